This is an optimization exercise on Yosys and OpenROAD, whose aim is small area and a short achievable clock period, not a production implementation.
Where RTL was checked, it was by simulation tests only, not by an equivalence proof against the original.
Order is by start time. A run may have started before the one above it ended, and the first run may already hold edits.
Some runs may be left out. An edit can pass the tests and still lose a function that they never use.
The RTL of runs 2 to 7, 9, 10, 14 to 16, 19, 20, 22 to 25, 27, 37 and 42 was laid out without a check of its function.

===== design/flow/run.sh =====
#!/bin/bash
# synth_recipe.tcl (not shown) runs the flow's synth.tcl, then flattens the netlist and writes it again
# the make line also repeats each setting of config.mk as NAME=value (left out here)
make -C /OpenROAD-flow-scripts/flow DESIGN_CONFIG=/design/flow/config.mk WORK_HOME=/design/flow/orfs CLKGATE_MAP_FILE= SYNTH_SCRIPT=/design/flow/synth_recipe.tcl finish

===== design/flow/config.mk =====
export PLATFORM = sky130hd
export DESIGN_NAME = SIMD
export DESIGN_NICKNAME = SIMD
export VERILOG_FILES = /design/flow/design.v
export SDC_FILE = /design/flow/constraint.sdc
export NUM_CORES = 4
export LEC_CHECK = 0
export CAP_MARGIN = 20
export CORE_MARGIN = 2
export CORE_UTILIZATION = 40
export SLEW_MARGIN = 20

===== design/flow/constraint.sdc =====
create_clock -name core_clock -period 10.6 [get_ports {clk}]
set_input_delay 2.1200 -clock core_clock [delete_from_list [all_inputs] [get_ports {clk}]]
set_output_delay 2.1200 -clock core_clock [all_outputs]
set_load 0.01 [all_outputs]

===== design/flow/design.v =====
`timescale 1ns/1ps
module SIMD(clk,rst,opcode,funct3,funct7,rd_data1,rd_data2,rd_data3,w_add,immed,instrc_add,wr_add,wr_data );
input clk;   
input rst;   
input [6:0] opcode;  
input [2:0] funct3;  
input [6:0] funct7;  
input [15:0] rd_data1;   
input [15:0] rd_data2;   
input [15:0] rd_data3;   
input [4:0] w_add;   
input [11:0] immed;  
output [6:0]instrc_add;
output [4:0] wr_add;     
output [15:0] wr_data;   
wire [1:0]mode;
reg [12:0]op;
wire [3:0]scr_r;
wire scr;
wire [2:0]op_r;
wire [1:0]mac_hl;
wire [15:0]sig_ex;
wire [6:0]n_instrc_add;
wire [1:0]alu_mode;
wire [12:0]alu_op;
wire alu_scr;
wire signed[15:0]source1;
wire [15:0]data2;
wire signed[15:0]source3;
wire [15:0]exsig_data;
wire signed[15:0]source2;
wire signed[7:0]source1_8_1;
wire signed[7:0]source1_8_2;
wire signed[7:0]source2_8_1;
wire signed[7:0]source2_8_2;
wire signed[7:0]source3_8_1;
wire signed[7:0]source3_8_2;
wire signed[3:0]source1_4_1;
wire signed[3:0]source1_4_2;
wire signed[3:0]source1_4_3;
wire signed[3:0]source1_4_4;
wire signed[3:0]source2_4_1;
wire signed[3:0]source2_4_2;
wire signed[3:0]source2_4_3;
wire signed[3:0]source2_4_4;
wire signed[3:0]source3_4_1;
wire signed[3:0]source3_4_2;
wire signed[3:0]source3_4_3;
wire signed[3:0]source3_4_4;
reg [15:0]result_reg;
reg [31:0]mul_reg;
reg[91:0] pip_reg;
reg [6:0] instrc_add;  
assign scr_r=opcode[3:0];
assign op_r=opcode[6:4];
assign mac_hl=funct7[1:0];
always @(posedge clk)
    begin
        if(!rst)
            instrc_add<=0;
        else
            instrc_add<=n_instrc_add;
    end
assign mode=(funct3==3'b001)? 2'b01:
            (funct3==3'b010)? 2'b10:
            (funct3==3'b100)? 2'b11:2'b00;
assign scr=(scr_r==4'b0011)? 1:0;
always @ (opcode or funct7 or mac_hl)
    begin
        case (opcode)
            7'b0111011:begin
                            case(funct7)
                                7'b0000000: op=13'b0000_0000_0000_1;  
                                7'b0100000: op=13'b0000_0000_0001_0;  
                                7'b1000001: op=13'b0000_0000_0010_0;  
                                7'b1000010: op=13'b0000_0000_0100_0;  
                                7'b0001000: op=13'b0000_0000_1000_0;  
                                7'b0010000: op=13'b0000_0001_0000_0;  
                                7'b0011000: op=13'b0000_0010_0000_0;  
                                7'b0110000: op=13'b0000_0100_0000_0;  
                                default:op=13'b0000_0000_0000_0;  
                            endcase
                        end
             7'b1001011:begin
                            case(mac_hl)
                                2'b01:op=13'b0000_1000_0000_0;  
                                2'b10:op=13'b0001_0000_0000_0;  
                                default:op=13'b0000_0000_0000_0;  
                            endcase
                        end
             7'b0100011:op=13'b0010_0000_0000_0;  
             7'b1100011:op=13'b0100_0000_0000_0;  
             7'b1010011:op=13'b1000_0000_0000_0;  
             default:op=13'b0000_0000_0000_0;  
        endcase                                   
    end
assign sig_ex={{4{immed[10]}},immed};
assign n_instrc_add=instrc_add+3'b100;
always @(posedge clk)
    begin
        if(!rst)
            pip_reg <=0;
        else
            begin
                pip_reg[1:0]<=mode;  
                pip_reg[14:2]<=op;  
                pip_reg[15]<=scr;  
                pip_reg[31:16]<= rd_data1;  
                pip_reg[47:32]<= rd_data2;  
                pip_reg[63:48]<= rd_data3;  
                pip_reg[68:64]<= w_add;  
                pip_reg[91:76]<= sig_ex; 
            end 
    end
assign alu_mode=pip_reg[1:0];
assign alu_op=pip_reg[14:2];
assign alu_scr=pip_reg[15];
assign source1=pip_reg[31:16];
assign data2=pip_reg[47:32];
assign source3=pip_reg[63:48];
assign wr_add=pip_reg[68:64];
assign exsig_data=pip_reg[91:76];
assign source2=(alu_scr==1'b0)? data2:exsig_data;
assign source1_8_1=source1[7:0];
assign source1_8_2=source1[15:8];
assign source2_8_1=source2[7:0];
assign source2_8_2=source2[15:8];
assign source3_8_1=source3[7:0];
assign source3_8_2=source3[15:8];
assign source1_4_1=source1[3:0];
assign source1_4_2=source1[7:4];
assign source1_4_3=source1[11:8];
assign source1_4_4=source1[15:12];
assign source2_4_1=source2[3:0];
assign source2_4_2=source2[7:4];
assign source2_4_3=source2[11:8];
assign source2_4_4=source2[15:12];
assign source3_4_1=source3[3:0];
assign source3_4_2=source3[7:4];
assign source3_4_3=source3[11:8];
assign source3_4_4=source3[15:12];
always @(alu_op or alu_mode or source1 or source2 or source3 or source1_8_1 or source1_8_2 or 
         source2_8_1 or source2_8_2 or source3_8_1 or source3_8_2 or source1_4_1 or source1_4_2 or
         source1_4_3 or source1_4_4 or source2_4_1 or source2_4_2 or source2_4_3 or source2_4_4 or
         source3_4_1 or source3_4_2 or source3_4_3 or source3_4_3 or source3_4_4)
    begin
        mul_reg=0;
        result_reg=0;
        case(alu_op)
           13'b0000_0000_0000_1:begin
                                    case(alu_mode)
                                        2'b01:result_reg=source1+source2;  
                                        2'b10:result_reg={source1_8_2+source2_8_2,source1_8_1+source2_8_1};  
                                        2'b11:result_reg={source1_4_4+source2_4_4,source1_4_3+source2_4_3,source1_4_2+source2_4_2,source1_4_1+source2_4_1};  
                                        default:result_reg=0;
                                    endcase
                                end
           13'b0000_0000_0001_0:begin
                                    case(alu_mode)
                                        2'b01:result_reg=source1-source2;  
                                        2'b10:result_reg={source1_8_2-source2_8_2,source1_8_1-source2_8_1};  
                                        2'b11:result_reg={source1_4_4-source2_4_4,source1_4_3-source2_4_3,source1_4_2-source2_4_2,source1_4_1-source2_4_1};  
                                        default:result_reg=0;                       
                                    endcase
                                end
           13'b0000_0000_0010_0:begin
                                    case(alu_mode)
                                        2'b01:begin
                                                mul_reg=source1*source2;  
                                                result_reg=mul_reg[15:0];  
                                              end
                                        2'b10:begin
                                                mul_reg[15:0]=source1_8_1*source2_8_1;  
                                                mul_reg[31:16]=source1_8_2*source2_8_2;
                                                result_reg={mul_reg[23:16],mul_reg[7:0]}; 
                                              end
                                        2'b11:begin
                                                mul_reg[7:0]=source1_4_1*source2_4_1;  
                                                mul_reg[15:8]=source1_4_2*source2_4_2;
                                                mul_reg[23:16]=source1_4_3*source2_4_3;
                                                mul_reg[31:24]=source1_4_4*source2_4_4;
                                                result_reg={mul_reg[27:24],mul_reg[19:16],mul_reg[11:8],mul_reg[3:0]}; 
                                              end
                                        default:begin
                                                    result_reg=0;
                                                    mul_reg=0;
                                                end
                                    endcase
                                end
           13'b0000_0000_0100_0:begin
                                    case(alu_mode)
                                        2'b01:begin 
                                                mul_reg=source1*source2;  
                                                result_reg=mul_reg[31:16];  
                                              end
                                        2'b10:begin
                                                mul_reg[15:0]=source1_8_1*source2_8_1;  
                                                mul_reg[31:16]=source1_8_2*source2_8_2;
                                                result_reg={mul_reg[31:24],mul_reg[15:8]}; 
                                              end
                                        2'b11:begin
                                                mul_reg[7:0]=source1_4_1*source2_4_1;  
                                                mul_reg[15:8]=source1_4_2*source2_4_2;
                                                mul_reg[23:16]=source1_4_3*source2_4_3;
                                                mul_reg[31:24]=source1_4_4*source2_4_4;
                                                result_reg={mul_reg[31:28],mul_reg[23:20],mul_reg[15:12],mul_reg[7:4]}; 
                                              end
                                        default:begin
                                                    result_reg=0;
                                                    mul_reg=0;
                                                end
                                    endcase
                                end
           13'b0000_0000_1000_0:result_reg=source1&source2;  
           13'b0000_0001_0000_0:result_reg=source1|source2;  
           13'b0000_0010_0000_0:result_reg=source1^source2;  
           13'b0000_0100_0000_0:result_reg=~source1;  
           13'b0000_1000_0000_0:begin
                                    case(alu_mode)
                                        2'b01:begin
                                                mul_reg=source1*source2+{{16{1'b0}},source3};  
                                                result_reg=mul_reg[15:0];  
                                              end
                                        2'b10:begin
                                                mul_reg[15:0]=source1_8_1*source2_8_1+{{8{1'b0}},source3_8_1};  
                                                mul_reg[31:16]=source1_8_2*source2_8_2+{{8{1'b0}},source3_8_2};
                                                result_reg={mul_reg[23:16],mul_reg[7:0]}; 
                                              end
                                        2'b11:begin
                                                mul_reg[7:0]=source1_4_1*source2_4_1+{{4{1'b0}},source3_4_1};  
                                                mul_reg[15:8]=source1_4_2*source2_4_2+{{4{1'b0}},source3_4_2};
                                                mul_reg[23:16]=source1_4_3*source2_4_3+{{4{1'b0}},source3_4_3};
                                                mul_reg[31:24]=source1_4_4*source2_4_4+{{4{1'b0}},source3_4_4};
                                                result_reg={mul_reg[27:24],mul_reg[19:16],mul_reg[11:8],mul_reg[3:0]}; 
                                              end
                                        default:begin
                                                    result_reg=0;
                                                    mul_reg=0;
                                                end
                                    endcase
                                end
           13'b0001_0000_0000_0:begin
                                    case(alu_mode)
                                        2'b01:begin
                                                mul_reg=source1*source2+{{16{1'b0}},source3};  
                                                result_reg=mul_reg[31:16];  
                                              end
                                        2'b10:begin
                                                mul_reg[15:0]=source1_8_1*source2_8_1+{{8{1'b0}},source3_8_1};  
                                                mul_reg[31:16]=source1_8_2*source2_8_2+{{8{1'b0}},source3_8_2};
                                                result_reg={mul_reg[31:24],mul_reg[15:8]}; 
                                              end
                                        2'b11:begin
                                                mul_reg[7:0]=source1_4_1*source2_4_1+{{4{1'b0}},source3_4_1};  
                                                mul_reg[15:8]=source1_4_2*source2_4_2+{{4{1'b0}},source3_4_2};
                                                mul_reg[23:16]=source1_4_3*source2_4_3+{{4{1'b0}},source3_4_3};
                                                mul_reg[31:24]=source1_4_4*source2_4_4+{{4{1'b0}},source3_4_4};
                                                result_reg={mul_reg[31:28],mul_reg[23:20],mul_reg[15:12],mul_reg[7:4]}; 
                                              end
                                        default:begin
                                                    result_reg=0;
                                                    mul_reg=0;
                                                end                                    
                                    endcase
                                end
           13'b0010_0000_0000_0:result_reg=(source1<<source2);  
           13'b0100_0000_0000_0:result_reg=(source1>>source2);  
           13'b1000_0000_0000_0:result_reg=(source1<<<source2);  
           default:result_reg=0;
        endcase
    end
assign wr_data=result_reg;
endmodule

==> results of run 1 <==
-- logic make-up after synthesis --
family,count (synthesis),share of synthesized area
AOI/OAI and AO/OA,629,0.126
xor gates and xnor gates,168,0.0445
adders and majority gates,994,0.510
buffers and inverters,1077,0.123
DFF,86,0.0520
muxes,49,0.0165
other,1,0.000113
and+or+nand+nor,897,0.127
-- layer usage --
metal | vias up | track usage | share of wire | wire (microns)
met1 | 14209 | 0.413 | 0.41 | 53400
met4 | 4 | 0.157 | 0.060 | 7870
li1 | 12704 | - | - | -
met2 | 1331 | 0.494 | 0.45 | 58500
met3 | 333 | 0.0530 | 0.087 | 11400
met5 | - | 0 | 0.00022 | 29
-- what timing repair did --
| action | 4_1_cts | 5_1_grt |
|---|---|---|
| resized for setup | 19 | 38 |
| pin swaps | 1 | 7 |
| endpoints found under the setup margin | 8 | 10 |
| buffers inserted | 0 | 1 |
-- cells in the mapped netlist, drive strengths merged (7+ instances only) --
cell type  number
inv           931
fa            593
ha            401
nand2         288
nor2          267
a21oi         170
xnor2         115
clkbuf        113
o21ai         112
dfxtp          86
and2           81
nor3           54
xor2           53
nand3          52
mux2i          42
a21o           41
a211oi         35
o211ai         27
o22ai          23
buf            22
nor2b          21
o21a           21
nand4          19
a31oi          18
o21bai         18
nand2b         17
o221ai         17
a22oi          16
or3            16
a221oi         15
nor4           15
a2111oi        13
and3           11
clkinv         11
a211o          10
nor4b          10
nor3b           9
o2111ai         9
o31ai           9
o32ai           8
or2             8
a221o           7
a311oi          7
a32oi           7
-- stage by stage --
step / hold WS [ns] / setup WS (ns)
after global routing: 0.529 / -0.230
after floorplan: 0.476 / 0.589
after detailed placement: 0.473 / 0.175
after global placement: 0.468 / 0.133
after CTS: 0.491 / 0.0559
final: 0.486 / 0.167
-- worst max-delay path: cells and delay by family, from the launching register on --
kind                       cells  cell delay (ns)
adders and majority gates      7             3.00
buffers and inverters         12             2.14
AOI/OAI and AO/OA              7             1.46
and+or+nand+nor                4             0.70
DFF                            1             0.38
muxes                          1             0.25
-- worst paths after layout --
kind | from | end | slack [ns] | cells past startpoint
max | pip_reg[15] | wr_data[14] | 0.17 | 31
min | instrc_add[2] | instrc_add[2] | 0.49 | 1
max reg2reg | instrc_add[2] | instrc_add[6] | 9.53 | 4
min reg2reg | instrc_add[2] | instrc_add[2] | 0.49 | 1
-- area by class of cell --
| type | count | share of cell area |
|---|---|---|
| Multi-Input combinational cell | 2739 | 0.746 |
| Inverter | 942 | 0.0960 |
| Timing Repair Buffer | 276 | 0.0667 |
| Sequential cell | 86 | 0.0468 |
| Tap cell | 1070 | 0.0363 |
| Clock buffer | 9 | 0.00611 |
| Clock inverter | 7 | 0.00227 |
| Antenna cell | 1 | 0.0000679 |
==> metrics.md, run 1 <==
| Metric | Value |
|---|---|
| Skew-Pair Late Insertion Delay | between 0.3 and 0.4 ns |
| # port buffers | approximately 110 |
| Worst Clk Skew | between 0.004 and 0.005 ns |
| Synth Warn # | 1 |
| Total vias in the final route | about 29000 |
| Fmax | 95.9 MHz |
| Critical path class | flop to output port |
| Maximum fanout along the worst path | 12 |
| Top cell type by total area after synthesis | fa_1 |
| WP data arrival | 8.31 ns |
| Final Hold Viols | 0 |
| Die Wd | approximately 290 microns |
| Asr flop ratio synth | 0 |
| Die area | 85000 sq um |
| Synthesized cell area | 33100 sq um |
| Placed insts | ~5000 |
| Startpoint type of the worst setup path | flop |
| Overall routing resource usage | 0.312 |
| WP data required | 8.48 ns |
| Core Footprint | a little over 80000 sq um |
| Dpl cell area | 36400 sq um |
| Share of the synthesized area in the top cell type | 0.359 |
| Outcome | timing/DRC/antenna clean |
| Initial DRC count | between 2000 and 3000 |
| Vias per cell | 5.57 |
| Final period utilization | 0.984 |
| Primary FF master, synth | dfxtp_1 |
| Layout cell share with drive strength beyond 1 | 0.0673 |
| Clk sinks | 86 |
| DRC violations left | 0 |
| FP Rows | between 100 and 150 |
| Final std cells w/o fill | around 5100 |
| Number of fill cells | roughly 8200 |
| Post-synthesis cell count | around 4000 |
| Root buf cell | clkbuf_16 |
| Commonest non-fill, non-tap cell in the layout | inv_1 |
| Largest cells by area after synthesis | fa_1 (36%), ha_1 (15%), inv_1 (10%) |
| Max_slew headroom | 0.221 |
| Post-synthesis sequential area ratio | 0.0520 |
| CTS max path bufs | 2 |
| Tightest Hold Check Type | flop to flop |
| H-Tree Depth | 3 |
| Vias in the first global route | around 30000 |
| Setup_tns | 0 ns |
| MaxCap Viol Count | 0 |
| Pre-antenna DRT Iters | 8 |
| CTS tree | built |
| Most frequent cell on the critical path | buf_4 |
| Final Util | 0.450 |
| Critical path endpoint category | output port |
| Leading cell types in the layout, fill and taps excluded | inv_1 (923), fa_1 (589), ha_1 (398) |
| Avg Inst Size Synth | 8.48 sq um |
| Netlist cell types | 81 |
| Worst slew pin tran | around 1.1 ns |
| Area Overhead vs Synth | 11.5% |
| Detail Route Antenna Nets | 0 |
| Largest net degree at the start of global routing | between 70 and 80 |
| Post-route minimum period | roughly 10 ns |
| Initial core utilization | 0.404 |
| NumNets Final | roughly 5100 |
| Crit-path slowest cell | clkdlybuf4s50_1 |
| Synthesized flop and latch total | 86 |
| Routability cong. | roughly 1.0 |
| First-pass GRT wire length | approximately 200 mm |
| Detailed Route WL | 131 mm |
| Die Y | 292 microns |
| Post-synth EDFFs | 0 |
| Hold buffer count at CTS | 0 |
| Total congestion overflow | 0 |
| CTS Buf Count | 9 |
| DP HPWL | around 110 mm |
| RSZ-0062 raised after global routing | true |
| Drt wl/cell | about 26 microns |
| Setup-failing EPs final | 0 |
| Slew Viols, Final | 0 |
| Area of all sequential standard cells | between 1500 and 2000 sq um |
| Multi-input gate area | between 20000 and 30000 sq um |
| Max reg flops | between 80 and 90 |
| Initial antenna violation count | 4 |
| Crit-path max cell delay | around 0.55 ns |
| Io pins | ~110 |
| Clock-pin slew on the worst setup and hold paths | about 0.070 ns |
| Fin area | approximately 37000 sq um |
Power of run 1 is not shown: the default activity estimate is doubtful for this run.
--- run 2: outline of the changes from run 1 ---
design/flow/design.v: 273 -> 895 lines; modules unchanged: 0
  SIMD: edited, 272 -> 895 lines, shown in part
  code outside the modules changed too, not shown
==> module SIMD, changes in run 2, first 68 of 1166 lines <==
@@ -1,272 +1,895 @@
-module SIMD(clk,rst,opcode,funct3,funct7,rd_data1,rd_data2,rd_data3,w_add,immed,instrc_add,wr_add,wr_data );
-input clk;   
-input rst;   
-input [6:0] opcode;  
-input [2:0] funct3;  
-input [6:0] funct7;  
-input [15:0] rd_data1;   
-input [15:0] rd_data2;   
-input [15:0] rd_data3;   
-input [4:0] w_add;   
-input [11:0] immed;  
-output [6:0]instrc_add;
-output [4:0] wr_add;     
-output [15:0] wr_data;   
-wire [1:0]mode;
-reg [12:0]op;
-wire [3:0]scr_r;
-wire scr;
-wire [2:0]op_r;
-wire [1:0]mac_hl;
-wire [15:0]sig_ex;
-wire [6:0]n_instrc_add;
-wire [1:0]alu_mode;
-wire [12:0]alu_op;
-wire alu_scr;
-wire signed[15:0]source1;
-wire [15:0]data2;
-wire signed[15:0]source3;
-wire [15:0]exsig_data;
-wire signed[15:0]source2;
-wire signed[7:0]source1_8_1;
-wire signed[7:0]source1_8_2;
-wire signed[7:0]source2_8_1;
-wire signed[7:0]source2_8_2;
-wire signed[7:0]source3_8_1;
-wire signed[7:0]source3_8_2;
-wire signed[3:0]source1_4_1;
-wire signed[3:0]source1_4_2;
-wire signed[3:0]source1_4_3;
-wire signed[3:0]source1_4_4;
-wire signed[3:0]source2_4_1;
-wire signed[3:0]source2_4_2;
-wire signed[3:0]source2_4_3;
-wire signed[3:0]source2_4_4;
-wire signed[3:0]source3_4_1;
-wire signed[3:0]source3_4_2;
-wire signed[3:0]source3_4_3;
-wire signed[3:0]source3_4_4;
-reg [15:0]result_reg;
-reg [31:0]mul_reg;
-reg[91:0] pip_reg;
-reg [6:0] instrc_add;  
-assign scr_r=opcode[3:0];
-assign op_r=opcode[6:4];
-assign mac_hl=funct7[1:0];
-always @(posedge clk)
-    begin
-        if(!rst)
-            instrc_add<=0;
-        else
-            instrc_add<=n_instrc_add;
+module SIMD(clk,rst,opcode,funct3,funct7,rd_data1,rd_data2,rd_data3,w_add,immed,instrc_add,wr_add,wr_data);
+input clk;
+input rst;
+input [6:0] opcode;
+input [2:0] funct3;
+input [6:0] funct7;
==> run 2 against run 1 <==
Compared with the run above: worst setup slack gained 1.9 ns; non-clock buffer count shrank 142; cell area shrank 55%; core utilization grew 0.18 points; register-to-register slack is essentially flat; global-route usage shrank 2.0 points; synthesized cell count shrank 55%; final cell count shrank 55%; critical path type is now input pin to flop; critical endpoint is now rx[15].
==> metrics.md, run 2 <==
| Metric | Value |
|---|---|
| Synthesized cell area | ~15000 sq um |
| Largest cells by area after synthesis | fa_1 (32%), dfxtp_1 (11%), ha_1 (7.2%) |
| Detailed Route WL | 54.4 mm |
| Avg Inst Size Synth | 8.28 sq um |
| Hold_ws | 0.481 ns |
| Core Footprint | between 30000 and 40000 sq um |
| Final Hold Viols | 0 |
| Routability cong. | 1.02 |
| Netlist cell types | 81 |
| Slew Viols, Final | 0 |
| Commonest non-fill, non-tap cell in the layout | fa_1 |
| Area Overhead vs Synth | 11.9% |
| Total congestion overflow | 0 |
| Largest net degree at the start of global routing | 70 |
| Clk sinks | around 80 |
| Total vias in the final route | between 10000 and 15000 |
| Post-synthesis cell count | around 1800 |
| Pre-antenna DRT Iters | 6 |
| Layout cell share with drive strength beyond 1 | 0.0444 |
| DRC violations left | 0 |
| Die area | 38200 sq um |
| Root buf cell | clkbuf_16 |
| Critical path endpoint category | flop |
| # port buffers | between 100 and 150 |
| Initial antenna violation count | 1 |
| Die Y | slightly below 200 microns |
| Post-route minimum period | ~8.5 ns |
| Ant diodes | 0 |
| RSZ-0062 raised after global routing | false |
| H-Tree Depth | 3 |
| Die Wd | 196 microns |
| CTS resizes | 0 |
| Fmax | 117 MHz |
| Worst Clk Skew | 0.000477 ns |
| Initial DRC count | ~1400 |
| Max_slew headroom | 0.239 |
| CTS max path bufs | 2 |
| Primary FF master, synth | dfxtp_1 |
| Clock-pin slew on the worst setup and hold paths | ~0.090 ns |
| Post-synthesis sequential area ratio | 0.112 |
| Overall routing resource usage | 0.292 |
| Maximum fanout along the worst path | 14 |
| Outcome | timing/DRC/antenna clean |
| Dpl cell area | approximately 16000 sq um |
| CTS Buf Count | 9 |
| Initial core utilization | 0.404 |
| CTS tree | built |
| Most common cell in the synthesized netlist | fa_1 |
| Setup_tns | 0 ns |
| WP data required | ~11 ns |
| Asr flop ratio synth | 0 |
| Final worst slack | between 2 and 2.5 ns |
| MaxCap Viol Count | 0 |
| Detail Route Antenna Nets | 0 |
| Drt wl/cell | between 20 and 25 microns |
| FP Rows | 70 |
| Fin area | 16400 sq um |
| Critical path class | input pin to flop |
| Number of fill cells | 3597 |
| Post-synth EDFFs | 0 |
| Commonest cells in the synthesized netlist | fa_1 (231), inv_1 (220), nand2_1 (220) |
| Skew-Pair Late Insertion Delay | about 0.36 ns |
| Pre-CTS setup slack | between 1.5 and 2 ns |
| Synth Warn # | 1 |
| Postcts setup bufs | 0 |
| First-pass GRT wire length | about 83 mm |
| Leading cell types in the layout, fill and taps excluded | fa_1 (231), nand2_1 (220), inv_1 (219) |
| Vias per cell | 5.78 |
| WP data arrival | 8.78 ns |
| Tightest Hold Check Type | flop to flop |
| Vias in the first global route | 13520 |
| Synthesized flop and latch total | 82 |
| Hold buffer count at CTS | 0 |
| DP HPWL | 43.3 mm |
| NumNets Final | ~2200 |
| Startpoint type of the worst setup path | input pin |
| Worst slew pin tran | between 1 and 1.5 ns |
| Final period utilization | 0.804 |
| Top cell type by total area after synthesis | fa_1 |
| Io pins | ~110 |
| Share of the synthesized area in the top cell type | 0.315 |
| Setup-failing EPs final | 0 |
## run 2: changes by cell type after synthesis, sizes merged, moves of 48 or more
cell,change
inv,-709
a21oi,-83
clkbuf,-49
xnor2,-51
ha,-316
nand2,-66
fa,-362
nor2,-93
and2,-48
## run 2: worst max-delay path, stage by stage
cell and delay (ns):
clkdlybuf4s50_1 0.47, nand4bb_1 0.25, nand4bb_1 0.53, a2111oi_4 1.07, buf_4 0.34, a21o_1 0.49, and2_1 0.29, nand2_1 0.10
fa_1 0.44, fa_1 0.43, fa_1 0.54, inv_1 0.05, fa_1 0.47, inv_1 0.05, fa_1 0.54, inv_1 0.05
ha_1 0.23, a311oi_1 0.19, o21ai_0 0.11
## run 2: path summary, 6_finish.rpt
kind / depth (start not counted) / start / slack (ns) / end
hold / removal: 1 / pc[0] / 0.48 / pc[0]
setup reg to reg: 4 / pc[0] / 9.54 / pc[4]
hold reg to reg: 1 / pc[0] / 0.48 / pc[0]
setup / recovery: 19 / opcode[6] / 2.08 / rx[15]
## run 2: logic make-up (layout without fill, tap and decap cells)
family / Yosys count / after routing / share of synthesized area
compound gates: 319 / 319 / 0.144
xor+xnor: 88 / 88 / 0.0525
fa+ha+maj: 316 / 316 / 0.388
buf+inv: 323 / 374 / 0.0871
flops: 82 / 82 / 0.112
mux: 36 / 36 / 0.0281
other cells: 1 / 2 / 0.000256
simple gates: 607 / 607 / 0.189
## run 2: area by class of cell
class,count,area (sq um),area share
Inverter,224,841,0.0512
Multi-Input combinational cell,1368,11800,0.717
Clock buffer,9,225,0.0137
Sequential cell,82,1640,0.100
Timing Repair Buffer,134,1280,0.0779
Clock inverter,7,70.1,0.00427
Tap cell,468,586,0.0357
## run 2: stage by stage
stage,cells,util
floorplan,1773,-
global placement,2276,0.444
detailed placement,2276,0.444
CTS,2292,0.452
global route,2292,0.452
finish,2292,0.452
## run 2: metal layers
metal  GRT usage  wire length, microns
met5           0                     0
met4       0.120                  2440
met3      0.0724                  5350
met2       0.468                 24500
met1       0.379                 22100
Power of run 2 is not shown: the default activity estimate is doubtful for this run.
==> run 3: changes to the inputs <==
--- a/design/flow/design.v
+++ b/design/flow/design.v
@@ -872,24 +872,17 @@
 assign instrc_add = {pc, 2'b00};
 assign wr_add = wr_add_r;
-wire [31:0] nx = tx | {16'h0000, lres};
-reg [31:0] rx, ry;
-reg r_k8, r_k16;
-reg [5:0] rsel;
-always @(posedge clk) begin
-    rx <= nx;
-    ry <= ty;
-    r_k8 <= p8;
-    r_k16 <= p16;
-    if (!rst) rsel <= 6'd0;
-    else rsel <= {m4 & hi, m4 & ~hi & ~lg, m8 & hi, m8 & ~hi & ~lg, m16 & hi, lg | (m16 & ~hi)};
-end
-wire [34:0] gx = {rx[31:24], r_k8, rx[23:16], r_k16, rx[15:8], r_k8, rx[7:0]};
-wire [34:0] gy = {ry[31:24], 1'b0, ry[23:16], 1'b0, ry[15:8], 1'b0, ry[7:0]};
+wire [34:0] gx = {tx[31:24], p8, tx[23:16], p16, tx[15:8], p8, tx[7:0]};
+wire [34:0] gy = {ty[31:24], 1'b0, ty[23:16], 1'b0, ty[15:8], 1'b0, ty[7:0]};
 wire [34:0] gs = gx + gy;
 wire [31:0] P = {gs[34:27], gs[25:18], gs[16:9], gs[7:0]};
-wire [15:0] res = ({16{rsel[0]}} & P[15:0]) | ({16{rsel[1]}} & P[31:16]) |
-                  ({16{rsel[2]}} & {P[23:16], P[7:0]}) | ({16{rsel[3]}} & {P[31:24], P[15:8]}) |
-                  ({16{rsel[4]}} & {P[27:24], P[19:16], P[11:8], P[3:0]}) |
-                  ({16{rsel[5]}} & {P[31:28], P[23:20], P[15:12], P[7:4]});
-assign wr_data = res;
+wire [15:0] res = ({16{m16 & ~hi}} & P[15:0]) | ({16{m16 & hi}} & P[31:16]) |
+                  ({16{m8 & ~hi}} & {P[23:16], P[7:0]}) | ({16{m8 & hi}} & {P[31:24], P[15:8]}) |
+                  ({16{m4 & ~hi}} & {P[27:24], P[19:16], P[11:8], P[3:0]}) |
+                  ({16{m4 & hi}} & {P[31:28], P[23:20], P[15:12], P[7:4]});
+reg [15:0] wr_data_r;
+always @(posedge clk) begin
+    if (!rst) wr_data_r <= 16'h0000;
+    else wr_data_r <= res | lres;
+end
+assign wr_data = wr_data_r;
 endmodule
==> run 3 against run 2 <==
Compared with the run above: core utilization up 1.3 points; sequential share of layout area down 6.7 points; register-to-register slack better by 0.07 ns; global-route usage up 1.7 points; area after synthesis down 6.4%; final cell count down 3.4%; worst setup slack worse by 1.6 ns.
==> metrics.md, run 3 <==
| Metric | Value |
|---|---|
| FP Rows | 67 |
| Drt wl/cell | ~25 microns |
| GRT Max-Usage Layer | met2 |
| DP HPWL | between 40 and 50 mm |
| Max_slew headroom | 0.258 |
| H-Tree Depth | 1 |
| Total vias in the final route | about 13000 |
| WP data arrival | slightly above 10 ns |
| Leading cell types in the layout, fill and taps excluded | inv_1 (236), fa_1 (230), nand2_1 (206) |
| HP Start | pc[0] |
| Setup-failing EPs final | 0 |
| Die Y | 189 microns |
| Asr flop ratio synth | 0 |
| Slew Viols, Final | 0 |
| Overall routing resource usage | 0.309 |
| Synthesized flop and latch total | 26 |
| Io pins | between 100 and 150 |
| CTS max path bufs | 2 |
| Vias per cell | 5.91 |
| Clock-pin slew on the worst setup and hold paths | approximately 0.070 ns |
| Ant diodes | 0 |
| Post-synth EDFFs | 0 |
| Critical path endpoint category | flop |
| Max reg flops | 16 |
| WP data required | approximately 11 ns |
| Hold depth | 1 |
| Largest net degree at the start of global routing | 41 |
| Hold buffer count at CTS | 0 |
| Met1 usage | 0.429 |
| Clk sinks | 26 |
| Initial antenna violation count | 0 |
| Netlist cell types | 84 |
| RSZ-0062 raised after global routing | false |
| Fin area | 15700 sq um |
| Worst R2R End | pc[4] |
| Final std cells w/o fill | 2214 |
| Startpoint type of the worst setup path | input pin |
| Final Hold Viols | 0 |
| Most common cell in the synthesized netlist | inv_1 |
| Flop2flop setup slack | 9.61 ns |
| Postcts setup bufs | 0 |
| Area of all sequential standard cells | ~520 sq um |
| Post-synthesis cell count | between 1500 and 2000 |
| Detailed Route WL | about 55 mm |
| Final period utilization | 0.956 |
| Number of fill cells | roughly 3400 |
| DRC violations left | 0 |
| Reg2Reg Launch Point | pc[0] |
| Worst Hold Path EP | pc[0] |
| Multi-input gate area | between 10000 and 15000 sq um |
| Largest cells by area after synthesis | fa_1 (34%), ha_1 (7.8%), inv_1 (6.4%) |
| Core Footprint | approximately 34000 sq um |
| Synthesized cell area | 13700 sq um |
| Crit-path max cell delay | 0.66 ns |
| CTS resizes | 0 |
| Outcome | timing/DRC/antenna clean |
| # port buffers | ~110 |
| Top cell type by total area after synthesis | fa_1 |
| Die area | 35800 sq um |
| First-pass GRT wire length | about 83 mm |
| Initial DRC count | about 1400 |
| Avg Inst Size Synth | about 8.2 sq um |
| Area Overhead vs Synth | 14.0% |
| Skew-Pair Late Insertion Delay | 0.26 ns |
| Commonest cells in the synthesized netlist | inv_1 (236), fa_1 (230), nand2_1 (207) |
| Crit-path slowest cell | fa_1 |
| Maximum fanout along the worst path | 20 |
| Initial core utilization | 0.408 |
| Detail Route Antenna Nets | 0 |
| Worst slew pin tran | roughly 1.1 ns |
| Setup_tns | 0 ns |
| CTS tree | built |
| Met2 Use GR | 0.481 |
| MaxCap Viol Count | 0 |
| GRT met3 Usage | 0.0562 |
| Synth Warn # | 1 |
| Share of the synthesized area in the top cell type | 0.335 |
| Root buf cell | clkbuf_16 |
| R2R depth | 4 |
| Pre-antenna DRT Iters | 5 |
| Dpl cell area | approximately 16000 sq um |
| Post-synthesis sequential area ratio | 0.0379 |
| Placed insts | 2210 |
| Primary FF master, synth | dfxtp_1 |
| Total congestion overflow | 0 |
| Post-route minimum period | ~10 ns |
| Tightest Hold Check Type | flop to flop |
| Fmax | 98.7 MHz |
| Layout cell share with drive strength beyond 1 | 0.0742 |
| Routability cong. | 0.984 |
| NumNets Final | between 2000 and 2500 |
| CTS Buf Count | 3 |
| Commonest non-fill, non-tap cell in the layout | inv_1 |
| Die Wd | between 150 and 200 microns |
| Worst Clk Skew | a little over 0.0006 ns |
| Critical path class | input pin to flop |
| Most frequent cell on the critical path | fa_1 |
| Vias in the first global route | between 10000 and 15000 |
==> run 3: cell count changes after synthesis, sizes merged, moves of 16 or more <==
cell / previous run / this run
nor2: 174 / 100
dfxtp: 82 / 26
a21oi: 87 / 54
and2: 33 / 63
o21ai: 67 / 42
mux2i: 30 / 49
mux2: 2 / 19
a21o: 32 / 16
buf: 35 / 19
==> run 3: logic make-up (layout without fill, tap and decap cells) <==
kind of cell | count (synthesis) | in the layout | share of synthesized area
adder cells (fa/ha/maj) | 316 | 316 | 0.414
flip-flops | 26 | 26 | 0.0379
buffers and inverters | 332 | 420 | 0.0932
AO/OA/AOI/OAI | 272 | 272 | 0.142
other | 1 | 2 | 0.000273
multiplexers | 70 | 70 | 0.0546
XOR/XNOR | 88 | 88 | 0.0561
AND/OR/NAND/NOR | 572 | 572 | 0.203
==> run 3: critical path, delay by kind of cell <==
| kind | cells | cell delay, ns |
|---|---|---|
| AOI/OAI and AO/OA | 6 | 1.42 |
| xor gates and xnor gates | 1 | 0.37 |
| adders and majority gates | 7 | 3.52 |
| buffers and inverters | 6 | 1.21 |
| and+or+nand+nor | 7 | 1.64 |
==> run 3: worst max path at each step <==
stage | depth (start not counted) | startpoint | slack [ns] | endpoint
final | 27 | funct3[0] | 0.47 | wr_data_r[4]
after global routing | 28 | funct3[2] | 0.1 | wr_data_r[13]
after CTS | 27 | funct3[2] | 0.45 | wr_data_r[4]
after detailed placement | 27 | funct3[2] | 0.19 | wr_data_r[4]
after global placement | 25 | opcode[1] | 0.35 | wr_data_r[14]
after floorplan | 28 | funct3[2] | 1.43 | wr_data_r[14]
==> run 3: through the flow <==
stage | hold WS, ns | utilization | worst slack [ns]
after floorplan | 0.469 | - | 1.43
after global placement | 0.449 | 0.461 | 0.351
after detailed placement | 0.452 | 0.461 | 0.193
after CTS | 0.471 | 0.464 | 0.453
after global routing | 0.496 | 0.464 | 0.0981
final | 0.461 | 0.464 | 0.470
==> run 3: layer usage <==
layer | vias up | wire length [microns]
met4 | 0 | 2510
li1 | 5697 | -
met1 | 6521 | 23000
met2 | 741 | 24300
met3 | 133 | 5320
met5 | - | 0
==> run 3: cell type report <==
| cell class | count | area share |
|---|---|---|
| clock inverters | 1 | 0.00192 |
| multi-input cells | 1320 | 0.764 |
| flip-flops and latches | 26 | 0.0333 |
| repair buffers | 178 | 0.103 |
| clock buffers | 3 | 0.00480 |
| well taps | 448 | 0.0358 |
| inverters | 238 | 0.0571 |
Power of run 3 is not shown: the default activity estimate is doubtful for this run.
--- run 4: outline of the changes from run 3 ---
design/flow/design.v: 888 -> 661 lines; modules unchanged: 0
  SIMD: edited, 888 -> 653 lines, shown in part
  SIMD_fa: new, 4 lines
  SIMD_ha: new, 4 lines
==> module SIMD, changes in run 4, first 36 of 877 lines <==
@@ -34,8 +34,11 @@
 wire hi = op_mulh | op_maddh;
 wire lg = op_and | op_or | op_xor | op_not | shl | shr;
-wire sgn = op_mulh;
-wire s4 = sgn & m4;
-wire s8 = sgn & m8;
-wire s16 = sgn & m16;
+wire ar = opcode[3];                  
+wire bsel = opcode[6] | funct7[6];    
+wire blog = funct7[4] | funct7[3];    
+wire sgn = ar & ~opcode[6] & funct7[6] & funct7[1];    
+wire s4 = sgn & funct3[2];
+wire s8 = sgn & funct3[1];
+wire s16 = sgn & funct3[0];
 wire i_16 = s16;
 wire i_4 = s4;
@@ -45,14 +48,20 @@
 wire i_8_16 = s8 | s16;
 wire [15:0] a = rd_data2;
-wire [15:0] lane1 = m16 ? 16'h0001 : m8 ? 16'h0101 : 16'h1111;
-wire [15:0] b = bmul ? rd_data1 : op_add ? lane1 : {16{op_sub}};
-wire [15:0] b8 = b & {16{m8 | m16}};
-wire [15:0] b16 = b & {16{m16}};
-wire [15:0] csrc = (op_madd | op_maddh) ? rd_data3 : (op_add | op_sub) ? rd_data1 : 16'h0000;
-wire [31:0] cc = m16 ? {16'h0000, csrc} :
-                 m8  ? {8'h00, csrc[15:8], 8'h00, csrc[7:0]} :
-                 m4  ? {4'h0, csrc[15:12], 4'h0, csrc[11:8], 4'h0, csrc[7:4], 4'h0, csrc[3:0]} : 32'h0;
-wire p8 = ~m4;         
-wire p16 = m16;        
+wire [15:0] lane1 = {3'b000, funct3[2], 3'b000, ~funct3[0], 3'b000, funct3[2], 4'b0001};
+wire [15:0] b = ~ar ? 16'h0000 : bsel ? rd_data1 : blog ? 16'h0000 : funct7[5] ? 16'hffff : lane1;
+wire [15:0] b8 = b & {16{~funct3[2]}};
+wire [15:0] b16 = b & {16{funct3[0]}};
+wire cen = ar & (opcode[6] | ~(funct7[6] | blog));
+wire [15:0] csrc = {16{cen}} & (opcode[6] ? rd_data3 : rd_data1);
+wire [31:0] cc = {4'h0,
==> module SIMD_fa as of run 4 <==
module SIMD_fa(input a, input b, input c, output s, output co);
assign s = a ^ b ^ c;
assign co = (a & b) | (c & (a ^ b));
endmodule
==> module SIMD_ha as of run 4 <==
module SIMD_ha(input a, input b, output s, output co);
assign s = a ^ b;
assign co = a & b;
endmodule
--- a/design/flow/config.mk
+++ b/design/flow/config.mk
@@ -10,2 +10,4 @@
 export CORE_UTILIZATION = 40
 export SLEW_MARGIN = 20
+export SYNTH_HIERARCHICAL = 1
+export SYNTH_MINIMUM_KEEP_SIZE = 0
==> run 4 against run 3 <==
Compared with the run above: clock skew up 0.0020 ns; sequential share of layout area up 7.0 points; critical path depth down 13; worst setup slack better by 1.6 ns; area after synthesis up 3.3%; global-route usage down 1.2 points.
==> metrics.md, run 4 <==
| Metric | Value |
|---|---|
| Outcome | timing/DRC/antenna clean |
| Worst Clk Skew | about 0.0026 ns |
| Hold buffer count at CTS | 0 |
| Commonest non-fill, non-tap cell in the layout | fa_1 |
| Synthesized flop and latch total | about 80 |
| Avg Inst Size Synth | just over 9 sq um |
| RSZ-0062 raised after global routing | false |
| Post-synthesis sequential area ratio | 0.116 |
| # port buffers | about 110 |
| Synth Warn # | 7 |
| Hold depth | 1 |
| Post-route minimum period | around 8.5 ns |
| Clk sinks | approximately 80 |
| Io pins | between 100 and 150 |
| Final Util | 0.460 |
| Pre-antenna DRT Iters | 6 |
| Startpoint type of the worst setup path | input pin |
| Leading cell types in the layout, fill and taps excluded | fa_1 (235), nor2_1 (167), nand2_1 (141) |
| Most common cell in the synthesized netlist | fa_1 |
| Area Overhead vs Synth | 12.5% |
| Die Wd | approximately 190 microns |
| Worst slew pin tran | approximately 1.2 ns |
| Critical path endpoint category | flop |
| Die Y | just under 200 microns |
| Final Hold Viols | 0 |
| Max_slew headroom | 0.222 |
| Final period utilization | 0.802 |
| Vias per cell | ~6.0 |
| Critical-path cell list | clkdlybuf4s50_1 -> buf_4 -> or2_1 -> o21a_1 -> o21a_1 -> a21boi_1 -> and3_1 -> fa_1 -> fa_1 -> fa_1 -> fa_1 -> fa_1 -> fa_1 -> and2_1 |
| MaxCap Viol Count | 0 |
| Initial DRC count | 1408 |
| Initial core utilization | 0.409 |
| Overall routing resource usage | 0.297 |
| Postcts setup bufs | 0 |
| Post-synth EDFFs | 0 |
| Die area | about 37000 sq um |
| CTS max path bufs | 2 |
| Detailed Route WL | approximately 53 mm |
| NumNets Final | between 2000 and 2500 |
| Netlist cell types | 79 |
| Fmax | 118 MHz |
| Maximum fanout along the worst path | 26 |
| CTS tree | built |
| Skew-Pair Late Insertion Delay | 0.35 ns |
| Asr flop ratio synth | 0 |
| H-Tree Depth | 3 |
| Commonest cells in the synthesized netlist | fa_1 (235), nor2_1 (168), nand2_1 (141) |
| Slew Viols, Final | 0 |
| Setup-failing EPs final | 0 |
| FP Rows | 68 |
| Total congestion overflow | 0 |
| Primary FF master, synth | dfxtp_1 |
| Share of the synthesized area in the top cell type | 0.332 |
| Root buf cell | clkbuf_16 |
| Post-synthesis cell count | approximately 1600 |
| Crit-path max cell delay | between 0.9 and 1 ns |
| Synthesized cell area | between 10000 and 15000 sq um |
| WP data arrival | between 8 and 9 ns |
| Layout cell share with drive strength beyond 1 | 0.0413 |
| Largest net degree at the start of global routing | roughly 160 |
| Clock-pin slew on the worst setup and hold paths | ~0.06 ns |
| Critical path class | input pin to flop |
| Largest cells by area after synthesis | fa_1 (33%), dfxtp_1 (12%), ha_1 (7.2%) |
| Core Footprint | 34700 sq um |
| Drt wl/cell | around 26 microns |
| Detail Route Antenna Nets | 0 |
| R2R depth | 4 |
| Setup_tns | 0 ns |
| First-pass GRT wire length | 81.0 mm |
| DRC violations left | 0 |
| Top cell type by total area after synthesis | fa_1 |
| Vias in the first global route | between 10000 and 15000 |
| Total vias in the final route | between 10000 and 15000 |
| CTS resizes | 0 |
| Initial antenna violation count | 1 |
| WP data required | about 11 ns |
| Most frequent cell on the critical path | fa_1 |
| Crit-path slowest cell | a21boi_1 |
| Routability cong. | around 1.0 |
| Tightest Hold Check Type | flop to flop |
| DP HPWL | between 40 and 50 mm |
| CTS Buf Count | 9 |
==> run 4: changes by cell type after synthesis, sizes merged, moves of 15 or more <==
cell and change:
dfxtp +56, nor2b +16, mux2 -16, xnor2 +15
nand3 -46, nor2 +69, nand2 -66, o21ai +31
xor2 -15, and3 +94, inv -194
==> run 4: final cells by class <==
type | count | area (sq um)
antenna | 2 | 5.00
clock buffer | 11 | 243
clock inverter | 5 | 38.8
fill | 3408 | 18800
inverter | 44 | 165
multi-input combinational | 1349 | 12000
sequential | 82 | 1640
tap | 455 | 569
timing repair buffer | 133 | 1270
==> run 4: cell families (layout without fill, tap and decap cells) <==
kind of cell	count (synthesis)	count (layout)	synth area share
xor gates and xnor gates	88	88	0.0543
AOI/OAI and AO/OA	274	274	0.130
muxes	60	60	0.0452
buffers and inverters	140	193	0.0391
adders and majority gates	317	317	0.404
DFF	82	82	0.116
and+or+nand+nor	604	604	0.211
other	1	8	0.000264
==> run 4: worst paths after layout <==
kind              from  endpoint  slack (ns)
min reg2reg      pc[0]     pc[0]        0.48
min              pc[0]     pc[0]        0.48
max          opcode[6]    rx[16]        2.10
max reg2reg      pc[0]     pc[4]        9.55
==> run 4: through the flow <==
stage                     area (sq um)  hold slack, ns  setup slack [ns]  cells
after floorplan                  14200           0.476              4.03   1571
after global placement           15700           0.456              1.98   2063
after detailed placement         15700           0.467              1.78   2063
after CTS                        15900           0.489              2.13   2079
after global routing             16000           0.519              1.84   2080
final                            16000           0.483              2.10   2081
==> run 4: critical path, delay by kind of cell <==
family | cells | cell delay, ns
compound gates | 3 | 2.00
fa+ha+maj | 6 | 2.70
buf+inv | 2 | 0.84
simple gates | 3 | 1.07
==> run 4: per-module statistics from Yosys, one instance, submodules excluded <==
module | cells | times used | area, sq um
SIMD_fa | 1 | 234 | 20.0
SIMD_ha | 1 | 18 | 12.5
SIMD | 1314 | 1 | 9280
==> run 4: routing by layer <==
layer	track usage	wire length, microns
met4	0.0969	1710
met2	0.444	22800
met1	0.420	23200
met5	0	0
met3	0.0764	5800
Power of run 4 is not shown: the default activity estimate is doubtful for this run.
==> run 5: changes to the inputs <==
--- a/design/flow/design.v
+++ b/design/flow/design.v
@@ -629,26 +629,19 @@
 assign instrc_add = {pc, 2'b00};
 assign wr_add = wr_add_r;
-wire [31:0] nx = tx | {16'h0000, lres};
-reg [31:0] rx, ry;
-reg r_k8, r_k16;
-reg [5:0] rsel;
 wire lov = op_add | op_sub | op_mul | op_madd;
-always @(posedge clk) begin
-    rx <= nx;
-    ry <= ty;
-    r_k8 <= p8;
-    r_k16 <= p16;
-    if (!rst) rsel <= 6'd0;
-    else rsel <= {m4 & hi, m4 & lov, m8 & hi, m8 & lov, m16 & hi, lg | (m16 & lov)};
-end
-wire [34:0] gx = {rx[31:24], r_k8, rx[23:16], r_k16, rx[15:8], r_k8, rx[7:0]};
-wire [34:0] gy = {ry[31:24], 1'b0, ry[23:16], 1'b0, ry[15:8], 1'b0, ry[7:0]};
+wire [34:0] gx = {tx[31:24], p8, tx[23:16], p16, tx[15:8], p8, tx[7:0]};
+wire [34:0] gy = {ty[31:24], 1'b0, ty[23:16], 1'b0, ty[15:8], 1'b0, ty[7:0]};
 wire [34:0] gs = gx + gy;
 wire [31:0] P = {gs[34:27], gs[25:18], gs[16:9], gs[7:0]};
-wire [15:0] res = ({16{rsel[0]}} & P[15:0]) | ({16{rsel[1]}} & P[31:16]) |
-                  ({16{rsel[2]}} & {P[23:16], P[7:0]}) | ({16{rsel[3]}} & {P[31:24], P[15:8]}) |
-                  ({16{rsel[4]}} & {P[27:24], P[19:16], P[11:8], P[3:0]}) |
-                  ({16{rsel[5]}} & {P[31:28], P[23:20], P[15:12], P[7:4]});
-assign wr_data = res;
+wire [15:0] res = ({16{m16 & lov}} & P[15:0]) | ({16{m16 & hi}} & P[31:16]) |
+                  ({16{m8 & lov}} & {P[23:16], P[7:0]}) | ({16{m8 & hi}} & {P[31:24], P[15:8]}) |
+                  ({16{m4 & lov}} & {P[27:24], P[19:16], P[11:8], P[3:0]}) |
+                  ({16{m4 & hi}} & {P[31:28], P[23:20], P[15:12], P[7:4]});
+reg [15:0] wr_data_r;
+always @(posedge clk) begin
+    if (!rst) wr_data_r <= 16'h0000;
+    else wr_data_r <= res | lres;
+end
+assign wr_data = wr_data_r;
 endmodule
 module SIMD_fa(input a, input b, input c, output s, output co);
==> run 5 against run 4 <==
Compared with the run above: still clean on timing, DRC and antenna; flip-flop and latch count down 56; cell area down 7.7%; non-clock buffer count up 18; fmax down 12%; clock-buffer cell count down 8; die area down 7.8%; critical path type unchanged.
==> metrics.md, run 5 <==
| Metric | Value |
|---|---|
| RSZ-0062 raised after global routing | false |
| Critical path endpoint category | flop |
| Routability cong. | 1.01 |
| Initial DRC count | 1469 |
| Vias per cell | 6.15 |
| Critical path class | input pin to flop |
| Area of all sequential standard cells | approximately 520 sq um |
| Synth Warn # | 7 |
| Layout cell share with drive strength beyond 1 | 0.0512 |
| Post-synthesis sequential area ratio | 0.0398 |
| Drt wl/cell | 26.3 microns |
| Final Hold Viols | 0 |
| WP data required | ~11 ns |
| Largest cells by area after synthesis | fa_1 (36%), ha_1 (7.9%), and3_1 (5.8%) |
| Core Footprint | 32400 sq um |
| Overall routing resource usage | 0.311 |
| Worst Clk Skew | ~0.00047 ns |
| Die Wd | about 180 microns |
| Crit-path max cell delay | about 0.68 ns |
| Initial antenna violation count | 1 |
| CTS Buf Count | 3 |
| FP Rows | 66 |
| Number of fill cells | around 3300 |
| Max_slew headroom | 0.257 |
| Post-synth EDFFs | 0 |
| Setup crit start | opcode[6] |
| Avg Inst Size Synth | between 8 and 9 sq um |
| Share of the synthesized area in the top cell type | 0.360 |
| Maximum fanout along the worst path | 23 |
| Area Overhead vs Synth | 12.7% |
| WP buf/inv | 4 |
| Skew-Pair Late Insertion Delay | around 0.26 ns |
| Die Y | roughly 180 microns |
| Detail Route Antenna Nets | 0 |
| Total vias in the final route | roughly 12000 |
| Vias in the first global route | between 10000 and 15000 |
| Top delay family on crit path | adder cells |
| Multi-input gate area | approximately 12000 sq um |
| Detailed Route WL | around 52 mm |
| Ant diodes | 0 |
| DP HPWL | between 40 and 50 mm |
| Postcts setup bufs | 0 |
| Crit-path slowest cell | clkdlybuf4s50_1 |
| Total congestion overflow | 0 |
| CTS resizes | 0 |
| Setup_tns | 0 ns |
| Setup-failing EPs final | 0 |
| Pre-antenna DRT Iters | 6 |
| CTS tree | built |
| Netlist cell types | 73 |
| CTS max path bufs | 2 |
| Clk sinks | 26 |
| Startpoint type of the worst setup path | input pin |
| H-Tree Depth | 1 |
| Hold buffer count at CTS | 0 |
| Most frequent cell on the critical path | fa_1 |
| Clock-pin slew on the worst setup and hold paths | about 0.060 ns |
| Primary FF master, synth | dfxtp_1 |
| First-pass GRT wire length | about 79 mm |
| Commonest cells in the synthesized netlist | fa_1 (235), nor2_1 (157), nand2_1 (125) |
| Synthesized cell area | about 13000 sq um |
| Asr flop ratio synth | 0 |
| DRC violations left | 0 |
| Synthesized flop and latch total | 26 |
| Fmax | a little over 100 MHz |
| Root buf cell | clkbuf_16 |
| NumNets Final | approximately 2000 |
| Slew Viols, Final | 0 |
| Io pins | ~110 |
| Top cell type by total area after synthesis | fa_1 |
| Tightest Hold Check Type | flop to flop |
| Flop2flop setup slack | around 9.6 ns |
| Post-route minimum period | around 9.7 ns |
| Commonest non-fill, non-tap cell in the layout | fa_1 |
| HP Start | pc[0] |
| Final period utilization | 0.914 |
| Leading cell types in the layout, fill and taps excluded | fa_1 (235), nor2_1 (157), nand2_1 (125) |
| Post-synthesis cell count | 1481 |
| Largest net degree at the start of global routing | around 110 |
| Worst slew pin tran | around 1.1 ns |
| Outcome | timing/DRC/antenna clean |
| # port buffers | 109 |
| Max reg flops | 16 |
| WP data arrival | about 9.8 ns |
| Initial core utilization | 0.404 |
| MaxCap Viol Count | 0 |
| Most common cell in the synthesized netlist | fa_1 |
| Reg2Reg Launch Point | pc[0] |
| Die area | around 34000 sq um |
[run 5: cell count changes after synthesis, sizes merged, moves of 11 or more]
cell	change
nand2b	+22
o21ai	-18
nor2	-11
nand2	-16
a31oi	+11
a21oi	-11
dfxtp	-56
[run 5: area by class of cell]
class | count | area share
clock inverters | 1 | 0.00204
flip-flops and latches | 26 | 0.0353
inverters | 54 | 0.0138
multi-input cells | 1309 | 0.812
clock buffers | 3 | 0.00510
well taps | 442 | 0.0376
repair buffers | 151 | 0.0947
[run 5: per-module statistics from Yosys (local to each module, per instance)]
module,times used,cells inside,flops+latches
SIMD,1,1229,26
SIMD_ha,18,1,0
SIMD_fa,234,1,0
[run 5: path summary, 6_finish.rpt]
check                 end  cells past startpoint
max          wr_data_r[5]                     25
min                 pc[0]                      1
max reg2reg         pc[4]                      4
min reg2reg         pc[0]                      1
[run 5: kinds of logic after synthesis]
logic type | count (synthesis) | synth area share
adder cells (fa/ha/maj) | 317 | 0.439
AO/OA/AOI/OAI | 246 | 0.129
multiplexers | 64 | 0.0571
AND/OR/NAND/NOR | 589 | 0.230
XOR/XNOR | 87 | 0.0583
other | 1 | 0.000287
flip-flops | 26 | 0.0398
buffers and inverters | 151 | 0.0473
[run 5: worst reg2reg max path: stages, from the launching register on]
cell and delay (ns):
dfxtp_1 0.38, ha_1 0.20, nand3_1 0.09, xor2_1 0.14, nor2_1 0.05
[run 5: routing by layer]
| layer | vias to the layer above | GRT usage | wire [microns] |
|---|---|---|---|
| met3 | 96 | 0.0356 | 4850 |
| met2 | 691 | 0.504 | 24100 |
| met4 | 0 | 0.0851 | 1640 |
| li1 | 5207 | - | - |
| met1 | 6211 | 0.440 | 21600 |
| met5 | - | 0 | 0 |
[run 5: stage by stage]
stage / cell area, sq um / hold WS [ns] / worst slack [ns] / utilization / std cells
3_5_place_dp: 14600 / 0.453 / 0.747 / 0.452 / 1982
3_3_place_gp: 14600 / 0.446 / 0.749 / 0.452 / 1982
2_1_floorplan: 13100 / 0.469 / 2.01 / - / 1486
5_1_grt: 14700 / 0.535 / 0.552 / 0.455 / 1986
6_report: 14700 / 0.467 / 0.914 / 0.455 / 1986
4_1_cts: 14700 / 0.472 / 1.01 / 0.455 / 1986
Power of run 5 is not shown: the default activity estimate is doubtful for this run.
==> run 6: changes to the inputs <==
--- a/design/flow/design.v
+++ b/design/flow/design.v
@@ -629,19 +629,26 @@
 assign instrc_add = {pc, 2'b00};
 assign wr_add = wr_add_r;
+wire [31:0] nx = tx | {16'h0000, lres};
+reg [31:0] rx, ry;
+reg r_k8, r_k16;
+reg [5:0] rsel;
 wire lov = op_add | op_sub | op_mul | op_madd;
-wire [34:0] gx = {tx[31:24], p8, tx[23:16], p16, tx[15:8], p8, tx[7:0]};
-wire [34:0] gy = {ty[31:24], 1'b0, ty[23:16], 1'b0, ty[15:8], 1'b0, ty[7:0]};
-wire [34:0] gs = gx + gy;
-wire [31:0] P = {gs[34:27], gs[25:18], gs[16:9], gs[7:0]};
-wire [15:0] res = ({16{m16 & lov}} & P[15:0]) | ({16{m16 & hi}} & P[31:16]) |
-                  ({16{m8 & lov}} & {P[23:16], P[7:0]}) | ({16{m8 & hi}} & {P[31:24], P[15:8]}) |
-                  ({16{m4 & lov}} & {P[27:24], P[19:16], P[11:8], P[3:0]}) |
-                  ({16{m4 & hi}} & {P[31:28], P[23:20], P[15:12], P[7:4]});
-reg [15:0] wr_data_r;
 always @(posedge clk) begin
-    if (!rst) wr_data_r <= 16'h0000;
-    else wr_data_r <= res | lres;
+    rx <= nx;
+    ry <= ty;
+    r_k8 <= p8;
+    r_k16 <= p16;
+    if (!rst) rsel <= 6'd0;
+    else rsel <= {m4 & hi, m4 & lov, m8 & hi, m8 & lov, m16 & hi, lg | (m16 & lov)};
 end
-assign wr_data = wr_data_r;
+wire [34:0] gx = {rx[31:24], r_k8, rx[23:16], r_k16, rx[15:8], r_k8, rx[7:0]};
+wire [34:0] gy = {ry[31:24], 1'b0, ry[23:16], 1'b0, ry[15:8], 1'b0, ry[7:0]};
+wire [34:0] gs = gx + gy;
+wire [31:0] P = {gs[34:27], gs[25:18], gs[16:9], gs[7:0]};
+wire [15:0] res = ({16{rsel[0]}} & P[15:0]) | ({16{rsel[1]}} & P[31:16]) |
+                  ({16{rsel[2]}} & {P[23:16], P[7:0]}) | ({16{rsel[3]}} & {P[31:24], P[15:8]}) |
+                  ({16{rsel[4]}} & {P[27:24], P[19:16], P[11:8], P[3:0]}) |
+                  ({16{rsel[5]}} & {P[31:28], P[23:20], P[15:12], P[7:4]});
+assign wr_data = res;
 endmodule
 module SIMD_fa(input a, input b, input c, output s, output co);
--- a/design/flow/config.mk
+++ b/design/flow/config.mk
@@ -9,4 +9,5 @@
 export CORE_MARGIN = 2
 export CORE_UTILIZATION = 40
+export SETUP_SLACK_MARGIN = 5
 export SLEW_MARGIN = 20
 export SYNTH_HIERARCHICAL = 1
==> run 6 against run 5 <==
Compared with the run above: still clean on timing, DRC and antenna; global-route usage down 0.49 points; synthesized cell count up 5.7%; worst hold slack gained 0.020 ns; critical path type unchanged; critical endpoint is now ry[17]; largest cell class unchanged.
==> metrics.md, run 6 <==
| Metric | Value |
|---|---|
| Fmax | 159 MHz |
| Flop2flop setup slack | 9.51 ns |
| Setup-failing EPs final | 0 |
| Placed insts | between 2000 and 2500 |
| Outcome | timing/DRC/antenna clean |
| HP Start | pc[0] |
| Vias per cell | 6.10 |
| Startpoint type of the worst setup path | input pin |
| Post-Synth Adder-Cell Area | 0.404 |
| Final Hold Viols | 0 |
| Clock-pin slew on the worst setup and hold paths | 0.07 ns |
| Post-synthesis sequential area ratio | 0.116 |
| Die Y | between 150 and 200 microns |
| Mux cell area share after synthesis | 0.0452 |
| Simple-gate share of the synthesized area | 0.211 |
| Root buf cell | clkbuf_16 |
| Slew Viols, Final | 0 |
| Netlist cell types | 79 |
| Worst Clk Skew | ~0.00065 ns |
| Final period utilization | 0.594 |
| Post-synth EDFFs | 0 |
| Total vias in the final route | between 10000 and 15000 |
| Drt wl/cell | ~26 microns |
| Max_slew headroom | 0.314 |
| Asr flop ratio synth | 0 |
| Routability cong. | 1.01 |
| Synth Warn # | 7 |
| Initial antenna violation count | 2 |
| Core Footprint | 34700 sq um |
| Largest net degree at the start of global routing | about 150 |
| DRC violations left | 0 |
| First-pass GRT wire length | approximately 83 mm |
| Synthesized flop and latch total | 82 |
| Setup_tns | 0 ns |
| Detail Route Antenna Nets | 0 |
| Commonest cells in the synthesized netlist | fa_1 (235), nor2_1 (168), nand2_1 (141) |
| WP data required | 10.81 ns |
| Die area | between 30000 and 40000 sq um |
| Area Overhead vs Synth | 27.6% |
| CTS tree | built |
| Largest cells by area after synthesis | fa_1 (33%), dfxtp_1 (12%), ha_1 (7.2%) |
| CTS Buf Count | 9 |
| Tightest Hold Check Type | flop to flop |
| Initial DRC count | around 1400 |
| FP Rows | just under 70 |
| Total congestion overflow | 0 |
| Post-route minimum period | 6.30 ns |
| Maximum fanout along the worst path | 4 |
| CTS max path bufs | 2 |
| DP HPWL | 40.9 mm |
| Primary FF master, synth | dfxtp_1 |
| Critical path class | input pin to flop |
| Most common cell in the synthesized netlist | fa_1 |
| Pre-antenna DRT Iters | 7 |
| Top cell type by total area after synthesis | fa_1 |
| Setup crit start | opcode[6] |
| Synthesized cell area | around 14000 sq um |
| Critical path endpoint category | flop |
| Die Wd | a little under 200 microns |
| NumNets Final | between 2000 and 2500 |
| H-Tree Depth | 3 |
| Xor/xnor share of the synthesized area | 0.0543 |
| Avg Inst Size Synth | just over 9 sq um |
| Clk sinks | 82 |
| Synth Area in Compound Gates | 0.130 |
| Share of the synthesized area in the top cell type | 0.332 |
| Commonest non-fill, non-tap cell in the layout | nor2_1 |
| Final std cells w/o fill | 2172 |
| Reg2Reg Launch Point | pc[0] |
| MaxCap Viol Count | 0 |
| Hold buffer count at CTS | 0 |
| Largest family of logic cells by synthesized area | adder cells |
| Layout cell share with drive strength beyond 1 | 0.231 |
| Overall routing resource usage | 0.306 |
| WP data arrival | between 6 and 7 ns |
| # port buffers | about 110 |
| Detailed Route WL | ~57 mm |
| Worst slew pin tran | ~1.0 ns |
| Initial core utilization | 0.409 |
| Skew-Pair Late Insertion Delay | 0.34 ns |
| Leading cell types in the layout, fill and taps excluded | nor2_1 (164), nand2_1 (132), fa_1 (122) |
| Post-synthesis cell count | between 1500 and 2000 |
| Vias in the first global route | about 13000 |
| Io pins | approximately 110 |
| RSZ-0062 raised after global routing | true |
[run 6: worst max-delay path, cell delays in order]
cell	delay, ns
buf_8	0.10
buf_12	0.12
or2_4	0.27
buf_6	0.14
buf_12	0.12
o31ai_4	0.35
a21oi_4	0.07
buf_6	0.15
buf_6	0.12
and3_4	0.17
fa_2	0.42
fa_1	0.59
fa_2	0.44
fa_2	0.35
fa_2	0.54
fa_2	0.43
[run 6: worst paths after layout]
| kind | to | cells after the start |
|---|---|---|
| setup / recovery | ry[17] | 16 |
| hold / removal | pc[0] | 1 |
| setup reg to reg | pc[4] | 4 |
| hold reg to reg | pc[0] | 1 |
[run 6: cell families (layout without fill, tap and decap cells)]
group           after synthesis  after routing
buf+inv                     140            281
compound gates              274            276
simple gates                604            604
xor+xnor                     88             88
flops                        82             82
mux                          60             60
fa+ha+maj                   317            317
other cells                   1              9
[run 6: per-module statistics from Yosys, one instance, submodules excluded]
module / area, sq um / flops+latches / copies in the design
SIMD: 9280 / 82 / 1
SIMD_fa: 20.0 / 0 / 234
SIMD_ha: 12.5 / 0 / 18
[run 6: metrics by stage]
step | util | hold WS [ns] | instance area, sq um | setup WS (ns)
floorplan | - | 0.476 | 14600 | 4.32
global placement | 0.461 | 0.468 | 16000 | 2.38
detailed placement | 0.461 | 0.475 | 16000 | 2.28
CTS | 0.508 | 0.495 | 17600 | 4.37
global route | 0.521 | 0.552 | 18100 | 4.27
finish | 0.521 | 0.488 | 18100 | 4.30
[run 6: per-layer routing]
layer	track usage	wire, microns	up-vias
met1	0.422	23500	6597
met3	0.0702	6100	153
met2	0.473	24800	822
met4	0.103	2130	0
li1	-	-	5679
met5	0	0	-
[run 6: cell type report]
type	instances	area [sq um]
antenna	3	7.51
clock buffer	9	225
clock inverter	7	106
fill	3179	16600
inverter	44	173
multi-input combinational	1351	13100
sequential	82	1640
tap	455	569
timing repair buffer	221	2250
[run 6: timing repair]
item / in CTS / in global routing
gates resized for setup: 203 / 89
hold endpoints to repair: 0 / 0
buffers inserted: 68 / 15
cloned: 7 / 1
setup endpoints to repair: 69 / 52
pin swaps: 51 / 77
Power of run 6 is not shown: the default activity estimate is doubtful for this run.
==> run 7: changes to the inputs <==
--- a/design/flow/config.mk
+++ b/design/flow/config.mk
@@ -9,5 +9,5 @@
 export CORE_MARGIN = 2
 export CORE_UTILIZATION = 40
-export SETUP_SLACK_MARGIN = 5
+export SETUP_SLACK_MARGIN = 3
 export SLEW_MARGIN = 20
 export SYNTH_HIERARCHICAL = 1
==> run 7 against run 6 <==
Compared with the run above: first-iteration DRC count down 5.8%; critical endpoint is now ry[16]; still clean; core utilization decreased by 5.9 points; cell area fell by 11%.
==> metrics.md, run 7 <==
| Metric | Value |
|---|---|
| Top delay family on crit path | adder cells |
| Die Y | ~190 microns |
| First-pass GRT wire length | just over 80 mm |
| Share of the synthesized area in the top cell type | 0.332 |
| NumNets Final | between 2000 and 2500 |
| Worst slew pin tran | 1.10 ns |
| Avg Inst Size Synth | a little over 9 sq um |
| WP buf/inv | 3 |
| Post-synth EDFFs | 0 |
| Initial core utilization | 0.409 |
| Critical-path cell list | clkdlybuf4s50_1 -> buf_4 -> and4b_1 -> buf_4 -> nand2_1 -> nand2_1 -> xnor2_1 -> fa_1 -> fa_1 -> fa_1 -> fa_1 -> fa_1 -> and2_1 -> fa_1 |
| Crit-path slowest cell | nand2_1 |
| Most common cell in the synthesized netlist | fa_1 |
| Initial antenna violation count | 1 |
| Hold depth | 1 |
| Pre-antenna DRT Iters | 8 |
| Final period utilization | 0.691 |
| Max_slew headroom | 0.260 |
| Initial DRC count | about 1300 |
| Synthesized cell area | between 10000 and 15000 sq um |
| Fmax | between 100 and 150 MHz |
| Io pins | 112 |
| # port buffers | approximately 110 |
| Most frequent cell on the critical path | fa_1 |
| Largest net degree at the start of global routing | around 160 |
| Total vias in the final route | about 13000 |
| Setup crit start | opcode[6] |
| DRC violations left | 0 |
| Critical path class | input pin to flop |
| Crit-path max cell delay | approximately 0.5 ns |
| Synth Warn # | 7 |
| WP data arrival | 7.55 ns |
| Total congestion overflow | 0 |
| Drt wl/cell | 25.7 microns |
| CTS tree | built |
| CTS Buf Count | 9 |
| DP HPWL | between 40 and 50 mm |
| Setup_tns | 0 ns |
| Final Hold Viols | 0 |
| Slew Viols, Final | 0 |
| R2R depth | 4 |
| Tightest Hold Check Type | flop to flop |
| Worst Clk Skew | ~0.0033 ns |
| Commonest cells in the synthesized netlist | fa_1 (235), nor2_1 (168), nand2_1 (141) |
| WP data required | 10.83 ns |
| Clock-pin slew on the worst setup and hold paths | 0.07 ns |
| Die Wd | ~190 microns |
| Maximum fanout along the worst path | 26 |
| Commonest non-fill, non-tap cell in the layout | fa_1 |
| H-Tree Depth | 3 |
| Startpoint type of the worst setup path | input pin |
| Reg2Reg Launch Point | pc[0] |
| Post-synthesis sequential area ratio | 0.116 |
| Core Footprint | between 30000 and 40000 sq um |
| HP Start | pc[0] |
| Area Overhead vs Synth | 13.1% |
| Overall routing resource usage | 0.298 |
| Detail Route Antenna Nets | 0 |
| Setup-failing EPs final | 0 |
| CTS max path bufs | 2 |
| Vias in the first global route | 12982 |
| FP Rows | between 60 and 70 |
| Die area | 37000 sq um |
| Number of fill cells | 3397 |
| Top cell type by total area after synthesis | fa_1 |
| Hold buffer count at CTS | 0 |
| Leading cell types in the layout, fill and taps excluded | fa_1 (235), nor2_1 (167), nand2_1 (141) |
| Synthesized flop and latch total | 82 |
| Clk sinks | 82 |
| Skew-Pair Late Insertion Delay | 0.35 ns |
| MaxCap Viol Count | 0 |
| Post-synthesis cell count | between 1500 and 2000 |
| RSZ-0062 raised after global routing | false |
| Detailed Route WL | around 54 mm |
| Crit path depth | 14 |
| Vias per cell | 6.04 |
| Routability cong. | between 1 and 1.5 |
| Netlist cell types | 79 |
| Post-route minimum period | roughly 7.3 ns |
| Layout cell share with drive strength beyond 1 | 0.0491 |
| Root buf cell | clkbuf_16 |
| Primary FF master, synth | dfxtp_1 |
| Largest cells by area after synthesis | fa_1 (33%), dfxtp_1 (12%), ha_1 (7.2%) |
| Critical path endpoint category | flop |
| Outcome | timing/DRC/antenna clean |
| Asr flop ratio synth | 0 |
-- run 7: cell count changes in the layout (fill, tap and decap cells not counted), sizes merged --
cell           delta
buf              -84
bufbuf            -2
bufinv            -2
clkdlybuf4s15     -4
clkdlybuf4s50    +38
clkinv            -1
clkinvlp          +2
diode             -1
dlygate4sd2      -21
dlymetal6s2s      -9
inv               -1
o21a              -2
-- run 7: metal layers --
metal	up-vias	part of all wire	GRT usage	wire length [microns]
li1	5495	-	-	-
met4	0	0.032	0.0960	1700
met5	-	0	0	0
met2	713	0.43	0.444	22900
met1	6286	0.43	0.423	23300
met3	102	0.11	0.0735	5790
-- run 7: timing repair --
| item | in CTS | in global routing |
|---|---|---|
| buffers inserted | 0 | 4 |
| resized for setup | 14 | 1 |
| cloned | 0 | 0 |
| endpoints found under the setup margin | 31 | 22 |
| pin swaps | 0 | 1 |
-- run 7: metrics by stage --
step	hold slack, ns	utilization	setup WS, ns	cells	area, sq um
2_1_floorplan	0.476	-	4.03	1571	14200
3_3_place_gp	0.456	0.451	1.98	2063	15700
3_5_place_dp	0.467	0.451	1.78	2063	15700
4_1_cts	0.489	0.461	3.06	2079	16000
5_1_grt	0.519	0.462	3.06	2084	16000
6_report	0.483	0.462	3.28	2085	16000
-- run 7: worst register-to-register path: cells and delay by family (launching register included) --
family	cells	cell delay (ns)
xor+xnor	1	0.12
fa+ha+maj	1	0.21
flops	1	0.39
simple gates	2	0.23
-- run 7: worst paths after layout --
| kind | slack [ns] | to |
|---|---|---|
| setup reg to reg | 9.55 | pc[4] |
| hold / removal | 0.48 | pc[0] |
| hold reg to reg | 0.48 | pc[0] |
| setup / recovery | 3.28 | ry[16] |
-- run 7: modules after synthesis, one instance, submodules excluded --
| module | cell area, sq um | times used |
|---|---|---|
| SIMD | 9280 | 1 |
| SIMD_ha | 12.5 | 18 |
| SIMD_fa | 20.0 | 234 |
-- run 7: cell families (layout without fill, tap and decap cells) --
logic type                 after synthesis  in the layout  share of synthesized area
and+or+nand+nor                        604            604                      0.211
adders and majority gates              317            317                      0.404
other                                    1              8                   0.000264
AOI/OAI and AO/OA                      274            274                      0.130
DFF                                     82             82                      0.116
xor gates and xnor gates                88             88                     0.0543
muxes                                   60             60                     0.0452
buffers and inverters                  140            197                     0.0391
-- run 7: area by class of cell --
class / count / area (sq um) / share of cell area
Multi-Input combinational cell: 1349 / 12100 / 0.753
Sequential cell: 82 / 1640 / 0.102
Timing Repair Buffer: 137 / 1300 / 0.0812
Tap cell: 455 / 569 / 0.0355
Clock buffer: 11 / 243 / 0.0151
Inverter: 44 / 165 / 0.0103
Clock inverter: 5 / 38.8 / 0.00242
Antenna cell: 2 / 5.00 / 0.000312
Power of run 7 is not shown: the default activity estimate is doubtful for this run.
## Run 8: large edit since run 7, in outline
design/flow/design.v: 661 -> 672 lines; modules unchanged: 2
  SIMD: edited, 653 -> 664 lines, shown in part
==> module SIMD, changes in run 8, first 41 of 672 lines <==
@@ -20,21 +20,28 @@
 wire m8  = (funct3 == 3'b010);
 wire m4  = (funct3 == 3'b100);
-wire mv  = m16 | m8 | m4;
-wire op_add  = alu & (funct7 == 7'b0000000) & mv;
-wire op_sub  = alu & (funct7 == 7'b0100000) & mv;
-wire op_mul  = alu & (funct7 == 7'b1000001) & mv;
-wire op_mulh = alu & (funct7 == 7'b1000010) & mv;
-wire op_madd  = mac & (funct7[1:0] == 2'b01) & mv;
-wire op_maddh = mac & (funct7[1:0] == 2'b10) & mv;
+wire op_add  = alu & (funct7 == 7'b0000000);
+wire op_sub  = alu & (funct7 == 7'b0100000);
+wire op_mul  = alu & (funct7 == 7'b1000001);
+wire op_mulh = alu & (funct7 == 7'b1000010);
+wire op_madd  = mac & (funct7[1:0] == 2'b01);
+wire op_maddh = mac & (funct7[1:0] == 2'b10);
 wire op_and = alu & (funct7 == 7'b0001000);
 wire op_or  = alu & (funct7 == 7'b0010000);
 wire op_xor = alu & (funct7 == 7'b0011000);
 wire op_not = alu & (funct7 == 7'b0110000);
-wire bmul = op_mul | op_mulh | op_madd | op_maddh;
-wire hi = op_mulh | op_maddh;
-wire lg = op_and | op_or | op_xor | op_not | shl | shr;
-wire ar = opcode[3];                  
-wire bsel = opcode[6] | funct7[6];    
-wire blog = funct7[4] | funct7[3];    
+wire lov = op_add | op_sub | op_mul | op_madd;    
+wire hiv = op_mulh | op_maddh;                    
+wire [15:0] imm = {{4{immed[10]}}, immed};
+wire [3:0] k = imm[3:0];
+wire shz = |imm[15:4];                            
+wire k0 = (k == 4'd0);
+wire lg = op_and | op_or | op_xor | op_not;
+wire sel_lo16 = lg | (m16 & lov) | shl | (shr & k0);
+wire sel_hi16 = (m16 & hiv) | (shr & ~k0);
+wire ar = opcode[3];                   
+wire bmul = opcode[6] | funct7[6];     
+wire blog = funct7[4] | funct7[3];     
+wire addsub = ar & ~bmul & ~blog;
+wire sub = addsub & funct7[5];
 wire sgn = ar & ~opcode[6] & funct7[6] & funct7[1];    
--- a/design/flow/config.mk
+++ b/design/flow/config.mk
@@ -9,5 +9,5 @@
 export CORE_MARGIN = 2
 export CORE_UTILIZATION = 40
-export SETUP_SLACK_MARGIN = 3
+export SETUP_SLACK_MARGIN = 5
 export SLEW_MARGIN = 20
 export SYNTH_HIERARCHICAL = 1
==> run 8 against run 7 <==
Compared with the run above: highest routed layer unchanged; critical endpoint is now ry[20]; via count is 4.4% lower; still clean on timing, DRC and antenna; flip-flop and latch count stayed put; core utilization is 8.1 points higher.
==> metrics.md, run 8 <==
| Metric | Value |
|---|---|
| Outcome | timing/DRC/antenna clean |
| Critical-path cell list | buf_12 -> and4bb_2 -> o311ai_4 -> xor2_2 -> buf_4 -> nor2_4 -> a222oi_1 -> buf_4 -> buf_6 -> nor3_1 -> fa_1 -> fa_2 -> fa_1 -> fa_2 -> fa_1 -> fa_2 -> fa_1 |
| Top delay family on crit path | adder cells |
| Startpoint type of the worst setup path | input pin |
| Synthesized flop and latch total | 82 |
| Critical path class | input pin to flop |
| Max_slew headroom | 0.262 |
| Total congestion overflow | 0 |
| Asr flop ratio synth | 0 |
| Share of the synthesized area in the top cell type | 0.363 |
| Avg Inst Size Synth | 9.38 sq um |
| Setup crit start | opcode[3] |
| HP Start | pc[0] |
| Post-route minimum period | between 6 and 7 ns |
| Initial antenna violation count | 1 |
| Final Util | 0.543 |
| DRC violations left | 0 |
| Worst Clk Skew | 0.000230 ns |
| Initial DRC count | roughly 1200 |
| Maximum fanout along the worst path | 4 |
| Number of fill cells | approximately 2900 |
| Netlist cell types | between 70 and 80 |
| Total vias in the final route | between 10000 and 15000 |
| Pre-antenna DRT Iters | 8 |
| Reg2Reg Launch Point | pc[0] |
| Crit-path slowest cell | fa_1 |
| Die Wd | approximately 190 microns |
| Overall routing resource usage | 0.312 |
| WP data arrival | between 6 and 7 ns |
| Setup_tns | 0 ns |
| Skew-Pair Late Insertion Delay | 0.34 ns |
| Commonest cells in the synthesized netlist | fa_1 (239), nor2_1 (184), nand2_1 (121) |
| Placed insts | ~1900 |
| Fmax | 148 MHz |
| Primary FF master, synth | dfxtp_1 |
| Hold_ws | 0.484 ns |
| Drt wl/cell | 26.2 microns |
| Clk sinks | a little over 80 |
| Most frequent cell on the critical path | fa_1 |
| FP Rows | 66 |
| MaxCap Viol Count | 0 |
| Synth Warn # | 7 |
| Routability cong. | 0.976 |
| Commonest non-fill, non-tap cell in the layout | nor2_1 |
| Final period utilization | 0.636 |
| Detailed Route WL | 53.7 mm |
| RSZ-0062 raised after global routing | true |
| Tightest Hold Check Type | flop to flop |
| Final Hold Viols | 0 |
| Leading cell types in the layout, fill and taps excluded | nor2_1 (148), fa_1 (124), fa_2 (115) |
| Post-synthesis sequential area ratio | 0.124 |
| CTS Buf Count | 9 |
| Die Y | between 150 and 200 microns |
| WP buf/inv | 4 |
| First-pass GRT wire length | slightly below 80 mm |
| Setup-failing EPs final | 0 |
| Detail Route Antenna Nets | 0 |
| Vias per cell | 5.87 |
| Final std cells w/o fill | around 2100 |
| Hold buffer count at CTS | 0 |
| Slew Viols, Final | 0 |
| Worst slew pin tran | 1.10 ns |
| Most common cell in the synthesized netlist | fa_1 |
| Root buf cell | clkbuf_16 |
| Critical path endpoint category | flop |
| WP data required | between 10 and 15 ns |
| Io pins | 112 |
| Synthesized cell area | approximately 13000 sq um |
| Post-synthesis cell count | 1407 |
| Area Overhead vs Synth | 34.0% |
| Clock-pin slew on the worst setup and hold paths | roughly 0.070 ns |
| Largest net degree at the start of global routing | 33 |
| # port buffers | around 110 |
| Top cell type by total area after synthesis | fa_1 |
| Largest cells by area after synthesis | fa_1 (36%), dfxtp_1 (12%), ha_1 (8.2%) |
| Initial core utilization | 0.406 |
| DP HPWL | 39.2 mm |
| CTS max path bufs | 2 |
| Die area | around 34000 sq um |
| CTS tree | built |
| Layout cell share with drive strength beyond 1 | 0.309 |
| Crit-path max cell delay | about 0.52 ns |
| Core Footprint | about 33000 sq um |
| Vias in the first global route | 12109 |
| NumNets Final | between 2000 and 2500 |
| H-Tree Depth | 3 |
| Post-synth EDFFs | 0 |
## run 8: worst reg2reg max path, cell delays in order (launching register included)
cell and delay, ns:
dfxtp_1 0.39, ha_1 0.21, nand3_1 0.09, xnor2_1 0.13, and2_1 0.14
## run 8: final cells by class
type	instances	area, sq um	area share
multi-input combinational	1206	12400	0.704
inverter	49	200	0.0113
tap	442	553	0.0313
clock buffer	9	225	0.0127
antenna	1	2.50	0.000142
clock inverter	7	66.3	0.00375
timing repair buffer	257	2550	0.144
sequential	82	1640	0.0928
## run 8: Yosys stat by module, one instance, submodules excluded
module,cell area [sq um],cells
SIMD_fa,20.0,1
SIMD,8170,1148
SIMD_ha,12.5,1
## run 8: metal layers
metal	share of wire	track usage
met5	0	0
met1	0.40	0.418
met3	0.12	0.0965
met4	0.043	0.110
met2	0.44	0.479
## run 8: final timing paths
| kind | slack, ns | depth (start not counted) | to |
|---|---|---|---|
| hold / removal | 0.48 | 1 | pc[0] |
| hold reg to reg | 0.48 | 1 | pc[0] |
| setup reg to reg | 9.55 | 4 | pc[4] |
| setup / recovery | 3.86 | 17 | ry[20] |
## run 8: what timing repair did
action	CTS	global route
pin swaps	95	75
gates cloned	3	2
gates resized for setup	260	118
setup endpoints to repair	67	58
buffers inserted	91	36
## run 8: cell families (layout without fill, tap and decap cells)
family / after synthesis / in the layout / synth area share
other: 1 / 7 / 0.000284
AO/OA/AOI/OAI: 210 / 210 / 0.120
adder cells (fa/ha/maj): 326 / 326 / 0.445
multiplexers: 13 / 13 / 0.00995
AND/OR/NAND/NOR: 556 / 557 / 0.199
flip-flops: 82 / 82 / 0.124
XOR/XNOR: 94 / 94 / 0.0624
buffers and inverters: 125 / 322 / 0.0385
## run 8: metrics by stage
stage	instance area, sq um	worst slack [ns]
after global placement	14900	2.55
after detailed placement	14900	2.43
final	17700	3.86
after CTS	16800	3.90
after floorplan	13500	3.68
after global routing	17700	3.80
Power of run 8 is not shown: the default activity estimate is doubtful for this run.
==> run 9: too many edits to list; what changed since run 8 <==
design/flow/design.v: 672 -> 672 lines; modules unchanged: 2
  SIMD: edited, 664 -> 664 lines, not shown
--- a/design/flow/config.mk
+++ b/design/flow/config.mk
@@ -9,5 +9,5 @@
 export CORE_MARGIN = 2
 export CORE_UTILIZATION = 40
-export SETUP_SLACK_MARGIN = 5
+export SETUP_SLACK_MARGIN = 4
 export SLEW_MARGIN = 20
 export SYNTH_HIERARCHICAL = 1
==> run 9 against run 8 <==
Compared with the run above: sequential share of layout area up 0.38 points; via count down 0.41%; cell area down 3.9%; clock-buffer cell count unchanged; area after synthesis down 0.62%; clock skew up 0.0036 ns; critical path depth up 1; synthesized cell count up 2.1%; register-to-register slack about the same; critical path type unchanged; worst setup slack worse by 0.084 ns.
==> metrics.md, run 9 <==
| Metric | Value |
|---|---|
| Root buf cell | clkbuf_16 |
| Share of the synthesized area in the top cell type | 0.365 |
| Layout cell share with drive strength beyond 1 | 0.241 |
| Area Overhead vs Synth | 29.6% |
| Multi-input gate area | 12100 sq um |
| Final period utilization | 0.643 |
| Io pins | 112 |
| Critical path class | input pin to flop |
| Asr flop ratio synth | 0 |
| Fmax | ~150 MHz |
| Max_slew headroom | 0.348 |
| Hold_ws | just under 0.5 ns |
| Synthesized cell area | 13100 sq um |
| DP HPWL | 38.6 mm |
| Die Y | about 190 microns |
| Hold buffer count at CTS | 0 |
| NumNets Final | between 2000 and 2500 |
| MaxCap Viol Count | 0 |
| Post-route minimum period | just under 7 ns |
| RSZ-0062 raised after global routing | true |
| Initial DRC count | about 1100 |
| Primary FF master, synth | dfxtp_1 |
| Mux cell area share after synthesis | 0.00773 |
| First-pass GRT wire length | between 70 and 80 mm |
| Critical path endpoint category | flop |
| Post-synthesis sequential area ratio | 0.125 |
| Number of fill cells | 2915 |
| FP Rows | 66 |
| # port buffers | 109 |
| Initial core utilization | 0.404 |
| Area of all sequential standard cells | 1640 sq um |
| CTS tree | built |
| Commonest non-fill, non-tap cell in the layout | nor2_1 |
| WP data required | 10.83 ns |
| Initial antenna violation count | 0 |
| Avg Inst Size Synth | 9.13 sq um |
| Outcome | timing/DRC/antenna clean |
| Worst Clk Skew | 0.00387 ns |
| Startpoint type of the worst setup path | input pin |
| Slew Viols, Final | 0 |
| Detailed Route WL | about 52 mm |
| CTS Buf Count | 9 |
| Maximum fanout along the worst path | 16 |
| Total vias in the final route | ~12000 |
| Post-synthesis cell count | 1436 |
| Most common cell in the synthesized netlist | nor2_1 |
| Post-Synth Adder-Cell Area | 0.449 |
| Vias per cell | between 5 and 6 |
| Commonest cells in the synthesized netlist | nor2_1 (261), fa_1 (239), nand2_1 (91) |
| CTS max path bufs | 2 |
| Core Footprint | 32500 sq um |
| Setup-failing EPs final | 0 |
| Drt wl/cell | around 25 microns |
| Detail Route Antenna Nets | 0 |
| Skew-Pair Late Insertion Delay | approximately 0.34 ns |
| Clk sinks | slightly above 80 |
| Die Wd | between 150 and 200 microns |
| Tightest Hold Check Type | flop to flop |
| Ant diodes | 0 |
| Xor/xnor share of the synthesized area | 0.0548 |
| Setup_tns | 0 ns |
| DRC violations left | 0 |
| H-Tree Depth | 3 |
| Post-synth EDFFs | 0 |
| Die area | between 30000 and 40000 sq um |
| Synth Area in Compound Gates | 0.141 |
| Pre-antenna DRT Iters | 5 |
| Total congestion overflow | 0 |
| Routability cong. | roughly 0.98 |
| Clock-pin slew on the worst setup and hold paths | ~0.07 ns |
| Overall routing resource usage | 0.307 |
| Leading cell types in the layout, fill and taps excluded | nor2_1 (224), fa_1 (139), fa_2 (100) |
| Vias in the first global route | around 12000 |
| Largest net degree at the start of global routing | 39 |
| Netlist cell types | 70 |
| Synth Warn # | 7 |
| Final Hold Viols | 0 |
| Worst slew pin tran | about 0.98 ns |
| WP data arrival | between 7 and 8 ns |
| Simple-gate share of the synthesized area | 0.185 |
| Largest family of logic cells by synthesized area | adder cells |
| Largest cells by area after synthesis | fa_1 (36%), dfxtp_1 (13%), ha_1 (8.4%) |
| Synthesized flop and latch total | 82 |
| Top cell type by total area after synthesis | fa_1 |
-- run 9: area by class of cell --
cell class / instances / area share
multi-input cells: 1237 / 0.711
repair buffers: 215 / 0.128
flip-flops and latches: 82 / 0.0966
well taps: 442 / 0.0325
clock buffers: 9 / 0.0133
inverters: 50 / 0.0119
clock inverters: 7 / 0.00751
-- run 9: per-module statistics from Yosys, one instance, submodules excluded --
module	flops+latches	cell area [sq um]	cells inside
SIMD	82	8090	1177
SIMD_fa	0	20.0	1
SIMD_ha	0	12.5	1
-- run 9: worst max-delay path: stages --
cell and delay [ns]:
buf_12 0.10, nand4bb_4 0.25, or2_4 0.31, a21o_1 0.20, a21oi_2 0.18, nor2_4 0.07, buf_4 0.13, a22oi_2 0.20
buf_12 0.21, nor2_1 0.09, fa_1 0.46, fa_1 0.40, and2_1 0.18, fa_2 0.35, fa_2 0.54, fa_2 0.44
fa_1 0.52, ha_2 0.26
-- run 9: layer usage --
metal / wire (microns) / vias to the layer above / GRT usage / share of wire
li1: - / 5188 / - / -
met1: 20800 / 5975 / 0.403 / 0.40
met2: 23100 / 692 / 0.485 / 0.45
met3: 5200 / 142 / 0.0733 / 0.10
met4: 2550 / 0 / 0.131 / 0.049
met5: 0 / - / 0 / 0
-- run 9: kinds of logic (layout without fill, tap and decap cells) --
logic type                 after synthesis  after routing
and+or+nand+nor                        527            527
adders and majority gates              327            327
AOI/OAI and AO/OA                      281            285
buffers and inverters                  126            281
xor gates and xnor gates                82             82
DFF                                     82             82
muxes                                   10             10
other                                    1              6
-- run 9: what timing repair did --
item	in CTS	in global routing
gates cloned	7	0
gates resized for setup	220	95
buffers inserted	68	15
pin swaps	86	57
endpoints found under the setup margin	48	34
-- run 9: per-stage QoR --
| step | cells | utilization | worst slack (ns) | instance area, sq um |
|---|---|---|---|---|
| floorplan | 1441 | - | 3.51 | 13400 |
| global placement | 1935 | 0.458 | 2.46 | 14900 |
| detailed placement | 1936 | 0.458 | 2.34 | 14900 |
| CTS | 2027 | 0.510 | 3.91 | 16600 |
| global route | 2042 | 0.524 | 3.72 | 17000 |
| finish | 2042 | 0.524 | 3.78 | 17000 |
-- run 9: final timing paths --
path / start / cells after the start / slack, ns / end
worst max-delay path: opcode[3] / 18 / 3.78 / ry[17]
worst max register to register: pc[0] / 4 / 9.54 / pc[4]
worst min register to register: pc[0] / 1 / 0.48 / pc[0]
worst min-delay path: pc[0] / 1 / 0.48 / pc[0]
Power of run 9 is not shown: the default activity estimate is doubtful for this run.
==> run 10: changes to the inputs <==
--- a/design/flow/config.mk
+++ b/design/flow/config.mk
@@ -9,5 +9,5 @@
 export CORE_MARGIN = 2
 export CORE_UTILIZATION = 40
-export SETUP_SLACK_MARGIN = 4
+export SETUP_SLACK_MARGIN = 5
 export SLEW_MARGIN = 20
 export SYNTH_HIERARCHICAL = 1
==> run 10 against run 9 <==
Compared with the run above: synthesized cell count is the same; critical path depth decreased by 8; area after synthesis stayed put; sequential share of layout area decreased by 0.25 points; first-iteration DRC count grew 12%; clock-buffer cell count did not move; clock skew decreased by 0.0025 ns; cell area rose by 2.6%; routed wire length is 0.92% higher; via count grew 0.81%; still clean on timing, DRC and antenna; register-to-register slack about the same; global-route usage rose by 0.12 points.
==> metrics.md, run 10 <==
| Metric | Value |
|---|---|
| Clock-pin slew on the worst setup and hold paths | around 0.07 ns |
| Startpoint type of the worst setup path | input pin |
| Detailed Route WL | about 52 mm |
| Die Y | about 190 microns |
| Io pins | 112 |
| Synthesized flop and latch total | 82 |
| Primary FF master, synth | dfxtp_1 |
| Layout cell share with drive strength beyond 1 | 0.282 |
| Reg2Reg Launch Point | pc[0] |
| First-pass GRT wire length | 77.1 mm |
| Final period utilization | 0.649 |
| Synth Warn # | 7 |
| Post-synthesis cell count | 1436 |
| Die area | 34300 sq um |
| Worst Clk Skew | roughly 0.0014 ns |
| Initial core utilization | 0.404 |
| Initial DRC count | approximately 1300 |
| Setup_tns | 0 ns |
| Vias in the first global route | between 10000 and 15000 |
| DRC violations left | 0 |
| Flop2flop setup slack | about 9.5 ns |
| Worst slew pin tran | ~1.1 ns |
| RSZ-0062 raised after global routing | true |
| WP data required | about 11 ns |
| Synthesized cell area | roughly 13000 sq um |
| Die Wd | ~190 microns |
| Max_slew headroom | 0.240 |
| CTS max path bufs | 2 |
| DP HPWL | about 38 mm |
| FP Rows | 66 |
| Maximum fanout along the worst path | 9 |
| Core Footprint | 32500 sq um |
| Asr flop ratio synth | 0 |
| Setup-failing EPs final | 0 |
| Total congestion overflow | 0 |
| Hold buffer count at CTS | 0 |
| R2R depth | 4 |
| Share of the synthesized area in the top cell type | 0.365 |
| Commonest non-fill, non-tap cell in the layout | nor2_1 |
| Drt wl/cell | approximately 25 microns |
| Final Hold Viols | 0 |
| Hold depth | 1 |
| Number of fill cells | between 2000 and 3000 |
| Worst R2R End | pc[4] |
| Largest net degree at the start of global routing | 34 |
| CTS tree | built |
| Root buf cell | clkbuf_16 |
| Detail Route Antenna Nets | 0 |
| CTS Buf Count | 9 |
| Skew-Pair Late Insertion Delay | about 0.35 ns |
| Commonest cells in the synthesized netlist | nor2_1 (261), fa_1 (239), nand2_1 (91) |
| Post-route minimum period | slightly below 7 ns |
| H-Tree Depth | 3 |
| Slew Viols, Final | 0 |
| Leading cell types in the layout, fill and taps excluded | nor2_1 (215), fa_2 (123), fa_1 (116) |
| Overall routing resource usage | 0.308 |
| Area of all sequential standard cells | ~1600 sq um |
| Worst Hold Path EP | pc[0] |
| Fmax | 145 MHz |
| Critical path class | input pin to flop |
| # port buffers | 109 |
| Critical path endpoint category | flop |
| Total vias in the final route | roughly 12000 |
| WP data arrival | approximately 7.2 ns |
| Post-synth EDFFs | 0 |
| Netlist cell types | 70 |
| Tightest Hold Check Type | flop to flop |
| Multi-input gate area | roughly 12000 sq um |
| Area Overhead vs Synth | 33.0% |
| Vias per cell | 5.85 |
| Post-synthesis sequential area ratio | 0.125 |
| NumNets Final | 2029 |
| Pre-antenna DRT Iters | 5 |
| Initial antenna violation count | 5 |
| Clk sinks | 82 |
| Routability cong. | roughly 0.99 |
| Most common cell in the synthesized netlist | nor2_1 |
| HP Start | pc[0] |
| Outcome | timing/DRC/antenna clean |
| Avg Inst Size Synth | slightly above 9 sq um |
| Top cell type by total area after synthesis | fa_1 |
| MaxCap Viol Count | 0 |
| Largest cells by area after synthesis | fa_1 (36%), dfxtp_1 (13%), ha_1 (8.4%) |
-- run 10: cell counts after synthesis --
Identical to the previous run, type by type.
-- run 10: metrics by stage --
| stage | setup slack [ns] | util | hold WS [ns] | cells | instance area [sq um] |
|---|---|---|---|---|---|
| 2_1_floorplan | 3.51 | - | 0.476 | 1441 | 13500 |
| 3_3_place_gp | 2.53 | 0.459 | 0.460 | 1936 | 14900 |
| 3_5_place_dp | 2.39 | 0.459 | 0.469 | 1936 | 14900 |
| 4_1_cts | 3.89 | 0.523 | 0.487 | 2040 | 17000 |
| 5_1_grt | 3.66 | 0.537 | 0.512 | 2066 | 17400 |
| 6_report | 3.72 | 0.537 | 0.488 | 2067 | 17400 |
-- run 10: cells by family (layout without fill, tap and decap cells) --
family	Yosys count	after routing	synth area share
buffers and inverters	126	307	0.0375
and+or+nand+nor	527	527	0.185
DFF	82	82	0.125
AOI/OAI and AO/OA	281	282	0.141
muxes	10	10	0.00773
xor gates and xnor gates	82	82	0.0548
other	1	8	0.000286
adders and majority gates	327	327	0.449
-- run 10: worst max-delay path, stage by stage --
cell	delay [ns]
clkdlybuf4s50_1	0.83
clkinv_1	0.71
nor3_1	0.49
fa_2	0.29
fa_1	0.45
fa_1	0.53
fa_2	0.37
fa_1	0.46
fa_2	0.36
fa_2	0.54
-- run 10: final cells by class --
type,count,area share
Sequential cell,82,0.0941
Clock inverter,7,0.00610
Tap cell,442,0.0317
Antenna cell,2,0.000287
Inverter,50,0.0114
Clock buffer,9,0.0129
Timing Repair Buffer,241,0.139
Multi-Input combinational cell,1234,0.704
-- run 10: Yosys stat by module, one instance, submodules excluded --
module   area [sq um]  times used
SIMD_ha          12.5          21
SIMD_fa          20.0         238
SIMD             8090           1
-- run 10: repair_timing --
action / CTS / global route
gates resized for setup: 318 / 73
endpoints found under the setup margin: 74 / 62
gates cloned: 6 / 1
pin swaps: 90 / 73
buffers inserted: 82 / 24
-- run 10: worst max-delay path by stage --
stage | from | endpoint | slack, ns | depth (start not counted)
2_1_floorplan | opcode[3] | ry[18] | 3.51 | 18
5_1_grt | opcode[2] | ry[18] | 3.66 | 18
3_3_place_gp | opcode[3] | ry[18] | 2.53 | 16
3_5_place_dp | opcode[3] | rx[15] | 2.39 | 18
4_1_cts | opcode[3] | ry[20] | 3.89 | 16
6_report | rd_data1[4] | ry[20] | 3.72 | 10
-- run 10: routing by layer --
layer / vias to the layer above / wire length, microns / share of wire / track usage
li1: 5228 / - / - / -
met1: 6073 / 21900 / 0.42 / 0.419
met2: 674 / 23400 / 0.45 / 0.487
met3: 119 / 4660 / 0.089 / 0.0578
met4: 0 / 2180 / 0.042 / 0.120
met5: - / 0 / 0 / 0
Power of run 10 is not shown: the default activity estimate is doubtful for this run.
==> run 11: changes to the inputs <==
==> design/flow/design.v: back to that of run 8 <==
--- a/design/flow/config.mk
+++ b/design/flow/config.mk
@@ -9,5 +9,5 @@
 export CORE_MARGIN = 2
 export CORE_UTILIZATION = 40
-export SETUP_SLACK_MARGIN = 5
+export SETUP_SLACK_MARGIN = 4
 export SLEW_MARGIN = 20
 export SYNTH_HIERARCHICAL = 1
==> run 11 against run 10 <==
Compared with the run above: synthesized cell count shrank 2.0%; cell area decreased by 4.2%; non-clock buffer count decreased by 19; clock-buffer cell count is the same; global-route usage decreased by 1.1 points; fmax increased by 1.1%; sequential share of layout area grew 0.41 points; clock skew rose by 0.0034 ns; critical path type unchanged; critical endpoint is now ry[18]; highest routed layer is now met5.
==> metrics.md, run 11 <==
| Metric | Value |
|---|---|
| RSZ-0062 raised after global routing | true |
| Vias in the first global route | around 12000 |
| Post-route minimum period | about 6.8 ns |
| Setup_tns | 0 ns |
| Slew Viols, Final | 0 |
| Io pins | 112 |
| FP Rows | 66 |
| WP data required | between 10 and 15 ns |
| Max_slew headroom | 0.225 |
| Area Overhead vs Synth | 26.6% |
| Initial DRC count | 1328 |
| Final Hold Viols | 0 |
| Critical-path cell list | buf_12 -> and4bb_4 -> o311ai_4 -> xor2_2 -> buf_4 -> nor3_2 -> buf_4 -> buf_4 -> a22oi_2 -> buf_6 -> nor3_1 -> fa_2 -> fa_2 -> fa_2 -> fa_2 -> fa_2 -> fa_2 -> ha_4 |
| Overall routing resource usage | 0.298 |
| Largest net degree at the start of global routing | 54 |
| Most frequent cell on the critical path | fa_2 |
| Largest cells by area after synthesis | fa_1 (36%), dfxtp_1 (12%), ha_1 (8.2%) |
| Number of fill cells | a little over 3000 |
| Worst slew pin tran | 1.16 ns |
| Synthesized flop and latch total | 82 |
| Post-synth EDFFs | 0 |
| Pre-antenna DRT Iters | 7 |
| Primary FF master, synth | dfxtp_1 |
| First-pass GRT wire length | around 75 mm |
| Multi-input gate area | approximately 12000 sq um |
| Drt wl/cell | 25.2 microns |
| CTS max path bufs | 2 |
| Commonest cells in the synthesized netlist | fa_1 (239), nor2_1 (184), nand2_1 (121) |
| Routability cong. | 0.991 |
| DRC violations left | 0 |
| Asr flop ratio synth | 0 |
| CTS Buf Count | 9 |
| MaxCap Viol Count | 0 |
| Leading cell types in the layout, fill and taps excluded | nor2_1 (171), fa_1 (166), nand2_1 (109) |
| Detailed Route WL | 50.9 mm |
| H-Tree Depth | 3 |
| Critical path endpoint category | flop |
| Total congestion overflow | 0 |
| Total vias in the final route | about 12000 |
| Ant diodes | 0 |
| Share of the synthesized area in the top cell type | 0.363 |
| Maximum fanout along the worst path | 7 |
| Outcome | timing/DRC/antenna clean |
| Setup crit start | opcode[3] |
| Synth Warn # | 7 |
| Vias per cell | 5.86 |
| Skew-Pair Late Insertion Delay | around 0.35 ns |
| Clock-pin slew on the worst setup and hold paths | approximately 0.070 ns |
| Critical path class | input pin to flop |
| Final period utilization | 0.642 |
| Die Wd | 186 microns |
| Startpoint type of the worst setup path | input pin |
| Hold buffer count at CTS | 0 |
| Synthesized cell area | 13200 sq um |
| Post-synthesis sequential area ratio | 0.124 |
| Die Y | about 190 microns |
| CTS tree | built |
| Core Footprint | roughly 33000 sq um |
| Setup-failing EPs final | 0 |
| Avg Inst Size Synth | 9.38 sq um |
| Tightest Hold Check Type | flop to flop |
| Most common cell in the synthesized netlist | fa_1 |
| WP data arrival | roughly 7 ns |
| Top cell type by total area after synthesis | fa_1 |
| # port buffers | about 110 |
| Initial antenna violation count | 1 |
| Reg2Reg Launch Point | pc[0] |
| Root buf cell | clkbuf_16 |
| Fmax | between 100 and 150 MHz |
| Post-synthesis cell count | 1407 |
| Worst Clk Skew | approximately 0.0048 ns |
| Crit-path slowest cell | fa_2 |
| Detail Route Antenna Nets | 0 |
| Crit-path max cell delay | between 0.5 and 0.6 ns |
| Layout cell share with drive strength beyond 1 | 0.215 |
| HP Start | pc[0] |
| Initial core utilization | 0.406 |
| DP HPWL | about 38 mm |
| Netlist cell types | 76 |
| Commonest non-fill, non-tap cell in the layout | nor2_1 |
| Clk sinks | approximately 80 |
| Die area | roughly 34000 sq um |
| Area of all sequential standard cells | ~1600 sq um |
| NumNets Final | ~2000 |
==> run 11: final cells by class <==
| type | count | area share |
|---|---|---|
| Clock inverter | 7 | 0.00629 |
| Clock buffer | 9 | 0.0135 |
| Timing Repair Buffer | 222 | 0.128 |
| Sequential cell | 82 | 0.0982 |
| Multi-Input combinational cell | 1206 | 0.709 |
| Inverter | 49 | 0.0121 |
| Tap cell | 442 | 0.0331 |
==> run 11: per-module statistics from Yosys (local to each module, per instance) <==
module | times used | flip-flops and latches | cell area [sq um] | cells inside
SIMD_fa | 238 | 0 | 20.0 | 1
SIMD | 1 | 82 | 8170 | 1148
SIMD_ha | 21 | 0 | 12.5 | 1
==> run 11: cell families (layout without fill, tap and decap cells) <==
kind of cell             Yosys count  after routing  share of synthesized area
AND/OR/NAND/NOR                  556            557                      0.199
multiplexers                      13             13                    0.00995
buffers and inverters            125            287                     0.0385
XOR/XNOR                          94             94                     0.0624
AO/OA/AOI/OAI                    210            210                      0.120
adder cells (fa/ha/maj)          326            326                      0.445
flip-flops                        82             82                      0.124
other                              1              6                   0.000284
==> run 11: metal layers <==
metal | share of wire | track usage | wire, microns | vias to the layer above
li1 | - | - | - | 5073
met1 | 0.41 | 0.395 | 20800 | 5838
met2 | 0.42 | 0.445 | 21500 | 723
met3 | 0.11 | 0.0802 | 5370 | 191
met4 | 0.063 | 0.157 | 3210 | 2
met5 | 0.00027 | 0 | 14 | -
==> run 11: final timing paths <==
| check | slack, ns | cells after the start | endpoint |
|---|---|---|---|
| min | 0.49 | 1 | pc[0] |
| min reg2reg | 0.49 | 1 | pc[0] |
| max reg2reg | 9.53 | 4 | pc[4] |
| max | 3.79 | 18 | ry[18] |
==> run 11: timing repair <==
item                       in CTS  in global routing
pin swaps                      36                 56
buffers inserted               64                 30
setup endpoints to repair      49                 30
resized for setup             142                 90
gates cloned                    4                  0
==> run 11: through the flow <==
stage	worst slack, ns	cell area (sq um)	hold WS (ns)	std cells	utilization
floorplan	3.68	13400	0.476	1412	-
global placement	2.55	14800	0.454	1903	0.455
detailed placement	2.44	14800	0.470	1903	0.455
CTS	3.87	16100	0.491	1987	0.495
global route	3.73	16700	0.515	2017	0.514
finish	3.79	16700	0.489	2017	0.514
==> run 11: worst max-delay path: cells and delay by family <==
| kind | cells | cell delay, ns |
|---|---|---|
| AOI/OAI and AO/OA | 2 | 0.17 |
| xor gates and xnor gates | 1 | 0.21 |
| adders and majority gates | 7 | 3.04 |
| buffers and inverters | 5 | 0.73 |
| and+or+nand+nor | 3 | 0.76 |
Power of run 11 is not shown: the default activity estimate is doubtful for this run.
==> run 12: changes to the inputs <==
--- a/design/flow/config.mk
+++ b/design/flow/config.mk
@@ -8,5 +8,5 @@
 export CAP_MARGIN = 20
 export CORE_MARGIN = 2
-export CORE_UTILIZATION = 40
+export CORE_UTILIZATION = 60
 export SETUP_SLACK_MARGIN = 4
 export SLEW_MARGIN = 20
==> run 12 against run 11 <==
Compared with the run above: routed wire length down 6.5%; global-route usage up 11 points; flip-flop and latch count is the same; worst hold slack got worse by 0.00078 ns; first-iteration DRC count grew 14%; via count is 0.43% higher; critical path depth is 3 lower; core utilization grew 23 points; final cell count fell by 10%; fmax up 0.74%; clock skew decreased by 0.0044 ns; largest cell class unchanged.
==> metrics.md, run 12 <==
| Metric | Value |
|---|---|
| Outcome | timing/DRC/antenna clean |
| Overall routing resource usage | 0.408 |
| Detailed Route WL | ~48 mm |
| Routability cong. | 1.02 |
| Initial core utilization | 0.609 |
| Share of the synthesized area in the top cell type | 0.363 |
| DP HPWL | about 35 mm |
| Setup-failing EPs final | 0 |
| Worst slew pin tran | slightly above 0.9 ns |
| Setup_tns | 0 ns |
| Clk sinks | ~80 |
| Critical path endpoint category | flop |
| Post-synthesis cell count | around 1400 |
| Die Wd | roughly 150 microns |
| CTS tree | built |
| H-Tree Depth | 3 |
| Crit path depth | 15 |
| Detail Route Antenna Nets | 0 |
| Reg2Reg Launch Point | pc[0] |
| Top cell type by total area after synthesis | fa_1 |
| FP Rows | 54 |
| Hold buffer count at CTS | 0 |
| Critical path class | input pin to flop |
| Top delay family on crit path | adder cells |
| Multi-input gate area | 11700 sq um |
| Final std cells w/o fill | approximately 1800 |
| Largest family of logic cells by synthesized area | adder cells |
| Placed insts | roughly 1700 |
| Pre-antenna DRT Iters | 5 |
| Synth Warn # | 7 |
| HP Start | pc[0] |
| Hold_ws | ~0.5 ns |
| R2R depth | 4 |
| Largest net degree at the start of global routing | 54 |
| Die area | 23200 sq um |
| Clock-pin slew on the worst setup and hold paths | around 0.07 ns |
| Primary FF master, synth | dfxtp_1 |
| Die Y | 152 microns |
| Largest cells by area after synthesis | fa_1 (36%), dfxtp_1 (12%), ha_1 (8.2%) |
| Post-Synth Adder-Cell Area | 0.445 |
| Asr flop ratio synth | 0 |
| Worst Clk Skew | around 0.00036 ns |
| Final Hold Viols | 0 |
| # port buffers | 109 |
| Slew Viols, Final | 0 |
| Most common cell in the synthesized netlist | fa_1 |
| Io pins | 112 |
| First-pass GRT wire length | just over 70 mm |
| Core Footprint | ~22000 sq um |
| Fmax | approximately 150 MHz |
| Post-synth EDFFs | 0 |
| Max_slew headroom | 0.389 |
| Commonest non-fill, non-tap cell in the layout | fa_1 |
| RSZ-0062 raised after global routing | true |
| WP data arrival | roughly 7 ns |
| Critical-path cell list | buf_12 -> and4bb_2 -> o311ai_4 -> xor2_2 -> and4_4 -> a222oi_1 -> buf_4 -> nor3_4 -> fa_1 -> fa_2 -> fa_1 -> fa_2 -> fa_1 -> fa_2 -> fa_2 |
| Final period utilization | 0.637 |
| Netlist cell types | 76 |
| Simple-gate share of the synthesized area | 0.199 |
| Avg Inst Size Synth | about 9.4 sq um |
| Startpoint type of the worst setup path | input pin |
| Vias per cell | 6.56 |
| WP data required | about 11 ns |
| Area Overhead vs Synth | 21.5% |
| Drt wl/cell | 26.3 microns |
| CTS Buf Count | 9 |
| Mux cell area share after synthesis | 0.00995 |
| WP buf/inv | 2 |
| Most frequent cell on the critical path | fa_2 |
| Post-route minimum period | 6.76 ns |
| Total congestion overflow | 0 |
| Initial antenna violation count | 2 |
| Initial DRC count | between 1500 and 2000 |
| Synth Area in Compound Gates | 0.120 |
| Setup crit start | opcode[3] |
| Number of fill cells | around 1600 |
| Leading cell types in the layout, fill and taps excluded | fa_1 (177), nor2_1 (159), nand2_1 (114) |
| Dpl cell area | 14600 sq um |
| NumNets Final | just under 2000 |
| Crit-path slowest cell | fa_2 |
| Fin area | 16000 sq um |
| Post-synthesis sequential area ratio | 0.124 |
| MaxCap Viol Count | 0 |
| Xor/xnor share of the synthesized area | 0.0624 |
| Synthesized flop and latch total | 82 |
| Maximum fanout along the worst path | 6 |
| Skew-Pair Late Insertion Delay | 0.34 ns |
| Root buf cell | clkbuf_16 |
| Commonest cells in the synthesized netlist | fa_1 (239), nor2_1 (184), nand2_1 (121) |
| Crit-path max cell delay | between 0.5 and 0.6 ns |
| DRC violations left | 0 |
| Vias in the first global route | 12091 |
| CTS max path bufs | 2 |
| Hold depth | 1 |
| Area of all sequential standard cells | 1640 sq um |
| Total vias in the final route | 11878 |
| Layout cell share with drive strength beyond 1 | 0.178 |
| Synthesized cell area | 13200 sq um |
| Tightest Hold Check Type | flop to flop |
==> run 12: final cells by class <==
type                            instances  share of cell area
Antenna cell                            2            0.000312
Clock buffer                            9              0.0140
Clock inverter                          7             0.00577
Inverter                               49              0.0122
Multi-Input combinational cell       1206               0.732
Sequential cell                        82               0.102
Tap cell                              280              0.0219
Timing Repair Buffer                  176               0.111
==> run 12: modules after synthesis (local to each module, per instance) <==
module   times used  cell area (sq um)  flip-flops and latches  cells inside
SIMD              1               8170                      82          1148
SIMD_fa         238               20.0                       0             1
SIMD_ha          21               12.5                       0             1
==> run 12: logic make-up after synthesis <==
kind of cell	after synthesis
flops	82
simple gates	556
compound gates	210
other cells	1
buf+inv	125
mux	13
fa+ha+maj	326
xor+xnor	94
==> run 12: metrics by stage <==
| stage | worst slack, ns | util |
|---|---|---|
| floorplan | 3.68 | - |
| global placement | 2.47 | 0.673 |
| detailed placement | 2.44 | 0.673 |
| CTS | 3.97 | 0.722 |
| global route | 3.77 | 0.739 |
| finish | 3.84 | 0.739 |
==> run 12: path summary, 6_finish.rpt <==
kind / to / slack [ns]
setup / recovery: ry[20] / 3.84
hold / removal: pc[0] / 0.49
setup reg to reg: pc[4] / 9.54
hold reg to reg: pc[0] / 0.49
==> run 12: what timing repair did <==
action	CTS	global route
gates resized for setup	111	79
cloned	2	0
pin swaps	31	33
setup buffers	42	9
setup endpoints to repair	49	27
==> run 12: per-layer routing <==
layer	GRT usage	vias to the layer above	share of wire
li1	-	4982	-
met1	0.533	5796	0.37
met5	0	-	0
met2	0.634	915	0.45
met4	0.190	0	0.051
met3	0.117	185	0.13
Power of run 12 is not shown: the default activity estimate is doubtful for this run.
==> run 13: changes to the inputs <==
--- a/design/flow/config.mk
+++ b/design/flow/config.mk
@@ -6,9 +6,9 @@
 export NUM_CORES = 4
 export LEC_CHECK = 0
-export CAP_MARGIN = 20
+export CAP_MARGIN = 0
 export CORE_MARGIN = 2
-export CORE_UTILIZATION = 60
+export CORE_UTILIZATION = 40
 export SETUP_SLACK_MARGIN = 4
-export SLEW_MARGIN = 20
+export SLEW_MARGIN = 0
 export SYNTH_HIERARCHICAL = 1
 export SYNTH_MINIMUM_KEEP_SIZE = 0
==> run 13 against run 12 <==
Compared with the run above: global-route usage down 11 points; clock skew up 0.0044 ns; flip-flop and latch count unchanged; area after synthesis unchanged; critical endpoint is now ry[18]; worst setup slack worse by 0.050 ns; non-clock buffer count up 46; die area up 49%; final cell count up 11%.
==> metrics.md, run 13 <==
| Metric | Value |
|---|---|
| Max_slew headroom | 0.225 |
| HP Start | pc[0] |
| WP data arrival | 7.04 ns |
| Primary FF master, synth | dfxtp_1 |
| First-pass GRT wire length | about 75 mm |
| Clk sinks | between 80 and 90 |
| Die area | ~34000 sq um |
| Final Hold Viols | 0 |
| Startpoint type of the worst setup path | input pin |
| Post-synthesis sequential area ratio | 0.124 |
| Die Wd | 186 microns |
| Worst Clk Skew | roughly 0.0048 ns |
| Initial DRC count | roughly 1300 |
| Total vias in the final route | 11827 |
| CTS tree | built |
| Final period utilization | 0.642 |
| Skew-Pair Late Insertion Delay | ~0.35 ns |
| Netlist cell types | 76 |
| Ant diodes | 0 |
| DRC violations left | 0 |
| CTS max path bufs | 2 |
| Most frequent cell on the critical path | fa_2 |
| Hold depth | 1 |
| Area Overhead vs Synth | 26.6% |
| CTS Buf Count | 9 |
| Vias per cell | between 5 and 6 |
| Setup-failing EPs final | 0 |
| Fin area | ~17000 sq um |
| Core Footprint | 32500 sq um |
| Post-route minimum period | around 6.8 ns |
| WP data required | 10.84 ns |
| Synthesized cell area | around 13000 sq um |
| H-Tree Depth | 3 |
| Fmax | between 100 and 150 MHz |
| Crit-path slowest cell | fa_2 |
| R2R depth | 4 |
| Die Y | 186 microns |
| Largest cells by area after synthesis | fa_1 (36%), dfxtp_1 (12%), ha_1 (8.2%) |
| Reg2Reg Launch Point | pc[0] |
| Critical path endpoint category | flop |
| Worst Hold Path EP | pc[0] |
| Tightest Hold Check Type | flop to flop |
| Outcome | timing/DRC/antenna clean |
| Slew Viols, Final | 0 |
| Synth Warn # | 7 |
| Asr flop ratio synth | 0 |
| Pre-antenna DRT Iters | 7 |
| Detail Route Antenna Nets | 0 |
| Crit-path max cell delay | 0.57 ns |
| Detailed Route WL | 50.9 mm |
| Leading cell types in the layout, fill and taps excluded | nor2_1 (171), fa_1 (166), nand2_1 (109) |
| Top cell type by total area after synthesis | fa_1 |
| Overall routing resource usage | 0.298 |
| Post-synthesis cell count | ~1400 |
| Hold buffer count at CTS | 0 |
| Clock-pin slew on the worst setup and hold paths | around 0.070 ns |
| Synthesized flop and latch total | 82 |
| Critical path class | input pin to flop |
| Routability cong. | between 0.9 and 1 |
| Critical-path cell list | buf_12 -> and4bb_4 -> o311ai_4 -> xor2_2 -> buf_4 -> nor3_2 -> buf_4 -> buf_4 -> a22oi_2 -> buf_6 -> nor3_1 -> fa_2 -> fa_2 -> fa_2 -> fa_2 -> fa_2 -> fa_2 -> ha_4 |
| RSZ-0062 raised after global routing | true |
| Most common cell in the synthesized netlist | fa_1 |
| Commonest non-fill, non-tap cell in the layout | nor2_1 |
| MaxCap Viol Count | 0 |
| Dpl cell area | 14800 sq um |
| Drt wl/cell | 25.2 microns |
| FP Rows | 66 |
| Commonest cells in the synthesized netlist | fa_1 (239), nor2_1 (184), nand2_1 (121) |
| NumNets Final | 1980 |
| Flop2flop setup slack | 9.53 ns |
| Layout cell share with drive strength beyond 1 | 0.215 |
| Vias in the first global route | approximately 12000 |
| Avg Inst Size Synth | approximately 9.4 sq um |
| Maximum fanout along the worst path | 7 |
| Worst R2R End | pc[4] |
| # port buffers | between 100 and 150 |
| Number of fill cells | 3023 |
| Post-synth EDFFs | 0 |
| Initial antenna violation count | 1 |
| Total congestion overflow | 0 |
| Initial core utilization | 0.406 |
| Worst slew pin tran | between 1 and 1.5 ns |
| DP HPWL | roughly 38 mm |
| Largest net degree at the start of global routing | 54 |
| Hold_ws | 0.489 ns |
| Share of the synthesized area in the top cell type | 0.363 |
| Root buf cell | clkbuf_16 |
| Setup_tns | 0 ns |
| Io pins | 112 |
[run 13: cell types whose count changed in the layout (fill, tap and decap cells not counted), moves of 6 or more]
cell / delta
buf_4: +35
buf_6: +14
fa_1: -11
fa_2: +11
nand2_2: +6
nor2_1: +12
nor2_2: -6
nor2_4: -6
nor3_1: -8
nor3_4: +8
[run 13: how the worst max path moves through the flow]
stage	start	end	slack, ns	cells past startpoint
6_report	opcode[3]	ry[18]	3.79	18
5_1_grt	opcode[3]	ry[18]	3.73	19
4_1_cts	opcode[2]	ry[20]	3.87	18
3_5_place_dp	opcode[3]	ry[18]	2.44	15
3_3_place_gp	opcode[3]	ry[18]	2.55	16
2_1_floorplan	opcode[3]	ry[17]	3.68	16
[run 13: area by class of cell]
class / count / area [sq um] / share of cell area
clock inverter: 7 / 105 / 0.00629
tap: 442 / 553 / 0.0331
clock buffer: 9 / 225 / 0.0135
multi-input combinational: 1206 / 11800 / 0.709
timing repair buffer: 222 / 2140 / 0.128
sequential: 82 / 1640 / 0.0982
inverter: 49 / 203 / 0.0121
[run 13: per-stage QoR]
stage | setup WS, ns | util | instances
6_report | 3.79 | 0.514 | 2017
3_5_place_dp | 2.44 | 0.455 | 1903
3_3_place_gp | 2.55 | 0.455 | 1903
2_1_floorplan | 3.68 | - | 1412
5_1_grt | 3.73 | 0.514 | 2017
4_1_cts | 3.87 | 0.495 | 1987
[run 13: what timing repair did]
item	CTS	global route
endpoints found under the setup margin	49	30
pin swaps	36	56
buffers inserted	64	30
gates cloned	4	0
resized for setup	142	90
[run 13: routing by layer]
layer,up-vias,part of all wire,GRT usage
met5,-,0.00027,0
met4,2,0.063,0.157
met3,191,0.11,0.0802
met2,723,0.42,0.445
met1,5838,0.41,0.395
li1,5073,-,-
[run 13: cells by family (layout without fill, tap and decap cells)]
family / count (synthesis) / in the layout / share of synthesized area
AND/OR/NAND/NOR: 556 / 557 / 0.199
adder cells (fa/ha/maj): 326 / 326 / 0.445
AO/OA/AOI/OAI: 210 / 210 / 0.120
buffers and inverters: 125 / 287 / 0.0385
XOR/XNOR: 94 / 94 / 0.0624
flip-flops: 82 / 82 / 0.124
multiplexers: 13 / 13 / 0.00995
other: 1 / 6 / 0.000284
[run 13: worst max-delay path: cells and delay by family]
family,cells,cell delay (ns)
adders and majority gates,7,3.04
xor gates and xnor gates,1,0.21
buffers and inverters,5,0.73
and+or+nand+nor,3,0.76
AOI/OAI and AO/OA,2,0.17
[run 13: modules after synthesis (local to each module, per instance)]
| module | flip-flops and latches | cells | cell area [sq um] |
|---|---|---|---|
| SIMD_ha | 0 | 1 | 12.5 |
| SIMD | 82 | 1148 | 8170 |
| SIMD_fa | 0 | 1 | 20.0 |
Power of run 13 is not shown: the default activity estimate is doubtful for this run.
## Run 14: large edit since run 13, in outline
design/flow/design.v: 672 -> 864 lines; modules unchanged: 2
  SIMD: edited, 664 -> 856 lines, not shown
--- a/design/flow/config.mk
+++ b/design/flow/config.mk
@@ -6,9 +6,9 @@
 export NUM_CORES = 4
 export LEC_CHECK = 0
-export CAP_MARGIN = 0
+export CAP_MARGIN = 20
 export CORE_MARGIN = 2
-export CORE_UTILIZATION = 40
+export CORE_UTILIZATION = 60
 export SETUP_SLACK_MARGIN = 4
-export SLEW_MARGIN = 0
+export SLEW_MARGIN = 20
 export SYNTH_HIERARCHICAL = 1
 export SYNTH_MINIMUM_KEEP_SIZE = 0
==> run 14 against run 13 <==
Compared with the run above: worst hold slack barely moved; area after synthesis fell by 3.4%; first-iteration DRC count fell by 16%; via count fell by 5.7%; flip-flop and latch count fell by 2; core utilization rose by 24 points; worst setup slack got worse by 0.11 ns.
==> metrics.md, run 14 <==
| Metric | Value |
|---|---|
| Setup-failing EPs final | 0 |
| HP Start | pc[0] |
| Fmax | between 100 and 150 MHz |
| Synth Warn # | 7 |
| Post-synthesis sequential area ratio | 0.126 |
| Setup crit start | immed[4] |
| Largest cells by area after synthesis | fa_1 (40%), dfxtp_1 (13%), ha_1 (8.5%) |
| Pre-antenna DRT Iters | 7 |
| Die area | approximately 22000 sq um |
| Hold buffer count at CTS | 0 |
| Core Footprint | ~21000 sq um |
| Number of fill cells | ~1500 |
| WP data required | roughly 11 ns |
| Area Overhead vs Synth | 24.7% |
| Vias in the first global route | between 10000 and 15000 |
| Reg2Reg Launch Point | pc[0] |
| Routability cong. | between 1 and 1.5 |
| Die Wd | between 100 and 150 microns |
| Worst slew pin tran | 0.978 ns |
| Io pins | around 110 |
| Final period utilization | 0.653 |
| Synthesized cell area | roughly 13000 sq um |
| MaxCap Viol Count | 0 |
| Clk sinks | 80 |
| Initial core utilization | 0.608 |
| Skew-Pair Late Insertion Delay | ~0.35 ns |
| CTS max path bufs | 2 |
| Maximum fanout along the worst path | 6 |
| First-pass GRT wire length | between 60 and 70 mm |
| Ant diodes | 0 |
| DP HPWL | approximately 32 mm |
| H-Tree Depth | 3 |
| Post-synthesis cell count | 1300 |
| Primary FF master, synth | dfxtp_1 |
| Largest net degree at the start of global routing | 38 |
| Vias per cell | roughly 6.4 |
| DRC violations left | 0 |
| Commonest non-fill, non-tap cell in the layout | nor2_1 |
| Critical path endpoint category | flop |
| Critical path class | input pin to flop |
| Initial antenna violation count | 0 |
| Outcome | timing/DRC/antenna clean |
| Worst Clk Skew | between 0.0015 and 0.002 ns |
| Post-route minimum period | about 6.9 ns |
| NumNets Final | 1893 |
| Total vias in the final route | between 10000 and 15000 |
| Tightest Hold Check Type | flop to flop |
| Commonest cells in the synthesized netlist | nor2_1 (268), fa_1 (252), ha_1 (87) |
| Top cell type by total area after synthesis | fa_1 |
| Share of the synthesized area in the top cell type | 0.396 |
| Asr flop ratio synth | 0 |
| Root buf cell | clkbuf_16 |
| Total congestion overflow | 0 |
| Netlist cell types | between 70 and 80 |
| Detail Route Antenna Nets | 0 |
| Max_slew headroom | 0.345 |
| WP data arrival | roughly 7.2 ns |
| CTS Buf Count | 9 |
| CTS tree | built |
| FP Rows | between 50 and 60 |
| Initial DRC count | about 1100 |
| Detailed Route WL | ~44 mm |
| Final Hold Viols | 0 |
| Die Y | between 100 and 150 microns |
| Most common cell in the synthesized netlist | nor2_1 |
| Layout cell share with drive strength beyond 1 | 0.214 |
| Avg Inst Size Synth | roughly 9.8 sq um |
| Synthesized flop and latch total | 80 |
| RSZ-0062 raised after global routing | true |
| Drt wl/cell | roughly 25 microns |
| Leading cell types in the layout, fill and taps excluded | nor2_1 (228), fa_1 (174), clkdlybuf4s50_1 (89) |
| Setup_tns | 0 ns |
| Startpoint type of the worst setup path | input pin |
| Clock-pin slew on the worst setup and hold paths | roughly 0.070 ns |
| Slew Viols, Final | 0 |
| Post-synth EDFFs | 0 |
| Overall routing resource usage | 0.402 |
| # port buffers | 109 |
[run 14: cell count changes in the layout (fill, tap and decap cells not counted), moves of 14 or more]
cell      previous run  this run
mux2i_1             12        42
nand2_1            109        69
inv_1               42        71
xnor2_1             55        40
buf_4               79        65
nor3_1              44         7
nor2b_1             42        20
a211o_1              1        15
nor2_1             171       228
nor2_4               3        21
nor3_2              16         1
a211oi_1            34         2
[run 14: final cells by class]
class                           instances  area (sq um)  share of cell area
Multi-Input combinational cell       1095         11300               0.711
Tap cell                              275           344              0.0216
Inverter                               75           294              0.0185
Sequential cell                        80          1600               0.101
Timing Repair Buffer                  209          2060               0.129
Clock buffer                            9           225              0.0142
Clock inverter                          7          70.1             0.00441
[run 14: cells by family (layout without fill, tap and decap cells)]
family	Yosys count	in the layout	synth area share
AO/OA/AOI/OAI	168	168	0.101
XOR/XNOR	74	74	0.0509
adder cells (fa/ha/maj)	339	339	0.481
buffers and inverters	130	300	0.0414
flip-flops	80	80	0.126
multiplexers	43	43	0.0338
other	1	6	0.000294
AND/OR/NAND/NOR	465	465	0.166
[run 14: worst paths after layout]
path	to	slack [ns]	cells past startpoint
worst max-delay path	ry[19]	3.68	18
worst min-delay path	pc[0]	0.49	1
worst max register to register	pc[4]	9.54	4
worst min register to register	pc[0]	0.49	1
[run 14: timing repair]
item                       4_1_cts  5_1_grt
gates resized for setup        156       79
gates cloned                     2        2
setup endpoints to repair       55       38
pin swaps                       71       44
buffers inserted                68       17
[run 14: per-module statistics from Yosys (local to each module, per instance)]
module / copies in the design / flip-flops and latches / cells / area (sq um)
SIMD: 1 / 80 / 1041 / 7720
SIMD_ha: 21 / 0 / 1 / 12.5
SIMD_fa: 238 / 0 / 1 / 20.0
[run 14: through the flow]
step	hold WS [ns]	cell area [sq um]	utilization	cells	setup slack, ns
2_1_floorplan	0.476	13100	-	1305	3.67
3_3_place_gp	0.460	14300	0.682	1645	2.45
3_5_place_dp	0.476	14300	0.682	1645	2.34
4_1_cts	0.494	15500	0.740	1731	3.77
5_1_grt	0.514	15900	0.759	1750	3.54
6_report	0.488	15900	0.759	1750	3.68
[run 14: critical path, cell delays in order]
cell and delay (ns):
clkdlybuf4s15_1 0.16, or3_4 0.37, nor4_4 0.32, a21bo_4 0.29
nor2_4 0.14, buf_6 0.13, buf_12 0.10, a22oi_2 0.06
buf_4 0.17, buf_12 0.14, nor2_2 0.13, fa_1 0.46
fa_1 0.52, fa_1 0.44, fa_2 0.35, fa_1 0.51
fa_2 0.45, ha_1 0.28
[run 14: routing by layer]
layer / vias up / GRT usage / wire length, microns
met5: - / 0 / 0
met4: 0 / 0.158 / 2290
met3: 184 / 0.148 / 5940
met2: 823 / 0.631 / 19600
met1: 5510 / 0.509 / 16500
li1: 4633 / - / -
Power of run 14 is not shown: the default activity estimate is doubtful for this run.
==> run 15: changes to the inputs <==
--- a/design/flow/config.mk
+++ b/design/flow/config.mk
@@ -8,5 +8,5 @@
 export CAP_MARGIN = 20
 export CORE_MARGIN = 2
-export CORE_UTILIZATION = 60
+export CORE_UTILIZATION = 75
 export SETUP_SLACK_MARGIN = 4
 export SLEW_MARGIN = 20
==> run 15 against run 14 <==
Compared with the run above: the run now fails in global routing; synthesized cell count is the same; area after synthesis is the same.
==> metrics.md, run 15 <==
| Metric | Value |
|---|---|
| Outcome | aborted with a tool error |
| Last stage | global routing |
| Error message | [ERROR GRT-0116] Global routing finished with congestion. Check the congestion regions in the DRC Viewer. |
| Die Wd | about 130 microns |
| Vias in the first global route | 15780 |
| Overall routing resource usage | 0.744 |
| Mux cell area share after synthesis | 0.0338 |
| Xor/xnor share of the synthesized area | 0.0509 |
| Synth Area in Compound Gates | 0.101 |
| Synth Warn # | 7 |
| Synthesized flop and latch total | 80 |
| DP HPWL | between 30 and 40 mm |
| Post-Synth Adder-Cell Area | 0.481 |
| Simple-gate share of the synthesized area | 0.166 |
| CTS max path bufs | 2 |
| Netlist cell types | between 70 and 80 |
| Asr flop ratio synth | 0 |
| Post-synth EDFFs | 0 |
| Avg Inst Size Synth | between 9 and 10 sq um |
| FP Rows | 47 |
| Synthesized cell area | roughly 13000 sq um |
| H-Tree Depth | 3 |
| Share of the synthesized area in the top cell type | 0.396 |
| Hold buffer count at CTS | 0 |
| First-pass GRT wire length | slightly below 100 mm |
| Primary FF master, synth | dfxtp_1 |
| Post-synthesis sequential area ratio | 0.126 |
| Top cell type by total area after synthesis | fa_1 |
| Post-synthesis cell count | 1300 |
| Commonest cells in the synthesized netlist | nor2_1 (268), fa_1 (252), ha_1 (87) |
| Largest net degree at the start of global routing | 38 |
| Io pins | roughly 110 |
| Initial core utilization | 0.768 |
| Routability cong. | 1.04 |
| # port buffers | 109 |
| Root buf cell | clkbuf_16 |
| Clk sinks | 80 |
| Most common cell in the synthesized netlist | nor2_1 |
| Largest cells by area after synthesis | fa_1 (40%), dfxtp_1 (13%), ha_1 (8.5%) |
| Die Y | 134 microns |
| CTS Buf Count | 9 |
| Total congestion overflow | between 40 and 50 |
| Largest family of logic cells by synthesized area | adder cells |
run 15: what timing repair did:
| action | CTS |
|---|---|
| endpoints found under the setup margin | 62 |
| pin swaps | 61 |
| resized for setup | 200 |
| setup buffers | 87 |
| cloned | 2 |
run 15: worst max-delay path by stage:
| stage | cells after the start | endpoint | slack, ns |
|---|---|---|---|
| 2_1_floorplan | 15 | ry[20] | 3.67 |
| 3_3_place_gp | 15 | ry[17] | 2.45 |
| 3_5_place_dp | 15 | rx[24] | 2.27 |
| 4_1_cts | 16 | ry[20] | 3.76 |
run 15: per-module statistics from Yosys, one instance, submodules excluded:
module | area, sq um | flops+latches | times used | cells
SIMD_fa | 20.0 | 0 | 238 | 1
SIMD_ha | 12.5 | 0 | 21 | 1
SIMD | 7720 | 80 | 1 | 1041
run 15: kinds of logic after synthesis:
kind of cell,count (synthesis)
AOI/OAI and AO/OA,168
xor gates and xnor gates,74
adders and majority gates,339
buffers and inverters,130
DFF,80
muxes,43
other,1
and+or+nand+nor,465
run 15: per-layer routing:
| metal | GRT overflow | GRT usage |
|---|---|---|
| met4 | 21 | 0.723 |
| met2 | 28 | 0.936 |
| met1 | 0 | 0.737 |
| met3 | 0 | 0.576 |
| met5 | 0 | 0.261 |
run 15: metrics by stage:
stage          hold slack, ns  utilization  worst slack [ns]  cells  area, sq um
2_1_floorplan           0.476            -              3.67   1305        13100
3_3_place_gp            0.452        0.856              2.45   1587        14200
3_5_place_dp            0.513        0.856              2.27   1587        14200
4_1_cts                 0.532        0.948              3.76   1692        15700
==> run 16: too many edits to list; what changed since run 15 <==
design/flow/design.v: 864 -> 864 lines; modules unchanged: 2
  SIMD: edited, 856 -> 856 lines, not shown
--- a/design/flow/config.mk
+++ b/design/flow/config.mk
@@ -8,5 +8,5 @@
 export CAP_MARGIN = 20
 export CORE_MARGIN = 2
-export CORE_UTILIZATION = 75
+export CORE_UTILIZATION = 60
 export SETUP_SLACK_MARGIN = 4
 export SLEW_MARGIN = 20
==> run 16 against run 15 <==
Compared with the run above: synthesized cell count is 4.6% higher; area after synthesis grew 1.8%; now clean on timing, DRC and antenna.
==> metrics.md, run 16 <==
| Metric | Value |
|---|---|
| Largest cells by area after synthesis | fa_1 (39%), dfxtp_1 (12%), ha_1 (8.3%) |
| CTS max path bufs | 2 |
| Io pins | about 110 |
| NumNets Final | ~1900 |
| Clk sinks | 80 |
| Final period utilization | 0.635 |
| HP Start | pc[0] |
| Crit-path slowest cell | fa_1 |
| Top cell type by total area after synthesis | fa_1 |
| Synthesized flop and latch total | 80 |
| # port buffers | about 110 |
| Number of fill cells | ~1500 |
| Worst Clk Skew | 0.000415 ns |
| Largest net degree at the start of global routing | 54 |
| Skew-Pair Late Insertion Delay | 0.33 ns |
| Hold depth | 1 |
| Post-route minimum period | a little under 7 ns |
| Worst slew pin tran | about 1.1 ns |
| Die Y | 151 microns |
| Detail Route Antenna Nets | 0 |
| Fmax | 149 MHz |
| H-Tree Depth | 3 |
| Total vias in the final route | 11456 |
| CTS Buf Count | 9 |
| Flop2flop setup slack | 9.55 ns |
| Die Wd | 151 microns |
| Max_slew headroom | 0.240 |
| Initial DRC count | roughly 1400 |
| Most frequent cell on the critical path | fa_1 |
| Critical-path cell list | clkdlybuf4s50_1 -> buf_12 -> nor2_2 -> and3_4 -> a221oi_2 -> buf_6 -> nor3_1 -> fa_1 -> fa_1 -> fa_1 -> fa_1 -> fa_1 -> fa_2 |
| Leading cell types in the layout, fill and taps excluded | fa_1 (191), nor2_1 (178), clkdlybuf4s50_1 (91) |
| Maximum fanout along the worst path | 16 |
| Pre-antenna DRT Iters | 5 |
| MaxCap Viol Count | 0 |
| Final Hold Viols | 0 |
| Clock-pin slew on the worst setup and hold paths | about 0.060 ns |
| Reg2Reg Launch Point | pc[0] |
| Share of the synthesized area in the top cell type | 0.389 |
| Xor/xnor share of the synthesized area | 0.0486 |
| Setup-failing EPs final | 0 |
| Largest family of logic cells by synthesized area | adder cells |
| Overall routing resource usage | 0.406 |
| Vias per cell | about 6.5 |
| Detailed Route WL | between 40 and 50 mm |
| Top delay family on crit path | adder cells |
| Area Overhead vs Synth | 24.0% |
| Root buf cell | clkbuf_16 |
| Primary FF master, synth | dfxtp_1 |
| FP Rows | 53 |
| Pre-CTS setup slack | 2.29 ns |
| DP HPWL | approximately 33 mm |
| Drt wl/cell | roughly 25 microns |
| Setup_tns | 0 ns |
| CTS tree | built |
| Final worst slack | between 3 and 4 ns |
| Asr flop ratio synth | 0 |
| Total congestion overflow | 0 |
| WP data arrival | ~7 ns |
| Synth Area in Compound Gates | 0.111 |
| Netlist cell types | 74 |
| Core Footprint | ~21000 sq um |
| First-pass GRT wire length | between 60 and 70 mm |
| Simple-gate share of the synthesized area | 0.173 |
| Mux cell area share after synthesis | 0.0208 |
| Commonest non-fill, non-tap cell in the layout | fa_1 |
| Critical path class | input pin to flop |
| Tightest Hold Check Type | flop to flop |
| Routability cong. | 1.01 |
| Critical path endpoint category | flop |
| Crit-path max cell delay | ~0.6 ns |
| Startpoint type of the worst setup path | input pin |
| Worst R2R End | pc[4] |
| Initial antenna violation count | 1 |
| R2R depth | 4 |
| Most common cell in the synthesized netlist | fa_1 |
| Commonest cells in the synthesized netlist | fa_1 (252), nor2_1 (202), ha_1 (86) |
| Synth Warn # | 7 |
| Vias in the first global route | 11766 |
| Layout cell share with drive strength beyond 1 | 0.198 |
| Post-Synth Adder-Cell Area | 0.472 |
| Post-synth EDFFs | 0 |
| Initial core utilization | 0.615 |
| Avg Inst Size Synth | ~9.5 sq um |
| Worst Hold Path EP | pc[0] |
| WP buf/inv | 3 |
| RSZ-0062 raised after global routing | true |
| Post-synthesis sequential area ratio | 0.123 |
| Outcome | timing/DRC/antenna clean |
| Post-synthesis cell count | about 1400 |
| Slew Viols, Final | 0 |
| DRC violations left | 0 |
| Synthesized cell area | roughly 13000 sq um |
| WP data required | about 11 ns |
| Die area | ~23000 sq um |
-- run 16: cell families (layout without fill, tap and decap cells) --
family                   count (synthesis)  count (layout)
AO/OA/AOI/OAI                          205             205
XOR/XNOR                                72              72
adder cells (fa/ha/maj)                338             338
buffers and inverters                  162             291
flip-flops                              80              80
multiplexers                            27              27
other                                    1               7
AND/OR/NAND/NOR                        475             476
-- run 16: area by class of cell --
cell class                 count  area, sq um  share of cell area
multi-input combinational   1124        11600               0.722
timing repair buffer         188         1860               0.116
clock buffer                  10          239              0.0149
sequential                    80         1600              0.0996
tap                          275          344              0.0214
clock inverter                 6         92.6             0.00576
inverter                      87          333              0.0207
antenna                        1         2.50            0.000156
-- run 16: modules after synthesis (local to each module, per instance) --
module	copies in the design	cells inside	area, sq um
SIMD_fa	238	1	20.0
SIMD_ha	21	1	12.5
SIMD	1	1101	7940
-- run 16: layer usage --
metal	GRT usage	wire, microns	up-vias
met2	0.616	19400	925
met5	0	0	-
li1	-	-	4789
met1	0.519	16800	5544
met3	0.156	6390	198
met4	0.185	2460	0
-- run 16: worst max-delay path by stage --
| stage | startpoint | endpoint | cells past startpoint |
|---|---|---|---|
| floorplan | opcode[3] | ry[17] | 16 |
| global placement | opcode[3] | ry[17] | 15 |
| detailed placement | opcode[3] | ry[17] | 15 |
| CTS | opcode[2] | ry[20] | 15 |
| global route | opcode[3] | ry[17] | 18 |
| finish | funct7[4] | ry[20] | 13 |
-- run 16: through the flow --
| step | utilization | std cells | area, sq um | hold WS, ns |
|---|---|---|---|---|
| after floorplan | - | 1365 | 13100 | 0.476 |
| after global placement | 0.678 | 1687 | 14300 | 0.453 |
| after detailed placement | 0.678 | 1687 | 14300 | 0.457 |
| after CTS | 0.738 | 1758 | 15600 | 0.473 |
| after global routing | 0.762 | 1770 | 16100 | 0.514 |
| final | 0.762 | 1771 | 16100 | 0.471 |
-- run 16: what timing repair did --
action,in CTS,in global routing
gates resized for setup,155,115
cloned,2,1
buffers inserted,53,11
hold buffers,0,0
pin swaps,32,48
setup endpoints to repair,49,31
Power of run 16 is not shown: the default activity estimate is doubtful for this run.
==> run 17: changes to the inputs <==
==> design/flow/design.v: back to that of run 8 <==
--- a/design/flow/config.mk
+++ b/design/flow/config.mk
@@ -8,5 +8,5 @@
 export CAP_MARGIN = 20
 export CORE_MARGIN = 2
-export CORE_UTILIZATION = 60
+export CORE_UTILIZATION = 65
 export SETUP_SLACK_MARGIN = 4
 export SLEW_MARGIN = 20
==> run 17 against run 16 <==
Compared with the run above: still clean; worst hold slack better by 0.014 ns; area after synthesis up 1.8%; sequential share of layout area rose by 0.22 points; fmax fell by 1.2%; core utilization grew 3.9 points; critical path depth shrank 2; die area fell by 5.9%; cell area grew 0.27%; clock-buffer cell count shrank 1; first-iteration DRC count rose by 11%; clock skew barely moved.
==> metrics.md, run 17 <==
| Metric | Value |
|---|---|
| Detail Route Antenna Nets | 0 |
| First-pass GRT wire length | between 70 and 80 mm |
| Tightest Hold Check Type | flop to flop |
| Max_slew headroom | 0.245 |
| Detailed Route WL | about 48 mm |
| Worst slew pin tran | about 1.1 ns |
| MaxCap Viol Count | 0 |
| Avg Inst Size Synth | roughly 9.4 sq um |
| Synth Warn # | 7 |
| FP Rows | 52 |
| Root buf cell | clkbuf_16 |
| Clk sinks | 82 |
| Die area | roughly 21000 sq um |
| Final Hold Viols | 0 |
| Synthesized cell area | 13200 sq um |
| Largest cells by area after synthesis | fa_1 (36%), dfxtp_1 (12%), ha_1 (8.2%) |
| Hold buffer count at CTS | 0 |
| Asr flop ratio synth | 0 |
| Pre-antenna DRT Iters | 6 |
| Ant diodes | 0 |
| Post-route minimum period | 6.81 ns |
| CTS Buf Count | 9 |
| Maximum fanout along the worst path | 11 |
| Vias per cell | 6.73 |
| Setup-failing EPs final | 0 |
| Most common cell in the synthesized netlist | fa_1 |
| Startpoint type of the worst setup path | input pin |
| Area Overhead vs Synth | 22.1% |
| Commonest non-fill, non-tap cell in the layout | fa_1 |
| Setup_tns | 0 ns |
| Post-synthesis sequential area ratio | 0.124 |
| Netlist cell types | 76 |
| Final std cells w/o fill | 1814 |
| Total vias in the final route | about 12000 |
| # port buffers | 109 |
| Initial DRC count | ~1500 |
| CTS tree | built |
| Vias in the first global route | 12317 |
| H-Tree Depth | 3 |
| Critical path class | input pin to flop |
| NumNets Final | slightly below 2000 |
| Critical path endpoint category | flop |
| Outcome | timing/DRC/antenna clean |
| Fin area | around 16000 sq um |
| Skew-Pair Late Insertion Delay | about 0.35 ns |
| Drt wl/cell | around 27 microns |
| RSZ-0062 raised after global routing | true |
| Placed insts | roughly 1700 |
| Primary FF master, synth | dfxtp_1 |
| Worst Clk Skew | approximately 0.0005 ns |
| Initial core utilization | 0.656 |
| Synthesized flop and latch total | between 80 and 90 |
| Core Footprint | between 20000 and 25000 sq um |
| DRC violations left | 0 |
| Clock-pin slew on the worst setup and hold paths | roughly 0.070 ns |
| Layout cell share with drive strength beyond 1 | 0.185 |
| Post-synth EDFFs | 0 |
| Post-synthesis cell count | approximately 1400 |
| Commonest cells in the synthesized netlist | fa_1 (239), nor2_1 (184), nand2_1 (121) |
| Final period utilization | 0.642 |
| Initial antenna violation count | 0 |
| Die Y | 146 microns |
| WP data arrival | between 7 and 8 ns |
| Largest net degree at the start of global routing | between 50 and 60 |
| Overall routing resource usage | 0.446 |
| Die Wd | 146 microns |
| Top cell type by total area after synthesis | fa_1 |
| Share of the synthesized area in the top cell type | 0.363 |
| DP HPWL | approximately 34 mm |
| Leading cell types in the layout, fill and taps excluded | fa_1 (180), nor2_1 (165), nand2_1 (111) |
| Io pins | 112 |
| Fmax | 147 MHz |
| Slew Viols, Final | 0 |
| Total congestion overflow | 0 |
| Dpl cell area | 14600 sq um |
| CTS max path bufs | 2 |
| Routability cong. | 1.02 |
| WP data required | ~11 ns |
## run 17: changes by cell type after synthesis, sizes merged, moves of 14 or more
cell    change
nor2       -17
inv        -36
mux2i      -15
o21ai      -25
clkbuf     +14
nand2      +53
a211oi     +30
xnor2      +20
a21oi      -19
nor2b      +15
and2       +25
## run 17: per-module statistics from Yosys (local to each module, per instance)
module,cells inside,flip-flops and latches
SIMD_fa,1,0
SIMD,1148,82
SIMD_ha,1,0
## run 17: per-layer routing
layer / track usage / part of all wire
met3: 0.134 / 0.14
met4: 0.270 / 0.075
met1: 0.562 / 0.35
met5: 0 / 0
met2: 0.680 / 0.44
## run 17: final timing paths
kind / start / end / slack, ns / cells after the start
hold reg to reg: pc[0] / pc[0] / 0.48 / 1
setup / recovery: rd_data1[2] / rx[15] / 3.79 / 11
setup reg to reg: pc[0] / pc[4] / 9.56 / 4
hold / removal: pc[0] / pc[0] / 0.48 / 1
## run 17: area by class of cell
| class | instances | area (sq um) |
|---|---|---|
| clock buffer | 9 | 225 |
| clock inverter | 7 | 70.1 |
| fill | 1295 | 3990 |
| inverter | 49 | 203 |
| multi-input combinational | 1206 | 11700 |
| sequential | 82 | 1640 |
| tap | 270 | 338 |
| timing repair buffer | 191 | 1920 |
## run 17: metrics by stage
stage          utilization  hold WS [ns]  worst slack, ns
2_1_floorplan            -         0.476             3.68
3_3_place_gp         0.726         0.451             2.61
3_5_place_dp         0.726         0.477             2.47
4_1_cts              0.782         0.497             3.95
5_1_grt              0.802         0.524             3.62
6_report             0.802         0.485             3.79
## run 17: cells by family (layout without fill, tap and decap cells)
| kind of cell | Yosys count | after routing | share of synthesized area |
|---|---|---|---|
| and+or+nand+nor | 556 | 557 | 0.199 |
| buffers and inverters | 125 | 256 | 0.0385 |
| xor gates and xnor gates | 94 | 94 | 0.0624 |
| AOI/OAI and AO/OA | 210 | 210 | 0.120 |
| DFF | 82 | 82 | 0.124 |
| muxes | 13 | 13 | 0.00995 |
| adders and majority gates | 326 | 326 | 0.445 |
| other | 1 | 6 | 0.000284 |
## run 17: critical path: stages
cell	delay (ns)
clkdlybuf4s50_1	0.88
inv_1	0.51
nor3_1	0.73
fa_1	0.60
fa_2	0.43
fa_2	0.38
fa_2	0.56
fa_2	0.43
ha_2	0.18
a211oi_2	0.13
nand2_1	0.07
## run 17: what timing repair did
action                                  CTS  global route
hold endpoints to repair                  0             0
resized for setup                       118            71
pin swaps                                28            37
gates cloned                              2             1
endpoints found under the setup margin   49            25
buffers inserted                         51            14
Power of run 17 is not shown: the default activity estimate is doubtful for this run.
==> run 18: changes to the inputs <==
--- a/design/flow/config.mk
+++ b/design/flow/config.mk
@@ -6,7 +6,8 @@
 export NUM_CORES = 4
 export LEC_CHECK = 0
+export ABC_AREA = 1
 export CAP_MARGIN = 20
 export CORE_MARGIN = 2
-export CORE_UTILIZATION = 65
+export CORE_UTILIZATION = 60
 export SETUP_SLACK_MARGIN = 4
 export SLEW_MARGIN = 20
==> run 18 against run 17 <==
Compared with the run above: still clean on timing, DRC and antenna; flip-flop and latch count did not move; first-iteration DRC count grew 28%; routed wire length up 11%; core utilization is 6.5 points lower; clock skew is essentially flat; global-route usage is 1.2 points lower; critical path type unchanged.
==> metrics.md, run 18 <==
| Metric | Value |
|---|---|
| Outcome | timing/DRC/antenna clean |
| CTS tree | built |
| Final period utilization | 0.624 |
| Detail Route Antenna Nets | 0 |
| Fmax | around 150 MHz |
| Post-synth EDFFs | 0 |
| Crit-path max cell delay | between 0.5 and 0.6 ns |
| Initial core utilization | 0.609 |
| Layout cell share with drive strength beyond 1 | 0.135 |
| Xor/xnor share of the synthesized area | 0.0210 |
| Routability cong. | 1.02 |
| Slew Viols, Final | 0 |
| Asr flop ratio synth | 0 |
| Vias in the first global route | 14103 |
| Core Footprint | 23300 sq um |
| Worst slew pin tran | about 0.95 ns |
| First-pass GRT wire length | just under 80 mm |
| Primary FF master, synth | dfxtp_1 |
| Avg Inst Size Synth | about 7.4 sq um |
| Top delay family on crit path | adder cells |
| Leading cell types in the layout, fill and taps excluded | nand2_1 (459), nor2_1 (273), inv_1 (207) |
| NumNets Final | between 2000 and 2500 |
| # port buffers | around 110 |
| R2R depth | 4 |
| Initial DRC count | 1939 |
| WP data arrival | 6.84 ns |
| Share of the synthesized area in the top cell type | 0.337 |
| Initial antenna violation count | 0 |
| Simple-gate share of the synthesized area | 0.318 |
| Critical path class | input pin to flop |
| Vias per cell | about 6.2 |
| Mux cell area share after synthesis | 0 |
| Total congestion overflow | 0 |
| MaxCap Viol Count | 0 |
| Setup-failing EPs final | 0 |
| Clock-pin slew on the worst setup and hold paths | about 0.070 ns |
| Top cell type by total area after synthesis | fa_1 |
| DRC violations left | 0 |
| Largest net degree at the start of global routing | 46 |
| Crit-path slowest cell | fa_2 |
| Startpoint type of the worst setup path | input pin |
| Post-synthesis cell count | 1915 |
| DP HPWL | about 40 mm |
| Area Overhead vs Synth | 21.1% |
| Netlist cell types | 47 |
| Largest cells by area after synthesis | fa_1 (34%), nand2_1 (13%), dfxtp_1 (12%) |
| Max_slew headroom | 0.363 |
| Synthesized flop and latch total | 82 |
| Root buf cell | clkbuf_16 |
| Clk sinks | 82 |
| Post-synthesis sequential area ratio | 0.116 |
| Number of fill cells | about 1800 |
| Most common cell in the synthesized netlist | nand2_1 |
| Post-Synth Adder-Cell Area | 0.414 |
| Commonest cells in the synthesized netlist | nand2_1 (497), nor2_1 (321), fa_1 (239) |
| Hold_ws | between 0.4 and 0.5 ns |
| CTS max path bufs | 2 |
| H-Tree Depth | 3 |
| Ant diodes | 0 |
| Synth Warn # | 7 |
| WP buf/inv | 3 |
| Total vias in the final route | ~15000 |
| Commonest non-fill, non-tap cell in the layout | nand2_1 |
| Die Wd | ~160 microns |
| Most frequent cell on the critical path | fa_2 |
| Skew-Pair Late Insertion Delay | between 0.3 and 0.4 ns |
| Detailed Route WL | roughly 54 mm |
| Pre-CTS setup slack | ~2.2 ns |
| Pre-antenna DRT Iters | 8 |
| CTS Buf Count | 9 |
| Post-route minimum period | 6.61 ns |
| RSZ-0062 raised after global routing | true |
| Largest family of logic cells by synthesized area | adder cells |
| Tightest Hold Check Type | flop to flop |
| Final worst slack | around 4.0 ns |
| Critical path endpoint category | flop |
| Crit path depth | 15 |
| Worst Clk Skew | ~0.00026 ns |
| Die area | approximately 25000 sq um |
| Overall routing resource usage | 0.433 |
| Final Hold Viols | 0 |
| Hold buffer count at CTS | 0 |
| Maximum fanout along the worst path | 17 |
| Drt wl/cell | around 23 microns |
| Synthesized cell area | about 14000 sq um |
| Setup_tns | 0 ns |
| Critical-path cell list | clkdlybuf4s50_1 -> nor2_1 -> nand3_2 -> inv_8 -> a32oi_2 -> nor2_1 -> fa_1 -> fa_1 -> nand2_1 -> inv_1 -> fa_2 -> fa_2 -> fa_2 -> fa_2 -> ha_1 |
| Hold depth | 1 |
| WP data required | 10.83 ns |
| FP Rows | 56 |
| Die Y | 158 microns |
| Io pins | between 100 and 150 |
| Synth Area in Compound Gates | 0.0492 |
[run 18: cell families (layout without fill, tap and decap cells)]
logic type,Yosys count,in the layout
AND/OR/NAND/NOR,1065,1065
adder cells (fa/ha/maj),326,326
buffers and inverters,295,421
AO/OA/AOI/OAI,112,113
flip-flops,82,82
XOR/XNOR,34,34
other,1,6
[run 18: layout make-up]
class / instances / area (sq um) / area share
Sequential cell: 82 / 1640 / 0.0954
Inverter: 230 / 917 / 0.0533
Tap cell: 319 / 399 / 0.0232
Timing Repair inverter: 1 / 5.00 / 0.000291
Timing Repair Buffer: 174 / 1650 / 0.0960
Clock buffer: 9 / 225 / 0.0131
Multi-Input combinational cell: 1544 / 12300 / 0.715
Clock inverter: 7 / 58.8 / 0.00342
[run 18: timing repair]
item	in CTS	in global routing
setup buffers	42	15
gates cloned	2	0
gates resized for setup	197	92
pin swaps	60	48
setup endpoints to repair	43	27
[run 18: path summary, 6_finish.rpt]
| kind | from | endpoint | slack [ns] |
|---|---|---|---|
| worst max-delay path | funct7[4] | ry[18] | 3.99 |
| worst min-delay path | pc[0] | pc[0] | 0.49 |
| worst max register to register | pc[0] | pc[4] | 9.58 |
| worst min register to register | pc[0] | pc[0] | 0.49 |
[run 18: layer usage]
layer	track usage	up-vias	part of all wire
li1	-	6256	-
met4	0.280	0	0.090
met5	0	-	0
met3	0.117	372	0.13
met1	0.519	6833	0.34
met2	0.691	1270	0.44
[run 18: through the flow]
| stage | cells | utilization | instance area [sq um] |
|---|---|---|---|
| 2_1_floorplan | 1920 | - | 14200 |
| 3_3_place_gp | 2290 | 0.662 | 15500 |
| 3_5_place_dp | 2290 | 0.663 | 15500 |
| 4_1_cts | 2350 | 0.718 | 16700 |
| 5_1_grt | 2366 | 0.737 | 17200 |
| 6_report | 2366 | 0.737 | 17200 |
[run 18: per-module statistics from Yosys, one instance, submodules excluded]
module	cells inside	area [sq um]	flip-flops and latches	times used
SIMD_fa	1	20.0	0	238
SIMD	1656	9180	82	1
SIMD_ha	1	12.5	0	21
[run 18: worst reg2reg max path: cells and delay by family, from the launching register on]
kind,cells,cell delay [ns]
XOR/XNOR,1,0.13
adder cells (fa/ha/maj),1,0.23
flip-flops,1,0.40
AND/OR/NAND/NOR,2,0.15
Power of run 18 is not shown: the default activity estimate is doubtful for this run.
==> run 19: changes to the inputs <==
--- a/design/flow/design.v
+++ b/design/flow/design.v
@@ -58,6 +58,8 @@
 wire u16 = sub & ~funct3[0];
 wire [15:0] a = rd_data1;
-wire [4:0] sha = shr ? 5'd16 - {1'b0, k} : {1'b0, k};
-wire [15:0] bsh = (16'h0001 << sha[3:0]) & {16{~shz & ~ar}};
+wire [15:0] kd = 16'h0001 << k;
+wire shsel_l = ~ar & ~shz & ~(opcode[6] & opcode[5]);
+wire shsel_r = ~ar & ~shz & opcode[6] & opcode[5];
+wire [15:0] bsh = ({16{shsel_l}} & kd) | ({16{shsel_r}} & {kd[1], kd[2], kd[3], kd[4], kd[5], kd[6], kd[7], kd[8], kd[9], kd[10], kd[11], kd[12], kd[13], kd[14], kd[15], kd[0]});
 wire [15:0] lane1 = {3'b000, funct3[2], 3'b000, ~funct3[0], 3'b000, funct3[2], 4'b0001};
 wire [15:0] b = ({16{ar & bmul}} & rd_data2) | ({16{addsub}} & lane1) | bsh;
@@ -643,14 +645,13 @@
 wire [31:0] nx = tx | {16'h0000, lres};
 reg [31:0] rx, ry;
-reg r_k8, r_k16;
 reg [5:0] rsel;
 always @(posedge clk) begin
     rx <= nx;
     ry <= ty;
-    r_k8 <= p8;
-    r_k16 <= p16;
     if (!rst) rsel <= 6'd0;
     else rsel <= {m4 & hiv, m4 & lov, m8 & hiv, m8 & lov, sel_hi16, sel_lo16};
 end
+wire r_k8 = ~(rsel[4] | rsel[5]);    
+wire r_k16 = rsel[0] | rsel[1];      
 wire [34:0] gx = {rx[31:24], r_k8, rx[23:16], r_k16, rx[15:8], r_k8, rx[7:0]};
 wire [34:0] gy = {ry[31:24], 1'b0, ry[23:16], 1'b0, ry[15:8], 1'b0, ry[7:0]};
--- a/design/flow/config.mk
+++ b/design/flow/config.mk
@@ -6,5 +6,4 @@
 export NUM_CORES = 4
 export LEC_CHECK = 0
-export ABC_AREA = 1
 export CAP_MARGIN = 20
 export CORE_MARGIN = 2
==> run 19 against run 18 <==
Compared with the run above: still clean on timing, DRC and antenna; worst hold slack worse by 0.012 ns; die area down 5.4%; routed wire length down 8.0%; critical endpoint is now ry[20]; largest cell class unchanged.
==> metrics.md, run 19 <==
| Metric | Value |
|---|---|
| Hold buffer count at CTS | 0 |
| # port buffers | 109 |
| Post-route minimum period | between 6 and 7 ns |
| Initial core utilization | 0.613 |
| Pre-antenna DRT Iters | 8 |
| Worst slew pin tran | approximately 1.1 ns |
| Synthesized cell area | 13400 sq um |
| Asr flop ratio synth | 0 |
| Max_slew headroom | 0.271 |
| Area Overhead vs Synth | 19.8% |
| Hold_ws | ~0.48 ns |
| Die Y | about 150 microns |
| Outcome | timing/DRC/antenna clean |
| Maximum fanout along the worst path | 8 |
| NumNets Final | about 1900 |
| First-pass GRT wire length | 73.0 mm |
| FP Rows | 54 |
| Routability cong. | ~1 |
| Vias in the first global route | 12456 |
| Critical-path cell list | dlygate4sd2_1 -> or3_4 -> nor3_4 -> buf_6 -> nand4_1 -> a21oi_4 -> nor2_4 -> buf_6 -> nor3_4 -> fa_1 -> fa_2 -> fa_2 -> fa_2 -> fa_1 -> fa_2 -> fa_1 |
| Skew-Pair Late Insertion Delay | 0.35 ns |
| Die area | ~24000 sq um |
| Final worst slack | about 3.7 ns |
| Primary FF master, synth | dfxtp_1 |
| Vias per cell | 6.83 |
| Io pins | 112 |
| CTS max path bufs | 2 |
| Setup_tns | 0 ns |
| Slew Viols, Final | 0 |
| Synth Warn # | 7 |
| Total congestion overflow | 0 |
| Detail Route Antenna Nets | 0 |
| Pre-CTS setup slack | around 2.6 ns |
| Share of the synthesized area in the top cell type | 0.357 |
| Total vias in the final route | approximately 12000 |
| Number of fill cells | about 1600 |
| Detailed Route WL | between 40 and 50 mm |
| H-Tree Depth | 3 |
| Overall routing resource usage | 0.414 |
| Tightest Hold Check Type | flop to flop |
| Crit-path max cell delay | about 0.48 ns |
| Initial antenna violation count | 2 |
| DRC violations left | 0 |
| Leading cell types in the layout, fill and taps excluded | fa_1 (203), and3_1 (109), nor2_1 (99) |
| CTS tree | built |
| Largest net degree at the start of global routing | 51 |
| Avg Inst Size Synth | between 9 and 10 sq um |
| Clock-pin slew on the worst setup and hold paths | ~0.070 ns |
| Post-synthesis cell count | approximately 1400 |
| Critical path class | input pin to flop |
| Die Wd | between 150 and 200 microns |
| WP data arrival | slightly above 7 ns |
| Reg2Reg Launch Point | pc[0] |
| DP HPWL | ~37 mm |
| Setup crit start | immed[5] |
| Worst Clk Skew | just under 0.001 ns |
| Netlist cell types | 70 |
| MaxCap Viol Count | 0 |
| Ant diodes | 0 |
| Startpoint type of the worst setup path | input pin |
| Core Footprint | 21900 sq um |
| Most frequent cell on the critical path | fa_2 |
| CTS Buf Count | 9 |
| Final period utilization | 0.647 |
| Largest cells by area after synthesis | fa_1 (36%), dfxtp_1 (12%), ha_1 (7.9%) |
| Commonest non-fill, non-tap cell in the layout | fa_1 |
| Drt wl/cell | between 20 and 30 microns |
| Final Hold Viols | 0 |
| Initial DRC count | 1779 |
| RSZ-0062 raised after global routing | true |
| Layout cell share with drive strength beyond 1 | 0.149 |
| Critical path endpoint category | flop |
| Clk sinks | 80 |
| Synthesized flop and latch total | 80 |
| Post-synth EDFFs | 0 |
| Root buf cell | clkbuf_16 |
| Commonest cells in the synthesized netlist | fa_1 (239), and3_1 (117), nand2_1 (107) |
| Most common cell in the synthesized netlist | fa_1 |
| WP data required | ~11 ns |
| Setup-failing EPs final | 0 |
| WP buf/inv | 3 |
| Top cell type by total area after synthesis | fa_1 |
| Crit-path slowest cell | fa_1 |
| HP Start | pc[0] |
| Fmax | ~150 MHz |
| Post-synthesis sequential area ratio | 0.119 |
| Top delay family on crit path | adder cells |
==> run 19: changes by cell type in the layout (fill, tap and decap cells not counted), sizes merged, moves of 64 or more <==
cell	before	now
and2	3	80
and3	1	117
inv	227	51
nor2	327	106
nand3	132	43
nand2	504	107
xnor2	1	65
==> run 19: repair_timing <==
| action | CTS | global route |
|---|---|---|
| buffers inserted | 36 | 16 |
| cloned | 0 | 1 |
| pin swaps | 36 | 12 |
| endpoints found under the setup margin | 42 | 27 |
| resized for setup | 123 | 56 |
==> run 19: cell type report <==
type                       count  area (sq um)  share of cell area
multi-input combinational   1210         12000               0.746
inverter                      53           211              0.0132
clock buffer                  11           233              0.0145
timing repair buffer         177          1650               0.102
sequential                    80          1600              0.0996
tap                          280           350              0.0218
clock inverter                 5          33.8             0.00210
==> run 19: path summary, 6_finish.rpt <==
| path | endpoint | slack (ns) | depth (start not counted) |
|---|---|---|---|
| worst max-delay path | ry[20] | 3.74 | 16 |
| worst max register to register | pc[4] | 9.53 | 4 |
| worst min-delay path | pc[0] | 0.48 | 1 |
| worst min register to register | pc[0] | 0.48 | 1 |
==> run 19: per-module statistics from Yosys, one instance, submodules excluded <==
module / area [sq um] / cells inside
SIMD_ha: 12.5 / 1
SIMD_fa: 20.0 / 1
SIMD: 8390 / 1166
==> run 19: logic make-up (layout without fill, tap and decap cells) <==
| family | after synthesis | after routing | synth area share |
|---|---|---|---|
| flops | 80 | 80 | 0.119 |
| other cells | 1 | 6 | 0.000279 |
| fa+ha+maj | 324 | 324 | 0.436 |
| mux | 8 | 8 | 0.00597 |
| compound gates | 203 | 203 | 0.111 |
| simple gates | 567 | 568 | 0.221 |
| buf+inv | 141 | 246 | 0.0409 |
| xor+xnor | 101 | 101 | 0.0659 |
==> run 19: through the flow <==
step                       util  cell area, sq um  cells
after floorplan               -             13600   1430
after global placement    0.676             14800   1747
after detailed placement  0.676             14800   1747
after CTS                 0.718             15700   1799
after global routing      0.734             16100   1816
final                     0.734             16100   1816
==> run 19: metal layers <==
metal,track usage,part of all wire,routed length (microns),vias to the layer above
met2,0.633,0.44,21800,1049
met4,0.273,0.082,4070,4
met3,0.112,0.13,6310,289
met1,0.518,0.35,17300,5976
met5,0,0.00057,28,-
li1,-,-,-,5090
==> run 19: worst register-to-register path: stages (launching register included) <==
cell     delay [ns]
dfxtp_1        0.38
ha_1           0.20
nand3_1        0.11
xnor2_1        0.13
and2_1         0.15
Power of run 19 is not shown: the default activity estimate is doubtful for this run.
==> run 20: changes to the inputs <==
--- a/design/flow/design.v
+++ b/design/flow/design.v
@@ -37,6 +37,6 @@
 wire k0 = (k == 4'd0);
 wire lg = op_and | op_or | op_xor | op_not;
-wire sel_lo16 = lg | (m16 & lov) | shl | (shr & k0);
-wire sel_hi16 = (m16 & hiv) | (shr & ~k0);
+wire sel_lo16 = lg | (m16 & lov) | (shl & ~shz) | (shr & k0 & ~shz);
+wire sel_hi16 = (m16 & hiv) | (shr & ~k0 & ~shz);
 wire ar = opcode[3];                   
 wire bmul = opcode[6] | funct7[6];     
@@ -59,6 +59,6 @@
 wire [15:0] a = rd_data1;
 wire [15:0] kd = 16'h0001 << k;
-wire shsel_l = ~ar & ~shz & ~(opcode[6] & opcode[5]);
-wire shsel_r = ~ar & ~shz & opcode[6] & opcode[5];
+wire shsel_l = ~ar & ~(opcode[6] & opcode[5]);
+wire shsel_r = ~ar & opcode[6] & opcode[5];
 wire [15:0] bsh = ({16{shsel_l}} & kd) | ({16{shsel_r}} & {kd[1], kd[2], kd[3], kd[4], kd[5], kd[6], kd[7], kd[8], kd[9], kd[10], kd[11], kd[12], kd[13], kd[14], kd[15], kd[0]});
 wire [15:0] lane1 = {3'b000, funct3[2], 3'b000, ~funct3[0], 3'b000, funct3[2], 4'b0001};
@@ -656,5 +656,198 @@
 wire [34:0] gx = {rx[31:24], r_k8, rx[23:16], r_k16, rx[15:8], r_k8, rx[7:0]};
 wire [34:0] gy = {ry[31:24], 1'b0, ry[23:16], 1'b0, ry[15:8], 1'b0, ry[7:0]};
-wire [34:0] gs = gx + gy;
+wire [34:0] gs_g, gs_p;
+assign gs_g[0] = gx[0] & gy[0];
+assign gs_p[0] = gx[0] ^ gy[0];
+assign gs_g[1] = gx[1] & gy[1];
+assign gs_p[1] = gx[1] ^ gy[1];
+assign gs_g[2] = gx[2] & gy[2];
+assign gs_p[2] = gx[2] ^ gy[2];
+assign gs_g[3] = gx[3] & gy[3];
+assign gs_p[3] = gx[3] ^ gy[3];
+assign gs_g[4] = gx[4] & gy[4];
+assign gs_p[4] = gx[4] ^ gy[4];
+assign gs_g[5] = gx[5] & gy[5];
+assign gs_p[5] = gx[5] ^ gy[5];
+assign gs_g[6] = gx[6] & gy[6];
+assign gs_p[6] = gx[6] ^ gy[6];
+assign gs_g[7] = gx[7] & gy[7];
+assign gs_p[7] = gx[7] ^ gy[7];
+assign gs_g[8] = gx[8] & gy[8];
+assign gs_p[8] = gx[8] ^ gy[8];
+assign gs_g[9] = gx[9] & gy[9];
+assign gs_p[9] = gx[9] ^ gy[9];
+assign gs_g[10] = gx[10] & gy[10];
+assign gs_p[10] = gx[10] ^ gy[10];
+assign gs_g[11] = gx[11] & gy[11];
+assign gs_p[11] = gx[11] ^ gy[11];
+assign gs_g[12] = gx[12] & gy[12];
+assign gs_p[12] = gx[12] ^ gy[12];
+assign gs_g[13] = gx[13] & gy[13];
+assign gs_p[13] = gx[13] ^ gy[13];
+assign gs_g[14] = gx[14] & gy[14];
+assign gs_p[14] = gx[14] ^ gy[14];
+assign gs_g[15] = gx[15] & gy[15];
+assign gs_p[15] = gx[15] ^ gy[15];
+assign gs_g[16] = gx[16] & gy[16];
+assign gs_p[16] = gx[16] ^ gy[16];
+assign gs_g[17] = gx[17] & gy[17];
+assign gs_p[17] = gx[17] ^ gy[17];
+assign gs_g[18] = gx[18] & gy[18];
+assign gs_p[18] = gx[18] ^ gy[18];
+assign gs_g[19] = gx[19] & gy[19];
+assign gs_p[19] = gx[19] ^ gy[19];
+assign gs_g[20] = gx[20] & gy[20];
+assign gs_p[20] = gx[20] ^ gy[20];
+assign gs_g[21] = gx[21] & gy[21];
+assign gs_p[21] = gx[21] ^ gy[21];
+assign gs_g[22] = gx[22] & gy[22];
+assign gs_p[22] = gx[22] ^ gy[22];
+assign gs_g[23] = gx[23] & gy[23];
+assign gs_p[23] = gx[23] ^ gy[23];
+assign gs_g[24] = gx[24] & gy[24];
+assign gs_p[24] = gx[24] ^ gy[24];
+assign gs_g[25] = gx[25] & gy[25];
+assign gs_p[25] = gx[25] ^ gy[25];
+assign gs_g[26] = gx[26] & gy[26];
+assign gs_p[26] = gx[26] ^ gy[26];
+assign gs_g[27] = gx[27] & gy[27];
+assign gs_p[27] = gx[27] ^ gy[27];
+assign gs_g[28] = gx[28] & gy[28];
+assign gs_p[28] = gx[28] ^ gy[28];
+assign gs_g[29] = gx[29] & gy[29];
+assign gs_p[29] = gx[29] ^ gy[29];
+assign gs_g[30] = gx[30] & gy[30];
+assign gs_p[30] = gx[30] ^ gy[30];
+assign gs_g[31] = gx[31] & gy[31];
+assign gs_p[31] = gx[31] ^ gy[31];
+assign gs_g[32] = gx[32] & gy[32];
+assign gs_p[32] = gx[32] ^ gy[32];
+assign gs_g[33] = gx[33] & gy[33];
+assign gs_p[33] = gx[33] ^ gy[33];
+assign gs_g[34] = gx[34] & gy[34];
+assign gs_p[34] = gx[34] ^ gy[34];
+wire gs_G1 = gs_g[1] | (gs_p[1] & gs_g[0]);
+wire gs_P1 = gs_p[1] & gs_p[0];
+wire gs_G2 = gs_g[3] | (gs_p[3] & gs_g[2]);
+wire gs_P2 = gs_p[3] & gs_p[2];
+wire gs_G3 = gs_g[5] | (gs_p[5] & gs_g[4]);
+wire gs_P3 = gs_p[5] & gs_p[4];
+wire gs_G4 = gs_g[7] | (gs_p[7] & gs_g[6]);
+wire gs_P4 = gs_p[7] & gs_p[6];
+wire gs_G5 = gs_g[9] | (gs_p[9] & gs_g[8]);
+wire gs_P5 = gs_p[9] & gs_p[8];
+wire gs_G6 = gs_g[11] | (gs_p[11] & gs_g[10]);
+wire gs_P6 = gs_p[11] & gs_p[10];
+wire gs_G7 = gs_g[13] | (gs_p[13] & gs_g[12]);
+wire gs_P7 = gs_p[13] & gs_p[12];
+wire gs_G8 = gs_g[15] | (gs_p[15] & gs_g[14]);
+wire gs_P8 = gs_p[15] & gs_p[14];
+wire gs_G9 = gs_g[17] | (gs_p[17] & gs_g[16]);
+wire gs_P9 = gs_p[17] & gs_p[16];
+wire gs_G10 = gs_g[19] | (gs_p[19] & gs_g[18]);
+wire gs_P10 = gs_p[19] & gs_p[18];
+wire gs_G11 = gs_g[21] | (gs_p[21] & gs_g[20]);
+wire gs_P11 = gs_p[21] & gs_p[20];
+wire gs_G12 = gs_g[23] | (gs_p[23] & gs_g[22]);
+wire gs_P12 = gs_p[23] & gs_p[22];
+wire gs_G13 = gs_g[25] | (gs_p[25] & gs_g[24]);
+wire gs_P13 = gs_p[25] & gs_p[24];
+wire gs_G14 = gs_g[27] | (gs_p[27] & gs_g[26]);
+wire gs_P14 = gs_p[27] & gs_p[26];
+wire gs_G15 = gs_g[29] | (gs_p[29] & gs_g[28]);
+wire gs_P15 = gs_p[29] & gs_p[28];
+wire gs_G16 = gs_g[31] | (gs_p[31] & gs_g[30]);
+wire gs_P16 = gs_p[31] & gs_p[30];
+wire gs_G17 = gs_g[33] | (gs_p[33] & gs_g[32]);
+wire gs_P17 = gs_p[33] & gs_p[32];
+wire gs_G18 = gs_G2 | (gs_P2 & gs_G1);
+wire gs_P18 = gs_P2 & gs_P1;
+wire gs_G19 = gs_G4 | (gs_P4 & gs_G3);
+wire gs_P19 = gs_P4 & gs_P3;
+wire gs_G20 = gs_G6 | (gs_P6 & gs_G5);
+wire gs_P20 = gs_P6 & gs_P5;
+wire gs_G21 = gs_G8 | (gs_P8 & gs_G7);
+wire gs_P21 = gs_P8 & gs_P7;
+wire gs_G22 = gs_G10 | (gs_P10 & gs_G9);
+wire gs_P22 = gs_P10 & gs_P9;
+wire gs_G23 = gs_G12 | (gs_P12 & gs_G11);
+wire gs_P23 = gs_P12 & gs_P11;
+wire gs_G24 = gs_G14 | (gs_P14 & gs_G13);
+wire gs_P24 = gs_P14 & gs_P13;
+wire gs_G25 = gs_G16 | (gs_P16 & gs_G15);
+wire gs_P25 = gs_P16 & gs_P15;
+wire gs_G26 = gs_G19 | (gs_P19 & gs_G18);
+wire gs_P26 = gs_P19 & gs_P18;
+wire gs_G27 = gs_G21 | (gs_P21 & gs_G20);
+wire gs_P27 = gs_P21 & gs_P20;
+wire gs_G28 = gs_G23 | (gs_P23 & gs_G22);
+wire gs_P28 = gs_P23 & gs_P22;
+wire gs_G29 = gs_G25 | (gs_P25 & gs_G24);
+wire gs_P29 = gs_P25 & gs_P24;
+wire gs_G30 = gs_G27 | (gs_P27 & gs_G26);
+wire gs_P30 = gs_P27 & gs_P26;
+wire gs_G31 = gs_G29 | (gs_P29 & gs_G28);
+wire gs_P31 = gs_P29 & gs_P28;
+wire gs_G32 = gs_G31 | (gs_P31 & gs_G30);
+wire gs_P32 = gs_P31 & gs_P30;
+wire gs_G33 = gs_G28 | (gs_P28 & gs_G30);
+wire gs_P33 = gs_P28 & gs_P30;
+wire gs_G34 = gs_G20 | (gs_P20 & gs_G26);
+wire gs_P34 = gs_P20 & gs_P26;
+wire gs_G35 = gs_G22 | (gs_P22 & gs_G30);
+wire gs_P35 = gs_P22 & gs_P30;
+wire gs_G36 = gs_G24 | (gs_P24 & gs_G33);
+wire gs_P36 = gs_P24 & gs_P33;
+wire gs_G37 = gs_G3 | (gs_P3 & gs_G18);
+wire gs_P37 = gs_P3 & gs_P18;
+wire gs_G38 = gs_G5 | (gs_P5 & gs_G26);
+wire gs_P38 = gs_P5 & gs_P26;
+wire gs_G39 = gs_G7 | (gs_P7 & gs_G34);
+wire gs_P39 = gs_P7 & gs_P34;
+wire gs_G40 = gs_G9 | (gs_P9 & gs_G30);
+wire gs_P40 = gs_P9 & gs_P30;
+wire gs_G41 = gs_G11 | (gs_P11 & gs_G35);
+wire gs_P41 = gs_P11 & gs_P35;
+wire gs_G42 = gs_G13 | (gs_P13 & gs_G33);
+wire gs_P42 = gs_P13 & gs_P33;
+wire gs_G43 = gs_G15 | (gs_P15 & gs_G36);
+wire gs_P43 = gs_P15 & gs_P36;
+wire gs_G44 = gs_G17 | (gs_P17 & gs_G32);
+wire gs_P44 = gs_P17 & gs_P32;
+wire gs_G45 = gs_g[2] | (gs_p[2] & gs_G1);
+wire gs_P45 = gs_p[2] & gs_P1;
+wire gs_G46 = gs_g[4] | (gs_p[4] & gs_G18);
+wire gs_P46 = gs_p[4] & gs_P18;
+wire gs_G47 = gs_g[6] | (gs_p[6] & gs_G37);
+wire gs_P47 = gs_p[6] & gs_P37;
+wire gs_G48 = gs_g[8] | (gs_p[8] & gs_G26);
+wire gs_P48 = gs_p[8] & gs_P26;
+wire gs_G49 = gs_g[10] | (gs_p[10] & gs_G38);
+wire gs_P49 = gs_p[10] & gs_P38;
+wire gs_G50 = gs_g[12] | (gs_p[12] & gs_G34);
+wire gs_P50 = gs_p[12] & gs_P34;
+wire gs_G51 = gs_g[14] | (gs_p[14] & gs_G39);
+wire gs_P51 = gs_p[14] & gs_P39;
+wire gs_G52 = gs_g[16] | (gs_p[16] & gs_G30);
+wire gs_P52 = gs_p[16] & gs_P30;
+wire gs_G53 = gs_g[18] | (gs_p[18] & gs_G40);
+wire gs_P53 = gs_p[18] & gs_P40;
+wire gs_G54 = gs_g[20] | (gs_p[20] & gs_G35);
+wire gs_P54 = gs_p[20] & gs_P35;
+wire gs_G55 = gs_g[22] | (gs_p[22] & gs_G41);
+wire gs_P55 = gs_p[22] & gs_P41;
+wire gs_G56 = gs_g[24] | (gs_p[24] & gs_G33);
+wire gs_P56 = gs_p[24] & gs_P33;
+wire gs_G57 = gs_g[26] | (gs_p[26] & gs_G42);
+wire gs_P57 = gs_p[26] & gs_P42;
+wire gs_G58 = gs_g[28] | (gs_p[28] & gs_G36);
+wire gs_P58 = gs_p[28] & gs_P36;
+wire gs_G59 = gs_g[30] | (gs_p[30] & gs_G43);
+wire gs_P59 = gs_p[30] & gs_P43;
+wire gs_G60 = gs_g[32] | (gs_p[32] & gs_G32);
+wire gs_P60 = gs_p[32] & gs_P32;
+wire gs_G61 = gs_g[34] | (gs_p[34] & gs_G44);
+wire gs_P61 = gs_p[34] & gs_P44;
+wire [34:0] gs = {gs_p[34] ^ gs_G44, gs_p[33] ^ gs_G60, gs_p[32] ^ gs_G32, gs_p[31] ^ gs_G59, gs_p[30] ^ gs_G43, gs_p[29] ^ gs_G58, gs_p[28] ^ gs_G36, gs_p[27] ^ gs_G57, gs_p[26] ^ gs_G42, gs_p[25] ^ gs_G56, gs_p[24] ^ gs_G33, gs_p[23] ^ gs_G55, gs_p[22] ^ gs_G41, gs_p[21] ^ gs_G54, gs_p[20] ^ gs_G35, gs_p[19] ^ gs_G53, gs_p[18] ^ gs_G40, gs_p[17] ^ gs_G52, gs_p[16] ^ gs_G30, gs_p[15] ^ gs_G51, gs_p[14] ^ gs_G39, gs_p[13] ^ gs_G50, gs_p[12] ^ gs_G34, gs_p[11] ^ gs_G49, gs_p[10] ^ gs_G38, gs_p[9] ^ gs_G48, gs_p[8] ^ gs_G26, gs_p[7] ^ gs_G47, gs_p[6] ^ gs_G37, gs_p[5] ^ gs_G46, gs_p[4] ^ gs_G18, gs_p[3] ^ gs_G45, gs_p[2] ^ gs_G1, gs_p[1] ^ gs_g[0], gs_p[0]};
 wire [31:0] P = {gs[34:27], gs[25:18], gs[16:9], gs[7:0]};
 wire [15:0] res = ({16{rsel[0]}} & P[15:0]) | ({16{rsel[1]}} & P[31:16]) |
==> run 20 against run 19 <==
Compared with the run above: fmax grew 4.8%; clock-buffer cell count shrank 2; flip-flop and latch count is the same; die area shrank 2.8%; core utilization shrank 2.2 points; register-to-register slack gained 0.02 ns; area after synthesis shrank 2.9%; final cell count shrank 5.9%; critical path depth shrank 2; non-clock buffer count shrank 19; cell area shrank 6.3%; synthesized cell count shrank 5.5%; critical endpoint is now rx[14].
==> metrics.md, run 20 <==
| Metric | Value |
|---|---|
| Outcome | timing/DRC/antenna clean |
| Post-synthesis sequential area ratio | 0.123 |
| Io pins | 112 |
| WP buf/inv | 3 |
| Pre-CTS setup slack | roughly 2.5 ns |
| H-Tree Depth | 3 |
| Area of all sequential standard cells | 1600 sq um |
| Detail Route Antenna Nets | 0 |
| Critical path class | input pin to flop |
| Die Wd | roughly 150 microns |
| Most common cell in the synthesized netlist | fa_1 |
| Startpoint type of the worst setup path | input pin |
| WP data arrival | 6.75 ns |
| Multi-input gate area | 11000 sq um |
| Post-synthesis cell count | between 1000 and 1500 |
| MaxCap Viol Count | 0 |
| Final worst slack | between 4 and 5 ns |
| Top delay family on crit path | adder cells |
| Metal2 WL | between 20 and 25 mm |
| Initial DRC count | ~1500 |
| Netlist cell types | 66 |
| Share of the synthesized area in the top cell type | 0.387 |
| CTS Buf Count | 9 |
| Area Overhead vs Synth | 15.6% |
| Worst Clk Skew | about 0.0053 ns |
| CTS tree | built |
| Core Footprint | roughly 21000 sq um |
| Root buf cell | clkbuf_16 |
| Max layer used | met5 |
| RSZ-0062 raised after global routing | true |
| Final Util | 0.712 |
| Critical path endpoint category | flop |
| Max_slew headroom | 0.293 |
| WP data required | 10.80 ns |
| Fmax | around 150 MHz |
| Largest cells by area after synthesis | fa_1 (39%), dfxtp_1 (12%), ha_1 (8.1%) |
| Overall routing resource usage | 0.429 |
| Die area | approximately 23000 sq um |
| Critical-path cell list | clkdlybuf4s50_1 -> a22oi_1 -> o21ai_2 -> buf_6 -> buf_4 -> and3_1 -> fa_1 -> fa_1 -> fa_1 -> fa_1 -> fa_1 -> ha_1 -> a221oi_1 -> o21ai_1 |
| Skew-Pair Late Insertion Delay | 0.34 ns |
| Vias in the first global route | 11486 |
| Drt wl/cell | about 28 microns |
| Final Hold Viols | 0 |
| Synthesized cell area | approximately 13000 sq um |
| Top cell type by total area after synthesis | fa_1 |
| Primary FF master, synth | dfxtp_1 |
| Setup_tns | 0 ns |
| Avg Inst Size Synth | roughly 9.7 sq um |
| Worst slew pin tran | 1.05 ns |
| DP HPWL | between 30 and 40 mm |
| CTS max path bufs | 2 |
| NumNets Final | 1847 |
| Synth Warn # | 7 |
| DRT met1 WL | between 15 and 20 mm |
| Total vias in the final route | ~11000 |
| Final period utilization | 0.618 |
| Largest net degree at the start of global routing | ~60 |
| Number of fill cells | roughly 1600 |
| Clock-pin slew on the worst setup and hold paths | ~0.06 ns |
| Leading cell types in the layout, fill and taps excluded | fa_1 (250), and3_1 (104), clkdlybuf4s50_1 (87) |
| Die Y | roughly 150 microns |
| Crit-path slowest cell | clkdlybuf4s50_1 |
| FP Rows | 53 |
| First-pass GRT wire length | 70.6 mm |
| Vias per cell | around 6.6 |
| Pre-antenna DRT Iters | 6 |
| Most frequent cell on the critical path | fa_1 |
| Routability cong. | ~1.0 |
| Initial core utilization | 0.616 |
| Slew Viols, Final | 0 |
| Setup-failing EPs final | 0 |
| Tightest Hold Check Type | flop to flop |
| Asr flop ratio synth | 0 |
| Layout cell share with drive strength beyond 1 | 0.0978 |
| Initial antenna violation count | 1 |
| Detailed Route WL | 47.6 mm |
| Maximum fanout along the worst path | 9 |
| DRC violations left | 0 |
| Commonest non-fill, non-tap cell in the layout | fa_1 |
| Synthesized flop and latch total | 80 |
| Clk sinks | 80 |
| Post-route minimum period | around 6.5 ns |
| Crit-path max cell delay | 0.66 ns |
| Total congestion overflow | 0 |
| WL met3 | around 6.9 mm |
| Post-synth EDFFs | 0 |
| # port buffers | 109 |
| Commonest cells in the synthesized netlist | fa_1 (252), and3_1 (104), nand2_1 (93) |
## run 20: cell types whose count changed in the layout (fill, tap and decap cells not counted), sizes merged, moves of 6 or more
| cell | previous run | this run |
|---|---|---|
| a22o | 16 | 3 |
| and2 | 80 | 67 |
| and3 | 117 | 104 |
| buf | 72 | 52 |
| fa | 239 | 252 |
| inv | 51 | 75 |
| mux2i | 8 | 0 |
| nand2 | 107 | 93 |
| nand3 | 43 | 33 |
| nor2 | 106 | 71 |
| nor2b | 29 | 36 |
| o21ai | 34 | 56 |
| xnor2 | 65 | 71 |
| xor2 | 36 | 21 |
## run 20: path summary, 6_finish.rpt
| kind | from | end | slack, ns | depth (start not counted) |
|---|---|---|---|---|
| worst max-delay path | rd_data2[8] | rx[14] | 4.05 | 14 |
| worst min-delay path | pc[0] | pc[0] | 0.48 | 1 |
| worst max register to register | pc[0] | pc[4] | 9.55 | 4 |
| worst min register to register | pc[0] | pc[0] | 0.48 | 1 |
## run 20: layout make-up
type,count,share of cell area
repair buffers,158,0.0969
diodes,2,0.000332
clock buffers,9,0.0150
well taps,275,0.0228
clock inverters,7,0.00714
flip-flops and latches,80,0.106
multi-input cells,1104,0.732
inverters,74,0.0192
## run 20: metrics by stage
step | cell area, sq um | hold slack (ns) | std cells
2_1_floorplan | 13100 | 0.476 | 1351
3_3_place_gp | 14300 | 0.451 | 1665
3_5_place_dp | 14300 | 0.464 | 1665
4_1_cts | 14900 | 0.481 | 1697
5_1_grt | 15100 | 0.499 | 1707
6_report | 15100 | 0.479 | 1709
## run 20: per-module statistics from Yosys (local to each module, per instance)
module,flip-flops and latches,cell area [sq um]
SIMD_fa,0,20.0
SIMD_ha,0,12.5
SIMD,80,8010
## run 20: cells by family after synthesis
group,after synthesis,share of synthesized area
adder cells (fa/ha/maj),336,0.468
other,1,0.000288
AND/OR/NAND/NOR,483,0.198
AO/OA/AOI/OAI,186,0.0977
XOR/XNOR,92,0.0618
buffers and inverters,168,0.0514
flip-flops,80,0.123
## run 20: per-layer routing
layer	GRT usage	up-vias
met1	0.560	5515
met5	0	-
met2	0.642	881
met3	0.149	198
met4	0.204	2
li1	-	4656
## run 20: repair_timing
action / in CTS / in global routing
setup buffers: 15 / 10
gates cloned: 1 / 0
setup endpoints to repair: 43 / 29
pin swaps: 4 / 5
gates resized for setup: 64 / 43
hold buffers: 0 / 0
Power of run 20 is not shown: the default activity estimate is doubtful for this run.
==> run 21: changes to the inputs <==
--- a/design/flow/design.v
+++ b/design/flow/design.v
@@ -37,6 +37,6 @@
 wire k0 = (k == 4'd0);
 wire lg = op_and | op_or | op_xor | op_not;
-wire sel_lo16 = lg | (m16 & lov) | (shl & ~shz) | (shr & k0 & ~shz);
-wire sel_hi16 = (m16 & hiv) | (shr & ~k0 & ~shz);
+wire sel_lo16 = lg | (m16 & lov) | shl | (shr & k0);
+wire sel_hi16 = (m16 & hiv) | (shr & ~k0);
 wire ar = opcode[3];                   
 wire bmul = opcode[6] | funct7[6];     
@@ -59,6 +59,6 @@
 wire [15:0] a = rd_data1;
 wire [15:0] kd = 16'h0001 << k;
-wire shsel_l = ~ar & ~(opcode[6] & opcode[5]);
-wire shsel_r = ~ar & opcode[6] & opcode[5];
+wire shsel_l = ~ar & ~shz & ~(opcode[6] & opcode[5]);
+wire shsel_r = ~ar & ~shz & opcode[6] & opcode[5];
 wire [15:0] bsh = ({16{shsel_l}} & kd) | ({16{shsel_r}} & {kd[1], kd[2], kd[3], kd[4], kd[5], kd[6], kd[7], kd[8], kd[9], kd[10], kd[11], kd[12], kd[13], kd[14], kd[15], kd[0]});
 wire [15:0] lane1 = {3'b000, funct3[2], 3'b000, ~funct3[0], 3'b000, funct3[2], 4'b0001};
==> run 21 against run 20 <==
Compared with the run above: non-clock buffer count is 17 higher; critical path depth is 3 higher; clock skew is 0.0014 ns lower; flip-flop and latch count stayed put; register-to-register slack hardly changed; routed wire length is 3.6% lower; clock-buffer cell count is 2 higher; cell area is 2.6% higher.
==> metrics.md, run 21 <==
| Metric | Value |
|---|---|
| Outcome | timing/DRC/antenna clean |
| Worst R2R End | pc[4] |
| WP data required | roughly 11 ns |
| Overall routing resource usage | 0.413 |
| Most common cell in the synthesized netlist | fa_1 |
| Leading cell types in the layout, fill and taps excluded | fa_1 (221), nor2_1 (148), clkdlybuf4s50_1 (87) |
| Skew-Pair Late Insertion Delay | between 0.3 and 0.4 ns |
| Initial antenna violation count | 1 |
| FP Rows | between 50 and 60 |
| Root buf cell | clkbuf_16 |
| CTS max path bufs | 2 |
| Initial core utilization | 0.613 |
| Final period utilization | 0.622 |
| Critical path endpoint category | flop |
| Vias in the first global route | 11551 |
| Avg Inst Size Synth | ~10 sq um |
| Largest net degree at the start of global routing | 54 |
| Primary FF master, synth | dfxtp_1 |
| Startpoint type of the worst setup path | input pin |
| Tightest Hold Check Type | flop to flop |
| NumNets Final | approximately 1900 |
| Post-route minimum period | 6.59 ns |
| Slew Viols, Final | 0 |
| Setup-failing EPs final | 0 |
| Worst slew pin tran | about 0.97 ns |
| Final std cells w/o fill | around 1700 |
| Routability cong. | between 0.9 and 1 |
| Area Overhead vs Synth | 20.1% |
| CTS Buf Count | 9 |
| Die Y | 150 microns |
| Critical Path Sink | rx[15] |
| Die area | 22600 sq um |
| Setup_tns | 0 ns |
| Detail Route Antenna Nets | 0 |
| Pre-antenna DRT Iters | 5 |
| Placed insts | 1667 |
| Largest cells by area after synthesis | fa_1 (39%), dfxtp_1 (12%), ha_1 (8.2%) |
| MaxCap Viol Count | 0 |
| Post-synthesis sequential area ratio | 0.124 |
| Fmax | between 150 and 200 MHz |
| Share of the synthesized area in the top cell type | 0.392 |
| Post-synth EDFFs | 0 |
| DP HPWL | approximately 34 mm |
| Total congestion overflow | 0 |
| R2R depth | 4 |
| # port buffers | 109 |
| DRC violations left | 0 |
| Top cell type by total area after synthesis | fa_1 |
| Clock-pin slew on the worst setup and hold paths | 0.06 ns |
| Commonest cells in the synthesized netlist | fa_1 (252), nor2_1 (154), ha_1 (84) |
| H-Tree Depth | 3 |
| RSZ-0062 raised after global routing | true |
| Initial DRC count | about 1100 |
| Max_slew headroom | 0.353 |
| First-pass GRT wire length | ~68 mm |
| Critical path class | input pin to flop |
| Synthesized flop and latch total | 80 |
| Maximum fanout along the worst path | 6 |
| Io pins | approximately 110 |
| Ant diodes | 0 |
| Commonest non-fill, non-tap cell in the layout | fa_1 |
| Final Hold Viols | 0 |
| WP data arrival | around 6.8 ns |
| Detailed Route WL | approximately 46 mm |
| Hold buffer count at CTS | 0 |
| Netlist cell types | between 70 and 80 |
| CTS tree | built |
| Flop2flop setup slack | about 9.6 ns |
| Synthesized cell area | about 13000 sq um |
| Synth Warn # | 7 |
| Vias per cell | between 6 and 7 |
| Clk sinks | 80 |
| Setup crit start | immed[8] |
| Die Wd | 150 microns |
| Drt wl/cell | between 20 and 30 microns |
| Total vias in the final route | 11374 |
| Core Footprint | approximately 21000 sq um |
| Layout cell share with drive strength beyond 1 | 0.153 |
| Worst Clk Skew | approximately 0.0038 ns |
| Post-synthesis cell count | around 1300 |
| Reg2Reg Launch Point | pc[0] |
| Asr flop ratio synth | 0 |
==> run 21: cell count changes after synthesis, moves of 12 or more <==
cell      previous run  this run
nor3_1              43        63
nand3_1             33        15
clkbuf_1            76        47
xnor2_1             71        53
nor2_1              69       154
nand2_1             93        71
xor2_1              21        39
a22o_1               3        15
and3_1             104        47
o22ai_1              2        14
==> run 21: what timing repair did <==
action,4_1_cts,5_1_grt
gates cloned,1,0
setup buffers,27,19
endpoints found under the setup margin,41,24
pin swaps,30,50
gates resized for setup,108,84
==> run 21: layout make-up <==
type                            count  area (sq um)
Fill cell                        1580          5560
Inverter                           76           322
Clock inverter                      4          30.0
Clock buffer                       11           243
Timing Repair Buffer              175          1670
Multi-Input combinational cell   1108         11300
Sequential cell                    80          1600
Tap cell                          275           344
==> run 21: worst min-delay path by stage <==
stage	start	to	slack, ns	cells after the start
after global placement	pc[0]	pc[0]	0.45	1
after detailed placement	pc[0]	pc[0]	0.47	1
final	pc[0]	pc[0]	0.49	1
after floorplan	pc[0]	pc[0]	0.48	1
after global routing	pc[0]	pc[0]	0.52	1
after CTS	pc[0]	pc[0]	0.49	1
==> run 21: worst max-delay path, cell delays in order <==
cell	delay, ns
dlygate4sd2_1	0.26
nor4_4	0.13
buf_4	0.18
nand3_4	0.12
nor4b_4	0.35
buf_4	0.17
a222oi_1	0.07
buf_4	0.22
nor3_4	0.16
fa_2	0.52
fa_2	0.41
fa_1	0.50
fa_2	0.60
fa_2	0.47
ha_1	0.21
a221oi_2	0.18
o21ai_1	0.12
==> run 21: per-module statistics from Yosys (local to each module, per instance) <==
module / cells / copies in the design / cell area, sq um / flops+latches
SIMD_fa: 1 / 238 / 20.0 / 0
SIMD_ha: 1 / 21 / 12.5 / 0
SIMD: 1066 / 1 / 7850 / 80
==> run 21: logic make-up after synthesis <==
family                   share of synthesized area
XOR/XNOR                                    0.0626
adder cells (fa/ha/maj)                      0.473
AND/OR/NAND/NOR                              0.188
flip-flops                                   0.124
AO/OA/AOI/OAI                                0.103
buffers and inverters                       0.0444
other                                     0.000291
multiplexers                               0.00389
==> run 21: metal layers <==
metal | vias up | part of all wire | track usage | routed length [microns]
met5 | - | 0.00057 | 0 | 26
met2 | 911 | 0.44 | 0.629 | 20200
li1 | 4691 | - | - | -
met4 | 2 | 0.063 | 0.220 | 2870
met3 | 232 | 0.13 | 0.102 | 5830
met1 | 5538 | 0.37 | 0.548 | 16900
==> run 21: per-stage QoR <==
stage / cell area (sq um) / hold WS [ns] / setup slack, ns / utilization
floorplan: 13000 / 0.476 / 3.99 / -
global placement: 14200 / 0.455 / 2.88 / 0.677
detailed placement: 14200 / 0.473 / 2.79 / 0.677
CTS: 15100 / 0.492 / 3.99 / 0.717
global route: 15500 / 0.522 / 3.95 / 0.736
finish: 15500 / 0.494 / 4.01 / 0.736
Power of run 21 is not shown: the default activity estimate is doubtful for this run.
==> run 22: changes to the inputs <==
--- a/design/flow/design.v
+++ b/design/flow/design.v
@@ -37,6 +37,6 @@
 wire k0 = (k == 4'd0);
 wire lg = op_and | op_or | op_xor | op_not;
-wire sel_lo16 = lg | (m16 & lov) | shl | (shr & k0);
-wire sel_hi16 = (m16 & hiv) | (shr & ~k0);
+wire sel_lo16 = lg | (m16 & lov) | (shl & ~shz) | (shr & k0 & ~shz);
+wire sel_hi16 = (m16 & hiv) | (shr & ~k0 & ~shz);
 wire ar = opcode[3];                   
 wire bmul = opcode[6] | funct7[6];     
@@ -59,6 +59,6 @@
 wire [15:0] a = rd_data1;
 wire [15:0] kd = 16'h0001 << k;
-wire shsel_l = ~ar & ~shz & ~(opcode[6] & opcode[5]);
-wire shsel_r = ~ar & ~shz & opcode[6] & opcode[5];
+wire shsel_l = ~ar & ~(opcode[6] & opcode[5]);
+wire shsel_r = ~ar & opcode[6] & opcode[5];
 wire [15:0] bsh = ({16{shsel_l}} & kd) | ({16{shsel_r}} & {kd[1], kd[2], kd[3], kd[4], kd[5], kd[6], kd[7], kd[8], kd[9], kd[10], kd[11], kd[12], kd[13], kd[14], kd[15], kd[0]});
 wire [15:0] lane1 = {3'b000, funct3[2], 3'b000, ~funct3[0], 3'b000, funct3[2], 4'b0001};
==> design/flow/flow/run.sh (new file) <==
#!/bin/bash
# The standard layout, with one change: the port buffers that placement
# inserts start as buf_1 instead of the default delay buffer (the resizer
# still sizes them as timing needs). Synthesis is the standard one, unchanged.
set -e
bash standard.sh synth > synth.log 2>&1
export BUFFER_PORTS_ARGS="-buffer_cell sky130_fd_sc_hd__buf_1"
bash standard.sh > layout.log 2>&1
==> design/flow/standard.sh (new file) <==
#!/bin/bash
# synth_recipe.tcl (not shown) runs the flow's synth.tcl, then flattens the netlist and writes it again
# the make line also repeats each setting of config.mk as NAME=value (left out here)
make -C /OpenROAD-flow-scripts/flow DESIGN_CONFIG=/design/flow/config.mk WORK_HOME=/design/flow/orfs CLKGATE_MAP_FILE= SYNTH_SCRIPT=/design/flow/synth_recipe.tcl "${@:-finish}"
removed: design/flow/run.sh
==> run 22 against run 21 <==
Compared with the run above: still clean on timing, DRC and antenna; clock-buffer cell count is 2 lower; die area increased by 1.2%; clock skew rose by 0.0035 ns; area after synthesis rose by 1.2%; final cell count fell by 1.6%; cell area down 7.2%; worst setup slack gained 0.044 ns; worst hold slack got worse by 0.0098 ns; critical endpoint is now rx[24].
==> metrics.md, run 22 <==
| Metric | Value |
|---|---|
| First-pass GRT wire length | a little under 70 mm |
| Post-synthesis sequential area ratio | 0.123 |
| Critical path endpoint category | flop |
| Hold depth | 1 |
| Post-route minimum period | between 6 and 7 ns |
| FP Rows | 53 |
| Hold_ws | between 0.4 and 0.5 ns |
| Die Y | about 150 microns |
| Synth Warn # | 7 |
| Overall routing resource usage | 0.420 |
| Setup-failing EPs final | 0 |
| Initial DRC count | ~1300 |
| Commonest non-fill, non-tap cell in the layout | fa_1 |
| Post-synth EDFFs | 0 |
| Initial core utilization | 0.616 |
| Outcome | timing/DRC/antenna clean |
| RSZ-0062 raised after global routing | true |
| Setup crit start | funct3[0] |
| Setup_tns | 0 ns |
| Primary FF master, synth | dfxtp_1 |
| Most common cell in the synthesized netlist | fa_1 |
| DRC violations left | 0 |
| Critical path class | input pin to flop |
| Tightest Hold Check Type | flop to flop |
| WP data arrival | around 6.8 ns |
| Maximum fanout along the worst path | between 60 and 70 |
| MaxCap Viol Count | 0 |
| Skew-Pair Late Insertion Delay | about 0.34 ns |
| Layout cell share with drive strength beyond 1 | 0.0953 |
| Synthesized flop and latch total | 80 |
| NumNets Final | 1842 |
| Hold buffer count at CTS | 0 |
| Asr flop ratio synth | 0 |
| Detailed Route WL | approximately 46 mm |
| Leading cell types in the layout, fill and taps excluded | fa_1 (246), and3_1 (103), buf_1 (101) |
| Final Hold Viols | 0 |
| Clk sinks | 80 |
| Startpoint type of the worst setup path | input pin |
| R2R depth | 4 |
| Ant diodes | 0 |
| Worst slew pin tran | between 1 and 1.5 ns |
| Max_slew headroom | 0.268 |
| CTS max path bufs | 2 |
| Area Overhead vs Synth | 10.1% |
| Top cell type by total area after synthesis | fa_1 |
| Largest cells by area after synthesis | fa_1 (39%), dfxtp_1 (12%), ha_1 (8.1%) |
| DP HPWL | ~35 mm |
| Commonest cells in the synthesized netlist | fa_1 (252), and3_1 (104), nand2_1 (93) |
| Worst R2R End | pc[4] |
| Synthesized cell area | roughly 13000 sq um |
| Io pins | about 110 |
| Avg Inst Size Synth | a little under 10 sq um |
| Vias in the first global route | approximately 11000 |
| Fmax | 153 MHz |
| Routability cong. | between 0.9 and 1 |
| Root buf cell | clkbuf_16 |
| H-Tree Depth | 3 |
| Core Footprint | approximately 21000 sq um |
| Worst Hold Path EP | pc[0] |
| Clock-pin slew on the worst setup and hold paths | around 0.07 ns |
| Total congestion overflow | 0 |
| Number of fill cells | 1696 |
| Flop2flop setup slack | 9.55 ns |
| Die Wd | roughly 150 microns |
| Slew Viols, Final | 0 |
| CTS Buf Count | 9 |
| Reg2Reg Launch Point | pc[0] |
| Netlist cell types | 66 |
| Die area | about 23000 sq um |
| Detail Route Antenna Nets | 0 |
| HP Start | pc[0] |
| Pre-antenna DRT Iters | 6 |
| Vias per cell | approximately 6.5 |
| Final period utilization | 0.617 |
| Drt wl/cell | roughly 27 microns |
| Total vias in the final route | roughly 11000 |
| Share of the synthesized area in the top cell type | 0.387 |
| Initial antenna violation count | 0 |
| CTS tree | built |
| WP data required | roughly 11 ns |
| # port buffers | 109 |
| Largest net degree at the start of global routing | 63 |
| Final Util | 0.679 |
| Post-synthesis cell count | 1346 |
| Worst Clk Skew | between 0.007 and 0.008 ns |
run 22: cell families (layout without fill, tap and decap cells):
family | count (synthesis) | in the layout | synth area share
other cells | 1 | 6 | 0.000288
simple gates | 483 | 483 | 0.198
fa+ha+maj | 336 | 336 | 0.468
xor+xnor | 92 | 92 | 0.0618
buf+inv | 168 | 244 | 0.0514
flops | 80 | 80 | 0.123
compound gates | 186 | 186 | 0.0977
run 22: routing by layer:
layer | part of all wire | vias to the layer above | wire length [microns] | global-route usage
li1 | - | 4639 | - | -
met1 | 0.38 | 5412 | 17600 | 0.567
met2 | 0.42 | 805 | 19300 | 0.607
met3 | 0.14 | 161 | 6420 | 0.136
met4 | 0.057 | 0 | 2600 | 0.214
met5 | 0 | - | 0 | 0
run 22: layout make-up:
type                    instances  area (sq um)  area share
clock buffers                   9           225      0.0157
clock inverters                 7          80.1     0.00558
inverters                      74           285      0.0199
multi-input cells            1103         11000       0.768
flip-flops and latches         80          1600       0.112
well taps                     275           344      0.0240
repair buffers                154           798      0.0556
run 22: critical path, stage by stage:
cell,delay [ns]
buf_1,0.08
buf_6,0.27
clkinvlp_4,0.24
nand2_8,0.21
buf_8,0.30
and2_2,0.36
nand2_1,0.10
xnor2_1,0.30
fa_1,0.48
fa_1,0.47
fa_1,0.41
fa_1,0.46
fa_1,0.41
fa_1,0.38
nor2b_1,0.14
run 22: worst max-delay path by stage:
| stage | slack, ns | endpoint |
|---|---|---|
| after global routing | 3.99 | ry[18] |
| after detailed placement | 3.08 | ry[20] |
| final | 4.05 | rx[24] |
| after global placement | 3.15 | ry[20] |
| after floorplan | 4.01 | ry[20] |
| after CTS | 4.02 | ry[20] |
run 22: timing repair:
action,CTS,global route
pin swaps,2,2
resized for setup,33,32
setup buffers,12,8
endpoints found under the setup margin,30,19
run 22: stage by stage:
step | cell area [sq um] | cells | setup WS (ns)
5_1_grt | 14400 | 1702 | 3.99
3_5_place_dp | 13700 | 1665 | 3.08
4_1_cts | 14200 | 1693 | 4.02
2_1_floorplan | 13100 | 1351 | 4.01
6_report | 14400 | 1702 | 4.05
3_3_place_gp | 13700 | 1665 | 3.15
run 22: Yosys stat by module, one instance, submodules excluded:
module   cells  flops+latches
SIMD_fa      1              0
SIMD_ha      1              0
SIMD      1087             80
Power of run 22 is not shown: the default activity estimate is doubtful for this run.
==> run 23: changes to the inputs <==
--- a/design/flow/config.mk
+++ b/design/flow/config.mk
@@ -9,5 +9,5 @@
 export CORE_MARGIN = 2
 export CORE_UTILIZATION = 60
-export SETUP_SLACK_MARGIN = 4
+export SETUP_SLACK_MARGIN = 5
 export SLEW_MARGIN = 20
 export SYNTH_HIERARCHICAL = 1
==> run 23 against run 22 <==
Compared with the run above: still clean; routed wire length increased by 6.6%; non-clock buffer count increased by 80; via count increased by 7.2%; sequential share of layout area decreased by 1.5 points; first-iteration DRC count increased by 20%; cell area increased by 15%; die area unchanged; clock skew decreased by 0.0064 ns.
==> metrics.md, run 23 <==
| Metric | Value |
|---|---|
| H-Tree Depth | 3 |
| DRC violations left | 0 |
| Die Y | 151 microns |
| Critical path endpoint category | flop |
| Leading cell types in the layout, fill and taps excluded | fa_1 (141), fa_2 (111), and3_1 (87) |
| Pre-antenna DRT Iters | 6 |
| Core Footprint | around 21000 sq um |
| Multi-input gate area | 12200 sq um |
| Final period utilization | 0.585 |
| Detailed Route WL | between 40 and 50 mm |
| Commonest non-fill, non-tap cell in the layout | fa_1 |
| Maximum fanout along the worst path | 5 |
| Tightest Hold Check Type | flop to flop |
| Setup_tns | 0 ns |
| Asr flop ratio synth | 0 |
| Outcome | timing/DRC/antenna clean |
| Mux cell area share after synthesis | 0 |
| CTS tree | built |
| Critical path class | input pin to flop |
| Clk sinks | 80 |
| Io pins | ~110 |
| Max_slew headroom | 0.357 |
| NumNets Final | roughly 1900 |
| Die area | 22900 sq um |
| Drt wl/cell | roughly 27 microns |
| Largest family of logic cells by synthesized area | adder cells |
| Die Wd | between 150 and 200 microns |
| Share of the synthesized area in the top cell type | 0.387 |
| Largest net degree at the start of global routing | between 50 and 60 |
| CTS max path bufs | 2 |
| Root buf cell | clkbuf_16 |
| Area Overhead vs Synth | 26.8% |
| Total congestion overflow | 0 |
| Post-route minimum period | roughly 6.2 ns |
| Fmax | around 160 MHz |
| Most common cell in the synthesized netlist | fa_1 |
| Synth Area in Compound Gates | 0.0977 |
| Number of fill cells | between 1000 and 1500 |
| WP data arrival | around 6.4 ns |
| FP Rows | 53 |
| First-pass GRT wire length | about 72 mm |
| Commonest cells in the synthesized netlist | fa_1 (252), and3_1 (104), nand2_1 (93) |
| Vias per cell | about 6.6 |
| Largest cells by area after synthesis | fa_1 (39%), dfxtp_1 (12%), ha_1 (8.1%) |
| Worst Clk Skew | 0.000941 ns |
| Overall routing resource usage | 0.436 |
| Area of all sequential standard cells | between 1500 and 2000 sq um |
| Initial DRC count | about 1500 |
| Worst slew pin tran | around 0.96 ns |
| Startpoint type of the worst setup path | input pin |
| Synth Warn # | 7 |
| Netlist cell types | 66 |
| Slew Viols, Final | 0 |
| Primary FF master, synth | dfxtp_1 |
| Top cell type by total area after synthesis | fa_1 |
| Layout cell share with drive strength beyond 1 | 0.304 |
| Post-synth EDFFs | 0 |
| Setup-failing EPs final | 0 |
| Post-synthesis cell count | about 1300 |
| Vias in the first global route | ~12000 |
| Simple-gate share of the synthesized area | 0.198 |
| Detail Route Antenna Nets | 0 |
| Avg Inst Size Synth | a little under 10 sq um |
| RSZ-0062 raised after global routing | true |
| CTS Buf Count | 9 |
| Post-synthesis sequential area ratio | 0.123 |
| Total vias in the final route | around 12000 |
| Placed insts | 1667 |
| Post-Synth Adder-Cell Area | 0.468 |
| Final std cells w/o fill | around 1800 |
| Clock-pin slew on the worst setup and hold paths | 0.07 ns |
| MaxCap Viol Count | 0 |
| # port buffers | ~110 |
| Initial antenna violation count | 1 |
| Synthesized flop and latch total | 80 |
| Synthesized cell area | ~13000 sq um |
| Xor/xnor share of the synthesized area | 0.0618 |
| Final Hold Viols | 0 |
| Initial core utilization | 0.616 |
| WP data required | roughly 11 ns |
| Skew-Pair Late Insertion Delay | roughly 0.34 ns |
| Routability cong. | 1.00 |
| DP HPWL | about 34 mm |
-- run 23: cell count changes in the layout (fill, tap and decap cells not counted), sizes merged --
cell      before  now
inv           73   76
clkinv         4    0
clkbuf        13   18
o21ai         56   57
bufbuf         0    3
buf          150  222
diode          0    1
nand2         93   94
clkinvlp       3    5
-- run 23: final cells by class --
class | instances | share of cell area
Clock inverter | 7 | 0.00515
Tap cell | 275 | 0.0208
Sequential cell | 80 | 0.0971
Antenna cell | 1 | 0.000151
Clock buffer | 9 | 0.0136
Multi-Input combinational cell | 1105 | 0.737
Inverter | 74 | 0.0179
Timing Repair inverter | 1 | 0.000379
Timing Repair Buffer | 234 | 0.108
-- run 23: per-stage QoR --
step | util | setup slack (ns) | hold WS (ns) | area, sq um
floorplan | - | 4.21 | 0.476 | 13700
finish | 0.781 | 4.40 | 0.473 | 16500
global route | 0.781 | 4.34 | 0.494 | 16500
global placement | 0.666 | 2.85 | 0.449 | 14100
detailed placement | 0.666 | 2.71 | 0.464 | 14100
CTS | 0.759 | 4.43 | 0.480 | 16100
-- run 23: final timing paths --
path                            slack (ns)  startpoint      to  depth (start not counted)
worst max-delay path                  4.40   opcode[3]  ry[20]                         16
worst min-delay path                  0.47       pc[0]   pc[0]                          1
worst max register to register        9.55       pc[0]   pc[4]                          4
worst min register to register        0.47       pc[0]   pc[0]                          1
-- run 23: modules after synthesis (local to each module, per instance) --
module / cell area, sq um / flip-flops and latches / cells inside / times used
SIMD_ha: 12.5 / 0 / 1 / 21
SIMD_fa: 20.0 / 0 / 1 / 238
SIMD: 8010 / 80 / 1087 / 1
-- run 23: kinds of logic after synthesis --
kind of cell,count (synthesis)
AO/OA/AOI/OAI,186
XOR/XNOR,92
adder cells (fa/ha/maj),336
buffers and inverters,168
flip-flops,80
other,1
AND/OR/NAND/NOR,483
-- run 23: what timing repair did --
| action | 4_1_cts | 5_1_grt |
|---|---|---|
| setup buffers | 80 | 13 |
| hold buffers | 0 | 0 |
| pin swaps | 66 | 65 |
| endpoints found under the setup margin | 66 | 58 |
| gates cloned | 7 | 1 |
| resized for setup | 224 | 89 |
-- run 23: critical path, cell delays in order --
cell and delay [ns]:
buf_12 0.09, nor2b_4 0.15, nor4b_4 0.24, buf_4 0.17, buf_8 0.12, a221oi_4 0.08, buf_6 0.16, buf_16 0.13
nor3_4 0.19, fa_1 0.47, fa_2 0.38, fa_1 0.46, fa_2 0.37, fa_1 0.49, fa_2 0.36, fa_1 0.43
-- run 23: per-layer routing --
| metal | track usage | vias to the layer above | wire length (microns) | share of wire |
|---|---|---|---|---|
| met5 | 0 | - | 0 | 0 |
| met4 | 0.285 | 0 | 3690 | 0.075 |
| met3 | 0.163 | 268 | 6920 | 0.14 |
| met2 | 0.646 | 949 | 21100 | 0.43 |
| met1 | 0.534 | 5767 | 17300 | 0.35 |
| li1 | - | 4823 | - | - |
Power of run 23 is not shown: the default activity estimate is doubtful for this run.
==> run 24: changes to the inputs <==
--- a/design/flow/flow/run.sh
+++ b/design/flow/flow/run.sh
@@ -6,3 +6,4 @@
 bash standard.sh synth > synth.log 2>&1
 export BUFFER_PORTS_ARGS="-buffer_cell sky130_fd_sc_hd__buf_1"
+export RECOVER_POWER=100
 bash standard.sh > layout.log 2>&1
--- a/design/flow/config.mk
+++ b/design/flow/config.mk
@@ -9,5 +9,5 @@
 export CORE_MARGIN = 2
 export CORE_UTILIZATION = 60
-export SETUP_SLACK_MARGIN = 5
+export SETUP_SLACK_MARGIN = 4
 export SLEW_MARGIN = 20
 export SYNTH_HIERARCHICAL = 1
==> run 24 against run 23 <==
Compared with the run above: the layout now fails its checks (max-capacitance violations, max-slew violations); non-clock buffer count shrank 80; via count fell by 6.4%; die area unchanged; cell area down 13%; worst hold slack better by 0.011 ns; global-route usage decreased by 1.6 points; first-iteration DRC count down 18%; synthesized cell count is the same; critical path type unchanged; critical endpoint is now rx[15].
==> metrics.md, run 24 <==
| Metric | Value |
|---|---|
| Vias per cell | 6.48 |
| Post-synthesis cell count | between 1000 and 1500 |
| Hold depth | 1 |
| Startpoint type of the worst setup path | input pin |
| Number of fill cells | 1706 |
| Most common cell in the synthesized netlist | fa_1 |
| H-Tree Depth | 3 |
| Blocking Checks | max-capacitance violations, max-slew violations |
| Overall routing resource usage | 0.420 |
| Commonest cells in the synthesized netlist | fa_1 (252), and3_1 (104), nand2_1 (93) |
| Outcome | failed layout checks |
| Flop2flop setup slack | roughly 9.5 ns |
| Crit-path max cell delay | between 1.5 and 2 ns |
| Die Y | 151 microns |
| Initial DRC count | between 1000 and 1500 |
| Max_slew headroom | -0.861 |
| Tightest Hold Check Type | flop to flop |
| Max layer used | met4 |
| FP Rows | 53 |
| Primary FF master, synth | dfxtp_1 |
| Skew-Pair Late Insertion Delay | 0.34 ns |
| Setup-failing EPs final | 0 |
| Post-route minimum period | between 8 and 9 ns |
| Hold buffer count at CTS | 0 |
| Core Footprint | 21200 sq um |
| Clk sinks | 80 |
| DP HPWL | 34.7 mm |
| Synthesized flop and latch total | 80 |
| Critical-path cell list | clkbuf_2 -> clkbuf_1 -> xnor2_1 -> o21ai_0 -> and2_0 -> fa_1 -> fa_2 -> fa_1 -> fa_1 -> fa_1 -> ha_1 -> a221oi_1 -> o21ai_0 |
| Share of the synthesized area in the top cell type | 0.387 |
| WP buf/inv | 2 |
| R2R depth | 4 |
| Most frequent cell on the critical path | fa_1 |
| Final Hold Viols | 0 |
| MaxCap Viol Count | 2 |
| Metal2 WL | around 19 mm |
| Die area | 22900 sq um |
| Worst Clk Skew | between 0.006 and 0.007 ns |
| Final Util | 0.677 |
| Slew Viols, Final | 55 |
| Final worst slack | 2.43 ns |
| Worst R2R End | pc[4] |
| Reg2Reg Launch Point | pc[0] |
| # port buffers | between 100 and 150 |
| Setup_tns | 0 ns |
| Vias in the first global route | between 10000 and 15000 |
| Crit-path slowest cell | clkbuf_1 |
| Largest net degree at the start of global routing | 63 |
| Total vias in the final route | about 11000 |
| HP Start | pc[0] |
| Detailed Route WL | between 40 and 50 mm |
| CTS max path bufs | 2 |
| Final period utilization | 0.770 |
| Critical path class | input pin to flop |
| Maximum fanout along the worst path | 54 |
| RSZ-0062 raised after global routing | true |
| CTS Buf Count | 9 |
| Synthesized cell area | about 13000 sq um |
| WL met3 | 6.37 mm |
| Area Overhead vs Synth | 9.83% |
| Synth Warn # | 7 |
| Worst Hold Path EP | pc[0] |
| DRC violations left | 0 |
| Root buf cell | clkbuf_16 |
| WP data required | roughly 11 ns |
| First-pass GRT wire length | 68.6 mm |
| Routability cong. | 0.977 |
| Top cell type by total area after synthesis | fa_1 |
| DRT met1 WL | approximately 18 mm |
| Hold_ws | ~0.48 ns |
| Netlist cell types | 66 |
| Fmax | ~120 MHz |
| Layout cell share with drive strength beyond 1 | 0.0890 |
| NumNets Final | 1842 |
| Initial core utilization | 0.616 |
| Avg Inst Size Synth | 9.68 sq um |
| Worst slew pin tran | 2.79 ns |
| Critical path endpoint category | flop |
| Leading cell types in the layout, fill and taps excluded | fa_1 (249), and3_1 (103), buf_1 (100) |
| Io pins | between 100 and 150 |
| Asr flop ratio synth | 0 |
| Total congestion overflow | 0 |
| Top delay family on crit path | adder cells |
| Drt wl/cell | between 20 and 30 microns |
| Die Wd | around 150 microns |
| Post-synth EDFFs | 0 |
| Pre-antenna DRT Iters | 6 |
| CTS tree | built |
| Clock-pin slew on the worst setup and hold paths | 0.07 ns |
| Post-synthesis sequential area ratio | 0.123 |
| Initial antenna violation count | 0 |
| Commonest non-fill, non-tap cell in the layout | fa_1 |
| Largest cells by area after synthesis | fa_1 (39%), dfxtp_1 (12%), ha_1 (8.1%) |
| Detail Route Antenna Nets | 0 |
| Pre-CTS setup slack | just over 3 ns |
| WP data arrival | 8.35 ns |
run 24: cell counts after synthesis:
Identical to the previous run, type by type.
run 24: worst max path at each step:
stage	slack [ns]	startpoint	to	cells after the start
floorplan	4.01	opcode[5]	ry[20]	16
global placement	3.15	opcode[3]	ry[20]	12
detailed placement	3.08	opcode[3]	ry[20]	12
CTS	4.02	immed[0]	ry[20]	14
global route	2.22	funct7[5]	rx[15]	13
finish	2.43	funct7[5]	rx[15]	13
run 24: through the flow:
stage | cells | instance area, sq um
after CTS | 1693 | 14200
after global routing | 1702 | 14300
after floorplan | 1351 | 13100
after detailed placement | 1665 | 13700
after global placement | 1665 | 13700
final | 1704 | 14300
run 24: layout make-up:
cell class / instances / area, sq um / share of cell area
sequential: 80 / 1600 / 0.112
clock buffer: 9 / 225 / 0.0157
timing repair buffer: 154 / 795 / 0.0555
tap: 275 / 344 / 0.0240
inverter: 74 / 283 / 0.0198
clock inverter: 7 / 80.1 / 0.00559
multi-input combinational: 1103 / 11000 / 0.767
antenna: 2 / 5.00 / 0.000350
run 24: repair_timing:
item	in CTS	in global routing
resized for setup	33	32
setup endpoints to repair	30	19
cloned	0	0
pin swaps	2	2
setup buffers	12	8
run 24: worst reg2reg max path, delay by kind of cell (launching register included):
| kind | cells | cell delay, ns |
|---|---|---|
| DFF | 1 | 0.38 |
| and+or+nand+nor | 2 | 0.23 |
| xor gates and xnor gates | 1 | 0.13 |
| adders and majority gates | 1 | 0.21 |
run 24: modules after synthesis, one instance, submodules excluded:
module	copies in the design	area [sq um]
SIMD_fa	238	20.0
SIMD	1	8010
SIMD_ha	21	12.5
run 24: routing by layer:
layer | global-route usage | up-vias
met4 | 0.214 | 0
met1 | 0.567 | 5406
met3 | 0.136 | 166
met5 | 0 | -
li1 | - | 4639
met2 | 0.607 | 837
run 24: logic make-up (layout without fill, tap and decap cells):
group / after synthesis / count (layout) / synth area share
AND/OR/NAND/NOR: 483 / 483 / 0.198
adder cells (fa/ha/maj): 336 / 336 / 0.468
AO/OA/AOI/OAI: 186 / 186 / 0.0977
buffers and inverters: 168 / 244 / 0.0514
XOR/XNOR: 92 / 92 / 0.0618
flip-flops: 80 / 80 / 0.123
other: 1 / 8 / 0.000288
Power of run 24 is not shown: the default activity estimate is doubtful for this run.
==> run 25: changes to the inputs <==
==> design/flow/flow/run.sh (replaced) <==
#!/bin/bash
# The standard layout with two changes after synthesis (which is the
# standard one, unchanged): the port buffers that placement inserts start as
# buf_1 instead of the default delay buffer, and the resizer may swap a cell
# for one of another footprint.
set -e
bash standard.sh synth > synth.log 2>&1
export BUFFER_PORTS_ARGS="-buffer_cell sky130_fd_sc_hd__buf_1"
bash standard.sh MATCH_CELL_FOOTPRINT=0 finish > layout.log 2>&1
==> run 25 against run 24 <==
Compared with the run above: now clean on timing, DRC and antenna; clock-buffer cell count did not move; clock skew decreased by 0.0016 ns; register-to-register slack about the same; sequential share of layout area is essentially flat; fmax increased by 25%; final cell count is essentially flat; worst setup slack better by 1.6 ns; critical path type unchanged; critical endpoint is now ry[20].
==> metrics.md, run 25 <==
| Metric | Value |
|---|---|
| CTS max path bufs | 2 |
| Critical path endpoint category | flop |
| MaxCap Viol Count | 0 |
| Core Footprint | around 21000 sq um |
| Synthesized cell area | 13000 sq um |
| WP data required | 10.84 ns |
| Initial antenna violation count | 1 |
| Post-route minimum period | roughly 6.5 ns |
| Worst R2R End | pc[4] |
| CTS tree | built |
| Die area | between 20000 and 25000 sq um |
| # port buffers | around 110 |
| Largest net degree at the start of global routing | 86 |
| Initial DRC count | ~1400 |
| Setup_tns | 0 ns |
| Fin area | between 10000 and 15000 sq um |
| Dpl cell area | 13700 sq um |
| Flop2flop setup slack | 9.54 ns |
| Total congestion overflow | 0 |
| Final Util | 0.678 |
| Worst Hold Path EP | pc[0] |
| Post-synthesis sequential area ratio | 0.123 |
| Crit-path slowest cell | fa_1 |
| Synth Warn # | 7 |
| Final period utilization | 0.617 |
| Number of fill cells | between 1500 and 2000 |
| Leading cell types in the layout, fill and taps excluded | fa_1 (249), and3_1 (104), buf_1 (101) |
| Final std cells w/o fill | between 1500 and 2000 |
| Crit-path max cell delay | 0.48 ns |
| Share of the synthesized area in the top cell type | 0.387 |
| NumNets Final | roughly 1800 |
| DRC violations left | 0 |
| Primary FF master, synth | dfxtp_1 |
| DP HPWL | around 34 mm |
| Hold depth | 1 |
| Routability cong. | around 1 |
| Hold buffer count at CTS | 0 |
| Final Hold Viols | 0 |
| HP Start | pc[0] |
| Fmax | roughly 150 MHz |
| WP data arrival | 6.79 ns |
| Pre-antenna DRT Iters | 6 |
| Top cell type by total area after synthesis | fa_1 |
| Worst slew pin tran | approximately 1.2 ns |
| Worst Clk Skew | roughly 0.0053 ns |
| Commonest non-fill, non-tap cell in the layout | fa_1 |
| Placed insts | 1666 |
| Clk sinks | 80 |
| First-pass GRT wire length | between 60 and 70 mm |
| Synthesized flop and latch total | 80 |
| Commonest cells in the synthesized netlist | fa_1 (252), and3_1 (104), nand2_1 (93) |
| Skew-Pair Late Insertion Delay | around 0.36 ns |
| Maximum fanout along the worst path | 12 |
| RSZ-0062 raised after global routing | true |
| CTS Buf Count | 9 |
| Die Wd | roughly 150 microns |
| Outcome | timing/DRC/antenna clean |
| Reg2Reg Launch Point | pc[0] |
| Setup-failing EPs final | 0 |
| Root buf cell | clkbuf_16 |
| Layout cell share with drive strength beyond 1 | 0.0911 |
| FP Rows | between 50 and 60 |
| Most common cell in the synthesized netlist | fa_1 |
| Overall routing resource usage | 0.414 |
| Tightest Hold Check Type | flop to flop |
| Vias in the first global route | roughly 11000 |
| Largest cells by area after synthesis | fa_1 (39%), dfxtp_1 (12%), ha_1 (8.1%) |
| Detail Route Antenna Nets | 0 |
| Critical path class | input pin to flop |
| Initial core utilization | 0.616 |
| Drt wl/cell | around 27 microns |
| Slew Viols, Final | 0 |
| Asr flop ratio synth | 0 |
| Area of all sequential standard cells | 1600 sq um |
| R2R depth | 4 |
| Clock-pin slew on the worst setup and hold paths | around 0.090 ns |
| Total vias in the final route | roughly 11000 |
| Area Overhead vs Synth | 10.1% |
| H-Tree Depth | 3 |
| Vias per cell | about 6.5 |
| Most frequent cell on the critical path | fa_1 |
| Max_slew headroom | 0.205 |
| Post-synth EDFFs | 0 |
| Critical-path cell list | buf_4 -> nor2b_4 -> nor4b_4 -> clkinvlp_4 -> o21ai_2 -> buf_6 -> buf_4 -> and2_1 -> fa_1 -> fa_1 -> fa_1 -> fa_1 -> fa_1 -> fa_1 -> fa_1 |
| Post-synthesis cell count | ~1300 |
| Detailed Route WL | roughly 46 mm |
| Netlist cell types | 66 |
| Multi-input gate area | between 10000 and 15000 sq um |
| Io pins | 112 |
| Avg Inst Size Synth | between 9 and 10 sq um |
| Die Y | about 150 microns |
| Startpoint type of the worst setup path | input pin |
## run 25: worst max-delay path by stage
stage,end,cells after the start,slack (ns),startpoint
after floorplan,ry[20],15,4.00,opcode[5]
after global placement,ry[20],15,2.58,opcode[3]
after detailed placement,ry[20],15,2.38,opcode[3]
after CTS,ry[20],15,3.95,opcode[3]
after global routing,ry[20],15,3.90,opcode[3]
final,ry[20],15,4.05,opcode[3]
## run 25: layout make-up
cell class	count	area share
well taps	275	0.0240
clock inverters	7	0.00462
diodes	3	0.000523
clock buffers	9	0.0157
flip-flops and latches	80	0.112
inverters	74	0.0196
repair buffers	153	0.0563
multi-input cells	1104	0.768
## run 25: metrics by stage
step	hold WS [ns]	setup WS [ns]
after CTS	0.481	3.95
after global placement	0.451	2.58
after detailed placement	0.462	2.38
after global routing	0.522	3.90
after floorplan	0.476	4.00
final	0.485	4.05
## run 25: modules after synthesis, one instance, submodules excluded
module,flops+latches,cells
SIMD,80,1087
SIMD_fa,0,1
SIMD_ha,0,1
## run 25: kinds of logic after synthesis
logic type / share of synthesized area
compound gates: 0.0977
xor+xnor: 0.0618
fa+ha+maj: 0.468
buf+inv: 0.0514
flops: 0.123
other cells: 0.000288
simple gates: 0.198
## run 25: per-layer routing
metal  routed length, microns  global-route usage  part of all wire
met5                        0                   0                 0
met4                     2720               0.210             0.059
met3                     6630               0.165              0.14
met2                    19400               0.599              0.42
met1                    17000               0.539              0.37
## run 25: worst max-delay path: cells and delay by family
kind	cells	cell delay, ns
AO/OA/AOI/OAI	1	0.20
adder cells (fa/ha/maj)	7	3.07
AND/OR/NAND/NOR	3	0.63
buffers and inverters	4	0.78
## run 25: repair_timing
action                                  in CTS  in global routing
endpoints found under the setup margin      43                 17
gates resized for setup                     21                 44
setup buffers                                7                 12
pin swaps                                    1                  5
cloned                                       0                  1
Power of run 25 is not shown: the default activity estimate is doubtful for this run.
==> run 26: changes to the inputs <==
--- a/design/flow/design.v
+++ b/design/flow/design.v
@@ -37,6 +37,6 @@
 wire k0 = (k == 4'd0);
 wire lg = op_and | op_or | op_xor | op_not;
-wire sel_lo16 = lg | (m16 & lov) | (shl & ~shz) | (shr & k0 & ~shz);
-wire sel_hi16 = (m16 & hiv) | (shr & ~k0 & ~shz);
+wire sel_lo16 = lg | (m16 & lov) | shl | (shr & k0);
+wire sel_hi16 = (m16 & hiv) | (shr & ~k0);
 wire ar = opcode[3];                   
 wire bmul = opcode[6] | funct7[6];     
@@ -59,6 +59,6 @@
 wire [15:0] a = rd_data1;
 wire [15:0] kd = 16'h0001 << k;
-wire shsel_l = ~ar & ~(opcode[6] & opcode[5]);
-wire shsel_r = ~ar & opcode[6] & opcode[5];
+wire shsel_l = ~ar & ~shz & ~(opcode[6] & opcode[5]);
+wire shsel_r = ~ar & ~shz & opcode[6] & opcode[5];
 wire [15:0] bsh = ({16{shsel_l}} & kd) | ({16{shsel_r}} & {kd[1], kd[2], kd[3], kd[4], kd[5], kd[6], kd[7], kd[8], kd[9], kd[10], kd[11], kd[12], kd[13], kd[14], kd[15], kd[0]});
 wire [15:0] lane1 = {3'b000, funct3[2], 3'b000, ~funct3[0], 3'b000, funct3[2], 4'b0001};
==> design/flow/flow/run.sh (replaced) <==
#!/bin/bash
set -e
export BUFFER_PORTS_ARGS="-buffer_cell sky130_fd_sc_hd__buf_1"
bash standard.sh > standard.log 2>&1
==> run 26 against run 25 <==
Compared with the run above: clock-buffer cell count is the same; core utilization grew 0.22 points; non-clock buffer count shrank 1; critical path depth is the same; critical path type unchanged; routed wire length shrank 1.4%; die area shrank 1.2%; register-to-register slack gained 0.02 ns.
==> metrics.md, run 26 <==
| Metric | Value |
|---|---|
| Hold buffer count at CTS | 0 |
| Die Wd | about 150 microns |
| Clk sinks | 80 |
| Worst slew pin tran | just under 0.9 ns |
| WP data arrival | about 6.8 ns |
| Initial core utilization | 0.613 |
| Vias per cell | 6.44 |
| Post-route minimum period | 6.55 ns |
| Largest net degree at the start of global routing | 56 |
| Avg Inst Size Synth | 9.72 sq um |
| Setup-failing EPs final | 0 |
| First-pass GRT wire length | 66.2 mm |
| Synth Warn # | 7 |
| Critical path endpoint category | flop |
| Fmax | about 150 MHz |
| Final period utilization | 0.618 |
| Drt wl/cell | ~26 microns |
| Final Hold Viols | 0 |
| Routability cong. | 0.948 |
| Io pins | 112 |
| CTS tree | built |
| Startpoint type of the worst setup path | input pin |
| Synthesized cell area | around 13000 sq um |
| H-Tree Depth | 3 |
| Leading cell types in the layout, fill and taps excluded | fa_1 (250), nor2_1 (153), buf_1 (104) |
| Core Footprint | ~21000 sq um |
| Critical path class | input pin to flop |
| MaxCap Viol Count | 0 |
| Largest cells by area after synthesis | fa_1 (39%), dfxtp_1 (12%), ha_1 (8.2%) |
| Commonest non-fill, non-tap cell in the layout | fa_1 |
| Detail Route Antenna Nets | 0 |
| Asr flop ratio synth | 0 |
| CTS max path bufs | 2 |
| Setup_tns | 0 ns |
| # port buffers | approximately 110 |
| Die area | 22600 sq um |
| Number of fill cells | ~1800 |
| Maximum fanout along the worst path | 11 |
| Total vias in the final route | 11004 |
| Tightest Hold Check Type | flop to flop |
| NumNets Final | about 1800 |
| DRC violations left | 0 |
| Netlist cell types | just under 80 |
| FP Rows | 53 |
| Die Y | approximately 150 microns |
| Top cell type by total area after synthesis | fa_1 |
| Post-synthesis sequential area ratio | 0.124 |
| Worst Clk Skew | 0.000553 ns |
| Most common cell in the synthesized netlist | fa_1 |
| DP HPWL | 34.2 mm |
| Vias in the first global route | between 10000 and 15000 |
| Max_slew headroom | 0.405 |
| Clock-pin slew on the worst setup and hold paths | 0.08 ns |
| Pre-antenna DRT Iters | 6 |
| Primary FF master, synth | dfxtp_1 |
| Area Overhead vs Synth | 11.1% |
| Share of the synthesized area in the top cell type | 0.392 |
| Synthesized flop and latch total | 80 |
| Detailed Route WL | 45.1 mm |
| RSZ-0062 raised after global routing | true |
| Post-synth EDFFs | 0 |
| Overall routing resource usage | 0.410 |
| Initial DRC count | ~1200 |
| CTS Buf Count | 9 |
| Initial antenna violation count | 1 |
| Post-synthesis cell count | 1325 |
| Total congestion overflow | 0 |
| Layout cell share with drive strength beyond 1 | 0.0936 |
| Outcome | timing/DRC/antenna clean |
| Slew Viols, Final | 0 |
| WP data required | ~11 ns |
| Commonest cells in the synthesized netlist | fa_1 (252), nor2_1 (154), ha_1 (84) |
| Skew-Pair Late Insertion Delay | about 0.36 ns |
| Root buf cell | clkbuf_16 |
## run 26: cell types whose count changed in the layout (fill, tap and decap cells not counted), moves of 9 or more
cell and delta:
o22ai_1 +12, o21ai_1 -12, and3_1 -59, nand3_1 -19, nor3_1 +9, nor2_1 +85
xnor2_1 -18, and2_1 -10, nor3_2 +10, a22o_1 +9, clkinv_1 +11, xor2_1 +18
nand2_1 -20
## run 26: routing by layer
metal,track usage,vias up,wire [microns]
met5,0,-,0
li1,-,4640,-
met3,0.112,154,5450
met1,0.544,5409,17100
met4,0.206,0,2150
met2,0.623,801,20500
## run 26: modules after synthesis (local to each module, per instance)
module,times used,area (sq um),flops+latches,cells inside
SIMD,1,7850,80,1066
SIMD_fa,238,20.0,0,1
SIMD_ha,21,12.5,0,1
## run 26: what timing repair did
action                                  in CTS  in global routing
setup buffers                               17                  2
endpoints found under the hold margin        0                  0
pin swaps                                    4                  4
resized for setup                           19                 34
endpoints found under the setup margin      30                 21
## run 26: cell families (layout without fill, tap and decap cells)
kind of cell	Yosys count	count (layout)	share of synthesized area
multiplexers	5	5	0.00389
buffers and inverters	142	244	0.0444
XOR/XNOR	92	92	0.0626
adder cells (fa/ha/maj)	336	336	0.473
other	1	7	0.000291
flip-flops	80	80	0.124
AND/OR/NAND/NOR	479	479	0.188
AO/OA/AOI/OAI	190	190	0.103
## run 26: path summary, 6_finish.rpt
path | from | endpoint | slack (ns) | cells past startpoint
setup / recovery | immed[8] | ry[20] | 4.05 | 15
hold reg to reg | pc[0] | pc[0] | 0.48 | 1
setup reg to reg | pc[0] | pc[4] | 9.56 | 4
hold / removal | pc[0] | pc[0] | 0.48 | 1
## run 26: final cells by class
| cell class | instances | area [sq um] | area share |
|---|---|---|---|
| Antenna cell | 1 | 2.50 | 0.000175 |
| Timing Repair Buffer | 152 | 777 | 0.0543 |
| Sequential cell | 80 | 1600 | 0.112 |
| Inverter | 76 | 292 | 0.0204 |
| Clock buffer | 9 | 225 | 0.0157 |
| Multi-Input combinational cell | 1108 | 11000 | 0.767 |
| Clock inverter | 7 | 85.1 | 0.00595 |
| Tap cell | 275 | 344 | 0.0241 |
## run 26: critical path: stages
cell      delay, ns
buf_1          0.10
nor4_4         0.35
nand3_2        0.21
buf_4          0.18
nor2_1         0.13
a222oi_1       0.12
buf_4          0.24
nor2_1         0.19
fa_1           0.48
fa_1           0.47
fa_1           0.49
fa_1           0.41
fa_1           0.47
fa_1           0.39
fa_1           0.43
## run 26: through the flow
| step | hold slack, ns | instance area, sq um | instances | setup WS, ns | utilization |
|---|---|---|---|---|---|
| after global placement | 0.452 | 13600 | 1672 | 3.19 | 0.647 |
| final | 0.483 | 14300 | 1708 | 4.05 | 0.680 |
| after detailed placement | 0.467 | 13600 | 1672 | 3.12 | 0.647 |
| after CTS | 0.482 | 14100 | 1705 | 4.00 | 0.672 |
| after floorplan | 0.476 | 13000 | 1330 | 3.99 | - |
| after global routing | 0.511 | 14300 | 1707 | 3.91 | 0.680 |
Power of run 26 is not shown: the default activity estimate is doubtful for this run.
==> run 27: changes to the inputs <==
--- a/design/flow/design.v
+++ b/design/flow/design.v
@@ -37,6 +37,6 @@
 wire k0 = (k == 4'd0);
 wire lg = op_and | op_or | op_xor | op_not;
-wire sel_lo16 = lg | (m16 & lov) | shl | (shr & k0);
-wire sel_hi16 = (m16 & hiv) | (shr & ~k0);
+wire sel_lo16 = lg | (m16 & lov) | (shl & ~shz) | (shr & k0 & ~shz);
+wire sel_hi16 = (m16 & hiv) | (shr & ~k0 & ~shz);
 wire ar = opcode[3];                   
 wire bmul = opcode[6] | funct7[6];     
@@ -59,6 +59,6 @@
 wire [15:0] a = rd_data1;
 wire [15:0] kd = 16'h0001 << k;
-wire shsel_l = ~ar & ~shz & ~(opcode[6] & opcode[5]);
-wire shsel_r = ~ar & ~shz & opcode[6] & opcode[5];
+wire shsel_l = ~ar & ~(opcode[6] & opcode[5]);
+wire shsel_r = ~ar & opcode[6] & opcode[5];
 wire [15:0] bsh = ({16{shsel_l}} & kd) | ({16{shsel_r}} & {kd[1], kd[2], kd[3], kd[4], kd[5], kd[6], kd[7], kd[8], kd[9], kd[10], kd[11], kd[12], kd[13], kd[14], kd[15], kd[0]});
 wire [15:0] lane1 = {3'b000, funct3[2], 3'b000, ~funct3[0], 3'b000, funct3[2], 4'b0001};
==> design/flow/flow/run.sh (replaced) <==
#!/bin/bash
# The standard layout with two changes after synthesis (which is the
# standard one, unchanged): the port buffers that placement inserts start as
# buf_1 instead of the default delay buffer, and the resizer may swap a cell
# for one of another footprint.
set -e
bash standard.sh synth > synth.log 2>&1
export BUFFER_PORTS_ARGS="-buffer_cell sky130_fd_sc_hd__buf_1"
bash standard.sh MATCH_CELL_FOOTPRINT=0 finish > layout.log 2>&1
--- a/design/flow/config.mk
+++ b/design/flow/config.mk
@@ -9,4 +9,5 @@
 export CORE_MARGIN = 2
 export CORE_UTILIZATION = 60
+export PLACE_DENSITY = 0.75
 export SETUP_SLACK_MARGIN = 4
 export SLEW_MARGIN = 20
==> run 27 against run 26 <==
Compared with the run above: still clean on timing, DRC and antenna; fmax hardly changed; register-to-register slack worse by 0.03 ns; global-route usage is 1.2 points lower; clock skew is 0.0032 ns higher; via count is 1.3% higher; core utilization is 0.13 points higher; critical path depth is 5 lower; synthesized cell count is 1.6% higher; clock-buffer cell count stayed put; die area is 1.2% higher; worst hold slack hardly changed; flip-flop and latch count stayed put.
==> metrics.md, run 27 <==
| Metric | Value |
|---|---|
| Top delay family on crit path | adder cells |
| First-pass GRT wire length | around 66 mm |
| WP data arrival | slightly below 7 ns |
| Vias in the first global route | about 11000 |
| Slew Viols, Final | 0 |
| Clock-pin slew on the worst setup and hold paths | ~0.06 ns |
| Synthesized cell area | about 13000 sq um |
| Setup-failing EPs final | 0 |
| Total congestion overflow | 0 |
| Startpoint type of the worst setup path | input pin |
| Synth Warn # | 7 |
| Top cell type by total area after synthesis | fa_1 |
| Root buf cell | clkbuf_16 |
| Worst slew pin tran | 1.12 ns |
| Total vias in the final route | around 11000 |
| Initial antenna violation count | 3 |
| Largest net degree at the start of global routing | 59 |
| Post-synthesis cell count | roughly 1300 |
| Netlist cell types | 66 |
| Post-route minimum period | between 6 and 7 ns |
| WP buf/inv | 2 |
| Initial DRC count | ~1200 |
| Outcome | timing/DRC/antenna clean |
| Post-synth EDFFs | 0 |
| Skew-Pair Late Insertion Delay | between 0.3 and 0.4 ns |
| Met2 Use GR | 0.582 |
| CTS max path bufs | 2 |
| Post-synthesis sequential area ratio | 0.123 |
| Asr flop ratio synth | 0 |
| Share of the synthesized area in the top cell type | 0.387 |
| FP Rows | 53 |
| # port buffers | between 100 and 150 |
| H-Tree Depth | 3 |
| Hold_ws | just under 0.5 ns |
| Avg Inst Size Synth | approximately 9.7 sq um |
| Final period utilization | 0.619 |
| Met1 usage | 0.524 |
| CTS Buf Count | 9 |
| Clk sinks | 80 |
| Largest cells by area after synthesis | fa_1 (39%), dfxtp_1 (12%), ha_1 (8.1%) |
| Most common cell in the synthesized netlist | fa_1 |
| Final Hold Viols | 0 |
| DP HPWL | 32.9 mm |
| Pre-antenna DRT Iters | 5 |
| Synthesized flop and latch total | 80 |
| Die Wd | approximately 150 microns |
| WP data required | roughly 11 ns |
| Detailed Route WL | 43.6 mm |
| Most frequent cell on the critical path | fa_1 |
| Core Footprint | 21200 sq um |
| Final worst slack | between 4 and 5 ns |
| Die area | 22900 sq um |
| GRT Max-Usage Layer | met2 |
| Worst Clk Skew | ~0.0037 ns |
| Tightest Hold Check Type | flop to flop |
| Die Y | between 150 and 200 microns |
| Critical path endpoint category | flop |
| Pre-CTS setup slack | ~2.7 ns |
| GRT met3 Usage | 0.154 |
| Detail Route Antenna Nets | 0 |
| Critical-path cell list | buf_1 -> inv_1 -> nor3_1 -> fa_1 -> fa_1 -> fa_1 -> fa_1 -> fa_1 -> fa_1 -> fa_1 |
| DRC violations left | 0 |
| Primary FF master, synth | dfxtp_1 |
| Max_slew headroom | 0.247 |
| Crit-path slowest cell | buf_1 |
| Layout cell share with drive strength beyond 1 | 0.0924 |
| Routability cong. | 0.998 |
| CTS tree | built |
| NumNets Final | between 1500 and 2000 |
| Initial core utilization | 0.616 |
| Io pins | 112 |
| Maximum fanout along the worst path | 14 |
| RSZ-0062 raised after global routing | true |
| Critical path class | input pin to flop |
| Leading cell types in the layout, fill and taps excluded | fa_1 (248), and3_1 (104), buf_1 (100) |
| Commonest non-fill, non-tap cell in the layout | fa_1 |
| Setup_tns | 0 ns |
| Drt wl/cell | approximately 26 microns |
| Fmax | roughly 150 MHz |
| MaxCap Viol Count | 0 |
| Vias per cell | about 6.5 |
| Overall routing resource usage | 0.399 |
| Area Overhead vs Synth | 10.6% |
| Crit-path max cell delay | about 0.77 ns |
| Commonest cells in the synthesized netlist | fa_1 (252), and3_1 (104), nand2_1 (93) |
-- run 27: final cells by class --
| cell class | count | area [sq um] |
|---|---|---|
| Clock inverter | 7 | 106 |
| Inverter | 74 | 285 |
| Sequential cell | 80 | 1600 |
| Clock buffer | 9 | 225 |
| Multi-Input combinational cell | 1103 | 11000 |
| Timing Repair Buffer | 156 | 847 |
| Fill cell | 1671 | 6740 |
| Antenna cell | 2 | 5.00 |
| Tap cell | 275 | 344 |
-- run 27: cells by family (layout without fill, tap and decap cells) --
kind of cell | Yosys count | after routing | synth area share
buffers and inverters | 168 | 246 | 0.0514
AO/OA/AOI/OAI | 186 | 186 | 0.0977
other | 1 | 8 | 0.000288
XOR/XNOR | 92 | 92 | 0.0618
adder cells (fa/ha/maj) | 336 | 336 | 0.468
flip-flops | 80 | 80 | 0.123
AND/OR/NAND/NOR | 483 | 483 | 0.198
-- run 27: repair_timing --
| item | CTS | global route |
|---|---|---|
| setup endpoints to repair | 35 | 24 |
| setup buffers | 20 | 5 |
| gates resized for setup | 29 | 35 |
| pin swaps | 4 | 3 |
| hold buffers | 0 | 0 |
-- run 27: layer usage --
layer	share of wire	wire length [microns]
met3	0.15	6420
met5	0.00053	23
met2	0.42	18500
met4	0.055	2420
met1	0.37	16300
-- run 27: modules after synthesis, one instance, submodules excluded --
module / cells inside / flip-flops and latches / area [sq um] / copies in the design
SIMD_fa: 1 / 0 / 20.0 / 238
SIMD: 1087 / 80 / 8010 / 1
SIMD_ha: 1 / 0 / 12.5 / 21
-- run 27: final timing paths --
check / start / endpoint / slack, ns / depth (start not counted)
worst max-delay path: rd_data1[2] / ry[20] / 4.04 / 10
worst min-delay path: pc[0] / pc[0] / 0.48 / 1
worst max register to register: pc[0] / pc[4] / 9.53 / 4
worst min register to register: pc[0] / pc[0] / 0.48 / 1
-- run 27: stage by stage --
stage               utilization  cell area, sq um  std cells
finish                    0.682             14400       1706
global route              0.681             14400       1704
CTS                       0.673             14200       1699
detailed placement        0.644             13600       1663
global placement          0.644             13600       1663
floorplan                     -             13100       1351
Power of run 27 is not shown: the default activity estimate is doubtful for this run.
## Run 28: large edit since run 27, in outline
design/flow/design.v: 866 -> 852 lines; modules unchanged: 2
  SIMD: edited, 858 -> 844 lines, shown in part
==> module SIMD as of run 28, first 48 of 844 lines <==
module SIMD(clk,rst,opcode,funct3,funct7,rd_data1,rd_data2,rd_data3,w_add,immed,instrc_add,wr_add,wr_data);
input clk;
input rst;
input [6:0] opcode;
input [2:0] funct3;
input [6:0] funct7;
input [15:0] rd_data1;
input [15:0] rd_data2;
input [15:0] rd_data3;
input [4:0] w_add;
input [11:0] immed;
output [6:0] instrc_add;
output [4:0] wr_add;
output [15:0] wr_data;
wire alu = (opcode == 7'b0111011);
wire mac = (opcode == 7'b1001011);
wire shl = (opcode == 7'b0100011) | (opcode == 7'b1010011);
wire shr = (opcode == 7'b1100011);
wire m16 = (funct3 == 3'b001);
wire m8  = (funct3 == 3'b010);
wire m4  = (funct3 == 3'b100);
wire op_add  = alu & (funct7 == 7'b0000000);
wire op_sub  = alu & (funct7 == 7'b0100000);
wire op_mul  = alu & (funct7 == 7'b1000001);
wire op_mulh = alu & (funct7 == 7'b1000010);
wire op_madd  = mac & (funct7[1:0] == 2'b01);
wire op_maddh = mac & (funct7[1:0] == 2'b10);
wire op_and = alu & (funct7 == 7'b0001000);
wire op_or  = alu & (funct7 == 7'b0010000);
wire op_xor = alu & (funct7 == 7'b0011000);
wire op_not = alu & (funct7 == 7'b0110000);
wire lov = op_add | op_sub | op_mul | op_madd;    
wire hiv = op_mulh | op_maddh;                    
wire [15:0] imm = {{4{immed[10]}}, immed};
wire [3:0] k = imm[3:0];
wire shz = |imm[15:4];                            
wire k0 = (k == 4'd0);
wire lg = op_and | op_or | op_xor | op_not;
wire sel_lo16 = lg | (m16 & lov) | (shl & ~shz) | (shr & k0 & ~shz);
wire sel_hi16 = (m16 & hiv) | (shr & ~k0 & ~shz);
wire ar = opcode[3];                   
wire bmul = opcode[6] | funct7[6];     
wire blog = funct7[4] | funct7[3];     
wire addsub = ar & ~bmul & ~blog;
wire sub = addsub & funct7[5];
wire sgn = ar & ~opcode[6] & funct7[6] & funct7[1];    
wire s4 = sgn & funct3[2];
wire s8 = sgn & funct3[1];
--- a/design/flow/config.mk
+++ b/design/flow/config.mk
@@ -9,6 +9,5 @@
 export CORE_MARGIN = 2
 export CORE_UTILIZATION = 60
-export PLACE_DENSITY = 0.75
-export SETUP_SLACK_MARGIN = 4
+export SETUP_SLACK_MARGIN = 3.5
 export SLEW_MARGIN = 20
 export SYNTH_HIERARCHICAL = 1
==> run 28 against run 27 <==
Compared with the run above: still clean; die area fell by 0.26%; clock skew decreased by 0.0036 ns; critical path depth grew 3; worst setup slack got worse by 0.35 ns; critical path type unchanged; critical endpoint is now ry[16].
==> metrics.md, run 28 <==
| Metric | Value |
|---|---|
| Outcome | timing/DRC/antenna clean |
| Layout cell share with drive strength beyond 1 | 0.0384 |
| WP data required | about 11 ns |
| MaxCap Viol Count | 0 |
| Clock-pin slew on the worst setup and hold paths | ~0.06 ns |
| GRT met3 Usage | 0.149 |
| Leading cell types in the layout, fill and taps excluded | fa_1 (240), buf_1 (107), nor3_1 (88), and3_1 (88), ha_1 (83) |
| DP HPWL | between 30 and 40 mm |
| RSZ-0062 raised after global routing | false |
| Worst slew pin tran | 1.00 ns |
| Vias per cell | 6.48 |
| Initial antenna violation count | 0 |
| Drt wl/cell | between 20 and 30 microns |
| Flop2flop setup slack | approximately 9.6 ns |
| Critical-path cell list | buf_1 -> nand3b_1 -> nor2_1 -> a221o_1 -> and3_1 -> fa_1 -> fa_1 -> fa_1 -> fa_1 -> fa_1 -> fa_1 -> and2_1 -> fa_1 |
| CTS Buf Count | 9 |
| Most frequent cell on the critical path | fa_1 |
| Total congestion overflow | 0 |
| Maximum fanout along the worst path | 16 |
| Hold buffer count at CTS | 0 |
| Clk sinks | 80 |
| Routability cong. | 0.986 |
| HP Start | pc[0] |
| Post-synth EDFFs | 0 |
| Overall routing resource usage | 0.397 |
| Detailed Route WL | 43.4 mm |
| Most common cell in the synthesized netlist | fa_1 |
| Reg2Reg Launch Point | pc[0] |
| Largest cells by area after synthesis | fa_1 (37%), dfxtp_1 (12%), ha_1 (8.0%) |
| Startpoint type of the worst setup path | input pin |
| Slew Viols, Final | 0 |
| Final period utilization | 0.652 |
| Postcts setup bufs | 0 |
| FP Rows | between 50 and 60 |
| Post-synthesis cell count | ~1300 |
| Critical path endpoint category | flop |
| Total vias in the final route | between 10000 and 15000 |
| Vias in the first global route | 11068 |
| Met1 usage | 0.523 |
| Io pins | approximately 110 |
| WP buf/inv | 1 |
| Asr flop ratio synth | 0 |
| Core Footprint | about 21000 sq um |
| Top delay family on crit path | adder cells |
| Avg Inst Size Synth | around 9.7 sq um |
| Commonest cells in the synthesized netlist | fa_1 (240), and3_1 (88), nor3_1 (88) |
| Detail Route Antenna Nets | 0 |
| Root buf cell | clkbuf_16 |
| Share of the synthesized area in the top cell type | 0.370 |
| NumNets Final | about 1800 |
| Post-synthesis sequential area ratio | 0.123 |
| GRT Max-Usage Layer | met2 |
| Initial DRC count | roughly 1100 |
| # port buffers | about 110 |
| Worst Clk Skew | about 0.00013 ns |
| Critical path class | input pin to flop |
| Skew-Pair Late Insertion Delay | approximately 0.32 ns |
| Number of fill cells | between 1500 and 2000 |
| CTS tree | built |
| First-pass GRT wire length | between 60 and 70 mm |
| Commonest non-fill, non-tap cell in the layout | fa_1 |
| Top cell type by total area after synthesis | fa_1 |
| Setup-failing EPs final | 0 |
| Area Overhead vs Synth | 6.60% |
| Die area | 22900 sq um |
| Pre-antenna DRT Iters | 7 |
| Largest net degree at the start of global routing | 60 |
| Post-route minimum period | between 6 and 7 ns |
| Crit-path max cell delay | between 0.7 and 0.8 ns |
| Fmax | between 100 and 150 MHz |
| Crit-path slowest cell | a221o_1 |
| CTS max path bufs | 2 |
| H-Tree Depth | 3 |
| Setup_tns | 0 ns |
| Final Util | 0.655 |
| Die Y | between 150 and 200 microns |
| WP data arrival | 7.11 ns |
| Die Wd | between 150 and 200 microns |
| Ant diodes | 0 |
| Setup crit start | opcode[6] |
| Initial core utilization | 0.614 |
| Synthesized cell area | about 13000 sq um |
| Tightest Hold Check Type | flop to flop |
| Met2 Use GR | 0.596 |
| Max_slew headroom | 0.329 |
| Final Hold Viols | 0 |
| DRC violations left | 0 |
| Netlist cell types | 70 |
| Synth Warn # | 7 |
| Primary FF master, synth | dfxtp_1 |
| Synthesized flop and latch total | 80 |
-- run 28: cell types whose count changed in the layout (fill, tap and decap cells not counted), moves of 17 or more --
cell	change
nor3_1	+50
xnor2_1	-40
xor2_1	+40
buf_4	-21
o221ai_1	+18
mux2i_1	+17
-- run 28: cells by family after synthesis --
group / after synthesis / synth area share
other cells: 1 / 0.000288
mux: 17 / 0.0131
compound gates: 178 / 0.0996
fa+ha+maj: 323 / 0.450
buf+inv: 167 / 0.0511
xor+xnor: 92 / 0.0620
flops: 80 / 0.123
simple gates: 488 / 0.201
-- run 28: worst register-to-register path, cell delays in order, from the launching register on --
cell	delay [ns]
dfxtp_1	0.38
ha_1	0.21
nand3_1	0.09
xnor2_1	0.13
and2_1	0.14
-- run 28: worst paths after layout --
kind,endpoint,cells past startpoint
setup reg to reg,pc[4],4
setup / recovery,ry[16],13
hold / removal,pc[0],1
hold reg to reg,pc[0],1
-- run 28: layout make-up --
cell class | count | area [sq um] | share of cell area
clock buffer | 9 | 225 | 0.0163
clock inverter | 5 | 60.1 | 0.00433
inverter | 81 | 304 | 0.0219
multi-input combinational | 1100 | 10700 | 0.776
sequential | 80 | 1600 | 0.116
tap | 275 | 344 | 0.0248
timing repair buffer | 130 | 573 | 0.0414
-- run 28: modules after synthesis, one instance, submodules excluded --
module | cell area, sq um | cells | flip-flops and latches
SIMD | 8220 | 1100 | 80
SIMD_fa | 20.0 | 1 | 0
SIMD_ha | 12.5 | 1 | 0
-- run 28: metal layers --
layer | vias up | wire [microns]
met3 | 164 | 5960
met2 | 763 | 18600
li1 | 4699 | -
met4 | 0 | 2090
met5 | - | 0
met1 | 5256 | 16800
-- run 28: repair_timing --
item	4_1_cts	5_1_grt
pin swaps	0	0
endpoints found under the setup margin	2	8
resized for setup	1	2
-- run 28: metrics by stage --
stage | instances | setup WS (ns) | hold WS, ns | cell area (sq um)
after floorplan | 1347 | 3.92 | 0.476 | 13000
after global placement | 1666 | 3.19 | 0.457 | 13600
after detailed placement | 1666 | 3.11 | 0.488 | 13600
after CTS | 1680 | 3.60 | 0.498 | 13900
after global routing | 1680 | 3.53 | 0.516 | 13900
final | 1680 | 3.69 | 0.492 | 13900
Power of run 28 is not shown: the default activity estimate is doubtful for this run.
==> run 29: changes to the inputs <==
--- a/design/flow/config.mk
+++ b/design/flow/config.mk
@@ -9,5 +9,5 @@
 export CORE_MARGIN = 2
 export CORE_UTILIZATION = 60
-export SETUP_SLACK_MARGIN = 3.5
+export SETUP_SLACK_MARGIN = 4.5
 export SLEW_MARGIN = 20
 export SYNTH_HIERARCHICAL = 1
==> run 29 against run 28 <==
Compared with the run above: cell area rose by 13%; non-clock buffer count rose by 85; still clean; worst setup slack improved by 0.61 ns; routed wire length rose by 9.7%; highest routed layer is now met5.
==> metrics.md, run 29 <==
| Metric | Value |
|---|---|
| Outcome | timing/DRC/antenna clean |
| Clock-pin slew on the worst setup and hold paths | ~0.06 ns |
| Layout cell share with drive strength beyond 1 | 0.207 |
| Initial core utilization | 0.614 |
| Simple-gate share of the synthesized area | 0.201 |
| Die Wd | around 150 microns |
| Setup_tns | 0 ns |
| Hold buffer count at CTS | 0 |
| Share of the synthesized area in the top cell type | 0.370 |
| Vias per cell | around 6.7 |
| Synthesized cell area | 13000 sq um |
| Setup-failing EPs final | 0 |
| Io pins | approximately 110 |
| Avg Inst Size Synth | 9.66 sq um |
| Core Footprint | 21200 sq um |
| CTS tree | built |
| CTS Buf Count | 9 |
| Synth Area in Compound Gates | 0.0996 |
| Startpoint type of the worst setup path | input pin |
| Post-route minimum period | 6.30 ns |
| WP data required | approximately 11 ns |
| Post-synth EDFFs | 0 |
| Xor/xnor share of the synthesized area | 0.0620 |
| Synthesized flop and latch total | 80 |
| Total congestion overflow | 0 |
| Final Util | 0.740 |
| Primary FF master, synth | dfxtp_1 |
| Initial antenna violation count | 1 |
| Post-synthesis sequential area ratio | 0.123 |
| Area Overhead vs Synth | 20.4% |
| # port buffers | 109 |
| H-Tree Depth | 3 |
| Largest cells by area after synthesis | fa_1 (37%), dfxtp_1 (12%), ha_1 (8.0%) |
| Total vias in the final route | about 12000 |
| NumNets Final | around 1900 |
| Commonest non-fill, non-tap cell in the layout | fa_1 |
| Synth Warn # | 7 |
| MaxCap Viol Count | 0 |
| Die area | about 23000 sq um |
| Largest net degree at the start of global routing | 52 |
| Final period utilization | 0.594 |
| Initial DRC count | 1235 |
| Worst slew pin tran | 1.02 ns |
| Leading cell types in the layout, fill and taps excluded | fa_1 (206), buf_1 (83), ha_1 (80), buf_4 (80), dfxtp_1 (78) |
| Final Hold Viols | 0 |
| Post-synthesis cell count | around 1300 |
| Routability cong. | about 0.97 |
| Post-Synth Adder-Cell Area | 0.450 |
| CTS max path bufs | 2 |
| Ant diodes | 0 |
| Tightest Hold Check Type | flop to flop |
| Root buf cell | clkbuf_16 |
| Slew Viols, Final | 0 |
| FP Rows | 53 |
| Vias in the first global route | 11303 |
| DP HPWL | 33.2 mm |
| Skew-Pair Late Insertion Delay | 0.34 ns |
| Pre-antenna DRT Iters | 8 |
| Clk sinks | 80 |
| First-pass GRT wire length | 67.4 mm |
| Fmax | around 160 MHz |
| Mux cell area share after synthesis | 0.0131 |
| Worst Clk Skew | 0.00597 ns |
| Die Y | around 150 microns |
| Critical path class | input pin to flop |
| Detailed Route WL | about 48 mm |
| Asr flop ratio synth | 0 |
| Detail Route Antenna Nets | 0 |
| Most common cell in the synthesized netlist | fa_1 |
| Commonest cells in the synthesized netlist | fa_1 (240), and3_1 (88), nor3_1 (88) |
| Critical path endpoint category | flop |
| WP data arrival | between 6 and 7 ns |
| Overall routing resource usage | 0.411 |
| RSZ-0062 raised after global routing | true |
| DRC violations left | 0 |
| Top cell type by total area after synthesis | fa_1 |
| Drt wl/cell | roughly 27 microns |
| Netlist cell types | 70 |
| Largest family of logic cells by synthesized area | adder cells |
| Max_slew headroom | 0.316 |
| Maximum fanout along the worst path | 13 |
run 29: cell counts after synthesis:
No cell type changed its count.
run 29: logic make-up (layout without fill, tap and decap cells):
family	Yosys count	count (layout)
AOI/OAI and AO/OA	178	181
muxes	17	17
and+or+nand+nor	488	488
other	1	2
buffers and inverters	167	313
DFF	80	80
adders and majority gates	323	323
xor gates and xnor gates	92	92
run 29: cell type report:
class	count	area (sq um)
Clock buffer	9	225
Clock inverter	7	103
Fill cell	1588	5500
Inverter	81	353
Multi-Input combinational cell	1103	11400
Sequential cell	80	1600
Tap cell	275	344
Timing Repair Buffer	215	1590
Timing Repair inverter	1	7.51
run 29: repair_timing:
action,in CTS,in global routing
buffers inserted,36,42
setup endpoints to repair,43,26
cloned,6,8
pin swaps,18,57
gates resized for setup,107,146
run 29: worst max-delay path, stage by stage:
cell and delay, ns:
buf_1 0.70, nand2_1 0.59, nand2_1 0.24, fa_1 0.45, fa_1 0.43, fa_1 0.40
fa_1 0.52, fa_1 0.44, inv_1 0.14, o221ai_1 0.32
run 29: per-stage QoR:
stage	cell area [sq um]	std cells	setup slack, ns	hold slack (ns)
finish	15700	1771	4.30	0.488
global route	15700	1771	4.31	0.509
CTS	14700	1721	4.44	0.495
detailed placement	13600	1663	2.67	0.479
global placement	13600	1663	2.81	0.450
floorplan	13100	1347	4.08	0.476
run 29: per-layer routing:
layer  share of wire  wire (microns)  up-vias  GRT usage
li1                -               -     4889          -
met1            0.37           17600     5728      0.532
met2            0.43           20300      997      0.613
met3            0.15            7060      222      0.164
met4           0.055            2640        4      0.174
met5         0.00097              46        -          0
run 29: final timing paths:
check	slack [ns]	depth (start not counted)	startpoint	end
worst max-delay path	4.30	10	funct3[1]	rx[10]
worst min-delay path	0.49	1	pc[0]	pc[0]
worst max register to register	9.56	4	pc[0]	pc[4]
worst min register to register	0.49	1	pc[0]	pc[0]
run 29: Yosys stat by module (local to each module, per instance):
module   cell area (sq um)  flops+latches
SIMD_fa               20.0              0
SIMD_ha               12.5              0
SIMD                  8220             80
Power of run 29 is not shown: the default activity estimate is doubtful for this run.
==> run 30: changes to the inputs <==
==> design/flow/flow/run.sh (replaced) <==
#!/bin/bash
# The standard layout; synthesis is the standard one, unchanged. After it:
#  - the port buffers that placement inserts start as buf_1 instead of the
#    default delay buffer (the resizer still sizes them as timing needs);
#  - the resizer may swap a cell for one of another footprint;
#  - the resizer may not use the delay cells and the low-power inverters
#    (added to the platform's don't-use list).
set -e
bash standard.sh synth > synth.log 2>&1
DU="sky130_fd_sc_hd__probe_p_8 sky130_fd_sc_hd__probec_p_8 sky130_fd_sc_hd__lpflow_bleeder_1 sky130_fd_sc_hd__lpflow_clkbufkapwr_1 sky130_fd_sc_hd__lpflow_clkbufkapwr_16 sky130_fd_sc_hd__lpflow_clkbufkapwr_2 sky130_fd_sc_hd__lpflow_clkbufkapwr_4 sky130_fd_sc_hd__lpflow_clkbufkapwr_8 sky130_fd_sc_hd__lpflow_clkinvkapwr_1 sky130_fd_sc_hd__lpflow_clkinvkapwr_16 sky130_fd_sc_hd__lpflow_clkinvkapwr_2 sky130_fd_sc_hd__lpflow_clkinvkapwr_4 sky130_fd_sc_hd__lpflow_clkinvkapwr_8 sky130_fd_sc_hd__lpflow_decapkapwr_12 sky130_fd_sc_hd__lpflow_decapkapwr_3 sky130_fd_sc_hd__lpflow_decapkapwr_4 sky130_fd_sc_hd__lpflow_decapkapwr_6 sky130_fd_sc_hd__lpflow_decapkapwr_8 sky130_fd_sc_hd__lpflow_inputiso0n_1 sky130_fd_sc_hd__lpflow_inputiso0p_1 sky130_fd_sc_hd__lpflow_inputiso1n_1 sky130_fd_sc_hd__lpflow_inputiso1p_1 sky130_fd_sc_hd__lpflow_inputisolatch_1 sky130_fd_sc_hd__lpflow_isobufsrc_1 sky130_fd_sc_hd__lpflow_isobufsrc_16 sky130_fd_sc_hd__lpflow_isobufsrc_2 sky130_fd_sc_hd__lpflow_isobufsrc_4 sky130_fd_sc_hd__lpflow_isobufsrc_8 sky130_fd_sc_hd__lpflow_isobufsrckapwr_16 sky130_fd_sc_hd__lpflow_lsbuf_lh_hl_isowell_tap_1 sky130_fd_sc_hd__lpflow_lsbuf_lh_hl_isowell_tap_2 sky130_fd_sc_hd__lpflow_lsbuf_lh_hl_isowell_tap_4 sky130_fd_sc_hd__lpflow_lsbuf_lh_isowell_4 sky130_fd_sc_hd__lpflow_lsbuf_lh_isowell_tap_1 sky130_fd_sc_hd__lpflow_lsbuf_lh_isowell_tap_2 sky130_fd_sc_hd__lpflow_lsbuf_lh_isowell_tap_4"
DU="$DU sky130_fd_sc_hd__clkdlybuf4s15_1 sky130_fd_sc_hd__clkdlybuf4s15_2 sky130_fd_sc_hd__clkdlybuf4s18_1 sky130_fd_sc_hd__clkdlybuf4s18_2 sky130_fd_sc_hd__clkdlybuf4s25_1 sky130_fd_sc_hd__clkdlybuf4s25_2 sky130_fd_sc_hd__clkdlybuf4s50_1 sky130_fd_sc_hd__clkdlybuf4s50_2 sky130_fd_sc_hd__dlygate4sd1_1 sky130_fd_sc_hd__dlygate4sd2_1 sky130_fd_sc_hd__dlygate4sd3_1 sky130_fd_sc_hd__dlymetal6s2s_1 sky130_fd_sc_hd__dlymetal6s4s_1 sky130_fd_sc_hd__dlymetal6s6s_1 sky130_fd_sc_hd__clkinvlp_2 sky130_fd_sc_hd__clkinvlp_4"
export BUFFER_PORTS_ARGS="-buffer_cell sky130_fd_sc_hd__buf_1"
bash standard.sh MATCH_CELL_FOOTPRINT=0 "DONT_USE_CELLS=$DU" finish > layout.log 2>&1
--- a/design/flow/config.mk
+++ b/design/flow/config.mk
@@ -9,5 +9,5 @@
 export CORE_MARGIN = 2
 export CORE_UTILIZATION = 60
-export SETUP_SLACK_MARGIN = 4.5
+export SETUP_SLACK_MARGIN = 4
 export SLEW_MARGIN = 20
 export SYNTH_HIERARCHICAL = 1
==> run 30 against run 29 <==
Compared with the run above: area after synthesis is the same; via count shrank 7.0%; first-iteration DRC count shrank 24%; non-clock buffer count shrank 79; global-route usage shrank 1.1 points; clock skew shrank 0.0057 ns; synthesized cell count is the same; fmax shrank 5.6%; clock-buffer cell count grew 2; cell area shrank 11%.
==> metrics.md, run 30 <==
| Metric | Value |
|---|---|
| Outcome | timing/DRC/antenna clean |
| Vias per cell | ~6.5 |
| Flop2flop setup slack | ~9.6 ns |
| Post-route minimum period | about 6.7 ns |
| # port buffers | between 100 and 150 |
| Area Overhead vs Synth | 7.53% |
| Io pins | around 110 |
| CTS Buf Count | 9 |
| Layout cell share with drive strength beyond 1 | 0.0573 |
| Drt wl/cell | 26.0 microns |
| Avg Inst Size Synth | 9.66 sq um |
| Slew Viols, Final | 0 |
| Pre-antenna DRT Iters | 6 |
| Asr flop ratio synth | 0 |
| NumNets Final | approximately 1800 |
| WP buf/inv | 2 |
| Die area | roughly 23000 sq um |
| Skew-Pair Late Insertion Delay | 0.33 ns |
| Share of the synthesized area in the top cell type | 0.370 |
| Vias in the first global route | ~11000 |
| Die Y | roughly 150 microns |
| DP HPWL | 33.6 mm |
| Commonest non-fill, non-tap cell in the layout | fa_1 |
| Placed insts | ~1700 |
| Clk sinks | 80 |
| Post-synthesis cell count | between 1000 and 1500 |
| Worst slew pin tran | between 1 and 1.5 ns |
| Fmax | 150 MHz |
| Critical path class | input pin to flop |
| Crit-path slowest cell | clkinv_1 |
| Setup_tns | 0 ns |
| DRC violations left | 0 |
| Post-synthesis sequential area ratio | 0.123 |
| MaxCap Viol Count | 0 |
| Initial antenna violation count | 2 |
| Reg2Reg Launch Point | pc[0] |
| Setup crit start | rd_data1[6] |
| Startpoint type of the worst setup path | input pin |
| Total vias in the final route | between 10000 and 15000 |
| Setup-failing EPs final | 0 |
| Hold buffer count at CTS | 0 |
| Clock-pin slew on the worst setup and hold paths | roughly 0.06 ns |
| Critical path endpoint category | flop |
| Top delay family on crit path | adder cells |
| Detail Route Antenna Nets | 0 |
| Initial core utilization | 0.614 |
| Crit-path max cell delay | 0.64 ns |
| Die Wd | 151 microns |
| Max_slew headroom | 0.283 |
| Total congestion overflow | 0 |
| Final Hold Viols | 0 |
| CTS max path bufs | 2 |
| Number of fill cells | approximately 1800 |
| Root buf cell | clkbuf_16 |
| Synthesized flop and latch total | 80 |
| RSZ-0062 raised after global routing | true |
| Synthesized cell area | 13000 sq um |
| Largest cells by area after synthesis | fa_1 (37%), dfxtp_1 (12%), ha_1 (8.0%) |
| Largest net degree at the start of global routing | 65 |
| Synth Warn # | 7 |
| Netlist cell types | 70 |
| Most frequent cell on the critical path | fa_1 |
| HP Start | pc[0] |
| Most common cell in the synthesized netlist | fa_1 |
| Top cell type by total area after synthesis | fa_1 |
| Post-synth EDFFs | 0 |
| Routability cong. | ~1 |
| Core Footprint | roughly 21000 sq um |
| WP data arrival | 6.87 ns |
| Primary FF master, synth | dfxtp_1 |
| H-Tree Depth | 3 |
| Critical-path cell list | buf_1 -> clkinv_1 -> nor3_1 -> fa_1 -> fa_1 -> fa_1 -> fa_1 -> fa_1 -> fa_1 |
| First-pass GRT wire length | approximately 66 mm |
| FP Rows | 53 |
| Leading cell types in the layout, fill and taps excluded | fa_1 (237), buf_1 (115), and3_1 (88) |
| Commonest cells in the synthesized netlist | fa_1 (240), and3_1 (88), nor3_1 (88) |
| Detailed Route WL | between 40 and 50 mm |
| Maximum fanout along the worst path | 11 |
| Initial DRC count | 942 |
| Worst Clk Skew | 0.000312 ns |
| Overall routing resource usage | 0.400 |
| CTS tree | built |
| Final std cells w/o fill | between 1500 and 2000 |
| Tightest Hold Check Type | flop to flop |
| WP data required | approximately 11 ns |
| Final period utilization | 0.630 |
-- run 30: cell families (layout without fill, tap and decap cells) --
logic type,count (synthesis),count (layout),share of synthesized area
buffers and inverters,167,233,0.0511
other,1,4,0.000288
AND/OR/NAND/NOR,488,489,0.201
flip-flops,80,80,0.123
XOR/XNOR,92,92,0.0620
multiplexers,17,17,0.0131
adder cells (fa/ha/maj),323,323,0.450
AO/OA/AOI/OAI,178,178,0.0996
-- run 30: final cells by class --
cell class,count,area (sq um),share of cell area
sequential,80,1600,0.115
inverter,81,304,0.0218
antenna,2,5.00,0.000358
tap,275,344,0.0246
timing repair buffer,136,561,0.0401
clock buffer,11,243,0.0174
clock inverter,5,62.6,0.00448
multi-input combinational,1101,10900,0.777
-- run 30: timing repair --
action | in CTS | in global routing
pin swaps | 1 | 2
setup buffers | 3 | 7
gates resized for setup | 18 | 29
endpoints found under the setup margin | 30 | 28
cloned | 1 | 0
-- run 30: final timing paths --
| kind | endpoint | cells after the start |
|---|---|---|
| worst min-delay path | pc[0] | 1 |
| worst min register to register | pc[0] | 1 |
| worst max-delay path | ry[16] | 9 |
| worst max register to register | pc[4] | 4 |
-- run 30: worst reg2reg max path, delay by kind of cell (launching register included) --
family | cells | cell delay, ns
adders and majority gates | 1 | 0.21
DFF | 1 | 0.38
xor gates and xnor gates | 1 | 0.13
and+or+nand+nor | 2 | 0.24
-- run 30: through the flow --
step	hold slack, ns	cell area (sq um)	util	worst slack [ns]
final	0.483	14000	0.661	3.93
after global placement	0.452	13500	0.638	3.02
after global routing	0.518	14000	0.660	3.93
after floorplan	0.476	13000	-	4.01
after detailed placement	0.458	13500	0.638	3.00
after CTS	0.477	13900	0.656	4.00
-- run 30: modules after synthesis (local to each module, per instance) --
module / flops+latches / cell area, sq um
SIMD: 80 / 8220
SIMD_ha: 0 / 12.5
SIMD_fa: 0 / 20.0
-- run 30: per-layer routing --
layer  GRT usage  wire [microns]  part of all wire  vias to the layer above
met2       0.594           18500              0.42                      751
met1       0.526           17200              0.39                     5375
met3       0.140            5950              0.14                      162
met5           0              13           0.00030                        -
met4       0.190            2230             0.051                        2
li1            -               -                 -                     4721
Power of run 30 is not shown: the default activity estimate is doubtful for this run.
==> run 31: changes to the inputs <==
==> design/flow/flow/run.sh (replaced) <==
#!/bin/bash
# The standard layout with two changes after synthesis (which is the
# standard one, unchanged): the port buffers that placement inserts start as
# buf_1 instead of the default delay buffer, and the resizer may swap a cell
# for one of another footprint.
set -e
bash standard.sh synth > synth.log 2>&1
export BUFFER_PORTS_ARGS="-buffer_cell sky130_fd_sc_hd__buf_1"
bash standard.sh MATCH_CELL_FOOTPRINT=0 finish > layout.log 2>&1
==> run 31 against run 30 <==
Compared with the run above: still clean on timing, DRC and antenna; routed wire length shrank 0.53%; worst hold slack is essentially flat; sequential share of layout area is essentially flat; global-route usage shrank 0.56 points; first-iteration DRC count grew 5.7%; clock-buffer cell count shrank 2; cell area grew 0.38%; clock skew grew 0.0032 ns; critical path type unchanged.
==> metrics.md, run 31 <==
| Metric | Value |
|---|---|
| Outcome | timing/DRC/antenna clean |
| Slew Viols, Final | 0 |
| Area Overhead vs Synth | 7.94% |
| DP HPWL | ~33 mm |
| Skew-Pair Late Insertion Delay | between 0.3 and 0.4 ns |
| Fmax | ~150 MHz |
| Primary FF master, synth | dfxtp_1 |
| Die Wd | approximately 150 microns |
| Clk sinks | 80 |
| Initial core utilization | 0.614 |
| Number of fill cells | 1763 |
| Vias per cell | ~6.5 |
| FP Rows | 53 |
| WP data arrival | roughly 7 ns |
| Multi-input gate area | between 10000 and 15000 sq um |
| DRC violations left | 0 |
| Max_slew headroom | 0.322 |
| Detailed Route WL | 43.7 mm |
| Crit-path max cell delay | between 0.7 and 0.8 ns |
| Vias in the first global route | around 11000 |
| # port buffers | approximately 110 |
| Die Y | approximately 150 microns |
| Most frequent cell on the critical path | fa_1 |
| Detail Route Antenna Nets | 0 |
| Post-route minimum period | around 6.6 ns |
| WP buf/inv | 2 |
| CTS Buf Count | 9 |
| H-Tree Depth | 3 |
| Io pins | around 110 |
| Netlist cell types | 70 |
| Pre-antenna DRT Iters | 6 |
| Total vias in the final route | 10997 |
| Root buf cell | clkbuf_16 |
| Total congestion overflow | 0 |
| Leading cell types in the layout, fill and taps excluded | fa_1 (237), buf_1 (102), nor3_1 (88), and3_1 (88), ha_1 (83) |
| Share of the synthesized area in the top cell type | 0.370 |
| Maximum fanout along the worst path | 12 |
| Synthesized flop and latch total | 80 |
| Synth Warn # | 7 |
| Drt wl/cell | about 26 microns |
| Setup-failing EPs final | 0 |
| Hold_ws | 0.482 ns |
| Avg Inst Size Synth | 9.66 sq um |
| Core Footprint | between 20000 and 25000 sq um |
| Die area | approximately 23000 sq um |
| Pre-CTS setup slack | about 2.8 ns |
| CTS tree | built |
| Final Util | 0.663 |
| Most common cell in the synthesized netlist | fa_1 |
| Post-synth EDFFs | 0 |
| Overall routing resource usage | 0.394 |
| Clock-pin slew on the worst setup and hold paths | approximately 0.070 ns |
| CTS max path bufs | 2 |
| Commonest cells in the synthesized netlist | fa_1 (240), and3_1 (88), nor3_1 (88) |
| Startpoint type of the worst setup path | input pin |
| Area of all sequential standard cells | around 1600 sq um |
| Hold buffer count at CTS | 0 |
| Post-synthesis cell count | roughly 1300 |
| Setup_tns | 0 ns |
| Crit-path slowest cell | clkdlybuf4s15_1 |
| Largest net degree at the start of global routing | 60 |
| Final Hold Viols | 0 |
| Worst slew pin tran | 1.02 ns |
| MaxCap Viol Count | 0 |
| Initial DRC count | ~1000 |
| Tightest Hold Check Type | flop to flop |
| Synthesized cell area | 13000 sq um |
| Asr flop ratio synth | 0 |
| Critical path endpoint category | flop |
| Routability cong. | slightly below 1 |
| Top delay family on crit path | adder cells |
| WP data required | roughly 11 ns |
| Largest cells by area after synthesis | fa_1 (37%), dfxtp_1 (12%), ha_1 (8.0%) |
| Final period utilization | 0.623 |
| Top cell type by total area after synthesis | fa_1 |
| Commonest non-fill, non-tap cell in the layout | fa_1 |
| Layout cell share with drive strength beyond 1 | 0.0595 |
| Initial antenna violation count | 3 |
| NumNets Final | 1813 |
| First-pass GRT wire length | approximately 65 mm |
| Critical path class | input pin to flop |
| Worst Clk Skew | between 0.003 and 0.004 ns |
| Post-synthesis sequential area ratio | 0.123 |
| RSZ-0062 raised after global routing | true |
| Critical-path cell list | clkdlybuf4s15_1 -> clkinvlp_4 -> nor3_1 -> fa_1 -> fa_1 -> fa_1 -> and2_1 -> fa_1 -> fa_1 -> fa_1 |
| Final worst slack | ~4 ns |
-- run 31: cell counts after synthesis --
Identical to the previous run, type by type.
-- run 31: per-module statistics from Yosys (local to each module, per instance) --
module / flip-flops and latches / cells inside / times used / cell area [sq um]
SIMD_ha: 0 / 1 / 20 / 12.5
SIMD_fa: 0 / 1 / 226 / 20.0
SIMD: 80 / 1100 / 1 / 8220
-- run 31: layout make-up --
type | instances | share of cell area
diodes | 4 | 0.000713
clock buffers | 9 | 0.0161
clock inverters | 7 | 0.00589
inverters | 81 | 0.0225
multi-input cells | 1100 | 0.770
flip-flops and latches | 80 | 0.114
well taps | 275 | 0.0245
repair buffers | 133 | 0.0454
repair inverters | 1 | 0.000357
-- run 31: cell families after synthesis --
kind of cell | after synthesis | share of synthesized area
and+or+nand+nor | 488 | 0.201
adders and majority gates | 323 | 0.450
AOI/OAI and AO/OA | 178 | 0.0996
buffers and inverters | 167 | 0.0511
xor gates and xnor gates | 92 | 0.0620
DFF | 80 | 0.123
muxes | 17 | 0.0131
other | 1 | 0.000288
-- run 31: routing by layer --
| layer | GRT usage | wire length, microns | up-vias |
|---|---|---|---|
| li1 | - | - | 4703 |
| met1 | 0.523 | 16900 | 5355 |
| met2 | 0.587 | 18600 | 786 |
| met3 | 0.154 | 6440 | 153 |
| met4 | 0.149 | 1790 | 0 |
| met5 | 0 | 0 | - |
-- run 31: worst paths after layout --
kind / cells past startpoint / startpoint / to / slack, ns
max: 10 / rd_data1[8] / ry[16] / 3.99
min: 1 / pc[0] / pc[0] / 0.48
max reg2reg: 4 / pc[0] / pc[4] / 9.52
min reg2reg: 1 / pc[0] / pc[0] / 0.48
-- run 31: through the flow --
stage	instances	instance area, sq um
after floorplan	1347	13000
after global placement	1665	13600
after detailed placement	1665	13600
after CTS	1682	13900
after global routing	1686	14000
final	1690	14000
-- run 31: what timing repair did --
action                                  in CTS  in global routing
endpoints found under the setup margin      28                 15
gates resized for setup                     14                 19
buffers inserted                             0                  3
cloned                                       1                  1
Power of run 31 is not shown: the default activity estimate is doubtful for this run.
==> run 32: changes to the inputs <==
--- a/design/flow/config.mk
+++ b/design/flow/config.mk
@@ -8,5 +8,5 @@
 export CAP_MARGIN = 20
 export CORE_MARGIN = 2
-export CORE_UTILIZATION = 60
+export CORE_UTILIZATION = 50
 export SETUP_SLACK_MARGIN = 4
 export SLEW_MARGIN = 20
==> run 32 against run 31 <==
Compared with the run above: largest cell class unchanged; core utilization down 12 points; synthesized cell count unchanged; still clean; non-clock buffer count unchanged; routed wire length up 2.5%; clock-buffer cell count unchanged; via count down 0.44%; final cell count up 3.2%; first-iteration DRC count up 32%; critical path type unchanged; highest routed layer unchanged; die area up 19%; worst setup slack worse by 0.033 ns; worst hold slack worse by 0.0038 ns; clock skew down 0.0033 ns.
==> metrics.md, run 32 <==
| Metric | Value |
|---|---|
| Outcome | timing/DRC/antenna clean |
| Core Footprint | between 20000 and 30000 sq um |
| Vias per cell | 6.28 |
| DRC violations left | 0 |
| Clock-pin slew on the worst setup and hold paths | 0.06 ns |
| Critical path class | input pin to flop |
| Share of the synthesized area in the top cell type | 0.370 |
| WP data arrival | just under 7 ns |
| Maximum fanout along the worst path | 11 |
| DP HPWL | ~34 mm |
| Total congestion overflow | 0 |
| Synthesized flop and latch total | 80 |
| Total vias in the final route | 10949 |
| NumNets Final | roughly 1800 |
| Synthesized cell area | about 13000 sq um |
| Die Y | approximately 170 microns |
| Routability cong. | between 0.9 and 1 |
| Initial antenna violation count | 1 |
| First-pass GRT wire length | 68.1 mm |
| Setup-failing EPs final | 0 |
| R2R depth | 4 |
| Final Hold Viols | 0 |
| Slew Viols, Final | 0 |
| RSZ-0062 raised after global routing | true |
| GRT met3 Usage | 0.0964 |
| Layout cell share with drive strength beyond 1 | 0.0589 |
| Final period utilization | 0.626 |
| Post-synthesis sequential area ratio | 0.123 |
| Vias in the first global route | roughly 11000 |
| Skew-Pair Late Insertion Delay | 0.33 ns |
| Largest net degree at the start of global routing | 65 |
| Hold depth | 1 |
| Met1 usage | 0.467 |
| Most common cell in the synthesized netlist | fa_1 |
| Tightest Hold Check Type | flop to flop |
| Avg Inst Size Synth | between 9 and 10 sq um |
| Commonest non-fill, non-tap cell in the layout | fa_1 |
| Hold buffer count at CTS | 0 |
| Overall routing resource usage | 0.341 |
| Netlist cell types | 70 |
| CTS Buf Count | 9 |
| Fmax | ~150 MHz |
| Post-route minimum period | between 6 and 7 ns |
| Critical path endpoint category | flop |
| H-Tree Depth | 3 |
| MaxCap Viol Count | 0 |
| Synth Warn # | 7 |
| Post-synth EDFFs | 0 |
| Flop2flop setup slack | ~9.6 ns |
| Worst Hold Path EP | pc[0] |
| Dpl cell area | ~14000 sq um |
| # port buffers | 109 |
| Initial DRC count | 1314 |
| Setup_tns | 0 ns |
| Die area | between 20000 and 30000 sq um |
| Asr flop ratio synth | 0 |
| Fin area | approximately 14000 sq um |
| Primary FF master, synth | dfxtp_1 |
| Reg2Reg Launch Point | pc[0] |
| CTS tree | built |
| Commonest cells in the synthesized netlist | fa_1 (240), and3_1 (88), nor3_1 (88) |
| Leading cell types in the layout, fill and taps excluded | fa_1 (237), buf_1 (102), and3_1 (88) |
| Initial core utilization | 0.505 |
| Io pins | approximately 110 |
| GRT Max-Usage Layer | met2 |
| Met2 Use GR | 0.516 |
| Startpoint type of the worst setup path | input pin |
| Worst Clk Skew | approximately 0.00021 ns |
| Root buf cell | clkbuf_16 |
| Clk sinks | 80 |
| Max_slew headroom | 0.211 |
| Pre-antenna DRT Iters | 8 |
| Detail Route Antenna Nets | 0 |
| FP Rows | 59 |
| Area Overhead vs Synth | 8.31% |
| Worst R2R End | pc[4] |
| Top cell type by total area after synthesis | fa_1 |
| WP data required | 10.80 ns |
| Post-synthesis cell count | between 1000 and 1500 |
| Drt wl/cell | between 20 and 30 microns |
| HP Start | pc[0] |
| CTS max path bufs | 2 |
| Largest cells by area after synthesis | fa_1 (37%), dfxtp_1 (12%), ha_1 (8.0%) |
| Detailed Route WL | 44.8 mm |
| Die Wd | around 170 microns |
| Worst slew pin tran | about 1.2 ns |
run 32: cell counts after synthesis:
No cell type changed its count.
run 32: layout make-up:
class                   instances  area [sq um]
clock inverters                 5          60.1
multi-input cells            1100         10800
flip-flops and latches         80          1600
well taps                     335           419
repair buffers                133           628
diodes                          1          2.50
fillers                      2366         11700
inverters                      81           315
clock buffers                   9           225
run 32: worst max-delay path by stage:
stage,from,to,depth (start not counted)
3_5_place_dp,opcode[3],ry[16],14
2_1_floorplan,opcode[6],ry[16],13
6_report,rd_data1[2],ry[16],11
3_3_place_gp,opcode[3],ry[16],14
4_1_cts,opcode[3],ry[16],14
5_1_grt,immed[0],ry[16],13
run 32: layer usage:
metal	wire (microns)	vias to the layer above
met2	19000	739
met5	0	-
met1	18300	5394
li1	-	4704
met4	1760	0
met3	5650	112
run 32: critical path: stages:
cell and delay [ns]:
buf_1 0.57, clkinv_1 0.63, nor3_1 0.46, fa_1 0.48
fa_2 0.37, fa_1 0.42, fa_2 0.35, fa_1 0.46
fa_1 0.36, and2_1 0.18, fa_1 0.42
run 32: cell families (layout without fill, tap and decap cells):
group,count (synthesis),count (layout),synth area share
xor gates and xnor gates,92,92,0.0620
muxes,17,17,0.0131
and+or+nand+nor,488,488,0.201
AOI/OAI and AO/OA,178,178,0.0996
other,1,3,0.000288
adders and majority gates,323,323,0.450
DFF,80,80,0.123
buffers and inverters,167,228,0.0511
run 32: Yosys stat by module, one instance, submodules excluded:
module   cells  flops+latches  cell area (sq um)  copies in the design
SIMD_ha      1              0               12.5                    20
SIMD      1100             80               8220                     1
SIMD_fa      1              0               20.0                   226
run 32: repair_timing:
item | 4_1_cts | 5_1_grt
buffers inserted | 0 | 2
setup endpoints to repair | 17 | 14
cloned | 0 | 0
pin swaps | 0 | 0
gates resized for setup | 13 | 22
run 32: metrics by stage:
step	setup WS, ns	util	std cells	hold slack, ns
floorplan	4.01	-	1347	0.476
global placement	3.28	0.531	1727	0.461
detailed placement	3.25	0.531	1727	0.463
CTS	4.01	0.543	1741	0.478
global route	3.97	0.546	1743	0.535
finish	3.96	0.546	1744	0.479
Power of run 32 is not shown: the default activity estimate is doubtful for this run.
==> run 33: changes to the inputs <==
--- a/design/flow/config.mk
+++ b/design/flow/config.mk
@@ -8,5 +8,5 @@
 export CAP_MARGIN = 20
 export CORE_MARGIN = 2
-export CORE_UTILIZATION = 50
+export CORE_UTILIZATION = 67
 export SETUP_SLACK_MARGIN = 4
 export SLEW_MARGIN = 20
==> run 33 against run 32 <==
Compared with the run above: still clean; sequential share of layout area is essentially flat; routed wire length shrank 3.0%; clock skew is essentially flat; critical endpoint unchanged.
==> metrics.md, run 33 <==
| Metric | Value |
|---|---|
| Initial antenna violation count | 4 |
| H-Tree Depth | 3 |
| Fmax | 149 MHz |
| Root buf cell | clkbuf_16 |
| CTS max path bufs | 2 |
| Largest cells by area after synthesis | fa_1 (37%), dfxtp_1 (12%), ha_1 (8.0%) |
| MaxCap Viol Count | 0 |
| Synth Warn # | 7 |
| Core Footprint | 18900 sq um |
| Most common cell in the synthesized netlist | fa_1 |
| Skew-Pair Late Insertion Delay | roughly 0.33 ns |
| Primary FF master, synth | dfxtp_1 |
| Largest net degree at the start of global routing | 60 |
| Initial DRC count | 1383 |
| Area Overhead vs Synth | 7.87% |
| Clock-pin slew on the worst setup and hold paths | roughly 0.06 ns |
| Initial core utilization | 0.688 |
| Io pins | 112 |
| Die Wd | 143 microns |
| Share of the synthesized area in the top cell type | 0.370 |
| Overall routing resource usage | 0.434 |
| Total congestion overflow | 0 |
| Routability cong. | between 1 and 1.5 |
| Vias per cell | ~6.7 |
| CTS tree | built |
| CTS Buf Count | 9 |
| DP HPWL | 32.5 mm |
| Pre-CTS setup slack | 2.60 ns |
| Post-synthesis cell count | about 1300 |
| Worst Clk Skew | about 0.00026 ns |
| Total vias in the final route | between 10000 and 15000 |
| Final Hold Viols | 0 |
| Synthesized cell area | between 10000 and 15000 sq um |
| WP data arrival | roughly 6.9 ns |
| Vias in the first global route | approximately 11000 |
| Layout cell share with drive strength beyond 1 | 0.0574 |
| Final period utilization | 0.633 |
| Top cell type by total area after synthesis | fa_1 |
| Outcome | timing/DRC/antenna clean |
| # port buffers | between 100 and 150 |
| Ant diodes | 0 |
| Drt wl/cell | roughly 26 microns |
| Setup_tns | 0 ns |
| First-pass GRT wire length | ~65 mm |
| Pre-antenna DRT Iters | 10 |
| Post-route minimum period | between 6 and 7 ns |
| Die Y | about 140 microns |
| Setup-failing EPs final | 0 |
| Tightest Hold Check Type | flop to flop |
| Asr flop ratio synth | 0 |
| Die area | 20500 sq um |
| Number of fill cells | approximately 1500 |
| NumNets Final | ~1800 |
| Synthesized flop and latch total | 80 |
| Commonest cells in the synthesized netlist | fa_1 (240), and3_1 (88), nor3_1 (88) |
| Critical-path cell list | buf_1 -> clkinvlp_4 -> nor3_1 -> fa_1 -> fa_2 -> fa_1 -> fa_2 -> fa_1 -> fa_1 -> and2_1 -> fa_1 |
| DRC violations left | 0 |
| Crit-path slowest cell | buf_1 |
| Netlist cell types | 70 |
| Post-synthesis sequential area ratio | 0.123 |
| Clk sinks | 80 |
| Most frequent cell on the critical path | fa_1 |
| R2R depth | 4 |
| Maximum fanout along the worst path | 11 |
| Startpoint type of the worst setup path | input pin |
| Final worst slack | a little under 4 ns |
| Avg Inst Size Synth | 9.66 sq um |
| WP data required | around 11 ns |
| RSZ-0062 raised after global routing | true |
| Commonest non-fill, non-tap cell in the layout | fa_1 |
| FP Rows | 50 |
| Detailed Route WL | around 43 mm |
| Critical path class | input pin to flop |
| Critical path endpoint category | flop |
| Detail Route Antenna Nets | 0 |
| Worst slew pin tran | just over 1 ns |
| Leading cell types in the layout, fill and taps excluded | fa_1 (237), buf_1 (106), and3_1 (88) |
| Crit-path max cell delay | between 0.7 and 0.8 ns |
| Slew Viols, Final | 0 |
| Hold_ws | 0.505 ns |
| Post-synth EDFFs | 0 |
| Hold depth | 1 |
| Max_slew headroom | 0.326 |
[run 33: layer usage]
layer | GRT usage | vias up | wire length [microns]
li1 | - | 4708 | -
met1 | 0.556 | 5441 | 15800
met2 | 0.675 | 902 | 19100
met3 | 0.157 | 201 | 6320
met4 | 0.175 | 4 | 2260
met5 | 0 | - | 23
[run 33: Yosys stat by module (local to each module, per instance)]
module | cells | flip-flops and latches | times used | area, sq um
SIMD | 1100 | 80 | 1 | 8220
SIMD_fa | 1 | 0 | 226 | 20.0
SIMD_ha | 1 | 0 | 20 | 12.5
[run 33: area by class of cell]
type / instances / area (sq um) / area share
multi-input cells: 1100 / 10800 / 0.771
flip-flops and latches: 80 / 1600 / 0.114
repair buffers: 134 / 619 / 0.0442
well taps: 260 / 325 / 0.0232
inverters: 81 / 312 / 0.0222
clock buffers: 10 / 229 / 0.0163
clock inverters: 6 / 116 / 0.00830
repair inverters: 1 / 7.51 / 0.000535
[run 33: final timing paths]
check | startpoint | endpoint | slack [ns]
worst max-delay path | rd_data1[10] | ry[16] | 3.89
worst min-delay path | pc[0] | pc[0] | 0.50
worst max register to register | pc[0] | pc[4] | 9.53
worst min register to register | pc[0] | pc[0] | 0.50
[run 33: worst max-delay path, delay by kind of cell]
kind	cells	cell delay (ns)
simple gates	2	0.54
buf+inv	2	1.30
fa+ha+maj	7	2.92
[run 33: cell families after synthesis]
logic type	count (synthesis)	share of synthesized area
multiplexers	17	0.0131
adder cells (fa/ha/maj)	323	0.450
buffers and inverters	167	0.0511
flip-flops	80	0.123
other	1	0.000288
AO/OA/AOI/OAI	178	0.0996
AND/OR/NAND/NOR	488	0.201
XOR/XNOR	92	0.0620
[run 33: timing repair]
| item | CTS | global route |
|---|---|---|
| endpoints found under the setup margin | 33 | 9 |
| setup buffers | 4 | 0 |
| resized for setup | 12 | 16 |
| pin swaps | 1 | 0 |
| gates cloned | 1 | 0 |
| hold buffers | 0 | 0 |
[run 33: per-stage QoR]
stage               instances  utilization  area [sq um]
global placement         1651        0.718         13600
detailed placement       1651        0.718         13600
floorplan                1347            -         13000
global route             1672        0.742         14000
CTS                      1672        0.740         14000
finish                   1672        0.742         14000
Power of run 33 is not shown: the default activity estimate is doubtful for this run.
==> run 34: changes to the inputs <==
--- a/design/flow/config.mk
+++ b/design/flow/config.mk
@@ -8,5 +8,6 @@
 export CAP_MARGIN = 20
 export CORE_MARGIN = 2
-export CORE_UTILIZATION = 67
+export CORE_UTILIZATION = 60
+export CTS_BUF_LIST = sky130_fd_sc_hd__clkbuf_4 sky130_fd_sc_hd__clkbuf_8
 export SETUP_SLACK_MARGIN = 4
 export SLEW_MARGIN = 20
==> run 34 against run 33 <==
Compared with the run above: synthesized cell count did not move; area after synthesis stayed put; global-route usage fell by 4.1 points; clock skew up 0.0092 ns; worst setup slack improved by 0.16 ns.
==> metrics.md, run 34 <==
| Metric | Value |
|---|---|
| Final Hold Viols | 0 |
| Detailed Route WL | 43.8 mm |
| Synth Area in Compound Gates | 0.0996 |
| Critical path class | input pin to flop |
| Io pins | roughly 110 |
| Mux cell area share after synthesis | 0.0131 |
| Synth Warn # | 7 |
| H-Tree Depth | 3 |
| RSZ-0062 raised after global routing | true |
| NumNets Final | around 1800 |
| Reg2Reg Launch Point | pc[0] |
| Top cell type by total area after synthesis | fa_1 |
| Asr flop ratio synth | 0 |
| Detail Route Antenna Nets | 0 |
| Worst Clk Skew | 0.00947 ns |
| Overall routing resource usage | 0.393 |
| Outcome | timing/DRC/antenna clean |
| Flop2flop setup slack | 9.52 ns |
| Skew-Pair Late Insertion Delay | ~0.37 ns |
| CTS max path bufs | 2 |
| Top delay family on crit path | adder cells |
| Xor/xnor share of the synthesized area | 0.0620 |
| CTS tree | built |
| Clk sinks | 80 |
| Final std cells w/o fill | around 1700 |
| Vias in the first global route | 11089 |
| Slew Viols, Final | 0 |
| Synthesized cell area | ~13000 sq um |
| Die area | 22900 sq um |
| Routability cong. | 0.985 |
| Initial DRC count | just over 1000 |
| Area Overhead vs Synth | 7.88% |
| Maximum fanout along the worst path | 11 |
| Tightest Hold Check Type | flop to flop |
| Leading cell types in the layout, fill and taps excluded | fa_1 (237), buf_1 (102), and3_1 (88) |
| Largest family of logic cells by synthesized area | adder cells |
| WP data arrival | around 6.8 ns |
| Worst slew pin tran | around 1.1 ns |
| CTS Buf Count | 9 |
| First-pass GRT wire length | between 60 and 70 mm |
| WP buf/inv | 2 |
| Max_slew headroom | 0.298 |
| Post-synthesis sequential area ratio | 0.123 |
| Share of the synthesized area in the top cell type | 0.370 |
| FP Rows | 53 |
| Largest cells by area after synthesis | fa_1 (37%), dfxtp_1 (12%), ha_1 (8.0%) |
| Total vias in the final route | approximately 11000 |
| Crit path depth | 11 |
| DP HPWL | 33.1 mm |
| Root buf cell | clkbuf_8 |
| Critical Path Sink | ry[16] |
| Fmax | between 150 and 200 MHz |
| Post-synth EDFFs | 0 |
| Clock-pin slew on the worst setup and hold paths | approximately 0.090 ns |
| Pre-antenna DRT Iters | 5 |
| # port buffers | about 110 |
| Post-Synth Adder-Cell Area | 0.450 |
| Setup-failing EPs final | 0 |
| Synthesized flop and latch total | 80 |
| Crit-path slowest cell | clkinv_1 |
| Worst R2R End | pc[4] |
| Setup crit start | rd_data1[6] |
| Drt wl/cell | ~26 microns |
| Vias per cell | 6.51 |
| Initial core utilization | 0.614 |
| Largest net degree at the start of global routing | 60 |
| Die Wd | 151 microns |
| MaxCap Viol Count | 0 |
| Most frequent cell on the critical path | fa_1 |
| Netlist cell types | 70 |
| Total congestion overflow | 0 |
| Setup_tns | 0 ns |
| Commonest non-fill, non-tap cell in the layout | fa_1 |
| Commonest cells in the synthesized netlist | fa_1 (240), and3_1 (88), nor3_1 (88) |
| Post-route minimum period | around 6.5 ns |
| Critical path endpoint category | flop |
| Simple-gate share of the synthesized area | 0.201 |
| Primary FF master, synth | dfxtp_1 |
| Most common cell in the synthesized netlist | fa_1 |
| Layout cell share with drive strength beyond 1 | 0.0663 |
| Critical-path cell list | buf_1 -> clkinv_1 -> nor2_1 -> fa_1 -> fa_1 -> fa_1 -> fa_2 -> fa_1 -> fa_1 -> and2_1 -> fa_1 |
| DRC violations left | 0 |
| Placed insts | approximately 1700 |
| Core Footprint | 21200 sq um |
| Number of fill cells | around 1800 |
| Area of all sequential standard cells | about 1600 sq um |
| WP data required | 10.84 ns |
| Avg Inst Size Synth | just under 10 sq um |
| Post-synthesis cell count | ~1300 |
| Initial antenna violation count | 2 |
| Crit-path max cell delay | ~0.60 ns |
| Final period utilization | 0.618 |
| Die Y | 151 microns |
| Startpoint type of the worst setup path | input pin |
| Multi-input gate area | about 11000 sq um |
| R2R depth | 4 |
-- run 34: cell counts after synthesis --
Identical to the previous run, type by type.
-- run 34: what timing repair did --
item / in CTS / in global routing
pin swaps: 0 / 2
setup endpoints to repair: 27 / 11
hold buffers: 0 / 0
endpoints found under the hold margin: 0 / 0
setup buffers: 0 / 10
cloned: 1 / 1
resized for setup: 12 / 25
-- run 34: how the worst min path moves through the flow --
stage          start  cells after the start    end
2_1_floorplan  pc[0]                      1  pc[0]
3_3_place_gp   pc[0]                      1  pc[0]
3_5_place_dp   pc[0]                      1  pc[0]
4_1_cts        pc[0]                      1  pc[0]
5_1_grt        pc[0]                      1  pc[0]
6_report       pc[0]                      1  pc[0]
-- run 34: final cells by class --
cell class              instances  share of cell area
diodes                          3            0.000535
clock buffers                   9             0.00883
clock inverters                 7             0.00589
inverters                      81              0.0228
multi-input cells            1100               0.773
flip-flops and latches         80               0.114
well taps                     275              0.0245
repair buffers                140              0.0501
repair inverters                1            0.000357
-- run 34: routing by layer --
metal / part of all wire / wire length [microns] / track usage / vias up
met1: 0.39 / 17100 / 0.516 / 5364
met3: 0.14 / 6170 / 0.158 / 151
met4: 0.043 / 1880 / 0.149 / 0
met5: 0 / 0 / 0 / -
li1: - / - / - / 4721
met2: 0.43 / 18600 / 0.587 / 803
-- run 34: per-module statistics from Yosys, one instance, submodules excluded --
module	flops+latches	cell area (sq um)	times used	cells
SIMD_ha	0	12.5	20	1
SIMD_fa	0	20.0	226	1
SIMD	80	8220	1	1100
-- run 34: metrics by stage --
stage | hold slack (ns) | setup slack [ns] | cell area, sq um | utilization
2_1_floorplan | 0.476 | 4.01 | 13000 | -
3_3_place_gp | 0.455 | 2.92 | 13600 | 0.642
3_5_place_dp | 0.461 | 2.82 | 13600 | 0.642
4_1_cts | 0.485 | 4.01 | 13800 | 0.653
5_1_grt | 0.551 | 3.99 | 14000 | 0.663
6_report | 0.483 | 4.05 | 14000 | 0.663
-- run 34: logic make-up (layout without fill, tap and decap cells) --
kind of cell,after synthesis,after routing
muxes,17,17
adders and majority gates,323,323
other,1,5
DFF,80,80
buffers and inverters,167,238
AOI/OAI and AO/OA,178,178
and+or+nand+nor,488,488
xor gates and xnor gates,92,92
Power of run 34 is not shown: the default activity estimate is doubtful for this run.
==> run 35: changes to the inputs <==
--- a/design/flow/design.v
+++ b/design/flow/design.v
@@ -629,10 +629,57 @@
 assign instrc_add = {pc, 2'b00};
 assign wr_add = wr_add_r;
-wire [31:0] nx = tx | {16'h0000, lres};
-reg [31:0] rx, ry;
+wire [8:0] lo_g, lo_p;
+assign lo_g[0] = tx[0] & ty[0];
+assign lo_p[0] = tx[0] ^ ty[0];
+assign lo_g[1] = tx[1] & ty[1];
+assign lo_p[1] = tx[1] ^ ty[1];
+assign lo_g[2] = tx[2] & ty[2];
+assign lo_p[2] = tx[2] ^ ty[2];
+assign lo_g[3] = tx[3] & ty[3];
+assign lo_p[3] = tx[3] ^ ty[3];
+assign lo_g[4] = tx[4] & ty[4];
+assign lo_p[4] = tx[4] ^ ty[4];
+assign lo_g[5] = tx[5] & ty[5];
+assign lo_p[5] = tx[5] ^ ty[5];
+assign lo_g[6] = tx[6] & ty[6];
+assign lo_p[6] = tx[6] ^ ty[6];
+assign lo_g[7] = tx[7] & ty[7];
+assign lo_p[7] = tx[7] ^ ty[7];
+assign lo_g[8] = 1'b0 & 1'b0;
+assign lo_p[8] = 1'b0 ^ 1'b0;
+wire lo_G1 = lo_g[1] | (lo_p[1] & lo_g[0]);
+wire lo_P1 = lo_p[1] & lo_p[0];
+wire lo_G2 = lo_g[3] | (lo_p[3] & lo_g[2]);
+wire lo_P2 = lo_p[3] & lo_p[2];
+wire lo_G3 = lo_g[5] | (lo_p[5] & lo_g[4]);
+wire lo_P3 = lo_p[5] & lo_p[4];
+wire lo_G4 = lo_g[7] | (lo_p[7] & lo_g[6]);
+wire lo_P4 = lo_p[7] & lo_p[6];
+wire lo_G5 = lo_G2 | (lo_P2 & lo_G1);
+wire lo_P5 = lo_P2 & lo_P1;
+wire lo_G6 = lo_G4 | (lo_P4 & lo_G3);
+wire lo_P6 = lo_P4 & lo_P3;
+wire lo_G7 = lo_G6 | (lo_P6 & lo_G5);
+wire lo_P7 = lo_P6 & lo_P5;
+wire lo_G8 = lo_G3 | (lo_P3 & lo_G5);
+wire lo_P8 = lo_P3 & lo_P5;
+wire lo_G9 = lo_g[2] | (lo_p[2] & lo_G1);
+wire lo_P9 = lo_p[2] & lo_P1;
+wire lo_G10 = lo_g[4] | (lo_p[4] & lo_G5);
+wire lo_P10 = lo_p[4] & lo_P5;
+wire lo_G11 = lo_g[6] | (lo_p[6] & lo_G8);
+wire lo_P11 = lo_p[6] & lo_P8;
+wire lo_G12 = lo_g[8] | (lo_p[8] & lo_G7);
+wire lo_P12 = lo_p[8] & lo_P7;
+wire [8:0] lo = {lo_p[8] ^ lo_G7, lo_p[7] ^ lo_G11, lo_p[6] ^ lo_G8, lo_p[5] ^ lo_G10, lo_p[4] ^ lo_G5, lo_p[3] ^ lo_G9, lo_p[2] ^ lo_G1, lo_p[1] ^ lo_g[0], lo_p[0]};
+reg [7:0] rlo;
+reg rc8;
+reg [31:8] rx, ry;
 reg [5:0] rsel;
 always @(posedge clk) begin
-    rx <= nx;
-    ry <= ty;
+    rlo <= lo[7:0] | lres[7:0];
+    rc8 <= lo[8] & p8;
+    rx <= tx[31:8] | {16'h0000, lres[15:8]};
+    ry <= ty[31:8];
     if (!rst) rsel <= 6'd0;
     else rsel <= {m4 & hiv, m4 & lov, m8 & hiv, m8 & lov, sel_hi16, sel_lo16};
@@ -640,7 +687,7 @@
 wire r_k8 = ~(rsel[4] | rsel[5]);    
 wire r_k16 = rsel[0] | rsel[1];      
-wire [34:0] gx = {rx[31:24], r_k8, rx[23:16], r_k16, rx[15:8], r_k8, rx[7:0]};
-wire [34:0] gy = {ry[31:24], 1'b0, ry[23:16], 1'b0, ry[15:8], 1'b0, ry[7:0]};
-wire [34:0] gs_g, gs_p;
+wire [26:0] gx = {rx[31:24], r_k8, rx[23:16], r_k16, rx[15:8], rc8};
+wire [26:0] gy = {ry[31:24], 1'b0, ry[23:16], 1'b0, ry[15:8], rc8};
+wire [26:0] gs_g, gs_p;
 assign gs_g[0] = gx[0] & gy[0];
 assign gs_p[0] = gx[0] ^ gy[0];
@@ -697,20 +744,4 @@
 assign gs_g[26] = gx[26] & gy[26];
 assign gs_p[26] = gx[26] ^ gy[26];
-assign gs_g[27] = gx[27] & gy[27];
-assign gs_p[27] = gx[27] ^ gy[27];
-assign gs_g[28] = gx[28] & gy[28];
-assign gs_p[28] = gx[28] ^ gy[28];
-assign gs_g[29] = gx[29] & gy[29];
-assign gs_p[29] = gx[29] ^ gy[29];
-assign gs_g[30] = gx[30] & gy[30];
-assign gs_p[30] = gx[30] ^ gy[30];
-assign gs_g[31] = gx[31] & gy[31];
-assign gs_p[31] = gx[31] ^ gy[31];
-assign gs_g[32] = gx[32] & gy[32];
-assign gs_p[32] = gx[32] ^ gy[32];
-assign gs_g[33] = gx[33] & gy[33];
-assign gs_p[33] = gx[33] ^ gy[33];
-assign gs_g[34] = gx[34] & gy[34];
-assign gs_p[34] = gx[34] ^ gy[34];
 wire gs_G1 = gs_g[1] | (gs_p[1] & gs_g[0]);
 wire gs_P1 = gs_p[1] & gs_p[0];
@@ -739,102 +770,70 @@
 wire gs_G13 = gs_g[25] | (gs_p[25] & gs_g[24]);
 wire gs_P13 = gs_p[25] & gs_p[24];
-wire gs_G14 = gs_g[27] | (gs_p[27] & gs_g[26]);
-wire gs_P14 = gs_p[27] & gs_p[26];
-wire gs_G15 = gs_g[29] | (gs_p[29] & gs_g[28]);
-wire gs_P15 = gs_p[29] & gs_p[28];
-wire gs_G16 = gs_g[31] | (gs_p[31] & gs_g[30]);
-wire gs_P16 = gs_p[31] & gs_p[30];
-wire gs_G17 = gs_g[33] | (gs_p[33] & gs_g[32]);
-wire gs_P17 = gs_p[33] & gs_p[32];
-wire gs_G18 = gs_G2 | (gs_P2 & gs_G1);
-wire gs_P18 = gs_P2 & gs_P1;
-wire gs_G19 = gs_G4 | (gs_P4 & gs_G3);
-wire gs_P19 = gs_P4 & gs_P3;
-wire gs_G20 = gs_G6 | (gs_P6 & gs_G5);
-wire gs_P20 = gs_P6 & gs_P5;
-wire gs_G21 = gs_G8 | (gs_P8 & gs_G7);
-wire gs_P21 = gs_P8 & gs_P7;
-wire gs_G22 = gs_G10 | (gs_P10 & gs_G9);
-wire gs_P22 = gs_P10 & gs_P9;
-wire gs_G23 = gs_G12 | (gs_P12 & gs_G11);
-wire gs_P23 = gs_P12 & gs_P11;
-wire gs_G24 = gs_G14 | (gs_P14 & gs_G13);
-wire gs_P24 = gs_P14 & gs_P13;
-wire gs_G25 = gs_G16 | (gs_P16 & gs_G15);
-wire gs_P25 = gs_P16 & gs_P15;
-wire gs_G26 = gs_G19 | (gs_P19 & gs_G18);
-wire gs_P26 = gs_P19 & gs_P18;
-wire gs_G27 = gs_G21 | (gs_P21 & gs_G20);
-wire gs_P27 = gs_P21 & gs_P20;
-wire gs_G28 = gs_G23 | (gs_P23 & gs_G22);
-wire gs_P28 = gs_P23 & gs_P22;
-wire gs_G29 = gs_G25 | (gs_P25 & gs_G24);
-wire gs_P29 = gs_P25 & gs_P24;
-wire gs_G30 = gs_G27 | (gs_P27 & gs_G26);
-wire gs_P30 = gs_P27 & gs_P26;
-wire gs_G31 = gs_G29 | (gs_P29 & gs_G28);
-wire gs_P31 = gs_P29 & gs_P28;
-wire gs_G32 = gs_G31 | (gs_P31 & gs_G30);
-wire gs_P32 = gs_P31 & gs_P30;
-wire gs_G33 = gs_G28 | (gs_P28 & gs_G30);
-wire gs_P33 = gs_P28 & gs_P30;
-wire gs_G34 = gs_G20 | (gs_P20 & gs_G26);
-wire gs_P34 = gs_P20 & gs_P26;
-wire gs_G35 = gs_G22 | (gs_P22 & gs_G30);
-wire gs_P35 = gs_P22 & gs_P30;
-wire gs_G36 = gs_G24 | (gs_P24 & gs_G33);
-wire gs_P36 = gs_P24 & gs_P33;
-wire gs_G37 = gs_G3 | (gs_P3 & gs_G18);
-wire gs_P37 = gs_P3 & gs_P18;
-wire gs_G38 = gs_G5 | (gs_P5 & gs_G26);
-wire gs_P38 = gs_P5 & gs_P26;
-wire gs_G39 = gs_G7 | (gs_P7 & gs_G34);
-wire gs_P39 = gs_P7 & gs_P34;
-wire gs_G40 = gs_G9 | (gs_P9 & gs_G30);
-wire gs_P40 = gs_P9 & gs_P30;
-wire gs_G41 = gs_G11 | (gs_P11 & gs_G35);
-wire gs_P41 = gs_P11 & gs_P35;
-wire gs_G42 = gs_G13 | (gs_P13 & gs_G33);
-wire gs_P42 = gs_P13 & gs_P33;
-wire gs_G43 = gs_G15 | (gs_P15 & gs_G36);
-wire gs_P43 = gs_P15 & gs_P36;
-wire gs_G44 = gs_G17 | (gs_P17 & gs_G32);
-wire gs_P44 = gs_P17 & gs_P32;
-wire gs_G45 = gs_g[2] | (gs_p[2] & gs_G1);
-wire gs_P45 = gs_p[2] & gs_P1;
-wire gs_G46 = gs_g[4] | (gs_p[4] & gs_G18);
-wire gs_P46 = gs_p[4] & gs_P18;
-wire gs_G47 = gs_g[6] | (gs_p[6] & gs_G37);
-wire gs_P47 = gs_p[6] & gs_P37;
-wire gs_G48 = gs_g[8] | (gs_p[8] & gs_G26);
-wire gs_P48 = gs_p[8] & gs_P26;
-wire gs_G49 = gs_g[10] | (gs_p[10] & gs_G38);
-wire gs_P49 = gs_p[10] & gs_P38;
-wire gs_G50 = gs_g[12] | (gs_p[12] & gs_G34);
-wire gs_P50 = gs_p[12] & gs_P34;
-wire gs_G51 = gs_g[14] | (gs_p[14] & gs_G39);
-wire gs_P51 = gs_p[14] & gs_P39;
-wire gs_G52 = gs_g[16] | (gs_p[16] & gs_G30);
-wire gs_P52 = gs_p[16] & gs_P30;
-wire gs_G53 = gs_g[18] | (gs_p[18] & gs_G40);
-wire gs_P53 = gs_p[18] & gs_P40;
-wire gs_G54 = gs_g[20] | (gs_p[20] & gs_G35);
-wire gs_P54 = gs_p[20] & gs_P35;
-wire gs_G55 = gs_g[22] | (gs_p[22] & gs_G41);
-wire gs_P55 = gs_p[22] & gs_P41;
-wire gs_G56 = gs_g[24] | (gs_p[24] & gs_G33);
-wire gs_P56 = gs_p[24] & gs_P33;
-wire gs_G57 = gs_g[26] | (gs_p[26] & gs_G42);
-wire gs_P57 = gs_p[26] & gs_P42;
-wire gs_G58 = gs_g[28] | (gs_p[28] & gs_G36);
-wire gs_P58 = gs_p[28] & gs_P36;
-wire gs_G59 = gs_g[30] | (gs_p[30] & gs_G43);
-wire gs_P59 = gs_p[30] & gs_P43;
-wire gs_G60 = gs_g[32] | (gs_p[32] & gs_G32);
-wire gs_P60 = gs_p[32] & gs_P32;
-wire gs_G61 = gs_g[34] | (gs_p[34] & gs_G44);
-wire gs_P61 = gs_p[34] & gs_P44;
-wire [34:0] gs = {gs_p[34] ^ gs_G44, gs_p[33] ^ gs_G60, gs_p[32] ^ gs_G32, gs_p[31] ^ gs_G59, gs_p[30] ^ gs_G43, gs_p[29] ^ gs_G58, gs_p[28] ^ gs_G36, gs_p[27] ^ gs_G57, gs_p[26] ^ gs_G42, gs_p[25] ^ gs_G56, gs_p[24] ^ gs_G33, gs_p[23] ^ gs_G55, gs_p[22] ^ gs_G41, gs_p[21] ^ gs_G54, gs_p[20] ^ gs_G35, gs_p[19] ^ gs_G53, gs_p[18] ^ gs_G40, gs_p[17] ^ gs_G52, gs_p[16] ^ gs_G30, gs_p[15] ^ gs_G51, gs_p[14] ^ gs_G39, gs_p[13] ^ gs_G50, gs_p[12] ^ gs_G34, gs_p[11] ^ gs_G49, gs_p[10] ^ gs_G38, gs_p[9] ^ gs_G48, gs_p[8] ^ gs_G26, gs_p[7] ^ gs_G47, gs_p[6] ^ gs_G37, gs_p[5] ^ gs_G46, gs_p[4] ^ gs_G18, gs_p[3] ^ gs_G45, gs_p[2] ^ gs_G1, gs_p[1] ^ gs_g[0], gs_p[0]};
-wire [31:0] P = {gs[34:27], gs[25:18], gs[16:9], gs[7:0]};
+wire gs_G14 = gs_G2 | (gs_P2 & gs_G1);
+wire gs_P14 = gs_P2 & gs_P1;
+wire gs_G15 = gs_G4 | (gs_P4 & gs_G3);
+wire gs_P15 = gs_P4 & gs_P3;
+wire gs_G16 = gs_G6 | (gs_P6 & gs_G5);
+wire gs_P16 = gs_P6 & gs_P5;
+wire gs_G17 = gs_G8 | (gs_P8 & gs_G7);
+wire gs_P17 = gs_P8 & gs_P7;
+wire gs_G18 = gs_G10 | (gs_P10 & gs_G9);
+wire gs_P18 = gs_P10 & gs_P9;
+wire gs_G19 = gs_G12 | (gs_P12 & gs_G11);
+wire gs_P19 = gs_P12 & gs_P11;
+wire gs_G20 = gs_G15 | (gs_P15 & gs_G14);
+wire gs_P20 = gs_P15 & gs_P14;
+wire gs_G21 = gs_G17 | (gs_P17 & gs_G16);
+wire gs_P21 = gs_P17 & gs_P16;
+wire gs_G22 = gs_G19 | (gs_P19 & gs_G18);
+wire gs_P22 = gs_P19 & gs_P18;
+wire gs_G23 = gs_G21 | (gs_P21 & gs_G20);
+wire gs_P23 = gs_P21 & gs_P20;
+wire gs_G24 = gs_G22 | (gs_P22 & gs_G23);
+wire gs_P24 = gs_P22 & gs_P23;
+wire gs_G25 = gs_G16 | (gs_P16 & gs_G20);
+wire gs_P25 = gs_P16 & gs_P20;
+wire gs_G26 = gs_G18 | (gs_P18 & gs_G23);
+wire gs_P26 = gs_P18 & gs_P23;
+wire gs_G27 = gs_G3 | (gs_P3 & gs_G14);
+wire gs_P27 = gs_P3 & gs_P14;
+wire gs_G28 = gs_G5 | (gs_P5 & gs_G20);
+wire gs_P28 = gs_P5 & gs_P20;
+wire gs_G29 = gs_G7 | (gs_P7 & gs_G25);
+wire gs_P29 = gs_P7 & gs_P25;
+wire gs_G30 = gs_G9 | (gs_P9 & gs_G23);
+wire gs_P30 = gs_P9 & gs_P23;
+wire gs_G31 = gs_G11 | (gs_P11 & gs_G26);
+wire gs_P31 = gs_P11 & gs_P26;
+wire gs_G32 = gs_G13 | (gs_P13 & gs_G24);
+wire gs_P32 = gs_P13 & gs_P24;
+wire gs_G33 = gs_g[2] | (gs_p[2] & gs_G1);
+wire gs_P33 = gs_p[2] & gs_P1;
+wire gs_G34 = gs_g[4] | (gs_p[4] & gs_G14);
+wire gs_P34 = gs_p[4] & gs_P14;
+wire gs_G35 = gs_g[6] | (gs_p[6] & gs_G27);
+wire gs_P35 = gs_p[6] & gs_P27;
+wire gs_G36 = gs_g[8] | (gs_p[8] & gs_G20);
+wire gs_P36 = gs_p[8] & gs_P20;
+wire gs_G37 = gs_g[10] | (gs_p[10] & gs_G28);
+wire gs_P37 = gs_p[10] & gs_P28;
+wire gs_G38 = gs_g[12] | (gs_p[12] & gs_G25);
+wire gs_P38 = gs_p[12] & gs_P25;
+wire gs_G39 = gs_g[14] | (gs_p[14] & gs_G29);
+wire gs_P39 = gs_p[14] & gs_P29;
+wire gs_G40 = gs_g[16] | (gs_p[16] & gs_G23);
+wire gs_P40 = gs_p[16] & gs_P23;
+wire gs_G41 = gs_g[18] | (gs_p[18] & gs_G30);
+wire gs_P41 = gs_p[18] & gs_P30;
+wire gs_G42 = gs_g[20] | (gs_p[20] & gs_G26);
+wire gs_P42 = gs_p[20] & gs_P26;
+wire gs_G43 = gs_g[22] | (gs_p[22] & gs_G31);
+wire gs_P43 = gs_p[22] & gs_P31;
+wire gs_G44 = gs_g[24] | (gs_p[24] & gs_G24);
+wire gs_P44 = gs_p[24] & gs_P24;
+wire gs_G45 = gs_g[26] | (gs_p[26] & gs_G32);
+wire gs_P45 = gs_p[26] & gs_P32;
+wire [26:0] gs = {gs_p[26] ^ gs_G32, gs_p[25] ^ gs_G44, gs_p[24] ^ gs_G24, gs_p[23] ^ gs_G43, gs_p[22] ^ gs_G31, gs_p[21] ^ gs_G42, gs_p[20] ^ gs_G26, gs_p[19] ^ gs_G41, gs_p[18] ^ gs_G30, gs_p[17] ^ gs_G40, gs_p[16] ^ gs_G23, gs_p[15] ^ gs_G39, gs_p[14] ^ gs_G29, gs_p[13] ^ gs_G38, gs_p[12] ^ gs_G25, gs_p[11] ^ gs_G37, gs_p[10] ^ gs_G28, gs_p[9] ^ gs_G36, gs_p[8] ^ gs_G20, gs_p[7] ^ gs_G35, gs_p[6] ^ gs_G27, gs_p[5] ^ gs_G34, gs_p[4] ^ gs_G14, gs_p[3] ^ gs_G33, gs_p[2] ^ gs_G1, gs_p[1] ^ gs_g[0], gs_p[0]};
+wire [31:0] P = {gs[26:19], gs[17:10], gs[8:1], rlo};
 wire [15:0] res = ({16{rsel[0]}} & P[15:0]) | ({16{rsel[1]}} & P[31:16]) |
                   ({16{rsel[2]}} & {P[23:16], P[7:0]}) | ({16{rsel[3]}} & {P[31:24], P[15:8]}) |
--- a/design/flow/config.mk
+++ b/design/flow/config.mk
@@ -9,5 +9,4 @@
 export CORE_MARGIN = 2
 export CORE_UTILIZATION = 60
-export CTS_BUF_LIST = sky130_fd_sc_hd__clkbuf_4 sky130_fd_sc_hd__clkbuf_8
 export SETUP_SLACK_MARGIN = 4
 export SLEW_MARGIN = 20
==> run 35 against run 34 <==
Compared with the run above: worst hold slack worse by 0.0082 ns; area after synthesis down 3.2%; flip-flop and latch count down 7; clock skew down 0.0024 ns; synthesized cell count down 3.5%; cell area down 2.6%.
==> metrics.md, run 35 <==
| Metric | Value |
|---|---|
| Final std cells w/o fill | 1650 |
| NumNets Final | 1782 |
| Startpoint type of the worst setup path | input pin |
| Critical path class | input pin to flop |
| Post-synthesis cell count | between 1000 and 1500 |
| Root buf cell | clkbuf_16 |
| Pre-antenna DRT Iters | 6 |
| Post-route minimum period | roughly 6.5 ns |
| Die Wd | about 150 microns |
| First-pass GRT wire length | between 60 and 70 mm |
| Drt wl/cell | 25.5 microns |
| CTS Buf Count | 9 |
| Post-synthesis sequential area ratio | 0.116 |
| Outcome | timing/DRC/antenna clean |
| Routability cong. | between 1 and 1.5 |
| Primary FF master, synth | dfxtp_1 |
| Clk sinks | 73 |
| Worst R2R End | pc[4] |
| MaxCap Viol Count | 0 |
| Setup crit start | opcode[3] |
| Area Overhead vs Synth | 8.58% |
| CTS tree | built |
| Avg Inst Size Synth | 9.68 sq um |
| Max_slew headroom | 0.365 |
| Overall routing resource usage | 0.391 |
| Hold buffer count at CTS | 0 |
| Fin area | 13700 sq um |
| FP Rows | 52 |
| Die area | 22100 sq um |
| Detail Route Antenna Nets | 0 |
| Asr flop ratio synth | 0 |
| Slew Viols, Final | 0 |
| Detailed Route WL | 42.0 mm |
| WP data arrival | between 6 and 7 ns |
| Final period utilization | 0.616 |
| Flop2flop setup slack | roughly 9.5 ns |
| Reg2Reg Launch Point | pc[0] |
| Dpl cell area | ~13000 sq um |
| Synth Warn # | 7 |
| Hold_ws | about 0.48 ns |
| Initial DRC count | 1172 |
| Fmax | ~150 MHz |
| Commonest cells in the synthesized netlist | fa_1 (241), nand2_1 (117), nor2_1 (103) |
| Setup-failing EPs final | 0 |
| Io pins | between 100 and 150 |
| DRC violations left | 0 |
| Setup_tns | 0 ns |
| Critical Path Sink | ry[16] |
| Ant diodes | 0 |
| Worst slew pin tran | between 0.9 and 1 ns |
| Post-synth EDFFs | 0 |
| Core Footprint | 20400 sq um |
| Synthesized flop and latch total | 73 |
| Top cell type by total area after synthesis | fa_1 |
| Netlist cell types | 73 |
| RSZ-0062 raised after global routing | false |
| Placed insts | 1626 |
| Total congestion overflow | 0 |
| Most common cell in the synthesized netlist | fa_1 |
| Share of the synthesized area in the top cell type | 0.384 |
| Leading cell types in the layout, fill and taps excluded | fa_1 (238), nand2_1 (113), nor2_1 (103) |
| Vias in the first global route | 10770 |
| Critical path endpoint category | flop |
| # port buffers | ~110 |
| Synthesized cell area | approximately 13000 sq um |
| Final Hold Viols | 0 |
| Commonest non-fill, non-tap cell in the layout | fa_1 |
| Clock-pin slew on the worst setup and hold paths | roughly 0.070 ns |
| H-Tree Depth | 3 |
| Largest cells by area after synthesis | fa_1 (38%), dfxtp_1 (12%), ha_1 (8.2%) |
| DP HPWL | 32.3 mm |
| CTS max path bufs | 2 |
| R2R depth | 4 |
| Vias per cell | approximately 6.4 |
| Largest net degree at the start of global routing | 78 |
| Initial core utilization | 0.616 |
| Layout cell share with drive strength beyond 1 | 0.0761 |
| Skew-Pair Late Insertion Delay | about 0.34 ns |
| Initial antenna violation count | 1 |
| WP data required | about 11 ns |
| Maximum fanout along the worst path | 24 |
| Worst Clk Skew | 0.00704 ns |
| Total vias in the final route | between 10000 and 15000 |
| Tightest Hold Check Type | flop to flop |
| Die Y | around 150 microns |
run 35: changes by cell type after synthesis, sizes merged, moves of 11 or more:
cell / change
inv: -11
a221oi: +17
nand2: +36
clkbuf: -20
and3: -45
a21oi: -20
o221ai: -19
nor2: +26
run 35: cell type report:
cell class	count	area [sq um]
multi-input combinational	1091	10700
fill	1738	6770
sequential	73	1460
timing repair buffer	140	673
tap	270	338
clock buffer	9	225
inverter	60	225
clock inverter	7	77.6
run 35: worst min-delay path by stage:
| stage | startpoint | cells after the start | end | slack, ns |
|---|---|---|---|---|
| global placement | pc[0] | 1 | pc[0] | 0.46 |
| CTS | pc[0] | 1 | pc[0] | 0.48 |
| finish | pc[0] | 1 | pc[0] | 0.48 |
| detailed placement | pc[0] | 1 | pc[0] | 0.46 |
| floorplan | pc[0] | 1 | pc[0] | 0.48 |
| global route | pc[0] | 1 | pc[0] | 0.53 |
run 35: cell families after synthesis:
| logic type | share of synthesized area |
|---|---|
| AND/OR/NAND/NOR | 0.206 |
| flip-flops | 0.116 |
| XOR/XNOR | 0.0620 |
| other | 0.000298 |
| multiplexers | 0.0127 |
| adder cells (fa/ha/maj) | 0.465 |
| buffers and inverters | 0.0469 |
| AO/OA/AOI/OAI | 0.0906 |
run 35: Yosys stat by module, one instance, submodules excluded:
module   flops+latches  cells inside  copies in the design  area (sq um)
SIMD                73          1053                     1          7800
SIMD_fa              0             1                   226          20.0
SIMD_ha              0             1                    20          12.5
run 35: metrics by stage:
stage          setup WS [ns]  utilization
2_1_floorplan           4.02            -
3_3_place_gp            3.21        0.645
3_5_place_dp            3.10        0.645
4_1_cts                 3.96        0.662
5_1_grt                 4.00        0.668
6_report                4.07        0.668
run 35: critical path, cell delays in order:
cell and delay, ns:
clkbuf_4 0.22, and2b_1 0.23, nor4b_4 0.13, buf_6 0.19
a221o_4 0.55, and3_1 0.23, fa_1 0.46, fa_1 0.41
fa_2 0.39, fa_2 0.35, fa_1 0.47, fa_1 0.37
and2_1 0.17, fa_1 0.43
run 35: what timing repair did:
item,4_1_cts,5_1_grt
buffers inserted,0,8
pin swaps,0,2
setup endpoints to repair,31,21
resized for setup,14,22
run 35: layer usage:
layer  vias up  track usage  wire length [microns]
met5         -            0                      0
met4         0        0.162                   1860
met3       107        0.114                   4740
met2       676        0.600                  18700
met1      5222        0.526                  16700
li1       4539            -                      -
Power of run 35 is not shown: the default activity estimate is doubtful for this run.
==> run 36: changes to the inputs <==
--- a/design/flow/config.mk
+++ b/design/flow/config.mk
@@ -9,4 +9,5 @@
 export CORE_MARGIN = 2
 export CORE_UTILIZATION = 60
+export CTS_BUF_LIST = sky130_fd_sc_hd__clkbuf_4 sky130_fd_sc_hd__clkbuf_8
 export SETUP_SLACK_MARGIN = 4
 export SLEW_MARGIN = 20
==> run 36 against run 35 <==
Compared with the run above: still clean; fmax down 0.11%; core utilization shrank 0.58 points; synthesized cell count stayed put; clock-buffer cell count did not move; register-to-register slack barely moved.
==> metrics.md, run 36 <==
| Metric | Value |
|---|---|
| Initial core utilization | 0.616 |
| CTS max path bufs | 2 |
| Startpoint type of the worst setup path | input pin |
| Primary FF master, synth | dfxtp_1 |
| CTS Buf Count | 9 |
| Skew-Pair Late Insertion Delay | between 0.3 and 0.4 ns |
| Most frequent cell on the critical path | fa_1 |
| Pre-antenna DRT Iters | 8 |
| WP data arrival | between 6 and 7 ns |
| WP data required | roughly 11 ns |
| Critical-path cell list | buf_1 -> nor3b_2 -> a21boi_1 -> a21oi_1 -> buf_4 -> nor3_1 -> fa_1 -> fa_2 -> fa_2 -> fa_2 -> fa_1 -> fa_1 -> and2_1 -> fa_1 |
| Post-synthesis sequential area ratio | 0.116 |
| H-Tree Depth | 3 |
| Vias per cell | between 6 and 7 |
| Worst Clk Skew | between 0.01 and 0.015 ns |
| Avg Inst Size Synth | between 9 and 10 sq um |
| R2R depth | 4 |
| Final std cells w/o fill | approximately 1600 |
| Commonest cells in the synthesized netlist | fa_1 (241), nand2_1 (117), nor2_1 (103) |
| Core Footprint | between 20000 and 25000 sq um |
| Post-route minimum period | about 6.5 ns |
| Total vias in the final route | ~11000 |
| Overall routing resource usage | 0.389 |
| Asr flop ratio synth | 0 |
| Setup_tns | 0 ns |
| Final worst slack | 4.06 ns |
| Slew Viols, Final | 0 |
| Routability cong. | about 1.0 |
| Outcome | timing/DRC/antenna clean |
| Die area | around 22000 sq um |
| Largest net degree at the start of global routing | 78 |
| Synthesized flop and latch total | 73 |
| Hold depth | 1 |
| Critical path class | input pin to flop |
| Root buf cell | clkbuf_8 |
| MaxCap Viol Count | 0 |
| Crit-path max cell delay | a little under 0.5 ns |
| Critical path endpoint category | flop |
| Worst slew pin tran | approximately 0.95 ns |
| Post-synth EDFFs | 0 |
| Netlist cell types | 73 |
| Tightest Hold Check Type | flop to flop |
| Total congestion overflow | 0 |
| First-pass GRT wire length | between 60 and 70 mm |
| Clk sinks | 73 |
| Maximum fanout along the worst path | 13 |
| Share of the synthesized area in the top cell type | 0.384 |
| Max_slew headroom | 0.368 |
| FP Rows | 52 |
| Detailed Route WL | 41.9 mm |
| Clock-pin slew on the worst setup and hold paths | roughly 0.10 ns |
| Crit-path slowest cell | fa_1 |
| RSZ-0062 raised after global routing | false |
| DRC violations left | 0 |
| Ant diodes | 0 |
| Top cell type by total area after synthesis | fa_1 |
| Final period utilization | 0.617 |
| Setup-failing EPs final | 0 |
| Synth Warn # | 7 |
| Io pins | between 100 and 150 |
| Hold_ws | roughly 0.48 ns |
| # port buffers | about 110 |
| Detail Route Antenna Nets | 0 |
| Die Y | around 150 microns |
| NumNets Final | between 1500 and 2000 |
| Drt wl/cell | between 20 and 30 microns |
| Most common cell in the synthesized netlist | fa_1 |
| DP HPWL | roughly 32 mm |
| Die Wd | 149 microns |
| Layout cell share with drive strength beyond 1 | 0.0747 |
| Leading cell types in the layout, fill and taps excluded | fa_1 (238), nand2_1 (113), nor2_1 (103), buf_1 (103), ha_1 (82) |
| Final Hold Viols | 0 |
| Pre-CTS setup slack | slightly above 3 ns |
| Initial antenna violation count | 1 |
| Commonest non-fill, non-tap cell in the layout | fa_1 |
| Initial DRC count | about 1200 |
| Post-synthesis cell count | 1299 |
| Hold buffer count at CTS | 0 |
| Placed insts | roughly 1600 |
| Area Overhead vs Synth | 7.64% |
| CTS tree | built |
| Largest cells by area after synthesis | fa_1 (38%), dfxtp_1 (12%), ha_1 (8.2%) |
| Vias in the first global route | between 10000 and 15000 |
| Fmax | between 150 and 200 MHz |
| Synthesized cell area | ~13000 sq um |
==> run 36: metrics by stage <==
step	utilization	area, sq um
5_1_grt	0.663	13500
6_report	0.663	13500
4_1_cts	0.657	13400
3_3_place_gp	0.645	13200
3_5_place_dp	0.645	13200
2_1_floorplan	-	12600
==> run 36: final timing paths <==
kind,endpoint,start,slack [ns]
max,ry[16],immed[1],4.06
min,pc[0],pc[0],0.48
max reg2reg,pc[4],pc[0],9.51
min reg2reg,pc[0],pc[0],0.48
==> run 36: cell type report <==
class | instances | area (sq um)
Timing Repair Buffer | 139 | 662
Multi-Input combinational cell | 1091 | 10700
Fill cell | 1755 | 6890
Clock inverter | 7 | 77.6
Clock buffer | 9 | 124
Sequential cell | 73 | 1460
Inverter | 60 | 225
Tap cell | 270 | 338
==> run 36: logic make-up after synthesis <==
| logic type | count (synthesis) | synth area share |
|---|---|---|
| compound gates | 152 | 0.0906 |
| buf+inv | 136 | 0.0469 |
| flops | 73 | 0.116 |
| fa+ha+maj | 323 | 0.465 |
| simple gates | 509 | 0.206 |
| mux | 16 | 0.0127 |
| xor+xnor | 89 | 0.0620 |
| other cells | 1 | 0.000298 |
==> run 36: critical path, delay by kind of cell <==
kind | cells | cell delay [ns]
adder cells (fa/ha/maj) | 7 | 2.87
AND/OR/NAND/NOR | 3 | 0.80
buffers and inverters | 2 | 0.53
AO/OA/AOI/OAI | 2 | 0.45
==> run 36: layer usage <==
layer	share of wire	track usage
met2	0.44	0.596
met4	0.045	0.159
met3	0.11	0.113
met5	0	0
met1	0.40	0.526
==> run 36: Yosys stat by module (local to each module, per instance) <==
module	flops+latches	cells
SIMD_ha	0	1
SIMD	73	1053
SIMD_fa	0	1
==> run 36: what timing repair did <==
| item | CTS | global route |
|---|---|---|
| hold endpoints to repair | 0 | 0 |
| setup endpoints to repair | 29 | 16 |
| resized for setup | 14 | 19 |
| pin swaps | 0 | 2 |
| setup buffers | 0 | 7 |
Power of run 36 is not shown: the default activity estimate is doubtful for this run.
==> run 37: changes to the inputs <==
--- a/design/flow/design.v
+++ b/design/flow/design.v
@@ -673,13 +673,16 @@
 wire lo_P12 = lo_p[8] & lo_P7;
 wire [8:0] lo = {lo_p[8] ^ lo_G7, lo_p[7] ^ lo_G11, lo_p[6] ^ lo_G8, lo_p[5] ^ lo_G10, lo_p[4] ^ lo_G5, lo_p[3] ^ lo_G9, lo_p[2] ^ lo_G1, lo_p[1] ^ lo_g[0], lo_p[0]};
+wire [3:0] hi4 = tx[31:28] + ty[31:28];
 reg [7:0] rlo;
+reg [3:0] rhi;
 reg rc8;
-reg [31:8] rx, ry;
+reg [27:8] rx, ry;
 reg [5:0] rsel;
 always @(posedge clk) begin
     rlo <= lo[7:0] | lres[7:0];
+    rhi <= hi4;
     rc8 <= lo[8] & p8;
-    rx <= tx[31:8] | {16'h0000, lres[15:8]};
-    ry <= ty[31:8];
+    rx <= tx[27:8] | {12'h000, lres[15:8]};
+    ry <= ty[27:8];
     if (!rst) rsel <= 6'd0;
     else rsel <= {m4 & hiv, m4 & lov, m8 & hiv, m8 & lov, sel_hi16, sel_lo16};
@@ -687,7 +690,7 @@
 wire r_k8 = ~(rsel[4] | rsel[5]);    
 wire r_k16 = rsel[0] | rsel[1];      
-wire [26:0] gx = {rx[31:24], r_k8, rx[23:16], r_k16, rx[15:8], rc8};
-wire [26:0] gy = {ry[31:24], 1'b0, ry[23:16], 1'b0, ry[15:8], rc8};
-wire [26:0] gs_g, gs_p;
+wire [23:0] gx = {1'b0, rx[27:24], r_k8, rx[23:16], r_k16, rx[15:8], rc8};
+wire [23:0] gy = {1'b0, ry[27:24], 1'b0, ry[23:16], 1'b0, ry[15:8], rc8};
+wire [23:0] gs_g, gs_p;
 assign gs_g[0] = gx[0] & gy[0];
 assign gs_p[0] = gx[0] ^ gy[0];
@@ -738,10 +741,4 @@
 assign gs_g[23] = gx[23] & gy[23];
 assign gs_p[23] = gx[23] ^ gy[23];
-assign gs_g[24] = gx[24] & gy[24];
-assign gs_p[24] = gx[24] ^ gy[24];
-assign gs_g[25] = gx[25] & gy[25];
-assign gs_p[25] = gx[25] ^ gy[25];
-assign gs_g[26] = gx[26] & gy[26];
-assign gs_p[26] = gx[26] ^ gy[26];
 wire gs_G1 = gs_g[1] | (gs_p[1] & gs_g[0]);
 wire gs_P1 = gs_p[1] & gs_p[0];
@@ -768,72 +765,65 @@
 wire gs_G12 = gs_g[23] | (gs_p[23] & gs_g[22]);
 wire gs_P12 = gs_p[23] & gs_p[22];
-wire gs_G13 = gs_g[25] | (gs_p[25] & gs_g[24]);
-wire gs_P13 = gs_p[25] & gs_p[24];
-wire gs_G14 = gs_G2 | (gs_P2 & gs_G1);
-wire gs_P14 = gs_P2 & gs_P1;
-wire gs_G15 = gs_G4 | (gs_P4 & gs_G3);
-wire gs_P15 = gs_P4 & gs_P3;
-wire gs_G16 = gs_G6 | (gs_P6 & gs_G5);
-wire gs_P16 = gs_P6 & gs_P5;
-wire gs_G17 = gs_G8 | (gs_P8 & gs_G7);
-wire gs_P17 = gs_P8 & gs_P7;
-wire gs_G18 = gs_G10 | (gs_P10 & gs_G9);
-wire gs_P18 = gs_P10 & gs_P9;
-wire gs_G19 = gs_G12 | (gs_P12 & gs_G11);
-wire gs_P19 = gs_P12 & gs_P11;
-wire gs_G20 = gs_G15 | (gs_P15 & gs_G14);
-wire gs_P20 = gs_P15 & gs_P14;
-wire gs_G21 = gs_G17 | (gs_P17 & gs_G16);
-wire gs_P21 = gs_P17 & gs_P16;
-wire gs_G22 = gs_G19 | (gs_P19 & gs_G18);
-wire gs_P22 = gs_P19 & gs_P18;
-wire gs_G23 = gs_G21 | (gs_P21 & gs_G20);
-wire gs_P23 = gs_P21 & gs_P20;
-wire gs_G24 = gs_G22 | (gs_P22 & gs_G23);
-wire gs_P24 = gs_P22 & gs_P23;
-wire gs_G25 = gs_G16 | (gs_P16 & gs_G20);
-wire gs_P25 = gs_P16 & gs_P20;
-wire gs_G26 = gs_G18 | (gs_P18 & gs_G23);
-wire gs_P26 = gs_P18 & gs_P23;
-wire gs_G27 = gs_G3 | (gs_P3 & gs_G14);
-wire gs_P27 = gs_P3 & gs_P14;
-wire gs_G28 = gs_G5 | (gs_P5 & gs_G20);
-wire gs_P28 = gs_P5 & gs_P20;
-wire gs_G29 = gs_G7 | (gs_P7 & gs_G25);
-wire gs_P29 = gs_P7 & gs_P25;
-wire gs_G30 = gs_G9 | (gs_P9 & gs_G23);
-wire gs_P30 = gs_P9 & gs_P23;
-wire gs_G31 = gs_G11 | (gs_P11 & gs_G26);
-wire gs_P31 = gs_P11 & gs_P26;
-wire gs_G32 = gs_G13 | (gs_P13 & gs_G24);
-wire gs_P32 = gs_P13 & gs_P24;
-wire gs_G33 = gs_g[2] | (gs_p[2] & gs_G1);
-wire gs_P33 = gs_p[2] & gs_P1;
-wire gs_G34 = gs_g[4] | (gs_p[4] & gs_G14);
-wire gs_P34 = gs_p[4] & gs_P14;
-wire gs_G35 = gs_g[6] | (gs_p[6] & gs_G27);
-wire gs_P35 = gs_p[6] & gs_P27;
-wire gs_G36 = gs_g[8] | (gs_p[8] & gs_G20);
-wire gs_P36 = gs_p[8] & gs_P20;
-wire gs_G37 = gs_g[10] | (gs_p[10] & gs_G28);
-wire gs_P37 = gs_p[10] & gs_P28;
-wire gs_G38 = gs_g[12] | (gs_p[12] & gs_G25);
-wire gs_P38 = gs_p[12] & gs_P25;
-wire gs_G39 = gs_g[14] | (gs_p[14] & gs_G29);
-wire gs_P39 = gs_p[14] & gs_P29;
-wire gs_G40 = gs_g[16] | (gs_p[16] & gs_G23);
-wire gs_P40 = gs_p[16] & gs_P23;
-wire gs_G41 = gs_g[18] | (gs_p[18] & gs_G30);
-wire gs_P41 = gs_p[18] & gs_P30;
-wire gs_G42 = gs_g[20] | (gs_p[20] & gs_G26);
-wire gs_P42 = gs_p[20] & gs_P26;
-wire gs_G43 = gs_g[22] | (gs_p[22] & gs_G31);
-wire gs_P43 = gs_p[22] & gs_P31;
-wire gs_G44 = gs_g[24] | (gs_p[24] & gs_G24);
-wire gs_P44 = gs_p[24] & gs_P24;
-wire gs_G45 = gs_g[26] | (gs_p[26] & gs_G32);
-wire gs_P45 = gs_p[26] & gs_P32;
-wire [26:0] gs = {gs_p[26] ^ gs_G32, gs_p[25] ^ gs_G44, gs_p[24] ^ gs_G24, gs_p[23] ^ gs_G43, gs_p[22] ^ gs_G31, gs_p[21] ^ gs_G42, gs_p[20] ^ gs_G26, gs_p[19] ^ gs_G41, gs_p[18] ^ gs_G30, gs_p[17] ^ gs_G40, gs_p[16] ^ gs_G23, gs_p[15] ^ gs_G39, gs_p[14] ^ gs_G29, gs_p[13] ^ gs_G38, gs_p[12] ^ gs_G25, gs_p[11] ^ gs_G37, gs_p[10] ^ gs_G28, gs_p[9] ^ gs_G36, gs_p[8] ^ gs_G20, gs_p[7] ^ gs_G35, gs_p[6] ^ gs_G27, gs_p[5] ^ gs_G34, gs_p[4] ^ gs_G14, gs_p[3] ^ gs_G33, gs_p[2] ^ gs_G1, gs_p[1] ^ gs_g[0], gs_p[0]};
-wire [31:0] P = {gs[26:19], gs[17:10], gs[8:1], rlo};
+wire gs_G13 = gs_G2 | (gs_P2 & gs_G1);
+wire gs_P13 = gs_P2 & gs_P1;
+wire gs_G14 = gs_G4 | (gs_P4 & gs_G3);
+wire gs_P14 = gs_P4 & gs_P3;
+wire gs_G15 = gs_G6 | (gs_P6 & gs_G5);
+wire gs_P15 = gs_P6 & gs_P5;
+wire gs_G16 = gs_G8 | (gs_P8 & gs_G7);
+wire gs_P16 = gs_P8 & gs_P7;
+wire gs_G17 = gs_G10 | (gs_P10 & gs_G9);
+wire gs_P17 = gs_P10 & gs_P9;
+wire gs_G18 = gs_G12 | (gs_P12 & gs_G11);
+wire gs_P18 = gs_P12 & gs_P11;
+wire gs_G19 = gs_G14 | (gs_P14 & gs_G13);
+wire gs_P19 = gs_P14 & gs_P13;
+wire gs_G20 = gs_G16 | (gs_P16 & gs_G15);
+wire gs_P20 = gs_P16 & gs_P15;
+wire gs_G21 = gs_G18 | (gs_P18 & gs_G17);
+wire gs_P21 = gs_P18 & gs_P17;
+wire gs_G22 = gs_G20 | (gs_P20 & gs_G19);
+wire gs_P22 = gs_P20 & gs_P19;
+wire gs_G23 = gs_G21 | (gs_P21 & gs_G22);
+wire gs_P23 = gs_P21 & gs_P22;
+wire gs_G24 = gs_G15 | (gs_P15 & gs_G19);
+wire gs_P24 = gs_P15 & gs_P19;
+wire gs_G25 = gs_G17 | (gs_P17 & gs_G22);
+wire gs_P25 = gs_P17 & gs_P22;
+wire gs_G26 = gs_G3 | (gs_P3 & gs_G13);
+wire gs_P26 = gs_P3 & gs_P13;
+wire gs_G27 = gs_G5 | (gs_P5 & gs_G19);
+wire gs_P27 = gs_P5 & gs_P19;
+wire gs_G28 = gs_G7 | (gs_P7 & gs_G24);
+wire gs_P28 = gs_P7 & gs_P24;
+wire gs_G29 = gs_G9 | (gs_P9 & gs_G22);
+wire gs_P29 = gs_P9 & gs_P22;
+wire gs_G30 = gs_G11 | (gs_P11 & gs_G25);
+wire gs_P30 = gs_P11 & gs_P25;
+wire gs_G31 = gs_g[2] | (gs_p[2] & gs_G1);
+wire gs_P31 = gs_p[2] & gs_P1;
+wire gs_G32 = gs_g[4] | (gs_p[4] & gs_G13);
+wire gs_P32 = gs_p[4] & gs_P13;
+wire gs_G33 = gs_g[6] | (gs_p[6] & gs_G26);
+wire gs_P33 = gs_p[6] & gs_P26;
+wire gs_G34 = gs_g[8] | (gs_p[8] & gs_G19);
+wire gs_P34 = gs_p[8] & gs_P19;
+wire gs_G35 = gs_g[10] | (gs_p[10] & gs_G27);
+wire gs_P35 = gs_p[10] & gs_P27;
+wire gs_G36 = gs_g[12] | (gs_p[12] & gs_G24);
+wire gs_P36 = gs_p[12] & gs_P24;
+wire gs_G37 = gs_g[14] | (gs_p[14] & gs_G28);
+wire gs_P37 = gs_p[14] & gs_P28;
+wire gs_G38 = gs_g[16] | (gs_p[16] & gs_G22);
+wire gs_P38 = gs_p[16] & gs_P22;
+wire gs_G39 = gs_g[18] | (gs_p[18] & gs_G29);
+wire gs_P39 = gs_p[18] & gs_P29;
+wire gs_G40 = gs_g[20] | (gs_p[20] & gs_G25);
+wire gs_P40 = gs_p[20] & gs_P25;
+wire gs_G41 = gs_g[22] | (gs_p[22] & gs_G30);
+wire gs_P41 = gs_p[22] & gs_P30;
+wire [23:0] gs = {gs_p[23] ^ gs_G41, gs_p[22] ^ gs_G30, gs_p[21] ^ gs_G40, gs_p[20] ^ gs_G25, gs_p[19] ^ gs_G39, gs_p[18] ^ gs_G29, gs_p[17] ^ gs_G38, gs_p[16] ^ gs_G22, gs_p[15] ^ gs_G37, gs_p[14] ^ gs_G28, gs_p[13] ^ gs_G36, gs_p[12] ^ gs_G24, gs_p[11] ^ gs_G35, gs_p[10] ^ gs_G27, gs_p[9] ^ gs_G34, gs_p[8] ^ gs_G19, gs_p[7] ^ gs_G33, gs_p[6] ^ gs_G26, gs_p[5] ^ gs_G32, gs_p[4] ^ gs_G13, gs_p[3] ^ gs_G31, gs_p[2] ^ gs_G1, gs_p[1] ^ gs_g[0], gs_p[0]};
+wire [3:0] top = rhi + {3'b000, gs[23]};
+wire [31:0] P = {top, gs[22:19], gs[17:10], gs[8:1], rlo};
 wire [15:0] res = ({16{rsel[0]}} & P[15:0]) | ({16{rsel[1]}} & P[31:16]) |
                   ({16{rsel[2]}} & {P[23:16], P[7:0]}) | ({16{rsel[3]}} & {P[31:24], P[15:8]}) |
==> run 37 against run 36 <==
Compared with the run above: still clean; die area shrank 2.2%; flip-flop and latch count decreased by 4; worst setup slack better by 0.0031 ns; worst hold slack better by 0.0054 ns; clock skew shrank 0.013 ns; routed wire length up 2.6%; global-route usage up 2.6 points; critical path type unchanged; critical endpoint unchanged; largest cell class unchanged; highest routed layer is now met5.
==> metrics.md, run 37 <==
| Metric | Value |
|---|---|
| Synthesized flop and latch total | between 60 and 70 |
| Clk sinks | 69 |
| Post-Synth Adder-Cell Area | 0.477 |
| Fmax | ~150 MHz |
| Outcome | timing/DRC/antenna clean |
| Post-route minimum period | roughly 6.5 ns |
| Largest net degree at the start of global routing | 48 |
| Pre-antenna DRT Iters | 7 |
| Avg Inst Size Synth | around 9.5 sq um |
| Worst slew pin tran | between 1 and 1.5 ns |
| Core Footprint | around 20000 sq um |
| Critical-path cell list | clkbuf_2 -> nor3_1 -> a221oi_1 -> buf_4 -> nor3_1 -> fa_1 -> fa_2 -> fa_1 -> fa_1 -> fa_1 -> fa_1 -> and2_1 -> fa_1 |
| Flop2flop setup slack | approximately 9.5 ns |
| WP data required | around 11 ns |
| First-pass GRT wire length | 66.1 mm |
| Setup-failing EPs final | 0 |
| Crit-path slowest cell | nor3_1 |
| Post-synth EDFFs | 0 |
| DP HPWL | around 33 mm |
| Primary FF master, synth | dfxtp_1 |
| Crit-path max cell delay | about 0.72 ns |
| Total vias in the final route | ~11000 |
| Clock-pin slew on the worst setup and hold paths | approximately 0.1 ns |
| Hold buffer count at CTS | 0 |
| Leading cell types in the layout, fill and taps excluded | fa_1 (240), nor2_1 (150), nand2_1 (127) |
| Synth Area in Compound Gates | 0.0842 |
| Worst R2R End | pc[4] |
| Slew Viols, Final | 0 |
| CTS Buf Count | 9 |
| Commonest non-fill, non-tap cell in the layout | fa_1 |
| Total congestion overflow | 0 |
| Detailed Route WL | ~43 mm |
| Die Wd | 147 microns |
| Die area | 21700 sq um |
| Netlist cell types | 59 |
| Most common cell in the synthesized netlist | fa_1 |
| Root buf cell | clkbuf_8 |
| Area Overhead vs Synth | 8.99% |
| Detail Route Antenna Nets | 0 |
| Final Hold Viols | 0 |
| Initial core utilization | 0.610 |
| Simple-gate share of the synthesized area | 0.199 |
| # port buffers | between 100 and 150 |
| Post-synthesis cell count | between 1000 and 1500 |
| Startpoint type of the worst setup path | input pin |
| Worst Clk Skew | 0.000353 ns |
| Skew-Pair Late Insertion Delay | approximately 0.38 ns |
| Worst Hold Path EP | pc[0] |
| Asr flop ratio synth | 0 |
| R2R depth | 4 |
| Critical path class | input pin to flop |
| Ant diodes | 0 |
| Layout cell share with drive strength beyond 1 | 0.0683 |
| DRC violations left | 0 |
| Hold depth | 1 |
| Initial antenna violation count | 2 |
| H-Tree Depth | 3 |
| Share of the synthesized area in the top cell type | 0.392 |
| HP Start | pc[0] |
| Drt wl/cell | roughly 26 microns |
| CTS tree | built |
| FP Rows | between 50 and 60 |
| Max_slew headroom | 0.251 |
| Final period utilization | 0.617 |
| WP data arrival | slightly below 7 ns |
| Critical path endpoint category | flop |
| Tightest Hold Check Type | flop to flop |
| Commonest cells in the synthesized netlist | fa_1 (241), nor2_1 (151), nand2_1 (130) |
| Largest family of logic cells by synthesized area | adder cells |
| Post-synthesis sequential area ratio | 0.112 |
| MaxCap Viol Count | 0 |
| Mux cell area share after synthesis | 0.0155 |
| Synth Warn # | 7 |
| Vias per cell | about 6.4 |
| RSZ-0062 raised after global routing | true |
| Xor/xnor share of the synthesized area | 0.0648 |
| Die Y | 147 microns |
| Io pins | ~110 |
| Vias in the first global route | 11000 |
| Top cell type by total area after synthesis | fa_1 |
| Reg2Reg Launch Point | pc[0] |
| Routability cong. | 0.998 |
| Synthesized cell area | 12300 sq um |
| Maximum fanout along the worst path | 15 |
| Initial DRC count | 1131 |
| Setup_tns | 0 ns |
| CTS max path bufs | 2 |
| Overall routing resource usage | 0.416 |
| NumNets Final | 1794 |
| Largest cells by area after synthesis | fa_1 (39%), dfxtp_1 (11%), ha_1 (8.4%) |
| Most frequent cell on the critical path | fa_1 |
-- run 37: worst max-delay path: cells and delay by family --
kind | cells | cell delay, ns
AND/OR/NAND/NOR | 3 | 1.10
adder cells (fa/ha/maj) | 7 | 2.90
buffers and inverters | 2 | 0.49
AO/OA/AOI/OAI | 1 | 0.18
-- run 37: worst max-delay path by stage --
stage / from / end / slack [ns]
after floorplan: funct7[6] / ry[16] / 4.00
after global placement: opcode[3] / ry[16] / 3.13
after detailed placement: opcode[3] / ry[16] / 3.07
after CTS: funct3[0] / ry[16] / 3.97
after global routing: funct3[2] / rlo[7] / 3.96
final: immed[3] / ry[16] / 4.06
-- run 37: through the flow --
step	hold slack (ns)	area [sq um]	util	std cells	setup slack, ns
6_report	0.488	13400	0.665	1661	4.06
5_1_grt	0.514	13400	0.665	1661	3.96
4_1_cts	0.490	13400	0.663	1659	3.97
3_5_place_dp	0.466	13000	0.643	1624	3.07
3_3_place_gp	0.450	13000	0.643	1624	3.13
2_1_floorplan	0.476	12400	-	1291	4.00
-- run 37: layer usage --
layer  track usage  wire (microns)
met3         0.101            5250
met5             0              15
met2         0.624           18900
met1         0.556           15900
met4         0.236            2930
-- run 37: cell type report --
type                       count  area, sq um
multi-input combinational   1081        10500
fill                        1754         6770
sequential                    69         1380
timing repair buffer         151          763
tap                          270          338
inverter                      74          282
clock buffer                   9          124
clock inverter                 7         65.1
-- run 37: modules after synthesis (local to each module, per instance) --
module   cell area (sq um)  copies in the design  flops+latches
SIMD                  7520                     1             69
SIMD_fa               20.0                   226              0
SIMD_ha               12.5                    20              0
-- run 37: logic make-up (layout without fill, tap and decap cells) --
logic type                 after synthesis  after routing
AOI/OAI and AO/OA                      139            139
xor gates and xnor gates                91             91
adders and majority gates              324            324
buffers and inverters                  141            241
DFF                                     69             69
muxes                                   19             19
other                                    1              2
and+or+nand+nor                        506            506
-- run 37: timing repair --
action | 4_1_cts | 5_1_grt
pin swaps | 4 | 1
endpoints found under the setup margin | 32 | 17
buffers inserted | 19 | 2
gates resized for setup | 16 | 10
Power of run 37 is not shown: the default activity estimate is doubtful for this run.
==> run 38: changes to the inputs <==
--- a/design/flow/design.v
+++ b/design/flow/design.v
@@ -678,5 +678,5 @@
 reg rc8;
 reg [27:8] rx, ry;
-reg [5:0] rsel;
+reg r16, r8, r4, rh;    
 always @(posedge clk) begin
     rlo <= lo[7:0] | lres[7:0];
@@ -685,9 +685,18 @@
     rx <= tx[27:8] | {12'h000, lres[15:8]};
     ry <= ty[27:8];
-    if (!rst) rsel <= 6'd0;
-    else rsel <= {m4 & hiv, m4 & lov, m8 & hiv, m8 & lov, sel_hi16, sel_lo16};
+    if (!rst) begin
+        r16 <= 1'b0;
+        r8 <= 1'b0;
+        r4 <= 1'b0;
+        rh <= 1'b0;
+    end else begin
+        r16 <= sel_lo16 | sel_hi16;
+        r8 <= m8 & (lov | hiv);
+        r4 <= m4 & (lov | hiv);
+        rh <= sel_hi16 | hiv;
+    end
 end
-wire r_k8 = ~(rsel[4] | rsel[5]);    
-wire r_k16 = rsel[0] | rsel[1];      
+wire r_k8 = ~r4;     
+wire r_k16 = r16;    
 wire [23:0] gx = {1'b0, rx[27:24], r_k8, rx[23:16], r_k16, rx[15:8], rc8};
 wire [23:0] gy = {1'b0, ry[27:24], 1'b0, ry[23:16], 1'b0, ry[15:8], rc8};
@@ -826,8 +835,8 @@
 wire [3:0] top = rhi + {3'b000, gs[23]};
 wire [31:0] P = {top, gs[22:19], gs[17:10], gs[8:1], rlo};
-wire [15:0] res = ({16{rsel[0]}} & P[15:0]) | ({16{rsel[1]}} & P[31:16]) |
-                  ({16{rsel[2]}} & {P[23:16], P[7:0]}) | ({16{rsel[3]}} & {P[31:24], P[15:8]}) |
-                  ({16{rsel[4]}} & {P[27:24], P[19:16], P[11:8], P[3:0]}) |
-                  ({16{rsel[5]}} & {P[31:28], P[23:20], P[15:12], P[7:4]});
+wire [15:0] res = ({16{r16 & ~rh}} & P[15:0]) | ({16{r16 & rh}} & P[31:16]) |
+                  ({16{r8 & ~rh}} & {P[23:16], P[7:0]}) | ({16{r8 & rh}} & {P[31:24], P[15:8]}) |
+                  ({16{r4 & ~rh}} & {P[27:24], P[19:16], P[11:8], P[3:0]}) |
+                  ({16{r4 & rh}} & {P[31:28], P[23:20], P[15:12], P[7:4]});
 assign wr_data = res;
 endmodule
--- a/design/flow/config.mk
+++ b/design/flow/config.mk
@@ -9,5 +9,4 @@
 export CORE_MARGIN = 2
 export CORE_UTILIZATION = 60
-export CTS_BUF_LIST = sky130_fd_sc_hd__clkbuf_4 sky130_fd_sc_hd__clkbuf_8
 export SETUP_SLACK_MARGIN = 4
 export SLEW_MARGIN = 20
==> run 38 against run 37 <==
Compared with the run above: clock-buffer cell count is 1 higher; via count fell by 0.97%; routed wire length decreased by 4.2%; worst setup slack better by 0.021 ns; critical endpoint unchanged; largest cell class unchanged.
==> metrics.md, run 38 <==
| Metric | Value |
|---|---|
| Tightest Hold Check Type | flop to flop |
| Commonest non-fill, non-tap cell in the layout | fa_1 |
| Vias in the first global route | between 10000 and 15000 |
| Final period utilization | 0.615 |
| Crit-path max cell delay | around 0.50 ns |
| Synth Warn # | 7 |
| Initial DRC count | approximately 1100 |
| Synthesized cell area | between 10000 and 15000 sq um |
| WP buf/inv | 3 |
| Slew Viols, Final | 0 |
| Hold_ws | between 0.4 and 0.5 ns |
| Worst slew pin tran | between 1 and 1.5 ns |
| Critical-path cell list | clkbuf_2 -> nand2b_2 -> nor4_4 -> buf_6 -> a221oi_2 -> buf_6 -> nor3_4 -> fa_1 -> fa_1 -> fa_1 -> fa_1 -> fa_1 -> fa_1 -> and2_1 -> fa_1 |
| Skew-Pair Late Insertion Delay | ~0.34 ns |
| Crit-path slowest cell | fa_1 |
| MaxCap Viol Count | 0 |
| Max_slew headroom | 0.277 |
| NumNets Final | between 1500 and 2000 |
| DRC violations left | 0 |
| Total congestion overflow | 0 |
| Core Footprint | around 20000 sq um |
| Primary FF master, synth | dfxtp_1 |
| Multi-input gate area | 10500 sq um |
| Post-route minimum period | 6.52 ns |
| RSZ-0062 raised after global routing | true |
| Vias per cell | between 6 and 7 |
| CTS Buf Count | 9 |
| Setup_tns | 0 ns |
| Post-synth EDFFs | 0 |
| Most frequent cell on the critical path | fa_1 |
| H-Tree Depth | 3 |
| Initial antenna violation count | 1 |
| Drt wl/cell | between 20 and 25 microns |
| Top delay family on crit path | adder cells |
| Initial core utilization | 0.609 |
| Total vias in the final route | about 11000 |
| Area Overhead vs Synth | 10.8% |
| Critical path class | input pin to flop |
| Synthesized flop and latch total | 67 |
| Outcome | timing/DRC/antenna clean |
| Area of all sequential standard cells | between 1000 and 1500 sq um |
| Commonest cells in the synthesized netlist | fa_1 (241), nor2_1 (137), nand2_1 (114) |
| Maximum fanout along the worst path | 13 |
| Post-synthesis cell count | roughly 1300 |
| FP Rows | 52 |
| Clk sinks | between 60 and 70 |
| Clock-pin slew on the worst setup and hold paths | 0.06 ns |
| Detailed Route WL | 41.2 mm |
| Layout cell share with drive strength beyond 1 | 0.0807 |
| Die Y | between 100 and 150 microns |
| Detail Route Antenna Nets | 0 |
| Root buf cell | clkbuf_16 |
| Most common cell in the synthesized netlist | fa_1 |
| Top cell type by total area after synthesis | fa_1 |
| Overall routing resource usage | 0.387 |
| Pre-antenna DRT Iters | 7 |
| Die area | 21600 sq um |
| Final Hold Viols | 0 |
| WP data arrival | a little under 7 ns |
| Post-synthesis sequential area ratio | 0.109 |
| Netlist cell types | between 60 and 70 |
| Startpoint type of the worst setup path | input pin |
| Largest net degree at the start of global routing | approximately 50 |
| WP data required | approximately 11 ns |
| CTS max path bufs | 2 |
| Leading cell types in the layout, fill and taps excluded | fa_1 (240), nor2_1 (133), nand2_1 (110) |
| Routability cong. | approximately 0.95 |
| First-pass GRT wire length | about 62 mm |
| Critical path endpoint category | flop |
| Io pins | between 100 and 150 |
| Number of fill cells | 1689 |
| Fmax | 153 MHz |
| Asr flop ratio synth | 0 |
| Die Wd | about 150 microns |
| CTS tree | built |
| DP HPWL | 32.1 mm |
| Largest cells by area after synthesis | fa_1 (39%), dfxtp_1 (11%), ha_1 (8.5%) |
| Setup-failing EPs final | 0 |
| Worst Clk Skew | 0.00398 ns |
| # port buffers | about 110 |
| Share of the synthesized area in the top cell type | 0.393 |
| Avg Inst Size Synth | 9.44 sq um |
-- run 38: changes by cell type in the layout (fill, tap and decap cells not counted), sizes merged, moves of 10 or more --
cell and change:
and3 +22, mux2i -13, nand2 -16, nor2 -13
nor3 -10, o21ai +28
-- run 38: kinds of logic (layout without fill, tap and decap cells) --
| family | count (synthesis) | after routing | synth area share |
|---|---|---|---|
| simple gates | 477 | 477 | 0.191 |
| fa+ha+maj | 324 | 324 | 0.478 |
| compound gates | 186 | 186 | 0.104 |
| buf+inv | 147 | 245 | 0.0466 |
| xor+xnor | 92 | 92 | 0.0656 |
| flops | 67 | 67 | 0.109 |
| mux | 7 | 7 | 0.00581 |
| other cells | 1 | 3 | 0.000305 |
-- run 38: final cells by class --
type / instances / share of cell area
multi-input cells: 1088 / 0.773
clock buffers: 10 / 0.0176
repair buffers: 156 / 0.0614
flip-flops and latches: 67 / 0.0986
well taps: 270 / 0.0248
diodes: 1 / 0.000184
clock inverters: 6 / 0.00359
inverters: 73 / 0.0204
-- run 38: routing by layer --
metal	part of all wire	up-vias	track usage
met1	0.38	5154	0.499
met2	0.45	714	0.603
li1	-	4515	-
met4	0.039	2	0.134
met3	0.14	123	0.149
met5	0.00032	-	0
-- run 38: repair_timing --
item / 4_1_cts / 5_1_grt
hold endpoints to repair: 0 / 0
gates resized for setup: 14 / 41
gates cloned: 0 / 1
hold buffers: 0 / 0
endpoints found under the setup margin: 36 / 21
setup buffers: 11 / 12
pin swaps: 2 / 1
-- run 38: metrics by stage --
step           std cells  setup WS [ns]  utilization  area [sq um]
3_3_place_gp        1630           3.09        0.642         13000
2_1_floorplan       1302           4.03            -         12300
3_5_place_dp        1630           3.04        0.642         13000
4_1_cts             1657           3.94        0.663         13400
5_1_grt             1670           3.98        0.674         13600
6_report            1671           4.08        0.674         13600
-- run 38: final timing paths --
check,slack [ns],end,startpoint,depth (start not counted)
max,4.08,ry[16],opcode[6],15
min,0.48,pc[0],pc[0],1
max reg2reg,9.55,pc[4],pc[0],4
min reg2reg,0.48,pc[0],pc[0],1
-- run 38: per-module statistics from Yosys (local to each module, per instance) --
module / cell area (sq um) / times used / flip-flops and latches
SIMD: 7500 / 1 / 67
SIMD_fa: 20.0 / 226 / 0
SIMD_ha: 12.5 / 20 / 0
Power of run 38 is not shown: the default activity estimate is doubtful for this run.
==> run 39: changes to the inputs <==
--- a/design/flow/config.mk
+++ b/design/flow/config.mk
@@ -9,4 +9,5 @@
 export CORE_MARGIN = 2
 export CORE_UTILIZATION = 60
+export CTS_BUF_LIST = sky130_fd_sc_hd__clkbuf_8 sky130_fd_sc_hd__clkbuf_16
 export SETUP_SLACK_MARGIN = 4
 export SLEW_MARGIN = 20
==> run 39 against run 38 <==
Compared with the run above: largest cell class unchanged; clock skew did not move; critical endpoint unchanged; routed wire length is the same; register-to-register slack is essentially flat; sequential share of layout area unchanged; still clean; die area unchanged; core utilization unchanged; worst hold slack did not move.
==> metrics.md, run 39 <==
| Metric | Value |
|---|---|
| Outcome | timing/DRC/antenna clean |
| FP Rows | 52 |
| Detail Route Antenna Nets | 0 |
| Total congestion overflow | 0 |
| Area Overhead vs Synth | 10.8% |
| Largest net degree at the start of global routing | between 50 and 60 |
| Setup-failing EPs final | 0 |
| Worst Clk Skew | a little under 0.004 ns |
| Worst slew pin tran | 1.08 ns |
| Maximum fanout along the worst path | 13 |
| MaxCap Viol Count | 0 |
| Post-route minimum period | between 6 and 7 ns |
| Skew-Pair Late Insertion Delay | 0.34 ns |
| Fmax | 153 MHz |
| Initial DRC count | roughly 1100 |
| Synthesized flop and latch total | 67 |
| Synth Warn # | 7 |
| RSZ-0062 raised after global routing | true |
| Vias in the first global route | between 10000 and 15000 |
| Initial core utilization | 0.609 |
| Critical path endpoint category | flop |
| Met2 Use GR | 0.603 |
| First-pass GRT wire length | 62.2 mm |
| Post-synthesis sequential area ratio | 0.109 |
| Clk sinks | 67 |
| Final period utilization | 0.615 |
| NumNets Final | between 1500 and 2000 |
| CTS tree | built |
| Total vias in the final route | approximately 11000 |
| Drt wl/cell | around 25 microns |
| Die area | between 20000 and 25000 sq um |
| Root buf cell | clkbuf_16 |
| Tightest Hold Check Type | flop to flop |
| Detailed Route WL | between 40 and 50 mm |
| Startpoint type of the worst setup path | input pin |
| CTS max path bufs | 2 |
| Slew Viols, Final | 0 |
| GRT Max-Usage Layer | met2 |
| Met1 usage | 0.499 |
| Multi-input gate area | 10500 sq um |
| Avg Inst Size Synth | between 9 and 10 sq um |
| Clock-pin slew on the worst setup and hold paths | 0.06 ns |
| DRC violations left | 0 |
| Commonest cells in the synthesized netlist | fa_1 (241), nor2_1 (137), nand2_1 (114) |
| Pre-antenna DRT Iters | 7 |
| Setup_tns | 0 ns |
| Leading cell types in the layout, fill and taps excluded | fa_1 (240), nor2_1 (133), nand2_1 (110) |
| Critical-path cell list | clkbuf_2 -> nand2b_2 -> nor4_4 -> buf_6 -> a221oi_2 -> buf_6 -> nor3_4 -> fa_1 -> fa_1 -> fa_1 -> fa_1 -> fa_1 -> fa_1 -> and2_1 -> fa_1 |
| Die Wd | between 100 and 150 microns |
| Crit-path max cell delay | 0.50 ns |
| Vias per cell | roughly 6.3 |
| Post-synthesis cell count | 1301 |
| H-Tree Depth | 3 |
| Top cell type by total area after synthesis | fa_1 |
| Final Hold Viols | 0 |
| Overall routing resource usage | 0.387 |
| Final Util | 0.674 |
| Post-synth EDFFs | 0 |
| Hold buffer count at CTS | 0 |
| CTS Buf Count | 9 |
| Core Footprint | 20200 sq um |
| Largest cells by area after synthesis | fa_1 (39%), dfxtp_1 (11%), ha_1 (8.5%) |
| Final worst slack | 4.08 ns |
| # port buffers | about 110 |
| GRT met3 Usage | 0.149 |
| Netlist cell types | 64 |
| WP data required | 10.81 ns |
| Most common cell in the synthesized netlist | fa_1 |
| DP HPWL | about 32 mm |
| Max_slew headroom | 0.277 |
| Io pins | between 100 and 150 |
| Critical path class | input pin to flop |
| Commonest non-fill, non-tap cell in the layout | fa_1 |
| Die Y | between 100 and 150 microns |
| Primary FF master, synth | dfxtp_1 |
| Asr flop ratio synth | 0 |
| Crit-path slowest cell | fa_1 |
| Most frequent cell on the critical path | fa_1 |
| Initial antenna violation count | 1 |
| Pre-CTS setup slack | 3.04 ns |
| Top delay family on crit path | adder cells |
| WP buf/inv | 3 |
| Synthesized cell area | approximately 12000 sq um |
| Number of fill cells | roughly 1700 |
| Area of all sequential standard cells | about 1300 sq um |
| WP data arrival | between 6 and 7 ns |
| Layout cell share with drive strength beyond 1 | 0.0807 |
| Routability cong. | around 0.95 |
| Share of the synthesized area in the top cell type | 0.393 |
-- run 39: cell counts in the layout (fill, tap and decap cells not counted) --
No cell type changed its count.
-- run 39: worst paths after layout --
path                            startpoint  endpoint  slack, ns  cells past startpoint
worst min-delay path                 pc[0]     pc[0]       0.48                      1
worst max register to register       pc[0]     pc[4]       9.55                      4
worst max-delay path             opcode[6]    ry[16]       4.08                     15
worst min register to register       pc[0]     pc[0]       0.48                      1
-- run 39: stage by stage --
| step | hold WS (ns) | instance area [sq um] | cells |
|---|---|---|---|
| final | 0.475 | 13600 | 1671 |
| after global routing | 0.502 | 13600 | 1670 |
| after CTS | 0.480 | 13400 | 1657 |
| after detailed placement | 0.461 | 13000 | 1630 |
| after global placement | 0.449 | 13000 | 1630 |
| after floorplan | 0.476 | 12300 | 1302 |
-- run 39: modules after synthesis (local to each module, per instance) --
module   copies in the design  flops+latches
SIMD                        1             67
SIMD_fa                   226              0
SIMD_ha                    20              0
-- run 39: area by class of cell --
| type | instances | area share |
|---|---|---|
| clock buffers | 10 | 0.0176 |
| clock inverters | 6 | 0.00359 |
| flip-flops and latches | 67 | 0.0986 |
| multi-input cells | 1088 | 0.773 |
| diodes | 1 | 0.000184 |
| repair buffers | 156 | 0.0614 |
| well taps | 270 | 0.0248 |
| inverters | 73 | 0.0204 |
-- run 39: metal layers --
layer | wire length (microns) | vias to the layer above | part of all wire
met3 | 5580 | 123 | 0.14
met1 | 15500 | 5154 | 0.38
met5 | 13 | - | 0.00032
met4 | 1600 | 2 | 0.039
met2 | 18500 | 714 | 0.45
li1 | - | 4515 | -
-- run 39: worst reg2reg max path: stages, from the launching register on --
cell and delay (ns):
dfxtp_1 0.37, ha_1 0.20, nand3_1 0.10, xnor2_1 0.12
and2_1 0.14
-- run 39: repair_timing --
item,CTS,global route
endpoints found under the setup margin,36,21
resized for setup,14,41
pin swaps,2,1
gates cloned,0,1
setup buffers,11,12
-- run 39: kinds of logic (layout without fill, tap and decap cells) --
family,count (synthesis),after routing,synth area share
AOI/OAI and AO/OA,186,186,0.104
xor gates and xnor gates,92,92,0.0656
adders and majority gates,324,324,0.478
buffers and inverters,147,245,0.0466
DFF,67,67,0.109
muxes,7,7,0.00581
other,1,3,0.000305
and+or+nand+nor,477,477,0.191
Power of run 39 is not shown: the default activity estimate is doubtful for this run.
==> run 40: changes to the inputs <==
--- a/design/flow/config.mk
+++ b/design/flow/config.mk
@@ -9,5 +9,5 @@
 export CORE_MARGIN = 2
 export CORE_UTILIZATION = 60
-export CTS_BUF_LIST = sky130_fd_sc_hd__clkbuf_8 sky130_fd_sc_hd__clkbuf_16
+export CTS_BUF_LIST = sky130_fd_sc_hd__clkbuf_4 sky130_fd_sc_hd__clkbuf_8
 export SETUP_SLACK_MARGIN = 4
 export SLEW_MARGIN = 20
==> run 40 against run 39 <==
Compared with the run above: area after synthesis unchanged; synthesized cell count unchanged; fmax decreased by 0.59%; routed wire length decreased by 0.42%; sequential share of layout area increased by 0.14 points; clock skew increased by 0.0058 ns; via count decreased by 1.5%; non-clock buffer count decreased by 4; worst setup slack got worse by 0.039 ns; global-route usage about the same; first-iteration DRC count decreased by 7.8%; final cell count decreased by 0.30%; highest routed layer unchanged.
==> metrics.md, run 40 <==
| Metric | Value |
|---|---|
| DRC violations left | 0 |
| Area Overhead vs Synth | 9.27% |
| Synthesized cell area | around 12000 sq um |
| Ant diodes | 0 |
| Number of fill cells | approximately 1700 |
| Reg2Reg Launch Point | pc[0] |
| H-Tree Depth | 3 |
| Post-synthesis sequential area ratio | 0.109 |
| Commonest cells in the synthesized netlist | fa_1 (241), nor2_1 (137), nand2_1 (114) |
| Synth Warn # | 7 |
| Multi-input gate area | around 10000 sq um |
| Most common cell in the synthesized netlist | fa_1 |
| NumNets Final | 1799 |
| Maximum fanout along the worst path | 16 |
| Fmax | between 150 and 200 MHz |
| Primary FF master, synth | dfxtp_1 |
| Pre-antenna DRT Iters | 5 |
| Largest cells by area after synthesis | fa_1 (39%), dfxtp_1 (11%), ha_1 (8.5%) |
| Outcome | timing/DRC/antenna clean |
| Netlist cell types | between 60 and 70 |
| Initial DRC count | ~1000 |
| Core Footprint | approximately 20000 sq um |
| Post-route minimum period | roughly 6.6 ns |
| HP Start | pc[0] |
| Vias in the first global route | approximately 11000 |
| Critical-path cell list | clkbuf_2 -> nand2b_2 -> nor4_4 -> buf_4 -> a221o_2 -> and3_1 -> fa_1 -> fa_1 -> fa_1 -> fa_1 -> fa_1 -> fa_1 -> and2_1 -> fa_1 |
| Die Wd | 147 microns |
| Final std cells w/o fill | between 1500 and 2000 |
| DP HPWL | about 32 mm |
| Tightest Hold Check Type | flop to flop |
| Crit-path slowest cell | fa_1 |
| MaxCap Viol Count | 0 |
| Io pins | 112 |
| Metal2 WL | approximately 18 mm |
| Max layer used | met5 |
| WP data arrival | just under 7 ns |
| Commonest non-fill, non-tap cell in the layout | fa_1 |
| Final Hold Viols | 0 |
| Clock-pin slew on the worst setup and hold paths | roughly 0.090 ns |
| Initial core utilization | 0.609 |
| Die area | 21600 sq um |
| Total vias in the final route | ~10000 |
| Leading cell types in the layout, fill and taps excluded | fa_1 (240), nor2_1 (134), nand2_1 (110) |
| Area of all sequential standard cells | roughly 1300 sq um |
| Asr flop ratio synth | 0 |
| DRT met1 WL | 15.3 mm |
| Startpoint type of the worst setup path | input pin |
| Worst R2R End | pc[4] |
| Crit-path max cell delay | 0.46 ns |
| Post-synthesis cell count | about 1300 |
| R2R depth | 4 |
| Most frequent cell on the critical path | fa_1 |
| Avg Inst Size Synth | 9.44 sq um |
| CTS max path bufs | 2 |
| Worst Clk Skew | between 0.009 and 0.01 ns |
| Detail Route Antenna Nets | 0 |
| Drt wl/cell | about 25 microns |
| Max_slew headroom | 0.292 |
| Top cell type by total area after synthesis | fa_1 |
| Slew Viols, Final | 0 |
| Overall routing resource usage | 0.387 |
| Initial antenna violation count | 2 |
| WP data required | 10.84 ns |
| Hold buffer count at CTS | 0 |
| Synthesized flop and latch total | between 60 and 70 |
| Flop2flop setup slack | roughly 9.5 ns |
| Worst Hold Path EP | pc[0] |
| Share of the synthesized area in the top cell type | 0.393 |
| Largest net degree at the start of global routing | 51 |
| Layout cell share with drive strength beyond 1 | 0.0738 |
| Hold_ws | 0.486 ns |
| CTS Buf Count | 9 |
| Skew-Pair Late Insertion Delay | 0.37 ns |
| Worst slew pin tran | between 1 and 1.5 ns |
| CTS tree | built |
| Placed insts | 1630 |
| Root buf cell | clkbuf_8 |
| Critical path class | input pin to flop |
| Setup crit start | opcode[6] |
| Setup_tns | 0 ns |
| Critical path endpoint category | flop |
| Total congestion overflow | 0 |
| First-pass GRT wire length | between 60 and 70 mm |
| RSZ-0062 raised after global routing | true |
| # port buffers | 109 |
| WL met3 | 5.72 mm |
| Clk sinks | between 60 and 70 |
| Setup-failing EPs final | 0 |
| Post-synth EDFFs | 0 |
| Detailed Route WL | a little over 40 mm |
| Vias per cell | 6.21 |
| FP Rows | 52 |
| Die Y | 147 microns |
| Final period utilization | 0.618 |
| Routability cong. | 0.955 |
| Hold depth | 1 |
==> run 40: cell counts after synthesis <==
Identical to the previous run, type by type.
==> run 40: stage by stage <==
| stage | util | instance area [sq um] | worst slack (ns) |
|---|---|---|---|
| 2_1_floorplan | - | 12300 | 4.03 |
| 3_3_place_gp | 0.642 | 13000 | 3.09 |
| 3_5_place_dp | 0.642 | 13000 | 3.04 |
| 4_1_cts | 0.658 | 13300 | 3.95 |
| 5_1_grt | 0.665 | 13400 | 3.93 |
| 6_report | 0.665 | 13400 | 4.05 |
==> run 40: area by class of cell <==
class	count	area share
clock inverter	6	0.00364
inverter	73	0.0204
tap	270	0.0252
clock buffer	10	0.0103
timing repair buffer	152	0.0586
sequential	67	0.100
multi-input combinational	1088	0.782
==> run 40: cells by family (layout without fill, tap and decap cells) <==
| logic type | after synthesis | in the layout | synth area share |
|---|---|---|---|
| AO/OA/AOI/OAI | 186 | 186 | 0.104 |
| XOR/XNOR | 92 | 92 | 0.0656 |
| adder cells (fa/ha/maj) | 324 | 324 | 0.478 |
| buffers and inverters | 147 | 241 | 0.0466 |
| flip-flops | 67 | 67 | 0.109 |
| multiplexers | 7 | 7 | 0.00581 |
| other | 1 | 2 | 0.000305 |
| AND/OR/NAND/NOR | 477 | 477 | 0.191 |
==> run 40: worst max-delay path by stage <==
stage / slack, ns / to
3_3_place_gp: 3.09 / ry[16]
6_report: 4.05 / ry[16]
3_5_place_dp: 3.04 / ry[16]
4_1_cts: 3.95 / ry[16]
5_1_grt: 3.93 / ry[16]
2_1_floorplan: 4.03 / ry[16]
==> run 40: per-layer routing <==
metal	global-route usage	up-vias
li1	-	4512
met1	0.491	5058
met2	0.593	663
met3	0.162	113
met4	0.154	2
met5	0	-
==> run 40: critical path, delay by kind of cell <==
family,cells,cell delay (ns)
adders and majority gates,7,2.93
and+or+nand+nor,4,0.97
buffers and inverters,2,0.33
AOI/OAI and AO/OA,1,0.42
==> run 40: per-module statistics from Yosys (local to each module, per instance) <==
| module | area, sq um | copies in the design | cells inside | flops+latches |
|---|---|---|---|---|
| SIMD_fa | 20.0 | 226 | 1 | 0 |
| SIMD_ha | 12.5 | 20 | 1 | 0 |
| SIMD | 7500 | 1 | 1055 | 67 |
==> run 40: what timing repair did <==
item	in CTS	in global routing
gates resized for setup	13	29
pin swaps	2	1
cloned	0	1
buffers inserted	11	8
endpoints found under the setup margin	36	21
Power of run 40 is not shown: the default activity estimate is doubtful for this run.
==> run 41: changes to the inputs <==
--- a/design/flow/config.mk
+++ b/design/flow/config.mk
@@ -9,5 +9,5 @@
 export CORE_MARGIN = 2
 export CORE_UTILIZATION = 60
-export CTS_BUF_LIST = sky130_fd_sc_hd__clkbuf_4 sky130_fd_sc_hd__clkbuf_8
+export CTS_BUF_LIST = sky130_fd_sc_hd__clkbuf_8
 export SETUP_SLACK_MARGIN = 4
 export SLEW_MARGIN = 20
==> run 41 against run 40 <==
Compared with the run above: area after synthesis stayed put; flip-flop and latch count unchanged; register-to-register slack hardly changed; clock-buffer cell count unchanged; synthesized cell count unchanged; still clean; highest routed layer unchanged; routed wire length did not move; fmax stayed put; final cell count stayed put.
==> metrics.md, run 41 <==
| Metric | Value |
|---|---|
| WL met3 | about 5.7 mm |
| Drt wl/cell | roughly 25 microns |
| Outcome | timing/DRC/antenna clean |
| Detailed Route WL | approximately 40 mm |
| Final period utilization | 0.618 |
| Die Y | approximately 150 microns |
| Vias per cell | ~6.2 |
| Commonest cells in the synthesized netlist | fa_1 (241), nor2_1 (137), nand2_1 (114) |
| Total congestion overflow | 0 |
| Final Hold Viols | 0 |
| Fmax | 153 MHz |
| CTS Buf Count | 9 |
| Initial DRC count | around 1000 |
| Slew Viols, Final | 0 |
| Vias in the first global route | roughly 11000 |
| Critical-path cell list | clkbuf_2 -> nand2b_2 -> nor4_4 -> buf_4 -> a221o_2 -> and3_1 -> fa_1 -> fa_1 -> fa_1 -> fa_1 -> fa_1 -> fa_1 -> and2_1 -> fa_1 |
| Leading cell types in the layout, fill and taps excluded | fa_1 (240), nor2_1 (134), nand2_1 (110) |
| # port buffers | about 110 |
| DRC violations left | 0 |
| Post-route minimum period | approximately 6.6 ns |
| Clock-pin slew on the worst setup and hold paths | 0.09 ns |
| CTS tree | built |
| Asr flop ratio synth | 0 |
| Die area | roughly 22000 sq um |
| Most frequent cell on the critical path | fa_1 |
| Startpoint type of the worst setup path | input pin |
| Top delay family on crit path | adder cells |
| Commonest non-fill, non-tap cell in the layout | fa_1 |
| Max_slew headroom | 0.292 |
| Clk sinks | 67 |
| Worst Clk Skew | between 0.009 and 0.01 ns |
| Post-synthesis sequential area ratio | 0.109 |
| Max layer used | met5 |
| Most common cell in the synthesized netlist | fa_1 |
| Metal2 WL | between 15 and 20 mm |
| NumNets Final | about 1800 |
| Netlist cell types | 64 |
| RSZ-0062 raised after global routing | true |
| CTS max path bufs | 2 |
| Pre-antenna DRT Iters | 5 |
| Avg Inst Size Synth | approximately 9.4 sq um |
| MaxCap Viol Count | 0 |
| Area Overhead vs Synth | 9.27% |
| Critical path class | input pin to flop |
| Worst slew pin tran | approximately 1.1 ns |
| WP data arrival | around 6.8 ns |
| Crit-path slowest cell | fa_1 |
| Synthesized flop and latch total | 67 |
| Crit-path max cell delay | ~0.46 ns |
| H-Tree Depth | 3 |
| Tightest Hold Check Type | flop to flop |
| Root buf cell | clkbuf_8 |
| Post-synthesis cell count | roughly 1300 |
| Synth Warn # | 7 |
| Post-synth EDFFs | 0 |
| Critical path endpoint category | flop |
| Core Footprint | between 20000 and 25000 sq um |
| Largest net degree at the start of global routing | 51 |
| Initial core utilization | 0.609 |
| WP buf/inv | 2 |
| Setup_tns | 0 ns |
| DP HPWL | between 30 and 40 mm |
| Total vias in the final route | between 10000 and 15000 |
| Setup-failing EPs final | 0 |
| Initial antenna violation count | 2 |
| Die Wd | between 100 and 150 microns |
| Maximum fanout along the worst path | 16 |
| Top cell type by total area after synthesis | fa_1 |
| First-pass GRT wire length | 62.2 mm |
| Overall routing resource usage | 0.387 |
| FP Rows | 52 |
| Primary FF master, synth | dfxtp_1 |
| DRT met1 WL | 15.3 mm |
| Synthesized cell area | around 12000 sq um |
| Skew-Pair Late Insertion Delay | 0.37 ns |
| Layout cell share with drive strength beyond 1 | 0.0738 |
| Detail Route Antenna Nets | 0 |
| WP data required | between 10 and 15 ns |
| Ant diodes | 0 |
| Io pins | roughly 110 |
| Share of the synthesized area in the top cell type | 0.393 |
| Largest cells by area after synthesis | fa_1 (39%), dfxtp_1 (11%), ha_1 (8.5%) |
| Routability cong. | about 0.95 |
## run 41: cell counts in the layout (fill, tap and decap cells not counted)
No cell type changed its count.
## run 41: worst reg2reg max path, stage by stage, from the launching register on
cell	delay, ns
dfxtp_1	0.39
ha_1	0.20
nand3_1	0.10
xnor2_1	0.13
and2_1	0.14
## run 41: final timing paths
kind / start / endpoint / slack [ns] / cells after the start
setup / recovery: opcode[6] / ry[16] / 4.05 / 14
hold / removal: pc[0] / pc[0] / 0.49 / 1
setup reg to reg: pc[0] / pc[4] / 9.53 / 4
hold reg to reg: pc[0] / pc[0] / 0.49 / 1
## run 41: cell families (layout without fill, tap and decap cells)
family,after synthesis,in the layout,synth area share
DFF,67,67,0.109
other,1,2,0.000305
muxes,7,7,0.00581
adders and majority gates,324,324,0.478
AOI/OAI and AO/OA,186,186,0.104
xor gates and xnor gates,92,92,0.0656
buffers and inverters,147,241,0.0466
and+or+nand+nor,477,477,0.191
## run 41: Yosys stat by module (local to each module, per instance)
module / flip-flops and latches / times used
SIMD: 67 / 1
SIMD_fa: 0 / 226
SIMD_ha: 0 / 20
## run 41: through the flow
stage	worst slack [ns]	util	hold WS, ns	instances	area, sq um
after floorplan	4.03	-	0.476	1302	12300
after global placement	3.09	0.642	0.449	1630	13000
after detailed placement	3.04	0.642	0.461	1630	13000
after CTS	3.95	0.658	0.486	1657	13300
after global routing	3.93	0.665	0.509	1666	13400
final	4.05	0.665	0.486	1666	13400
## run 41: cell type report
class | instances | area [sq um]
multi-input cells | 1088 | 10500
fillers | 1716 | 6750
flip-flops and latches | 67 | 1340
repair buffers | 152 | 786
well taps | 270 | 338
inverters | 73 | 274
clock buffers | 10 | 138
clock inverters | 6 | 48.8
## run 41: per-layer routing
layer	up-vias	GRT usage
li1	4512	-
met1	5058	0.491
met2	663	0.593
met3	113	0.162
met4	2	0.154
met5	-	0
## run 41: timing repair
item | 4_1_cts | 5_1_grt
hold endpoints to repair | 0 | 0
pin swaps | 2 | 1
resized for setup | 13 | 29
cloned | 0 | 1
hold buffers | 0 | 0
setup endpoints to repair | 36 | 21
setup buffers | 11 | 8
Power of run 41 is not shown: the default activity estimate is doubtful for this run.
==> run 42: too many edits to list; what changed since run 41 <==
design/flow/design.v: 850 -> 850 lines; modules unchanged: 2
  SIMD: edited, 842 -> 842 lines, shown in part
==> module SIMD, changes in run 42, first 28 of 444 lines <==
@@ -338,33 +338,33 @@
 assign pp255 = (a[15] & b[14]) ^ i_4_8_16;
 assign pp256 = a[15] & b[15];
-SIMD_ha us257 (.a(u0), .b((cc[0])), .s(s257), .co(c258));
-SIMD_fa us259 (.a((cc[1])), .b(pp17), .c(pp2), .s(s259), .co(c260));
-SIMD_fa us261 (.a((cc[2])), .b(pp18), .c(pp3), .s(s261), .co(c262));
-SIMD_ha us263 (.a(pp33), .b(c260), .s(s263), .co(c264));
-SIMD_fa us265 (.a((cc[3])), .b(pp19), .c(pp34), .s(s265), .co(c266));
-SIMD_fa us267 (.a(pp4), .b(pp49), .c(c262), .s(s267), .co(c268));
+SIMD_ha us257 (.a(u0), .b(pp1), .s(s257), .co(c258));
+SIMD_fa us259 (.a(pp17), .b(pp2), .c(c258), .s(s259), .co(c260));
+SIMD_fa us261 (.a(pp18), .b(pp3), .c(pp33), .s(s261), .co(c262));
+SIMD_ha us263 (.a((cc[2])), .b(s261), .s(s263), .co(c264));
+SIMD_fa us265 (.a(pp19), .b(pp34), .c(pp4), .s(s265), .co(c266));
+SIMD_fa us267 (.a(pp49), .b(c262), .c((cc[3])), .s(s267), .co(c268));
 SIMD_ha us269 (.a(s265), .b(c264), .s(s269), .co(c270));
-SIMD_fa us271 (.a((s4 | cc[4])), .b(pp35), .c(pp5), .s(s271), .co(c272));
-SIMD_fa us273 (.a(pp65), .b(pp20), .c(pp50), .s(s273), .co(c274));
-SIMD_fa us275 (.a(c266), .b(s271), .c(s273), .s(s275), .co(c276));
-SIMD_ha us277 (.a(c268), .b(c270), .s(s277), .co(c278));
-SIMD_fa us279 (.a((cc[5])), .b(pp21), .c(pp6), .s(s279), .co(c280));
-SIMD_fa us281 (.a(pp66), .b(pp81), .c(pp36), .s(s281), .co(c282));
-SIMD_fa us283 (.a(pp51), .b(c272), .c(s279), .s(s283), .co(c284));
-SIMD_fa us285 (.a(c274), .b(s281), .c(s283), .s(s285), .co(c286));
+SIMD_fa us271 (.a(pp35), .b(pp5), .c(pp65), .s(s271), .co(c272));
+SIMD_fa us273 (.a(pp20), .b(pp50), .c((s4 | cc[4])), .s(s273), .co(c274));
+SIMD_fa us275 (.a(s271), .b(c266), .c(c268), .s(s275), .co(c276));
+SIMD_ha us277 (.a(s273), .b(c270), .s(s277), .co(c278));
==> run 42 against run 41 <==
Compared with the run above: register-to-register slack improved by 0.10 ns; clock skew shrank 0.0049 ns; die area up 3.1%; critical path depth unchanged; routed wire length rose by 4.8%; via count grew 2.6%; sequential share of layout area decreased by 0.28 points; core utilization fell by 0.43 points; critical endpoint unchanged.
==> metrics.md, run 42 <==
| Metric | Value |
|---|---|
| Outcome | timing/DRC/antenna clean |
| Routability cong. | 0.995 |
| WP data required | about 11 ns |
| R2R depth | 4 |
| Critical path class | input pin to flop |
| Commonest non-fill, non-tap cell in the layout | fa_1 |
| Most frequent cell on the critical path | fa_1 |
| First-pass GRT wire length | 64.0 mm |
| Initial antenna violation count | 2 |
| Flop2flop setup slack | between 9 and 10 ns |
| Top delay family on crit path | adder cells |
| FP Rows | 53 |
| MaxCap Viol Count | 0 |
| CTS Buf Count | 9 |
| Reg2Reg Launch Point | pc[0] |
| Die Y | around 150 microns |
| Netlist cell types | 78 |
| Initial DRC count | ~1000 |
| Core Footprint | 20900 sq um |
| Critical-path cell list | clkbuf_2 -> or2_2 -> mux2i_2 -> a22oi_1 -> buf_4 -> nor3_2 -> fa_1 -> fa_1 -> fa_1 -> fa_1 -> fa_1 -> fa_1 -> and2_1 -> fa_1 |
| Max_slew headroom | 0.204 |
| DP HPWL | about 32 mm |
| Largest net degree at the start of global routing | just over 80 |
| Avg Inst Size Synth | 9.70 sq um |
| Tightest Hold Check Type | flop to flop |
| Largest cells by area after synthesis | fa_1 (38%), dfxtp_1 (11%), ha_1 (8.2%) |
| Fmax | around 150 MHz |
| Critical path endpoint category | flop |
| Primary FF master, synth | dfxtp_1 |
| Clock-pin slew on the worst setup and hold paths | 0.08 ns |
| # port buffers | between 100 and 150 |
| WP buf/inv | 2 |
| Die Wd | 149 microns |
| NumNets Final | 1799 |
| WP data arrival | around 6.8 ns |
| Worst Hold Path EP | pc[0] |
| Synthesized flop and latch total | 67 |
| Detailed Route WL | ~43 mm |
| Setup_tns | 0 ns |
| DRC violations left | 0 |
| Top cell type by total area after synthesis | fa_1 |
| Synthesized cell area | around 13000 sq um |
| Total vias in the final route | roughly 11000 |
| Slew Viols, Final | 0 |
| Asr flop ratio synth | 0 |
| Most common cell in the synthesized netlist | fa_1 |
| Post-route minimum period | ~6.5 ns |
| Vias in the first global route | around 11000 |
| Vias per cell | around 6.3 |
| Startpoint type of the worst setup path | input pin |
| Worst Clk Skew | 0.00482 ns |
| Post-synthesis cell count | between 1000 and 1500 |
| Commonest cells in the synthesized netlist | fa_1 (241), nand2_1 (115), and3_1 (87) |
| HP Start | pc[0] |
| Area Overhead vs Synth | 8.94% |
| Overall routing resource usage | 0.394 |
| RSZ-0062 raised after global routing | false |
| Final period utilization | 0.617 |
| Hold depth | 1 |
| Io pins | about 110 |
| Layout cell share with drive strength beyond 1 | 0.0895 |
| Total congestion overflow | 0 |
| H-Tree Depth | 3 |
| Skew-Pair Late Insertion Delay | between 0.3 and 0.4 ns |
| Worst slew pin tran | ~1.2 ns |
| Crit-path slowest cell | fa_1 |
| Root buf cell | clkbuf_8 |
| Crit-path max cell delay | 0.49 ns |
| CTS max path bufs | 2 |
| Leading cell types in the layout, fill and taps excluded | fa_1 (241), nand2_1 (113), buf_1 (99) |
| Pre-antenna DRT Iters | 6 |
| Drt wl/cell | between 20 and 30 microns |
| Maximum fanout along the worst path | 16 |
| Setup-failing EPs final | 0 |
| CTS tree | built |
| Die area | between 20000 and 25000 sq um |
| Initial core utilization | 0.607 |
| Final Hold Viols | 0 |
| Share of the synthesized area in the top cell type | 0.381 |
| Synth Warn # | 7 |
| Post-synth EDFFs | 0 |
| Clk sinks | 67 |
| Post-synthesis sequential area ratio | 0.106 |
| Detail Route Antenna Nets | 0 |
| Worst R2R End | pc[4] |
[run 42: cell types whose count changed after synthesis, sizes merged, moves of 11 or more]
cell,delta
nor2,-69
and3,+33
o21ai,-28
nand3,+19
buf,+18
mux2i,+17
a22o,-12
nor3,+11
[run 42: logic make-up after synthesis]
kind of cell	synth area share
AND/OR/NAND/NOR	0.209
adder cells (fa/ha/maj)	0.463
buffers and inverters	0.0549
AO/OA/AOI/OAI	0.0852
XOR/XNOR	0.0636
flip-flops	0.106
multiplexers	0.0182
other	0.000296
[run 42: through the flow]
stage               hold slack [ns]  cell area, sq um   util  setup WS [ns]  instances
finish                        0.471             13800  0.661           4.06       1672
floorplan                     0.469             12700      -           4.06       1308
CTS                           0.479             13600  0.649           3.98       1655
global placement              0.449             13200  0.630           3.15       1624
detailed placement            0.460             13200  0.630           3.12       1624
global route                  0.504             13800  0.661           4.00       1671
[run 42: worst max-delay path by stage]
stage               startpoint  cells past startpoint     end  slack, ns
floorplan            opcode[6]                     15  ry[16]       4.06
global placement     opcode[3]                     12  ry[16]       3.15
detailed placement   opcode[3]                     12  ry[16]       3.12
CTS                  opcode[6]                     13  ry[16]       3.98
global route         funct3[2]                     15  ry[16]       4.00
finish                immed[3]                     14  ry[16]       4.06
[run 42: what timing repair did]
action | 4_1_cts | 5_1_grt
hold buffers | 0 | 0
resized for setup | 13 | 35
gates cloned | 0 | 2
setup buffers | 15 | 14
setup endpoints to repair | 27 | 9
pin swaps | 2 | 4
[run 42: worst reg2reg max path: stages, from the launching register on]
cell	delay, ns
dfxtp_1	0.38
ha_1	0.20
nand3_1	0.10
xor2_1	0.14
nor2_1	0.05
[run 42: cell type report]
cell class	instances	area [sq um]
multi-input cells	1081	10800
fillers	1785	7080
flip-flops and latches	67	1340
repair buffers	158	816
well taps	275	344
inverters	74	287
clock buffers	9	124
clock inverters	7	118
diodes	1	2.50
[run 42: Yosys stat by module (local to each module, per instance)]
module	cell area, sq um	times used
SIMD	7900	1
SIMD_fa	20.0	226
SIMD_ha	12.5	20
[run 42: metal layers]
metal,up-vias,track usage,share of wire
li1,4550,-,-
met1,5309,0.539,0.40
met2,647,0.598,0.44
met3,111,0.113,0.12
met4,0,0.149,0.041
met5,-,0,0
Power of run 42 is not shown: the default activity estimate is doubtful for this run.
==> run 43: changes to the inputs <==
==> design/flow/design.v: back to that of run 38 <==
--- a/design/flow/config.mk
+++ b/design/flow/config.mk
@@ -10,5 +10,5 @@
 export CORE_UTILIZATION = 60
 export CTS_BUF_LIST = sky130_fd_sc_hd__clkbuf_8
-export SETUP_SLACK_MARGIN = 4
+export SETUP_SLACK_MARGIN = 3.8
 export SLEW_MARGIN = 20
 export SYNTH_HIERARCHICAL = 1
==> run 43 against run 42 <==
Compared with the run above: clock-buffer cell count unchanged; synthesized cell count down 0.46%; sequential share of layout area is 0.48 points higher; still clean on timing, DRC and antenna; fmax shrank 2.6%; critical path type unchanged; largest cell class unchanged; first-iteration DRC count rose by 6.0%; cell area decreased by 4.7%; critical endpoint unchanged; highest routed layer unchanged.
==> metrics.md, run 43 <==
| Metric | Value |
|---|---|
| Outcome | timing/DRC/antenna clean |
| RSZ-0062 raised after global routing | true |
| Initial core utilization | 0.609 |
| Overall routing resource usage | 0.393 |
| Worst slew pin tran | 1.11 ns |
| Drt wl/cell | around 25 microns |
| Initial DRC count | roughly 1100 |
| Worst R2R End | pc[4] |
| Post-synthesis sequential area ratio | 0.109 |
| Most common cell in the synthesized netlist | fa_1 |
| Leading cell types in the layout, fill and taps excluded | fa_1 (241), nor2_1 (136), nand2_1 (112) |
| Hold_ws | ~0.47 ns |
| Layout cell share with drive strength beyond 1 | 0.0479 |
| NumNets Final | ~1800 |
| Mux cell area share after synthesis | 0.00581 |
| Netlist cell types | 64 |
| Detail Route Antenna Nets | 0 |
| WP data arrival | between 6 and 7 ns |
| Maximum fanout along the worst path | 17 |
| Fmax | around 150 MHz |
| Final worst slack | 3.89 ns |
| Slew Viols, Final | 0 |
| Clock-pin slew on the worst setup and hold paths | 0.08 ns |
| Pre-CTS setup slack | ~3.2 ns |
| H-Tree Depth | 3 |
| Total congestion overflow | 0 |
| MaxCap Viol Count | 0 |
| CTS Buf Count | 9 |
| Synth Warn # | 7 |
| Synthesized flop and latch total | 67 |
| Post-synth EDFFs | 0 |
| R2R depth | 4 |
| Vias in the first global route | 10694 |
| # port buffers | approximately 110 |
| Final period utilization | 0.633 |
| Skew-Pair Late Insertion Delay | 0.36 ns |
| Root buf cell | clkbuf_8 |
| Setup_tns | 0 ns |
| Largest cells by area after synthesis | fa_1 (39%), dfxtp_1 (11%), ha_1 (8.5%) |
| Tightest Hold Check Type | flop to flop |
| Critical path class | input pin to flop |
| Area of all sequential standard cells | approximately 1300 sq um |
| Post-route minimum period | 6.71 ns |
| HP Start | pc[0] |
| Commonest non-fill, non-tap cell in the layout | fa_1 |
| Synth Area in Compound Gates | 0.104 |
| Top cell type by total area after synthesis | fa_1 |
| Worst Hold Path EP | pc[0] |
| Critical path endpoint category | flop |
| Detailed Route WL | between 40 and 50 mm |
| Final Util | 0.652 |
| Io pins | 112 |
| Synthesized cell area | ~12000 sq um |
| Number of fill cells | between 1500 and 2000 |
| Hold depth | 1 |
| Vias per cell | 6.26 |
| Largest family of logic cells by synthesized area | adder cells |
| Clk sinks | 67 |
| Final Hold Viols | 0 |
| FP Rows | 52 |
| Worst Clk Skew | approximately 0.0046 ns |
| Largest net degree at the start of global routing | 51 |
| Core Footprint | approximately 20000 sq um |
| Startpoint type of the worst setup path | input pin |
| DP HPWL | roughly 33 mm |
| Initial antenna violation count | 2 |
| Max_slew headroom | 0.257 |
| Post-synthesis cell count | around 1300 |
| Avg Inst Size Synth | approximately 9.4 sq um |
| Setup-failing EPs final | 0 |
| Die Y | approximately 150 microns |
| Simple-gate share of the synthesized area | 0.191 |
| Xor/xnor share of the synthesized area | 0.0656 |
| DRC violations left | 0 |
| Asr flop ratio synth | 0 |
| Total vias in the final route | ~10000 |
| Post-Synth Adder-Cell Area | 0.478 |
| First-pass GRT wire length | approximately 64 mm |
| CTS tree | built |
| CTS max path bufs | 2 |
| Flop2flop setup slack | approximately 9.5 ns |
| Primary FF master, synth | dfxtp_1 |
| Reg2Reg Launch Point | pc[0] |
| Area Overhead vs Synth | 7.13% |
| Ant diodes | 0 |
| WP data required | 10.85 ns |
| Multi-input gate area | 10400 sq um |
| Commonest cells in the synthesized netlist | fa_1 (241), nor2_1 (137), nand2_1 (114) |
| Pre-antenna DRT Iters | 5 |
| Die Wd | around 150 microns |
| Share of the synthesized area in the top cell type | 0.393 |
| Die area | approximately 22000 sq um |
| Routability cong. | just over 1 |
-- run 43: layer usage --
metal,share of wire,vias to the layer above,global-route usage
met5,0,-,0
met4,0.044,0,0.154
met3,0.13,106,0.128
met2,0.44,655,0.597
met1,0.39,5096,0.529
li1,-,4466,-
-- run 43: kinds of logic (layout without fill, tap and decap cells) --
| kind of cell | Yosys count | after routing |
|---|---|---|
| AND/OR/NAND/NOR | 477 | 477 |
| multiplexers | 7 | 7 |
| AO/OA/AOI/OAI | 186 | 186 |
| other | 1 | 2 |
| adder cells (fa/ha/maj) | 324 | 324 |
| flip-flops | 67 | 67 |
| XOR/XNOR | 92 | 92 |
| buffers and inverters | 147 | 223 |
-- run 43: layout make-up --
cell class / instances / share of cell area
clock inverter: 7 / 0.00533
timing repair buffer: 134 / 0.0460
tap: 270 / 0.0257
multi-input combinational: 1088 / 0.791
sequential: 67 / 0.102
inverter: 73 / 0.0208
clock buffer: 9 / 0.00942
-- run 43: worst max-delay path, stage by stage --
cell and delay, ns:
clkbuf_2 0.24, nor2_1 0.33, and2_0 0.40, a22oi_1 0.11, buf_4 0.24, nor3_1 0.26
fa_1 0.50, fa_1 0.45, fa_1 0.45, fa_1 0.42, fa_1 0.46, fa_1 0.36
and2_1 0.17, fa_1 0.42
-- run 43: worst max path at each step --
stage	from	endpoint	slack, ns	cells past startpoint
floorplan	opcode[6]	ry[16]	3.90	14
global placement	opcode[3]	ry[16]	3.27	12
detailed placement	opcode[3]	rhi[3]	3.21	15
CTS	funct3[2]	rlo[7]	3.85	14
global route	opcode[3]	ry[16]	3.80	13
finish	opcode[3]	ry[16]	3.89	14
-- run 43: metrics by stage --
stage | std cells | instance area, sq um
final | 1648 | 13200
after CTS | 1648 | 13100
after global placement | 1631 | 12900
after detailed placement | 1631 | 12900
after global routing | 1648 | 13200
after floorplan | 1302 | 12300
-- run 43: Yosys stat by module, one instance, submodules excluded --
module   flip-flops and latches  area (sq um)  copies in the design  cells
SIMD                         67          7500                     1   1055
SIMD_fa                       0          20.0                   226      1
SIMD_ha                       0          12.5                    20      1
-- run 43: timing repair --
item,4_1_cts,5_1_grt
buffers inserted,1,0
hold buffers,0,0
pin swaps,1,0
setup endpoints to repair,9,18
resized for setup,5,11
Power of run 43 is not shown: the default activity estimate is doubtful for this run.
==> run 44: changes to the inputs <==
--- a/design/flow/config.mk
+++ b/design/flow/config.mk
@@ -10,5 +10,5 @@
 export CORE_UTILIZATION = 60
 export CTS_BUF_LIST = sky130_fd_sc_hd__clkbuf_8
-export SETUP_SLACK_MARGIN = 3.8
+export SETUP_SLACK_MARGIN = 4.25
 export SLEW_MARGIN = 20
 export SYNTH_HIERARCHICAL = 1
==> run 44 against run 43 <==
Compared with the run above: still clean on timing, DRC and antenna; critical path depth up 1; clock skew grew 0.0017 ns; final cell count up 2.9%; fmax up 6.3%; via count increased by 5.3%; non-clock buffer count is 44 higher; flip-flop and latch count unchanged; synthesized cell count is the same.
==> metrics.md, run 44 <==
| Metric | Value |
|---|---|
| Final worst slack | roughly 4.3 ns |
| Asr flop ratio synth | 0 |
| Vias per cell | approximately 6.4 |
| CTS tree | built |
| Final period utilization | 0.595 |
| Final Hold Viols | 0 |
| Worst Clk Skew | between 0.006 and 0.007 ns |
| Io pins | about 110 |
| Maximum fanout along the worst path | 10 |
| Top cell type by total area after synthesis | fa_1 |
| Initial antenna violation count | 4 |
| Post-synthesis cell count | ~1300 |
| Pre-CTS setup slack | between 2 and 3 ns |
| H-Tree Depth | 3 |
| RSZ-0062 raised after global routing | true |
| Detailed Route WL | 42.9 mm |
| Pre-antenna DRT Iters | 6 |
| Core Footprint | between 20000 and 25000 sq um |
| Setup-failing EPs final | 0 |
| Leading cell types in the layout, fill and taps excluded | fa_1 (234), nor2_1 (121), nand2_1 (103) |
| Avg Inst Size Synth | about 9.4 sq um |
| Outcome | timing/DRC/antenna clean |
| CTS max path bufs | 2 |
| Flop2flop setup slack | ~9.5 ns |
| Routability cong. | around 1.0 |
| Synthesized flop and latch total | 67 |
| Commonest cells in the synthesized netlist | fa_1 (241), nor2_1 (137), nand2_1 (114) |
| Root buf cell | clkbuf_8 |
| Post-route minimum period | around 6.3 ns |
| Largest cells by area after synthesis | fa_1 (39%), dfxtp_1 (11%), ha_1 (8.5%) |
| Initial core utilization | 0.609 |
| Post-synthesis sequential area ratio | 0.109 |
| Synth Warn # | 7 |
| Commonest non-fill, non-tap cell in the layout | fa_1 |
| DRC violations left | 0 |
| WP data arrival | ~6.5 ns |
| Worst R2R End | pc[4] |
| Worst Hold Path EP | pc[0] |
| Die Y | roughly 150 microns |
| Layout cell share with drive strength beyond 1 | 0.137 |
| Area Overhead vs Synth | 15.4% |
| Detail Route Antenna Nets | 0 |
| Vias in the first global route | roughly 11000 |
| Hold depth | 1 |
| Setup_tns | 0 ns |
| Clk sinks | between 60 and 70 |
| Clock-pin slew on the worst setup and hold paths | ~0.080 ns |
| Critical path class | input pin to flop |
| Drt wl/cell | 25.3 microns |
| Tightest Hold Check Type | flop to flop |
| Startpoint type of the worst setup path | input pin |
| Worst slew pin tran | about 0.94 ns |
| Slew Viols, Final | 0 |
| Synthesized cell area | approximately 12000 sq um |
| Skew-Pair Late Insertion Delay | 0.35 ns |
| R2R depth | 4 |
| DP HPWL | 32.0 mm |
| Total congestion overflow | 0 |
| Initial DRC count | between 1000 and 1500 |
| Overall routing resource usage | 0.396 |
| Setup crit start | immed[1] |
| Fmax | approximately 160 MHz |
| MaxCap Viol Count | 0 |
| Die area | around 22000 sq um |
| Largest net degree at the start of global routing | slightly above 50 |
| CTS Buf Count | 9 |
| Reg2Reg Launch Point | pc[0] |
| # port buffers | 109 |
| Most common cell in the synthesized netlist | fa_1 |
| HP Start | pc[0] |
| Die Wd | between 100 and 150 microns |
| First-pass GRT wire length | about 64 mm |
| Hold buffer count at CTS | 0 |
| Max_slew headroom | 0.370 |
| FP Rows | between 50 and 60 |
| Critical path endpoint category | flop |
| Post-synth EDFFs | 0 |
| Netlist cell types | 64 |
| Share of the synthesized area in the top cell type | 0.393 |
| WP data required | between 10 and 15 ns |
| Total vias in the final route | 10865 |
| Primary FF master, synth | dfxtp_1 |
| NumNets Final | ~1800 |
[run 44: changes by cell type in the layout (fill, tap and decap cells not counted), sizes merged]
cell,previous run,this run
clkinv,2,1
buf,130,171
bufinv,1,3
o21a,8,9
a22oi,10,11
inv,74,73
diode,0,1
clkbuf,13,16
[run 44: through the flow]
stage | hold slack [ns] | area, sq um | util | cells
global placement | 0.450 | 13000 | 0.644 | 1626
detailed placement | 0.466 | 13000 | 0.644 | 1626
CTS | 0.497 | 13600 | 0.674 | 1670
finish | 0.491 | 14200 | 0.702 | 1695
floorplan | 0.476 | 12400 | - | 1302
global route | 0.525 | 14200 | 0.702 | 1694
[run 44: worst max path at each step]
| stage | end | slack, ns | cells after the start |
|---|---|---|---|
| 2_1_floorplan | ry[16] | 4.26 | 13 |
| 3_3_place_gp | ry[16] | 3.02 | 12 |
| 3_5_place_dp | rhi[3] | 2.99 | 17 |
| 4_1_cts | rhi[3] | 4.21 | 18 |
| 5_1_grt | ry[16] | 4.20 | 15 |
| 6_report | rx[15] | 4.29 | 15 |
[run 44: cells by family after synthesis]
family,Yosys count,share of synthesized area
mux,7,0.00581
flops,67,0.109
other cells,1,0.000305
simple gates,477,0.191
xor+xnor,92,0.0656
fa+ha+maj,324,0.478
compound gates,186,0.104
buf+inv,147,0.0466
[run 44: critical path, cell delays in order]
cell and delay (ns):
clkbuf_2 0.19, or3b_2 0.53, nor4_4 0.21, a221oi_4 0.06
buf_6 0.17, nor2_1 0.12, xnor2_1 0.18, fa_1 0.49
fa_1 0.47, fa_1 0.41, fa_1 0.52, fa_1 0.43
ha_1 0.21, a221oi_1 0.24, o21ai_1 0.13
[run 44: modules after synthesis (local to each module, per instance)]
module	times used	flip-flops and latches	cells	cell area [sq um]
SIMD	1	67	1055	7500
SIMD_ha	20	0	1	12.5
SIMD_fa	226	0	1	20.0
[run 44: per-layer routing]
| metal | GRT usage | vias to the layer above | wire, microns |
|---|---|---|---|
| met2 | 0.608 | 827 | 19100 |
| met5 | 0 | - | 23 |
| met4 | 0.165 | 4 | 2080 |
| met3 | 0.146 | 175 | 5900 |
| met1 | 0.512 | 5293 | 15800 |
| li1 | - | 4566 | - |
[run 44: layout make-up]
cell class                 count  area [sq um]
sequential                    67          1340
clock inverter                 7           118
clock buffer                   9           124
multi-input combinational   1090         10800
inverter                      73           278
tap                          270           338
antenna                        1          2.50
timing repair buffer         178          1120
fill                        1627          6000
[run 44: what timing repair did]
item	in CTS	in global routing
setup endpoints to repair	42	25
gates resized for setup	38	100
buffers inserted	26	21
cloned	2	2
pin swaps	7	14
Power of run 44 is not shown: the default activity estimate is doubtful for this run.
==> run 45: changes to the inputs <==
--- a/design/flow/config.mk
+++ b/design/flow/config.mk
@@ -10,5 +10,6 @@
 export CORE_UTILIZATION = 60
 export CTS_BUF_LIST = sky130_fd_sc_hd__clkbuf_8
-export SETUP_SLACK_MARGIN = 4.25
+export GPL_ROUTABILITY_DRIVEN = 0
+export SETUP_SLACK_MARGIN = 4
 export SLEW_MARGIN = 20
 export SYNTH_HIERARCHICAL = 1
==> run 45 against run 44 <==
Compared with the run above: via count fell by 2.4%; die area is the same; first-iteration DRC count increased by 9.7%; global-route usage decreased by 0.66 points; critical path type unchanged.
==> metrics.md, run 45 <==
| Metric | Value |
|---|---|
| Fmax | 154 MHz |
| Synth Warn # | 7 |
| Synthesized flop and latch total | between 60 and 70 |
| Pre-antenna DRT Iters | 9 |
| Tightest Hold Check Type | flop to flop |
| Layout cell share with drive strength beyond 1 | 0.0919 |
| Detail Route Antenna Nets | 0 |
| Max_slew headroom | 0.371 |
| Setup_tns | 0 ns |
| Setup-failing EPs final | 0 |
| Asr flop ratio synth | 0 |
| Skew-Pair Late Insertion Delay | roughly 0.36 ns |
| RSZ-0062 raised after global routing | false |
| Final Hold Viols | 0 |
| Worst slew pin tran | 0.942 ns |
| Largest net degree at the start of global routing | 39 |
| Top delay family on crit path | adder cells |
| # port buffers | between 100 and 150 |
| CTS tree | built |
| Crit-path slowest cell | fa_1 |
| Critical path class | input pin to flop |
| Die area | approximately 22000 sq um |
| Netlist cell types | 64 |
| Largest cells by area after synthesis | fa_1 (39%), dfxtp_1 (11%), ha_1 (8.5%) |
| Detailed Route WL | slightly above 40 mm |
| Drt wl/cell | between 20 and 25 microns |
| NumNets Final | 1818 |
| Share of the synthesized area in the top cell type | 0.393 |
| Avg Inst Size Synth | between 9 and 10 sq um |
| FP Rows | 52 |
| Initial antenna violation count | 1 |
| Hold depth | 1 |
| DP HPWL | roughly 32 mm |
| Area of all sequential standard cells | 1340 sq um |
| Root buf cell | clkbuf_8 |
| Commonest non-fill, non-tap cell in the layout | fa_1 |
| Clock-pin slew on the worst setup and hold paths | 0.09 ns |
| Leading cell types in the layout, fill and taps excluded | fa_1 (241), nor2_1 (131), nand2_1 (108) |
| Post-synth EDFFs | 0 |
| Number of fill cells | roughly 1700 |
| Worst Clk Skew | approximately 0.014 ns |
| Startpoint type of the worst setup path | input pin |
| Die Y | ~150 microns |
| Top cell type by total area after synthesis | fa_1 |
| Synthesized cell area | ~12000 sq um |
| CTS Buf Count | 9 |
| Total vias in the final route | roughly 11000 |
| Critical path endpoint category | flop |
| Crit-path max cell delay | approximately 0.47 ns |
| Most frequent cell on the critical path | fa_1 |
| Initial DRC count | roughly 1200 |
| Final period utilization | 0.613 |
| Initial core utilization | 0.609 |
| Primary FF master, synth | dfxtp_1 |
| Multi-input gate area | about 11000 sq um |
| Clk sinks | 67 |
| Slew Viols, Final | 0 |
| Outcome | timing/DRC/antenna clean |
| First-pass GRT wire length | ~63 mm |
| Maximum fanout along the worst path | 16 |
| Critical-path cell list | clkbuf_2 -> nand2_1 -> and3_1 -> a221oi_2 -> buf_4 -> nor2_1 -> fa_1 -> fa_1 -> fa_1 -> fa_1 -> fa_1 -> fa_1 -> and2_1 -> fa_1 |
| Vias in the first global route | around 11000 |
| Total congestion overflow | 0 |
| Commonest cells in the synthesized netlist | fa_1 (241), nor2_1 (137), nand2_1 (114) |
| Ant diodes | 0 |
| H-Tree Depth | 3 |
| Hold_ws | 0.491 ns |
| Vias per cell | about 6.3 |
| Flop2flop setup slack | between 9 and 10 ns |
| Core Footprint | around 20000 sq um |
| Post-route minimum period | around 6.5 ns |
| Overall routing resource usage | 0.390 |
| WP data required | approximately 11 ns |
| WP data arrival | approximately 6.7 ns |
| Post-synthesis cell count | around 1300 |
| MaxCap Viol Count | 0 |
| Post-synthesis sequential area ratio | 0.109 |
| R2R depth | 4 |
| Most common cell in the synthesized netlist | fa_1 |
| Die Wd | approximately 150 microns |
| WP buf/inv | 2 |
| CTS max path bufs | 2 |
| Io pins | ~110 |
| Area Overhead vs Synth | 10.9% |
| DRC violations left | 0 |
| Hold buffer count at CTS | 0 |
| Crit path depth | 14 |
## run 45: area by class of cell
cell class,instances,share of cell area
clock buffer,10,0.0101
clock inverter,6,0.00358
inverter,73,0.0204
multi-input combinational,1088,0.775
sequential,67,0.0985
tap,270,0.0248
timing repair buffer,171,0.0679
## run 45: stage by stage
stage	area (sq um)	utilization	cells	setup WS (ns)
5_1_grt	13600	0.675	1685	3.98
3_3_place_gp	12900	0.642	1629	3.17
3_5_place_dp	12900	0.642	1629	2.98
4_1_cts	13300	0.661	1664	3.95
2_1_floorplan	12300	-	1302	4.03
6_report	13600	0.675	1685	4.10
## run 45: Yosys stat by module (local to each module, per instance)
module | cells | flops+latches
SIMD_fa | 1 | 0
SIMD | 1055 | 67
SIMD_ha | 1 | 0
## run 45: repair_timing
action	in CTS	in global routing
resized for setup	17	38
setup endpoints to repair	35	26
setup buffers	19	19
cloned	0	1
pin swaps	2	1
## run 45: logic make-up after synthesis
| kind of cell | share of synthesized area |
|---|---|
| other | 0.000305 |
| AOI/OAI and AO/OA | 0.104 |
| buffers and inverters | 0.0466 |
| adders and majority gates | 0.478 |
| and+or+nand+nor | 0.191 |
| xor gates and xnor gates | 0.0656 |
| DFF | 0.109 |
| muxes | 0.00581 |
## run 45: worst paths after layout
kind | from | end
hold reg to reg | pc[0] | pc[0]
hold / removal | pc[0] | pc[0]
setup / recovery | opcode[6] | ry[16]
setup reg to reg | pc[0] | pc[4]
## run 45: routing by layer
layer,track usage,up-vias,part of all wire
met5,0,-,0
met4,0.126,0,0.036
met3,0.122,109,0.13
met2,0.592,714,0.44
met1,0.538,5228,0.39
li1,-,4551,-
## run 45: worst register-to-register path: stages (launching register included)
cell	delay [ns]
dfxtp_1	0.39
ha_1	0.20
nand3_1	0.10
xnor2_1	0.13
and2_1	0.15
Power of run 45 is not shown: the default activity estimate is doubtful for this run.
==> run 46: changes to the inputs <==
--- a/design/flow/config.mk
+++ b/design/flow/config.mk
@@ -8,7 +8,6 @@
 export CAP_MARGIN = 20
 export CORE_MARGIN = 2
-export CORE_UTILIZATION = 60
+export CORE_UTILIZATION = 55
 export CTS_BUF_LIST = sky130_fd_sc_hd__clkbuf_8
-export GPL_ROUTABILITY_DRIVEN = 0
 export SETUP_SLACK_MARGIN = 4
 export SLEW_MARGIN = 20
==> run 46 against run 45 <==
Compared with the run above: area after synthesis unchanged; worst setup slack improved by 0.018 ns; synthesized cell count stayed put; still clean; final cell count down 0.12%; register-to-register slack better by 0.03 ns; cell area fell by 0.54%; via count is 1.4% lower; routed wire length up 2.6%; non-clock buffer count fell by 12; worst hold slack lost 0.0096 ns; flip-flop and latch count unchanged.
==> metrics.md, run 46 <==
| Metric | Value |
|---|---|
| Initial DRC count | 965 |
| Vias per cell | slightly above 6 |
| First-pass GRT wire length | 64.2 mm |
| Detail Route Antenna Nets | 0 |
| Largest cells by area after synthesis | fa_1 (39%), dfxtp_1 (11%), ha_1 (8.5%) |
| Hold buffer count at CTS | 0 |
| Netlist cell types | 64 |
| Synthesized cell area | ~12000 sq um |
| RSZ-0062 raised after global routing | false |
| Top cell type by total area after synthesis | fa_1 |
| Post-synthesis sequential area ratio | 0.109 |
| Fmax | about 150 MHz |
| CTS max path bufs | 2 |
| Largest net degree at the start of global routing | 51 |
| Critical path endpoint category | flop |
| Post-synth EDFFs | 0 |
| Io pins | roughly 110 |
| Setup-failing EPs final | 0 |
| # port buffers | roughly 110 |
| Critical path class | input pin to flop |
| Asr flop ratio synth | 0 |
| Die Wd | about 150 microns |
| Layout cell share with drive strength beyond 1 | 0.0813 |
| Placed insts | around 1600 |
| Commonest cells in the synthesized netlist | fa_1 (241), nor2_1 (137), nand2_1 (114) |
| Dpl cell area | ~13000 sq um |
| Setup_tns | 0 ns |
| Root buf cell | clkbuf_8 |
| Fin area | 13500 sq um |
| Die Y | roughly 150 microns |
| Synth Warn # | 7 |
| CTS tree | built |
| Ant diodes | 0 |
| Routability cong. | 0.976 |
| Max_slew headroom | 0.337 |
| Post-route minimum period | roughly 6.5 ns |
| NumNets Final | between 1500 and 2000 |
| Synthesized flop and latch total | 67 |
| Core Footprint | between 20000 and 25000 sq um |
| Worst Clk Skew | around 0.00062 ns |
| Final period utilization | 0.611 |
| Total congestion overflow | 0 |
| MaxCap Viol Count | 0 |
| Area Overhead vs Synth | 10.3% |
| Primary FF master, synth | dfxtp_1 |
| Most common cell in the synthesized netlist | fa_1 |
| Commonest non-fill, non-tap cell in the layout | fa_1 |
| WP data arrival | 6.63 ns |
| Skew-Pair Late Insertion Delay | 0.35 ns |
| Pre-antenna DRT Iters | 5 |
| Worst slew pin tran | ~1 ns |
| DRC violations left | 0 |
| Post-synthesis cell count | around 1300 |
| Initial core utilization | 0.561 |
| Clk sinks | 67 |
| Tightest Hold Check Type | flop to flop |
| Reg2Reg Launch Point | pc[0] |
| WP data required | around 11 ns |
| FP Rows | between 50 and 60 |
| Detailed Route WL | 42.3 mm |
| Overall routing resource usage | 0.365 |
| Drt wl/cell | about 25 microns |
| R2R depth | 4 |
| DP HPWL | about 33 mm |
| Vias in the first global route | 10686 |
| Outcome | timing/DRC/antenna clean |
| CTS Buf Count | 9 |
| Share of the synthesized area in the top cell type | 0.393 |
| Maximum fanout along the worst path | 11 |
| Number of fill cells | ~2000 |
| Worst R2R End | pc[4] |
| Avg Inst Size Synth | 9.44 sq um |
| Slew Viols, Final | 0 |
| H-Tree Depth | 3 |
| Leading cell types in the layout, fill and taps excluded | fa_1 (241), nor2_1 (134), nand2_1 (110) |
| Startpoint type of the worst setup path | input pin |
| Clock-pin slew on the worst setup and hold paths | about 0.080 ns |
| Flop2flop setup slack | ~9.6 ns |
| Initial antenna violation count | 4 |
| Critical Path Sink | rx[12] |
| Final Hold Viols | 0 |
| Total vias in the final route | approximately 10000 |
| Final std cells w/o fill | between 1500 and 2000 |
| Die area | 23500 sq um |
| Setup crit start | opcode[6] |
==> run 46: layout make-up <==
class / instances / area [sq um] / share of cell area
Clock inverter: 7 / 70.1 / 0.00517
Sequential cell: 67 / 1340 / 0.0991
Timing Repair Buffer: 159 / 848 / 0.0627
Tap cell: 280 / 350 / 0.0259
Clock buffer: 9 / 124 / 0.00915
Multi-Input combinational cell: 1088 / 10500 / 0.778
Inverter: 73 / 278 / 0.0205
==> run 46: what timing repair did <==
action	4_1_cts	5_1_grt
endpoints found under the setup margin	35	26
buffers inserted	18	8
pin swaps	3	1
cloned	0	1
resized for setup	12	36
==> run 46: critical path, cell delays in order <==
cell,delay [ns]
clkbuf_2,0.18
nand2b_1,0.25
nor4_4,0.27
buf_4,0.17
buf_2,0.28
a22o_1,0.21
nand2_1,0.07
o21ai_0,0.14
fa_1,0.45
fa_1,0.39
fa_1,0.47
fa_1,0.53
fa_1,0.42
ha_1,0.26
a221oi_1,0.22
o21ai_1,0.20
==> run 46: modules after synthesis, one instance, submodules excluded <==
| module | cells inside | cell area, sq um | times used |
|---|---|---|---|
| SIMD | 1055 | 7500 | 1 |
| SIMD_fa | 1 | 20.0 | 226 |
| SIMD_ha | 1 | 12.5 | 20 |
==> run 46: layer usage <==
layer | part of all wire | vias to the layer above | global-route usage
met3 | 0.13 | 84 | 0.125
li1 | - | 4514 | -
met4 | 0.030 | 0 | 0.119
met1 | 0.40 | 5172 | 0.496
met5 | 0 | - | 0
met2 | 0.44 | 682 | 0.554
==> run 46: logic make-up after synthesis <==
kind of cell               share of synthesized area
other                                       0.000305
muxes                                        0.00581
xor gates and xnor gates                      0.0656
buffers and inverters                         0.0466
DFF                                            0.109
adders and majority gates                      0.478
and+or+nand+nor                                0.191
AOI/OAI and AO/OA                              0.104
==> run 46: how the worst min path moves through the flow <==
stage | start | to | slack, ns | cells past startpoint
global placement | pc[0] | pc[0] | 0.45 | 1
finish | pc[0] | pc[0] | 0.48 | 1
floorplan | pc[0] | pc[0] | 0.48 | 1
detailed placement | pc[0] | pc[0] | 0.46 | 1
global route | pc[0] | pc[0] | 0.52 | 1
CTS | pc[0] | pc[0] | 0.48 | 1
==> run 46: per-stage QoR <==
| step | util | setup slack (ns) | hold slack (ns) |
|---|---|---|---|
| after floorplan | - | 4.03 | 0.476 |
| after global placement | 0.593 | 3.19 | 0.452 |
| after detailed placement | 0.593 | 3.12 | 0.463 |
| after CTS | 0.610 | 3.99 | 0.483 |
| after global routing | 0.619 | 4.01 | 0.516 |
| final | 0.619 | 4.12 | 0.481 |
Power of run 46 is not shown: the default activity estimate is doubtful for this run.

-- port drivers added, routing unchanged --
The results above use ideal ports. As a check the final layouts listed here were re-extracted and re-timed, cells and wires unchanged.
Step 1 (the two cells are an assumption about what drives the block):
set clk [get_ports {clk}]
set_driving_cell -lib_cell sky130_fd_sc_hd__clkbuf_16 $clk
set_driving_cell -lib_cell sky130_fd_sc_hd__buf_2 [delete_from_list [all_inputs] $clk]
Step 2 moves the port delays by t, midway between the first and last clock arrival at a register: inputs arrive t later, outputs are due t later. That takes back most of the time a late clock gives input paths.
Slacks: ideal / step 1 / step 2; pairs: ideal / step 1.
run	t (ns)	slack for setup (ns)	slew at the worst register clock pin (ns)	pins driven straight from the clock port
run 1	0.432	0.167 / 0.113 / 0.546	0.10 / 0.10	1
run 2	0.423	2.081 / 2.113 / 1.689	0.09 / 0.09	1
run 3	0.297	0.470 / 0.468 / 0.170	0.07 / 0.07	1
run 4	0.392	2.099 / 2.125 / 1.733	0.07 / 0.07	1
run 5	0.296	0.914 / 0.907 / 0.611	0.07 / 0.07	1
run 6	0.389	4.303 / 4.313 / 3.924	0.07 / 0.07	1
run 7	0.392	3.277 / 3.302 / 2.910	0.07 / 0.07	1
run 8	0.372	3.863 / 3.840 / 3.468	0.07 / 0.07	1
run 9	0.386	3.779 / 3.771 / 3.386	0.07 / 0.07	1
run 10	0.391	3.723 / 3.746 / 3.355	0.07 / 0.07	1
run 11	0.379	3.795 / 3.787 / 3.408	0.07 / 0.07	1
run 12	0.381	3.845 / 3.837 / 3.457	0.07 / 0.07	1
run 13	0.379	3.795 / 3.787 / 3.408	0.07 / 0.07	1
run 14	0.390	3.681 / 3.680 / 3.290	0.07 / 0.07	1
run 16	0.367	3.872 / 3.890 / 3.523	0.07 / 0.07	1
run 17	0.390	3.791 / 3.798 / 3.408	0.07 / 0.07	1
run 18	0.396	3.990 / 4.018 / 3.622	0.07 / 0.07	1
run 19	0.401	3.739 / 3.764 / 3.363	0.07 / 0.07	1
run 20	0.394	4.053 / 4.064 / 3.670	0.08 / 0.08	1
run 21	0.394	4.010 / 4.039 / 3.645	0.07 / 0.07	1
run 22	0.393	4.055 / 4.078 / 3.685	0.07 / 0.07	1
run 23	0.391	4.397 / 4.354 / 3.963	0.07 / 0.07	1
run 24	0.392	2.434 / 2.466 / 2.074	0.07 / 0.07	1
run 25	0.397	4.055 / 4.073 / 3.676	0.09 / 0.09	1
run 26	0.404	4.045 / 4.076 / 3.672	0.08 / 0.08	1
run 27	0.386	4.040 / 4.059 / 3.674	0.07 / 0.07	1
run 28	0.370	3.690 / 3.718 / 3.347	0.06 / 0.06	1
run 29	0.385	4.303 / 4.322 / 3.938	0.07 / 0.07	1
run 30	0.373	3.927 / 3.944 / 3.571	0.06 / 0.06	1
run 31	0.388	3.995 / 4.022 / 3.634	0.07 / 0.07	1
run 32	0.366	3.962 / 3.976 / 3.609	0.06 / 0.06	1
run 33	0.374	3.894 / 3.913 / 3.539	0.06 / 0.06	1
run 34	0.407	4.051 / 4.070 / 3.663	0.09 / 0.09	1
run 35	0.390	4.068 / 4.091 / 3.702	0.08 / 0.08	1
run 36	0.399	4.060 / 4.076 / 3.677	0.11 / 0.11	1
run 37	0.436	4.063 / 4.064 / 3.628	0.12 / 0.12	1
run 38	0.391	4.085 / 4.118 / 3.727	0.07 / 0.07	1
run 39	0.391	4.085 / 4.118 / 3.727	0.07 / 0.07	1
run 40	0.413	4.046 / 4.072 / 3.658	0.10 / 0.10	1
run 41	0.413	4.046 / 4.072 / 3.658	0.10 / 0.10	1
run 42	0.390	4.064 / 4.079 / 3.689	0.10 / 0.10	1
run 43	0.405	3.893 / 3.919 / 3.514	0.09 / 0.09	1
run 44	0.405	4.291 / 4.320 / 3.915	0.09 / 0.09	1
run 45	0.401	4.102 / 4.128 / 3.726	0.10 / 0.10	1
run 46	0.396	4.120 / 4.143 / 3.746	0.09 / 0.09	1
The setup slack of run 37, which loses most, moves by +0.001 ns with the drivers and by -0.435 ns with both steps.
